Source: an optimization exercise on an open RTL-to-GDS flow (aim: small area and a short achievable clock period). Production flows keep margins and buffers that such runs may drop. RTL that was checked went through simulation tests only; none was proved equivalent to the original. Order is by start time. A run may have started before the one above it ended, and the first run may already hold edits. Some runs may be left out. An edit can pass the tests and still lose a function that they never use. No functional check of the RTL was part of runs 2 to 8, 12 to 16 and 22 to 24. Power and IR drop assume default switching activity.

[flow/design.v]
`timescale 1ns / 1ps
module full_adder(
    input a_in,
    input b_in,
    input c_in,
    output sum,
    output carry
    );
    assign sum=a_in^b_in^c_in;
    assign carry=(a_in & b_in)|(b_in & c_in)|(a_in & c_in);
endmodule
`timescale 1ns / 1ps
module genericadder(a_in, b_in, c_in, sum, carry);
    parameter width=24;
    input [width-1:0] a_in, b_in;
    input c_in;
    output [width-1:0] sum;
    output carry;
    wire[width:0] c;
    genvar i;
    assign c[0] = c_in;
    generate
    for(i=0; i<width; i=i+1)
    begin : Adder_gen
    full_adder dut(a_in[i],b_in[i],c[i],sum[i],c[i+1]);
    end
    endgenerate
    assign carry = c[width];
    endmodule
`timescale 1ns / 1ps
module multiplier(a_in, b_in, prod);
    parameter width = 12;
    input [width-1:0] a_in;
    input [width-1:0] b_in;
    output [2*width-1:0] prod;
    assign prod = a_in * b_in;
endmodule
`timescale 1ns / 1ps
module mac(
     input [11:0] Ain,
     input [11:0] Bin,
     input clk,reset,
     output [24:0] Mac_out
);
    wire carry;
    wire Cin;
    reg [24:0] sum_reg;
    assign Cin = 1'b0;
    wire [23:0] mult_out;
    wire [24:0] add_out;
    wire [24:0] sum;
    multiplier dut1(Ain,Bin,mult_out);
    genericadder #(.width(25)) dut2({1'b0,mult_out},sum,Cin,add_out,carry);
    always @(posedge clk)
    if (reset) begin
    sum_reg <= 24'b0;
    end else begin
    sum_reg <= add_out;
    end
    assign Mac_out = sum_reg;
    assign sum = sum_reg;
endmodule
[flow/config.mk]
export PLATFORM = sky130hd
export DESIGN_NAME = mac
export DESIGN_NICKNAME = mac
export VERILOG_FILES = /design/flow/design.v
export SDC_FILE = /design/flow/constraint.sdc
export NUM_CORES = 4
export LEC_CHECK = 0
export CAP_MARGIN = 20
export CORE_MARGIN = 2
export CORE_UTILIZATION = 40
export SLEW_MARGIN = 20
[flow/run.sh]
#!/bin/bash
# synth_recipe.tcl (not shown) runs the flow's synth.tcl, then flattens the netlist and writes it again
# the make line also repeats each setting of config.mk as NAME=value (left out here)
make -C /OpenROAD-flow-scripts/flow DESIGN_CONFIG=/design/flow/config.mk WORK_HOME=/design/flow/orfs CLKGATE_MAP_FILE= SYNTH_SCRIPT=/design/flow/synth_recipe.tcl finish
[flow/constraint.sdc]
create_clock -name core_clock -period 12.5 [get_ports {clk}]
set_input_delay 2.5000 -clock core_clock [delete_from_list [all_inputs] [get_ports {clk}]]
set_output_delay 2.5000 -clock core_clock [all_outputs]
set_load 0.01 [all_outputs]
==> insert_results.sql, run 1 <==
INSERT INTO impl_metrics (metric_group, metric, value, unit) VALUES
('status', 'run_status', 'complete, no violations', ''),
('yosys', 'synthesis.area', '6250', 'um^2'),
('placement', 'placement.setup.worst_slack', '-0.739', 'ns'),
('worst_setup_path', 'cp_max_fo', '4', ''),
('timing', 'fmax', '0.0821', 'GHz'),
('timing', 'setup_viol', '0', ''),
('finish', 'flow.area_growth_from_synthesis', '14.4', '%'),
('worst_setup_path', 'worst_r2r_endpoint', 'sum_reg[23]$_SDFF_PP0_', ''),
('clock_network', 'clock_sink_count', '25', ''),
('yosys', 'synth-edff-count', '0', ''),
('floorplanning', 'initial_standard_cell_utilization_of_the_core', '41.0', '%'),
('placement', 'placedInstanceArea', '7000', 'um^2'),
('floorplanning', 'overall_die_area', '16600', 'um^2'),
('worst_setup_path', 'worst_path_dominant_cell_family', 'adder cells', ''),
('worst_setup_path', 'path_common_cell', 'sky130_fd_sc_hd__fa_2', ''),
('yosys', 'ys_top_cells_by_area', 'sky130_fd_sc_hd__fa_1 39%, sky130_fd_sc_hd__ha_1 13%, sky130_fd_sc_hd__and2_1 10%', ''),
('drt', 'detail_route.wl_per_cell', '14.4', 'um'),
('worst_setup_path', 'criticalPathCategory', 'in2reg', ''),
('worst_setup_path', 'timing.critical_path.required', '12.61', 'ns'),
('worst_setup_path', 'critPathArrivalTime', '12.28', 'ns'),
('grt', 'globalRouteOverflowTotal', '0', ''),
('worst_setup_path', 'startpoint', 'Ain[2]', ''),
('yosys', 'synth_fp_nets', '899', ''),
('drt', 'vias_per_cell', '4.84', ''),
('yosys', 'syn_avg_cell_area', '9.10', 'um^2'),
('grt', 'grt_pass1_wl', '22800', 'um'),
('worst_hold_path', 'holdCritPathClass', 'reg2reg', ''),
('timing', 'worstMarginPinSlew', '0.898', 'ns'),
('placement', 'hpwl', '11700', 'um'),
('finish', 'ant_cells', '0', ''),
('yosys', 'ys_warn_count', '1', ''),
('floorplanning', 'x_dimension_of_the_die', '129', 'um'),
('yosys', 'postSynthRegisterBits', '25', ''),
('floorplanning', 'num_rows', '45', ''),
('yosys', 'yosys_cell_types', '46', ''),
('pwr', 'vdd_drop_max', '0.156', 'mV'),
('grt', 'grt_antenna_before_repair', '0', ''),
('clock_network', 'cts.reportedPaths.clkPinSlew', '0.06', 'ns'),
('worst_setup_path', 'critical-path-max-stage-delay', '0.57', 'ns'),
('timing', 'slew_viol_final', '0', ''),
('timing', 'rsz_0062_raised_after_global_routing', 'no', ''),
('timing', 'finalHoldViolCount', '0', ''),
('yosys', 'post_synth_arst_share', '0', '%'),
('grt', 'grt_most_used_layer', 'met2', ''),
('clock_network', 'cts-hold-fix-buffers', '0', ''),
('grt', 'grtUsageMet2', '32.7', '%'),
('yosys', 'ys.flop_type', 'sky130_fd_sc_hd__dfxtp_1', ''),
('finish', 'largest_register_ff_count', '25', ''),
('pwr', 'totalPowerFinal', '2.02', 'mW'),
('clock_network', 'cts.path.max_buffers', '2', ''),
('worst_setup_path', 'reg2reg_slack', '3.77', 'ns'),
('grt', 'grt.met3_usage', '1.87', '%'),
('grt', 'number_of_global_route_vias_before_repair', '4997', ''),
('floorplanning', 'ioPinCount', '51', ''),
('drt', 'detail-route-antenna-nets', '0', ''),
('drt', 'total_routed_length', '13500', 'um'),
('clock_network', 'tritoncts_clock_tree', 'done', ''),
('job', 'count_of_max_cap_constraint_violations', '0', ''),
('timing', 'fin_crit_sh', '97.4', '%'),
('yosys', 'synth.yosys.seq_area_share', '8.01', '%'),
('worst_setup_path', 'reg2reg_depth', '27', ''),
('pwr', 'p_per_area', '282', 'nW/um^2'),
('timing', 'worst_slack', '0.325', 'ns'),
('drt', 'detailedRoute.firstIterationViolations', '189', ''),
('clock_network', 'worstSkewPairLatency', '0.26', 'ns'),
('grt', 'grt_max_degree', '26', ''),
('timing', 'fin_crit', '12.17', 'ns'),
('yosys', 'syn-instance-count', '687', ''),
('finish', 'post-route-util', '46.8', '%'),
('worst_setup_path', 'timing.critical_path.buf_inv', '4', ''),
('grt', 'global_route.usage.met1', '20.9', '%');
cell usage in the layout, fill, tap and decap left out, types with 2 or more instances in the layout:
cell type,Yosys,layout
sky130_fd_sc_hd__nor2_1,23,23
sky130_fd_sc_hd__a21oi_2,3,3
sky130_fd_sc_hd__dfxtp_1,25,25
sky130_fd_sc_hd__fa_1,123,103
sky130_fd_sc_hd__nand3_1,6,6
sky130_fd_sc_hd__nor2b_1,7,7
sky130_fd_sc_hd__or3_1,2,2
sky130_fd_sc_hd__ha_4,0,4
sky130_fd_sc_hd__xnor2_1,10,9
sky130_fd_sc_hd__dlymetal6s2s_1,0,2
sky130_fd_sc_hd__nor3_1,4,4
sky130_fd_sc_hd__dlygate4sd2_1,0,2
sky130_fd_sc_hd__a41oi_1,2,2
sky130_fd_sc_hd__a211o_1,2,2
sky130_fd_sc_hd__inv_1,136,135
sky130_fd_sc_hd__a21oi_1,13,13
sky130_fd_sc_hd__o21ai_0,11,11
sky130_fd_sc_hd__o21ai_1,2,2
sky130_fd_sc_hd__fa_2,0,20
sky130_fd_sc_hd__and2_1,104,104
sky130_fd_sc_hd__a21o_1,4,4
sky130_fd_sc_hd__ha_1,63,58
sky130_fd_sc_hd__clkbuf_16,0,3
sky130_fd_sc_hd__buf_4,26,29
sky130_fd_sc_hd__a31oi_1,2,2
sky130_fd_sc_hd__clkdlybuf4s50_1,0,36
sky130_fd_sc_hd__nand2_1,58,58
sky130_fd_sc_hd__nor3b_1,3,3
sky130_fd_sc_hd__clkbuf_2,1,8
sky130_fd_sc_hd__xor2_1,8,8
sky130_fd_sc_hd__buf_6,0,6
sky130_fd_sc_hd__o21bai_1,2,2
synth_stat cells (3+ instances only):
| cell | instances |
|---|---|
| sky130_fd_sc_hd__nor2_1 | 23 |
| sky130_fd_sc_hd__a21oi_1 | 13 |
| sky130_fd_sc_hd__nand2_1 | 58 |
| sky130_fd_sc_hd__and2_1 | 104 |
| sky130_fd_sc_hd__fa_1 | 123 |
| sky130_fd_sc_hd__buf_4 | 26 |
| sky130_fd_sc_hd__clkbuf_1 | 27 |
| sky130_fd_sc_hd__xnor2_1 | 10 |
| sky130_fd_sc_hd__nor3b_1 | 3 |
| sky130_fd_sc_hd__nor2b_1 | 7 |
| sky130_fd_sc_hd__o21ai_0 | 11 |
| sky130_fd_sc_hd__ha_1 | 63 |
| sky130_fd_sc_hd__xor2_1 | 8 |
| sky130_fd_sc_hd__dfxtp_1 | 25 |
| sky130_fd_sc_hd__nand3_1 | 6 |
| sky130_fd_sc_hd__a21oi_2 | 3 |
| sky130_fd_sc_hd__inv_1 | 136 |
| sky130_fd_sc_hd__nor3_1 | 4 |
| sky130_fd_sc_hd__a21o_1 | 4 |
through the flow:
stage | cells | setup TNS [ns]
after floorplan | 687 | 0
after global placement | 928 | -1.08
after detailed placement | 928 | -1.61
after CTS | 933 | 0
after global routing | 933 | 0
final | 933 | 0
kinds of logic after synthesis:
| logic type | count (synthesis) | synth area share (%) |
|---|---|---|
| muxes | 1 | 0.160 |
| buffers and inverters | 190 | 13.0 |
| xor gates and xnor gates | 18 | 2.52 |
| and+or+nand+nor | 212 | 18.0 |
| AOI/OAI and AO/OA | 55 | 6.31 |
| DFF | 25 | 8.01 |
| adders and majority gates | 186 | 52.0 |
repair_timing:
action	CTS	global route
setup buffers	1	0
endpoints found under the setup margin	3	2
gates resized for setup	24	33
pin swaps	6	20
where the power goes:
part           internal [mW]  leakage (nW)  total [mW]  switching [mW]
Combinational          0.829          3.10        1.80           0.971
Sequential             0.126         0.208       0.146          0.0191
Clock                 0.0431        0.0409      0.0711          0.0280
Total                  0.998          3.35        2.02            1.02
worst min path at each step:
stage                                 startpoint                endpoint  slack, ns  cells past startpoint
after floorplan           sum_reg[24]$_SDFF_PP0_  sum_reg[24]$_SDFF_PP0_       0.48                      2
after global placement    sum_reg[24]$_SDFF_PP0_  sum_reg[24]$_SDFF_PP0_       0.50                      2
after detailed placement  sum_reg[24]$_SDFF_PP0_  sum_reg[24]$_SDFF_PP0_       0.51                      2
after CTS                 sum_reg[24]$_SDFF_PP0_  sum_reg[24]$_SDFF_PP0_       0.53                      2
after global routing      sum_reg[24]$_SDFF_PP0_  sum_reg[24]$_SDFF_PP0_       0.55                      2
final                     sum_reg[24]$_SDFF_PP0_  sum_reg[24]$_SDFF_PP0_       0.53                      2
worst min-delay path: stages, from the launching register on:
cell and delay, ns:
sky130_fd_sc_hd__dfxtp_1 0.35, sky130_fd_sc_hd__xnor2_1 0.07, sky130_fd_sc_hd__nor2_1 0.07
final cells by class:
cell class              instances  area, um^2
clock buffers                   3        75.1
clock inverters                 1        5.00
fillers                      1461        8110
inverters                     136         510
multi-input cells             472        5050
flip-flops and latches         25         500
well taps                     211         264
repair buffers                 85         746
layer usage:
metal | vias to the layer above | part of all wire [%]
li1 | 2118 | -
met1 | 2301 | 40
met2 | 81 | 55
met3 | 12 | 3.2
met4 | 0 | 1.1
met5 | - | 0
==> run 2: changes to the inputs <==
==> flow/design.v (replaced) <==
`timescale 1ns / 1ps
module full_adder(
    input a_in,
    input b_in,
    input c_in,
    output sum,
    output carry
    );
    assign sum=a_in^b_in^c_in;
    assign carry=(a_in & b_in)|(b_in & c_in)|(a_in & c_in);
endmodule
`timescale 1ns / 1ps
module genericadder(a_in, b_in, c_in, sum, carry);
    parameter width=24;
    input [width-1:0] a_in, b_in;
    input c_in;
    output [width-1:0] sum;
    output carry;
    wire[width:0] c;
    genvar i;
    assign c[0] = c_in;
    generate
    for(i=0; i<width; i=i+1)
    begin : Adder_gen
    full_adder dut(a_in[i],b_in[i],c[i],sum[i],c[i+1]);
    end
    endgenerate
    assign carry = c[width];
    endmodule
`timescale 1ns / 1ps
module multiplier(a_in, b_in, prod);
    parameter width = 12;
    input [width-1:0] a_in;
    input [width-1:0] b_in;
    output [2*width-1:0] prod;
    assign prod = a_in * b_in;
endmodule
module mac(
     input [11:0] Ain,
     input [11:0] Bin,
     input clk,reset,
     output [24:0] Mac_out
);
    wire [11:0] a = Ain;
    wire [11:0] b = Bin;
    wire bone0;
    wire btwo0;
    wire bneg0;
    wire pp1;
    wire pp2;
    wire pp3;
    wire pp4;
    wire pp5;
    wire pp6;
    wire pp7;
    wire pp8;
    wire pp9;
    wire pp10;
    wire pp11;
    wire pp12;
    wire pp13;
    wire pp14;
    wire bone1;
    wire btwo1;
    wire bneg1;
    wire pp15;
    wire pp16;
    wire pp17;
    wire pp18;
    wire pp19;
    wire pp20;
    wire pp21;
    wire pp22;
    wire pp23;
    wire pp24;
    wire pp25;
    wire pp26;
    wire pp27;
    wire pp28;
    wire bone2;
    wire btwo2;
    wire bneg2;
    wire pp29;
    wire pp30;
    wire pp31;
    wire pp32;
    wire pp33;
    wire pp34;
    wire pp35;
    wire pp36;
    wire pp37;
    wire pp38;
    wire pp39;
    wire pp40;
    wire pp41;
    wire pp42;
    wire bone3;
    wire btwo3;
    wire bneg3;
    wire pp43;
    wire pp44;
    wire pp45;
    wire pp46;
    wire pp47;
    wire pp48;
    wire pp49;
    wire pp50;
    wire pp51;
    wire pp52;
    wire pp53;
    wire pp54;
    wire pp55;
    wire pp56;
    wire bone4;
    wire btwo4;
    wire bneg4;
    wire pp57;
    wire pp58;
    wire pp59;
    wire pp60;
    wire pp61;
    wire pp62;
    wire pp63;
    wire pp64;
    wire pp65;
    wire pp66;
    wire pp67;
    wire pp68;
    wire pp69;
    wire pp70;
    wire bone5;
    wire btwo5;
    wire bneg5;
    wire pp71;
    wire pp72;
    wire pp73;
    wire pp74;
    wire pp75;
    wire pp76;
    wire pp77;
    wire pp78;
    wire pp79;
    wire pp80;
    wire pp81;
    wire pp82;
    wire pp83;
    wire pp84;
    wire pp85;
    wire pp86;
    wire pp87;
    wire pp88;
    wire pp89;
    wire pp90;
    wire pp91;
    wire pp92;
    wire pp93;
    wire pp94;
    wire pp95;
    wire pp96;
    wire s97;
    wire c98;
    wire s99;
    wire c100;
    wire s101;
    wire c102;
    wire s103;
    wire c104;
    wire s105;
    wire c106;
    wire s107;
    wire c108;
    wire s109;
    wire c110;
    wire s111;
    wire c112;
    wire s113;
    wire c114;
    wire s115;
    wire c116;
    wire s117;
    wire c118;
    wire s119;
    wire c120;
    wire s121;
    wire c122;
    wire s123;
    wire c124;
    wire s125;
    wire c126;
    wire s127;
    wire c128;
    wire s129;
    wire c130;
    wire s131;
    wire c132;
    wire s133;
    wire c134;
    wire s135;
    wire c136;
    wire s137;
    wire c138;
    wire s139;
    wire c140;
    wire s141;
    wire c142;
    wire s143;
    wire c144;
    wire s145;
    wire c146;
    wire s147;
    wire c148;
    wire s149;
    wire c150;
    wire s151;
    wire c152;
    wire s153;
    wire c154;
    wire s155;
    wire c156;
    wire s157;
    wire c158;
    wire s159;
    wire c160;
    wire s161;
    wire c162;
    wire s163;
    wire c164;
    wire s165;
    wire c166;
    wire s167;
    wire c168;
    wire s169;
    wire c170;
    wire s171;
    wire c172;
    wire s173;
    wire c174;
    wire s175;
    wire c176;
    wire s177;
    wire c178;
    wire s179;
    wire c180;
    wire s181;
    wire c182;
    wire s183;
    wire c184;
    wire s185;
    wire c186;
    wire s187;
    wire c188;
    wire s189;
    wire c190;
    wire s191;
    wire c192;
    wire s193;
    wire c194;
    wire s195;
    wire c196;
    wire s197;
    wire c198;
    wire s199;
    wire c200;
    wire s201;
    wire c202;
    wire s203;
    wire c204;
    wire s205;
    wire c206;
    wire s207;
    wire c208;
    wire s209;
    wire c210;
    wire s211;
    wire c212;
    wire s213;
    wire c214;
    wire s215;
    wire c216;
    wire s217;
    wire c218;
    wire s219;
    wire c220;
    wire s221;
    wire c222;
    wire s223;
    wire c224;
    wire s225;
    wire c226;
    wire s227;
    wire c228;
    wire s229;
    wire c230;
    wire s231;
    wire c232;
    wire s233;
    wire c234;
    wire s235;
    wire c236;
    wire s237;
    wire c238;
    wire s239;
    wire c240;
    wire s241;
    wire c242;
    wire s243;
    wire c244;
    wire s245;
    wire c246;
    wire s247;
    wire c248;
    wire s249;
    wire c250;
    wire s251;
    wire c252;
    wire s253;
    wire c254;
    wire s255;
    wire c256;
    wire s257;
    wire c258;
    wire s259;
    wire c260;
    wire s261;
    wire c262;
    wire s263;
    wire c264;
    wire s265;
    wire c266;
    wire s267;
    wire c268;
    wire s269;
    wire c270;
    wire s271;
    wire c272;
    wire s273;
    wire c274;
    wire s275;
    wire c276;
    wire s277;
    wire c278;
    wire s279;
    wire c280;
    wire s281;
    wire c282;
    wire s283;
    wire c284;
    wire s285;
    wire c286;
    wire s287;
    wire c288;
    wire s289;
    wire c290;
    wire s291;
    wire c292;
    wire s293;
    wire c294;
    wire s295;
    wire c296;
    wire s297;
    wire c298;
    wire s299;
    wire c300;
    wire s301;
    wire c302;
    wire s303;
    wire c304;
    wire s305;
    wire c306;
    wire s307;
    wire c308;
    wire s309;
    wire c310;
    wire s311;
    wire c312;
    wire s313;
    wire c314;
    wire s315;
    wire c316;
    wire s317;
    wire c318;
    wire s319;
    wire c320;
    wire s321;
    wire c322;
    wire s323;
    wire c324;
    wire s325;
    wire c326;
    wire s327;
    wire c328;
    wire s329;
    wire c330;
    wire s331;
    wire c332;
    wire s333;
    wire c334;
    wire s335;
    wire c336;
    wire s337;
    wire c338;
    wire s339;
    wire c340;
    wire s341;
    wire c342;
    wire s343;
    wire c344;
    wire s345;
    wire c346;
    wire s347;
    wire c348;
    wire [24:0] row0, row1;
    reg [24:0] acc_s;
    reg [24:0] acc_c;
    assign bone0 = b[0] ^ 1'b0;
    assign btwo0 = (b[1] & ~b[0] & ~1'b0) | (~b[1] & b[0] & 1'b0);
    assign bneg0 = b[1];
    assign pp1 = ((bone0 & a[0]) | (btwo0 & 1'b0)) ^ bneg0;
    assign pp2 = ((bone0 & a[1]) | (btwo0 & a[0])) ^ bneg0;
    assign pp3 = ((bone0 & a[2]) | (btwo0 & a[1])) ^ bneg0;
    assign pp4 = ((bone0 & a[3]) | (btwo0 & a[2])) ^ bneg0;
    assign pp5 = ((bone0 & a[4]) | (btwo0 & a[3])) ^ bneg0;
    assign pp6 = ((bone0 & a[5]) | (btwo0 & a[4])) ^ bneg0;
    assign pp7 = ((bone0 & a[6]) | (btwo0 & a[5])) ^ bneg0;
    assign pp8 = ((bone0 & a[7]) | (btwo0 & a[6])) ^ bneg0;
    assign pp9 = ((bone0 & a[8]) | (btwo0 & a[7])) ^ bneg0;
    assign pp10 = ((bone0 & a[9]) | (btwo0 & a[8])) ^ bneg0;
    assign pp11 = ((bone0 & a[10]) | (btwo0 & a[9])) ^ bneg0;
    assign pp12 = ((bone0 & a[11]) | (btwo0 & a[10])) ^ bneg0;
    assign pp13 = ((bone0 & 1'b0) | (btwo0 & a[11])) ^ bneg0;
    assign pp14 = ~bneg0;
    assign bone1 = b[2] ^ b[1];
    assign btwo1 = (b[3] & ~b[2] & ~b[1]) | (~b[3] & b[2] & b[1]);
    assign bneg1 = b[3];
    assign pp15 = ((bone1 & a[0]) | (btwo1 & 1'b0)) ^ bneg1;
    assign pp16 = ((bone1 & a[1]) | (btwo1 & a[0])) ^ bneg1;
    assign pp17 = ((bone1 & a[2]) | (btwo1 & a[1])) ^ bneg1;
    assign pp18 = ((bone1 & a[3]) | (btwo1 & a[2])) ^ bneg1;
    assign pp19 = ((bone1 & a[4]) | (btwo1 & a[3])) ^ bneg1;
    assign pp20 = ((bone1 & a[5]) | (btwo1 & a[4])) ^ bneg1;
    assign pp21 = ((bone1 & a[6]) | (btwo1 & a[5])) ^ bneg1;
    assign pp22 = ((bone1 & a[7]) | (btwo1 & a[6])) ^ bneg1;
    assign pp23 = ((bone1 & a[8]) | (btwo1 & a[7])) ^ bneg1;
    assign pp24 = ((bone1 & a[9]) | (btwo1 & a[8])) ^ bneg1;
    assign pp25 = ((bone1 & a[10]) | (btwo1 & a[9])) ^ bneg1;
    assign pp26 = ((bone1 & a[11]) | (btwo1 & a[10])) ^ bneg1;
    assign pp27 = ((bone1 & 1'b0) | (btwo1 & a[11])) ^ bneg1;
    assign pp28 = ~bneg1;
    assign bone2 = b[4] ^ b[3];
    assign btwo2 = (b[5] & ~b[4] & ~b[3]) | (~b[5] & b[4] & b[3]);
    assign bneg2 = b[5];
    assign pp29 = ((bone2 & a[0]) | (btwo2 & 1'b0)) ^ bneg2;
    assign pp30 = ((bone2 & a[1]) | (btwo2 & a[0])) ^ bneg2;
    assign pp31 = ((bone2 & a[2]) | (btwo2 & a[1])) ^ bneg2;
    assign pp32 = ((bone2 & a[3]) | (btwo2 & a[2])) ^ bneg2;
    assign pp33 = ((bone2 & a[4]) | (btwo2 & a[3])) ^ bneg2;
    assign pp34 = ((bone2 & a[5]) | (btwo2 & a[4])) ^ bneg2;
    assign pp35 = ((bone2 & a[6]) | (btwo2 & a[5])) ^ bneg2;
    assign pp36 = ((bone2 & a[7]) | (btwo2 & a[6])) ^ bneg2;
    assign pp37 = ((bone2 & a[8]) | (btwo2 & a[7])) ^ bneg2;
    assign pp38 = ((bone2 & a[9]) | (btwo2 & a[8])) ^ bneg2;
    assign pp39 = ((bone2 & a[10]) | (btwo2 & a[9])) ^ bneg2;
    assign pp40 = ((bone2 & a[11]) | (btwo2 & a[10])) ^ bneg2;
    assign pp41 = ((bone2 & 1'b0) | (btwo2 & a[11])) ^ bneg2;
    assign pp42 = ~bneg2;
    assign bone3 = b[6] ^ b[5];
    assign btwo3 = (b[7] & ~b[6] & ~b[5]) | (~b[7] & b[6] & b[5]);
    assign bneg3 = b[7];
    assign pp43 = ((bone3 & a[0]) | (btwo3 & 1'b0)) ^ bneg3;
    assign pp44 = ((bone3 & a[1]) | (btwo3 & a[0])) ^ bneg3;
    assign pp45 = ((bone3 & a[2]) | (btwo3 & a[1])) ^ bneg3;
    assign pp46 = ((bone3 & a[3]) | (btwo3 & a[2])) ^ bneg3;
    assign pp47 = ((bone3 & a[4]) | (btwo3 & a[3])) ^ bneg3;
    assign pp48 = ((bone3 & a[5]) | (btwo3 & a[4])) ^ bneg3;
    assign pp49 = ((bone3 & a[6]) | (btwo3 & a[5])) ^ bneg3;
    assign pp50 = ((bone3 & a[7]) | (btwo3 & a[6])) ^ bneg3;
    assign pp51 = ((bone3 & a[8]) | (btwo3 & a[7])) ^ bneg3;
    assign pp52 = ((bone3 & a[9]) | (btwo3 & a[8])) ^ bneg3;
    assign pp53 = ((bone3 & a[10]) | (btwo3 & a[9])) ^ bneg3;
    assign pp54 = ((bone3 & a[11]) | (btwo3 & a[10])) ^ bneg3;
    assign pp55 = ((bone3 & 1'b0) | (btwo3 & a[11])) ^ bneg3;
    assign pp56 = ~bneg3;
    assign bone4 = b[8] ^ b[7];
    assign btwo4 = (b[9] & ~b[8] & ~b[7]) | (~b[9] & b[8] & b[7]);
    assign bneg4 = b[9];
    assign pp57 = ((bone4 & a[0]) | (btwo4 & 1'b0)) ^ bneg4;
    assign pp58 = ((bone4 & a[1]) | (btwo4 & a[0])) ^ bneg4;
    assign pp59 = ((bone4 & a[2]) | (btwo4 & a[1])) ^ bneg4;
    assign pp60 = ((bone4 & a[3]) | (btwo4 & a[2])) ^ bneg4;
    assign pp61 = ((bone4 & a[4]) | (btwo4 & a[3])) ^ bneg4;
    assign pp62 = ((bone4 & a[5]) | (btwo4 & a[4])) ^ bneg4;
    assign pp63 = ((bone4 & a[6]) | (btwo4 & a[5])) ^ bneg4;
    assign pp64 = ((bone4 & a[7]) | (btwo4 & a[6])) ^ bneg4;
    assign pp65 = ((bone4 & a[8]) | (btwo4 & a[7])) ^ bneg4;
    assign pp66 = ((bone4 & a[9]) | (btwo4 & a[8])) ^ bneg4;
    assign pp67 = ((bone4 & a[10]) | (btwo4 & a[9])) ^ bneg4;
    assign pp68 = ((bone4 & a[11]) | (btwo4 & a[10])) ^ bneg4;
    assign pp69 = ((bone4 & 1'b0) | (btwo4 & a[11])) ^ bneg4;
    assign pp70 = ~bneg4;
    assign bone5 = b[10] ^ b[9];
    assign btwo5 = (b[11] & ~b[10] & ~b[9]) | (~b[11] & b[10] & b[9]);
    assign bneg5 = b[11];
    assign pp71 = ((bone5 & a[0]) | (btwo5 & 1'b0)) ^ bneg5;
    assign pp72 = ((bone5 & a[1]) | (btwo5 & a[0])) ^ bneg5;
    assign pp73 = ((bone5 & a[2]) | (btwo5 & a[1])) ^ bneg5;
    assign pp74 = ((bone5 & a[3]) | (btwo5 & a[2])) ^ bneg5;
    assign pp75 = ((bone5 & a[4]) | (btwo5 & a[3])) ^ bneg5;
    assign pp76 = ((bone5 & a[5]) | (btwo5 & a[4])) ^ bneg5;
    assign pp77 = ((bone5 & a[6]) | (btwo5 & a[5])) ^ bneg5;
    assign pp78 = ((bone5 & a[7]) | (btwo5 & a[6])) ^ bneg5;
    assign pp79 = ((bone5 & a[8]) | (btwo5 & a[7])) ^ bneg5;
    assign pp80 = ((bone5 & a[9]) | (btwo5 & a[8])) ^ bneg5;
    assign pp81 = ((bone5 & a[10]) | (btwo5 & a[9])) ^ bneg5;
    assign pp82 = ((bone5 & a[11]) | (btwo5 & a[10])) ^ bneg5;
    assign pp83 = ((bone5 & 1'b0) | (btwo5 & a[11])) ^ bneg5;
    assign pp84 = ~bneg5;
    assign pp85 = a[0] & b[11];
    assign pp86 = a[1] & b[11];
    assign pp87 = a[2] & b[11];
    assign pp88 = a[3] & b[11];
    assign pp89 = a[4] & b[11];
    assign pp90 = a[5] & b[11];
    assign pp91 = a[6] & b[11];
    assign pp92 = a[7] & b[11];
    assign pp93 = a[8] & b[11];
    assign pp94 = a[9] & b[11];
    assign pp95 = a[10] & b[11];
    assign pp96 = a[11] & b[11];
    assign s97 = 1'b1 ^ acc_s[13];
    assign c98 = 1'b1 & acc_s[13];
    assign s99 = 1'b1 ^ acc_s[14];
    assign c100 = 1'b1 & acc_s[14];
    assign s101 = acc_s[6] ^ acc_c[6];
    assign c102 = acc_s[6] & acc_c[6];
    assign s103 = acc_s[7] ^ acc_c[7];
    assign c104 = acc_s[7] & acc_c[7];
    full_adder fa1 (acc_s[8], acc_c[8], bneg4, s105, c106);
    assign s107 = pp9 ^ pp21;
    assign c108 = pp9 & pp21;
    full_adder fa2 (acc_s[9], acc_c[9], pp10, s109, c110);
    assign s111 = pp22 ^ pp34;
    assign c112 = pp22 & pp34;
    full_adder fa3 (acc_s[10], acc_c[10], bneg5, s113, c114);
    full_adder fa4 (pp11, pp23, pp35, s115, c116);
    assign s117 = pp47 ^ pp59;
    assign c118 = pp47 & pp59;
    full_adder fa5 (acc_s[11], acc_c[11], pp12, s119, c120);
    full_adder fa6 (pp24, pp36, pp48, s121, c122);
    assign s123 = pp60 ^ pp72;
    assign c124 = pp60 & pp72;
    full_adder fa7 (acc_s[12], acc_c[12], pp85, s125, c126);
    full_adder fa8 (pp13, pp25, pp37, s127, c128);
    full_adder fa9 (pp49, pp61, pp73, s129, c130);
    full_adder fa10 (acc_c[13], s97, pp14, s131, c132);
    full_adder fa11 (pp86, pp26, pp38, s133, c134);
    full_adder fa12 (pp50, pp62, pp74, s135, c136);
    full_adder fa13 (acc_c[14], c98, s99, s137, c138);
    full_adder fa14 (pp87, pp27, pp39, s139, c140);
    full_adder fa15 (pp51, pp63, pp75, s141, c142);
    full_adder fa16 (acc_s[15], acc_c[15], c100, s143, c144);
    full_adder fa17 (pp28, pp88, pp40, s145, c146);
    full_adder fa18 (pp52, pp64, pp76, s147, c148);
    full_adder fa19 (1'b1, acc_s[16], acc_c[16], s149, c150);
    full_adder fa20 (pp89, pp41, pp53, s151, c152);
    assign s153 = pp65 ^ pp77;
    assign c154 = pp65 & pp77;
    full_adder fa21 (acc_s[17], acc_c[17], pp42, s155, c156);
    full_adder fa22 (pp90, pp54, pp66, s157, c158);
    full_adder fa23 (1'b1, acc_s[18], acc_c[18], s159, c160);
    assign s161 = pp91 ^ pp55;
    assign c162 = pp91 & pp55;
    full_adder fa24 (acc_s[19], acc_c[19], pp56, s163, c164);
    assign s165 = 1'b1 ^ acc_s[20];
    assign c166 = 1'b1 & acc_s[20];
    assign s167 = acc_s[2] ^ acc_c[2];
    assign c168 = acc_s[2] & acc_c[2];
    assign s169 = acc_s[3] ^ acc_c[3];
    assign c170 = acc_s[3] & acc_c[3];
    full_adder fa25 (acc_s[4], acc_c[4], bneg2, s171, c172);
    assign s173 = pp5 ^ pp17;
    assign c174 = pp5 & pp17;
    full_adder fa26 (acc_s[5], acc_c[5], pp6, s175, c176);
    assign s177 = pp18 ^ pp30;
    assign c178 = pp18 & pp30;
    full_adder fa27 (s101, bneg3, pp7, s179, c180);
    full_adder fa28 (pp19, pp31, pp43, s181, c182);
    full_adder fa29 (c102, s103, pp8, s183, c184);
    full_adder fa30 (pp20, pp32, pp44, s185, c186);
    full_adder fa31 (c104, pp33, pp45, s187, c188);
    full_adder fa32 (pp57, s105, s107, s189, c190);
    full_adder fa33 (pp46, pp58, c106, s191, c192);
    full_adder fa34 (c108, s111, s109, s193, c194);
    full_adder fa35 (pp71, c112, s113, s195, c196);
    full_adder fa36 (s117, c110, s115, s197, c198);
    full_adder fa37 (c114, c118, s123, s199, c200);
    full_adder fa38 (c116, s119, s121, s201, c202);
    full_adder fa39 (c124, s125, c120, s203, c204);
    full_adder fa40 (c122, s127, s129, s205, c206);
    full_adder fa41 (c126, s131, c128, s207, c208);
    full_adder fa42 (c130, s133, s135, s209, c210);
    full_adder fa43 (s137, c132, c134, s211, c212);
    full_adder fa44 (c136, s139, s141, s213, c214);
    full_adder fa45 (c138, s143, c140, s215, c216);
    full_adder fa46 (c142, s145, s147, s217, c218);
    full_adder fa47 (s149, c144, s153, s219, c220);
    full_adder fa48 (c146, c148, s151, s221, c222);
    full_adder fa49 (c150, pp78, c154, s223, c224);
    full_adder fa50 (s155, c152, s157, s225, c226);
    full_adder fa51 (s159, pp67, pp79, s227, c228);
    full_adder fa52 (c156, s161, c158, s229, c230);
    full_adder fa53 (c160, pp92, pp68, s231, c232);
    full_adder fa54 (pp80, c162, s163, s233, c234);
    full_adder fa55 (acc_c[20], s165, pp93, s235, c236);
    full_adder fa56 (pp69, pp81, c164, s237, c238);
    full_adder fa57 (acc_s[21], acc_c[21], c166, s239, c240);
    full_adder fa58 (pp70, pp94, pp82, s241, c242);
    full_adder fa59 (1'b1, acc_s[22], acc_c[22], s243, c244);
    assign s245 = pp95 ^ pp83;
    assign c246 = pp95 & pp83;
    full_adder fa60 (acc_s[23], acc_c[23], pp84, s247, c248);
    assign s249 = acc_s[0] ^ acc_c[0];
    assign c250 = acc_s[0] & acc_c[0];
    assign s251 = acc_s[1] ^ acc_c[1];
    assign c252 = acc_s[1] & acc_c[1];
    full_adder fa61 (s167, bneg1, pp3, s253, c254);
    full_adder fa62 (c168, s169, pp4, s255, c256);
    full_adder fa63 (c170, pp29, s171, s257, c258);
    full_adder fa64 (c172, c174, s177, s259, c260);
    full_adder fa65 (c178, c176, s179, s261, c262);
    full_adder fa66 (c180, c182, s183, s263, c264);
    full_adder fa67 (c184, c186, s187, s265, c266);
    full_adder fa68 (c188, s191, c190, s267, c268);
    full_adder fa69 (c192, s195, c194, s269, c270);
    full_adder fa70 (c196, s199, c198, s271, c272);
    full_adder fa71 (c200, s203, c202, s273, c274);
    full_adder fa72 (c204, s207, c206, s275, c276);
    full_adder fa73 (c208, s211, c210, s277, c278);
    full_adder fa74 (c212, s215, c214, s279, c280);
    full_adder fa75 (s219, c216, c218, s281, c282);
    full_adder fa76 (c220, s223, c222, s283, c284);
    full_adder fa77 (s227, c224, s229, s285, c286);
    full_adder fa78 (c228, s231, s233, s287, c288);
    full_adder fa79 (s235, c232, c234, s289, c290);
    full_adder fa80 (s239, c236, c238, s291, c292);
    full_adder fa81 (s243, c240, s245, s293, c294);
    full_adder fa82 (c244, pp96, c246, s295, c296);
    full_adder fa83 (1'b1, acc_s[24], acc_c[24], s297, c298);
    assign s299 = s249 ^ bneg0;
    assign c300 = s249 & bneg0;
    full_adder fa84 (c250, s251, pp2, s301, c302);
    full_adder fa85 (c252, pp15, s253, s303, c304);
    full_adder fa86 (pp16, c254, s255, s305, c306);
    full_adder fa87 (s173, c256, s257, s307, c308);
    full_adder fa88 (s175, c258, s259, s309, c310);
    full_adder fa89 (s181, c260, s261, s311, c312);
    full_adder fa90 (s185, c262, s263, s313, c314);
    full_adder fa91 (s189, c264, s265, s315, c316);
    full_adder fa92 (c266, s193, s267, s317, c318);
    full_adder fa93 (s197, c268, s269, s319, c320);
    full_adder fa94 (s201, c270, s271, s321, c322);
    full_adder fa95 (s205, c272, s273, s323, c324);
    full_adder fa96 (s209, c274, s275, s325, c326);
    full_adder fa97 (s213, c276, s277, s327, c328);
    full_adder fa98 (s217, c278, s279, s329, c330);
    full_adder fa99 (s221, c280, s281, s331, c332);
    full_adder fa100 (s225, c282, s283, s333, c334);
    full_adder fa101 (c226, c284, s285, s335, c336);
    full_adder fa102 (c230, s287, c286, s337, c338);
    full_adder fa103 (s237, c288, s289, s339, c340);
    full_adder fa104 (s241, c290, s291, s341, c342);
    full_adder fa105 (c242, s293, c292, s343, c344);
    full_adder fa106 (s247, c294, s295, s345, c346);
    full_adder fa107 (s297, c248, c296, s347, c348);
    assign row0 = {c346, s345, c342, c340, s339, c336, c334, c332, c330, c328, c326, c324, c322, c320, c318, c316, c314, c312, c310, c308, c306, c304, c302, c300, s299};
    assign row1 = {s347, c344, s343, s341, c338, s337, s335, s333, s331, s329, s327, s325, s323, s321, s319, s317, s315, s313, s311, s309, s307, s305, s303, s301, pp1};
    always @(posedge clk)
        if (reset) begin
            acc_s <= 25'd0;
            acc_c <= 25'd0;
        end else begin
            acc_s <= row0;
            acc_c <= row1;
        end
    assign Mac_out = acc_s + acc_c;
endmodule
==> insert_results.sql, run 2 <==
INSERT INTO impl_metrics (metric_group, metric, value, unit) VALUES
('worst_setup_path', 'cp_max_fo', '22', ''),
('yosys', 'synth_top_cells_by_count', '122 x sky130_fd_sc_hd__inv_1, 105 x sky130_fd_sc_hd__fa_1, 93 x sky130_fd_sc_hd__nor2_1', ''),
('timing', 'worst_slack', '5.84', 'ns'),
('worst_hold_path', 'min_delay_path_depth', '3', ''),
('drt', 'vias', '6665', ''),
('clock_network', 'postCtsResizedCells', '0', ''),
('timing', 'worstMarginPinSlew', '1.08', 'ns'),
('clock_network', 'tritoncts_clock_tree', 'done', ''),
('finish', 'ant_cells', '0', ''),
('status', 'run_status', 'complete, no violations', ''),
('finish', 'finish.net_count', '1155', ''),
('placement', 'placement.setup.worst_slack', '5.41', 'ns'),
('yosys', 'ys_top_cells_by_area', 'sky130_fd_sc_hd__fa_1 27%, sky130_fd_sc_hd__dfxtp_1 13%, sky130_fd_sc_hd__ha_1 6.3%', ''),
('finish', 'layout_common_cells', '122 x sky130_fd_sc_hd__inv_1, 105 x sky130_fd_sc_hd__fa_1, 91 x sky130_fd_sc_hd__nor2_1', ''),
('yosys', 'syn_avg_cell_area', '7.91', 'um^2'),
('floorplanning', 'ioPinCount', '51', ''),
('worst_hold_path', 'hold_path_startpoint', 'acc_c[24]$_SDFF_PP0_', ''),
('pwr', 'p_per_area', '217', 'nW/um^2'),
('timing', 'worst_hold_margin', '0.696', 'ns'),
('finish', 'flow.area_growth_from_synthesis', '9.38', '%'),
('worst_setup_path', 'reg2reg_slack', '9.70', 'ns'),
('worst_setup_path', 'criticalPathCategory', 'in2reg', ''),
('placement', 'numPortBuffers', '50', ''),
('finish', 'share_of_layout_cells_above_drive_strength_1', '2.64', '%'),
('timing', 'slew_viol_final', '0', ''),
('clock_network', 'clock_sink_count', '50', ''),
('timing', 'fin_crit', '6.66', 'ns'),
('yosys', 'synth-edff-count', '0', ''),
('yosys', 'ys_warn_count', '1', ''),
('finish', 'post-route-util', '44.5', '%'),
('drt', 'detail_route.wl_per_cell', '16.5', 'um'),
('floorplanning', 'core', '19400', 'um^2'),
('worst_setup_path', 'setup.worst_path.end_class', 'flip-flop', ''),
('worst_setup_path', 'critical_path.startpoint_type', 'input pin', ''),
('pwr', 'vdd_drop_max', '0.0750', 'mV'),
('yosys', 'postSynthRegisterBits', '50', ''),
('yosys', 'synth.yosys.seq_area_share', '12.7', '%'),
('drt', 'detail-route-antenna-nets', '0', ''),
('yosys', 'synth_area_leader_cell', 'sky130_fd_sc_hd__fa_1', ''),
('finish', 'most_common_cell_after_layout_fill_and_taps_aside', 'sky130_fd_sc_hd__inv_1', ''),
('clock_network', 'cts_root_buffer', 'sky130_fd_sc_hd__clkbuf_16', ''),
('clock_network', 'worstSkewPairLatency', '0.29', 'ns'),
('worst_setup_path', 'critPathArrivalTime', '6.81', 'ns'),
('timing', 'setup_total_negative_slack', '0', 'ns'),
('pwr', 'static-leakage-power', '3.63', 'nW'),
('timing', 'slew_headroom', '27.7', '%'),
('yosys', 'synth_top_area_share', '26.6', '%'),
('timing', 'rsz_0062_raised_after_global_routing', 'no', ''),
('yosys', 'synth_fp_nets', '1169', ''),
('drt', 'detailedRoute.firstIterationViolations', '563', ''),
('yosys', 'synthesis.area', '7900', 'um^2'),
('grt', 'globalRouteOverflowTotal', '0', ''),
('yosys', 'syn-instance-count', '998', ''),
('floorplanning', 'initial_standard_cell_utilization_of_the_core', '40.7', '%'),
('timing', 'fin_crit_sh', '53.3', '%'),
('worst_setup_path', 'reg2reg_depth', '8', ''),
('grt', 'grt_max_degree', '55', ''),
('drt', 'vias_per_cell', '5.33', ''),
('yosys', 'ys.flop_type', 'sky130_fd_sc_hd__dfxtp_1', ''),
('clock_network', 'cts_max_level', '2', ''),
('clock_network', 'cts.reportedPaths.clkPinSlew', '0.07', 'ns'),
('worst_hold_path', 'holdPathEnd', 'acc_c[24]$_SDFF_PP0_', ''),
('floorplanning', 'x_dimension_of_the_die', '145', 'um'),
('floorplanning', 'overall_die_area', '20900', 'um^2'),
('timing', 'fin_worst_skew', '0.00887', 'ns'),
('worst_hold_path', 'holdCritPathClass', 'reg2reg', ''),
('drt', 'drt-pass1-iter-count', '8', ''),
('grt', 'grt_pass1_wl', '34500', 'um'),
('clock_network', 'cts-hold-fix-buffers', '0', ''),
('worst_setup_path', 'timing.rr.start', 'acc_s[14]$_SDFF_PP0_', ''),
('drt', 'total_routed_length', '20600', 'um'),
('worst_setup_path', 'timing.critical_path.required', '12.65', 'ns'),
('grt', 'number_of_global_route_vias_before_repair', '6291', ''),
('job', 'count_of_max_cap_constraint_violations', '0', ''),
('yosys', 'yosys_cell_types', '62', ''),
('grt', 'globalRouteTotalUtil', '21.2', '%'),
('yosys', 'post_synth_arst_share', '0', '%'),
('floorplanning', 'die_height', '145', 'um'),
('clock_network', 'cts.path.max_buffers', '2', ''),
('placement', 'hpwl', '15900', 'um'),
('grt', 'grt_antenna_before_repair', '0', ''),
('yosys', 'synth_most_common_cell', 'sky130_fd_sc_hd__inv_1', ''),
('clock_network', 'numCtsBuffers', '5', ''),
('timing', 'setup_viol', '0', ''),
('pwr', 'totalPowerFinal', '1.87', 'mW'),
('drt', 'route.detailed.drc', '0', ''),
('worst_setup_path', 'worst_r2r_endpoint', 'acc_c[14]$_SDFF_PP0_', ''),
('clock_network', 'cts.repair_timing.setup_buffer_count', '0', ''),
('floorplanning', 'num_rows', '51', ''),
('timing', 'fmax', '0.150', 'GHz'),
('timing', 'finalHoldViolCount', '0', ''),
('placement', 'final_gp_congestion', '0.898', '');
==> run 2: cell types whose count changed in the layout (fill, tap and decap cells not counted), moves of 15 or more <==
| cell | before | now |
|---|---|---|
| sky130_fd_sc_hd__and2_1 | 104 | 15 |
| sky130_fd_sc_hd__nor2_1 | 23 | 91 |
| sky130_fd_sc_hd__a21oi_1 | 13 | 67 |
| sky130_fd_sc_hd__o21ai_0 | 11 | 62 |
| sky130_fd_sc_hd__nor2b_1 | 7 | 53 |
| sky130_fd_sc_hd__a211oi_1 | 0 | 29 |
| sky130_fd_sc_hd__a221oi_1 | 0 | 29 |
| sky130_fd_sc_hd__dfxtp_1 | 25 | 50 |
| sky130_fd_sc_hd__nand2_1 | 58 | 83 |
| sky130_fd_sc_hd__buf_4 | 29 | 8 |
| sky130_fd_sc_hd__fa_2 | 20 | 0 |
| sky130_fd_sc_hd__ha_1 | 58 | 40 |
| sky130_fd_sc_hd__xor2_1 | 8 | 23 |
==> run 2: layer usage <==
layer  routed length [um]  track usage (%)  part of all wire (%)
met2                 8690             31.5                    42
met3                 1160             2.68                   5.6
met1                10400             32.9                    51
met5                    0                0                     0
met4                  318             4.45                   1.5
==> run 2: logic make-up (layout without fill, tap and decap cells) <==
family,after synthesis,count (layout),synth area share (%)
adder cells (fa/ha/maj),157,157,34.5
buffers and inverters,204,191,9.84
AND/OR/NAND/NOR,285,285,17.1
XOR/XNOR,45,45,4.99
flip-flops,50,50,12.7
AO/OA/AOI/OAI,257,257,20.9
==> run 2: power by group <==
group	internal [mW]	switching, mW	total (mW)	leakage [nW]
combinational	0.697	0.740	1.44	3.14
clock	0.0945	0.0595	0.154	0.0771
sequential	0.232	0.0462	0.278	0.416
total	1.02	0.846	1.87	3.63
==> run 2: cell type report <==
type	count	area, um^2
well taps	265	332
clock inverters	2	37.5
clock buffers	6	129
flip-flops and latches	50	1000
repair buffers	58	546
inverters	125	469
multi-input cells	744	6120
fillers	1970	10800
==> run 2: metrics by stage <==
step           instances  cell area, um^2
2_1_floorplan        998             7900
3_3_place_gp        1242             8470
3_5_place_dp        1242             8470
4_1_cts             1250             8630
5_1_grt             1250             8640
6_report            1250             8640
==> run 2: how the worst max path moves through the flow <==
stage,endpoint,cells after the start,slack (ns),startpoint
global route,acc_c[18]$_SDFF_PP0_,13,5.45,Bin[7]
CTS,acc_c[15]$_SDFF_PP0_,10,5.72,Bin[9]
global placement,acc_c[15]$_SDFF_PP0_,10,5.45,Bin[9]
floorplan,acc_c[18]$_SDFF_PP0_,12,6.67,Bin[7]
detailed placement,acc_c[13]$_SDFF_PP0_,12,5.41,Bin[9]
finish,acc_c[18]$_SDFF_PP0_,13,5.84,Bin[7]
==> run 2: worst max-delay path, stage by stage <==
cell,delay (ns)
sky130_fd_sc_hd__clkdlybuf4s50_1,1.07
sky130_fd_sc_hd__nand2_1,0.48
sky130_fd_sc_hd__nor2_1,0.20
sky130_fd_sc_hd__a211oi_1,0.07
sky130_fd_sc_hd__nor2_1,0.10
sky130_fd_sc_hd__a221oi_1,0.09
sky130_fd_sc_hd__fa_1,0.51
sky130_fd_sc_hd__fa_1,0.54
sky130_fd_sc_hd__inv_1,0.05
sky130_fd_sc_hd__fa_1,0.53
sky130_fd_sc_hd__inv_1,0.06
sky130_fd_sc_hd__fa_1,0.46
sky130_fd_sc_hd__nor2b_1,0.13
==> run 3: changes to the inputs <==
==> flow/design.v (replaced) <==
`timescale 1ns / 1ps
module full_adder(
    input a_in,
    input b_in,
    input c_in,
    output sum,
    output carry
    );
    assign sum=a_in^b_in^c_in;
    assign carry=(a_in & b_in)|(b_in & c_in)|(a_in & c_in);
endmodule
`timescale 1ns / 1ps
module genericadder(a_in, b_in, c_in, sum, carry);
    parameter width=24;
    input [width-1:0] a_in, b_in;
    input c_in;
    output [width-1:0] sum;
    output carry;
    wire[width:0] c;
    genvar i;
    assign c[0] = c_in;
    generate
    for(i=0; i<width; i=i+1)
    begin : Adder_gen
    full_adder dut(a_in[i],b_in[i],c[i],sum[i],c[i+1]);
    end
    endgenerate
    assign carry = c[width];
    endmodule
`timescale 1ns / 1ps
module multiplier(a_in, b_in, prod);
    parameter width = 12;
    input [width-1:0] a_in;
    input [width-1:0] b_in;
    output [2*width-1:0] prod;
    assign prod = a_in * b_in;
endmodule
module mac(
     input [11:0] Ain,
     input [11:0] Bin,
     input clk,reset,
     output [24:0] Mac_out
);
    wire [11:0] a = Ain;
    wire [11:0] b = Bin;
    wire pp1;
    wire pp2;
    wire pp3;
    wire pp4;
    wire pp5;
    wire pp6;
    wire pp7;
    wire pp8;
    wire pp9;
    wire pp10;
    wire pp11;
    wire pp12;
    wire pp13;
    wire pp14;
    wire pp15;
    wire pp16;
    wire pp17;
    wire pp18;
    wire pp19;
    wire pp20;
    wire pp21;
    wire pp22;
    wire pp23;
    wire pp24;
    wire pp25;
    wire pp26;
    wire pp27;
    wire pp28;
    wire pp29;
    wire pp30;
    wire pp31;
    wire pp32;
    wire pp33;
    wire pp34;
    wire pp35;
    wire pp36;
    wire pp37;
    wire pp38;
    wire pp39;
    wire pp40;
    wire pp41;
    wire pp42;
    wire pp43;
    wire pp44;
    wire pp45;
    wire pp46;
    wire pp47;
    wire pp48;
    wire pp49;
    wire pp50;
    wire pp51;
    wire pp52;
    wire pp53;
    wire pp54;
    wire pp55;
    wire pp56;
    wire pp57;
    wire pp58;
    wire pp59;
    wire pp60;
    wire pp61;
    wire pp62;
    wire pp63;
    wire pp64;
    wire pp65;
    wire pp66;
    wire pp67;
    wire pp68;
    wire pp69;
    wire pp70;
    wire pp71;
    wire pp72;
    wire pp73;
    wire pp74;
    wire pp75;
    wire pp76;
    wire pp77;
    wire pp78;
    wire pp79;
    wire pp80;
    wire pp81;
    wire pp82;
    wire pp83;
    wire pp84;
    wire pp85;
    wire pp86;
    wire pp87;
    wire pp88;
    wire pp89;
    wire pp90;
    wire pp91;
    wire pp92;
    wire pp93;
    wire pp94;
    wire pp95;
    wire pp96;
    wire pp97;
    wire pp98;
    wire pp99;
    wire pp100;
    wire pp101;
    wire pp102;
    wire pp103;
    wire pp104;
    wire pp105;
    wire pp106;
    wire pp107;
    wire pp108;
    wire pp109;
    wire pp110;
    wire pp111;
    wire pp112;
    wire pp113;
    wire pp114;
    wire pp115;
    wire pp116;
    wire pp117;
    wire pp118;
    wire pp119;
    wire pp120;
    wire pp121;
    wire pp122;
    wire pp123;
    wire pp124;
    wire pp125;
    wire pp126;
    wire pp127;
    wire pp128;
    wire pp129;
    wire pp130;
    wire pp131;
    wire pp132;
    wire pp133;
    wire pp134;
    wire pp135;
    wire pp136;
    wire pp137;
    wire pp138;
    wire pp139;
    wire pp140;
    wire pp141;
    wire pp142;
    wire pp143;
    wire pp144;
    wire s145;
    wire c146;
    wire s147;
    wire c148;
    wire s149;
    wire c150;
    wire s151;
    wire c152;
    wire s153;
    wire c154;
    wire s155;
    wire c156;
    wire s157;
    wire c158;
    wire s159;
    wire c160;
    wire s161;
    wire c162;
    wire s163;
    wire c164;
    wire s165;
    wire c166;
    wire s167;
    wire c168;
    wire s169;
    wire c170;
    wire s171;
    wire c172;
    wire s173;
    wire c174;
    wire s175;
    wire c176;
    wire s177;
    wire c178;
    wire s179;
    wire c180;
    wire s181;
    wire c182;
    wire s183;
    wire c184;
    wire s185;
    wire c186;
    wire s187;
    wire c188;
    wire s189;
    wire c190;
    wire s191;
    wire c192;
    wire s193;
    wire c194;
    wire s195;
    wire c196;
    wire s197;
    wire c198;
    wire s199;
    wire c200;
    wire s201;
    wire c202;
    wire s203;
    wire c204;
    wire s205;
    wire c206;
    wire s207;
    wire c208;
    wire s209;
    wire c210;
    wire s211;
    wire c212;
    wire s213;
    wire c214;
    wire s215;
    wire c216;
    wire s217;
    wire c218;
    wire s219;
    wire c220;
    wire s221;
    wire c222;
    wire s223;
    wire c224;
    wire s225;
    wire c226;
    wire s227;
    wire c228;
    wire s229;
    wire c230;
    wire s231;
    wire c232;
    wire s233;
    wire c234;
    wire s235;
    wire c236;
    wire s237;
    wire c238;
    wire s239;
    wire c240;
    wire s241;
    wire c242;
    wire s243;
    wire c244;
    wire s245;
    wire c246;
    wire s247;
    wire c248;
    wire s249;
    wire c250;
    wire s251;
    wire c252;
    wire s253;
    wire c254;
    wire s255;
    wire c256;
    wire s257;
    wire c258;
    wire s259;
    wire c260;
    wire s261;
    wire c262;
    wire s263;
    wire c264;
    wire s265;
    wire c266;
    wire s267;
    wire c268;
    wire s269;
    wire c270;
    wire s271;
    wire c272;
    wire s273;
    wire c274;
    wire s275;
    wire c276;
    wire s277;
    wire c278;
    wire s279;
    wire c280;
    wire s281;
    wire c282;
    wire s283;
    wire c284;
    wire s285;
    wire c286;
    wire s287;
    wire c288;
    wire s289;
    wire c290;
    wire s291;
    wire c292;
    wire s293;
    wire c294;
    wire s295;
    wire c296;
    wire s297;
    wire c298;
    wire s299;
    wire c300;
    wire s301;
    wire c302;
    wire s303;
    wire c304;
    wire s305;
    wire c306;
    wire s307;
    wire c308;
    wire s309;
    wire c310;
    wire s311;
    wire c312;
    wire s313;
    wire c314;
    wire s315;
    wire c316;
    wire s317;
    wire c318;
    wire s319;
    wire c320;
    wire s321;
    wire c322;
    wire s323;
    wire c324;
    wire s325;
    wire c326;
    wire s327;
    wire c328;
    wire s329;
    wire c330;
    wire s331;
    wire c332;
    wire s333;
    wire c334;
    wire s335;
    wire c336;
    wire s337;
    wire c338;
    wire s339;
    wire c340;
    wire s341;
    wire c342;
    wire s343;
    wire c344;
    wire s345;
    wire c346;
    wire s347;
    wire c348;
    wire s349;
    wire c350;
    wire s351;
    wire c352;
    wire s353;
    wire c354;
    wire s355;
    wire c356;
    wire s357;
    wire c358;
    wire s359;
    wire c360;
    wire s361;
    wire c362;
    wire s363;
    wire c364;
    wire s365;
    wire c366;
    wire s367;
    wire c368;
    wire s369;
    wire c370;
    wire s371;
    wire c372;
    wire s373;
    wire c374;
    wire s375;
    wire c376;
    wire s377;
    wire c378;
    wire s379;
    wire c380;
    wire s381;
    wire c382;
    wire s383;
    wire c384;
    wire s385;
    wire c386;
    wire s387;
    wire c388;
    wire s389;
    wire c390;
    wire s391;
    wire c392;
    wire s393;
    wire c394;
    wire s395;
    wire c396;
    wire s397;
    wire c398;
    wire s399;
    wire c400;
    wire s401;
    wire c402;
    wire s403;
    wire c404;
    wire s405;
    wire c406;
    wire s407;
    wire c408;
    wire s409;
    wire c410;
    wire s411;
    wire c412;
    wire s413;
    wire c414;
    wire s415;
    wire c416;
    wire s417;
    wire c418;
    wire s419;
    wire c420;
    wire s421;
    wire c422;
    wire s423;
    wire c424;
    wire s425;
    wire c426;
    wire s427;
    wire c428;
    wire s429;
    wire c430;
    wire s431;
    wire c432;
    wire s433;
    wire c434;
    wire s435;
    wire c436;
    wire s437;
    wire c438;
    wire s439;
    wire c440;
    wire s441;
    wire c442;
    wire s443;
    wire c444;
    wire s445;
    wire c446;
    wire s447;
    wire c448;
    wire s449;
    wire c450;
    wire s451;
    wire c452;
    wire s453;
    wire c454;
    wire s455;
    wire c456;
    wire s457;
    wire c458;
    wire [24:0] row0, row1;
    reg [24:0] acc_s;
    reg [24:0] acc_c;
    assign pp1 = a[0] & b[0];
    assign pp2 = a[0] & b[1];
    assign pp3 = a[0] & b[2];
    assign pp4 = a[0] & b[3];
    assign pp5 = a[0] & b[4];
    assign pp6 = a[0] & b[5];
    assign pp7 = a[0] & b[6];
    assign pp8 = a[0] & b[7];
    assign pp9 = a[0] & b[8];
    assign pp10 = a[0] & b[9];
    assign pp11 = a[0] & b[10];
    assign pp12 = a[0] & b[11];
    assign pp13 = a[1] & b[0];
    assign pp14 = a[1] & b[1];
    assign pp15 = a[1] & b[2];
    assign pp16 = a[1] & b[3];
    assign pp17 = a[1] & b[4];
    assign pp18 = a[1] & b[5];
    assign pp19 = a[1] & b[6];
    assign pp20 = a[1] & b[7];
    assign pp21 = a[1] & b[8];
    assign pp22 = a[1] & b[9];
    assign pp23 = a[1] & b[10];
    assign pp24 = a[1] & b[11];
    assign pp25 = a[2] & b[0];
    assign pp26 = a[2] & b[1];
    assign pp27 = a[2] & b[2];
    assign pp28 = a[2] & b[3];
    assign pp29 = a[2] & b[4];
    assign pp30 = a[2] & b[5];
    assign pp31 = a[2] & b[6];
    assign pp32 = a[2] & b[7];
    assign pp33 = a[2] & b[8];
    assign pp34 = a[2] & b[9];
    assign pp35 = a[2] & b[10];
    assign pp36 = a[2] & b[11];
    assign pp37 = a[3] & b[0];
    assign pp38 = a[3] & b[1];
    assign pp39 = a[3] & b[2];
    assign pp40 = a[3] & b[3];
    assign pp41 = a[3] & b[4];
    assign pp42 = a[3] & b[5];
    assign pp43 = a[3] & b[6];
    assign pp44 = a[3] & b[7];
    assign pp45 = a[3] & b[8];
    assign pp46 = a[3] & b[9];
    assign pp47 = a[3] & b[10];
    assign pp48 = a[3] & b[11];
    assign pp49 = a[4] & b[0];
    assign pp50 = a[4] & b[1];
    assign pp51 = a[4] & b[2];
    assign pp52 = a[4] & b[3];
    assign pp53 = a[4] & b[4];
    assign pp54 = a[4] & b[5];
    assign pp55 = a[4] & b[6];
    assign pp56 = a[4] & b[7];
    assign pp57 = a[4] & b[8];
    assign pp58 = a[4] & b[9];
    assign pp59 = a[4] & b[10];
    assign pp60 = a[4] & b[11];
    assign pp61 = a[5] & b[0];
    assign pp62 = a[5] & b[1];
    assign pp63 = a[5] & b[2];
    assign pp64 = a[5] & b[3];
    assign pp65 = a[5] & b[4];
    assign pp66 = a[5] & b[5];
    assign pp67 = a[5] & b[6];
    assign pp68 = a[5] & b[7];
    assign pp69 = a[5] & b[8];
    assign pp70 = a[5] & b[9];
    assign pp71 = a[5] & b[10];
    assign pp72 = a[5] & b[11];
    assign pp73 = a[6] & b[0];
    assign pp74 = a[6] & b[1];
    assign pp75 = a[6] & b[2];
    assign pp76 = a[6] & b[3];
    assign pp77 = a[6] & b[4];
    assign pp78 = a[6] & b[5];
    assign pp79 = a[6] & b[6];
    assign pp80 = a[6] & b[7];
    assign pp81 = a[6] & b[8];
    assign pp82 = a[6] & b[9];
    assign pp83 = a[6] & b[10];
    assign pp84 = a[6] & b[11];
    assign pp85 = a[7] & b[0];
    assign pp86 = a[7] & b[1];
    assign pp87 = a[7] & b[2];
    assign pp88 = a[7] & b[3];
    assign pp89 = a[7] & b[4];
    assign pp90 = a[7] & b[5];
    assign pp91 = a[7] & b[6];
    assign pp92 = a[7] & b[7];
    assign pp93 = a[7] & b[8];
    assign pp94 = a[7] & b[9];
    assign pp95 = a[7] & b[10];
    assign pp96 = a[7] & b[11];
    assign pp97 = a[8] & b[0];
    assign pp98 = a[8] & b[1];
    assign pp99 = a[8] & b[2];
    assign pp100 = a[8] & b[3];
    assign pp101 = a[8] & b[4];
    assign pp102 = a[8] & b[5];
    assign pp103 = a[8] & b[6];
    assign pp104 = a[8] & b[7];
    assign pp105 = a[8] & b[8];
    assign pp106 = a[8] & b[9];
    assign pp107 = a[8] & b[10];
    assign pp108 = a[8] & b[11];
    assign pp109 = a[9] & b[0];
    assign pp110 = a[9] & b[1];
    assign pp111 = a[9] & b[2];
    assign pp112 = a[9] & b[3];
    assign pp113 = a[9] & b[4];
    assign pp114 = a[9] & b[5];
    assign pp115 = a[9] & b[6];
    assign pp116 = a[9] & b[7];
    assign pp117 = a[9] & b[8];
    assign pp118 = a[9] & b[9];
    assign pp119 = a[9] & b[10];
    assign pp120 = a[9] & b[11];
    assign pp121 = a[10] & b[0];
    assign pp122 = a[10] & b[1];
    assign pp123 = a[10] & b[2];
    assign pp124 = a[10] & b[3];
    assign pp125 = a[10] & b[4];
    assign pp126 = a[10] & b[5];
    assign pp127 = a[10] & b[6];
    assign pp128 = a[10] & b[7];
    assign pp129 = a[10] & b[8];
    assign pp130 = a[10] & b[9];
    assign pp131 = a[10] & b[10];
    assign pp132 = a[10] & b[11];
    assign pp133 = a[11] & b[0];
    assign pp134 = a[11] & b[1];
    assign pp135 = a[11] & b[2];
    assign pp136 = a[11] & b[3];
    assign pp137 = a[11] & b[4];
    assign pp138 = a[11] & b[5];
    assign pp139 = a[11] & b[6];
    assign pp140 = a[11] & b[7];
    assign pp141 = a[11] & b[8];
    assign pp142 = a[11] & b[9];
    assign pp143 = a[11] & b[10];
    assign pp144 = a[11] & b[11];
    assign s145 = acc_s[11] ^ acc_c[11];
    assign c146 = acc_s[11] & acc_c[11];
    assign s147 = acc_s[12] ^ acc_c[12];
    assign c148 = acc_s[12] & acc_c[12];
    assign s149 = acc_s[7] ^ acc_c[7];
    assign c150 = acc_s[7] & acc_c[7];
    full_adder fa1 (acc_s[8], acc_c[8], pp9, s151, c152);
    assign s153 = pp20 ^ pp31;
    assign c154 = pp20 & pp31;
    full_adder fa2 (acc_s[9], acc_c[9], pp10, s155, c156);
    full_adder fa3 (pp21, pp32, pp43, s157, c158);
    assign s159 = pp54 ^ pp65;
    assign c160 = pp54 & pp65;
    full_adder fa4 (acc_s[10], acc_c[10], pp11, s161, c162);
    full_adder fa5 (pp22, pp33, pp44, s163, c164);
    full_adder fa6 (pp55, pp66, pp77, s165, c166);
    assign s167 = pp88 ^ pp99;
    assign c168 = pp88 & pp99;
    full_adder fa7 (s145, pp12, pp23, s169, c170);
    full_adder fa8 (pp34, pp45, pp56, s171, c172);
    full_adder fa9 (pp67, pp78, pp89, s173, c174);
    full_adder fa10 (pp100, pp111, pp122, s175, c176);
    full_adder fa11 (c146, s147, pp24, s177, c178);
    full_adder fa12 (pp35, pp46, pp57, s179, c180);
    full_adder fa13 (pp68, pp79, pp90, s181, c182);
    full_adder fa14 (pp101, pp112, pp123, s183, c184);
    full_adder fa15 (acc_s[13], acc_c[13], c148, s185, c186);
    full_adder fa16 (pp36, pp47, pp58, s187, c188);
    full_adder fa17 (pp69, pp80, pp91, s189, c190);
    full_adder fa18 (pp102, pp113, pp124, s191, c192);
    full_adder fa19 (acc_s[14], acc_c[14], pp48, s193, c194);
    full_adder fa20 (pp59, pp70, pp81, s195, c196);
    full_adder fa21 (pp92, pp103, pp114, s197, c198);
    full_adder fa22 (acc_s[15], acc_c[15], pp60, s199, c200);
    full_adder fa23 (pp71, pp82, pp93, s201, c202);
    full_adder fa24 (acc_s[16], acc_c[16], pp72, s203, c204);
    assign s205 = acc_s[4] ^ acc_c[4];
    assign c206 = acc_s[4] & acc_c[4];
    full_adder fa25 (acc_s[5], acc_c[5], pp6, s207, c208);
    assign s209 = pp17 ^ pp28;
    assign c210 = pp17 & pp28;
    full_adder fa26 (acc_s[6], acc_c[6], pp7, s211, c212);
    full_adder fa27 (pp18, pp29, pp40, s213, c214);
    assign s215 = pp51 ^ pp62;
    assign c216 = pp51 & pp62;
    full_adder fa28 (s149, pp8, pp19, s217, c218);
    full_adder fa29 (pp30, pp41, pp52, s219, c220);
    full_adder fa30 (pp63, pp74, pp85, s221, c222);
    full_adder fa31 (c150, pp42, pp53, s223, c224);
    full_adder fa32 (pp64, pp75, pp86, s225, c226);
    full_adder fa33 (pp97, s153, s151, s227, c228);
    full_adder fa34 (pp76, pp87, pp98, s229, c230);
    full_adder fa35 (pp109, c154, s159, s231, c232);
    full_adder fa36 (c152, s155, s157, s233, c234);
    full_adder fa37 (pp110, pp121, c160, s235, c236);
    full_adder fa38 (s167, c156, c158, s237, c238);
    full_adder fa39 (s161, s163, s165, s239, c240);
    full_adder fa40 (pp133, c168, c162, s241, c242);
    full_adder fa41 (c164, c166, s169, s243, c244);
    full_adder fa42 (s171, s173, s175, s245, c246);
    full_adder fa43 (pp134, c170, c172, s247, c248);
    full_adder fa44 (c174, c176, s177, s249, c250);
    full_adder fa45 (s179, s181, s183, s251, c252);
    full_adder fa46 (s185, pp135, c178, s253, c254);
    full_adder fa47 (c180, c182, c184, s255, c256);
    full_adder fa48 (s187, s189, s191, s257, c258);
    full_adder fa49 (c186, pp125, pp136, s259, c260);
    full_adder fa50 (c188, c190, c192, s261, c262);
    full_adder fa51 (s193, s195, s197, s263, c264);
    full_adder fa52 (pp104, pp115, pp126, s265, c266);
    full_adder fa53 (pp137, c194, c196, s267, c268);
    full_adder fa54 (c198, s199, s201, s269, c270);
    full_adder fa55 (pp83, pp94, pp105, s271, c272);
    full_adder fa56 (pp116, pp127, pp138, s273, c274);
    full_adder fa57 (c200, c202, s203, s275, c276);
    full_adder fa58 (acc_s[17], acc_c[17], pp84, s277, c278);
    full_adder fa59 (pp95, pp106, pp117, s279, c280);
    full_adder fa60 (pp128, pp139, c204, s281, c282);
    full_adder fa61 (acc_s[18], acc_c[18], pp96, s283, c284);
    full_adder fa62 (pp107, pp118, pp129, s285, c286);
    full_adder fa63 (acc_s[19], acc_c[19], pp108, s287, c288);
    assign s289 = acc_s[2] ^ acc_c[2];
    assign c290 = acc_s[2] & acc_c[2];
    full_adder fa64 (acc_s[3], acc_c[3], pp4, s291, c292);
    assign s293 = pp15 ^ pp26;
    assign c294 = pp15 & pp26;
    full_adder fa65 (s205, pp5, pp16, s295, c296);
    full_adder fa66 (pp27, pp38, pp49, s297, c298);
    full_adder fa67 (c206, pp39, pp50, s299, c300);
    full_adder fa68 (pp61, s209, s207, s301, c302);
    full_adder fa69 (pp73, c210, s215, s303, c304);
    full_adder fa70 (c208, s211, s213, s305, c306);
    full_adder fa71 (c216, c212, c214, s307, c308);
    full_adder fa72 (s217, s219, s221, s309, c310);
    full_adder fa73 (c218, c220, c222, s311, c312);
    full_adder fa74 (s223, s225, s227, s313, c314);
    full_adder fa75 (c224, c226, s229, s315, c316);
    full_adder fa76 (s231, c228, s233, s317, c318);
    full_adder fa77 (c230, c232, s235, s319, c320);
    full_adder fa78 (c234, s237, s239, s321, c322);
    full_adder fa79 (c236, c238, c240, s323, c324);
    full_adder fa80 (s241, s243, s245, s325, c326);
    full_adder fa81 (c242, c244, c246, s327, c328);
    full_adder fa82 (s247, s249, s251, s329, c330);
    full_adder fa83 (c248, c250, c252, s331, c332);
    full_adder fa84 (s253, s255, s257, s333, c334);
    full_adder fa85 (s259, c254, c256, s335, c336);
    full_adder fa86 (c258, s261, s263, s337, c338);
    full_adder fa87 (c260, s265, c262, s339, c340);
    full_adder fa88 (c264, s267, s269, s341, c342);
    full_adder fa89 (c266, s271, s273, s343, c344);
    full_adder fa90 (c268, c270, s275, s345, c346);
    full_adder fa91 (c272, c274, s277, s347, c348);
    full_adder fa92 (s279, c276, s281, s349, c350);
    full_adder fa93 (pp140, c278, c280, s351, c352);
    full_adder fa94 (s283, s285, c282, s353, c354);
    full_adder fa95 (pp119, pp130, pp141, s355, c356);
    full_adder fa96 (c284, c286, s287, s357, c358);
    full_adder fa97 (acc_s[20], acc_c[20], pp120, s359, c360);
    full_adder fa98 (pp131, pp142, c288, s361, c362);
    full_adder fa99 (acc_s[21], acc_c[21], pp132, s363, c364);
    assign s365 = acc_s[1] ^ acc_c[1];
    assign c366 = acc_s[1] & acc_c[1];
    full_adder fa100 (s289, pp3, pp14, s367, c368);
    full_adder fa101 (c290, pp37, s293, s369, c370);
    full_adder fa102 (c294, c292, s295, s371, c372);
    full_adder fa103 (c296, c298, s299, s373, c374);
    full_adder fa104 (c300, s303, c302, s375, c376);
    full_adder fa105 (c304, c306, s307, s377, c378);
    full_adder fa106 (c308, c310, s311, s379, c380);
    full_adder fa107 (c312, s315, c314, s381, c382);
    full_adder fa108 (c316, s319, c318, s383, c384);
    full_adder fa109 (c320, c322, s323, s385, c386);
    full_adder fa110 (c324, c326, s327, s387, c388);
    full_adder fa111 (c328, c330, s331, s389, c390);
    full_adder fa112 (c332, s335, c334, s391, c392);
    full_adder fa113 (c336, s339, c338, s393, c394);
    full_adder fa114 (s343, c340, c342, s395, c396);
    full_adder fa115 (c344, s347, c346, s397, c398);
    full_adder fa116 (c348, s351, c350, s399, c400);
    full_adder fa117 (s355, c352, s357, s401, c402);
    full_adder fa118 (c356, s359, c358, s403, c404);
    full_adder fa119 (pp143, c360, s363, s405, c406);
    full_adder fa120 (acc_s[22], acc_c[22], pp144, s407, c408);
    assign s409 = acc_s[0] ^ acc_c[0];
    assign c410 = acc_s[0] & acc_c[0];
    full_adder fa121 (s365, pp2, pp13, s411, c412);
    full_adder fa122 (c366, pp25, s367, s413, c414);
    full_adder fa123 (c368, s291, s369, s415, c416);
    full_adder fa124 (s297, c370, s371, s417, c418);
    full_adder fa125 (c372, s373, s301, s419, c420);
    full_adder fa126 (c374, s305, s375, s421, c422);
    full_adder fa127 (s309, c376, s377, s423, c424);
    full_adder fa128 (c378, s379, s313, s425, c426);
    full_adder fa129 (c380, s317, s381, s427, c428);
    full_adder fa130 (s321, c382, s383, s429, c430);
    full_adder fa131 (s325, c384, s385, s431, c432);
    full_adder fa132 (s329, c386, s387, s433, c434);
    full_adder fa133 (s333, c388, s389, s435, c436);
    full_adder fa134 (s337, c390, s391, s437, c438);
    full_adder fa135 (s341, c392, s393, s439, c440);
    full_adder fa136 (s345, c394, s395, s441, c442);
    full_adder fa137 (s349, c396, s397, s443, c444);
    full_adder fa138 (s353, c398, s399, s445, c446);
    full_adder fa139 (c354, s401, c400, s447, c448);
    full_adder fa140 (s361, c402, s403, s449, c450);
    full_adder fa141 (c362, s405, c404, s451, c452);
    full_adder fa142 (c364, s407, c406, s453, c454);
    full_adder fa143 (acc_s[23], acc_c[23], c408, s455, c456);
    assign s457 = acc_s[24] ^ acc_c[24];
    assign c458 = acc_s[24] & acc_c[24];
    assign row0 = {s457, s455, s453, c450, s449, c446, c444, c442, c440, c438, c436, c434, c432, c430, c428, c426, c424, c422, c420, c418, c416, c414, c412, c410, s409};
    assign row1 = {c456, c454, c452, s451, c448, s447, s445, s443, s441, s439, s437, s435, s433, s431, s429, s427, s425, s423, s421, s419, s417, s415, s413, s411, pp1};
    always @(posedge clk)
        if (reset) begin
            acc_s <= 25'd0;
            acc_c <= 25'd0;
        end else begin
            acc_s <= row0;
            acc_c <= row1;
        end
    assign Mac_out = acc_s + acc_c;
endmodule
==> insert_results.sql, run 3 <==
INSERT INTO impl_metrics (metric_group, metric, value, unit) VALUES
('pwr', 'static-leakage-power', '3.71', 'nW'),
('yosys', 'synth_fp_nets', '970', ''),
('clock_network', 'cts-hold-fix-buffers', '0', ''),
('clock_network', 'cts.reportedPaths.clkPinSlew', '0.07', 'ns'),
('grt', 'globalRouteTotalUtil', '19.1', '%'),
('floorplanning', 'die_height', '136', 'um'),
('placement', 'final_gp_congestion', '0.826', ''),
('finish', 'finish.net_count', '990', ''),
('clock_network', 'cts_root_buffer', 'sky130_fd_sc_hd__clkbuf_16', ''),
('timing', 'fin_worst_skew', '0.00394', 'ns'),
('drt', 'detail-route-antenna-nets', '0', ''),
('floorplanning', 'overall_die_area', '18600', 'um^2'),
('clock_network', 'cts.repair_timing.setup_buffer_count', '0', ''),
('floorplanning', 'core', '17200', 'um^2'),
('floorplanning', 'ioPinCount', '51', ''),
('yosys', 'ys.flop_type', 'sky130_fd_sc_hd__dfxtp_1', ''),
('drt', 'vias', '4885', ''),
('drt', 'detail_route.wl_per_cell', '16.0', 'um'),
('worst_setup_path', 'criticalPathCategory', 'in2reg', ''),
('finish', 'share_of_layout_cells_above_drive_strength_1', '2.91', '%'),
('timing', 'rsz_0062_raised_after_global_routing', 'no', ''),
('finish', 'ant_cells', '0', ''),
('timing', 'fmax', '0.165', 'GHz'),
('worst_setup_path', 'reg2reg_depth', '11', ''),
('status', 'run_status', 'complete, no violations', ''),
('drt', 'detailedRoute.firstIterationViolations', '244', ''),
('timing', 'setup_viol', '0', ''),
('worst_setup_path', 'timing.critical_path.required', '12.65', 'ns'),
('timing', 'worstMarginPinSlew', '0.952', 'ns'),
('placement', 'numPortBuffers', '50', ''),
('yosys', 'synthesis.area', '7020', 'um^2'),
('timing', 'finalHoldViolCount', '0', ''),
('timing', 'worst_hold_margin', '0.576', 'ns'),
('worst_setup_path', 'critPathArrivalTime', '6.19', 'ns'),
('yosys', 'yosys_cell_types', '50', ''),
('yosys', 'post_synth_arst_share', '0', '%'),
('timing', 'slew_viol_final', '0', ''),
('yosys', 'synth-edff-count', '0', ''),
('yosys', 'syn_avg_cell_area', '9.11', 'um^2'),
('grt', 'grt_pass1_wl', '27500', 'um'),
('clock_network', 'tritoncts_clock_tree', 'done', ''),
('grt', 'grt_max_degree', '51', ''),
('clock_network', 'numCtsBuffers', '5', ''),
('worst_setup_path', 'cp_max_fo', '12', ''),
('worst_hold_path', 'min_delay_path_depth', '2', ''),
('clock_network', 'worstSkewPairLatency', '0.29', 'ns'),
('worst_setup_path', 'critical-path-max-stage-delay', '0.71', 'ns'),
('yosys', 'ys_top_cells_by_area', 'sky130_fd_sc_hd__fa_1 41%, sky130_fd_sc_hd__dfxtp_1 14%, sky130_fd_sc_hd__inv_1 8.8%', ''),
('yosys', 'synth_area_leader_cell', 'sky130_fd_sc_hd__fa_1', ''),
('timing', 'fin_crit', '6.04', 'ns'),
('timing', 'slew_headroom', '36.6', '%'),
('finish', 'most_common_cell_after_layout_fill_and_taps_aside', 'sky130_fd_sc_hd__inv_1', ''),
('finish', 'flow.area_growth_from_synthesis', '11.8', '%'),
('grt', 'number_of_global_route_vias_before_repair', '5263', ''),
('yosys', 'syn-instance-count', '770', ''),
('grt', 'grt_antenna_before_repair', '0', ''),
('drt', 'total_routed_length', '16200', 'um'),
('yosys', 'synth_most_common_cell', 'sky130_fd_sc_hd__inv_1', ''),
('floorplanning', 'num_rows', '48', ''),
('worst_setup_path', 'path_common_cell', 'sky130_fd_sc_hd__fa_1', ''),
('worst_setup_path', 'crit_path_top_delay_cell', 'sky130_fd_sc_hd__clkdlybuf4s50_1', ''),
('pwr', 'vdd_drop_max', '0.0869', 'mV'),
('drt', 'vias_per_cell', '4.81', ''),
('worst_hold_path', 'holdCritPathClass', 'reg2reg', ''),
('drt', 'drt-pass1-iter-count', '4', ''),
('worst_setup_path', 'crit_chain', 'clkdlybuf4s50_1 -> and2_1 -> fa_1 -> fa_1 -> inv_1 -> fa_1 -> fa_1 -> inv_1 -> fa_1 -> nor2b_1', ''),
('yosys', 'synth_top_area_share', '40.8', '%'),
('clock_network', 'cts.path.max_buffers', '2', ''),
('placement', 'dp.cells', '1008', ''),
('yosys', 'synth.yosys.seq_area_share', '14.3', '%'),
('job', 'count_of_max_cap_constraint_violations', '0', ''),
('yosys', 'synth_top_cells_by_count', '164 x sky130_fd_sc_hd__inv_1, 143 x sky130_fd_sc_hd__fa_1, 101 x sky130_fd_sc_hd__nand2_1', ''),
('grt', 'globalRouteOverflowTotal', '0', ''),
('placement', 'hpwl', '13300', 'um'),
('timing', 'fin_crit_sh', '48.4', '%'),
('pwr', 'p_per_area', '210', 'nW/um^2'),
('floorplanning', 'initial_standard_cell_utilization_of_the_core', '40.7', '%'),
('yosys', 'ys_warn_count', '1', ''),
('worst_setup_path', 'critical_path.startpoint_type', 'input pin', ''),
('drt', 'route.detailed.drc', '0', ''),
('timing', 'setup_total_negative_slack', '0', 'ns'),
('worst_setup_path', 'setup.worst_path.end_class', 'flip-flop', ''),
('finish', 'stdcell_count', '1016', ''),
('floorplanning', 'x_dimension_of_the_die', '136', 'um'),
('clock_network', 'cts_max_level', '2', ''),
('yosys', 'postSynthRegisterBits', '50', ''),
('clock_network', 'clock_sink_count', '50', ''),
('finish', 'layout_common_cells', '164 x sky130_fd_sc_hd__inv_1, 143 x sky130_fd_sc_hd__fa_1, 101 x sky130_fd_sc_hd__nand2_1', ''),
('clock_network', 'postCtsResizedCells', '0', '');
run 3: cell types whose count changed in the layout (fill, tap and decap cells not counted), moves of 11 or more:
cell                       delta
sky130_fd_sc_hd__a211oi_1    -26
sky130_fd_sc_hd__a21oi_1     -47
sky130_fd_sc_hd__a221oi_1    -28
sky130_fd_sc_hd__and2_1      +40
sky130_fd_sc_hd__fa_1        +38
sky130_fd_sc_hd__inv_1       +42
sky130_fd_sc_hd__maj3_1      -12
sky130_fd_sc_hd__nand2_1     +18
sky130_fd_sc_hd__nor2_1      -76
sky130_fd_sc_hd__o21ai_0     -52
sky130_fd_sc_hd__o22ai_1     -12
sky130_fd_sc_hd__xnor2_1     -11
sky130_fd_sc_hd__xor2_1      -12
run 3: per-layer routing:
layer / track usage (%) / part of all wire [%]
met2: 31.5 / 47
met1: 26.9 / 47
met4: 4.34 / 1.2
met5: 0 / 0
met3: 2.46 / 4.8
run 3: path summary, 6_finish.rpt:
path	startpoint	end	slack [ns]
max	Bin[9]	acc_c[11]$_SDFF_PP0_	6.46
min	acc_s[24]$_SDFF_PP0_	acc_s[24]$_SDFF_PP0_	0.58
max reg2reg	acc_s[11]$_SDFF_PP0_	acc_c[12]$_SDFF_PP0_	8.93
min reg2reg	acc_s[24]$_SDFF_PP0_	acc_s[24]$_SDFF_PP0_	0.58
run 3: report_power, final:
part           leakage (nW)  switching [mW]  internal, mW  total (mW)
registers             0.413          0.0345         0.220       0.255
clock network        0.0971          0.0628         0.120       0.183
logic                  3.20           0.636         0.576        1.21
total                  3.71           0.733         0.916        1.65
run 3: per-stage QoR:
stage                     area [um^2]  util [%]  setup WS (ns)  power [mW]
final                            7850      45.5           6.46        1.65
after global placement           7650      44.4           6.15        1.47
after global routing             7850      45.5           6.28        1.87
after CTS                        7850      45.5           6.44        1.68
after detailed placement         7650      44.4           6.13        1.49
after floorplan                  7020         -           6.96        1.11
run 3: final cells by class:
class / instances / area (um^2)
timing repair buffer: 50 / 495
fill: 1734 / 9390
clock inverter: 2 / 60.1
inverter: 164 / 616
clock buffer: 6 / 139
sequential: 50 / 1000
tap: 225 / 282
multi-input combinational: 519 / 5250
run 3: cells by family (layout without fill, tap and decap cells):
kind of cell | after synthesis | count (layout) | synth area share, %
AOI/OAI and AO/OA | 72 | 72 | 7.29
xor gates and xnor gates | 22 | 22 | 2.75
adders and majority gates | 174 | 174 | 46.3
buffers and inverters | 201 | 222 | 10.9
DFF | 50 | 50 | 14.3
muxes | 2 | 2 | 0.303
and+or+nand+nor | 249 | 249 | 18.2
run 3: worst max-delay path, delay by kind of cell:
kind | cells | cell delay, ns
adder cells (fa/ha/maj) | 5 | 2.38
buffers and inverters | 3 | 0.82
AND/OR/NAND/NOR | 2 | 0.48
==> run 4: changes to the inputs <==
--- a/flow/config.mk
+++ b/flow/config.mk
@@ -10,2 +10,3 @@
 export CORE_UTILIZATION = 40
 export SLEW_MARGIN = 20
+export SYNTH_HIERARCHICAL = 1
==> insert_results.sql, run 4 <==
INSERT INTO impl_metrics (metric_group, metric, value, unit) VALUES
('grt', 'globalRouteOverflowTotal', '0', ''),
('yosys', 'synth_xor_area_share', '2.95', '%'),
('yosys', 'synth_top_area_share', '44.1', '%'),
('clock_network', 'cts_max_level', '2', ''),
('placement', 'hpwl', '12800', 'um'),
('worst_setup_path', 'reg2reg_depth', '7', ''),
('grt', 'grt_pass1_wl', '27600', 'um'),
('floorplanning', 'num_rows', '46', ''),
('yosys', 'ys_top_cells_by_area', 'sky130_fd_sc_hd__fa_1 44%, sky130_fd_sc_hd__dfxtp_1 15%, sky130_fd_sc_hd__and2_1 14%', ''),
('floorplanning', 'initial_standard_cell_utilization_of_the_core', '41.0', '%'),
('timing', 'slew_headroom', '32.3', '%'),
('placement', 'final_gp_congestion', '0.837', ''),
('yosys', 'yosys_cell_types', '42', ''),
('clock_network', 'clock_sink_count', '50', ''),
('yosys', 'synth_area_leader_cell', 'sky130_fd_sc_hd__fa_1', ''),
('worst_hold_path', 'holdCritPathClass', 'reg2reg', ''),
('floorplanning', 'core', '15900', 'um^2'),
('floorplanning', 'overall_die_area', '17400', 'um^2'),
('yosys', 'syn_avg_cell_area', '11.0', 'um^2'),
('drt', 'detail-route-antenna-nets', '0', ''),
('grt', 'globalRouteTotalUtil', '20.5', '%'),
('timing', 'setup_total_negative_slack', '0', 'ns'),
('pwr', 'p_per_area', '222', 'nW/um^2'),
('yosys', 'postSynthRegisterBits', '50', ''),
('timing', 'setup_viol', '0', ''),
('clock_network', 'cts.repair_timing.setup_buffer_count', '0', ''),
('yosys', 'post_synth_arst_share', '0', '%'),
('drt', 'vias', '4310', ''),
('drt', 'detail_route.wl_per_cell', '19.8', 'um'),
('timing', 'worstMarginPinSlew', '1.02', 'ns'),
('grt', 'number_of_global_route_vias_before_repair', '5013', ''),
('drt', 'route.detailed.drc', '0', ''),
('pwr', 'vdd_drop_max', '0.135', 'mV'),
('yosys', 'synth-adder-area-share', '49.8', '%'),
('finish', 'most_common_cell_after_layout_fill_and_taps_aside', 'sky130_fd_sc_hd__fa_1', ''),
('yosys', 'synthesis.area', '6540', 'um^2'),
('clock_network', 'cts_root_buffer', 'sky130_fd_sc_hd__clkbuf_16', ''),
('yosys', 'yosys-mux-area-fraction', '0', '%'),
('floorplanning', 'die_height', '132', 'um'),
('yosys', 'synth_fp_nets', '797', ''),
('yosys', 'synth-edff-count', '0', ''),
('clock_network', 'worstSkewPairLatency', '0.29', 'ns'),
('clock_network', 'cts-hold-fix-buffers', '0', ''),
('grt', 'grt_max_degree', '51', ''),
('yosys', 'synth-compound-area-share', '7.73', '%'),
('timing', 'fin_crit', '6.19', 'ns'),
('drt', 'vias_per_cell', '5.18', ''),
('drt', 'total_routed_length', '16500', 'um'),
('worst_setup_path', 'timing.critical_path.required', '12.64', 'ns'),
('timing', 'slew_viol_final', '0', ''),
('yosys', 'synth_top_cells_by_count', '144 x sky130_fd_sc_hd__fa_1, 143 x sky130_fd_sc_hd__and2_1, 51 x sky130_fd_sc_hd__nor2b_1', ''),
('worst_setup_path', 'setup.worst_path.end_class', 'flip-flop', ''),
('worst_hold_path', 'min_delay_path_depth', '2', ''),
('floorplanning', 'x_dimension_of_the_die', '132', 'um'),
('worst_setup_path', 'critical_path.startpoint_type', 'input pin', ''),
('timing', 'rsz_0062_raised_after_global_routing', 'no', ''),
('drt', 'drt-pass1-iter-count', '4', ''),
('clock_network', 'tritoncts_clock_tree', 'done', ''),
('timing', 'finalHoldViolCount', '0', ''),
('finish', 'layout.filler_cells', '1512', ''),
('finish', 'ant_cells', '0', ''),
('placement', 'numPortBuffers', '50', ''),
('worst_setup_path', 'cp_max_fo', '12', ''),
('floorplanning', 'ioPinCount', '51', ''),
('finish', 'share_of_layout_cells_above_drive_strength_1', '3.25', '%'),
('clock_network', 'cts.reportedPaths.clkPinSlew', '0.07', 'ns'),
('timing', 'fmax', '0.162', 'GHz'),
('timing', 'fin_worst_skew', '0.00382', 'ns'),
('yosys', 'ys.flop_type', 'sky130_fd_sc_hd__dfxtp_1', ''),
('yosys', 'yosys.area_share.simple', '21.7', '%'),
('job', 'count_of_max_cap_constraint_violations', '0', ''),
('finish', 'finish.net_count', '815', ''),
('yosys', 'synth_most_common_cell', 'sky130_fd_sc_hd__fa_1', ''),
('worst_setup_path', 'critPathArrivalTime', '6.33', 'ns'),
('finish', 'layout_common_cells', '144 x sky130_fd_sc_hd__fa_1, 143 x sky130_fd_sc_hd__and2_1, 51 x sky130_fd_sc_hd__nor2b_1', ''),
('pwr', 'totalPowerFinal', '1.64', 'mW'),
('clock_network', 'numCtsBuffers', '5', ''),
('clock_network', 'cts.path.max_buffers', '2', ''),
('yosys', 'dominant_combinational_cell_family_by_area_after_synthesis', 'adder cells', ''),
('drt', 'detailedRoute.firstIterationViolations', '204', ''),
('yosys', 'ys_warn_count', '7', ''),
('status', 'run_status', 'complete, no violations', ''),
('yosys', 'syn-instance-count', '597', ''),
('pwr', 'static-leakage-power', '3.24', 'nW'),
('finish', 'flow.area_growth_from_synthesis', '12.4', '%'),
('clock_network', 'postCtsResizedCells', '0', ''),
('grt', 'grt_antenna_before_repair', '0', ''),
('timing', 'fin_crit_sh', '49.5', '%'),
('worst_setup_path', 'criticalPathCategory', 'in2reg', ''),
('yosys', 'synth.yosys.seq_area_share', '15.3', '%');
[run 4: changes by cell type after synthesis, sizes merged, moves of 3 or more]
cell / delta
buf: -4
nor2b: +4
nand2: -88
xnor2: +3
and2: +88
a21o: +4
clkbuf: +6
nor2: -7
inv: -160
nand3: -5
xor2: -3
a31o: -3
[run 4: modules after synthesis (local to each module, per instance)]
module	cells	flip-flops and latches	cell area [um^2]
mac	454	50	3680
full_adder	1	0	20.0
[run 4: kinds of logic (layout without fill, tap and decap cells)]
logic type,Yosys count,in the layout
buf+inv,43,62
flops,50,50
fa+ha+maj,174,174
simple gates,236,236
compound gates,72,72
xor+xnor,22,22
[run 4: metrics by stage]
| step | hold slack, ns | cell area, um^2 | util (%) | std cells | setup WS [ns] |
|---|---|---|---|---|---|
| after detailed placement | 0.578 | 7160 | 44.9 | 824 | 5.98 |
| after floorplan | 0.545 | 6540 | - | 597 | 7.00 |
| after CTS | 0.592 | 7360 | 46.1 | 832 | 6.29 |
| final | 0.587 | 7360 | 46.1 | 832 | 6.31 |
| after global placement | 0.555 | 7160 | 44.9 | 824 | 6.04 |
| after global routing | 0.600 | 7360 | 46.1 | 832 | 6.20 |
[run 4: worst paths after layout]
path / slack (ns) / from / end
min reg2reg: 0.59 / acc_c[24]$_SDFF_PP0_ / acc_s[24]$_SDFF_PP0_
min: 0.59 / acc_c[24]$_SDFF_PP0_ / acc_s[24]$_SDFF_PP0_
max reg2reg: 8.93 / acc_s[12]$_SDFF_PP0_ / acc_c[13]$_SDFF_PP0_
max: 6.31 / Ain[2] / acc_c[10]$_SDFF_PP0_
[run 4: cell type report]
cell class	count	area, um^2	share of cell area [%]
Timing Repair Buffer	50	495	6.73
Inverter	4	15.0	0.204
Tap cell	216	270	3.67
Clock buffer	6	139	1.89
Sequential cell	50	1000	13.6
Multi-Input combinational cell	504	5380	73.1
Clock inverter	2	60.1	0.816
[run 4: where the power goes]
part	leakage, nW	switching (mW)	total (mW)	internal, mW
sequential	0.413	0.0407	0.261	0.220
combinational	2.73	0.584	1.19	0.606
clock	0.0971	0.0651	0.185	0.120
total	3.24	0.690	1.64	0.947
[run 4: critical path: stages]
cell                              delay [ns]
sky130_fd_sc_hd__clkdlybuf4s50_1        0.76
sky130_fd_sc_hd__and2_1                 0.36
sky130_fd_sc_hd__fa_1                   0.49
sky130_fd_sc_hd__fa_1                   0.54
sky130_fd_sc_hd__fa_1                   0.47
sky130_fd_sc_hd__fa_1                   0.54
sky130_fd_sc_hd__fa_1                   0.52
sky130_fd_sc_hd__nor2b_1                0.15
[run 4: routing by layer]
metal / track usage (%) / wire [um] / vias up
met3: 2.85 / 508 / 20
li1: - / - / 1950
met2: 36.3 / 8580 / 88
met1: 26.9 / 7160 / 2252
met4: 3.93 / 217 / 0
met5: 0 / 0 / -
==> run 5: changes to the inputs <==
--- a/flow/design.v
+++ b/flow/design.v
@@ -505,166 +505,166 @@
     reg [24:0] acc_s;
     reg [24:0] acc_c;
-    assign pp1 = a[0] & b[0];
-    assign pp2 = a[0] & b[1];
-    assign pp3 = a[0] & b[2];
-    assign pp4 = a[0] & b[3];
-    assign pp5 = a[0] & b[4];
-    assign pp6 = a[0] & b[5];
-    assign pp7 = a[0] & b[6];
-    assign pp8 = a[0] & b[7];
-    assign pp9 = a[0] & b[8];
-    assign pp10 = a[0] & b[9];
-    assign pp11 = a[0] & b[10];
-    assign pp12 = a[0] & b[11];
-    assign pp13 = a[1] & b[0];
-    assign pp14 = a[1] & b[1];
-    assign pp15 = a[1] & b[2];
-    assign pp16 = a[1] & b[3];
-    assign pp17 = a[1] & b[4];
-    assign pp18 = a[1] & b[5];
-    assign pp19 = a[1] & b[6];
-    assign pp20 = a[1] & b[7];
-    assign pp21 = a[1] & b[8];
-    assign pp22 = a[1] & b[9];
-    assign pp23 = a[1] & b[10];
-    assign pp24 = a[1] & b[11];
-    assign pp25 = a[2] & b[0];
-    assign pp26 = a[2] & b[1];
-    assign pp27 = a[2] & b[2];
-    assign pp28 = a[2] & b[3];
-    assign pp29 = a[2] & b[4];
-    assign pp30 = a[2] & b[5];
-    assign pp31 = a[2] & b[6];
-    assign pp32 = a[2] & b[7];
-    assign pp33 = a[2] & b[8];
-    assign pp34 = a[2] & b[9];
-    assign pp35 = a[2] & b[10];
-    assign pp36 = a[2] & b[11];
-    assign pp37 = a[3] & b[0];
-    assign pp38 = a[3] & b[1];
-    assign pp39 = a[3] & b[2];
-    assign pp40 = a[3] & b[3];
-    assign pp41 = a[3] & b[4];
-    assign pp42 = a[3] & b[5];
-    assign pp43 = a[3] & b[6];
-    assign pp44 = a[3] & b[7];
-    assign pp45 = a[3] & b[8];
-    assign pp46 = a[3] & b[9];
-    assign pp47 = a[3] & b[10];
-    assign pp48 = a[3] & b[11];
-    assign pp49 = a[4] & b[0];
-    assign pp50 = a[4] & b[1];
-    assign pp51 = a[4] & b[2];
-    assign pp52 = a[4] & b[3];
-    assign pp53 = a[4] & b[4];
-    assign pp54 = a[4] & b[5];
-    assign pp55 = a[4] & b[6];
-    assign pp56 = a[4] & b[7];
-    assign pp57 = a[4] & b[8];
-    assign pp58 = a[4] & b[9];
-    assign pp59 = a[4] & b[10];
-    assign pp60 = a[4] & b[11];
-    assign pp61 = a[5] & b[0];
-    assign pp62 = a[5] & b[1];
-    assign pp63 = a[5] & b[2];
-    assign pp64 = a[5] & b[3];
-    assign pp65 = a[5] & b[4];
-    assign pp66 = a[5] & b[5];
-    assign pp67 = a[5] & b[6];
-    assign pp68 = a[5] & b[7];
-    assign pp69 = a[5] & b[8];
-    assign pp70 = a[5] & b[9];
-    assign pp71 = a[5] & b[10];
-    assign pp72 = a[5] & b[11];
-    assign pp73 = a[6] & b[0];
-    assign pp74 = a[6] & b[1];
-    assign pp75 = a[6] & b[2];
-    assign pp76 = a[6] & b[3];
-    assign pp77 = a[6] & b[4];
-    assign pp78 = a[6] & b[5];
-    assign pp79 = a[6] & b[6];
-    assign pp80 = a[6] & b[7];
-    assign pp81 = a[6] & b[8];
-    assign pp82 = a[6] & b[9];
-    assign pp83 = a[6] & b[10];
-    assign pp84 = a[6] & b[11];
-    assign pp85 = a[7] & b[0];
-    assign pp86 = a[7] & b[1];
-    assign pp87 = a[7] & b[2];
-    assign pp88 = a[7] & b[3];
-    assign pp89 = a[7] & b[4];
-    assign pp90 = a[7] & b[5];
-    assign pp91 = a[7] & b[6];
-    assign pp92 = a[7] & b[7];
-    assign pp93 = a[7] & b[8];
-    assign pp94 = a[7] & b[9];
-    assign pp95 = a[7] & b[10];
-    assign pp96 = a[7] & b[11];
-    assign pp97 = a[8] & b[0];
-    assign pp98 = a[8] & b[1];
-    assign pp99 = a[8] & b[2];
-    assign pp100 = a[8] & b[3];
-    assign pp101 = a[8] & b[4];
-    assign pp102 = a[8] & b[5];
-    assign pp103 = a[8] & b[6];
-    assign pp104 = a[8] & b[7];
-    assign pp105 = a[8] & b[8];
-    assign pp106 = a[8] & b[9];
-    assign pp107 = a[8] & b[10];
-    assign pp108 = a[8] & b[11];
-    assign pp109 = a[9] & b[0];
-    assign pp110 = a[9] & b[1];
-    assign pp111 = a[9] & b[2];
-    assign pp112 = a[9] & b[3];
-    assign pp113 = a[9] & b[4];
-    assign pp114 = a[9] & b[5];
-    assign pp115 = a[9] & b[6];
-    assign pp116 = a[9] & b[7];
-    assign pp117 = a[9] & b[8];
-    assign pp118 = a[9] & b[9];
-    assign pp119 = a[9] & b[10];
-    assign pp120 = a[9] & b[11];
-    assign pp121 = a[10] & b[0];
-    assign pp122 = a[10] & b[1];
-    assign pp123 = a[10] & b[2];
-    assign pp124 = a[10] & b[3];
-    assign pp125 = a[10] & b[4];
-    assign pp126 = a[10] & b[5];
-    assign pp127 = a[10] & b[6];
-    assign pp128 = a[10] & b[7];
-    assign pp129 = a[10] & b[8];
-    assign pp130 = a[10] & b[9];
-    assign pp131 = a[10] & b[10];
-    assign pp132 = a[10] & b[11];
-    assign pp133 = a[11] & b[0];
-    assign pp134 = a[11] & b[1];
-    assign pp135 = a[11] & b[2];
-    assign pp136 = a[11] & b[3];
-    assign pp137 = a[11] & b[4];
-    assign pp138 = a[11] & b[5];
-    assign pp139 = a[11] & b[6];
-    assign pp140 = a[11] & b[7];
-    assign pp141 = a[11] & b[8];
-    assign pp142 = a[11] & b[9];
-    assign pp143 = a[11] & b[10];
-    assign pp144 = a[11] & b[11];
-    assign s145 = acc_s[11] ^ acc_c[11];
-    assign c146 = acc_s[11] & acc_c[11];
-    assign s147 = acc_s[12] ^ acc_c[12];
-    assign c148 = acc_s[12] & acc_c[12];
-    assign s149 = acc_s[7] ^ acc_c[7];
-    assign c150 = acc_s[7] & acc_c[7];
+    assign pp1 = ~(a[0] & b[0]);
+    assign pp2 = ~(a[0] & b[1]);
+    assign pp3 = ~(a[0] & b[2]);
+    assign pp4 = ~(a[0] & b[3]);
+    assign pp5 = ~(a[0] & b[4]);
+    assign pp6 = ~(a[0] & b[5]);
+    assign pp7 = ~(a[0] & b[6]);
+    assign pp8 = ~(a[0] & b[7]);
+    assign pp9 = ~(a[0] & b[8]);
+    assign pp10 = ~(a[0] & b[9]);
+    assign pp11 = ~(a[0] & b[10]);
+    assign pp12 = ~(a[0] & b[11]);
+    assign pp13 = ~(a[1] & b[0]);
+    assign pp14 = ~(a[1] & b[1]);
+    assign pp15 = ~(a[1] & b[2]);
+    assign pp16 = ~(a[1] & b[3]);
+    assign pp17 = ~(a[1] & b[4]);
+    assign pp18 = ~(a[1] & b[5]);
+    assign pp19 = ~(a[1] & b[6]);
+    assign pp20 = ~(a[1] & b[7]);
+    assign pp21 = ~(a[1] & b[8]);
+    assign pp22 = ~(a[1] & b[9]);
+    assign pp23 = ~(a[1] & b[10]);
+    assign pp24 = ~(a[1] & b[11]);
+    assign pp25 = ~(a[2] & b[0]);
+    assign pp26 = ~(a[2] & b[1]);
+    assign pp27 = ~(a[2] & b[2]);
+    assign pp28 = ~(a[2] & b[3]);
+    assign pp29 = ~(a[2] & b[4]);
+    assign pp30 = ~(a[2] & b[5]);
+    assign pp31 = ~(a[2] & b[6]);
+    assign pp32 = ~(a[2] & b[7]);
+    assign pp33 = ~(a[2] & b[8]);
+    assign pp34 = ~(a[2] & b[9]);
+    assign pp35 = ~(a[2] & b[10]);
+    assign pp36 = ~(a[2] & b[11]);
+    assign pp37 = ~(a[3] & b[0]);
+    assign pp38 = ~(a[3] & b[1]);
+    assign pp39 = ~(a[3] & b[2]);
+    assign pp40 = ~(a[3] & b[3]);
+    assign pp41 = ~(a[3] & b[4]);
+    assign pp42 = ~(a[3] & b[5]);
+    assign pp43 = ~(a[3] & b[6]);
+    assign pp44 = ~(a[3] & b[7]);
+    assign pp45 = ~(a[3] & b[8]);
+    assign pp46 = ~(a[3] & b[9]);
+    assign pp47 = ~(a[3] & b[10]);
+    assign pp48 = ~(a[3] & b[11]);
+    assign pp49 = ~(a[4] & b[0]);
+    assign pp50 = ~(a[4] & b[1]);
+    assign pp51 = ~(a[4] & b[2]);
+    assign pp52 = ~(a[4] & b[3]);
+    assign pp53 = ~(a[4] & b[4]);
+    assign pp54 = ~(a[4] & b[5]);
+    assign pp55 = ~(a[4] & b[6]);
+    assign pp56 = ~(a[4] & b[7]);
+    assign pp57 = ~(a[4] & b[8]);
+    assign pp58 = ~(a[4] & b[9]);
+    assign pp59 = ~(a[4] & b[10]);
+    assign pp60 = ~(a[4] & b[11]);
+    assign pp61 = ~(a[5] & b[0]);
+    assign pp62 = ~(a[5] & b[1]);
+    assign pp63 = ~(a[5] & b[2]);
+    assign pp64 = ~(a[5] & b[3]);
+    assign pp65 = ~(a[5] & b[4]);
+    assign pp66 = ~(a[5] & b[5]);
+    assign pp67 = ~(a[5] & b[6]);
+    assign pp68 = ~(a[5] & b[7]);
+    assign pp69 = ~(a[5] & b[8]);
+    assign pp70 = ~(a[5] & b[9]);
+    assign pp71 = ~(a[5] & b[10]);
+    assign pp72 = ~(a[5] & b[11]);
+    assign pp73 = ~(a[6] & b[0]);
+    assign pp74 = ~(a[6] & b[1]);
+    assign pp75 = ~(a[6] & b[2]);
+    assign pp76 = ~(a[6] & b[3]);
+    assign pp77 = ~(a[6] & b[4]);
+    assign pp78 = ~(a[6] & b[5]);
+    assign pp79 = ~(a[6] & b[6]);
+    assign pp80 = ~(a[6] & b[7]);
+    assign pp81 = ~(a[6] & b[8]);
+    assign pp82 = ~(a[6] & b[9]);
+    assign pp83 = ~(a[6] & b[10]);
+    assign pp84 = ~(a[6] & b[11]);
+    assign pp85 = ~(a[7] & b[0]);
+    assign pp86 = ~(a[7] & b[1]);
+    assign pp87 = ~(a[7] & b[2]);
+    assign pp88 = ~(a[7] & b[3]);
+    assign pp89 = ~(a[7] & b[4]);
+    assign pp90 = ~(a[7] & b[5]);
+    assign pp91 = ~(a[7] & b[6]);
+    assign pp92 = ~(a[7] & b[7]);
+    assign pp93 = ~(a[7] & b[8]);
+    assign pp94 = ~(a[7] & b[9]);
+    assign pp95 = ~(a[7] & b[10]);
+    assign pp96 = ~(a[7] & b[11]);
+    assign pp97 = ~(a[8] & b[0]);
+    assign pp98 = ~(a[8] & b[1]);
+    assign pp99 = ~(a[8] & b[2]);
+    assign pp100 = ~(a[8] & b[3]);
+    assign pp101 = ~(a[8] & b[4]);
+    assign pp102 = ~(a[8] & b[5]);
+    assign pp103 = ~(a[8] & b[6]);
+    assign pp104 = ~(a[8] & b[7]);
+    assign pp105 = ~(a[8] & b[8]);
+    assign pp106 = ~(a[8] & b[9]);
+    assign pp107 = ~(a[8] & b[10]);
+    assign pp108 = ~(a[8] & b[11]);
+    assign pp109 = ~(a[9] & b[0]);
+    assign pp110 = ~(a[9] & b[1]);
+    assign pp111 = ~(a[9] & b[2]);
+    assign pp112 = ~(a[9] & b[3]);
+    assign pp113 = ~(a[9] & b[4]);
+    assign pp114 = ~(a[9] & b[5]);
+    assign pp115 = ~(a[9] & b[6]);
+    assign pp116 = ~(a[9] & b[7]);
+    assign pp117 = ~(a[9] & b[8]);
+    assign pp118 = ~(a[9] & b[9]);
+    assign pp119 = ~(a[9] & b[10]);
+    assign pp120 = ~(a[9] & b[11]);
+    assign pp121 = ~(a[10] & b[0]);
+    assign pp122 = ~(a[10] & b[1]);
+    assign pp123 = ~(a[10] & b[2]);
+    assign pp124 = ~(a[10] & b[3]);
+    assign pp125 = ~(a[10] & b[4]);
+    assign pp126 = ~(a[10] & b[5]);
+    assign pp127 = ~(a[10] & b[6]);
+    assign pp128 = ~(a[10] & b[7]);
+    assign pp129 = ~(a[10] & b[8]);
+    assign pp130 = ~(a[10] & b[9]);
+    assign pp131 = ~(a[10] & b[10]);
+    assign pp132 = ~(a[10] & b[11]);
+    assign pp133 = ~(a[11] & b[0]);
+    assign pp134 = ~(a[11] & b[1]);
+    assign pp135 = ~(a[11] & b[2]);
+    assign pp136 = ~(a[11] & b[3]);
+    assign pp137 = ~(a[11] & b[4]);
+    assign pp138 = ~(a[11] & b[5]);
+    assign pp139 = ~(a[11] & b[6]);
+    assign pp140 = ~(a[11] & b[7]);
+    assign pp141 = ~(a[11] & b[8]);
+    assign pp142 = ~(a[11] & b[9]);
+    assign pp143 = ~(a[11] & b[10]);
+    assign pp144 = ~(a[11] & b[11]);
+    assign s145 = ~(acc_s[11] ^ acc_c[11]);
+    assign c146 = acc_s[11] | acc_c[11];
+    assign s147 = ~(acc_s[12] ^ acc_c[12]);
+    assign c148 = acc_s[12] | acc_c[12];
+    assign s149 = ~(acc_s[7] ^ acc_c[7]);
+    assign c150 = acc_s[7] | acc_c[7];
     full_adder fa1 (acc_s[8], acc_c[8], pp9, s151, c152);
-    assign s153 = pp20 ^ pp31;
-    assign c154 = pp20 & pp31;
+    assign s153 = ~(pp20 ^ pp31);
+    assign c154 = pp20 | pp31;
     full_adder fa2 (acc_s[9], acc_c[9], pp10, s155, c156);
     full_adder fa3 (pp21, pp32, pp43, s157, c158);
-    assign s159 = pp54 ^ pp65;
-    assign c160 = pp54 & pp65;
+    assign s159 = ~(pp54 ^ pp65);
+    assign c160 = pp54 | pp65;
     full_adder fa4 (acc_s[10], acc_c[10], pp11, s161, c162);
     full_adder fa5 (pp22, pp33, pp44, s163, c164);
     full_adder fa6 (pp55, pp66, pp77, s165, c166);
-    assign s167 = pp88 ^ pp99;
-    assign c168 = pp88 & pp99;
+    assign s167 = ~(pp88 ^ pp99);
+    assign c168 = pp88 | pp99;
     full_adder fa7 (s145, pp12, pp23, s169, c170);
     full_adder fa8 (pp34, pp45, pp56, s171, c172);
@@ -685,13 +685,13 @@
     full_adder fa23 (pp71, pp82, pp93, s201, c202);
     full_adder fa24 (acc_s[16], acc_c[16], pp72, s203, c204);
-    assign s205 = acc_s[4] ^ acc_c[4];
-    assign c206 = acc_s[4] & acc_c[4];
+    assign s205 = ~(acc_s[4] ^ acc_c[4]);
+    assign c206 = acc_s[4] | acc_c[4];
     full_adder fa25 (acc_s[5], acc_c[5], pp6, s207, c208);
-    assign s209 = pp17 ^ pp28;
-    assign c210 = pp17 & pp28;
+    assign s209 = ~(pp17 ^ pp28);
+    assign c210 = pp17 | pp28;
     full_adder fa26 (acc_s[6], acc_c[6], pp7, s211, c212);
     full_adder fa27 (pp18, pp29, pp40, s213, c214);
-    assign s215 = pp51 ^ pp62;
-    assign c216 = pp51 & pp62;
+    assign s215 = ~(pp51 ^ pp62);
+    assign c216 = pp51 | pp62;
     full_adder fa28 (s149, pp8, pp19, s217, c218);
     full_adder fa29 (pp30, pp41, pp52, s219, c220);
@@ -730,9 +730,9 @@
     full_adder fa62 (pp107, pp118, pp129, s285, c286);
     full_adder fa63 (acc_s[19], acc_c[19], pp108, s287, c288);
-    assign s289 = acc_s[2] ^ acc_c[2];
-    assign c290 = acc_s[2] & acc_c[2];
+    assign s289 = ~(acc_s[2] ^ acc_c[2]);
+    assign c290 = acc_s[2] | acc_c[2];
     full_adder fa64 (acc_s[3], acc_c[3], pp4, s291, c292);
-    assign s293 = pp15 ^ pp26;
-    assign c294 = pp15 & pp26;
+    assign s293 = ~(pp15 ^ pp26);
+    assign c294 = pp15 | pp26;
     full_adder fa65 (s205, pp5, pp16, s295, c296);
     full_adder fa66 (pp27, pp38, pp49, s297, c298);
@@ -770,6 +770,6 @@
     full_adder fa98 (pp131, pp142, c288, s361, c362);
     full_adder fa99 (acc_s[21], acc_c[21], pp132, s363, c364);
-    assign s365 = acc_s[1] ^ acc_c[1];
-    assign c366 = acc_s[1] & acc_c[1];
+    assign s365 = ~(acc_s[1] ^ acc_c[1]);
+    assign c366 = acc_s[1] | acc_c[1];
     full_adder fa100 (s289, pp3, pp14, s367, c368);
     full_adder fa101 (c290, pp37, s293, s369, c370);
@@ -793,6 +793,6 @@
     full_adder fa119 (pp143, c360, s363, s405, c406);
     full_adder fa120 (acc_s[22], acc_c[22], pp144, s407, c408);
-    assign s409 = acc_s[0] ^ acc_c[0];
-    assign c410 = acc_s[0] & acc_c[0];
+    assign s409 = ~(acc_s[0] ^ acc_c[0]);
+    assign c410 = acc_s[0] | acc_c[0];
     full_adder fa121 (s365, pp2, pp13, s411, c412);
     full_adder fa122 (c366, pp25, s367, s413, c414);
@@ -818,16 +818,16 @@
     full_adder fa142 (c364, s407, c406, s453, c454);
     full_adder fa143 (acc_s[23], acc_c[23], c408, s455, c456);
-    assign s457 = acc_s[24] ^ acc_c[24];
-    assign c458 = acc_s[24] & acc_c[24];
+    assign s457 = ~(acc_s[24] ^ acc_c[24]);
+    assign c458 = acc_s[24] | acc_c[24];
     assign row0 = {s457, s455, s453, c450, s449, c446, c444, c442, c440, c438, c436, c434, c432, c430, c428, c426, c424, c422, c420, c418, c416, c414, c412, c410, s409};
     assign row1 = {c456, c454, c452, s451, c448, s447, s445, s443, s441, s439, s437, s435, s433, s431, s429, s427, s425, s423, s421, s419, s417, s415, s413, s411, pp1};
     always @(posedge clk)
         if (reset) begin
-            acc_s <= 25'd0;
-            acc_c <= 25'd0;
+            acc_s <= {25{1'b1}};
+            acc_c <= {25{1'b1}};
         end else begin
             acc_s <= row0;
             acc_c <= row1;
         end
-    assign Mac_out = acc_s + acc_c;
+    assign Mac_out = (~acc_s) + (~acc_c);
 endmodule
==> insert_results.sql, run 5 <==
INSERT INTO impl_metrics (metric_group, metric, value, unit) VALUES
('drt', 'total_routed_length', '16200', 'um'),
('floorplanning', 'overall_die_area', '17200', 'um^2'),
('clock_network', 'cts.path.max_buffers', '2', ''),
('clock_network', 'worstSkewPairLatency', '0.30', 'ns'),
('job', 'count_of_max_cap_constraint_violations', '0', ''),
('grt', 'number_of_global_route_vias_before_repair', '5322', ''),
('clock_network', 'tritoncts_clock_tree', 'done', ''),
('clock_network', 'numCtsBuffers', '5', ''),
('yosys', 'ys.flop_type', 'sky130_fd_sc_hd__dfxtp_1', ''),
('clock_network', 'cts.reportedPaths.clkPinSlew', '0.07', 'ns'),
('clock_network', 'cts_root_buffer', 'sky130_fd_sc_hd__clkbuf_16', ''),
('drt', 'drt-pass1-iter-count', '4', ''),
('worst_setup_path', 'path_common_cell', 'sky130_fd_sc_hd__fa_1', ''),
('placement', 'placedInstanceArea', '7110', 'um^2'),
('status', 'run_status', 'complete, no violations', ''),
('finish', 'finish.net_count', '893', ''),
('timing', 'finalHoldViolCount', '0', ''),
('yosys', 'synth.yosys.seq_area_share', '15.5', '%'),
('yosys', 'syn_avg_cell_area', '9.65', 'um^2'),
('floorplanning', 'num_rows', '46', ''),
('floorplanning', 'x_dimension_of_the_die', '131', 'um'),
('yosys', 'synth_fp_nets', '871', ''),
('worst_hold_path', 'hold_path_startpoint', 'acc_s[24]$_SDFF_PP1_', ''),
('placement', 'numPortBuffers', '50', ''),
('timing', 'fin_crit', '6.31', 'ns'),
('worst_setup_path', 'timing.critical_path.required', '12.69', 'ns'),
('finish', 'most_common_cell_after_layout_fill_and_taps_aside', 'sky130_fd_sc_hd__nand2_1', ''),
('yosys', 'ys_warn_count', '7', ''),
('yosys', 'postSynthRegisterBits', '50', ''),
('yosys', 'synth-edff-count', '0', ''),
('finish', 'share_of_layout_cells_above_drive_strength_1', '9.08', '%'),
('timing', 'rsz_0062_raised_after_global_routing', 'no', ''),
('floorplanning', 'ioPinCount', '51', ''),
('timing', 'slew_headroom', '48.1', '%'),
('clock_network', 'cts_max_level', '2', ''),
('worst_hold_path', 'holdCritPathClass', 'reg2reg', ''),
('pwr', 'vdd_drop_max', '0.115', 'mV'),
('yosys', 'synth_top_area_share', '44.5', '%'),
('finish', 'stdcell_count', '910', ''),
('grt', 'grt_max_degree', '51', ''),
('placement', 'final_gp_congestion', '0.861', ''),
('timing', 'setup_viol', '0', ''),
('drt', 'route.detailed.drc', '0', ''),
('clock_network', 'postCtsResizedCells', '0', ''),
('yosys', 'synthesis.area', '6470', 'um^2'),
('finish', 'flow.area_growth_from_synthesis', '12.4', '%'),
('yosys', 'ys_top_cells_by_area', 'sky130_fd_sc_hd__fa_1 45%, sky130_fd_sc_hd__dfxtp_1 15%, sky130_fd_sc_hd__nand2_1 8.5%', ''),
('floorplanning', 'core', '15800', 'um^2'),
('placement', 'hpwl', '12900', 'um'),
('pwr', 'static-leakage-power', '2.98', 'nW'),
('worst_setup_path', 'crit_chain', 'clkdlybuf4s50_1 -> nand2_1 -> fa_1 -> fa_1 -> fa_1 -> fa_1 -> fa_1 -> or2_2', ''),
('yosys', 'synth_area_leader_cell', 'sky130_fd_sc_hd__fa_1', ''),
('floorplanning', 'die_height', '131', 'um'),
('timing', 'fin_crit_sh', '50.5', '%'),
('yosys', 'synth_most_common_cell', 'sky130_fd_sc_hd__nand2_1', ''),
('worst_setup_path', 'startpoint', 'Ain[3]', ''),
('finish', 'layout.filler_cells', '1524', ''),
('finish', 'layout_common_cells', '147 x sky130_fd_sc_hd__nand2_1, 144 x sky130_fd_sc_hd__fa_1, 81 x sky130_fd_sc_hd__inv_1', ''),
('worst_setup_path', 'timing.critical_path.buf_inv', '1', ''),
('clock_network', 'cts.repair_timing.setup_buffer_count', '0', ''),
('drt', 'detail-route-antenna-nets', '0', ''),
('yosys', 'post_synth_arst_share', '0', '%'),
('clock_network', 'cts-hold-fix-buffers', '0', ''),
('floorplanning', 'initial_standard_cell_utilization_of_the_core', '40.9', '%'),
('finish', 'ant_cells', '0', ''),
('worst_setup_path', 'critPathArrivalTime', '6.50', 'ns'),
('finish', 'postLayoutCellArea', '7280', 'um^2'),
('yosys', 'synth_top_cells_by_count', '147 x sky130_fd_sc_hd__nand2_1, 144 x sky130_fd_sc_hd__fa_1, 81 x sky130_fd_sc_hd__inv_1', ''),
('grt', 'globalRouteOverflowTotal', '0', ''),
('worst_setup_path', 'setup.worst_path.end_class', 'flip-flop', ''),
('pwr', 'p_per_area', '222', 'nW/um^2'),
('timing', 'setup_total_negative_slack', '0', 'ns'),
('drt', 'detail_route.wl_per_cell', '17.9', 'um'),
('worst_setup_path', 'criticalPathCategory', 'in2reg', ''),
('worst_setup_path', 'crit_path_top_delay_cell', 'sky130_fd_sc_hd__clkdlybuf4s50_1', ''),
('clock_network', 'clock_sink_count', '50', ''),
('yosys', 'syn-instance-count', '671', ''),
('grt', 'grt_pass1_wl', '27800', 'um'),
('timing', 'fmax', '0.158', 'GHz'),
('drt', 'vias_per_cell', '5.10', ''),
('drt', 'detailedRoute.firstIterationViolations', '284', ''),
('worst_setup_path', 'cp_max_fo', '12', ''),
('timing', 'worstMarginPinSlew', '0.778', 'ns'),
('grt', 'grt_antenna_before_repair', '0', ''),
('drt', 'vias', '4640', ''),
('worst_setup_path', 'timing.rr.start', 'acc_s[11]$_SDFF_PP1_', ''),
('worst_setup_path', 'worst_path_dominant_cell_family', 'adder cells', ''),
('grt', 'globalRouteTotalUtil', '20.4', '%'),
('worst_setup_path', 'critical_path.startpoint_type', 'input pin', ''),
('placement', 'dp.cells', '902', ''),
('worst_setup_path', 'critical-path-max-stage-delay', '0.93', 'ns'),
('timing', 'fin_worst_skew', '0.00524', 'ns'),
('yosys', 'yosys_cell_types', '44', ''),
('timing', 'slew_viol_final', '0', '');
-- run 5: metal layers --
layer  share of wire, %  track usage, %  vias to the layer above
met3                5.2            4.09                       32
li1                   -               -                     2097
met4                2.9            6.28                        0
met5                  0               0                        -
met2                 50            35.2                      133
met1                 42            26.0                     2378
-- run 5: logic make-up after synthesis --
logic type                 count (synthesis)  synth area share (%)
AOI/OAI and AO/OA                         63                  6.63
xor gates and xnor gates                  23                  3.11
adders and majority gates                174                  50.3
buffers and inverters                    116                  6.73
DFF                                       50                  15.5
and+or+nand+nor                          245                  17.7
-- run 5: area by class of cell --
class / instances / area, um^2 / area share, %
clock inverter: 3 / 45.0 / 0.619
inverter: 81 / 304 / 4.18
clock buffer: 5 / 125 / 1.72
timing repair buffer: 50 / 495 / 6.81
tap: 216 / 270 / 3.71
multi-input combinational: 505 / 5040 / 69.2
sequential: 50 / 1000 / 13.8
-- run 5: worst min-delay path, cell delays in order (launching register included) --
cell                       delay, ns
sky130_fd_sc_hd__dfxtp_1        0.33
sky130_fd_sc_hd__xor2_1         0.09
sky130_fd_sc_hd__nand2b_1       0.06
-- run 5: Yosys stat by module (local to each module, per instance) --
module | times used | cells inside
full_adder | 143 | 1
mac | 1 | 528
-- run 5: report_power, final --
group | internal, mW | leakage [nW] | switching (mW) | total [mW]
clock network | 0.0946 | 0.0760 | 0.0671 | 0.162
logic | 0.595 | 2.49 | 0.603 | 1.20
registers | 0.220 | 0.415 | 0.0352 | 0.255
total | 0.910 | 2.98 | 0.705 | 1.61
-- run 5: per-stage QoR --
stage                     utilization [%]  setup WS, ns  power, mW  hold WS, ns
after detailed placement             44.9          5.89       1.46        0.493
after global placement               44.9          5.90       1.44        0.483
after global routing                 46.0          6.05       1.82        0.541
after CTS                            46.0          6.19       1.65        0.515
after floorplan                         -          6.80       1.07        0.468
final                                46.0          6.19       1.61        0.506
-- run 5: worst paths after layout --
path                                             end  slack, ns  cells past startpoint
worst max-delay path            acc_c[10]$_SDFF_PP1_       6.19                      8
worst min-delay path            acc_s[24]$_SDFF_PP1_       0.51                      2
worst max register to register  acc_c[12]$_SDFF_PP1_       8.74                      9
worst min register to register  acc_s[24]$_SDFF_PP1_       0.51                      2
==> run 6: changes to the inputs <==
--- a/flow/design.v
+++ b/flow/design.v
@@ -830,4 +830,4 @@
             acc_c <= row1;
         end
-    assign Mac_out = (~acc_s) + (~acc_c);
+    assign Mac_out = ~(acc_s + acc_c + 25'd1);
 endmodule
==> flow/flow/run.sh (new file) <==
#!/bin/bash
# Standard layout with port buffers of a fixed, faster cell and a tighter
# setup-repair target; every tool's output stays in orfs/logs and standard.log.
set -o pipefail
bash standard.sh BUFFER_PORTS_ARGS="-buffer_cell sky130_fd_sc_hd__buf_2" SETUP_SLACK_MARGIN=6.5 finish > standard.log 2>&1
==> flow/standard.sh (new file) <==
#!/bin/bash
# synth_recipe.tcl (not shown) runs the flow's synth.tcl, then flattens the netlist and writes it again
# the make line also repeats each setting of config.mk as NAME=value (left out here)
make -C /OpenROAD-flow-scripts/flow DESIGN_CONFIG=/design/flow/config.mk WORK_HOME=/design/flow/orfs CLKGATE_MAP_FILE= SYNTH_SCRIPT=/design/flow/synth_recipe.tcl "${@:-finish}"
removed: flow/run.sh
==> insert_results.sql, run 6 <==
INSERT INTO impl_metrics (metric_group, metric, value, unit) VALUES
('placement', 'placement.setup.worst_slack', '6.60', 'ns'),
('clock_network', 'tritoncts_clock_tree', 'done', ''),
('worst_setup_path', 'crit_path_top_delay_cell', 'sky130_fd_sc_hd__fa_1', ''),
('pwr', 'p_per_area', '248', 'nW/um^2'),
('grt', 'grt_max_degree', '51', ''),
('yosys', 'synth_fp_nets', '836', ''),
('grt', 'globalRouteOverflowTotal', '0', ''),
('worst_setup_path', 'timing.rr.start', 'acc_c[11]$_SDFF_PP1_', ''),
('grt', 'grt_antenna_before_repair', '0', ''),
('grt', 'globalRouteTotalUtil', '19.9', '%'),
('placement', 'numPortBuffers', '50', ''),
('floorplanning', 'die_height', '130', 'um'),
('worst_setup_path', 'critPathArrivalTime', '5.79', 'ns'),
('worst_setup_path', 'setup.worst_path.end_class', 'flip-flop', ''),
('worst_hold_path', 'hold_path_startpoint', 'acc_c[0]$_SDFF_PP1_', ''),
('drt', 'routed-wl-met2', '7960', 'um'),
('yosys', 'ys.flop_type', 'sky130_fd_sc_hd__dfxtp_1', ''),
('status', 'run_status', 'complete, no violations', ''),
('finish', 'finish.net_count', '862', ''),
('grt', 'grt_pass1_wl', '25700', 'um'),
('worst_setup_path', 'startpoint', 'Bin[1]', ''),
('yosys', 'syn_avg_cell_area', '10.1', 'um^2'),
('yosys', 'dominant_combinational_cell_family_by_area_after_synthesis', 'adder cells', ''),
('drt', 'detail-route-antenna-nets', '0', ''),
('timing', 'worstMarginPinSlew', '0.764', 'ns'),
('placement', 'final_gp_congestion', '0.875', ''),
('clock_network', 'numCtsBuffers', '5', ''),
('clock_network', 'cts.repair_timing.setup_buffer_count', '0', ''),
('drt', 'vias_per_cell', '5.11', ''),
('floorplanning', 'core', '15700', 'um^2'),
('drt', 'total_routed_length', '15100', 'um'),
('grt', 'number_of_global_route_vias_before_repair', '5049', ''),
('worst_hold_path', 'holdCritPathClass', 'reg2reg', ''),
('worst_setup_path', 'crit_chain', 'buf_2 -> nand2_1 -> fa_1 -> fa_1 -> fa_1 -> fa_1 -> fa_1 -> or2_2', ''),
('yosys', 'synthesis.area', '6350', 'um^2'),
('placement', 'hpwl', '12200', 'um'),
('finish', 'most_common_cell_after_layout_fill_and_taps_aside', 'sky130_fd_sc_hd__fa_1', ''),
('yosys', 'synth_most_common_cell', 'sky130_fd_sc_hd__fa_1', ''),
('timing', 'fin_crit', '5.61', 'ns'),
('floorplanning', 'ioPinCount', '51', ''),
('worst_setup_path', 'path_common_cell', 'sky130_fd_sc_hd__fa_1', ''),
('timing', 'fin_worst_skew', '0.00483', 'ns'),
('yosys', 'ys_top_cells_by_area', 'sky130_fd_sc_hd__fa_1 45%, sky130_fd_sc_hd__dfxtp_1 16%, sky130_fd_sc_hd__nand2_1 8.4%', ''),
('yosys', 'ys_warn_count', '7', ''),
('drt', 'highest_layer', 'met4', ''),
('timing', 'fmax', '0.178', 'GHz'),
('job', 'count_of_max_cap_constraint_violations', '0', ''),
('clock_network', 'cts_max_level', '2', ''),
('drt', 'route.detailed.drc', '0', ''),
('floorplanning', 'num_rows', '46', ''),
('worst_setup_path', 'critical-path-max-stage-delay', '0.54', 'ns'),
('drt', 'drt-pass1-iter-count', '5', ''),
('floorplanning', 'overall_die_area', '16900', 'um^2'),
('timing', 'slew_headroom', '49.1', '%'),
('worst_setup_path', 'criticalPathCategory', 'in2reg', ''),
('pwr', 'vdd_drop_max', '0.128', 'mV'),
('worst_setup_path', 'timing.critical_path.required', '12.69', 'ns'),
('clock_network', 'postCtsResizedCells', '0', ''),
('clock_network', 'cts-hold-fix-buffers', '0', ''),
('worst_hold_path', 'min_delay_path_depth', '3', ''),
('timing', 'worst_slack', '6.89', 'ns'),
('drt', 'vias', '4460', ''),
('finish', 'layout.filler_cells', '1527', ''),
('timing', 'finalHoldViolCount', '0', ''),
('drt', 'route.layer.met1.wl', '6080', 'um'),
('finish', 'stdcell_count', '872', ''),
('yosys', 'synth_top_cells_by_count', '144 x sky130_fd_sc_hd__fa_1, 142 x sky130_fd_sc_hd__nand2_1, 50 x sky130_fd_sc_hd__dfxtp_1', ''),
('finish', 'flow.area_growth_from_synthesis', '8.57', '%'),
('yosys', 'synth_xor_area_share', '3.17', '%'),
('placement', 'dp.cells', '864', ''),
('yosys', 'synth_area_leader_cell', 'sky130_fd_sc_hd__fa_1', ''),
('timing', 'slew_viol_final', '0', ''),
('drt', 'detailedRoute.firstIterationViolations', '173', ''),
('clock_network', 'clock_sink_count', '50', ''),
('yosys', 'yosys_cell_types', '43', ''),
('yosys', 'yosys.area_share.simple', '17.3', '%'),
('worst_setup_path', 'critical_path.startpoint_type', 'input pin', ''),
('clock_network', 'cts.path.max_buffers', '2', ''),
('clock_network', 'cts_root_buffer', 'sky130_fd_sc_hd__clkbuf_16', ''),
('clock_network', 'worstSkewPairLatency', '0.30', 'ns'),
('pwr', 'static-leakage-power', '2.65', 'nW'),
('finish', 'share_of_layout_cells_above_drive_strength_1', '16.8', '%'),
('drt', 'detail_route.wl_per_cell', '17.3', 'um'),
('timing', 'fin_crit_sh', '44.9', '%'),
('timing', 'rsz_0062_raised_after_global_routing', 'no', ''),
('yosys', 'synth-compound-area-share', '6.54', '%'),
('yosys', 'syn-instance-count', '629', ''),
('floorplanning', 'x_dimension_of_the_die', '130', 'um'),
('clock_network', 'cts.reportedPaths.clkPinSlew', '0.07', 'ns'),
('floorplanning', 'initial_standard_cell_utilization_of_the_core', '40.4', '%'),
('yosys', 'synth_top_area_share', '45.4', '%'),
('yosys', 'synth.yosys.seq_area_share', '15.8', '%'),
('yosys', 'synth-adder-area-share', '52.7', '%'),
('worst_setup_path', 'reg2reg_depth', '9', ''),
('yosys', 'post_synth_arst_share', '0', '%'),
('timing', 'setup_total_negative_slack', '0', 'ns'),
('yosys', 'synth-edff-count', '0', ''),
('worst_setup_path', 'cp_max_fo', '12', ''),
('finish', 'layout_common_cells', '144 x sky130_fd_sc_hd__fa_1, 142 x sky130_fd_sc_hd__nand2_1, 50 x sky130_fd_sc_hd__dfxtp_1, 50 x sky130_fd_sc_hd__buf_2, 47 x sky130_fd_sc_hd__or2_2', ''),
('finish', 'post-route-util', '43.9', '%'),
('finish', 'ant_cells', '0', ''),
('yosys', 'yosys-mux-area-fraction', '0', '%'),
('timing', 'setup_viol', '0', ''),
('yosys', 'postSynthRegisterBits', '50', ''),
('drt', 'met3_length', '797', 'um');
-- run 6: cell count changes in the layout (fill, tap and decap cells not counted), moves of 5 or more --
cell / change
sky130_fd_sc_hd__buf_2: +49
sky130_fd_sc_hd__clkdlybuf4s50_1: -49
sky130_fd_sc_hd__inv_1: -36
sky130_fd_sc_hd__nand3_1: +5
sky130_fd_sc_hd__ha_1: +7
sky130_fd_sc_hd__a21oi_1: -5
sky130_fd_sc_hd__nand2_1: -5
-- run 6: final cells by class --
type	instances	area, um^2	share of cell area (%)
Clock inverter	1	5.00	0.0726
Clock buffer	7	143	2.07
Sequential cell	50	1000	14.5
Timing Repair Buffer	50	250	3.63
Multi-Input combinational cell	503	5060	73.4
Tap cell	216	270	3.92
Inverter	45	169	2.45
-- run 6: where the power goes --
| group | total (mW) | internal [mW] | switching, mW |
|---|---|---|---|
| clock network | 0.140 | 0.0795 | 0.0609 |
| logic | 1.31 | 0.615 | 0.692 |
| registers | 0.262 | 0.220 | 0.0421 |
-- run 6: logic make-up after synthesis --
kind of cell	after synthesis
fa+ha+maj	181
compound gates	63
buf+inv	76
flops	50
simple gates	236
xor+xnor	23
-- run 6: layer usage --
metal  global-route usage (%)  vias up
li1                         -     2024
met1                     25.3     2292
met2                     35.9      124
met3                     3.08       20
met4                     4.68        0
met5                        0        -
-- run 6: final timing paths --
check                         endpoint  slack [ns]
setup / recovery  acc_c[12]$_SDFF_PP1_        6.89
hold reg to reg    acc_s[1]$_SDFF_PP1_        0.59
hold / removal     acc_s[1]$_SDFF_PP1_        0.59
setup reg to reg  acc_c[12]$_SDFF_PP1_        8.75
-- run 6: through the flow --
stage	hold WS, ns	instance area (um^2)	total power, mW
finish	0.588	6900	1.71
global route	0.613	6900	1.93
CTS	0.592	6900	1.74
detailed placement	0.584	6750	1.59
global placement	0.572	6750	1.57
floorplan	0.559	6350	1.22
-- run 6: modules after synthesis, one instance, submodules excluded --
module,times used,flops+latches,area (um^2),cells
full_adder,143,0,20.0,1
mac,1,50,3490,486
-- run 6: critical path: cells and delay by family --
kind                       cells  cell delay (ns)
buffers and inverters          1             0.29
adders and majority gates      5             2.56
and+or+nand+nor                2             0.43
==> run 7: changes to the inputs <==
==> flow/flow/run.sh (replaced) <==
#!/bin/bash
# Standard layout with port buffers of a fixed, faster cell and a tighter
# setup-repair target; every tool's output stays in orfs/logs and standard.log.
set -o pipefail
bash standard.sh BUFFER_PORTS_ARGS="-buffer_cell sky130_fd_sc_hd__buf_2" SETUP_SLACK_MARGIN=7.5 finish > standard.log 2>&1
==> insert_results.sql, run 7 <==
INSERT INTO impl_metrics (metric_group, metric, value, unit) VALUES
('status', 'run_status', 'complete, no violations', ''),
('clock_network', 'cts.reportedPaths.clkPinSlew', '0.07', 'ns'),
('floorplanning', 'die_height', '130', 'um'),
('drt', 'detailedRoute.firstIterationViolations', '214', ''),
('pwr', 'totalPowerFinal', '2.05', 'mW'),
('grt', 'globalRouteOverflowTotal', '0', ''),
('yosys', 'synth_area_leader_cell', 'sky130_fd_sc_hd__fa_1', ''),
('pwr', 'static-leakage-power', '3.17', 'nW'),
('yosys', 'synthesis.area', '6350', 'um^2'),
('floorplanning', 'x_dimension_of_the_die', '130', 'um'),
('yosys', 'syn_avg_cell_area', '10.1', 'um^2'),
('clock_network', 'cts_root_buffer', 'sky130_fd_sc_hd__clkbuf_16', ''),
('clock_network', 'cts.path.max_buffers', '2', ''),
('pwr', 'p_per_area', '242', 'nW/um^2'),
('clock_network', 'clock_sink_count', '50', ''),
('timing', 'fin_crit_sh', '41.8', '%'),
('finish', 'most_common_cell_after_layout_fill_and_taps_aside', 'sky130_fd_sc_hd__nand2_1', ''),
('yosys', 'post_synth_arst_share', '0', '%'),
('timing', 'slew_headroom', '43.3', '%'),
('job', 'count_of_max_cap_constraint_violations', '0', ''),
('drt', 'detail-route-antenna-nets', '0', ''),
('finish', 'layout_common_cells', '108 x sky130_fd_sc_hd__nand2_1, 83 x sky130_fd_sc_hd__fa_1, 61 x sky130_fd_sc_hd__fa_2', ''),
('placement', 'numPortBuffers', '50', ''),
('drt', 'total_routed_length', '17400', 'um'),
('placement', 'dp.cells', '864', ''),
('drt', 'detail_route.wl_per_cell', '18.8', 'um'),
('clock_network', 'cts_max_level', '2', ''),
('worst_setup_path', 'timing.critical_path.required', '10.00', 'ns'),
('yosys', 'ys.flop_type', 'sky130_fd_sc_hd__dfxtp_1', ''),
('timing', 'fin_crit', '5.22', 'ns'),
('worst_setup_path', 'criticalPathCategory', 'reg2out', ''),
('yosys', 'synth_fp_nets', '836', ''),
('grt', 'grt_antenna_before_repair', '0', ''),
('yosys', 'synth-edff-count', '0', ''),
('finish', 'finish.net_count', '912', ''),
('placement', 'final_gp_congestion', '0.903', ''),
('yosys', 'ys_top_cells_by_area', 'sky130_fd_sc_hd__fa_1 45%, sky130_fd_sc_hd__dfxtp_1 16%, sky130_fd_sc_hd__nand2_1 8.4%', ''),
('yosys', 'synth_top_cells_by_count', '144 x sky130_fd_sc_hd__fa_1, 142 x sky130_fd_sc_hd__nand2_1, 50 x sky130_fd_sc_hd__dfxtp_1', ''),
('timing', 'setup_viol', '0', ''),
('worst_hold_path', 'holdCritPathClass', 'reg2reg', ''),
('grt', 'grt_max_degree', '51', ''),
('timing', 'slew_viol_final', '0', ''),
('yosys', 'syn-instance-count', '629', ''),
('drt', 'route.detailed.drc', '0', ''),
('timing', 'finalHoldViolCount', '0', ''),
('timing', 'worstMarginPinSlew', '0.850', 'ns'),
('timing', 'setup_total_negative_slack', '0', 'ns'),
('timing', 'worst_hold_margin', '0.603', 'ns'),
('finish', 'ant_cells', '0', ''),
('yosys', 'synth_top_area_share', '45.4', '%'),
('yosys', 'synth.yosys.seq_area_share', '15.8', '%'),
('clock_network', 'worstSkewPairLatency', '0.29', 'ns'),
('drt', 'vias_per_cell', '5.11', ''),
('worst_setup_path', 'setup.worst_path.end_class', 'output pin', ''),
('yosys', 'synth_most_common_cell', 'sky130_fd_sc_hd__fa_1', ''),
('worst_setup_path', 'critPathArrivalTime', '2.72', 'ns'),
('clock_network', 'tritoncts_clock_tree', 'done', ''),
('timing', 'rsz_0062_raised_after_global_routing', 'yes', ''),
('floorplanning', 'core', '15700', 'um^2'),
('clock_network', 'numCtsBuffers', '5', ''),
('timing', 'fmax', '0.192', 'GHz'),
('pwr', 'vdd_drop_max', '0.141', 'mV'),
('placement', 'placedInstanceArea', '6960', 'um^2'),
('yosys', 'yosys_cell_types', '43', ''),
('worst_setup_path', 'cp_max_fo', '2', ''),
('clock_network', 'cts-hold-fix-buffers', '0', ''),
('grt', 'globalRouteTotalUtil', '21.3', '%'),
('finish', 'share_of_layout_cells_above_drive_strength_1', '45.8', '%'),
('worst_setup_path', 'critical_path.startpoint_type', 'flip-flop', ''),
('floorplanning', 'initial_standard_cell_utilization_of_the_core', '40.4', '%'),
('drt', 'vias', '4715', ''),
('floorplanning', 'num_rows', '46', ''),
('finish', 'postLayoutCellArea', '8480', 'um^2'),
('placement', 'hpwl', '12600', 'um'),
('finish', 'flow.area_growth_from_synthesis', '33.5', '%'),
('timing', 'fin_worst_skew', '0.00849', 'ns'),
('floorplanning', 'overall_die_area', '16900', 'um^2'),
('grt', 'number_of_global_route_vias_before_repair', '5287', ''),
('drt', 'drt-pass1-iter-count', '5', ''),
('floorplanning', 'ioPinCount', '51', ''),
('finish', 'layout.filler_cells', '1331', ''),
('yosys', 'postSynthRegisterBits', '50', ''),
('finish', 'stdcell_count', '922', ''),
('yosys', 'ys_warn_count', '7', ''),
('grt', 'grt_pass1_wl', '27200', 'um');
run 7: cell counts after synthesis:
Identical to the previous run, type by type.
run 7: path summary, 6_finish.rpt:
check	startpoint	endpoint	slack, ns	depth (start not counted)
setup / recovery	acc_c[7]$_SDFF_PP1_	Mac_out[24]	7.28	11
setup reg to reg	acc_s[12]$_SDFF_PP1_	acc_c[14]$_SDFF_PP1_	8.88	10
hold / removal	acc_c[0]$_SDFF_PP1_	acc_s[0]$_SDFF_PP1_	0.60	3
hold reg to reg	acc_c[0]$_SDFF_PP1_	acc_s[0]$_SDFF_PP1_	0.60	3
run 7: per-module statistics from Yosys, one instance, submodules excluded:
module,flops+latches,cells inside
full_adder,0,1
mac,50,486
run 7: final cells by class:
cell class | instances | area [um^2] | area share [%]
Clock buffer | 6 | 139 | 1.64
Clock inverter | 2 | 12.5 | 0.148
Inverter | 45 | 171 | 2.02
Multi-Input combinational cell | 503 | 5770 | 68.0
Sequential cell | 50 | 1030 | 12.2
Tap cell | 216 | 270 | 3.19
Timing Repair Buffer | 100 | 1090 | 12.8
run 7: cell families after synthesis:
logic type	count (synthesis)	synth area share (%)
and+or+nand+nor	236	17.3
AOI/OAI and AO/OA	63	6.54
adders and majority gates	181	52.7
buffers and inverters	76	4.61
DFF	50	15.8
xor gates and xnor gates	23	3.17
run 7: where the power goes:
| group | switching [mW] | leakage [nW] | internal (mW) |
|---|---|---|---|
| registers | 0.0498 | 0.409 | 0.225 |
| clock network | 0.0639 | 0.0729 | 0.0795 |
| logic | 0.794 | 2.69 | 0.838 |
run 7: timing repair:
item | in CTS | in global routing
pin swaps | 49 | 48
buffers inserted | 34 | 13
gates resized for setup | 172 | 64
cloned | 1 | 2
endpoints found under the setup margin | 37 | 30
run 7: critical path, stage by stage (launching register included):
cell and delay, ns:
sky130_fd_sc_hd__dfxtp_2 0.34, sky130_fd_sc_hd__inv_2 0.04, sky130_fd_sc_hd__ha_4 0.25, sky130_fd_sc_hd__a21oi_4 0.14, sky130_fd_sc_hd__o211ai_1 0.15, sky130_fd_sc_hd__or3b_4 0.41
sky130_fd_sc_hd__o21ai_4 0.17, sky130_fd_sc_hd__a31oi_4 0.11, sky130_fd_sc_hd__or2_4 0.26, sky130_fd_sc_hd__a221oi_2 0.26, sky130_fd_sc_hd__xnor2_1 0.14, sky130_fd_sc_hd__buf_2 0.15
run 7: per-layer routing:
layer	wire length (um)	part of all wire (%)	GRT usage [%]
met1	6750	39	25.4
met2	9520	55	40.2
met4	400	2.3	5.06
met3	706	4.1	3.28
met5	0	0	0
run 7: stage by stage:
step           util [%]  worst slack (ns)
2_1_floorplan         -              7.12
4_1_cts            51.2              7.29
6_report           54.0              7.28
5_1_grt            54.0              7.17
3_3_place_gp       44.3              6.79
3_5_place_dp       44.3              6.74
==> run 8: changes to the inputs <==
==> flow/design.v (replaced) <==
`timescale 1ns / 1ps
module full_adder(
    input a_in,
    input b_in,
    input c_in,
    output sum,
    output carry
    );
    assign sum=a_in^b_in^c_in;
    assign carry=(a_in & b_in)|(b_in & c_in)|(a_in & c_in);
endmodule
`timescale 1ns / 1ps
module genericadder(a_in, b_in, c_in, sum, carry);
    parameter width=24;
    input [width-1:0] a_in, b_in;
    input c_in;
    output [width-1:0] sum;
    output carry;
    wire[width:0] c;
    genvar i;
    assign c[0] = c_in;
    generate
    for(i=0; i<width; i=i+1)
    begin : Adder_gen
    full_adder dut(a_in[i],b_in[i],c[i],sum[i],c[i+1]);
    end
    endgenerate
    assign carry = c[width];
    endmodule
`timescale 1ns / 1ps
module multiplier(a_in, b_in, prod);
    parameter width = 12;
    input [width-1:0] a_in;
    input [width-1:0] b_in;
    output [2*width-1:0] prod;
    assign prod = a_in * b_in;
endmodule
module mac(
     input [11:0] Ain,
     input [11:0] Bin,
     input clk,reset,
     output [24:0] Mac_out
);
    reg [24:0] acc_s;
    reg [24:4] acc_c;
    wire pp0_0 = ~(Ain[0] & Bin[0]);
    wire pp0_1 = ~(Ain[0] & Bin[1]);
    wire pp0_2 = ~(Ain[0] & Bin[2]);
    wire pp0_3 = ~(Ain[0] & Bin[3]);
    wire pp0_4 = ~(Ain[0] & Bin[4]);
    wire pp0_5 = ~(Ain[0] & Bin[5]);
    wire pp0_6 = ~(Ain[0] & Bin[6]);
    wire pp0_7 = ~(Ain[0] & Bin[7]);
    wire pp0_8 = ~(Ain[0] & Bin[8]);
    wire pp0_9 = ~(Ain[0] & Bin[9]);
    wire pp0_10 = ~(Ain[0] & Bin[10]);
    wire pp0_11 = ~(Ain[0] & Bin[11]);
    wire pp1_0 = ~(Ain[1] & Bin[0]);
    wire pp1_1 = ~(Ain[1] & Bin[1]);
    wire pp1_2 = ~(Ain[1] & Bin[2]);
    wire pp1_3 = ~(Ain[1] & Bin[3]);
    wire pp1_4 = ~(Ain[1] & Bin[4]);
    wire pp1_5 = ~(Ain[1] & Bin[5]);
    wire pp1_6 = ~(Ain[1] & Bin[6]);
    wire pp1_7 = ~(Ain[1] & Bin[7]);
    wire pp1_8 = ~(Ain[1] & Bin[8]);
    wire pp1_9 = ~(Ain[1] & Bin[9]);
    wire pp1_10 = ~(Ain[1] & Bin[10]);
    wire pp1_11 = ~(Ain[1] & Bin[11]);
    wire pp2_0 = ~(Ain[2] & Bin[0]);
    wire pp2_1 = ~(Ain[2] & Bin[1]);
    wire pp2_2 = ~(Ain[2] & Bin[2]);
    wire pp2_3 = ~(Ain[2] & Bin[3]);
    wire pp2_4 = ~(Ain[2] & Bin[4]);
    wire pp2_5 = ~(Ain[2] & Bin[5]);
    wire pp2_6 = ~(Ain[2] & Bin[6]);
    wire pp2_7 = ~(Ain[2] & Bin[7]);
    wire pp2_8 = ~(Ain[2] & Bin[8]);
    wire pp2_9 = ~(Ain[2] & Bin[9]);
    wire pp2_10 = ~(Ain[2] & Bin[10]);
    wire pp2_11 = ~(Ain[2] & Bin[11]);
    wire pp3_0 = ~(Ain[3] & Bin[0]);
    wire pp3_1 = ~(Ain[3] & Bin[1]);
    wire pp3_2 = ~(Ain[3] & Bin[2]);
    wire pp3_3 = ~(Ain[3] & Bin[3]);
    wire pp3_4 = ~(Ain[3] & Bin[4]);
    wire pp3_5 = ~(Ain[3] & Bin[5]);
    wire pp3_6 = ~(Ain[3] & Bin[6]);
    wire pp3_7 = ~(Ain[3] & Bin[7]);
    wire pp3_8 = ~(Ain[3] & Bin[8]);
    wire pp3_9 = ~(Ain[3] & Bin[9]);
    wire pp3_10 = ~(Ain[3] & Bin[10]);
    wire pp3_11 = ~(Ain[3] & Bin[11]);
    wire pp4_0 = ~(Ain[4] & Bin[0]);
    wire pp4_1 = ~(Ain[4] & Bin[1]);
    wire pp4_2 = ~(Ain[4] & Bin[2]);
    wire pp4_3 = ~(Ain[4] & Bin[3]);
    wire pp4_4 = ~(Ain[4] & Bin[4]);
    wire pp4_5 = ~(Ain[4] & Bin[5]);
    wire pp4_6 = ~(Ain[4] & Bin[6]);
    wire pp4_7 = ~(Ain[4] & Bin[7]);
    wire pp4_8 = ~(Ain[4] & Bin[8]);
    wire pp4_9 = ~(Ain[4] & Bin[9]);
    wire pp4_10 = ~(Ain[4] & Bin[10]);
    wire pp4_11 = ~(Ain[4] & Bin[11]);
    wire pp5_0 = ~(Ain[5] & Bin[0]);
    wire pp5_1 = ~(Ain[5] & Bin[1]);
    wire pp5_2 = ~(Ain[5] & Bin[2]);
    wire pp5_3 = ~(Ain[5] & Bin[3]);
    wire pp5_4 = ~(Ain[5] & Bin[4]);
    wire pp5_5 = ~(Ain[5] & Bin[5]);
    wire pp5_6 = ~(Ain[5] & Bin[6]);
    wire pp5_7 = ~(Ain[5] & Bin[7]);
    wire pp5_8 = ~(Ain[5] & Bin[8]);
    wire pp5_9 = ~(Ain[5] & Bin[9]);
    wire pp5_10 = ~(Ain[5] & Bin[10]);
    wire pp5_11 = ~(Ain[5] & Bin[11]);
    wire pp6_0 = ~(Ain[6] & Bin[0]);
    wire pp6_1 = ~(Ain[6] & Bin[1]);
    wire pp6_2 = ~(Ain[6] & Bin[2]);
    wire pp6_3 = ~(Ain[6] & Bin[3]);
    wire pp6_4 = ~(Ain[6] & Bin[4]);
    wire pp6_5 = ~(Ain[6] & Bin[5]);
    wire pp6_6 = ~(Ain[6] & Bin[6]);
    wire pp6_7 = ~(Ain[6] & Bin[7]);
    wire pp6_8 = ~(Ain[6] & Bin[8]);
    wire pp6_9 = ~(Ain[6] & Bin[9]);
    wire pp6_10 = ~(Ain[6] & Bin[10]);
    wire pp6_11 = ~(Ain[6] & Bin[11]);
    wire pp7_0 = ~(Ain[7] & Bin[0]);
    wire pp7_1 = ~(Ain[7] & Bin[1]);
    wire pp7_2 = ~(Ain[7] & Bin[2]);
    wire pp7_3 = ~(Ain[7] & Bin[3]);
    wire pp7_4 = ~(Ain[7] & Bin[4]);
    wire pp7_5 = ~(Ain[7] & Bin[5]);
    wire pp7_6 = ~(Ain[7] & Bin[6]);
    wire pp7_7 = ~(Ain[7] & Bin[7]);
    wire pp7_8 = ~(Ain[7] & Bin[8]);
    wire pp7_9 = ~(Ain[7] & Bin[9]);
    wire pp7_10 = ~(Ain[7] & Bin[10]);
    wire pp7_11 = ~(Ain[7] & Bin[11]);
    wire pp8_0 = ~(Ain[8] & Bin[0]);
    wire pp8_1 = ~(Ain[8] & Bin[1]);
    wire pp8_2 = ~(Ain[8] & Bin[2]);
    wire pp8_3 = ~(Ain[8] & Bin[3]);
    wire pp8_4 = ~(Ain[8] & Bin[4]);
    wire pp8_5 = ~(Ain[8] & Bin[5]);
    wire pp8_6 = ~(Ain[8] & Bin[6]);
    wire pp8_7 = ~(Ain[8] & Bin[7]);
    wire pp8_8 = ~(Ain[8] & Bin[8]);
    wire pp8_9 = ~(Ain[8] & Bin[9]);
    wire pp8_10 = ~(Ain[8] & Bin[10]);
    wire pp8_11 = ~(Ain[8] & Bin[11]);
    wire pp9_0 = ~(Ain[9] & Bin[0]);
    wire pp9_1 = ~(Ain[9] & Bin[1]);
    wire pp9_2 = ~(Ain[9] & Bin[2]);
    wire pp9_3 = ~(Ain[9] & Bin[3]);
    wire pp9_4 = ~(Ain[9] & Bin[4]);
    wire pp9_5 = ~(Ain[9] & Bin[5]);
    wire pp9_6 = ~(Ain[9] & Bin[6]);
    wire pp9_7 = ~(Ain[9] & Bin[7]);
    wire pp9_8 = ~(Ain[9] & Bin[8]);
    wire pp9_9 = ~(Ain[9] & Bin[9]);
    wire pp9_10 = ~(Ain[9] & Bin[10]);
    wire pp9_11 = ~(Ain[9] & Bin[11]);
    wire pp10_0 = ~(Ain[10] & Bin[0]);
    wire pp10_1 = ~(Ain[10] & Bin[1]);
    wire pp10_2 = ~(Ain[10] & Bin[2]);
    wire pp10_3 = ~(Ain[10] & Bin[3]);
    wire pp10_4 = ~(Ain[10] & Bin[4]);
    wire pp10_5 = ~(Ain[10] & Bin[5]);
    wire pp10_6 = ~(Ain[10] & Bin[6]);
    wire pp10_7 = ~(Ain[10] & Bin[7]);
    wire pp10_8 = ~(Ain[10] & Bin[8]);
    wire pp10_9 = ~(Ain[10] & Bin[9]);
    wire pp10_10 = ~(Ain[10] & Bin[10]);
    wire pp10_11 = ~(Ain[10] & Bin[11]);
    wire pp11_0 = ~(Ain[11] & Bin[0]);
    wire pp11_1 = ~(Ain[11] & Bin[1]);
    wire pp11_2 = ~(Ain[11] & Bin[2]);
    wire pp11_3 = ~(Ain[11] & Bin[3]);
    wire pp11_4 = ~(Ain[11] & Bin[4]);
    wire pp11_5 = ~(Ain[11] & Bin[5]);
    wire pp11_6 = ~(Ain[11] & Bin[6]);
    wire pp11_7 = ~(Ain[11] & Bin[7]);
    wire pp11_8 = ~(Ain[11] & Bin[8]);
    wire pp11_9 = ~(Ain[11] & Bin[9]);
    wire pp11_10 = ~(Ain[11] & Bin[10]);
    wire pp11_11 = ~(Ain[11] & Bin[11]);
    wire na_s0 = ~acc_s[0];
    wire na_s1 = ~acc_s[1];
    wire na_s2 = ~acc_s[2];
    wire na_s3 = ~acc_s[3];
    wire na_s4 = ~acc_s[4];
    wire na_c4 = ~acc_c[4];
    wire na_s5 = ~acc_s[5];
    wire na_c5 = ~acc_c[5];
    wire na_s6 = ~acc_s[6];
    wire na_c6 = ~acc_c[6];
    wire na_s7 = ~acc_s[7];
    wire na_c7 = ~acc_c[7];
    wire na_s8 = ~acc_s[8];
    wire na_c8 = ~acc_c[8];
    wire na_s9 = ~acc_s[9];
    wire na_c9 = ~acc_c[9];
    wire na_s10 = ~acc_s[10];
    wire na_c10 = ~acc_c[10];
    wire na_s11 = ~acc_s[11];
    wire na_c11 = ~acc_c[11];
    wire na_s12 = ~acc_s[12];
    wire na_c12 = ~acc_c[12];
    wire na_s13 = ~acc_s[13];
    wire na_c13 = ~acc_c[13];
    wire na_s14 = ~acc_s[14];
    wire na_c14 = ~acc_c[14];
    wire na_s15 = ~acc_s[15];
    wire na_c15 = ~acc_c[15];
    wire na_s16 = ~acc_s[16];
    wire na_c16 = ~acc_c[16];
    wire na_s17 = ~acc_s[17];
    wire na_c17 = ~acc_c[17];
    wire na_s18 = ~acc_s[18];
    wire na_c18 = ~acc_c[18];
    wire na_s19 = ~acc_s[19];
    wire na_c19 = ~acc_c[19];
    wire na_s20 = ~acc_s[20];
    wire na_c20 = ~acc_c[20];
    wire na_s21 = ~acc_s[21];
    wire na_c21 = ~acc_c[21];
    wire na_s22 = ~acc_s[22];
    wire na_c22 = ~acc_c[22];
    wire na_s23 = ~acc_s[23];
    wire na_c23 = ~acc_c[23];
    wire na_s24 = ~acc_s[24];
    wire na_c24 = ~acc_c[24];
    wire s1, c2;
    wire s3, c4;
    wire s5, c6;
    wire s7, c8;
    wire s9, c10;
    wire s11, c12;
    wire s13, c14;
    wire s15, c16;
    wire s17, c18;
    wire s19, c20;
    wire s21, c22;
    wire s23, c24;
    wire s25, c26;
    wire s27, c28;
    wire s29, c30;
    wire s31, c32;
    wire s33, c34;
    wire s35, c36;
    wire s37, c38;
    wire s39, c40;
    wire s41, c42;
    wire s43, c44;
    wire s45, c46;
    wire s47, c48;
    wire s49, c50;
    wire s51, c52;
    wire s53, c54;
    wire s55, c56;
    wire s57, c58;
    wire s59, c60;
    wire s61, c62;
    wire s63, c64;
    wire s65, c66;
    wire s67, c68;
    wire s69, c70;
    wire s71, c72;
    wire s73, c74;
    wire s75, c76;
    wire s77, c78;
    wire s79, c80;
    wire s81, c82;
    wire s83, c84;
    wire s85, c86;
    wire s87, c88;
    wire s89, c90;
    wire s91, c92;
    wire s93, c94;
    wire s95, c96;
    wire s97, c98;
    wire s99, c100;
    wire s101, c102;
    wire s103, c104;
    wire s105, c106;
    wire s107, c108;
    wire s109, c110;
    wire s111, c112;
    wire s113, c114;
    wire s115, c116;
    wire s117, c118;
    wire s119, c120;
    wire s121, c122;
    wire s123, c124;
    wire s125, c126;
    wire s127, c128;
    wire s129, c130;
    wire s131, c132;
    wire s133, c134;
    wire s135, c136;
    wire s137, c138;
    wire s139, c140;
    wire s141, c142;
    wire s143, c144;
    wire s145, c146;
    wire s147, c148;
    wire s149, c150;
    wire s151, c152;
    wire s153, c154;
    wire s155, c156;
    wire s157, c158;
    wire s159, c160;
    wire s161, c162;
    wire s163, c164;
    wire s165, c166;
    wire s167, c168;
    wire s169, c170;
    wire s171, c172;
    wire s173, c174;
    wire s175, c176;
    wire s177, c178;
    wire s179, c180;
    wire s181, c182;
    wire s183, c184;
    wire s185, c186;
    wire s187, c188;
    wire s189, c190;
    wire s191, c192;
    wire s193, c194;
    wire s195, c196;
    wire s197, c198;
    wire s199, c200;
    wire s201, c202;
    wire s203, c204;
    wire s205, c206;
    wire s207, c208;
    wire s209, c210;
    wire s211, c212;
    wire s213, c214;
    wire s215, c216;
    wire s217, c218;
    wire s219, c220;
    wire s221, c222;
    wire s223, c224;
    wire s225, c226;
    wire s227, c228;
    wire s229, c230;
    wire s231, c232;
    wire s233, c234;
    wire s235, c236;
    wire s237, c238;
    wire s239, c240;
    wire s241, c242;
    wire s243, c244;
    wire s245, c246;
    wire s247, c248;
    wire s249, c250;
    wire s251, c252;
    wire s253, c254;
    wire s255, c256;
    wire s257, c258;
    wire s259, c260;
    wire s261, c262;
    wire s263, c264;
    wire s265, c266;
    wire s267, c268;
    wire s269, c270;
    wire s271, c272;
    wire s273, c274;
    wire s275, c276;
    wire s277, c278;
    wire s279, c280;
    wire s281, c282;
    wire s283, c284;
    wire s285, c286;
    wire s287, c288;
    wire s289, c290;
    wire s291, c292;
    wire s293, c294;
    wire s295, c296;
    wire s297, c298;
    wire s299, c300;
    wire s301, c302;
    wire s303, c304;
    wire s305, c306;
    wire s307, c308;
    wire s309, c310;
    wire s311, c312;
    wire s313, c314;
    xnor2m h0s (na_s0, pp0_0, s1);
    or2m h0c (na_s0, pp0_0, c2);
    xnor2m h1s (na_s1, pp0_1, s3);
    or2m h1c (na_s1, pp0_1, c4);
    full_adder f2 (c2, s3, pp1_0, s5, c6);
    xnor2m h3s (na_s2, pp0_2, s7);
    or2m h3c (na_s2, pp0_2, c8);
    full_adder f4 (s7, pp2_0, pp1_1, s9, c10);
    full_adder f5 (c6, s9, c4, s11, c12);
    xnor2m h6s (na_s3, pp0_3, s13);
    or2m h6c (na_s3, pp0_3, c14);
    full_adder f7 (pp3_0, pp2_1, pp1_2, s15, c16);
    full_adder f8 (s15, c8, s13, s17, c18);
    full_adder f9 (c12, s17, c10, s19, c20);
    xnor2m h10s (na_s4, na_c4, s21);
    or2m h10c (na_s4, na_c4, c22);
    full_adder f11 (pp1_3, pp0_4, s21, s23, c24);
    full_adder f12 (pp4_0, pp3_1, pp2_2, s25, c26);
    full_adder f13 (s25, s23, c14, s27, c28);
    full_adder f14 (s27, c18, c16, s29, c30);
    xnor2m h15s (na_s5, na_c5, s31);
    or2m h15c (na_s5, na_c5, c32);
    full_adder f16 (pp0_5, c22, s31, s33, c34);
    full_adder f17 (pp3_2, pp2_3, pp1_4, s35, c36);
    full_adder f18 (s33, pp5_0, pp4_1, s37, c38);
    full_adder f19 (s35, c26, c24, s39, c40);
    full_adder f20 (s39, s37, c28, s41, c42);
    xnor2m h21s (na_s6, na_c6, s43);
    or2m h21c (na_s6, na_c6, c44);
    full_adder f22 (pp0_6, c32, s43, s45, c46);
    full_adder f23 (pp3_3, pp2_4, pp1_5, s47, c48);
    full_adder f24 (pp6_0, pp5_1, pp4_2, s49, c50);
    full_adder f25 (s49, s47, s45, s51, c52);
    full_adder f26 (c38, c36, c34, s53, c54);
    fa_fast f27 (c40, s51, s53, s55, c56);
    xnor2m h28s (na_s7, na_c7, s57);
    or2m h28c (na_s7, na_c7, c58);
    full_adder f29 (pp0_7, c44, s57, s59, c60);
    full_adder f30 (pp3_4, pp2_5, pp1_6, s61, c62);
    full_adder f31 (pp6_1, pp5_2, pp4_3, s63, c64);
    full_adder f32 (s61, s59, pp7_0, s65, c66);
    full_adder f33 (s63, c48, c46, s67, c68);
    fa_fast f34 (c50, c52, s65, s69, c70);
    fa_fast f35 (s67, s69, c54, s71, c72);
    xnor2m h36s (na_s8, na_c8, s73);
    or2m h36c (na_s8, na_c8, c74);
    full_adder f37 (pp0_8, c58, s73, s75, c76);
    full_adder f38 (pp3_5, pp2_6, pp1_7, s77, c78);
    full_adder f39 (pp6_2, pp5_3, pp4_4, s79, c80);
    fa_fast f40 (pp8_0, pp7_1, s75, s81, c82);
    full_adder f41 (s79, s77, c60, s83, c84);
    fa_fast f42 (c64, c62, s81, s85, c86);
    fa_fast f43 (s85, c66, s83, s87, c88);
    fa_fast f44 (c68, s87, c70, s89, c90);
    xnor2m h45s (na_s9, na_c9, s91);
    or2m h45c (na_s9, na_c9, c92);
    full_adder f46 (pp0_9, c74, s91, s93, c94);
    fa_fast f47 (pp3_6, pp2_7, pp1_8, s95, c96);
    fa_fast f48 (pp6_3, pp5_4, pp4_5, s97, c98);
    full_adder f49 (pp9_0, pp8_1, pp7_2, s99, c100);
    fa_fast f50 (s97, s95, s93, s101, c102);
    full_adder f51 (s99, c78, c76, s103, c104);
    full_adder f52 (c82, s101, c80, s105, c106);
    fa_fast f53 (c84, s103, c86, s107, c108);
    fa_fast f54 (s105, s107, c88, s109, c110);
    xnor2m h55s (na_s10, na_c10, s111);
    or2m h55c (na_s10, na_c10, c112);
    fa_fast f56 (s111, c92, pp0_10, s113, c114);
    fa_fast f57 (pp3_7, pp2_8, pp1_9, s115, c116);
    fa_fast f58 (pp6_4, pp5_5, pp4_6, s117, c118);
    fa_fast f59 (pp9_1, pp8_2, pp7_3, s119, c120);
    fa_fast f60 (pp10_0, s113, s115, s121, c122);
    fa_fast f61 (s119, s117, c94, s123, c124);
    full_adder f62 (c100, c98, c96, s125, c126);
    fa_fast f63 (s121, s123, c102, s127, c128);
    fa_fast f64 (s125, c104, s127, s129, c130);
    fa_fast f65 (c106, s129, c108, s131, c132);
    xnor2m h66s (na_s11, na_c11, s133);
    or2m h66c (na_s11, na_c11, c134);
    fa_fast f67 (s133, c112, pp0_11, s135, c136);
    fa_fast f68 (pp3_8, pp2_9, pp1_10, s137, c138);
    fa_fast f69 (pp6_5, pp5_6, pp4_7, s139, c140);
    fa_fast f70 (pp9_2, pp8_3, pp7_4, s141, c142);
    full_adder f71 (s135, pp11_0, pp10_1, s143, c144);
    fa_fast f72 (s141, s139, s137, s145, c146);
    fa_fast f73 (c118, c116, c114, s147, c148);
    fa_fast f74 (c120, s143, s145, s149, c150);
    fa_fast f75 (s147, c122, c124, s151, c152);
    fa_fast f76 (c126, s149, s151, s153, c154);
    fa_fast f77 (c128, s153, c130, s155, c156);
    xnor2m h78s (na_s12, na_c12, s157);
    or2m h78c (na_s12, na_c12, c158);
    fa_fast f79 (s157, c134, pp1_11, s159, c160);
    fa_fast f80 (pp4_8, pp3_9, pp2_10, s161, c162);
    fa_fast f81 (pp7_5, pp6_6, pp5_7, s163, c164);
    fa_fast f82 (pp10_2, pp9_3, pp8_4, s165, c166);
    fa_fast f83 (pp11_1, s159, s161, s167, c168);
    fa_fast f84 (s165, s163, c136, s169, c170);
    fa_fast f85 (c142, c140, c138, s171, c172);
    fa_fast f86 (s167, c144, s169, s173, c174);
    fa_fast f87 (s171, c146, c148, s175, c176);
    fa_fast f88 (s173, s175, c150, s177, c178);
    fa_fast f89 (c152, s177, c154, s179, c180);
    full_adder f90 (c158, na_c13, na_s13, s181, c182);
    fa_fast f91 (s181, pp3_10, pp2_11, s183, c184);
    fa_fast f92 (pp6_7, pp5_8, pp4_9, s185, c186);
    fa_fast f93 (pp9_4, pp8_5, pp7_6, s187, c188);
    fa_fast f94 (pp11_2, pp10_3, s183, s189, c190);
    fa_fast f95 (s187, s185, c160, s191, c192);
    fa_fast f96 (c166, c164, c162, s193, c194);
    fa_fast f97 (s189, s191, c168, s195, c196);
    fa_fast f98 (s193, c172, c170, s197, c198);
    fa_fast f99 (s195, c174, s197, s199, c200);
    fa_fast f100 (c176, s199, c178, s201, c202);
    full_adder f101 (c182, na_c14, na_s14, s203, c204);
    fa_fast f102 (s203, pp4_10, pp3_11, s205, c206);
    fa_fast f103 (pp7_7, pp6_8, pp5_9, s207, c208);
    fa_fast f104 (pp10_4, pp9_5, pp8_6, s209, c210);
    fa_fast f105 (pp11_3, s207, s205, s211, c212);
    fa_fast f106 (s209, c186, c184, s213, c214);
    fa_fast f107 (c188, s211, c190, s215, c216);
    fa_fast f108 (s213, c194, c192, s217, c218);
    fa_fast f109 (s215, s217, c196, s219, c220);
    fa_fast f110 (c198, s219, c200, s221, c222);
    full_adder f111 (c204, na_c15, na_s15, s223, c224);
    fa_fast f112 (s223, pp5_10, pp4_11, s225, c226);
    fa_fast f113 (pp8_7, pp7_8, pp6_9, s227, c228);
    fa_fast f114 (pp11_4, pp10_5, pp9_6, s229, c230);
    fa_fast f115 (s229, s227, s225, s231, c232);
    fa_fast f116 (c210, c208, c206, s233, c234);
    fa_fast f117 (s231, s233, c212, s235, c236);
    fa_fast f118 (c214, s235, c216, s237, c238);
    fa_fast f119 (c218, s237, c220, s239, c240);
    fa_fast f120 (na_c16, na_s16, c224, s241, c242);
    full_adder f121 (pp6_10, pp5_11, s241, s243, c244);
    full_adder f122 (pp9_7, pp8_8, pp7_9, s245, c246);
    fa_fast f123 (pp11_5, pp10_6, s243, s247, c248);
    full_adder f124 (s245, c228, c226, s249, c250);
    fa_fast f125 (c230, s247, c232, s251, c252);
    fa_fast f126 (c234, s249, s251, s253, c254);
    fa_fast f127 (c236, s253, c238, s255, c256);
    fa_fast f128 (na_c17, na_s17, c242, s257, c258);
    fa_fast f129 (pp7_10, pp6_11, s257, s259, c260);
    full_adder f130 (pp10_7, pp9_8, pp8_9, s261, c262);
    fa_fast f131 (pp11_6, s259, s261, s263, c264);
    fa_fast f132 (c246, c244, s263, s265, c266);
    fa_fast f133 (c248, s265, c250, s267, c268);
    fa_fast f134 (c252, s267, c254, s269, c270);
    full_adder f135 (pp7_11, na_c18, na_s18, s271, c272);
    full_adder f136 (pp10_8, pp9_9, pp8_10, s273, c274);
    full_adder f137 (s271, c258, pp11_7, s275, c276);
    full_adder f138 (s273, c260, c262, s277, c278);
    fa_fast f139 (c264, s275, s277, s279, c280);
    fa_fast f140 (c266, s279, c268, s281, c282);
    full_adder f141 (pp8_11, na_c19, na_s19, s283, c284);
    full_adder f142 (pp11_8, pp10_9, pp9_10, s285, c286);
    full_adder f143 (s285, s283, c272, s287, c288);
    fa_fast f144 (c274, c276, s287, s289, c290);
    fa_fast f145 (c278, s289, c280, s291, c292);
    full_adder f146 (pp9_11, na_c20, na_s20, s293, c294);
    full_adder f147 (s293, pp11_9, pp10_10, s295, c296);
    fa_fast f148 (c286, c284, s295, s297, c298);
    fa_fast f149 (c288, s297, c290, s299, c300);
    full_adder f150 (pp10_11, na_c21, na_s21, s301, c302);
    full_adder f151 (s301, c294, pp11_10, s303, c304);
    fa_fast f152 (c296, s303, c298, s305, c306);
    full_adder f153 (pp11_11, na_c22, na_s22, s307, c308);
    full_adder f154 (c304, s307, c302, s309, c310);
    full_adder f155 (c308, na_c23, na_s23, s311, c312);
    xnor2m h156s (na_s24, na_c24, s313);
    or2m h156c (na_s24, na_c24, c314);
    wire [24:0] ns = {s313, s311, s309, s305, s299, s291, s281, s269, s255, s239, s221, s201, s179, s155, s131, s109, s89, s71, c42, c30, s29, s19, s11, s5, s1};
    wire [24:4] nc = {c312, c310, c306, c300, c292, c282, c270, c256, c240, c222, c202, c180, c156, c132, c110, c90, c72, c56, s55, s41, c20};
    always @(posedge clk) begin
        acc_s <= ~(ns | {25{reset}});
        acc_c <= ~(nc | {21{reset}});
    end
    assign Mac_out = acc_s + {acc_c, 4'd0};
endmodule
module fa_fast(input a, input b, input c, output sum, output carry);
    wire ab;
    xor2m x1 (a, b, ab);
    xor2m x2 (ab, c, sum);
    maj3m m1 (a, b, c, carry);
endmodule
module xor2m(input a, input b, output y);
    assign y = a ^ b;
endmodule
module xnor2m(input a, input b, output y);
    assign y = ~(a ^ b);
endmodule
module or2m(input a, input b, output y);
    assign y = a | b;
endmodule
module maj3m(input a, input b, input c, output y);
    assign y = (a & b) | (a & c) | (b & c);
endmodule
==> flow/flow/run.sh (replaced) <==
#!/bin/bash
# The standard layout (standard.sh, standard synthesis unchanged), with
# two options: the port buffers are buf_2 cells, and the setup repair aims at
# a slack margin of 6.5 ns.  ORFS keeps each step's log in orfs/logs; the make
# output goes to standard.log.
set -o pipefail
bash standard.sh BUFFER_PORTS_ARGS="-buffer_cell sky130_fd_sc_hd__buf_2" SETUP_SLACK_MARGIN=6.5 finish > standard.log 2>&1
==> insert_results.sql, run 8 <==
INSERT INTO impl_metrics (metric_group, metric, value, unit) VALUES
('timing', 'fin_crit_sh', '40.8', '%'),
('drt', 'detail-route-antenna-nets', '0', ''),
('clock_network', 'cts-hold-fix-buffers', '0', ''),
('worst_hold_path', 'holdCritPathClass', 'reg2reg', ''),
('yosys', 'ys_top_cells_by_area', 'sky130_fd_sc_hd__xor2_1 23%, sky130_fd_sc_hd__fa_1 16%, sky130_fd_sc_hd__maj3_2 14%', ''),
('floorplanning', 'num_rows', '48', ''),
('clock_network', 'numCtsBuffers', '5', ''),
('floorplanning', 'ioPinCount', '51', ''),
('clock_network', 'clock_sink_count', '46', ''),
('yosys', 'synthesis.area', '6950', 'um^2'),
('grt', 'globalRouteOverflowTotal', '0', ''),
('drt', 'vias', '5373', ''),
('clock_network', 'cts.path.max_buffers', '2', ''),
('worst_setup_path', 'setup.worst_path.end_class', 'output pin', ''),
('floorplanning', 'x_dimension_of_the_die', '136', 'um'),
('drt', 'detail_route.wl_per_cell', '15.8', 'um'),
('drt', 'vias_per_cell', '5.06', ''),
('yosys', 'synth_area_leader_cell', 'sky130_fd_sc_hd__xor2_1', ''),
('yosys', 'postSynthRegisterBits', '46', ''),
('grt', 'grt_antenna_before_repair', '0', ''),
('worst_hold_path', 'holdPathEnd', 'acc_s[24]$_DFF_P_', ''),
('clock_network', 'worstSkewPairLatency', '0.29', 'ns'),
('job', 'count_of_max_cap_constraint_violations', '0', ''),
('drt', 'route.detailed.drc', '0', ''),
('worst_setup_path', 'worst_r2r_endpoint', 'acc_s[17]$_DFF_P_', ''),
('worst_setup_path', 'critical-path-max-stage-delay', '0.42', 'ns'),
('worst_setup_path', 'crit_chain', 'ha_1 -> fa_1 -> a211o_1 -> a21o_1 -> a21bo_2 -> a22o_1 -> xor2_1 -> buf_2', ''),
('worst_hold_path', 'min_delay_path_depth', '3', ''),
('timing', 'worstMarginPinSlew', '0.878', 'ns'),
('clock_network', 'cts.reportedPaths.clkPinSlew', '0.07', 'ns'),
('timing', 'fin_crit', '5.10', 'ns'),
('floorplanning', 'overall_die_area', '18400', 'um^2'),
('clock_network', 'cts_max_level', '2', ''),
('timing', 'finalHoldViolCount', '0', ''),
('yosys', 'ys.flop_type', 'sky130_fd_sc_hd__dfxtp_1', ''),
('finish', 'share_of_layout_cells_above_drive_strength_1', '18.7', '%'),
('worst_setup_path', 'startpoint', 'acc_s[4]$_DFF_P_', ''),
('finish', 'multi_input_gate_area_in_the_final_layout', '5670', 'um^2'),
('worst_setup_path', 'cp_max_fo', '4', ''),
('worst_setup_path', 'criticalPathCategory', 'reg2out', ''),
('yosys', 'syn_avg_cell_area', '8.50', 'um^2'),
('placement', 'hpwl', '13300', 'um'),
('worst_setup_path', 'reg2reg_slack', '8.00', 'ns'),
('yosys', 'synth-edff-count', '0', ''),
('yosys', 'synth_top_area_share', '23.1', '%'),
('grt', 'number_of_global_route_vias_before_repair', '5168', ''),
('grt', 'grt_max_degree', '47', ''),
('worst_setup_path', 'timing.critical_path.required', '10.00', 'ns'),
('worst_setup_path', 'critPathArrivalTime', '2.60', 'ns'),
('pwr', 'p_per_area', '263', 'nW/um^2'),
('drt', 'detailedRoute.firstIterationViolations', '209', ''),
('finish', 'layout.filler_cells', '1773', ''),
('drt', 'total_routed_length', '16800', 'um'),
('timing', 'setup_total_negative_slack', '0', 'ns'),
('timing', 'rsz_0062_raised_after_global_routing', 'no', ''),
('pwr', 'static-leakage-power', '2.86', 'nW'),
('yosys', 'synth_most_common_cell', 'sky130_fd_sc_hd__xor2_1', ''),
('placement', 'final_gp_congestion', '0.829', ''),
('floorplanning', 'initial_standard_cell_utilization_of_the_core', '40.6', '%'),
('grt', 'globalRouteTotalUtil', '18.9', '%'),
('finish', 'layout_common_cells', '183 x sky130_fd_sc_hd__xor2_1, 155 x sky130_fd_sc_hd__nand2_1, 87 x sky130_fd_sc_hd__maj3_2', ''),
('finish', 'post-route-util', '43.7', '%'),
('yosys', 'synth.yosys.seq_area_share', '13.3', '%'),
('worst_setup_path', 'timing.critical_path.buf_inv', '1', ''),
('timing', 'fmax', '0.196', 'GHz'),
('yosys', 'synth_fp_nets', '920', ''),
('finish', 'ant_cells', '0', ''),
('clock_network', 'cts_root_buffer', 'sky130_fd_sc_hd__clkbuf_16', ''),
('worst_setup_path', 'worst_path_dominant_cell_family', 'compound AO/OA/AOI/OAI gates', ''),
('yosys', 'syn-instance-count', '817', ''),
('timing', 'slew_viol_final', '0', ''),
('timing', 'fin_worst_skew', '0.00549', 'ns'),
('worst_setup_path', 'crit_path_top_delay_cell', 'sky130_fd_sc_hd__fa_1', ''),
('finish', 'flow.area_growth_from_synthesis', '7.71', '%'),
('clock_network', 'postCtsResizedCells', '0', ''),
('finish', 'largest_register_ff_count', '25', ''),
('timing', 'slew_headroom', '41.5', '%'),
('grt', 'grt_pass1_wl', '27400', 'um'),
('yosys', 'synth_top_cells_by_count', '183 x sky130_fd_sc_hd__xor2_1, 155 x sky130_fd_sc_hd__nand2_1, 87 x sky130_fd_sc_hd__maj3_2', ''),
('finish', 'most_common_cell_after_layout_fill_and_taps_aside', 'sky130_fd_sc_hd__xor2_1', ''),
('worst_hold_path', 'hold_path_startpoint', 'acc_s[24]$_DFF_P_', ''),
('clock_network', 'tritoncts_clock_tree', 'done', ''),
('timing', 'worst_hold_margin', '0.547', 'ns'),
('placement', 'numPortBuffers', '50', ''),
('status', 'run_status', 'complete, no violations', ''),
('yosys', 'post_synth_arst_share', '0', '%'),
('pwr', 'vdd_drop_max', '0.0935', 'mV'),
('yosys', 'ys_warn_count', '7', ''),
('finish', 'layout.area.seq', '921', 'um^2'),
('finish', 'finish.net_count', '938', ''),
('floorplanning', 'core', '17100', 'um^2'),
('worst_setup_path', 'critical_path.startpoint_type', 'flip-flop', ''),
('clock_network', 'cts.repair_timing.setup_buffer_count', '0', ''),
('worst_setup_path', 'timing.rr.start', 'acc_c[12]$_DFF_P_', ''),
('floorplanning', 'die_height', '136', 'um'),
('worst_setup_path', 'reg2reg_depth', '16', ''),
('timing', 'setup_viol', '0', ''),
('yosys', 'yosys_cell_types', '55', ''),
('drt', 'drt-pass1-iter-count', '4', '');
## run 8: layer usage
layer	wire length, um	vias to the layer above	part of all wire [%]	track usage (%)
met5	0	-	0	0
met4	165	0	0.98	3.94
met3	819	9	4.9	2.84
met2	7180	100	43	28.5
met1	8610	2600	51	28.6
li1	-	2664	-	-
## run 8: kinds of logic after synthesis
kind of cell | after synthesis | synth area share [%]
simple gates | 254 | 15.3
compound gates | 62 | 6.67
mux | 1 | 0.144
xor+xnor | 202 | 25.5
fa+ha+maj | 164 | 34.1
buf+inv | 88 | 5.04
flops | 46 | 13.3
## run 8: how the worst max path moves through the flow
| stage | slack, ns | endpoint | cells past startpoint |
|---|---|---|---|
| global placement | 7.27 | acc_s[15]$_DFF_P_ | 13 |
| detailed placement | 7.19 | acc_s[14]$_DFF_P_ | 13 |
| CTS | 7.37 | Mac_out[20] | 8 |
| floorplan | 7.49 | acc_s[14]$_DFF_P_ | 13 |
| finish | 7.40 | Mac_out[20] | 8 |
| global route | 7.22 | acc_s[14]$_DFF_P_ | 13 |
## run 8: through the flow
stage	total power [mW]	cells	setup slack [ns]	instance area, um^2
final	1.96	1061	7.40	7480
after global routing	2.17	1061	7.22	7480
after CTS	1.98	1061	7.37	7480
after detailed placement	1.81	1053	7.19	7310
after global placement	1.80	1053	7.27	7310
after floorplan	1.54	817	7.49	6950
## run 8: final cells by class
type                    instances  share of cell area [%]
multi-input cells             683                    75.8
flip-flops and latches         46                    12.3
well taps                     225                    3.76
repair buffers                 50                    3.35
inverters                      49                    2.46
clock buffers                   5                    1.67
clock inverters                 3                   0.602
## run 8: where the power goes
part	switching [mW]	internal [mW]
clock network	0.0601	0.0943
logic	0.865	0.708
registers	0.0295	0.207
total	0.955	1.01
## run 8: per-module statistics from Yosys (local to each module, per instance), a selection
module | area (um^2) | copies in the design
xor2m | 8.76 | 174
full_adder | 20.0 | 56
or2m | 6.26 | 13
maj3m | 11.3 | 87
mac | 3120 | 1
xnor2m | 8.76 | 14
## run 8: worst register-to-register path, stage by stage, from the launching register on
cell	delay, ns
sky130_fd_sc_hd__dfxtp_1	0.33
sky130_fd_sc_hd__inv_1	0.06
sky130_fd_sc_hd__or2_1	0.24
sky130_fd_sc_hd__fa_1	0.39
sky130_fd_sc_hd__fa_1	0.39
sky130_fd_sc_hd__fa_1	0.43
sky130_fd_sc_hd__maj3_2	0.36
sky130_fd_sc_hd__xor2_1	0.34
sky130_fd_sc_hd__xor2_1	0.27
sky130_fd_sc_hd__xor2_1	0.21
sky130_fd_sc_hd__xor2_1	0.25
sky130_fd_sc_hd__xor2_1	0.24
sky130_fd_sc_hd__xor2_1	0.19
sky130_fd_sc_hd__xor2_1	0.24
sky130_fd_sc_hd__xor2_1	0.20
sky130_fd_sc_hd__xor2_1	0.15
sky130_fd_sc_hd__nor2_1	0.06
==> run 9: changes to the inputs <==
--- a/flow/design.v
+++ b/flow/design.v
@@ -409,13 +409,13 @@
     full_adder f11 (pp1_3, pp0_4, s21, s23, c24);
     full_adder f12 (pp4_0, pp3_1, pp2_2, s25, c26);
-    full_adder f13 (s25, s23, c14, s27, c28);
-    full_adder f14 (s27, c18, c16, s29, c30);
+    full_adder f13 (s23, c16, c14, s27, c28);
+    full_adder f14 (s27, c18, s25, s29, c30);
     xnor2m h15s (na_s5, na_c5, s31);
     or2m h15c (na_s5, na_c5, c32);
     full_adder f16 (pp0_5, c22, s31, s33, c34);
     full_adder f17 (pp3_2, pp2_3, pp1_4, s35, c36);
-    full_adder f18 (s33, pp5_0, pp4_1, s37, c38);
-    full_adder f19 (s35, c26, c24, s39, c40);
-    full_adder f20 (s39, s37, c28, s41, c42);
+    full_adder f18 (c24, pp5_0, pp4_1, s37, c38);
+    full_adder f19 (s35, s33, c26, s39, c40);
+    full_adder f20 (s39, c28, s37, s41, c42);
     xnor2m h21s (na_s6, na_c6, s43);
     or2m h21c (na_s6, na_c6, c44);
@@ -423,7 +423,7 @@
     full_adder f23 (pp3_3, pp2_4, pp1_5, s47, c48);
     full_adder f24 (pp6_0, pp5_1, pp4_2, s49, c50);
-    full_adder f25 (s49, s47, s45, s51, c52);
-    full_adder f26 (c38, c36, c34, s53, c54);
-    fa_fast f27 (c40, s51, s53, s55, c56);
+    full_adder f25 (s45, c36, c34, s51, c52);
+    full_adder f26 (c38, s49, s47, s53, c54);
+    full_adder f27 (s53, s51, c40, s55, c56);
     xnor2m h28s (na_s7, na_c7, s57);
     or2m h28c (na_s7, na_c7, c58);
@@ -431,8 +431,8 @@
     full_adder f30 (pp3_4, pp2_5, pp1_6, s61, c62);
     full_adder f31 (pp6_1, pp5_2, pp4_3, s63, c64);
-    full_adder f32 (s61, s59, pp7_0, s65, c66);
-    full_adder f33 (s63, c48, c46, s67, c68);
-    fa_fast f34 (c50, c52, s65, s69, c70);
-    fa_fast f35 (s67, s69, c54, s71, c72);
+    full_adder f32 (c48, c46, pp7_0, s65, c66);
+    full_adder f33 (s61, s59, c50, s67, c68);
+    full_adder f34 (s65, c52, s63, s69, c70);
+    full_adder f35 (s69, c54, s67, s71, c72);
     xnor2m h36s (na_s8, na_c8, s73);
     or2m h36c (na_s8, na_c8, c74);
@@ -440,121 +440,121 @@
     full_adder f38 (pp3_5, pp2_6, pp1_7, s77, c78);
     full_adder f39 (pp6_2, pp5_3, pp4_4, s79, c80);
-    fa_fast f40 (pp8_0, pp7_1, s75, s81, c82);
-    full_adder f41 (s79, s77, c60, s83, c84);
-    fa_fast f42 (c64, c62, s81, s85, c86);
-    fa_fast f43 (s85, c66, s83, s87, c88);
-    fa_fast f44 (c68, s87, c70, s89, c90);
+    full_adder f40 (c60, pp8_0, pp7_1, s81, c82);
+    full_adder f41 (s75, c64, c62, s83, c84);
+    full_adder f42 (c66, s79, s77, s85, c86);
+    full_adder f43 (s83, c68, s81, s87, c88);
+    full_adder f44 (s87, c70, s85, s89, c90);
     xnor2m h45s (na_s9, na_c9, s91);
     or2m h45c (na_s9, na_c9, c92);
     full_adder f46 (pp0_9, c74, s91, s93, c94);
-    fa_fast f47 (pp3_6, pp2_7, pp1_8, s95, c96);
-    fa_fast f48 (pp6_3, pp5_4, pp4_5, s97, c98);
+    full_adder f47 (pp3_6, pp2_7, pp1_8, s95, c96);
+    full_adder f48 (pp6_3, pp5_4, pp4_5, s97, c98);
     full_adder f49 (pp9_0, pp8_1, pp7_2, s99, c100);
-    fa_fast f50 (s97, s95, s93, s101, c102);
-    full_adder f51 (s99, c78, c76, s103, c104);
-    full_adder f52 (c82, s101, c80, s105, c106);
-    fa_fast f53 (c84, s103, c86, s107, c108);
-    fa_fast f54 (s105, s107, c88, s109, c110);
+    full_adder f50 (c80, c78, c76, s101, c102);
+    full_adder f51 (s97, s95, s93, s103, c104);
+    full_adder f52 (c84, c82, s99, s105, c106);
+    full_adder f53 (c86, s103, s101, s107, c108);
+    full_adder f54 (s107, s105, c88, s109, c110);
     xnor2m h55s (na_s10, na_c10, s111);
     or2m h55c (na_s10, na_c10, c112);
-    fa_fast f56 (s111, c92, pp0_10, s113, c114);
-    fa_fast f57 (pp3_7, pp2_8, pp1_9, s115, c116);
-    fa_fast f58 (pp6_4, pp5_5, pp4_6, s117, c118);
-    fa_fast f59 (pp9_1, pp8_2, pp7_3, s119, c120);
-    fa_fast f60 (pp10_0, s113, s115, s121, c122);
-    fa_fast f61 (s119, s117, c94, s123, c124);
-    full_adder f62 (c100, c98, c96, s125, c126);
-    fa_fast f63 (s121, s123, c102, s127, c128);
-    fa_fast f64 (s125, c104, s127, s129, c130);
-    fa_fast f65 (c106, s129, c108, s131, c132);
+    full_adder f56 (pp0_10, c92, s111, s113, c114);
+    full_adder f57 (pp3_7, pp2_8, pp1_9, s115, c116);
+    full_adder f58 (pp6_4, pp5_5, pp4_6, s117, c118);
+    full_adder f59 (pp9_1, pp8_2, pp7_3, s119, c120);
+    full_adder f60 (c96, c94, pp10_0, s121, c122);
+    full_adder f61 (s113, c100, c98, s123, c124);
+    full_adder f62 (s119, s117, s115, s125, c126);
+    full_adder f63 (c104, s121, c102, s127, c128);
+    full_adder f64 (c106, s125, s123, s129, c130);
+    full_adder f65 (s129, c108, s127, s131, c132);
     xnor2m h66s (na_s11, na_c11, s133);
     or2m h66c (na_s11, na_c11, c134);
-    fa_fast f67 (s133, c112, pp0_11, s135, c136);
-    fa_fast f68 (pp3_8, pp2_9, pp1_10, s137, c138);
-    fa_fast f69 (pp6_5, pp5_6, pp4_7, s139, c140);
-    fa_fast f70 (pp9_2, pp8_3, pp7_4, s141, c142);
-    full_adder f71 (s135, pp11_0, pp10_1, s143, c144);
-    fa_fast f72 (s141, s139, s137, s145, c146);
-    fa_fast f73 (c118, c116, c114, s147, c148);
-    fa_fast f74 (c120, s143, s145, s149, c150);
-    fa_fast f75 (s147, c122, c124, s151, c152);
-    fa_fast f76 (c126, s149, s151, s153, c154);
-    fa_fast f77 (c128, s153, c130, s155, c156);
+    full_adder f67 (pp0_11, c112, s133, s135, c136);
+    full_adder f68 (pp3_8, pp2_9, pp1_10, s137, c138);
+    full_adder f69 (pp6_5, pp5_6, pp4_7, s139, c140);
+    full_adder f70 (pp9_2, pp8_3, pp7_4, s141, c142);
+    full_adder f71 (c114, pp11_0, pp10_1, s143, c144);
+    full_adder f72 (c120, c118, c116, s145, c146);
+    full_adder f73 (s139, s137, s135, s147, c148);
+    full_adder f74 (c124, c122, s141, s149, c150);
+    full_adder f75 (s145, c126, s143, s151, c152);
+    full_adder f76 (s149, c128, s147, s153, c154);
+    full_adder f77 (s153, c130, s151, s155, c156);
     xnor2m h78s (na_s12, na_c12, s157);
     or2m h78c (na_s12, na_c12, c158);
-    fa_fast f79 (s157, c134, pp1_11, s159, c160);
-    fa_fast f80 (pp4_8, pp3_9, pp2_10, s161, c162);
-    fa_fast f81 (pp7_5, pp6_6, pp5_7, s163, c164);
-    fa_fast f82 (pp10_2, pp9_3, pp8_4, s165, c166);
-    fa_fast f83 (pp11_1, s159, s161, s167, c168);
-    fa_fast f84 (s165, s163, c136, s169, c170);
-    fa_fast f85 (c142, c140, c138, s171, c172);
-    fa_fast f86 (s167, c144, s169, s173, c174);
-    fa_fast f87 (s171, c146, c148, s175, c176);
-    fa_fast f88 (s173, s175, c150, s177, c178);
-    fa_fast f89 (c152, s177, c154, s179, c180);
+    full_adder f79 (pp1_11, c134, s157, s159, c160);
+    full_adder f80 (pp4_8, pp3_9, pp2_10, s161, c162);
+    full_adder f81 (pp7_5, pp6_6, pp5_7, s163, c164);
+    full_adder f82 (pp10_2, pp9_3, pp8_4, s165, c166);
+    full_adder f83 (c138, c136, pp11_1, s167, c168);
+    full_adder f84 (s159, c142, c140, s169, c170);
+    full_adder f85 (s165, s163, s161, s171, c172);
+    full_adder f86 (s167, c146, c144, s173, c174);
+    full_adder f87 (s171, s169, c148, s175, c176);
+    full_adder f88 (s173, c152, c150, s177, c178);
+    full_adder f89 (s177, c154, s175, s179, c180);
     full_adder f90 (c158, na_c13, na_s13, s181, c182);
-    fa_fast f91 (s181, pp3_10, pp2_11, s183, c184);
-    fa_fast f92 (pp6_7, pp5_8, pp4_9, s185, c186);
-    fa_fast f93 (pp9_4, pp8_5, pp7_6, s187, c188);
-    fa_fast f94 (pp11_2, pp10_3, s183, s189, c190);
-    fa_fast f95 (s187, s185, c160, s191, c192);
-    fa_fast f96 (c166, c164, c162, s193, c194);
-    fa_fast f97 (s189, s191, c168, s195, c196);
-    fa_fast f98 (s193, c172, c170, s197, c198);
-    fa_fast f99 (s195, c174, s197, s199, c200);
-    fa_fast f100 (c176, s199, c178, s201, c202);
+    full_adder f91 (pp3_10, pp2_11, s181, s183, c184);
+    full_adder f92 (pp6_7, pp5_8, pp4_9, s185, c186);
+    full_adder f93 (pp9_4, pp8_5, pp7_6, s187, c188);
+    full_adder f94 (c160, pp11_2, pp10_3, s189, c190);
+    full_adder f95 (c166, c164, c162, s191, c192);
+    full_adder f96 (s187, s185, s183, s193, c194);
+    full_adder f97 (s189, c170, c168, s195, c196);
+    full_adder f98 (s193, s191, c172, s197, c198);
+    full_adder f99 (c176, s195, c174, s199, c200);
+    full_adder f100 (s199, c178, s197, s201, c202);
     full_adder f101 (c182, na_c14, na_s14, s203, c204);
-    fa_fast f102 (s203, pp4_10, pp3_11, s205, c206);
-    fa_fast f103 (pp7_7, pp6_8, pp5_9, s207, c208);
-    fa_fast f104 (pp10_4, pp9_5, pp8_6, s209, c210);
-    fa_fast f105 (pp11_3, s207, s205, s211, c212);
-    fa_fast f106 (s209, c186, c184, s213, c214);
-    fa_fast f107 (c188, s211, c190, s215, c216);
-    fa_fast f108 (s213, c194, c192, s217, c218);
-    fa_fast f109 (s215, s217, c196, s219, c220);
-    fa_fast f110 (c198, s219, c200, s221, c222);
+    full_adder f102 (pp4_10, pp3_11, s203, s205, c206);
+    full_adder f103 (pp7_7, pp6_8, pp5_9, s207, c208);
+    full_adder f104 (pp10_4, pp9_5, pp8_6, s209, c210);
+    full_adder f105 (c186, c184, pp11_3, s211, c212);
+    full_adder f106 (s207, s205, c188, s213, c214);
+    full_adder f107 (c192, c190, s209, s215, c216);
+    full_adder f108 (s213, c194, s211, s217, c218);
+    full_adder f109 (c198, s215, c196, s219, c220);
+    full_adder f110 (s219, c200, s217, s221, c222);
     full_adder f111 (c204, na_c15, na_s15, s223, c224);
-    fa_fast f112 (s223, pp5_10, pp4_11, s225, c226);
-    fa_fast f113 (pp8_7, pp7_8, pp6_9, s227, c228);
-    fa_fast f114 (pp11_4, pp10_5, pp9_6, s229, c230);
-    fa_fast f115 (s229, s227, s225, s231, c232);
-    fa_fast f116 (c210, c208, c206, s233, c234);
-    fa_fast f117 (s231, s233, c212, s235, c236);
-    fa_fast f118 (c214, s235, c216, s237, c238);
-    fa_fast f119 (c218, s237, c220, s239, c240);
-    fa_fast f120 (na_c16, na_s16, c224, s241, c242);
-    full_adder f121 (pp6_10, pp5_11, s241, s243, c244);
-    full_adder f122 (pp9_7, pp8_8, pp7_9, s245, c246);
-    fa_fast f123 (pp11_5, pp10_6, s243, s247, c248);
-    full_adder f124 (s245, c228, c226, s249, c250);
-    fa_fast f125 (c230, s247, c232, s251, c252);
-    fa_fast f126 (c234, s249, s251, s253, c254);
-    fa_fast f127 (c236, s253, c238, s255, c256);
-    fa_fast f128 (na_c17, na_s17, c242, s257, c258);
-    fa_fast f129 (pp7_10, pp6_11, s257, s259, c260);
-    full_adder f130 (pp10_7, pp9_8, pp8_9, s261, c262);
-    fa_fast f131 (pp11_6, s259, s261, s263, c264);
-    fa_fast f132 (c246, c244, s263, s265, c266);
-    fa_fast f133 (c248, s265, c250, s267, c268);
-    fa_fast f134 (c252, s267, c254, s269, c270);
+    full_adder f112 (pp5_10, pp4_11, s223, s225, c226);
+    full_adder f113 (pp8_7, pp7_8, pp6_9, s227, c228);
+    full_adder f114 (pp11_4, pp10_5, pp9_6, s229, c230);
+    full_adder f115 (c210, c208, c206, s231, c232);
+    full_adder f116 (s229, s227, s225, s233, c234);
+    full_adder f117 (s231, c214, c212, s235, c236);
+    full_adder f118 (c218, c216, s233, s237, c238);
+    full_adder f119 (s237, c220, s235, s239, c240);
+    full_adder f120 (c224, na_c16, na_s16, s241, c242);
+    full_adder f121 (pp7_9, pp6_10, pp5_11, s243, c244);
+    full_adder f122 (pp10_6, pp9_7, pp8_8, s245, c246);
+    full_adder f123 (c226, s241, pp11_5, s247, c248);
+    full_adder f124 (s243, c230, c228, s249, c250);
+    full_adder f125 (s247, c232, s245, s251, c252);
+    full_adder f126 (c236, s249, c234, s253, c254);
+    full_adder f127 (c238, s253, s251, s255, c256);
+    full_adder f128 (pp6_11, na_c17, na_s17, s257, c258);
+    full_adder f129 (pp9_8, pp8_9, pp7_10, s259, c260);
+    full_adder f130 (c242, pp11_6, pp10_7, s261, c262);
+    full_adder f131 (s257, c246, c244, s263, c264);
+    full_adder f132 (c248, s261, s259, s265, c266);
+    full_adder f133 (c252, s263, c250, s267, c268);
+    full_adder f134 (s267, c254, s265, s269, c270);
     full_adder f135 (pp7_11, na_c18, na_s18, s271, c272);
     full_adder f136 (pp10_8, pp9_9, pp8_10, s273, c274);
-    full_adder f137 (s271, c258, pp11_7, s275, c276);
-    full_adder f138 (s273, c260, c262, s277, c278);
-    fa_fast f139 (c264, s275, s277, s279, c280);
-    fa_fast f140 (c266, s279, c268, s281, c282);
+    full_adder f137 (c260, c258, pp11_7, s275, c276);
+    full_adder f138 (s273, s271, c262, s277, c278);
+    full_adder f139 (s277, s275, c264, s279, c280);
+    full_adder f140 (c268, s279, c266, s281, c282);
     full_adder f141 (pp8_11, na_c19, na_s19, s283, c284);
     full_adder f142 (pp11_8, pp10_9, pp9_10, s285, c286);
-    full_adder f143 (s285, s283, c272, s287, c288);
-    fa_fast f144 (c274, c276, s287, s289, c290);
-    fa_fast f145 (c278, s289, c280, s291, c292);
+    full_adder f143 (s283, c274, c272, s287, c288);
+    full_adder f144 (c278, c276, s285, s289, c290);
+    full_adder f145 (s289, c280, s287, s291, c292);
     full_adder f146 (pp9_11, na_c20, na_s20, s293, c294);
-    full_adder f147 (s293, pp11_9, pp10_10, s295, c296);
-    fa_fast f148 (c286, c284, s295, s297, c298);
-    fa_fast f149 (c288, s297, c290, s299, c300);
+    full_adder f147 (c284, pp11_9, pp10_10, s295, c296);
+    full_adder f148 (c288, s293, c286, s297, c298);
+    full_adder f149 (s297, c290, s295, s299, c300);
     full_adder f150 (pp10_11, na_c21, na_s21, s301, c302);
     full_adder f151 (s301, c294, pp11_10, s303, c304);
-    fa_fast f152 (c296, s303, c298, s305, c306);
+    full_adder f152 (c298, s303, c296, s305, c306);
     full_adder f153 (pp11_11, na_c22, na_s22, s307, c308);
     full_adder f154 (c304, s307, c302, s309, c310);
@@ -562,6 +562,6 @@
     xnor2m h156s (na_s24, na_c24, s313);
     or2m h156c (na_s24, na_c24, c314);
-    wire [24:0] ns = {s313, s311, s309, s305, s299, s291, s281, s269, s255, s239, s221, s201, s179, s155, s131, s109, s89, s71, c42, c30, s29, s19, s11, s5, s1};
-    wire [24:4] nc = {c312, c310, c306, c300, c292, c282, c270, c256, c240, c222, c202, c180, c156, c132, c110, c90, c72, c56, s55, s41, c20};
+    wire [24:0] ns = {s313, s311, s309, c300, c292, s291, c270, c256, c240, c222, c202, c180, c156, c132, c110, c90, c72, c56, c42, c30, s29, s19, s11, s5, s1};
+    wire [24:4] nc = {c312, c310, c306, s305, s299, c282, s281, s269, s255, s239, s221, s201, s179, s155, s131, s109, s89, s71, s55, s41, c20};
     always @(posedge clk) begin
         acc_s <= ~(ns | {25{reset}});
==> insert_results.sql, run 9 <==
INSERT INTO impl_metrics (metric_group, metric, value, unit) VALUES
('status', 'run_status', 'complete, no violations', ''),
('yosys', 'synth_xor_area_share', '4.38', '%'),
('yosys', 'synthesis.area', '6000', 'um^2'),
('finish', 'finish.net_count', '831', ''),
('timing', 'setup_total_negative_slack', '0', 'ns'),
('worst_setup_path', 'reg2reg_depth', '11', ''),
('clock_network', 'postCtsResizedCells', '0', ''),
('clock_network', 'cts.repair_timing.setup_buffer_count', '0', ''),
('yosys', 'ys_top_cells_by_area', 'sky130_fd_sc_hd__fa_1 48%, sky130_fd_sc_hd__dfxtp_1 15%, sky130_fd_sc_hd__nand2_1 9.6%', ''),
('timing', 'finalHoldViolCount', '0', ''),
('timing', 'worstMarginPinSlew', '0.913', 'ns'),
('worst_setup_path', 'setup.worst_path.end_class', 'flip-flop', ''),
('yosys', 'synth-compound-area-share', '5.95', '%'),
('yosys', 'synth-edff-count', '0', ''),
('grt', 'globalRouteOverflowTotal', '0', ''),
('clock_network', 'cts.path.max_buffers', '2', ''),
('yosys', 'yosys.area_share.simple', '16.4', '%'),
('pwr', 'vdd_drop_max', '0.109', 'mV'),
('finish', 'layout_common_cells', '154 x sky130_fd_sc_hd__nand2_1, 144 x sky130_fd_sc_hd__fa_1, 54 x sky130_fd_sc_hd__nor2_1', ''),
('yosys', 'yosys-mux-area-fraction', '0.167', '%'),
('yosys', 'synth_top_cells_by_count', '154 x sky130_fd_sc_hd__nand2_1, 144 x sky130_fd_sc_hd__fa_1, 54 x sky130_fd_sc_hd__nor2_1', ''),
('clock_network', 'numCtsBuffers', '5', ''),
('yosys', 'synth_most_common_cell', 'sky130_fd_sc_hd__nand2_1', ''),
('yosys', 'ys_warn_count', '7', ''),
('drt', 'vias', '4308', ''),
('worst_setup_path', 'cp_max_fo', '12', ''),
('finish', 'stdcell_count', '826', ''),
('floorplanning', 'overall_die_area', '16000', 'um^2'),
('placement', 'dp.cells', '818', ''),
('clock_network', 'cts.reportedPaths.clkPinSlew', '0.07', 'ns'),
('yosys', 'synth_fp_nets', '808', ''),
('yosys', 'ys.flop_type', 'sky130_fd_sc_hd__dfxtp_1', ''),
('clock_network', 'tritoncts_clock_tree', 'done', ''),
('clock_network', 'cts_max_level', '2', ''),
('yosys', 'synth.yosys.seq_area_share', '15.4', '%'),
('clock_network', 'cts_root_buffer', 'sky130_fd_sc_hd__clkbuf_16', ''),
('drt', 'route.detailed.drc', '0', ''),
('worst_setup_path', 'critical_path.startpoint_type', 'input pin', ''),
('worst_setup_path', 'critPathArrivalTime', '5.58', 'ns'),
('yosys', 'syn-instance-count', '618', ''),
('clock_network', 'clock_sink_count', '46', ''),
('pwr', 'totalPowerFinal', '1.49', 'mW'),
('grt', 'grt_antenna_before_repair', '0', ''),
('drt', 'detailedRoute.firstIterationViolations', '228', ''),
('grt', 'grt_pass1_wl', '25100', 'um'),
('yosys', 'postSynthRegisterBits', '46', ''),
('timing', 'setup_viol', '0', ''),
('pwr', 'p_per_area', '229', 'nW/um^2'),
('floorplanning', 'initial_standard_cell_utilization_of_the_core', '41.1', '%'),
('yosys', 'syn_avg_cell_area', '9.70', 'um^2'),
('worst_hold_path', 'min_delay_path_depth', '3', ''),
('clock_network', 'cts-hold-fix-buffers', '0', ''),
('job', 'count_of_max_cap_constraint_violations', '0', ''),
('placement', 'hpwl', '11500', 'um'),
('worst_hold_path', 'holdCritPathClass', 'reg2reg', ''),
('worst_setup_path', 'criticalPathCategory', 'in2reg', ''),
('drt', 'total_routed_length', '14500', 'um'),
('worst_setup_path', 'cp_capture_point', 'acc_c[15]$_DFF_P_', ''),
('grt', 'number_of_global_route_vias_before_repair', '4989', ''),
('finish', 'ant_cells', '0', ''),
('finish', 'largest_register_ff_count', '25', ''),
('timing', 'fmax', '0.184', 'GHz'),
('finish', 'flow.area_growth_from_synthesis', '8.10', '%'),
('finish', 'most_common_cell_after_layout_fill_and_taps_aside', 'sky130_fd_sc_hd__nand2_1', ''),
('worst_setup_path', 'startpoint', 'Ain[7]', ''),
('worst_setup_path', 'timing.critical_path.required', '12.64', 'ns'),
('yosys', 'dominant_combinational_cell_family_by_area_after_synthesis', 'adder cells', ''),
('drt', 'detail-route-antenna-nets', '0', ''),
('timing', 'fin_worst_skew', '0.0114', 'ns'),
('drt', 'vias_per_cell', '5.22', ''),
('timing', 'slew_headroom', '39.1', '%'),
('floorplanning', 'num_rows', '44', ''),
('timing', 'fin_crit', '5.44', 'ns'),
('finish', 'layout.filler_cells', '1415', ''),
('worst_setup_path', 'worst_r2r_endpoint', 'acc_c[17]$_DFF_P_', ''),
('floorplanning', 'ioPinCount', '51', ''),
('drt', 'drt-pass1-iter-count', '4', ''),
('timing', 'rsz_0062_raised_after_global_routing', 'no', ''),
('grt', 'globalRouteTotalUtil', '20.0', '%'),
('worst_setup_path', 'reg2reg_slack', '7.64', 'ns'),
('grt', 'grt_max_degree', '47', ''),
('drt', 'detail_route.wl_per_cell', '17.5', 'um'),
('timing', 'worst_hold_margin', '0.542', 'ns'),
('yosys', 'synth_top_area_share', '48.1', '%'),
('placement', 'numPortBuffers', '50', ''),
('floorplanning', 'core', '14600', 'um^2'),
('clock_network', 'worstSkewPairLatency', '0.30', 'ns'),
('yosys', 'post_synth_arst_share', '0', '%'),
('yosys', 'yosys_cell_types', '42', ''),
('floorplanning', 'die_height', '126', 'um'),
('yosys', 'synth_area_leader_cell', 'sky130_fd_sc_hd__fa_1', ''),
('placement', 'final_gp_congestion', '0.856', ''),
('finish', 'share_of_layout_cells_above_drive_strength_1', '9.66', '%'),
('floorplanning', 'x_dimension_of_the_die', '126', 'um'),
('worst_setup_path', 'timing.rr.start', 'acc_c[12]$_DFF_P_', ''),
('timing', 'slew_viol_final', '0', ''),
('yosys', 'synth-adder-area-share', '52.3', '%'),
('pwr', 'static-leakage-power', '2.50', 'nW'),
('timing', 'fin_crit_sh', '43.5', '%');
## run 9: through the flow
step | instance area, um^2 | utilization [%] | setup WS [ns]
floorplan | 6000 | - | 6.95
global placement | 6330 | 43.4 | 6.83
detailed placement | 6330 | 43.4 | 6.76
CTS | 6480 | 44.4 | 7.06
global route | 6480 | 44.4 | 6.94
finish | 6480 | 44.4 | 7.06
## run 9: critical path: stages
cell and delay, ns:
sky130_fd_sc_hd__buf_2 0.30, sky130_fd_sc_hd__nand2_1 0.13, sky130_fd_sc_hd__fa_1 0.52, sky130_fd_sc_hd__fa_1 0.52, sky130_fd_sc_hd__fa_1 0.48, sky130_fd_sc_hd__fa_1 0.53
sky130_fd_sc_hd__fa_1 0.56, sky130_fd_sc_hd__nor2_1 0.04
## run 9: how the worst min path moves through the flow
stage                       from                end
2_1_floorplan  acc_s[24]$_DFF_P_  acc_s[24]$_DFF_P_
3_3_place_gp    acc_s[0]$_DFF_P_   acc_s[0]$_DFF_P_
3_5_place_dp    acc_s[0]$_DFF_P_   acc_s[0]$_DFF_P_
4_1_cts         acc_s[0]$_DFF_P_   acc_s[0]$_DFF_P_
5_1_grt         acc_s[0]$_DFF_P_   acc_s[0]$_DFF_P_
6_report        acc_s[0]$_DFF_P_   acc_s[0]$_DFF_P_
## run 9: cells by family after synthesis
family	after synthesis
AO/OA/AOI/OAI	53
multiplexers	1
AND/OR/NAND/NOR	240
adder cells (fa/ha/maj)	164
XOR/XNOR	30
buffers and inverters	84
flip-flops	46
## run 9: layout make-up
type | count | area (um^2) | area share (%)
Clock buffer | 7 | 143 | 2.20
Clock inverter | 1 | 5.00 | 0.0772
Inverter | 50 | 188 | 2.90
Multi-Input combinational cell | 488 | 4740 | 73.2
Sequential cell | 46 | 921 | 14.2
Tap cell | 184 | 230 | 3.55
Timing Repair Buffer | 50 | 250 | 3.86
## run 9: routing by layer
| metal | part of all wire [%] | track usage (%) | vias up |
|---|---|---|---|
| met3 | 5.0 | 2.70 | 31 |
| met5 | 0 | 0 | - |
| met2 | 53 | 36.1 | 137 |
| li1 | - | - | 1937 |
| met1 | 39 | 24.8 | 2203 |
| met4 | 2.8 | 6.21 | 0 |
## run 9: Yosys stat by module, one instance, submodules excluded
module	times used	flip-flops and latches	area [um^2]	cells
xnor2m	14	0	8.76	1
or2m	13	0	6.26	1
mac	1	46	2930	448
full_adder	143	0	20.0	1
## run 9: power by group
part,internal [mW],switching (mW)
registers,0.207,0.0308
clock network,0.0795,0.0581
logic,0.504,0.606
total,0.791,0.695
==> run 10: changes to the inputs <==
==> flow/flow/run.sh (replaced) <==
#!/bin/bash
# The standard layout (standard.sh, standard synthesis unchanged), with
# two options: the port buffers are buf_2 cells, and the setup repair aims at
# a slack margin of 8.0 ns.  ORFS keeps each step's log in orfs/logs; the make
# output goes to standard.log.
set -o pipefail
bash standard.sh BUFFER_PORTS_ARGS="-buffer_cell sky130_fd_sc_hd__buf_2" SETUP_SLACK_MARGIN=8.0 finish > standard.log 2>&1
==> insert_results.sql, run 10 <==
INSERT INTO impl_metrics (metric_group, metric, value, unit) VALUES
('floorplanning', 'overall_die_area', '16000', 'um^2'),
('timing', 'setup_viol', '0', ''),
('finish', 'multi_input_gate_area_in_the_final_layout', '5520', 'um^2'),
('yosys', 'synth_area_leader_cell', 'sky130_fd_sc_hd__fa_1', ''),
('placement', 'placedInstanceArea', '6660', 'um^2'),
('floorplanning', 'initial_standard_cell_utilization_of_the_core', '41.1', '%'),
('grt', 'grt_antenna_before_repair', '0', ''),
('drt', 'detail-route-antenna-nets', '0', ''),
('clock_network', 'clock_sink_count', '46', ''),
('yosys', 'yosys_cell_types', '42', ''),
('finish', 'ant_cells', '0', ''),
('clock_network', 'numCtsBuffers', '5', ''),
('yosys', 'postSynthRegisterBits', '46', ''),
('placement', 'numPortBuffers', '50', ''),
('timing', 'setup_total_negative_slack', '0', 'ns'),
('floorplanning', 'ioPinCount', '51', ''),
('yosys', 'syn_avg_cell_area', '9.70', 'um^2'),
('yosys', 'post_synth_arst_share', '0', '%'),
('floorplanning', 'core', '14600', 'um^2'),
('floorplanning', 'num_rows', '44', ''),
('pwr', 'p_per_area', '214', 'nW/um^2'),
('timing', 'fin_worst_skew', '0.00644', 'ns'),
('pwr', 'totalPowerFinal', '1.79', 'mW'),
('yosys', 'synth_fp_nets', '808', ''),
('yosys', 'ys.flop_type', 'sky130_fd_sc_hd__dfxtp_1', ''),
('yosys', 'synth_top_cells_by_count', '154 x sky130_fd_sc_hd__nand2_1, 144 x sky130_fd_sc_hd__fa_1, 54 x sky130_fd_sc_hd__nor2_1', ''),
('timing', 'finalHoldViolCount', '0', ''),
('yosys', 'synthesis.area', '6000', 'um^2'),
('finish', 'share_of_layout_cells_above_drive_strength_1', '45.0', '%'),
('worst_setup_path', 'critPathArrivalTime', '5.10', 'ns'),
('yosys', 'synth-edff-count', '0', ''),
('finish', 'post-route-util', '57.2', '%'),
('drt', 'drt-pass1-iter-count', '5', ''),
('timing', 'worstMarginPinSlew', '0.904', 'ns'),
('drt', 'vias_per_cell', '5.31', ''),
('grt', 'grt_max_degree', '47', ''),
('timing', 'slew_viol_final', '0', ''),
('drt', 'detail_route.wl_per_cell', '19.3', 'um'),
('finish', 'postLayoutCellArea', '8340', 'um^2'),
('worst_hold_path', 'holdCritPathClass', 'reg2reg', ''),
('worst_setup_path', 'critical_path.startpoint_type', 'input pin', ''),
('pwr', 'vdd_drop_max', '0.111', 'mV'),
('timing', 'worst_hold_margin', '0.547', 'ns'),
('worst_setup_path', 'setup.worst_path.end_class', 'flip-flop', ''),
('clock_network', 'cts.path.max_buffers', '2', ''),
('finish', 'finish.net_count', '894', ''),
('yosys', 'ys_warn_count', '7', ''),
('grt', 'globalRouteOverflowTotal', '0', ''),
('timing', 'slew_headroom', '39.8', '%'),
('job', 'count_of_max_cap_constraint_violations', '0', ''),
('drt', 'total_routed_length', '17200', 'um'),
('drt', 'vias', '4723', ''),
('grt', 'globalRouteTotalUtil', '22.5', '%'),
('placement', 'hpwl', '12400', 'um'),
('floorplanning', 'x_dimension_of_the_die', '126', 'um'),
('yosys', 'synth_top_area_share', '48.1', '%'),
('finish', 'flow.area_growth_from_synthesis', '39.1', '%'),
('timing', 'rsz_0062_raised_after_global_routing', 'yes', ''),
('yosys', 'synth.yosys.seq_area_share', '15.4', '%'),
('clock_network', 'worstSkewPairLatency', '0.29', 'ns'),
('timing', 'fmax', '0.202', 'GHz'),
('drt', 'detailedRoute.firstIterationViolations', '181', ''),
('finish', 'most_common_cell_after_layout_fill_and_taps_aside', 'sky130_fd_sc_hd__nand2_1', ''),
('yosys', 'ys_top_cells_by_area', 'sky130_fd_sc_hd__fa_1 48%, sky130_fd_sc_hd__dfxtp_1 15%, sky130_fd_sc_hd__nand2_1 9.6%', ''),
('clock_network', 'cts_root_buffer', 'sky130_fd_sc_hd__clkbuf_16', ''),
('clock_network', 'cts_max_level', '2', ''),
('grt', 'grt_pass1_wl', '27800', 'um'),
('status', 'run_status', 'complete, no violations', ''),
('yosys', 'synth_most_common_cell', 'sky130_fd_sc_hd__nand2_1', ''),
('clock_network', 'cts.reportedPaths.clkPinSlew', '0.07', 'ns'),
('finish', 'layout.area.seq', '941', 'um^2'),
('pwr', 'static-leakage-power', '3.13', 'nW'),
('drt', 'route.detailed.drc', '0', ''),
('finish', 'layout_common_cells', '114 x sky130_fd_sc_hd__nand2_1, 95 x sky130_fd_sc_hd__fa_2, 51 x sky130_fd_sc_hd__nor2_1', ''),
('placement', 'final_gp_congestion', '0.858', ''),
('timing', 'fin_crit', '4.96', 'ns'),
('worst_setup_path', 'timing.critical_path.required', '12.65', 'ns'),
('yosys', 'syn-instance-count', '618', ''),
('timing', 'fin_crit_sh', '39.6', '%'),
('grt', 'number_of_global_route_vias_before_repair', '5386', ''),
('worst_setup_path', 'cp_max_fo', '8', ''),
('finish', 'layout.filler_cells', '1223', ''),
('worst_setup_path', 'criticalPathCategory', 'in2reg', ''),
('floorplanning', 'die_height', '126', 'um'),
('finish', 'largest_register_ff_count', '25', ''),
('clock_network', 'tritoncts_clock_tree', 'done', '');
[run 10: cell types whose count changed in the layout (fill, tap and decap cells not counted), moves of 12 or more]
cell	change
sky130_fd_sc_hd__dfxtp_1	-14
sky130_fd_sc_hd__a21oi_1	-14
sky130_fd_sc_hd__dfxtp_2	+13
sky130_fd_sc_hd__buf_4	+39
sky130_fd_sc_hd__nand2_2	+22
sky130_fd_sc_hd__buf_2	-24
sky130_fd_sc_hd__ha_1	-12
sky130_fd_sc_hd__nand2_4	+18
sky130_fd_sc_hd__buf_6	+15
sky130_fd_sc_hd__fa_2	+95
sky130_fd_sc_hd__buf_12	+20
sky130_fd_sc_hd__fa_1	-95
sky130_fd_sc_hd__nand2_1	-40
[run 10: worst max-delay path, stage by stage]
cell and delay, ns:
sky130_fd_sc_hd__buf_12 0.11, sky130_fd_sc_hd__nand2_4 0.05, sky130_fd_sc_hd__fa_2 0.59, sky130_fd_sc_hd__fa_2 0.47
sky130_fd_sc_hd__fa_2 0.38, sky130_fd_sc_hd__fa_2 0.42, sky130_fd_sc_hd__fa_2 0.53, sky130_fd_sc_hd__nor2_1 0.04
[run 10: Yosys stat by module, one instance, submodules excluded]
module | times used | area [um^2] | flops+latches
mac | 1 | 2930 | 46
full_adder | 143 | 20.0 | 0
xnor2m | 14 | 8.76 | 0
or2m | 13 | 6.26 | 0
[run 10: per-layer routing]
layer,up-vias,part of all wire [%],GRT usage [%]
met1,2457,38,26.9
li1,2068,-,-
met5,-,0,0
met4,0,3.0,7.18
met3,45,4.1,3.46
met2,153,55,41.4
[run 10: what timing repair did]
item | CTS | global route
hold buffers | 0 | 0
gates resized for setup | 191 | 32
setup endpoints to repair | 46 | 42
pin swaps | 63 | 27
setup buffers | 47 | 11
gates cloned | 3 | 2
[run 10: per-stage QoR]
step,setup WS [ns],instances
CTS,7.55,876
finish,7.54,889
global route,7.48,889
detailed placement,6.93,818
floorplan,7.39,618
global placement,6.99,818
[run 10: final timing paths]
kind                       end  slack [ns]               from  cells after the start
min reg2reg   acc_s[0]$_DFF_P_        0.55   acc_s[0]$_DFF_P_                      3
min           acc_s[0]$_DFF_P_        0.55   acc_s[0]$_DFF_P_                      3
max reg2reg  acc_c[18]$_DFF_P_        7.89  acc_c[12]$_DFF_P_                     11
max          acc_c[15]$_DFF_P_        7.54             Bin[8]                      8
[run 10: area by class of cell]
cell class | instances | share of cell area, %
Multi-Input combinational cell | 488 | 66.2
Timing Repair Buffer | 113 | 15.1
Sequential cell | 46 | 11.3
Tap cell | 184 | 2.76
Inverter | 50 | 2.25
Clock buffer | 5 | 1.50
Clock inverter | 3 | 0.825
[run 10: power breakdown]
group	switching, mW	internal, mW
sequential	0.0440	0.212
clock	0.0618	0.115
combinational	0.692	0.664
[run 10: logic make-up after synthesis]
logic type / count (synthesis) / share of synthesized area (%)
and+or+nand+nor: 240 / 16.4
adders and majority gates: 164 / 52.3
buffers and inverters: 84 / 5.51
AOI/OAI and AO/OA: 53 / 5.95
DFF: 46 / 15.4
xor gates and xnor gates: 30 / 4.38
muxes: 1 / 0.167
==> run 11: changes to the inputs <==
==> flow/flow/run.sh (replaced) <==
#!/bin/bash
# The standard layout (standard.sh, standard synthesis unchanged), with
# two options: the port buffers are buf_2 cells, and the setup repair aims at
# a slack margin of 7.5 ns.  ORFS keeps each step's log in orfs/logs; the make
# output goes to standard.log.
set -o pipefail
bash standard.sh BUFFER_PORTS_ARGS="-buffer_cell sky130_fd_sc_hd__buf_2" SETUP_SLACK_MARGIN=7.5 finish > standard.log 2>&1
==> insert_results.sql, run 11 <==
INSERT INTO impl_metrics (metric_group, metric, value, unit) VALUES
('pwr', 'total_switching_power', '0.703', 'mW'),
('timing', 'finalHoldViolCount', '0', ''),
('clock_network', 'clock_sink_count', '46', ''),
('drt', 'drt-pass1-iter-count', '4', ''),
('worst_hold_path', 'holdPathEnd', 'acc_s[0]$_DFF_P_', ''),
('worst_setup_path', 'worst_r2r_endpoint', 'acc_c[18]$_DFF_P_', ''),
('yosys', 'synthesis.area', '6000', 'um^2'),
('clock_network', 'numCtsBuffers', '5', ''),
('placement', 'numPortBuffers', '50', ''),
('yosys', 'yosys.area_share.simple', '16.4', '%'),
('yosys', 'synth_most_common_cell', 'sky130_fd_sc_hd__nand2_1', ''),
('yosys', 'synth_xor_area_share', '4.38', '%'),
('timing', 'rsz_0062_raised_after_global_routing', 'yes', ''),
('yosys', 'ys_warn_count', '7', ''),
('finish', 'largest_register_ff_count', '25', ''),
('yosys', 'synth_top_cells_by_count', '154 x sky130_fd_sc_hd__nand2_1, 144 x sky130_fd_sc_hd__fa_1, 54 x sky130_fd_sc_hd__nor2_1', ''),
('yosys', 'syn_avg_cell_area', '9.70', 'um^2'),
('clock_network', 'cts.path.max_buffers', '2', ''),
('finish', 'finish.net_count', '831', ''),
('worst_setup_path', 'critical-path-max-stage-delay', '0.57', 'ns'),
('timing', 'fin_worst_skew', '0.00721', 'ns'),
('worst_setup_path', 'setup.worst_path.end_class', 'flip-flop', ''),
('drt', 'total_routed_length', '14700', 'um'),
('pwr', 'swShare', '46.1', '%'),
('finish', 'share_of_layout_cells_above_drive_strength_1', '23.1', '%'),
('yosys', 'synth-edff-count', '0', ''),
('finish', 'layout_common_cells', '132 x sky130_fd_sc_hd__nand2_1, 89 x sky130_fd_sc_hd__fa_1, 55 x sky130_fd_sc_hd__fa_2', ''),
('grt', 'grt_max_degree', '47', ''),
('placement', 'hpwl', '11800', 'um'),
('finish', 'flow.area_growth_from_synthesis', '15.2', '%'),
('drt', 'vias', '4304', ''),
('worst_setup_path', 'path_common_cell', 'sky130_fd_sc_hd__fa_2', ''),
('grt', 'grt_pass1_wl', '25200', 'um'),
('pwr', 'vdd_drop_max', '0.0966', 'mV'),
('floorplanning', 'ioPinCount', '51', ''),
('clock_network', 'cts-hold-fix-buffers', '0', ''),
('yosys', 'synth_top_area_share', '48.1', '%'),
('clock_network', 'cts_max_level', '2', ''),
('worst_setup_path', 'critPathArrivalTime', '5.10', 'ns'),
('pwr', 'intPower', '0.823', 'mW'),
('job', 'count_of_max_cap_constraint_violations', '0', ''),
('yosys', 'synth_fp_nets', '808', ''),
('timing', 'setup_total_negative_slack', '0', 'ns'),
('timing', 'fin_crit', '4.96', 'ns'),
('timing', 'setup_viol', '0', ''),
('yosys', 'synth.yosys.seq_area_share', '15.4', '%'),
('clock_network', 'cts.repair_timing.setup_buffer_count', '0', ''),
('worst_hold_path', 'min_delay_path_depth', '3', ''),
('floorplanning', 'overall_die_area', '16000', 'um^2'),
('worst_hold_path', 'holdCritPathClass', 'reg2reg', ''),
('grt', 'number_of_global_route_vias_before_repair', '5009', ''),
('worst_setup_path', 'reg2reg_slack', '7.77', 'ns'),
('worst_setup_path', 'crit_chain', 'buf_6 -> nand2_2 -> fa_2 -> fa_2 -> fa_2 -> fa_1 -> fa_1 -> nor2_1', ''),
('status', 'run_status', 'complete, no violations', ''),
('worst_setup_path', 'reg2reg_depth', '11', ''),
('pwr', 'clkPwrFrac', '8.9', '%'),
('pwr', 'static-leakage-power', '2.57', 'nW'),
('drt', 'vias_per_cell', '5.21', ''),
('grt', 'globalRouteTotalUtil', '20.0', '%'),
('floorplanning', 'core', '14600', 'um^2'),
('yosys', 'dominant_combinational_cell_family_by_area_after_synthesis', 'adder cells', ''),
('pwr', 'p_per_area', '221', 'nW/um^2'),
('yosys', 'synth-adder-area-share', '52.3', '%'),
('clock_network', 'worstSkewPairLatency', '0.29', 'ns'),
('worst_setup_path', 'crit_path_top_delay_cell', 'sky130_fd_sc_hd__fa_2', ''),
('floorplanning', 'x_dimension_of_the_die', '126', 'um'),
('finish', 'most_common_cell_after_layout_fill_and_taps_aside', 'sky130_fd_sc_hd__nand2_1', ''),
('yosys', 'ys.flop_type', 'sky130_fd_sc_hd__dfxtp_1', ''),
('drt', 'route.detailed.drc', '0', ''),
('floorplanning', 'num_rows', '44', ''),
('yosys', 'synth_area_leader_cell', 'sky130_fd_sc_hd__fa_1', ''),
('worst_hold_path', 'hold_path_startpoint', 'acc_s[0]$_DFF_P_', ''),
('timing', 'slew_headroom', '39.7', '%'),
('worst_setup_path', 'cp_max_fo', '12', ''),
('clock_network', 'tritoncts_clock_tree', 'done', ''),
('finish', 'ant_cells', '0', ''),
('finish', 'post-route-util', '47.3', '%'),
('finish', 'layout.filler_cells', '1353', ''),
('worst_setup_path', 'critical_path.startpoint_type', 'input pin', ''),
('yosys', 'yosys_cell_types', '42', ''),
('timing', 'worstMarginPinSlew', '0.905', 'ns'),
('yosys', 'ys_top_cells_by_area', 'sky130_fd_sc_hd__fa_1 48%, sky130_fd_sc_hd__dfxtp_1 15%, sky130_fd_sc_hd__nand2_1 9.6%', ''),
('yosys', 'syn-instance-count', '618', ''),
('timing', 'slew_viol_final', '0', ''),
('floorplanning', 'initial_standard_cell_utilization_of_the_core', '41.1', '%'),
('floorplanning', 'die_height', '126', 'um'),
('drt', 'detail_route.wl_per_cell', '17.8', 'um'),
('grt', 'grt_antenna_before_repair', '0', ''),
('timing', 'fin_crit_sh', '39.7', '%'),
('yosys', 'post_synth_arst_share', '0', '%'),
('drt', 'detailedRoute.firstIterationViolations', '154', ''),
('yosys', 'yosys-mux-area-fraction', '0.167', '%'),
('pwr', 'power_frac_seq', '15.8', '%'),
('worst_setup_path', 'timing.rr.start', 'acc_c[12]$_DFF_P_', ''),
('worst_setup_path', 'timing.critical_path.required', '12.64', 'ns'),
('placement', 'final_gp_congestion', '0.827', ''),
('clock_network', 'cts_root_buffer', 'sky130_fd_sc_hd__clkbuf_16', ''),
('drt', 'detail-route-antenna-nets', '0', ''),
('yosys', 'synth-compound-area-share', '5.95', '%'),
('pwr', 'power.combinational.fraction', '75.3', '%'),
('yosys', 'postSynthRegisterBits', '46', ''),
('clock_network', 'cts.reportedPaths.clkPinSlew', '0.06', 'ns'),
('timing', 'fmax', '0.202', 'GHz'),
('worst_setup_path', 'criticalPathCategory', 'in2reg', ''),
('grt', 'globalRouteOverflowTotal', '0', '');
run 11: area by class of cell:
cell class,instances,area (um^2),area share (%)
clock inverter,1,5.00,0.0725
sequential,46,922,13.4
inverter,50,188,2.72
clock buffer,7,143,2.07
timing repair buffer,50,414,6.00
multi-input combinational,488,5000,72.5
tap,184,230,3.33
run 11: metal layers:
layer / global-route usage [%] / up-vias / wire length [um]
li1: - / 1941 / -
met3: 2.40 / 37 / 545
met1: 23.3 / 2221 / 5660
met5: 0 / - / 0
met2: 38.6 / 105 / 8090
met4: 5.56 / 0 / 425
run 11: metrics by stage:
stage          hold WS [ns]  worst slack (ns)  std cells  instance area, um^2  total power, mW
3_3_place_gp          0.518              7.04        818                 6540             1.37
4_1_cts               0.557              7.49        826                 6790             1.55
5_1_grt               0.609              7.46        826                 6910             1.73
2_1_floorplan         0.503              7.39        618                 6510             1.10
3_5_place_dp          0.541              6.98        818                 6540             1.40
6_report              0.546              7.54        826                 6910             1.53
run 11: kinds of logic (layout without fill, tap and decap cells):
kind of cell	Yosys count	count (layout)
mux	1	1
flops	46	46
compound gates	53	53
xor+xnor	30	30
buf+inv	84	108
simple gates	240	240
fa+ha+maj	164	164
run 11: timing repair:
item | 4_1_cts | 5_1_grt
pin swaps | 0 | 7
resized for setup | 35 | 31
endpoints found under the setup margin | 19 | 14
run 11: power by group through the flow:
| stage | combinational [mW] | sequential (mW) | clock (mW) |
|---|---|---|---|
| finish | 1.15 | 0.241 | 0.137 |
| detailed placement | 1.16 | 0.243 | 0 |
| global route | 1.34 | 0.247 | 0.145 |
| floorplan | 0.872 | 0.231 | 0 |
| global placement | 1.13 | 0.243 | 0 |
| CTS | 1.17 | 0.241 | 0.140 |
run 11: worst max path at each step:
stage / to / slack [ns] / start
6_report: acc_c[13]$_DFF_P_ / 7.54 / Ain[9]
5_1_grt: Mac_out[18] / 7.46 / acc_s[4]$_DFF_P_
4_1_cts: acc_c[14]$_DFF_P_ / 7.49 / Bin[10]
3_5_place_dp: acc_c[14]$_DFF_P_ / 6.98 / Bin[10]
3_3_place_gp: acc_c[14]$_DFF_P_ / 7.04 / Bin[10]
2_1_floorplan: acc_c[13]$_DFF_P_ / 7.39 / Bin[5]
run 11: per-module statistics from Yosys (local to each module, per instance):
module	cells	area [um^2]
xnor2m	1	8.76
mac	448	2930
or2m	1	6.26
full_adder	1	20.0
run 11: critical path, delay by kind of cell:
| family | cells | cell delay (ns) |
|---|---|---|
| buffers and inverters | 1 | 0.16 |
| and+or+nand+nor | 2 | 0.12 |
| adders and majority gates | 5 | 2.31 |
==> run 12: changes to the inputs <==
--- a/flow/design.v
+++ b/flow/design.v
@@ -395,169 +395,169 @@
     xnor2m h1s (na_s1, pp0_1, s3);
     or2m h1c (na_s1, pp0_1, c4);
-    full_adder f2 (c2, s3, pp1_0, s5, c6);
+    full_adder f2 (pp1_0, s3, c2, s5, c6);
     xnor2m h3s (na_s2, pp0_2, s7);
     or2m h3c (na_s2, pp0_2, c8);
-    full_adder f4 (s7, pp2_0, pp1_1, s9, c10);
-    full_adder f5 (c6, s9, c4, s11, c12);
+    full_adder f4 (pp1_1, pp2_0, s7, s9, c10);
+    full_adder f5 (c4, s9, c6, s11, c12);
     xnor2m h6s (na_s3, pp0_3, s13);
     or2m h6c (na_s3, pp0_3, c14);
-    full_adder f7 (pp3_0, pp2_1, pp1_2, s15, c16);
-    full_adder f8 (s15, c8, s13, s17, c18);
-    full_adder f9 (c12, s17, c10, s19, c20);
+    full_adder f7 (pp1_2, pp2_1, pp3_0, s15, c16);
+    full_adder f8 (s13, c8, s15, s17, c18);
+    full_adder f9 (c10, s17, c12, s19, c20);
     xnor2m h10s (na_s4, na_c4, s21);
     or2m h10c (na_s4, na_c4, c22);
-    full_adder f11 (pp1_3, pp0_4, s21, s23, c24);
-    full_adder f12 (pp4_0, pp3_1, pp2_2, s25, c26);
-    full_adder f13 (s23, c16, c14, s27, c28);
-    full_adder f14 (s27, c18, s25, s29, c30);
+    full_adder f11 (s21, pp0_4, pp1_3, s23, c24);
+    full_adder f12 (pp2_2, pp3_1, pp4_0, s25, c26);
+    full_adder f13 (c14, c16, s23, s27, c28);
+    full_adder f14 (s25, c18, s27, s29, c30);
     xnor2m h15s (na_s5, na_c5, s31);
     or2m h15c (na_s5, na_c5, c32);
-    full_adder f16 (pp0_5, c22, s31, s33, c34);
-    full_adder f17 (pp3_2, pp2_3, pp1_4, s35, c36);
-    full_adder f18 (c24, pp5_0, pp4_1, s37, c38);
-    full_adder f19 (s35, s33, c26, s39, c40);
-    full_adder f20 (s39, c28, s37, s41, c42);
+    full_adder f16 (s31, c22, pp0_5, s33, c34);
+    full_adder f17 (pp1_4, pp2_3, pp3_2, s35, c36);
+    full_adder f18 (pp4_1, pp5_0, c24, s37, c38);
+    full_adder f19 (c26, s33, s35, s39, c40);
+    full_adder f20 (s37, c28, s39, s41, c42);
     xnor2m h21s (na_s6, na_c6, s43);
     or2m h21c (na_s6, na_c6, c44);
-    full_adder f22 (pp0_6, c32, s43, s45, c46);
-    full_adder f23 (pp3_3, pp2_4, pp1_5, s47, c48);
-    full_adder f24 (pp6_0, pp5_1, pp4_2, s49, c50);
-    full_adder f25 (s45, c36, c34, s51, c52);
-    full_adder f26 (c38, s49, s47, s53, c54);
-    full_adder f27 (s53, s51, c40, s55, c56);
+    full_adder f22 (s43, c32, pp0_6, s45, c46);
+    full_adder f23 (pp1_5, pp2_4, pp3_3, s47, c48);
+    full_adder f24 (pp4_2, pp5_1, pp6_0, s49, c50);
+    full_adder f25 (c34, c36, s45, s51, c52);
+    full_adder f26 (s47, s49, c38, s53, c54);
+    full_adder f27 (c40, s51, s53, s55, c56);
     xnor2m h28s (na_s7, na_c7, s57);
     or2m h28c (na_s7, na_c7, c58);
-    full_adder f29 (pp0_7, c44, s57, s59, c60);
-    full_adder f30 (pp3_4, pp2_5, pp1_6, s61, c62);
-    full_adder f31 (pp6_1, pp5_2, pp4_3, s63, c64);
-    full_adder f32 (c48, c46, pp7_0, s65, c66);
-    full_adder f33 (s61, s59, c50, s67, c68);
-    full_adder f34 (s65, c52, s63, s69, c70);
-    full_adder f35 (s69, c54, s67, s71, c72);
+    full_adder f29 (s57, c44, pp0_7, s59, c60);
+    full_adder f30 (pp1_6, pp2_5, pp3_4, s61, c62);
+    full_adder f31 (pp4_3, pp5_2, pp6_1, s63, c64);
+    full_adder f32 (pp7_0, c46, c48, s65, c66);
+    full_adder f33 (c50, s59, s61, s67, c68);
+    full_adder f34 (s63, c52, s65, s69, c70);
+    full_adder f35 (s67, c54, s69, s71, c72);
     xnor2m h36s (na_s8, na_c8, s73);
     or2m h36c (na_s8, na_c8, c74);
-    full_adder f37 (pp0_8, c58, s73, s75, c76);
-    full_adder f38 (pp3_5, pp2_6, pp1_7, s77, c78);
-    full_adder f39 (pp6_2, pp5_3, pp4_4, s79, c80);
-    full_adder f40 (c60, pp8_0, pp7_1, s81, c82);
-    full_adder f41 (s75, c64, c62, s83, c84);
-    full_adder f42 (c66, s79, s77, s85, c86);
-    full_adder f43 (s83, c68, s81, s87, c88);
-    full_adder f44 (s87, c70, s85, s89, c90);
+    full_adder f37 (s73, c58, pp0_8, s75, c76);
+    full_adder f38 (pp1_7, pp2_6, pp3_5, s77, c78);
+    full_adder f39 (pp4_4, pp5_3, pp6_2, s79, c80);
+    full_adder f40 (pp7_1, pp8_0, c60, s81, c82);
+    full_adder f41 (c62, c64, s75, s83, c84);
+    full_adder f42 (s77, s79, c66, s85, c86);
+    full_adder f43 (s81, c68, s83, s87, c88);
+    full_adder f44 (s85, c70, s87, s89, c90);
     xnor2m h45s (na_s9, na_c9, s91);
     or2m h45c (na_s9, na_c9, c92);
-    full_adder f46 (pp0_9, c74, s91, s93, c94);
-    full_adder f47 (pp3_6, pp2_7, pp1_8, s95, c96);
-    full_adder f48 (pp6_3, pp5_4, pp4_5, s97, c98);
-    full_adder f49 (pp9_0, pp8_1, pp7_2, s99, c100);
-    full_adder f50 (c80, c78, c76, s101, c102);
-    full_adder f51 (s97, s95, s93, s103, c104);
-    full_adder f52 (c84, c82, s99, s105, c106);
-    full_adder f53 (c86, s103, s101, s107, c108);
-    full_adder f54 (s107, s105, c88, s109, c110);
+    full_adder f46 (s91, c74, pp0_9, s93, c94);
+    full_adder f47 (pp1_8, pp2_7, pp3_6, s95, c96);
+    full_adder f48 (pp4_5, pp5_4, pp6_3, s97, c98);
+    full_adder f49 (pp7_2, pp8_1, pp9_0, s99, c100);
+    full_adder f50 (c76, c78, c80, s101, c102);
+    full_adder f51 (s93, s95, s97, s103, c104);
+    full_adder f52 (s99, c82, c84, s105, c106);
+    full_adder f53 (s101, s103, c86, s107, c108);
+    full_adder f54 (c88, s105, s107, s109, c110);
     xnor2m h55s (na_s10, na_c10, s111);
     or2m h55c (na_s10, na_c10, c112);
-    full_adder f56 (pp0_10, c92, s111, s113, c114);
-    full_adder f57 (pp3_7, pp2_8, pp1_9, s115, c116);
-    full_adder f58 (pp6_4, pp5_5, pp4_6, s117, c118);
-    full_adder f59 (pp9_1, pp8_2, pp7_3, s119, c120);
-    full_adder f60 (c96, c94, pp10_0, s121, c122);
-    full_adder f61 (s113, c100, c98, s123, c124);
-    full_adder f62 (s119, s117, s115, s125, c126);
-    full_adder f63 (c104, s121, c102, s127, c128);
-    full_adder f64 (c106, s125, s123, s129, c130);
-    full_adder f65 (s129, c108, s127, s131, c132);
+    full_adder f56 (s111, c92, pp0_10, s113, c114);
+    full_adder f57 (pp1_9, pp2_8, pp3_7, s115, c116);
+    full_adder f58 (pp4_6, pp5_5, pp6_4, s117, c118);
+    full_adder f59 (pp7_3, pp8_2, pp9_1, s119, c120);
+    full_adder f60 (pp10_0, c94, c96, s121, c122);
+    full_adder f61 (c98, c100, s113, s123, c124);
+    full_adder f62 (s115, s117, s119, s125, c126);
+    full_adder f63 (c102, s121, c104, s127, c128);
+    full_adder f64 (s123, s125, c106, s129, c130);
+    full_adder f65 (s127, c108, s129, s131, c132);
     xnor2m h66s (na_s11, na_c11, s133);
     or2m h66c (na_s11, na_c11, c134);
-    full_adder f67 (pp0_11, c112, s133, s135, c136);
-    full_adder f68 (pp3_8, pp2_9, pp1_10, s137, c138);
-    full_adder f69 (pp6_5, pp5_6, pp4_7, s139, c140);
-    full_adder f70 (pp9_2, pp8_3, pp7_4, s141, c142);
-    full_adder f71 (c114, pp11_0, pp10_1, s143, c144);
-    full_adder f72 (c120, c118, c116, s145, c146);
-    full_adder f73 (s139, s137, s135, s147, c148);
-    full_adder f74 (c124, c122, s141, s149, c150);
-    full_adder f75 (s145, c126, s143, s151, c152);
-    full_adder f76 (s149, c128, s147, s153, c154);
-    full_adder f77 (s153, c130, s151, s155, c156);
+    full_adder f67 (s133, c112, pp0_11, s135, c136);
+    full_adder f68 (pp1_10, pp2_9, pp3_8, s137, c138);
+    full_adder f69 (pp4_7, pp5_6, pp6_5, s139, c140);
+    full_adder f70 (pp7_4, pp8_3, pp9_2, s141, c142);
+    full_adder f71 (pp10_1, pp11_0, c114, s143, c144);
+    full_adder f72 (c116, c118, c120, s145, c146);
+    full_adder f73 (s135, s137, s139, s147, c148);
+    full_adder f74 (s141, c122, c124, s149, c150);
+    full_adder f75 (s143, c126, s145, s151, c152);
+    full_adder f76 (s147, c128, s149, s153, c154);
+    full_adder f77 (s151, c130, s153, s155, c156);
     xnor2m h78s (na_s12, na_c12, s157);
     or2m h78c (na_s12, na_c12, c158);
-    full_adder f79 (pp1_11, c134, s157, s159, c160);
-    full_adder f80 (pp4_8, pp3_9, pp2_10, s161, c162);
-    full_adder f81 (pp7_5, pp6_6, pp5_7, s163, c164);
-    full_adder f82 (pp10_2, pp9_3, pp8_4, s165, c166);
-    full_adder f83 (c138, c136, pp11_1, s167, c168);
-    full_adder f84 (s159, c142, c140, s169, c170);
-    full_adder f85 (s165, s163, s161, s171, c172);
-    full_adder f86 (s167, c146, c144, s173, c174);
-    full_adder f87 (s171, s169, c148, s175, c176);
-    full_adder f88 (s173, c152, c150, s177, c178);
-    full_adder f89 (s177, c154, s175, s179, c180);
-    full_adder f90 (c158, na_c13, na_s13, s181, c182);
-    full_adder f91 (pp3_10, pp2_11, s181, s183, c184);
-    full_adder f92 (pp6_7, pp5_8, pp4_9, s185, c186);
-    full_adder f93 (pp9_4, pp8_5, pp7_6, s187, c188);
-    full_adder f94 (c160, pp11_2, pp10_3, s189, c190);
-    full_adder f95 (c166, c164, c162, s191, c192);
-    full_adder f96 (s187, s185, s183, s193, c194);
-    full_adder f97 (s189, c170, c168, s195, c196);
-    full_adder f98 (s193, s191, c172, s197, c198);
-    full_adder f99 (c176, s195, c174, s199, c200);
-    full_adder f100 (s199, c178, s197, s201, c202);
-    full_adder f101 (c182, na_c14, na_s14, s203, c204);
-    full_adder f102 (pp4_10, pp3_11, s203, s205, c206);
-    full_adder f103 (pp7_7, pp6_8, pp5_9, s207, c208);
-    full_adder f104 (pp10_4, pp9_5, pp8_6, s209, c210);
-    full_adder f105 (c186, c184, pp11_3, s211, c212);
-    full_adder f106 (s207, s205, c188, s213, c214);
-    full_adder f107 (c192, c190, s209, s215, c216);
-    full_adder f108 (s213, c194, s211, s217, c218);
-    full_adder f109 (c198, s215, c196, s219, c220);
-    full_adder f110 (s219, c200, s217, s221, c222);
-    full_adder f111 (c204, na_c15, na_s15, s223, c224);
-    full_adder f112 (pp5_10, pp4_11, s223, s225, c226);
-    full_adder f113 (pp8_7, pp7_8, pp6_9, s227, c228);
-    full_adder f114 (pp11_4, pp10_5, pp9_6, s229, c230);
-    full_adder f115 (c210, c208, c206, s231, c232);
-    full_adder f116 (s229, s227, s225, s233, c234);
-    full_adder f117 (s231, c214, c212, s235, c236);
-    full_adder f118 (c218, c216, s233, s237, c238);
-    full_adder f119 (s237, c220, s235, s239, c240);
-    full_adder f120 (c224, na_c16, na_s16, s241, c242);
-    full_adder f121 (pp7_9, pp6_10, pp5_11, s243, c244);
-    full_adder f122 (pp10_6, pp9_7, pp8_8, s245, c246);
-    full_adder f123 (c226, s241, pp11_5, s247, c248);
-    full_adder f124 (s243, c230, c228, s249, c250);
-    full_adder f125 (s247, c232, s245, s251, c252);
-    full_adder f126 (c236, s249, c234, s253, c254);
-    full_adder f127 (c238, s253, s251, s255, c256);
-    full_adder f128 (pp6_11, na_c17, na_s17, s257, c258);
-    full_adder f129 (pp9_8, pp8_9, pp7_10, s259, c260);
-    full_adder f130 (c242, pp11_6, pp10_7, s261, c262);
-    full_adder f131 (s257, c246, c244, s263, c264);
-    full_adder f132 (c248, s261, s259, s265, c266);
-    full_adder f133 (c252, s263, c250, s267, c268);
-    full_adder f134 (s267, c254, s265, s269, c270);
-    full_adder f135 (pp7_11, na_c18, na_s18, s271, c272);
-    full_adder f136 (pp10_8, pp9_9, pp8_10, s273, c274);
-    full_adder f137 (c260, c258, pp11_7, s275, c276);
-    full_adder f138 (s273, s271, c262, s277, c278);
-    full_adder f139 (s277, s275, c264, s279, c280);
-    full_adder f140 (c268, s279, c266, s281, c282);
-    full_adder f141 (pp8_11, na_c19, na_s19, s283, c284);
-    full_adder f142 (pp11_8, pp10_9, pp9_10, s285, c286);
-    full_adder f143 (s283, c274, c272, s287, c288);
-    full_adder f144 (c278, c276, s285, s289, c290);
-    full_adder f145 (s289, c280, s287, s291, c292);
-    full_adder f146 (pp9_11, na_c20, na_s20, s293, c294);
-    full_adder f147 (c284, pp11_9, pp10_10, s295, c296);
-    full_adder f148 (c288, s293, c286, s297, c298);
-    full_adder f149 (s297, c290, s295, s299, c300);
-    full_adder f150 (pp10_11, na_c21, na_s21, s301, c302);
-    full_adder f151 (s301, c294, pp11_10, s303, c304);
-    full_adder f152 (c298, s303, c296, s305, c306);
-    full_adder f153 (pp11_11, na_c22, na_s22, s307, c308);
-    full_adder f154 (c304, s307, c302, s309, c310);
-    full_adder f155 (c308, na_c23, na_s23, s311, c312);
+    full_adder f79 (s157, c134, pp1_11, s159, c160);
+    full_adder f80 (pp2_10, pp3_9, pp4_8, s161, c162);
+    full_adder f81 (pp5_7, pp6_6, pp7_5, s163, c164);
+    full_adder f82 (pp8_4, pp9_3, pp10_2, s165, c166);
+    full_adder f83 (pp11_1, c136, c138, s167, c168);
+    full_adder f84 (c140, c142, s159, s169, c170);
+    full_adder f85 (s161, s163, s165, s171, c172);
+    full_adder f86 (c144, c146, s167, s173, c174);
+    full_adder f87 (c148, s169, s171, s175, c176);
+    full_adder f88 (c150, c152, s173, s177, c178);
+    full_adder f89 (s175, c154, s177, s179, c180);
+    full_adder f90 (na_s13, na_c13, c158, s181, c182);
+    full_adder f91 (s181, pp2_11, pp3_10, s183, c184);
+    full_adder f92 (pp4_9, pp5_8, pp6_7, s185, c186);
+    full_adder f93 (pp7_6, pp8_5, pp9_4, s187, c188);
+    full_adder f94 (pp10_3, pp11_2, c160, s189, c190);
+    full_adder f95 (c162, c164, c166, s191, c192);
+    full_adder f96 (s183, s185, s187, s193, c194);
+    full_adder f97 (c168, c170, s189, s195, c196);
+    full_adder f98 (c172, s191, s193, s197, c198);
+    full_adder f99 (c174, s195, c176, s199, c200);
+    full_adder f100 (s197, c178, s199, s201, c202);
+    full_adder f101 (na_s14, na_c14, c182, s203, c204);
+    full_adder f102 (s203, pp3_11, pp4_10, s205, c206);
+    full_adder f103 (pp5_9, pp6_8, pp7_7, s207, c208);
+    full_adder f104 (pp8_6, pp9_5, pp10_4, s209, c210);
+    full_adder f105 (pp11_3, c184, c186, s211, c212);
+    full_adder f106 (c188, s205, s207, s213, c214);
+    full_adder f107 (s209, c190, c192, s215, c216);
+    full_adder f108 (s211, c194, s213, s217, c218);
+    full_adder f109 (c196, s215, c198, s219, c220);
+    full_adder f110 (s217, c200, s219, s221, c222);
+    full_adder f111 (na_s15, na_c15, c204, s223, c224);
+    full_adder f112 (s223, pp4_11, pp5_10, s225, c226);
+    full_adder f113 (pp6_9, pp7_8, pp8_7, s227, c228);
+    full_adder f114 (pp9_6, pp10_5, pp11_4, s229, c230);
+    full_adder f115 (c206, c208, c210, s231, c232);
+    full_adder f116 (s225, s227, s229, s233, c234);
+    full_adder f117 (c212, c214, s231, s235, c236);
+    full_adder f118 (s233, c216, c218, s237, c238);
+    full_adder f119 (s235, c220, s237, s239, c240);
+    full_adder f120 (na_s16, na_c16, c224, s241, c242);
+    full_adder f121 (pp5_11, pp6_10, pp7_9, s243, c244);
+    full_adder f122 (pp8_8, pp9_7, pp10_6, s245, c246);
+    full_adder f123 (pp11_5, s241, c226, s247, c248);
+    full_adder f124 (c228, c230, s243, s249, c250);
+    full_adder f125 (s245, c232, s247, s251, c252);
+    full_adder f126 (c234, s249, c236, s253, c254);
+    full_adder f127 (s251, s253, c238, s255, c256);
+    full_adder f128 (na_s17, na_c17, pp6_11, s257, c258);
+    full_adder f129 (pp7_10, pp8_9, pp9_8, s259, c260);
+    full_adder f130 (pp10_7, pp11_6, c242, s261, c262);
+    full_adder f131 (c244, c246, s257, s263, c264);
+    full_adder f132 (s259, s261, c248, s265, c266);
+    full_adder f133 (c250, s263, c252, s267, c268);
+    full_adder f134 (s265, c254, s267, s269, c270);
+    full_adder f135 (na_s18, na_c18, pp7_11, s271, c272);
+    full_adder f136 (pp8_10, pp9_9, pp10_8, s273, c274);
+    full_adder f137 (pp11_7, c258, c260, s275, c276);
+    full_adder f138 (c262, s271, s273, s277, c278);
+    full_adder f139 (c264, s275, s277, s279, c280);
+    full_adder f140 (c266, s279, c268, s281, c282);
+    full_adder f141 (na_s19, na_c19, pp8_11, s283, c284);
+    full_adder f142 (pp9_10, pp10_9, pp11_8, s285, c286);
+    full_adder f143 (c272, c274, s283, s287, c288);
+    full_adder f144 (s285, c276, c278, s289, c290);
+    full_adder f145 (s287, c280, s289, s291, c292);
+    full_adder f146 (na_s20, na_c20, pp9_11, s293, c294);
+    full_adder f147 (pp10_10, pp11_9, c284, s295, c296);
+    full_adder f148 (c286, s293, c288, s297, c298);
+    full_adder f149 (s295, c290, s297, s299, c300);
+    full_adder f150 (na_s21, na_c21, pp10_11, s301, c302);
+    full_adder f151 (pp11_10, c294, s301, s303, c304);
+    full_adder f152 (c296, s303, c298, s305, c306);
+    full_adder f153 (na_s22, na_c22, pp11_11, s307, c308);
+    full_adder f154 (c302, s307, c304, s309, c310);
+    full_adder f155 (na_s23, na_c23, c308, s311, c312);
     xnor2m h156s (na_s24, na_c24, s313);
     or2m h156c (na_s24, na_c24, c314);
==> insert_results.sql, run 12 <==
INSERT INTO impl_metrics (metric_group, metric, value, unit) VALUES
('floorplanning', 'num_rows', '44', ''),
('job', 'count_of_max_cap_constraint_violations', '0', ''),
('yosys', 'synth_fp_nets', '808', ''),
('floorplanning', 'initial_standard_cell_utilization_of_the_core', '41.1', '%'),
('grt', 'number_of_global_route_vias_before_repair', '4892', ''),
('timing', 'fmax', '0.202', 'GHz'),
('pwr', 'p_per_area', '218', 'nW/um^2'),
('yosys', 'syn-instance-count', '618', ''),
('worst_setup_path', 'crit_path_top_delay_cell', 'sky130_fd_sc_hd__fa_2', ''),
('grt', 'grt_max_degree', '47', ''),
('yosys', 'syn_avg_cell_area', '9.70', 'um^2'),
('finish', 'most_common_cell_after_layout_fill_and_taps_aside', 'sky130_fd_sc_hd__nand2_1', ''),
('yosys', 'post_synth_arst_share', '0', '%'),
('drt', 'detail_route.wl_per_cell', '17.9', 'um'),
('drt', 'drt-pass1-iter-count', '4', ''),
('pwr', 'vdd_drop_max', '0.142', 'mV'),
('clock_network', 'cts.path.max_buffers', '2', ''),
('status', 'run_status', 'complete, no violations', ''),
('yosys', 'synth_top_cells_by_count', '154 x sky130_fd_sc_hd__nand2_1, 144 x sky130_fd_sc_hd__fa_1, 54 x sky130_fd_sc_hd__nor2_1', ''),
('yosys', 'synth_most_common_cell', 'sky130_fd_sc_hd__nand2_1', ''),
('worst_setup_path', 'timing.critical_path.buf_inv', '1', ''),
('yosys', 'postSynthRegisterBits', '46', ''),
('grt', 'globalRouteOverflowTotal', '0', ''),
('drt', 'total_routed_length', '15100', 'um'),
('worst_setup_path', 'critical-path-max-stage-delay', '0.55', 'ns'),
('yosys', 'yosys_cell_types', '42', ''),
('timing', 'fin_crit', '4.95', 'ns'),
('worst_setup_path', 'path_common_cell', 'sky130_fd_sc_hd__fa_1', ''),
('placement', 'placedInstanceArea', '6480', 'um^2'),
('drt', 'vias', '4390', ''),
('floorplanning', 'x_dimension_of_the_die', '126', 'um'),
('floorplanning', 'core', '14600', 'um^2'),
('yosys', 'synthesis.area', '6000', 'um^2'),
('finish', 'share_of_layout_cells_above_drive_strength_1', '22.7', '%'),
('finish', 'post-route-util', '48.4', '%'),
('placement', 'numPortBuffers', '50', ''),
('timing', 'finalHoldViolCount', '0', ''),
('grt', 'globalRouteTotalUtil', '20.1', '%'),
('finish', 'layout_common_cells', '138 x sky130_fd_sc_hd__nand2_1, 99 x sky130_fd_sc_hd__fa_1, 54 x sky130_fd_sc_hd__nor2_1', ''),
('timing', 'setup_total_negative_slack', '0', 'ns'),
('drt', 'route.detailed.drc', '0', ''),
('clock_network', 'worstSkewPairLatency', '0.30', 'ns'),
('yosys', 'synth_area_leader_cell', 'sky130_fd_sc_hd__fa_1', ''),
('floorplanning', 'overall_die_area', '16000', 'um^2'),
('grt', 'grt_pass1_wl', '25000', 'um'),
('yosys', 'ys_warn_count', '7', ''),
('floorplanning', 'die_height', '126', 'um'),
('yosys', 'ys.flop_type', 'sky130_fd_sc_hd__dfxtp_1', ''),
('timing', 'fin_worst_skew', '0.00345', 'ns'),
('clock_network', 'cts-hold-fix-buffers', '0', ''),
('floorplanning', 'ioPinCount', '51', ''),
('clock_network', 'cts.reportedPaths.clkPinSlew', '0.06', 'ns'),
('timing', 'slew_headroom', '36.1', '%'),
('placement', 'final_gp_congestion', '0.801', ''),
('clock_network', 'clock_sink_count', '46', ''),
('finish', 'ant_cells', '0', ''),
('drt', 'detailedRoute.firstIterationViolations', '235', ''),
('finish', 'largest_register_ff_count', '25', ''),
('clock_network', 'cts_max_level', '2', ''),
('worst_setup_path', 'cp_max_fo', '7', ''),
('worst_setup_path', 'critical_path.startpoint_type', 'input pin', ''),
('yosys', 'ys_top_cells_by_area', 'sky130_fd_sc_hd__fa_1 48%, sky130_fd_sc_hd__dfxtp_1 15%, sky130_fd_sc_hd__nand2_1 9.6%', ''),
('timing', 'fin_crit_sh', '39.6', '%'),
('yosys', 'synth_top_area_share', '48.1', '%'),
('worst_setup_path', 'critPathArrivalTime', '5.10', 'ns'),
('timing', 'slew_viol_final', '0', ''),
('yosys', 'synth-edff-count', '0', ''),
('drt', 'vias_per_cell', '5.20', ''),
('timing', 'worstMarginPinSlew', '0.958', 'ns'),
('grt', 'grt_antenna_before_repair', '0', ''),
('clock_network', 'cts_root_buffer', 'sky130_fd_sc_hd__clkbuf_16', ''),
('timing', 'rsz_0062_raised_after_global_routing', 'yes', ''),
('worst_setup_path', 'timing.critical_path.required', '12.65', 'ns'),
('timing', 'setup_viol', '0', ''),
('drt', 'detail-route-antenna-nets', '0', ''),
('finish', 'finish.net_count', '851', ''),
('pwr', 'static-leakage-power', '2.69', 'nW'),
('worst_setup_path', 'crit_chain', 'buf_12 -> nand2_4 -> fa_2 -> fa_2 -> fa_1 -> fa_1 -> fa_1 -> nor2_1', ''),
('clock_network', 'tritoncts_clock_tree', 'done', ''),
('clock_network', 'numCtsBuffers', '5', ''),
('yosys', 'synth.yosys.seq_area_share', '15.4', '%'),
('timing', 'worst_hold_margin', '0.548', 'ns'),
('worst_setup_path', 'criticalPathCategory', 'in2reg', ''),
('finish', 'layout.filler_cells', '1346', ''),
('finish', 'flow.area_growth_from_synthesis', '17.7', '%'),
('worst_setup_path', 'setup.worst_path.end_class', 'flip-flop', ''),
('worst_setup_path', 'worst_path_dominant_cell_family', 'adder cells', ''),
('worst_hold_path', 'holdCritPathClass', 'reg2reg', ''),
('finish', 'postLayoutCellArea', '7060', 'um^2'),
('placement', 'hpwl', '11900', 'um');
[run 12: modules after synthesis, one instance, submodules excluded]
module | cells inside | times used | flops+latches
mac | 448 | 1 | 46
full_adder | 1 | 143 | 0
xnor2m | 1 | 14 | 0
or2m | 1 | 13 | 0
[run 12: timing repair]
action / 4_1_cts / 5_1_grt
gates resized for setup: 30 / 57
pin swaps: 3 / 13
endpoints found under the setup margin: 13 / 11
buffers inserted: 0 / 20
[run 12: metal layers]
metal / up-vias / share of wire (%) / track usage (%)
met1: 2306 / 40 / 25.1
li1: 1976 / - / -
met5: - / 0 / 0
met2: 93 / 55 / 35.7
met3: 15 / 3.7 / 3.16
met4: 0 / 1.8 / 6.72
[run 12: final timing paths]
check / startpoint / to / slack, ns / depth (start not counted)
max: Bin[11] / acc_c[12]$_DFF_P_ / 7.55 / 8
min: acc_s[24]$_DFF_P_ / acc_s[24]$_DFF_P_ / 0.55 / 3
max reg2reg: acc_c[12]$_DFF_P_ / acc_c[18]$_DFF_P_ / 8.11 / 11
min reg2reg: acc_s[24]$_DFF_P_ / acc_s[24]$_DFF_P_ / 0.55 / 3
[run 12: worst reg2reg max path: cells and delay by family, from the launching register on]
kind / cells / cell delay [ns]
DFF: 1 / 0.34
adders and majority gates: 8 / 3.56
and+or+nand+nor: 2 / 0.27
buffers and inverters: 1 / 0.06
[run 12: area by class of cell]
type / instances / area, um^2 / share of cell area, %
Multi-Input combinational cell: 488 / 4950 / 70.2
Sequential cell: 46 / 921 / 13.0
Timing Repair Buffer: 70 / 629 / 8.92
Tap cell: 184 / 230 / 3.26
Inverter: 50 / 188 / 2.66
Clock buffer: 6 / 129 / 1.83
Clock inverter: 1 / 7.51 / 0.106
[run 12: stage by stage]
stage                     worst slack [ns]  cells  total power [mW]
final                                 7.55    845              1.54
after floorplan                       7.38    618              1.09
after global routing                  7.47    845              1.73
after global placement                7.06    818              1.38
after detailed placement              7.03    818              1.39
after CTS                             7.50    825              1.55
[run 12: kinds of logic after synthesis]
| family | after synthesis | share of synthesized area [%] |
|---|---|---|
| and+or+nand+nor | 240 | 16.4 |
| adders and majority gates | 164 | 52.3 |
| buffers and inverters | 84 | 5.51 |
| AOI/OAI and AO/OA | 53 | 5.95 |
| DFF | 46 | 15.4 |
| xor gates and xnor gates | 30 | 4.38 |
| muxes | 1 | 0.167 |
[run 12: where the power goes]
group / internal (mW) / switching (mW)
clock: 0.0733 / 0.0616
sequential: 0.207 / 0.0328
combinational: 0.539 / 0.622
total: 0.819 / 0.716
==> run 13: changes to the inputs <==
==> flow/flow/run.sh (replaced) <==
#!/bin/bash
# The standard layout (standard.sh, standard synthesis unchanged), with
# two options: the port buffers are buf_2 cells, and the setup repair aims at
# a slack margin of 7.8 ns.  ORFS keeps each step's log in orfs/logs; the make
# output goes to standard.log.
set -o pipefail
bash standard.sh BUFFER_PORTS_ARGS="-buffer_cell sky130_fd_sc_hd__buf_2" SETUP_SLACK_MARGIN=7.8 finish > standard.log 2>&1
==> insert_results.sql, run 13 <==
INSERT INTO impl_metrics (metric_group, metric, value, unit) VALUES
('worst_hold_path', 'hold_path_startpoint', 'acc_s[24]$_DFF_P_', ''),
('yosys', 'synth_fp_nets', '808', ''),
('clock_network', 'cts-hold-fix-buffers', '0', ''),
('finish', 'flow.area_growth_from_synthesis', '30.6', '%'),
('job', 'count_of_max_cap_constraint_violations', '0', ''),
('timing', 'rsz_0062_raised_after_global_routing', 'yes', ''),
('grt', 'grt_antenna_before_repair', '0', ''),
('yosys', 'synth_most_common_cell', 'sky130_fd_sc_hd__nand2_1', ''),
('drt', 'detailedRoute.firstIterationViolations', '242', ''),
('placement', 'final_gp_congestion', '0.867', ''),
('worst_setup_path', 'critPathArrivalTime', '5.08', 'ns'),
('worst_setup_path', 'critical_path.startpoint_type', 'input pin', ''),
('timing', 'setup_total_negative_slack', '0', 'ns'),
('timing', 'worstMarginPinSlew', '0.955', 'ns'),
('placement', 'numPortBuffers', '50', ''),
('finish', 'largest_register_ff_count', '25', ''),
('worst_setup_path', 'crit_chain', 'buf_12 -> nand2_4 -> fa_2 -> fa_2 -> fa_1 -> fa_1 -> fa_2 -> nor2_1', ''),
('finish', 'share_of_layout_cells_above_drive_strength_1', '38.4', '%'),
('floorplanning', 'initial_standard_cell_utilization_of_the_core', '41.1', '%'),
('pwr', 'p_per_area', '216', 'nW/um^2'),
('yosys', 'synth_area_leader_cell', 'sky130_fd_sc_hd__fa_1', ''),
('yosys', 'syn_avg_cell_area', '9.70', 'um^2'),
('worst_setup_path', 'setup.worst_path.end_class', 'flip-flop', ''),
('clock_network', 'cts_max_level', '2', ''),
('timing', 'fin_crit', '4.93', 'ns'),
('worst_hold_path', 'holdPathEnd', 'acc_s[24]$_DFF_P_', ''),
('worst_hold_path', 'min_delay_path_depth', '3', ''),
('worst_setup_path', 'path_common_cell', 'sky130_fd_sc_hd__fa_2', ''),
('pwr', 'static-leakage-power', '2.92', 'nW'),
('clock_network', 'numCtsBuffers', '5', ''),
('timing', 'slew_viol_final', '0', ''),
('yosys', 'synth.yosys.seq_area_share', '15.4', '%'),
('clock_network', 'cts_root_buffer', 'sky130_fd_sc_hd__clkbuf_16', ''),
('grt', 'grt_max_degree', '47', ''),
('yosys', 'ys_top_cells_by_area', 'sky130_fd_sc_hd__fa_1 48%, sky130_fd_sc_hd__dfxtp_1 15%, sky130_fd_sc_hd__nand2_1 9.6%', ''),
('yosys', 'synth_top_cells_by_count', '154 x sky130_fd_sc_hd__nand2_1, 144 x sky130_fd_sc_hd__fa_1, 54 x sky130_fd_sc_hd__nor2_1', ''),
('yosys', 'synth_top_area_share', '48.1', '%'),
('finish', 'stdcell_count', '872', ''),
('clock_network', 'tritoncts_clock_tree', 'done', ''),
('status', 'run_status', 'complete, no violations', ''),
('clock_network', 'worstSkewPairLatency', '0.29', 'ns'),
('drt', 'detail-route-antenna-nets', '0', ''),
('worst_setup_path', 'timing.critical_path.buf_inv', '1', ''),
('finish', 'layout_common_cells', '123 x sky130_fd_sc_hd__nand2_1, 75 x sky130_fd_sc_hd__fa_2, 69 x sky130_fd_sc_hd__fa_1', ''),
('floorplanning', 'num_rows', '44', ''),
('yosys', 'synthesis.area', '6000', 'um^2'),
('worst_setup_path', 'criticalPathCategory', 'in2reg', ''),
('timing', 'fmax', '0.203', 'GHz'),
('worst_setup_path', 'crit_path_top_delay_cell', 'sky130_fd_sc_hd__fa_2', ''),
('floorplanning', 'ioPinCount', '51', ''),
('drt', 'detail_route.wl_per_cell', '18.3', 'um'),
('floorplanning', 'die_height', '126', 'um'),
('worst_setup_path', 'reg2reg_depth', '12', ''),
('worst_setup_path', 'critical-path-max-stage-delay', '0.54', 'ns'),
('drt', 'total_routed_length', '15900', 'um'),
('grt', 'globalRouteOverflowTotal', '0', ''),
('floorplanning', 'core', '14600', 'um^2'),
('finish', 'finish.net_count', '877', ''),
('grt', 'number_of_global_route_vias_before_repair', '5061', ''),
('pwr', 'vdd_drop_max', '0.126', 'mV'),
('drt', 'drt-pass1-iter-count', '5', ''),
('finish', 'ant_cells', '0', ''),
('timing', 'finalHoldViolCount', '0', ''),
('drt', 'vias_per_cell', '5.16', ''),
('placement', 'hpwl', '12100', 'um'),
('yosys', 'yosys_cell_types', '42', ''),
('drt', 'vias', '4502', ''),
('yosys', 'postSynthRegisterBits', '46', ''),
('worst_setup_path', 'worst_path_dominant_cell_family', 'adder cells', ''),
('yosys', 'ys_warn_count', '7', ''),
('clock_network', 'cts.reportedPaths.clkPinSlew', '0.07', 'ns'),
('yosys', 'ys.flop_type', 'sky130_fd_sc_hd__dfxtp_1', ''),
('floorplanning', 'overall_die_area', '16000', 'um^2'),
('worst_hold_path', 'holdCritPathClass', 'reg2reg', ''),
('yosys', 'syn-instance-count', '618', ''),
('worst_setup_path', 'worst_r2r_endpoint', 'acc_c[18]$_DFF_P_', ''),
('yosys', 'synth-edff-count', '0', ''),
('yosys', 'post_synth_arst_share', '0', '%'),
('drt', 'route.detailed.drc', '0', ''),
('timing', 'fin_crit_sh', '39.5', '%'),
('floorplanning', 'x_dimension_of_the_die', '126', 'um'),
('timing', 'setup_viol', '0', ''),
('clock_network', 'cts.path.max_buffers', '2', ''),
('timing', 'slew_headroom', '36.3', '%'),
('worst_setup_path', 'cp_max_fo', '7', ''),
('grt', 'globalRouteTotalUtil', '20.8', '%'),
('clock_network', 'clock_sink_count', '46', ''),
('placement', 'dp.cells', '818', ''),
('worst_setup_path', 'reg2reg_slack', '8.08', 'ns'),
('timing', 'fin_worst_skew', '0.00647', 'ns'),
('worst_setup_path', 'timing.rr.start', 'acc_s[12]$_DFF_P_', ''),
('finish', 'most_common_cell_after_layout_fill_and_taps_aside', 'sky130_fd_sc_hd__nand2_1', ''),
('grt', 'grt_pass1_wl', '26000', 'um'),
('worst_setup_path', 'timing.critical_path.required', '12.65', 'ns');
[run 13: cell counts after synthesis]
Identical to the previous run, type by type.
[run 13: stage by stage]
step | instance area (um^2) | power, mW | setup WS [ns] | util (%) | hold slack, ns
6_report | 7830 | 1.69 | 7.57 | 53.7 | 0.543
5_1_grt | 7830 | 1.88 | 7.51 | 53.7 | 0.578
4_1_cts | 7660 | 1.68 | 7.58 | 52.5 | 0.552
3_5_place_dp | 6560 | 1.42 | 7.01 | 45.0 | 0.530
3_3_place_gp | 6560 | 1.40 | 7.03 | 45.0 | 0.518
2_1_floorplan | 6540 | 1.11 | 7.39 | - | 0.503
[run 13: final cells by class]
class	count	area, um^2
inverter	50	188
timing repair buffer	96	978
sequential	46	946
clock inverter	1	8.76
clock buffer	7	153
multi-input combinational	488	5330
tap	184	230
fill	1301	6760
[run 13: layer usage]
metal	up-vias	track usage, %	share of wire (%)
met3	26	2.28	4.0
li1	2031	-	-
met1	2324	25.9	38
met4	0	5.37	2.1
met2	121	38.4	55
met5	-	0	0
[run 13: kinds of logic after synthesis]
| kind of cell | count (synthesis) | synth area share, % |
|---|---|---|
| flip-flops | 46 | 15.4 |
| AND/OR/NAND/NOR | 240 | 16.4 |
| adder cells (fa/ha/maj) | 164 | 52.3 |
| multiplexers | 1 | 0.167 |
| AO/OA/AOI/OAI | 53 | 5.95 |
| XOR/XNOR | 30 | 4.38 |
| buffers and inverters | 84 | 5.51 |
[run 13: where the power goes]
group	internal (mW)	total (mW)	switching (mW)	leakage, nW
registers	0.212	0.259	0.0463	0.386
logic	0.627	1.28	0.657	2.46
clock network	0.0856	0.146	0.0607	0.0801
total	0.925	1.69	0.764	2.92
[run 13: what timing repair did]
item                       in CTS  in global routing
cloned                          1                  0
resized for setup             157                 29
setup endpoints to repair      37                 32
setup buffers                  37                  8
pin swaps                      38                 18
[run 13: worst reg2reg max path: cells and delay by family, from the launching register on]
| family | cells | cell delay [ns] |
|---|---|---|
| flops | 1 | 0.35 |
| buf+inv | 2 | 0.16 |
| fa+ha+maj | 8 | 3.51 |
| simple gates | 2 | 0.26 |
[run 13: worst max-delay path by stage]
stage / startpoint / cells past startpoint / slack, ns / endpoint
2_1_floorplan: Ain[4] / 8 / 7.39 / acc_c[13]$_DFF_P_
3_3_place_gp: Bin[11] / 8 / 7.03 / acc_c[13]$_DFF_P_
3_5_place_dp: Bin[11] / 8 / 7.01 / acc_c[13]$_DFF_P_
4_1_cts: Bin[4] / 8 / 7.58 / acc_c[13]$_DFF_P_
5_1_grt: Bin[10] / 8 / 7.51 / acc_c[12]$_DFF_P_
6_report: Bin[10] / 8 / 7.57 / acc_c[12]$_DFF_P_
[run 13: per-module statistics from Yosys (local to each module, per instance)]
module,times used,cells inside
xnor2m,14,1
or2m,13,1
mac,1,448
full_adder,143,1
==> run 14: changes to the inputs <==
==> flow/flow/run.sh (replaced) <==
#!/bin/bash
# The standard layout (standard.sh, standard synthesis unchanged), with
# two options: the port buffers are buf_2 cells, and the setup repair aims at
# a slack margin of 7.5 ns.  ORFS keeps each step's log in orfs/logs; the make
# output goes to standard.log.
set -o pipefail
bash standard.sh BUFFER_PORTS_ARGS="-buffer_cell sky130_fd_sc_hd__buf_2" SETUP_SLACK_MARGIN=7.5 finish > standard.log 2>&1
--- a/flow/config.mk
+++ b/flow/config.mk
@@ -8,5 +8,6 @@
 export CAP_MARGIN = 20
 export CORE_MARGIN = 2
-export CORE_UTILIZATION = 40
+export CORE_UTILIZATION = 60
+export CTS_BUF_LIST = sky130_fd_sc_hd__clkbuf_4 sky130_fd_sc_hd__clkbuf_8
 export SLEW_MARGIN = 20
 export SYNTH_HIERARCHICAL = 1
==> insert_results.sql, run 14 <==
INSERT INTO impl_metrics (metric_group, metric, value, unit) VALUES
('status', 'run_status', 'complete, no violations', ''),
('timing', 'finalHoldViolCount', '0', ''),
('clock_network', 'cts.repair_timing.setup_buffer_count', '0', ''),
('timing', 'worstMarginPinSlew', '0.889', 'ns'),
('yosys', 'ys.flop_type', 'sky130_fd_sc_hd__dfxtp_1', ''),
('timing', 'rsz_0062_raised_after_global_routing', 'yes', ''),
('worst_setup_path', 'cp_max_fo', '12', ''),
('finish', 'finish.net_count', '831', ''),
('yosys', 'synth_most_common_cell', 'sky130_fd_sc_hd__nand2_1', ''),
('grt', 'number_of_global_route_vias_before_repair', '4997', ''),
('worst_hold_path', 'min_delay_path_depth', '3', ''),
('pwr', 'p_per_area', '229', 'nW/um^2'),
('placement', 'placement.setup.worst_slack', '7.01', 'ns'),
('clock_network', 'clock_sink_count', '46', ''),
('floorplanning', 'core', '9730', 'um^2'),
('timing', 'fmax', '0.202', 'GHz'),
('yosys', 'synth-adder-area-share', '52.3', '%'),
('finish', 'layout.filler_cells', '796', ''),
('pwr', 'vdd_drop_max', '0.154', 'mV'),
('finish', 'ant_cells', '0', ''),
('placement', 'hpwl', '12100', 'um'),
('grt', 'globalRouteTotalUtil', '30.6', '%'),
('floorplanning', 'num_rows', '36', ''),
('worst_setup_path', 'crit_path_top_delay_cell', 'sky130_fd_sc_hd__fa_1', ''),
('drt', 'total_routed_length', '15300', 'um'),
('yosys', 'yosys.area_share.simple', '16.4', '%'),
('grt', 'globalRouteOverflowTotal', '0', ''),
('finish', 'postLayoutCellArea', '6730', 'um^2'),
('clock_network', 'tritoncts_clock_tree', 'done', ''),
('placement', 'placedInstanceArea', '6420', 'um^2'),
('yosys', 'synth_area_leader_cell', 'sky130_fd_sc_hd__fa_1', ''),
('placement', 'dp.cells', '767', ''),
('worst_hold_path', 'holdCritPathClass', 'reg2reg', ''),
('yosys', 'yosys_cell_types', '42', ''),
('yosys', 'syn_avg_cell_area', '9.70', 'um^2'),
('finish', 'flow.area_growth_from_synthesis', '12.3', '%'),
('worst_setup_path', 'critical-path-max-stage-delay', '0.53', 'ns'),
('worst_setup_path', 'critPathArrivalTime', '5.13', 'ns'),
('yosys', 'synth_fp_nets', '808', ''),
('drt', 'detail-route-antenna-nets', '0', ''),
('yosys', 'synth_top_cells_by_count', '154 x sky130_fd_sc_hd__nand2_1, 144 x sky130_fd_sc_hd__fa_1, 54 x sky130_fd_sc_hd__nor2_1', ''),
('finish', 'layout_common_cells', '140 x sky130_fd_sc_hd__nand2_1, 102 x sky130_fd_sc_hd__fa_1, 54 x sky130_fd_sc_hd__nor2_1', ''),
('drt', 'vias_per_cell', '5.74', ''),
('worst_setup_path', 'crit_cells', '8', ''),
('finish', 'share_of_layout_cells_above_drive_strength_1', '19.9', '%'),
('drt', 'detailedRoute.firstIterationViolations', '210', ''),
('worst_setup_path', 'criticalPathCategory', 'in2reg', ''),
('job', 'count_of_max_cap_constraint_violations', '0', ''),
('clock_network', 'cts.path.max_buffers', '2', ''),
('floorplanning', 'x_dimension_of_the_die', '104', 'um'),
('timing', 'fin_crit_sh', '39.7', '%'),
('drt', 'detail_route.wl_per_cell', '19.8', 'um'),
('grt', 'grt_pass1_wl', '25400', 'um'),
('pwr', 'static-leakage-power', '2.54', 'nW'),
('yosys', 'yosys-mux-area-fraction', '0.167', '%'),
('yosys', 'dominant_combinational_cell_family_by_area_after_synthesis', 'adder cells', ''),
('finish', 'largest_register_ff_count', '25', ''),
('yosys', 'post_synth_arst_share', '0', '%'),
('yosys', 'postSynthRegisterBits', '46', ''),
('yosys', 'synth_xor_area_share', '4.38', '%'),
('drt', 'met3_length', '999', 'um'),
('yosys', 'synth_top_area_share', '48.1', '%'),
('clock_network', 'cts_root_buffer', 'sky130_fd_sc_hd__clkbuf_8', ''),
('floorplanning', 'initial_standard_cell_utilization_of_the_core', '61.6', '%'),
('grt', 'grt_max_degree', '47', ''),
('yosys', 'ys_warn_count', '7', ''),
('worst_setup_path', 'critical_path.startpoint_type', 'input pin', ''),
('worst_setup_path', 'setup.worst_path.end_class', 'flip-flop', ''),
('worst_setup_path', 'crit_chain', 'buf_6 -> nand2_1 -> fa_1 -> fa_2 -> fa_1 -> fa_1 -> fa_1 -> nor2_1', ''),
('timing', 'worst_slack', '7.54', 'ns'),
('timing', 'slew_viol_final', '0', ''),
('yosys', 'syn-instance-count', '618', ''),
('worst_setup_path', 'timing.critical_path.required', '12.67', 'ns'),
('clock_network', 'cts.reportedPaths.clkPinSlew', '0.10', 'ns'),
('drt', 'route.detailed.drc', '0', ''),
('drt', 'drt-pass1-iter-count', '5', ''),
('yosys', 'synth-compound-area-share', '5.95', '%'),
('grt', 'grt_antenna_before_repair', '0', ''),
('floorplanning', 'overall_die_area', '10800', 'um^2'),
('yosys', 'synthesis.area', '6000', 'um^2'),
('floorplanning', 'die_height', '104', 'um'),
('placement', 'numPortBuffers', '50', ''),
('worst_setup_path', 'reg2reg_depth', '11', ''),
('timing', 'fin_worst_skew', '0.0122', 'ns'),
('placement', 'final_gp_congestion', '0.843', ''),
('drt', 'routed-wl-met2', '8240', 'um'),
('worst_setup_path', 'timing.critical_path.buf_inv', '1', ''),
('finish', 'stdcell_count', '775', ''),
('timing', 'slew_headroom', '40.7', '%'),
('clock_network', 'cts_max_level', '2', ''),
('worst_setup_path', 'path_common_cell', 'sky130_fd_sc_hd__fa_1', ''),
('clock_network', 'numCtsBuffers', '5', ''),
('drt', 'vias', '4445', ''),
('timing', 'setup_viol', '0', ''),
('yosys', 'ys_top_cells_by_area', 'sky130_fd_sc_hd__fa_1 48%, sky130_fd_sc_hd__dfxtp_1 15%, sky130_fd_sc_hd__nand2_1 9.6%', ''),
('yosys', 'synth-edff-count', '0', ''),
('worst_setup_path', 'worst_path_dominant_cell_family', 'adder cells', ''),
('timing', 'setup_total_negative_slack', '0', 'ns'),
('yosys', 'synth.yosys.seq_area_share', '15.4', '%'),
('drt', 'highest_layer', 'met4', ''),
('clock_network', 'worstSkewPairLatency', '0.31', 'ns'),
('finish', 'most_common_cell_after_layout_fill_and_taps_aside', 'sky130_fd_sc_hd__nand2_1', ''),
('drt', 'route.layer.met1.wl', '5560', 'um'),
('timing', 'fin_crit', '4.96', 'ns'),
('floorplanning', 'ioPinCount', '51', '');
## run 14: changes by cell type in the layout (fill, tap and decap cells not counted), sizes merged
cell	before	now
buf	95	49
bufbuf	1	0
bufinv	0	1
clkinv	1	0
clkinvlp	0	1
## run 14: where the power goes
group	total, mW	leakage, nW	internal (mW)	switching, mW
clock network	0.118	0.0548	0.0620	0.0560
registers	0.243	0.381	0.207	0.0355
logic	1.18	2.11	0.540	0.641
total	1.54	2.54	0.810	0.733
## run 14: area by class of cell
type	count	area, um^2	share of cell area [%]
clock buffers	6	76.3	1.13
flip-flops and latches	46	922	13.7
multi-input cells	488	4950	73.5
clock inverters	2	37.5	0.557
repair buffers	50	394	5.85
well taps	133	166	2.47
inverters	50	188	2.79
## run 14: logic make-up after synthesis
| kind of cell | count (synthesis) |
|---|---|
| simple gates | 240 |
| fa+ha+maj | 164 |
| buf+inv | 84 |
| compound gates | 53 |
| flops | 46 |
| xor+xnor | 30 |
| mux | 1 |
## run 14: metrics by stage
stage                     util [%]  power (mW)  hold slack (ns)
after CTS                     67.8        1.54            0.564
after global routing          69.2        1.73            0.605
final                         69.2        1.54            0.555
after detailed placement      66.0        1.41            0.537
after global placement        66.0        1.39            0.516
after floorplan                  -        1.09            0.503
## run 14: per-layer routing
metal	vias to the layer above	track usage (%)
met5	-	0
met4	0	11.3
met3	51	6.70
met2	158	55.0
met1	2298	36.1
li1	1938	-
## run 14: tightest hold or removal path, delay by kind of cell (launching register included)
kind	cells	cell delay, ns
buffers and inverters	1	0.06
DFF	1	0.33
xor gates and xnor gates	1	0.06
and+or+nand+nor	1	0.08
## run 14: path summary, 6_finish.rpt
path                                          end         startpoint  slack (ns)
worst max-delay path            acc_c[12]$_DFF_P_             Bin[6]        7.54
worst max register to register  acc_c[17]$_DFF_P_  acc_c[12]$_DFF_P_        8.03
worst min-delay path            acc_s[24]$_DFF_P_  acc_s[24]$_DFF_P_        0.56
worst min register to register  acc_s[24]$_DFF_P_  acc_s[24]$_DFF_P_        0.56
## run 14: timing repair
action                                  4_1_cts  5_1_grt
gates resized for setup                      24       34
pin swaps                                     1       10
gates cloned                                  0        0
endpoints found under the setup margin       14       14
hold buffers                                  0        0
## run 14: Yosys stat by module (local to each module, per instance)
module | flops+latches | copies in the design | cell area, um^2
mac | 46 | 1 | 2930
full_adder | 0 | 143 | 20.0
xnor2m | 0 | 14 | 8.76
or2m | 0 | 13 | 6.26
==> run 15: changes to the inputs <==
==> flow/flow/run.sh (replaced) <==
#!/bin/bash
# The standard layout (standard.sh, standard synthesis unchanged), with
# two options: the port buffers are buf_2 cells, and the setup repair aims at
# a slack margin of 7.0 ns.  ORFS keeps each step's log in orfs/logs; the make
# output goes to standard.log.
set -o pipefail
bash standard.sh BUFFER_PORTS_ARGS="-buffer_cell sky130_fd_sc_hd__buf_2" SETUP_SLACK_MARGIN=7.0 finish > standard.log 2>&1
==> insert_results.sql, run 15 <==
INSERT INTO impl_metrics (metric_group, metric, value, unit) VALUES
('yosys', 'synth_fp_nets', '808', ''),
('finish', 'most_common_cell_after_layout_fill_and_taps_aside', 'sky130_fd_sc_hd__nand2_1', ''),
('clock_network', 'cts.reportedPaths.clkPinSlew', '0.09', 'ns'),
('yosys', 'ys_warn_count', '7', ''),
('clock_network', 'clock_sink_count', '46', ''),
('worst_setup_path', 'worst_path_dominant_cell_family', 'adder cells', ''),
('yosys', 'synth_top_cells_by_count', '154 x sky130_fd_sc_hd__nand2_1, 144 x sky130_fd_sc_hd__fa_1, 54 x sky130_fd_sc_hd__nor2_1', ''),
('drt', 'drt-pass1-iter-count', '5', ''),
('floorplanning', 'core', '9730', 'um^2'),
('worst_setup_path', 'path_common_cell', 'sky130_fd_sc_hd__fa_1', ''),
('finish', 'flow.area_growth_from_synthesis', '6.47', '%'),
('timing', 'worstMarginPinSlew', '0.875', 'ns'),
('yosys', 'ys.flop_type', 'sky130_fd_sc_hd__dfxtp_1', ''),
('yosys', 'synth_area_leader_cell', 'sky130_fd_sc_hd__fa_1', ''),
('job', 'count_of_max_cap_constraint_violations', '0', ''),
('pwr', 'totalPowerFinal', '1.45', 'mW'),
('drt', 'total_routed_length', '14500', 'um'),
('timing', 'finalHoldViolCount', '0', ''),
('floorplanning', 'initial_standard_cell_utilization_of_the_core', '61.6', '%'),
('drt', 'vias_per_cell', '5.63', ''),
('pwr', 'p_per_area', '227', 'nW/um^2'),
('clock_network', 'cts_max_level', '2', ''),
('yosys', 'synth-edff-count', '0', ''),
('clock_network', 'cts.repair_timing.setup_buffer_count', '0', ''),
('worst_hold_path', 'holdCritPathClass', 'reg2reg', ''),
('pwr', 'vdd_drop_max', '0.118', 'mV'),
('grt', 'globalRouteOverflowTotal', '0', ''),
('clock_network', 'cts-hold-fix-buffers', '0', ''),
('worst_setup_path', 'critical_path.startpoint_type', 'input pin', ''),
('drt', 'detailedRoute.firstIterationViolations', '162', ''),
('timing', 'setup_total_negative_slack', '0', 'ns'),
('clock_network', 'tritoncts_clock_tree', 'done', ''),
('status', 'run_status', 'complete, no violations', ''),
('grt', 'grtUsageMet2', '53.9', '%'),
('grt', 'grt_max_degree', '47', ''),
('clock_network', 'cts.path.max_buffers', '2', ''),
('yosys', 'synth.yosys.seq_area_share', '15.4', '%'),
('finish', 'layout_common_cells', '154 x sky130_fd_sc_hd__nand2_1, 144 x sky130_fd_sc_hd__fa_1, 54 x sky130_fd_sc_hd__nor2_1', ''),
('grt', 'grt_most_used_layer', 'met2', ''),
('placement', 'hpwl', '11300', 'um'),
('placement', 'numPortBuffers', '50', ''),
('timing', 'fmax', '0.191', 'GHz'),
('worst_setup_path', 'critical-path-max-stage-delay', '0.52', 'ns'),
('grt', 'number_of_global_route_vias_before_repair', '5035', ''),
('finish', 'share_of_layout_cells_above_drive_strength_1', '9.81', '%'),
('yosys', 'synth_most_common_cell', 'sky130_fd_sc_hd__nand2_1', ''),
('drt', 'detail-route-antenna-nets', '0', ''),
('grt', 'grt_pass1_wl', '25100', 'um'),
('worst_setup_path', 'cp_max_fo', '12', ''),
('finish', 'ant_cells', '0', ''),
('yosys', 'yosys_cell_types', '42', ''),
('placement', 'final_gp_congestion', '0.868', ''),
('yosys', 'syn-instance-count', '618', ''),
('yosys', 'post_synth_arst_share', '0', '%'),
('grt', 'global_route.usage.met1', '36.6', '%'),
('worst_setup_path', 'criticalPathCategory', 'in2reg', ''),
('worst_setup_path', 'timing.critical_path.required', '12.66', 'ns'),
('yosys', 'synth_top_area_share', '48.1', '%'),
('floorplanning', 'num_rows', '36', ''),
('drt', 'detail_route.wl_per_cell', '18.7', 'um'),
('yosys', 'postSynthRegisterBits', '46', ''),
('clock_network', 'worstSkewPairLatency', '0.31', 'ns'),
('finish', 'finish.net_count', '831', ''),
('clock_network', 'postCtsResizedCells', '0', ''),
('yosys', 'syn_avg_cell_area', '9.70', 'um^2'),
('grt', 'grt.met3_usage', '4.39', '%'),
('clock_network', 'cts_root_buffer', 'sky130_fd_sc_hd__clkbuf_8', ''),
('drt', 'vias', '4365', ''),
('grt', 'globalRouteTotalUtil', '30.0', '%'),
('timing', 'fin_crit_sh', '41.9', '%'),
('timing', 'fin_worst_skew', '0.00447', 'ns'),
('worst_setup_path', 'timing.critical_path.buf_inv', '1', ''),
('yosys', 'ys_top_cells_by_area', 'sky130_fd_sc_hd__fa_1 48%, sky130_fd_sc_hd__dfxtp_1 15%, sky130_fd_sc_hd__nand2_1 9.6%', ''),
('timing', 'slew_headroom', '41.7', '%'),
('floorplanning', 'x_dimension_of_the_die', '104', 'um'),
('yosys', 'synthesis.area', '6000', 'um^2'),
('clock_network', 'numCtsBuffers', '5', ''),
('drt', 'route.detailed.drc', '0', ''),
('floorplanning', 'overall_die_area', '10800', 'um^2'),
('timing', 'slew_viol_final', '0', ''),
('floorplanning', 'ioPinCount', '51', ''),
('finish', 'layout.filler_cells', '850', ''),
('timing', 'setup_viol', '0', ''),
('worst_setup_path', 'crit_path_top_delay_cell', 'sky130_fd_sc_hd__fa_1', ''),
('floorplanning', 'die_height', '104', 'um'),
('timing', 'fin_crit', '5.24', 'ns'),
('grt', 'grt_antenna_before_repair', '0', ''),
('pwr', 'static-leakage-power', '2.49', 'nW'),
('worst_setup_path', 'crit_chain', 'buf_2 -> nand2_1 -> fa_1 -> fa_1 -> fa_1 -> fa_1 -> fa_1 -> nor2_1', ''),
('timing', 'rsz_0062_raised_after_global_routing', 'no', ''),
('finish', 'largest_register_ff_count', '25', ''),
('worst_setup_path', 'setup.worst_path.end_class', 'flip-flop', ''),
('worst_setup_path', 'critPathArrivalTime', '5.40', 'ns');
## run 15: modules after synthesis (local to each module, per instance)
module      cells  flip-flops and latches  area [um^2]
or2m            1                       0         6.26
mac           448                      46         2930
xnor2m          1                       0         8.76
full_adder      1                       0         20.0
## run 15: metal layers
| layer | wire (um) | vias up |
|---|---|---|
| li1 | - | 1935 |
| met1 | 5310 | 2237 |
| met2 | 7790 | 154 |
| met3 | 841 | 39 |
| met4 | 549 | 0 |
| met5 | 0 | - |
## run 15: kinds of logic after synthesis
logic type,synth area share (%)
simple gates,16.4
fa+ha+maj,52.3
buf+inv,5.51
compound gates,5.95
flops,15.4
xor+xnor,4.38
mux,0.167
## run 15: final cells by class
cell class                 count  area (um^2)  share of cell area, %
tap                          133          166                   2.61
multi-input combinational    488         4740                   74.3
clock inverter                 1         30.0                  0.470
sequential                    46          921                   14.4
inverter                      50          188                   2.94
clock buffer                   7         83.8                   1.31
timing repair buffer          50          250                   3.92
## run 15: final timing paths
check | end | slack, ns | depth (start not counted) | from
worst min-delay path | acc_s[0]$_DFF_P_ | 0.56 | 3 | acc_s[0]$_DFF_P_
worst max register to register | acc_c[17]$_DFF_P_ | 8.16 | 11 | acc_c[12]$_DFF_P_
worst min register to register | acc_s[0]$_DFF_P_ | 0.56 | 3 | acc_s[0]$_DFF_P_
worst max-delay path | acc_c[12]$_DFF_P_ | 7.26 | 8 | Ain[1]
## run 15: stage by stage
| stage | area, um^2 | setup slack, ns | util, % | hold WS [ns] | cells |
|---|---|---|---|---|---|
| 2_1_floorplan | 6000 | 7.13 | - | 0.503 | 618 |
| 3_3_place_gp | 6270 | 6.93 | 64.4 | 0.517 | 767 |
| 3_5_place_dp | 6270 | 6.92 | 64.4 | 0.542 | 767 |
| 4_1_cts | 6380 | 7.26 | 65.6 | 0.568 | 775 |
| 5_1_grt | 6380 | 7.15 | 65.6 | 0.620 | 775 |
| 6_report | 6380 | 7.26 | 65.6 | 0.556 | 775 |
## run 15: worst reg2reg max path: cells and delay by family (launching register included)
kind	cells	cell delay (ns)
adder cells (fa/ha/maj)	8	3.54
flip-flops	1	0.35
AND/OR/NAND/NOR	2	0.26
buffers and inverters	1	0.06
## run 15: where the power goes
part	internal [mW]	switching, mW	total [mW]
Combinational	0.496	0.599	1.09
Clock	0.0643	0.0531	0.117
Sequential	0.207	0.0325	0.240
Total	0.767	0.684	1.45
==> run 16: changes to the inputs <==
==> flow/flow/run.sh (replaced) <==
#!/bin/bash
# The standard layout (standard.sh, standard synthesis unchanged), with
# two options: the port buffers are buf_2 cells, and the setup repair aims at
# a slack margin of 7.25 ns.  ORFS keeps each step's log in orfs/logs; the make
# output goes to standard.log.
set -o pipefail
bash standard.sh BUFFER_PORTS_ARGS="-buffer_cell sky130_fd_sc_hd__buf_2" SETUP_SLACK_MARGIN=7.25 finish > standard.log 2>&1
==> insert_results.sql, run 16 <==
INSERT INTO impl_metrics (metric_group, metric, value, unit) VALUES
('yosys', 'synth_top_cells_by_count', '154 x sky130_fd_sc_hd__nand2_1, 144 x sky130_fd_sc_hd__fa_1, 54 x sky130_fd_sc_hd__nor2_1', ''),
('floorplanning', 'initial_standard_cell_utilization_of_the_core', '61.6', '%'),
('yosys', 'synth_area_leader_cell', 'sky130_fd_sc_hd__fa_1', ''),
('clock_network', 'tritoncts_clock_tree', 'done', ''),
('floorplanning', 'overall_die_area', '10800', 'um^2'),
('worst_setup_path', 'path_common_cell', 'sky130_fd_sc_hd__fa_1', ''),
('finish', 'stdcell_count', '775', ''),
('drt', 'vias_per_cell', '5.58', ''),
('job', 'count_of_max_cap_constraint_violations', '0', ''),
('yosys', 'postSynthRegisterBits', '46', ''),
('timing', 'slew_viol_final', '0', ''),
('grt', 'number_of_global_route_vias_before_repair', '4805', ''),
('finish', 'post-route-util', '65.8', '%'),
('worst_setup_path', 'setup.worst_path.end_class', 'flip-flop', ''),
('finish', 'layout_common_cells', '154 x sky130_fd_sc_hd__nand2_1, 144 x sky130_fd_sc_hd__fa_1, 54 x sky130_fd_sc_hd__nor2_1', ''),
('worst_setup_path', 'crit_chain', 'buf_2 -> nand2_1 -> fa_1 -> fa_1 -> fa_1 -> fa_1 -> fa_1 -> nor2_1', ''),
('status', 'run_status', 'complete, no violations', ''),
('yosys', 'synth_fp_nets', '808', ''),
('worst_setup_path', 'cp_max_fo', '12', ''),
('yosys', 'post_synth_arst_share', '0', '%'),
('timing', 'finalHoldViolCount', '0', ''),
('clock_network', 'numCtsBuffers', '5', ''),
('yosys', 'synth.yosys.seq_area_share', '15.4', '%'),
('floorplanning', 'x_dimension_of_the_die', '104', 'um'),
('finish', 'finish.net_count', '831', ''),
('finish', 'most_common_cell_after_layout_fill_and_taps_aside', 'sky130_fd_sc_hd__nand2_1', ''),
('grt', 'globalRouteTotalUtil', '28.4', '%'),
('clock_network', 'cts.path.max_buffers', '2', ''),
('timing', 'rsz_0062_raised_after_global_routing', 'no', ''),
('clock_network', 'worstSkewPairLatency', '0.32', 'ns'),
('pwr', 'p_per_area', '229', 'nW/um^2'),
('yosys', 'dominant_combinational_cell_family_by_area_after_synthesis', 'adder cells', ''),
('clock_network', 'cts.reportedPaths.clkPinSlew', '0.09', 'ns'),
('yosys', 'synth_top_area_share', '48.1', '%'),
('finish', 'postLayoutCellArea', '6400', 'um^2'),
('timing', 'setup_total_negative_slack', '0', 'ns'),
('floorplanning', 'core', '9730', 'um^2'),
('floorplanning', 'die_height', '104', 'um'),
('placement', 'final_gp_congestion', '0.867', ''),
('yosys', 'syn-instance-count', '618', ''),
('drt', 'detailedRoute.firstIterationViolations', '192', ''),
('yosys', 'synth_xor_area_share', '4.38', '%'),
('placement', 'dp.cells', '767', ''),
('worst_setup_path', 'timing.critical_path.buf_inv', '1', ''),
('yosys', 'ys_top_cells_by_area', 'sky130_fd_sc_hd__fa_1 48%, sky130_fd_sc_hd__dfxtp_1 15%, sky130_fd_sc_hd__nand2_1 9.6%', ''),
('clock_network', 'cts-hold-fix-buffers', '0', ''),
('worst_setup_path', 'critical-path-max-stage-delay', '0.53', 'ns'),
('grt', 'grt_antenna_before_repair', '0', ''),
('worst_setup_path', 'criticalPathCategory', 'in2reg', ''),
('yosys', 'synth-adder-area-share', '52.3', '%'),
('worst_setup_path', 'reg2reg_slack', '8.09', 'ns'),
('floorplanning', 'ioPinCount', '51', ''),
('placement', 'hpwl', '11300', 'um'),
('finish', 'multi_input_gate_area_in_the_final_layout', '4740', 'um^2'),
('worst_setup_path', 'worst_path_dominant_cell_family', 'adder cells', ''),
('yosys', 'synth-compound-area-share', '5.95', '%'),
('timing', 'worst_slack', '7.33', 'ns'),
('worst_hold_path', 'holdCritPathClass', 'reg2reg', ''),
('clock_network', 'cts_max_level', '2', ''),
('drt', 'total_routed_length', '14000', 'um'),
('clock_network', 'cts_root_buffer', 'sky130_fd_sc_hd__clkbuf_8', ''),
('yosys', 'synth-edff-count', '0', ''),
('drt', 'detail_route.wl_per_cell', '18.1', 'um'),
('worst_setup_path', 'critPathArrivalTime', '5.35', 'ns'),
('clock_network', 'clock_sink_count', '46', ''),
('yosys', 'synthesis.area', '6000', 'um^2'),
('yosys', 'ys.flop_type', 'sky130_fd_sc_hd__dfxtp_1', ''),
('pwr', 'static-leakage-power', '2.49', 'nW'),
('yosys', 'synth_most_common_cell', 'sky130_fd_sc_hd__nand2_1', ''),
('timing', 'fin_crit', '5.17', 'ns'),
('placement', 'placedInstanceArea', '6270', 'um^2'),
('placement', 'placement.setup.worst_slack', '6.97', 'ns'),
('grt', 'grt_pass1_wl', '23700', 'um'),
('timing', 'slew_headroom', '38.7', '%'),
('drt', 'detail-route-antenna-nets', '0', ''),
('drt', 'route.detailed.drc', '0', ''),
('yosys', 'ys_warn_count', '7', ''),
('floorplanning', 'num_rows', '36', ''),
('drt', 'vias', '4324', ''),
('timing', 'fin_crit_sh', '41.4', '%'),
('finish', 'layout.filler_cells', '840', ''),
('finish', 'flow.area_growth_from_synthesis', '6.78', '%'),
('timing', 'worst_hold_margin', '0.552', 'ns'),
('grt', 'grt_max_degree', '47', ''),
('worst_setup_path', 'timing.critical_path.required', '12.67', 'ns'),
('pwr', 'vdd_drop_max', '0.130', 'mV'),
('timing', 'fmax', '0.193', 'GHz'),
('yosys', 'syn_avg_cell_area', '9.70', 'um^2'),
('placement', 'numPortBuffers', '50', ''),
('yosys', 'yosys.area_share.simple', '16.4', '%'),
('finish', 'layout.area.seq', '921', 'um^2'),
('finish', 'largest_register_ff_count', '25', ''),
('timing', 'setup_viol', '0', ''),
('finish', 'ant_cells', '0', ''),
('yosys', 'yosys_cell_types', '42', ''),
('yosys', 'yosys-mux-area-fraction', '0.167', '%'),
('worst_setup_path', 'crit_path_top_delay_cell', 'sky130_fd_sc_hd__fa_1', ''),
('timing', 'fin_worst_skew', '0.0126', 'ns'),
('timing', 'worstMarginPinSlew', '0.920', 'ns'),
('drt', 'drt-pass1-iter-count', '6', ''),
('grt', 'globalRouteOverflowTotal', '0', ''),
('worst_setup_path', 'critical_path.startpoint_type', 'input pin', ''),
('finish', 'share_of_layout_cells_above_drive_strength_1', '9.81', '%'),
('pwr', 'totalPowerFinal', '1.47', 'mW');
-- run 16: cell count changes in the layout (fill, tap and decap cells not counted) --
cell and delta:
sky130_fd_sc_hd__buf_2 -8, sky130_fd_sc_hd__clkbuf_4 +6, sky130_fd_sc_hd__clkinv_2 +1, sky130_fd_sc_hd__inv_6 +1, sky130_fd_sc_hd__o21ai_0 -1, sky130_fd_sc_hd__o21ai_1 +1
-- run 16: power breakdown --
part,switching (mW),total [mW],internal [mW]
clock network,0.0579,0.118,0.0600
logic,0.606,1.11,0.502
registers,0.0328,0.240,0.207
total,0.697,1.47,0.770
-- run 16: repair_timing --
action                     CTS  global route
setup endpoints to repair    0             7
setup buffers                0             0
gates resized for setup      0             9
-- run 16: modules after synthesis (local to each module, per instance) --
module | times used | flops+latches
full_adder | 143 | 0
mac | 1 | 46
or2m | 13 | 0
xnor2m | 14 | 0
-- run 16: path summary, 6_finish.rpt --
kind	cells past startpoint	startpoint	end
worst max-delay path	8	Ain[7]	acc_c[11]$_DFF_P_
worst min-delay path	3	acc_s[24]$_DFF_P_	acc_s[24]$_DFF_P_
worst max register to register	11	acc_c[12]$_DFF_P_	acc_c[17]$_DFF_P_
worst min register to register	3	acc_s[24]$_DFF_P_	acc_s[24]$_DFF_P_
-- run 16: area by class of cell --
type,instances,share of cell area [%]
inverters,50,2.93
multi-input cells,488,74.1
clock buffers,5,1.07
repair buffers,50,4.22
clock inverters,3,0.684
flip-flops and latches,46,14.4
well taps,133,2.60
-- run 16: worst min-delay path: cells and delay by family, from the launching register on --
family / cells / cell delay, ns
buf+inv: 1 / 0.06
flops: 1 / 0.33
xor+xnor: 1 / 0.06
simple gates: 1 / 0.07
-- run 16: metal layers --
| metal | track usage [%] | wire length (um) |
|---|---|---|
| met1 | 35.0 | 5180 |
| met2 | 51.2 | 7680 |
| met5 | 0 | 0 |
| met4 | 8.78 | 317 |
| met3 | 4.64 | 857 |
-- run 16: logic make-up after synthesis --
logic type               after synthesis
flip-flops                            46
XOR/XNOR                              30
AND/OR/NAND/NOR                      240
multiplexers                           1
AO/OA/AOI/OAI                         53
adder cells (fa/ha/maj)              164
buffers and inverters                 84
==> run 17: changes to the inputs <==
--- a/flow/design.v
+++ b/flow/design.v
@@ -193,11 +193,8 @@
     wire na_s3 = ~acc_s[3];
     wire na_s4 = ~acc_s[4];
-    wire na_c4 = ~acc_c[4];
     wire na_s5 = ~acc_s[5];
-    wire na_c5 = ~acc_c[5];
     wire na_s6 = ~acc_s[6];
     wire na_c6 = ~acc_c[6];
     wire na_s7 = ~acc_s[7];
-    wire na_c7 = ~acc_c[7];
     wire na_s8 = ~acc_s[8];
     wire na_c8 = ~acc_c[8];
@@ -227,11 +224,8 @@
     wire na_c20 = ~acc_c[20];
     wire na_s21 = ~acc_s[21];
-    wire na_c21 = ~acc_c[21];
     wire na_s22 = ~acc_s[22];
     wire na_c22 = ~acc_c[22];
     wire na_s23 = ~acc_s[23];
-    wire na_c23 = ~acc_c[23];
     wire na_s24 = ~acc_s[24];
-    wire na_c24 = ~acc_c[24];
     wire s1, c2;
     wire s3, c4;
@@ -405,34 +399,34 @@
     full_adder f8 (s13, c8, s15, s17, c18);
     full_adder f9 (c10, s17, c12, s19, c20);
-    xnor2m h10s (na_s4, na_c4, s21);
-    or2m h10c (na_s4, na_c4, c22);
-    full_adder f11 (s21, pp0_4, pp1_3, s23, c24);
-    full_adder f12 (pp2_2, pp3_1, pp4_0, s25, c26);
-    full_adder f13 (c14, c16, s23, s27, c28);
-    full_adder f14 (s25, c18, s27, s29, c30);
-    xnor2m h15s (na_s5, na_c5, s31);
-    or2m h15c (na_s5, na_c5, c32);
-    full_adder f16 (s31, c22, pp0_5, s33, c34);
-    full_adder f17 (pp1_4, pp2_3, pp3_2, s35, c36);
-    full_adder f18 (pp4_1, pp5_0, c24, s37, c38);
-    full_adder f19 (c26, s33, s35, s39, c40);
-    full_adder f20 (s37, c28, s39, s41, c42);
+    xnor2m h10s (na_s4, pp0_4, s21);
+    or2m h10c (na_s4, pp0_4, c22);
+    full_adder f11 (pp1_3, pp2_2, pp3_1, s23, c24);
+    full_adder f12 (pp4_0, s21, c14, s25, c26);
+    full_adder f13 (c16, s23, s25, s27, c28);
+    full_adder f14 (c18, s27, c20, s29, c30);
+    xnor2m h15s (na_s5, pp0_5, s31);
+    or2m h15c (na_s5, pp0_5, c32);
+    full_adder f16 (pp1_4, pp2_3, pp3_2, s33, c34);
+    full_adder f17 (pp4_1, pp5_0, s31, s35, c36);
+    full_adder f18 (c22, c24, s33, s37, c38);
+    full_adder f19 (s35, c26, s37, s39, c40);
+    full_adder f20 (c28, s39, c30, s41, c42);
     xnor2m h21s (na_s6, na_c6, s43);
     or2m h21c (na_s6, na_c6, c44);
-    full_adder f22 (s43, c32, pp0_6, s45, c46);
-    full_adder f23 (pp1_5, pp2_4, pp3_3, s47, c48);
-    full_adder f24 (pp4_2, pp5_1, pp6_0, s49, c50);
-    full_adder f25 (c34, c36, s45, s51, c52);
-    full_adder f26 (s47, s49, c38, s53, c54);
-    full_adder f27 (c40, s51, s53, s55, c56);
-    xnor2m h28s (na_s7, na_c7, s57);
-    or2m h28c (na_s7, na_c7, c58);
-    full_adder f29 (s57, c44, pp0_7, s59, c60);
-    full_adder f30 (pp1_6, pp2_5, pp3_4, s61, c62);
-    full_adder f31 (pp4_3, pp5_2, pp6_1, s63, c64);
-    full_adder f32 (pp7_0, c46, c48, s65, c66);
-    full_adder f33 (c50, s59, s61, s67, c68);
-    full_adder f34 (s63, c52, s65, s69, c70);
-    full_adder f35 (s67, c54, s69, s71, c72);
+    full_adder f22 (s43, pp0_6, pp1_5, s45, c46);
+    full_adder f23 (pp2_4, pp3_3, pp4_2, s47, c48);
+    full_adder f24 (pp5_1, pp6_0, c32, s49, c50);
+    full_adder f25 (c34, s45, s47, s51, c52);
+    full_adder f26 (c36, s49, c38, s53, c54);
+    full_adder f27 (s51, c40, s53, s55, c56);
+    xnor2m h28s (na_s7, c44, s57);
+    or2m h28c (na_s7, c44, c58);
+    full_adder f29 (s57, pp0_7, pp1_6, s59, c60);
+    full_adder f30 (pp2_5, pp3_4, pp4_3, s61, c62);
+    full_adder f31 (pp5_2, pp6_1, pp7_0, s63, c64);
+    full_adder f32 (c46, c48, s59, s65, c66);
+    full_adder f33 (s61, s63, c50, s67, c68);
+    full_adder f34 (c52, s65, s67, s69, c70);
+    full_adder f35 (c54, s69, c56, s71, c72);
     xnor2m h36s (na_s8, na_c8, s73);
     or2m h36c (na_s8, na_c8, c74);
@@ -442,6 +436,6 @@
     full_adder f40 (pp7_1, pp8_0, c60, s81, c82);
     full_adder f41 (c62, c64, s75, s83, c84);
-    full_adder f42 (s77, s79, c66, s85, c86);
-    full_adder f43 (s81, c68, s83, s87, c88);
+    full_adder f42 (s77, s79, s81, s85, c86);
+    full_adder f43 (c66, s83, c68, s87, c88);
     full_adder f44 (s85, c70, s87, s89, c90);
     xnor2m h45s (na_s9, na_c9, s91);
@@ -455,5 +449,5 @@
     full_adder f52 (s99, c82, c84, s105, c106);
     full_adder f53 (s101, s103, c86, s107, c108);
-    full_adder f54 (c88, s105, s107, s109, c110);
+    full_adder f54 (s105, c88, s107, s109, c110);
     xnor2m h55s (na_s10, na_c10, s111);
     or2m h55c (na_s10, na_c10, c112);
@@ -554,14 +548,14 @@
     full_adder f148 (c286, s293, c288, s297, c298);
     full_adder f149 (s295, c290, s297, s299, c300);
-    full_adder f150 (na_s21, na_c21, pp10_11, s301, c302);
-    full_adder f151 (pp11_10, c294, s301, s303, c304);
-    full_adder f152 (c296, s303, c298, s305, c306);
+    full_adder f150 (na_s21, pp10_11, pp11_10, s301, c302);
+    full_adder f151 (c294, s301, c296, s303, c304);
+    full_adder f152 (c298, s303, c300, s305, c306);
     full_adder f153 (na_s22, na_c22, pp11_11, s307, c308);
     full_adder f154 (c302, s307, c304, s309, c310);
-    full_adder f155 (na_s23, na_c23, c308, s311, c312);
-    xnor2m h156s (na_s24, na_c24, s313);
-    or2m h156c (na_s24, na_c24, c314);
-    wire [24:0] ns = {s313, s311, s309, c300, c292, s291, c270, c256, c240, c222, c202, c180, c156, c132, c110, c90, c72, c56, c42, c30, s29, s19, s11, s5, s1};
-    wire [24:4] nc = {c312, c310, c306, s305, s299, c282, s281, s269, s255, s239, s221, s201, s179, s155, s131, s109, s89, s71, s55, s41, c20};
+    full_adder f155 (na_s23, c308, c310, s311, c312);
+    xnor2m h156s (na_s24, c312, s313);
+    or2m h156c (na_s24, c312, c314);
+    wire [24:0] ns = {s313, s311, s309, s305, c292, s291, c270, c256, c240, c222, c202, c180, c156, c132, c110, c90, s89, s71, s55, s41, s29, s19, s11, s5, s1};
+    wire [24:4] nc = {1'b1, 1'b1, c306, 1'b1, s299, c282, s281, s269, s255, s239, s221, s201, s179, s155, s131, s109, c72, 1'b1, c42, 1'b1, 1'b1};
     always @(posedge clk) begin
         acc_s <= ~(ns | {25{reset}});
==> flow/flow/run.sh (replaced) <==
#!/bin/bash
# The standard layout (standard.sh, standard synthesis unchanged), with
# two options: the port buffers are buf_2 cells, and the setup repair aims at
# a slack margin of 7.5 ns.  ORFS keeps each step's log in orfs/logs; the make
# output goes to standard.log.
set -o pipefail
bash standard.sh BUFFER_PORTS_ARGS="-buffer_cell sky130_fd_sc_hd__buf_2" SETUP_SLACK_MARGIN=7.5 finish > standard.log 2>&1
==> insert_results.sql, run 17 <==
INSERT INTO impl_metrics (metric_group, metric, value, unit) VALUES
('yosys', 'yosys_cell_types', '40', ''),
('yosys', 'synth_top_area_share', '50.5', '%'),
('pwr', 'swShare', '47.3', '%'),
('worst_setup_path', 'cp_max_fo', '12', ''),
('clock_network', 'cts.reportedPaths.clkPinSlew', '0.09', 'ns'),
('timing', 'setup_total_negative_slack', '0', 'ns'),
('timing', 'slew_viol_final', '0', ''),
('timing', 'fmax', '0.202', 'GHz'),
('drt', 'total_routed_length', '13300', 'um'),
('floorplanning', 'die_height', '101', 'um'),
('clock_network', 'worstSkewPairLatency', '0.30', 'ns'),
('floorplanning', 'core', '9200', 'um^2'),
('yosys', 'post_synth_arst_share', '0', '%'),
('floorplanning', 'initial_standard_cell_utilization_of_the_core', '61.7', '%'),
('job', 'count_of_max_cap_constraint_violations', '0', ''),
('worst_setup_path', 'critPathArrivalTime', '5.11', 'ns'),
('finish', 'layout_common_cells', '133 x sky130_fd_sc_hd__nand2_1, 91 x sky130_fd_sc_hd__fa_1, 52 x sky130_fd_sc_hd__fa_2', ''),
('finish', 'most_common_cell_after_layout_fill_and_taps_aside', 'sky130_fd_sc_hd__nand2_1', ''),
('timing', 'worstMarginPinSlew', '0.822', 'ns'),
('finish', 'finish.net_count', '782', ''),
('grt', 'grt_max_degree', '41', ''),
('yosys', 'synth.yosys.seq_area_share', '14.1', '%'),
('yosys', 'synth_fp_nets', '760', ''),
('pwr', 'intPower', '0.768', 'mW'),
('timing', 'fin_crit', '4.95', 'ns'),
('pwr', 'static-leakage-power', '2.35', 'nW'),
('yosys', 'synthesis.area', '5670', 'um^2'),
('clock_network', 'tritoncts_clock_tree', 'done', ''),
('drt', 'detailedRoute.firstIterationViolations', '141', ''),
('placement', 'placement.setup.worst_slack', '7.05', 'ns'),
('worst_setup_path', 'setup.worst_path.end_class', 'flip-flop', ''),
('timing', 'worst_hold_margin', '0.549', 'ns'),
('timing', 'worst_slack', '7.55', 'ns'),
('worst_setup_path', 'critical_path.startpoint_type', 'input pin', ''),
('grt', 'grt_pass1_wl', '22500', 'um'),
('placement', 'hpwl', '10800', 'um'),
('clock_network', 'cts_root_buffer', 'sky130_fd_sc_hd__clkbuf_8', ''),
('timing', 'fin_crit_sh', '39.6', '%'),
('drt', 'detail-route-antenna-nets', '0', ''),
('timing', 'finalHoldViolCount', '0', ''),
('pwr', 'vdd_drop_max', '0.124', 'mV'),
('finish', 'share_of_layout_cells_above_drive_strength_1', '24.2', '%'),
('timing', 'setup_viol', '0', ''),
('finish', 'flow.area_growth_from_synthesis', '14.1', '%'),
('timing', 'slew_headroom', '45.2', '%'),
('finish', 'ant_cells', '0', ''),
('clock_network', 'cts_max_level', '2', ''),
('pwr', 'clkPwrFrac', '7.8', '%'),
('grt', 'globalRouteOverflowTotal', '0', ''),
('drt', 'drt-pass1-iter-count', '4', ''),
('yosys', 'synth-edff-count', '0', ''),
('worst_hold_path', 'holdCritPathClass', 'reg2reg', ''),
('worst_setup_path', 'timing.critical_path.required', '12.66', 'ns'),
('finish', 'postLayoutCellArea', '6470', 'um^2'),
('placement', 'final_gp_congestion', '0.869', ''),
('yosys', 'ys_warn_count', '7', ''),
('drt', 'vias', '4098', ''),
('yosys', 'synth_top_cells_by_count', '152 x sky130_fd_sc_hd__nand2_1, 143 x sky130_fd_sc_hd__fa_1, 44 x sky130_fd_sc_hd__nor2_1', ''),
('worst_setup_path', 'criticalPathCategory', 'in2reg', ''),
('clock_network', 'cts.path.max_buffers', '2', ''),
('yosys', 'synth_most_common_cell', 'sky130_fd_sc_hd__nand2_1', ''),
('floorplanning', 'num_rows', '35', ''),
('yosys', 'syn-instance-count', '575', ''),
('grt', 'number_of_global_route_vias_before_repair', '4524', ''),
('drt', 'vias_per_cell', '5.78', ''),
('yosys', 'ys_top_cells_by_area', 'sky130_fd_sc_hd__fa_1 50%, sky130_fd_sc_hd__dfxtp_1 14%, sky130_fd_sc_hd__nand2_1 10%', ''),
('yosys', 'syn_avg_cell_area', '9.87', 'um^2'),
('yosys', 'ys.flop_type', 'sky130_fd_sc_hd__dfxtp_1', ''),
('clock_network', 'numCtsBuffers', '5', ''),
('placement', 'placedInstanceArea', '6080', 'um^2'),
('floorplanning', 'x_dimension_of_the_die', '101', 'um'),
('pwr', 'power_frac_seq', '14.7', '%'),
('timing', 'rsz_0062_raised_after_global_routing', 'no', ''),
('grt', 'grt_antenna_before_repair', '0', ''),
('finish', 'largest_register_ff_count', '25', ''),
('yosys', 'synth_area_leader_cell', 'sky130_fd_sc_hd__fa_1', ''),
('clock_network', 'clock_sink_count', '40', ''),
('yosys', 'postSynthRegisterBits', '40', ''),
('placement', 'numPortBuffers', '50', ''),
('grt', 'globalRouteTotalUtil', '29.2', '%'),
('pwr', 'power.combinational.fraction', '77.5', '%'),
('floorplanning', 'ioPinCount', '51', ''),
('pwr', 'total_switching_power', '0.689', 'mW'),
('floorplanning', 'overall_die_area', '10300', 'um^2'),
('pwr', 'p_per_area', '225', 'nW/um^2'),
('timing', 'fin_worst_skew', '0.00648', 'ns'),
('pwr', 'totalPowerFinal', '1.46', 'mW'),
('drt', 'detail_route.wl_per_cell', '18.8', 'um'),
('drt', 'route.detailed.drc', '0', ''),
('status', 'run_status', 'complete, no violations', '');
## run 17: what timing repair did
item / CTS / global route
setup endpoints to repair: 6 / 12
hold buffers: 0 / 0
setup buffers: 0 / 1
resized for setup: 21 / 58
cloned: 0 / 0
pin swaps: 0 / 16
## run 17: power by group through the flow
stage | clock network [mW] | logic, mW | registers [mW]
floorplan | 0 | 0.841 | 0.206
global placement | 0 | 1.09 | 0.217
detailed placement | 0 | 1.13 | 0.217
CTS | 0.117 | 1.14 | 0.215
global route | 0.122 | 1.28 | 0.219
finish | 0.114 | 1.13 | 0.214
## run 17: kinds of logic (layout without fill, tap and decap cells)
group	after synthesis	in the layout	share of synthesized area, %
and+or+nand+nor	222	222	15.9
adders and majority gates	159	159	54.0
buffers and inverters	78	101	5.69
AOI/OAI and AO/OA	47	47	5.87
DFF	40	40	14.1
xor gates and xnor gates	29	29	4.48
## run 17: worst max-delay path, stage by stage
cell and delay, ns:
sky130_fd_sc_hd__buf_12 0.12, sky130_fd_sc_hd__nand2_2 0.07, sky130_fd_sc_hd__fa_2 0.58, sky130_fd_sc_hd__fa_2 0.45, sky130_fd_sc_hd__fa_2 0.38, sky130_fd_sc_hd__fa_2 0.45, sky130_fd_sc_hd__fa_1 0.50, sky130_fd_sc_hd__nor2_1 0.04
## run 17: path summary, 6_finish.rpt
check	depth (start not counted)	slack [ns]	end	startpoint
worst min-delay path	3	0.55	acc_s[24]$_DFF_P_	acc_s[24]$_DFF_P_
worst max register to register	12	7.99	acc_s[21]$_DFF_P_	acc_c[12]$_DFF_P_
worst min register to register	3	0.55	acc_s[24]$_DFF_P_	acc_s[24]$_DFF_P_
worst max-delay path	8	7.55	acc_c[13]$_DFF_P_	Ain[9]
## run 17: Yosys stat by module (local to each module, per instance)
| module | area (um^2) | times used | cells inside | flip-flops and latches |
|---|---|---|---|---|
| xnor2m | 8.76 | 14 | 1 | 0 |
| full_adder | 20.0 | 143 | 1 | 0 |
| mac | 2610 | 1 | 405 | 40 |
| or2m | 6.26 | 13 | 1 | 0 |
## run 17: layout make-up
class,count,area [um^2]
clock inverter,3,46.3
tap,111,139
clock buffer,5,68.8
multi-input combinational,457,4770
timing repair buffer,51,492
fill,715,2720
sequential,40,801
inverter,42,158
## run 17: metal layers
metal | GRT usage, % | part of all wire (%) | vias to the layer above
met3 | 4.14 | 5.5 | 25
met5 | 0 | 0 | -
met2 | 51.2 | 55 | 122
li1 | - | - | 1803
met1 | 37.3 | 37 | 2148
met4 | 10.5 | 2.9 | 0
## run 17: through the flow
step / std cells / util (%)
after detailed placement: 700 / 66.1
after floorplan: 575 / -
after global routing: 709 / 70.4
final: 709 / 70.4
after global placement: 700 / 66.1
after CTS: 708 / 67.9
==> run 18: changes to the inputs <==
==> flow/flow/run.sh (replaced) <==
#!/bin/bash
# The standard layout (standard.sh, standard synthesis unchanged), with
# two options: the port buffers are buf_2 cells, and the setup repair aims at
# a slack margin of 7.25 ns.  ORFS keeps each step's log in orfs/logs; the make
# output goes to standard.log.
set -o pipefail
bash standard.sh BUFFER_PORTS_ARGS="-buffer_cell sky130_fd_sc_hd__buf_2" SETUP_SLACK_MARGIN=7.25 finish > standard.log 2>&1
==> insert_results.sql, run 18 <==
INSERT INTO impl_metrics (metric_group, metric, value, unit) VALUES
('status', 'run_status', 'complete, no violations', ''),
('job', 'count_of_max_cap_constraint_violations', '0', ''),
('finish', 'finish.net_count', '781', ''),
('clock_network', 'tritoncts_clock_tree', 'done', ''),
('pwr', 'static-leakage-power', '2.24', 'nW'),
('worst_setup_path', 'critPathArrivalTime', '5.34', 'ns'),
('pwr', 'intPower', '0.693', 'mW'),
('yosys', 'ys_top_cells_by_area', 'sky130_fd_sc_hd__fa_1 50%, sky130_fd_sc_hd__dfxtp_1 14%, sky130_fd_sc_hd__nand2_1 10%', ''),
('worst_setup_path', 'crit_chain', 'buf_2 -> nand2_1 -> xnor2_1 -> fa_1 -> fa_1 -> fa_1 -> fa_1 -> fa_1 -> nor2_1', ''),
('timing', 'worstMarginPinSlew', '0.839', 'ns'),
('grt', 'globalRouteOverflowTotal', '0', ''),
('grt', 'grt_max_degree', '41', ''),
('drt', 'vias', '4030', ''),
('grt', 'grt_pass1_wl', '22600', 'um'),
('grt', 'globalRouteTotalUtil', '29.4', '%'),
('floorplanning', 'overall_die_area', '10300', 'um^2'),
('placement', 'placedInstanceArea', '5900', 'um^2'),
('timing', 'fin_worst_skew', '0.00911', 'ns'),
('pwr', 'power.combinational.fraction', '77.4', '%'),
('timing', 'setup_total_negative_slack', '0', 'ns'),
('drt', 'drt-pass1-iter-count', '4', ''),
('yosys', 'synth_fp_nets', '760', ''),
('yosys', 'synth_xor_area_share', '4.48', '%'),
('finish', 'flow.area_growth_from_synthesis', '5.64', '%'),
('clock_network', 'cts_root_buffer', 'sky130_fd_sc_hd__clkbuf_8', ''),
('yosys', 'ys_warn_count', '7', ''),
('worst_hold_path', 'min_delay_path_depth', '3', ''),
('timing', 'finalHoldViolCount', '0', ''),
('finish', 'stdcell_count', '707', ''),
('yosys', 'yosys_cell_types', '40', ''),
('worst_setup_path', 'reg2reg_slack', '7.94', 'ns'),
('yosys', 'yosys-mux-area-fraction', '0', '%'),
('placement', 'final_gp_congestion', '0.900', ''),
('yosys', 'synth_area_leader_cell', 'sky130_fd_sc_hd__fa_1', ''),
('timing', 'rsz_0062_raised_after_global_routing', 'yes', ''),
('clock_network', 'cts.path.max_buffers', '2', ''),
('drt', 'total_routed_length', '13300', 'um'),
('pwr', 'power_frac_seq', '16.1', '%'),
('floorplanning', 'core', '9200', 'um^2'),
('worst_setup_path', 'crit_path_top_delay_cell', 'sky130_fd_sc_hd__fa_1', ''),
('yosys', 'yosys.area_share.simple', '15.9', '%'),
('finish', 'layout_common_cells', '152 x sky130_fd_sc_hd__nand2_1, 143 x sky130_fd_sc_hd__fa_1, 44 x sky130_fd_sc_hd__nor2_1, 44 x sky130_fd_sc_hd__buf_2, 42 x sky130_fd_sc_hd__inv_1', ''),
('worst_setup_path', 'setup.worst_path.end_class', 'flip-flop', ''),
('yosys', 'synth-edff-count', '0', ''),
('worst_setup_path', 'criticalPathCategory', 'in2reg', ''),
('yosys', 'synth-adder-area-share', '54.0', '%'),
('drt', 'detailedRoute.firstIterationViolations', '191', ''),
('finish', 'postLayoutCellArea', '5990', 'um^2'),
('placement', 'numPortBuffers', '50', ''),
('finish', 'layout.filler_cells', '814', ''),
('pwr', 'totalPowerFinal', '1.34', 'mW'),
('placement', 'hpwl', '10600', 'um'),
('clock_network', 'cts.repair_timing.setup_buffer_count', '0', ''),
('yosys', 'ys.flop_type', 'sky130_fd_sc_hd__dfxtp_1', ''),
('finish', 'post-route-util', '65.2', '%'),
('timing', 'worst_slack', '7.32', 'ns'),
('yosys', 'synth-compound-area-share', '5.87', '%'),
('yosys', 'post_synth_arst_share', '0', '%'),
('worst_setup_path', 'timing.critical_path.required', '12.66', 'ns'),
('timing', 'slew_headroom', '44.1', '%'),
('floorplanning', 'initial_standard_cell_utilization_of_the_core', '61.7', '%'),
('placement', 'placement.setup.worst_slack', '6.95', 'ns'),
('pwr', 'swShare', '48.3', '%'),
('drt', 'route.detailed.drc', '0', ''),
('placement', 'dp.cells', '700', ''),
('yosys', 'syn-instance-count', '575', ''),
('worst_setup_path', 'critical_path.startpoint_type', 'input pin', ''),
('worst_setup_path', 'worst_r2r_endpoint', 'acc_s[21]$_DFF_P_', ''),
('grt', 'grt_antenna_before_repair', '0', ''),
('yosys', 'syn_avg_cell_area', '9.87', 'um^2'),
('worst_hold_path', 'hold_path_startpoint', 'acc_s[24]$_DFF_P_', ''),
('floorplanning', 'ioPinCount', '51', ''),
('pwr', 'p_per_area', '223', 'nW/um^2'),
('yosys', 'postSynthRegisterBits', '40', ''),
('timing', 'worst_hold_margin', '0.543', 'ns'),
('finish', 'share_of_layout_cells_above_drive_strength_1', '11.2', '%'),
('timing', 'fin_crit', '5.18', 'ns'),
('worst_hold_path', 'holdCritPathClass', 'reg2reg', ''),
('yosys', 'synth_top_cells_by_count', '152 x sky130_fd_sc_hd__nand2_1, 143 x sky130_fd_sc_hd__fa_1, 44 x sky130_fd_sc_hd__nor2_1', ''),
('finish', 'ant_cells', '0', ''),
('timing', 'setup_viol', '0', ''),
('yosys', 'dominant_combinational_cell_family_by_area_after_synthesis', 'adder cells', ''),
('finish', 'most_common_cell_after_layout_fill_and_taps_aside', 'sky130_fd_sc_hd__nand2_1', ''),
('pwr', 'clkPwrFrac', '6.5', '%'),
('worst_setup_path', 'path_common_cell', 'sky130_fd_sc_hd__fa_1', ''),
('worst_setup_path', 'timing.rr.start', 'acc_c[12]$_DFF_P_', ''),
('clock_network', 'cts_max_level', '2', ''),
('worst_setup_path', 'cp_max_fo', '12', ''),
('clock_network', 'clock_sink_count', '40', ''),
('worst_setup_path', 'reg2reg_depth', '12', ''),
('grt', 'number_of_global_route_vias_before_repair', '4560', ''),
('floorplanning', 'x_dimension_of_the_die', '101', 'um'),
('clock_network', 'numCtsBuffers', '5', ''),
('timing', 'fmax', '0.193', 'GHz'),
('timing', 'slew_viol_final', '0', ''),
('yosys', 'synth.yosys.seq_area_share', '14.1', '%'),
('pwr', 'vdd_drop_max', '0.133', 'mV'),
('yosys', 'synth_most_common_cell', 'sky130_fd_sc_hd__nand2_1', ''),
('clock_network', 'cts.reportedPaths.clkPinSlew', '0.08', 'ns'),
('worst_hold_path', 'holdPathEnd', 'acc_s[24]$_DFF_P_', ''),
('clock_network', 'worstSkewPairLatency', '0.30', 'ns'),
('pwr', 'total_switching_power', '0.646', 'mW'),
('drt', 'vias_per_cell', '5.70', ''),
('worst_setup_path', 'critical-path-max-stage-delay', '0.49', 'ns'),
('drt', 'detail_route.wl_per_cell', '18.8', 'um'),
('floorplanning', 'die_height', '101', 'um'),
('timing', 'fin_crit_sh', '41.4', '%'),
('floorplanning', 'num_rows', '35', ''),
('drt', 'detail-route-antenna-nets', '0', ''),
('finish', 'layout.area.seq', '801', 'um^2'),
('finish', 'largest_register_ff_count', '25', ''),
('yosys', 'synth_top_area_share', '50.5', '%'),
('finish', 'multi_input_gate_area_in_the_final_layout', '4550', 'um^2'),
('yosys', 'synthesis.area', '5670', 'um^2');
## run 18: cell counts after synthesis
Identical to the previous run, type by type.
## run 18: kinds of logic (layout without fill, tap and decap cells)
family | after synthesis | count (layout)
AND/OR/NAND/NOR | 222 | 222
adder cells (fa/ha/maj) | 159 | 159
buffers and inverters | 78 | 99
AO/OA/AOI/OAI | 47 | 47
flip-flops | 40 | 40
XOR/XNOR | 29 | 29
## run 18: critical path, delay by kind of cell
family | cells | cell delay, ns
XOR/XNOR | 1 | 0.20
adder cells (fa/ha/maj) | 5 | 2.22
buffers and inverters | 1 | 0.24
AND/OR/NAND/NOR | 2 | 0.16
## run 18: how the worst max path moves through the flow
stage,from,endpoint,slack [ns],cells after the start
floorplan,Bin[0],acc_s[5]$_DFF_P_,7.25,9
global placement,Bin[10],acc_c[13]$_DFF_P_,6.96,8
detailed placement,Bin[10],acc_c[13]$_DFF_P_,6.95,8
CTS,Bin[10],acc_c[13]$_DFF_P_,7.27,8
global route,Bin[6],acc_c[13]$_DFF_P_,7.25,8
finish,Bin[2],acc_s[5]$_DFF_P_,7.32,9
## run 18: per-layer routing
| metal | up-vias | track usage [%] | routed length, um |
|---|---|---|---|
| li1 | 1795 | - | - |
| met1 | 2111 | 37.8 | 5240 |
| met5 | - | 0 | 0 |
| met4 | 0 | 8.42 | 231 |
| met2 | 108 | 52.7 | 7200 |
| met3 | 16 | 3.73 | 643 |
## run 18: final cells by class
cell class | instances | share of cell area, %
clock buffer | 5 | 1.15
clock inverter | 2 | 0.209
inverter | 42 | 2.63
multi-input combinational | 457 | 75.9
sequential | 40 | 13.4
tap | 111 | 2.32
timing repair buffer | 50 | 4.42
## run 18: Yosys stat by module (local to each module, per instance)
| module | area [um^2] | cells inside |
|---|---|---|
| or2m | 6.26 | 1 |
| mac | 2610 | 405 |
| xnor2m | 8.76 | 1 |
| full_adder | 20.0 | 1 |
## run 18: power by group through the flow
stage / clock [mW] / combinational, mW / sequential (mW)
2_1_floorplan: 0 / 0.802 / 0.206
3_3_place_gp: 0 / 1.03 / 0.218
3_5_place_dp: 0 / 1.05 / 0.218
4_1_cts: 0.0895 / 1.06 / 0.215
5_1_grt: 0.0954 / 1.20 / 0.220
6_report: 0.0877 / 1.04 / 0.215
## run 18: what timing repair did
item,in CTS,in global routing
hold buffers,0,0
gates resized for setup,0,6
hold endpoints to repair,0,0
setup endpoints to repair,0,5
==> run 19: changes to the inputs <==
==> flow/flow/run.sh (replaced) <==
#!/bin/bash
# The standard layout (standard.sh, standard synthesis unchanged), with
# two options: the port buffers are buf_2 cells, and the setup repair aims at
# a slack margin of 7.0 ns.  ORFS keeps each step's log in orfs/logs; the make
# output goes to standard.log.
set -o pipefail
bash standard.sh BUFFER_PORTS_ARGS="-buffer_cell sky130_fd_sc_hd__buf_2" SETUP_SLACK_MARGIN=7.0 finish > standard.log 2>&1
==> insert_results.sql, run 19 <==
INSERT INTO impl_metrics (metric_group, metric, value, unit) VALUES
('status', 'run_status', 'complete, no violations', ''),
('placement', 'numPortBuffers', '50', ''),
('yosys', 'post_synth_arst_share', '0', '%'),
('placement', 'placedInstanceArea', '5900', 'um^2'),
('yosys', 'dominant_combinational_cell_family_by_area_after_synthesis', 'adder cells', ''),
('pwr', 'totalPowerFinal', '1.36', 'mW'),
('clock_network', 'tritoncts_clock_tree', 'done', ''),
('timing', 'fin_crit', '5.21', 'ns'),
('clock_network', 'postCtsResizedCells', '0', ''),
('pwr', 'clkPwrFrac', '8.5', '%'),
('finish', 'post-route-util', '65.4', '%'),
('grt', 'globalRouteTotalUtil', '27.9', '%'),
('clock_network', 'cts-hold-fix-buffers', '0', ''),
('yosys', 'synth_fp_nets', '760', ''),
('worst_setup_path', 'reg2reg_slack', '7.86', 'ns'),
('placement', 'hpwl', '10400', 'um'),
('worst_setup_path', 'timing.critical_path.required', '12.67', 'ns'),
('floorplanning', 'ioPinCount', '51', ''),
('drt', 'detail_route.wl_per_cell', '18.1', 'um'),
('finish', 'most_common_cell_after_layout_fill_and_taps_aside', 'sky130_fd_sc_hd__nand2_1', ''),
('pwr', 'power.combinational.fraction', '75.8', '%'),
('drt', 'drt-pass1-iter-count', '4', ''),
('timing', 'worstMarginPinSlew', '0.851', 'ns'),
('timing', 'worst_slack', '7.29', 'ns'),
('finish', 'largest_register_ff_count', '25', ''),
('worst_setup_path', 'critical_path.startpoint_type', 'input pin', ''),
('pwr', 'static-leakage-power', '2.25', 'nW'),
('grt', 'grt_max_degree', '41', ''),
('pwr', 'total_switching_power', '0.650', 'mW'),
('yosys', 'synth_top_area_share', '50.5', '%'),
('placement', 'dp.cells', '700', ''),
('yosys', 'synth_most_common_cell', 'sky130_fd_sc_hd__nand2_1', ''),
('job', 'count_of_max_cap_constraint_violations', '0', ''),
('timing', 'rsz_0062_raised_after_global_routing', 'no', ''),
('grt', 'grt_antenna_before_repair', '0', ''),
('timing', 'setup_total_negative_slack', '0', 'ns'),
('yosys', 'yosys-mux-area-fraction', '0', '%'),
('yosys', 'synth-edff-count', '0', ''),
('worst_hold_path', 'hold_path_startpoint', 'acc_s[24]$_DFF_P_', ''),
('yosys', 'synth_top_cells_by_count', '152 x sky130_fd_sc_hd__nand2_1, 143 x sky130_fd_sc_hd__fa_1, 44 x sky130_fd_sc_hd__nor2_1', ''),
('finish', 'layout.filler_cells', '793', ''),
('pwr', 'swShare', '47.6', '%'),
('placement', 'placement.setup.worst_slack', '6.96', 'ns'),
('worst_hold_path', 'holdPathEnd', 'acc_s[24]$_DFF_P_', ''),
('finish', 'ant_cells', '0', ''),
('worst_setup_path', 'worst_r2r_endpoint', 'acc_s[21]$_DFF_P_', ''),
('yosys', 'ys_warn_count', '7', ''),
('worst_setup_path', 'critPathArrivalTime', '5.38', 'ns'),
('placement', 'final_gp_congestion', '0.857', ''),
('yosys', 'postSynthRegisterBits', '40', ''),
('yosys', 'synth-compound-area-share', '5.87', '%'),
('timing', 'slew_headroom', '43.3', '%'),
('finish', 'stdcell_count', '708', ''),
('clock_network', 'cts.reportedPaths.clkPinSlew', '0.09', 'ns'),
('yosys', 'synth.yosys.seq_area_share', '14.1', '%'),
('yosys', 'synthesis.area', '5670', 'um^2'),
('drt', 'total_routed_length', '12800', 'um'),
('yosys', 'yosys_cell_types', '40', ''),
('clock_network', 'cts.repair_timing.setup_buffer_count', '0', ''),
('worst_setup_path', 'setup.worst_path.end_class', 'flip-flop', ''),
('clock_network', 'clock_sink_count', '40', ''),
('floorplanning', 'num_rows', '35', ''),
('clock_network', 'numCtsBuffers', '5', ''),
('finish', 'finish.net_count', '781', ''),
('worst_setup_path', 'timing.rr.start', 'acc_c[12]$_DFF_P_', ''),
('worst_setup_path', 'startpoint', 'Bin[10]', ''),
('pwr', 'vdd_drop_max', '0.115', 'mV'),
('floorplanning', 'core', '9200', 'um^2'),
('yosys', 'synth-adder-area-share', '54.0', '%'),
('pwr', 'p_per_area', '227', 'nW/um^2'),
('worst_setup_path', 'cp_max_fo', '12', ''),
('drt', 'vias', '4030', ''),
('pwr', 'intPower', '0.714', 'mW'),
('yosys', 'ys.flop_type', 'sky130_fd_sc_hd__dfxtp_1', ''),
('timing', 'worst_hold_margin', '0.554', 'ns'),
('worst_setup_path', 'reg2reg_depth', '12', ''),
('yosys', 'yosys.area_share.simple', '15.9', '%'),
('drt', 'detailedRoute.firstIterationViolations', '175', ''),
('worst_hold_path', 'min_delay_path_depth', '3', ''),
('grt', 'number_of_global_route_vias_before_repair', '4299', ''),
('drt', 'route.detailed.drc', '0', ''),
('clock_network', 'cts.path.max_buffers', '2', ''),
('clock_network', 'worstSkewPairLatency', '0.30', 'ns'),
('timing', 'setup_viol', '0', ''),
('yosys', 'syn-instance-count', '575', ''),
('worst_hold_path', 'holdCritPathClass', 'reg2reg', ''),
('yosys', 'synth_xor_area_share', '4.48', '%'),
('timing', 'finalHoldViolCount', '0', ''),
('pwr', 'power_frac_seq', '15.7', '%'),
('finish', 'share_of_layout_cells_above_drive_strength_1', '11.4', '%'),
('worst_setup_path', 'criticalPathCategory', 'in2reg', ''),
('yosys', 'syn_avg_cell_area', '9.87', 'um^2'),
('timing', 'slew_viol_final', '0', ''),
('timing', 'fin_crit_sh', '41.7', '%'),
('yosys', 'ys_top_cells_by_area', 'sky130_fd_sc_hd__fa_1 50%, sky130_fd_sc_hd__dfxtp_1 14%, sky130_fd_sc_hd__nand2_1 10%', ''),
('floorplanning', 'die_height', '101', 'um'),
('yosys', 'synth_area_leader_cell', 'sky130_fd_sc_hd__fa_1', ''),
('clock_network', 'cts_max_level', '2', ''),
('timing', 'fmax', '0.192', 'GHz'),
('finish', 'flow.area_growth_from_synthesis', '5.98', '%'),
('finish', 'postLayoutCellArea', '6010', 'um^2'),
('drt', 'vias_per_cell', '5.69', ''),
('floorplanning', 'x_dimension_of_the_die', '101', 'um'),
('floorplanning', 'initial_standard_cell_utilization_of_the_core', '61.7', '%'),
('clock_network', 'cts_root_buffer', 'sky130_fd_sc_hd__clkbuf_8', ''),
('grt', 'grt_pass1_wl', '21700', 'um'),
('timing', 'fin_worst_skew', '0.00554', 'ns'),
('finish', 'layout_common_cells', '152 x sky130_fd_sc_hd__nand2_1, 143 x sky130_fd_sc_hd__fa_1, 50 x sky130_fd_sc_hd__buf_2', ''),
('floorplanning', 'overall_die_area', '10300', 'um^2'),
('drt', 'detail-route-antenna-nets', '0', ''),
('grt', 'globalRouteOverflowTotal', '0', '');
-- run 19: cell types whose count changed in the layout (fill, tap and decap cells not counted), sizes merged --
| cell | before | now |
|---|---|---|
| inv | 42 | 43 |
| buf | 44 | 50 |
| clkinv | 1 | 0 |
| clkbuf | 11 | 5 |
| bufinv | 0 | 1 |
-- run 19: cell families after synthesis --
family	count (synthesis)
AOI/OAI and AO/OA	47
xor gates and xnor gates	29
adders and majority gates	159
buffers and inverters	78
DFF	40
and+or+nand+nor	222
-- run 19: critical path: stages --
cell and delay [ns]:
sky130_fd_sc_hd__buf_2 0.29, sky130_fd_sc_hd__nand2_1 0.13, sky130_fd_sc_hd__fa_1 0.53, sky130_fd_sc_hd__fa_1 0.54, sky130_fd_sc_hd__fa_1 0.40, sky130_fd_sc_hd__fa_1 0.46
sky130_fd_sc_hd__fa_1 0.49, sky130_fd_sc_hd__nor2_1 0.04
-- run 19: modules after synthesis (local to each module, per instance) --
module,cell area (um^2),flops+latches
or2m,6.26,0
xnor2m,8.76,0
mac,2610,40
full_adder,20.0,0
-- run 19: power by group through the flow --
stage | combinational (mW) | clock [mW] | sequential (mW)
2_1_floorplan | 0.801 | 0 | 0.206
3_3_place_gp | 1.03 | 0 | 0.217
3_5_place_dp | 1.05 | 0 | 0.218
4_1_cts | 1.06 | 0.117 | 0.216
5_1_grt | 1.20 | 0.121 | 0.219
6_report | 1.03 | 0.115 | 0.214
-- run 19: final cells by class --
cell class	count	area (um^2)	share of cell area, %
sequential	40	801	13.3
multi-input combinational	457	4550	75.7
tap	111	139	2.31
inverter	42	158	2.62
clock inverter	3	46.3	0.770
clock buffer	5	68.8	1.14
timing repair buffer	50	250	4.16
-- run 19: how the worst max path moves through the flow --
stage	slack (ns)	end	depth (start not counted)
after floorplan	7.13	acc_c[13]$_DFF_P_	8
after global placement	6.98	acc_c[13]$_DFF_P_	8
after detailed placement	6.96	acc_c[13]$_DFF_P_	8
after CTS	7.29	acc_c[13]$_DFF_P_	8
after global routing	7.14	acc_s[5]$_DFF_P_	9
final	7.29	acc_c[13]$_DFF_P_	8
-- run 19: metal layers --
| metal | vias up | global-route usage [%] | routed length (um) |
|---|---|---|---|
| met5 | - | 0 | 0 |
| met4 | 0 | 8.11 | 296 |
| met3 | 19 | 3.45 | 756 |
| met2 | 151 | 49.1 | 6790 |
| met1 | 2066 | 36.5 | 4990 |
| li1 | 1794 | - | - |
==> run 20: changes to the inputs <==
==> flow/flow/run.sh (replaced) <==
#!/bin/bash
# The standard layout (standard.sh, standard synthesis unchanged), with
# two options: the port buffers are buf_2 cells, and the setup repair aims at
# a slack margin of 7.25 ns.  ORFS keeps each step's log in orfs/logs; the make
# output goes to standard.log.
set -o pipefail
bash standard.sh BUFFER_PORTS_ARGS="-buffer_cell sky130_fd_sc_hd__buf_2" SETUP_SLACK_MARGIN=7.25 finish > standard.log 2>&1
--- a/flow/config.mk
+++ b/flow/config.mk
@@ -10,4 +10,6 @@
 export CORE_UTILIZATION = 60
 export CTS_BUF_LIST = sky130_fd_sc_hd__clkbuf_4 sky130_fd_sc_hd__clkbuf_8
+export CTS_CLUSTER_DIAMETER = 200
+export CTS_CLUSTER_SIZE = 40
 export SLEW_MARGIN = 20
 export SYNTH_HIERARCHICAL = 1
==> insert_results.sql, run 20 <==
INSERT INTO impl_metrics (metric_group, metric, value, unit) VALUES
('worst_setup_path', 'timing.critical_path.required', '12.66', 'ns'),
('worst_setup_path', 'crit_path_top_delay_cell', 'sky130_fd_sc_hd__fa_1', ''),
('status', 'run_status', 'complete, no violations', ''),
('drt', 'met3_length', '643', 'um'),
('grt', 'globalRouteTotalUtil', '29.4', '%'),
('timing', 'finalHoldViolCount', '0', ''),
('clock_network', 'cts.reportedPaths.clkPinSlew', '0.08', 'ns'),
('grt', 'grt_pass1_wl', '22600', 'um'),
('yosys', 'yosys_cell_types', '40', ''),
('pwr', 'vdd_drop_max', '0.133', 'mV'),
('drt', 'highest_layer', 'met4', ''),
('finish', 'layout_common_cells', '152 x sky130_fd_sc_hd__nand2_1, 143 x sky130_fd_sc_hd__fa_1, 44 x sky130_fd_sc_hd__nor2_1, 44 x sky130_fd_sc_hd__buf_2, 42 x sky130_fd_sc_hd__inv_1', ''),
('yosys', 'synth_most_common_cell', 'sky130_fd_sc_hd__nand2_1', ''),
('floorplanning', 'ioPinCount', '51', ''),
('grt', 'grt_antenna_before_repair', '0', ''),
('yosys', 'synthesis.area', '5670', 'um^2'),
('worst_setup_path', 'worst_path_dominant_cell_family', 'adder cells', ''),
('drt', 'route.layer.met1.wl', '5240', 'um'),
('worst_setup_path', 'critical_path.startpoint_type', 'input pin', ''),
('yosys', 'synth_xor_area_share', '4.48', '%'),
('finish', 'largest_register_ff_count', '25', ''),
('drt', 'detail-route-antenna-nets', '0', ''),
('timing', 'setup_viol', '0', ''),
('yosys', 'synth_fp_nets', '760', ''),
('timing', 'slew_headroom', '44.1', '%'),
('clock_network', 'cts.path.max_buffers', '2', ''),
('timing', 'worstMarginPinSlew', '0.839', 'ns'),
('clock_network', 'numCtsBuffers', '5', ''),
('grt', 'grt_max_degree', '41', ''),
('timing', 'fin_crit_sh', '41.4', '%'),
('pwr', 'p_per_area', '223', 'nW/um^2'),
('finish', 'flow.area_growth_from_synthesis', '5.64', '%'),
('yosys', 'postSynthRegisterBits', '40', ''),
('worst_setup_path', 'criticalPathCategory', 'in2reg', ''),
('timing', 'setup_total_negative_slack', '0', 'ns'),
('clock_network', 'worstSkewPairLatency', '0.30', 'ns'),
('timing', 'fin_worst_skew', '0.00911', 'ns'),
('worst_setup_path', 'setup.worst_path.end_class', 'flip-flop', ''),
('floorplanning', 'num_rows', '35', ''),
('clock_network', 'tritoncts_clock_tree', 'done', ''),
('finish', 'finish.net_count', '781', ''),
('drt', 'vias_per_cell', '5.70', ''),
('placement', 'hpwl', '10600', 'um'),
('finish', 'ant_cells', '0', ''),
('yosys', 'synth-edff-count', '0', ''),
('floorplanning', 'x_dimension_of_the_die', '101', 'um'),
('timing', 'fmax', '0.193', 'GHz'),
('yosys', 'syn-instance-count', '575', ''),
('worst_setup_path', 'path_common_cell', 'sky130_fd_sc_hd__fa_1', ''),
('placement', 'final_gp_congestion', '0.900', ''),
('grt', 'globalRouteOverflowTotal', '0', ''),
('worst_setup_path', 'critPathArrivalTime', '5.34', 'ns'),
('worst_setup_path', 'crit_chain', 'buf_2 -> nand2_1 -> xnor2_1 -> fa_1 -> fa_1 -> fa_1 -> fa_1 -> fa_1 -> nor2_1', ''),
('drt', 'total_routed_length', '13300', 'um'),
('drt', 'route.detailed.drc', '0', ''),
('clock_network', 'cts.repair_timing.setup_buffer_count', '0', ''),
('yosys', 'synth_top_cells_by_count', '152 x sky130_fd_sc_hd__nand2_1, 143 x sky130_fd_sc_hd__fa_1, 44 x sky130_fd_sc_hd__nor2_1', ''),
('clock_network', 'clock_sink_count', '40', ''),
('yosys', 'ys_top_cells_by_area', 'sky130_fd_sc_hd__fa_1 50%, sky130_fd_sc_hd__dfxtp_1 14%, sky130_fd_sc_hd__nand2_1 10%', ''),
('finish', 'share_of_layout_cells_above_drive_strength_1', '11.2', '%'),
('grt', 'number_of_global_route_vias_before_repair', '4560', ''),
('floorplanning', 'initial_standard_cell_utilization_of_the_core', '61.7', '%'),
('yosys', 'dominant_combinational_cell_family_by_area_after_synthesis', 'adder cells', ''),
('timing', 'fin_crit', '5.18', 'ns'),
('yosys', 'synth.yosys.seq_area_share', '14.1', '%'),
('finish', 'postLayoutCellArea', '5990', 'um^2'),
('yosys', 'yosys.area_share.simple', '15.9', '%'),
('timing', 'rsz_0062_raised_after_global_routing', 'yes', ''),
('drt', 'routed-wl-met2', '7200', 'um'),
('floorplanning', 'overall_die_area', '10300', 'um^2'),
('job', 'count_of_max_cap_constraint_violations', '0', ''),
('worst_setup_path', 'critical-path-max-stage-delay', '0.49', 'ns'),
('drt', 'vias', '4030', ''),
('yosys', 'synth_area_leader_cell', 'sky130_fd_sc_hd__fa_1', ''),
('drt', 'detail_route.wl_per_cell', '18.8', 'um'),
('worst_hold_path', 'holdCritPathClass', 'reg2reg', ''),
('timing', 'slew_viol_final', '0', ''),
('drt', 'drt-pass1-iter-count', '4', ''),
('yosys', 'synth_top_area_share', '50.5', '%'),
('worst_setup_path', 'cp_max_fo', '12', ''),
('pwr', 'static-leakage-power', '2.24', 'nW'),
('yosys', 'yosys-mux-area-fraction', '0', '%'),
('drt', 'detailedRoute.firstIterationViolations', '191', ''),
('floorplanning', 'core', '9200', 'um^2'),
('clock_network', 'cts-hold-fix-buffers', '0', ''),
('placement', 'placedInstanceArea', '5900', 'um^2'),
('worst_setup_path', 'timing.critical_path.buf_inv', '1', ''),
('yosys', 'post_synth_arst_share', '0', '%'),
('yosys', 'ys_warn_count', '7', ''),
('yosys', 'synth-adder-area-share', '54.0', '%'),
('yosys', 'syn_avg_cell_area', '9.87', 'um^2'),
('yosys', 'ys.flop_type', 'sky130_fd_sc_hd__dfxtp_1', ''),
('yosys', 'synth-compound-area-share', '5.87', '%'),
('clock_network', 'cts_max_level', '2', ''),
('placement', 'numPortBuffers', '50', ''),
('clock_network', 'cts_root_buffer', 'sky130_fd_sc_hd__clkbuf_8', ''),
('finish', 'most_common_cell_after_layout_fill_and_taps_aside', 'sky130_fd_sc_hd__nand2_1', ''),
('floorplanning', 'die_height', '101', 'um');
==> run 20: routing by layer <==
metal / global-route usage [%] / vias up
li1: - / 1795
met1: 37.8 / 2111
met2: 52.7 / 108
met3: 3.73 / 16
met4: 8.42 / 0
met5: 0 / -
==> run 20: final cells by class <==
class | instances | area [um^2]
well taps | 111 | 139
flip-flops and latches | 40 | 801
clock buffers | 5 | 68.8
fillers | 814 | 3200
clock inverters | 2 | 12.5
inverters | 42 | 158
multi-input cells | 457 | 4550
repair buffers | 50 | 265
==> run 20: worst reg2reg max path, delay by kind of cell, from the launching register on <==
kind | cells | cell delay, ns
adder cells (fa/ha/maj) | 9 | 3.76
buffers and inverters | 1 | 0.06
flip-flops | 1 | 0.34
AND/OR/NAND/NOR | 2 | 0.28
==> run 20: path summary, 6_finish.rpt <==
check                    startpoint                 to  slack (ns)  cells past startpoint
setup reg to reg  acc_c[12]$_DFF_P_  acc_s[21]$_DFF_P_        7.94                     12
hold / removal    acc_s[24]$_DFF_P_  acc_s[24]$_DFF_P_        0.54                      3
hold reg to reg   acc_s[24]$_DFF_P_  acc_s[24]$_DFF_P_        0.54                      3
setup / recovery             Bin[2]   acc_s[5]$_DFF_P_        7.32                      9
==> run 20: cells by family after synthesis <==
family | after synthesis
AOI/OAI and AO/OA | 47
xor gates and xnor gates | 29
adders and majority gates | 159
buffers and inverters | 78
DFF | 40
and+or+nand+nor | 222
==> run 20: per-stage QoR <==
step	hold WS [ns]	util (%)	cells	total power, mW	setup WS, ns
2_1_floorplan	0.504	-	575	1.01	7.25
3_3_place_gp	0.519	64.1	700	1.25	6.96
3_5_place_dp	0.526	64.1	700	1.27	6.95
4_1_cts	0.551	65.0	707	1.36	7.27
5_1_grt	0.599	65.2	707	1.52	7.25
6_report	0.543	65.2	707	1.34	7.32
==> run 20: where the power goes <==
part           internal, mW  switching [mW]  total (mW)  leakage (nW)
registers             0.184          0.0311       0.215         0.332
clock network        0.0379          0.0497      0.0877        0.0400
logic                 0.471           0.565        1.04          1.87
total                 0.693           0.646        1.34          2.24
==> run 20: what timing repair did <==
item	CTS	global route
setup endpoints to repair	0	5
hold endpoints to repair	0	0
resized for setup	0	6
==> run 20: per-module statistics from Yosys (local to each module, per instance) <==
module	flops+latches	cells
mac	40	405
full_adder	0	1
xnor2m	0	1
or2m	0	1
==> run 21: changes to the inputs <==
--- a/flow/config.mk
+++ b/flow/config.mk
@@ -8,8 +8,7 @@
 export CAP_MARGIN = 20
 export CORE_MARGIN = 2
-export CORE_UTILIZATION = 60
+export CORE_UTILIZATION = 75
 export CTS_BUF_LIST = sky130_fd_sc_hd__clkbuf_4 sky130_fd_sc_hd__clkbuf_8
-export CTS_CLUSTER_DIAMETER = 200
-export CTS_CLUSTER_SIZE = 40
+export PLACE_DENSITY = 0.8
 export SLEW_MARGIN = 20
 export SYNTH_HIERARCHICAL = 1
==> insert_results.sql, run 21 <==
INSERT INTO impl_metrics (metric_group, metric, value, unit) VALUES
('timing', 'fmax', '0.193', 'GHz'),
('yosys', 'postSynthRegisterBits', '40', ''),
('status', 'run_status', 'complete, no violations', ''),
('yosys', 'synth_top_area_share', '50.5', '%'),
('floorplanning', 'overall_die_area', '8280', 'um^2'),
('yosys', 'ys.flop_type', 'sky130_fd_sc_hd__dfxtp_1', ''),
('drt', 'met3_length', '1290', 'um'),
('placement', 'hpwl', '10700', 'um'),
('yosys', 'syn_avg_cell_area', '9.87', 'um^2'),
('timing', 'fin_crit_sh', '41.5', '%'),
('worst_setup_path', 'critical_path.startpoint_type', 'input pin', ''),
('yosys', 'post_synth_arst_share', '0', '%'),
('drt', 'detail_route.wl_per_cell', '19.6', 'um'),
('finish', 'post-route-util', '82.8', '%'),
('placement', 'numPortBuffers', '50', ''),
('finish', 'ant_cells', '0', ''),
('timing', 'fin_worst_skew', '0.0133', 'ns'),
('worst_setup_path', 'criticalPathCategory', 'in2reg', ''),
('grt', 'grt_max_degree', '41', ''),
('finish', 'layout_common_cells', '152 x sky130_fd_sc_hd__nand2_1, 143 x sky130_fd_sc_hd__fa_1, 44 x sky130_fd_sc_hd__nor2_1', ''),
('floorplanning', 'core', '7290', 'um^2'),
('drt', 'detailedRoute.firstIterationViolations', '352', ''),
('pwr', 'p_per_area', '231', 'nW/um^2'),
('drt', 'route.layer.met1.wl', '4500', 'um'),
('yosys', 'synth.yosys.seq_area_share', '14.1', '%'),
('finish', 'finish.net_count', '781', ''),
('finish', 'flow.area_growth_from_synthesis', '6.39', '%'),
('job', 'count_of_max_cap_constraint_violations', '0', ''),
('floorplanning', 'num_rows', '31', ''),
('yosys', 'synth-edff-count', '0', ''),
('clock_network', 'worstSkewPairLatency', '0.30', 'ns'),
('clock_network', 'cts.repair_timing.setup_buffer_count', '0', ''),
('clock_network', 'tritoncts_clock_tree', 'done', ''),
('yosys', 'ys_top_cells_by_area', 'sky130_fd_sc_hd__fa_1 50%, sky130_fd_sc_hd__dfxtp_1 14%, sky130_fd_sc_hd__nand2_1 10%', ''),
('clock_network', 'cts_root_buffer', 'sky130_fd_sc_hd__clkbuf_8', ''),
('floorplanning', 'die_height', '91.0', 'um'),
('yosys', 'ys_warn_count', '7', ''),
('yosys', 'synth_area_leader_cell', 'sky130_fd_sc_hd__fa_1', ''),
('pwr', 'totalPowerFinal', '1.40', 'mW'),
('yosys', 'synth_top_cells_by_count', '152 x sky130_fd_sc_hd__nand2_1, 143 x sky130_fd_sc_hd__fa_1, 44 x sky130_fd_sc_hd__nor2_1', ''),
('yosys', 'synth_most_common_cell', 'sky130_fd_sc_hd__nand2_1', ''),
('yosys', 'yosys_cell_types', '40', ''),
('floorplanning', 'ioPinCount', '51', ''),
('timing', 'fin_crit', '5.18', 'ns'),
('yosys', 'synth_fp_nets', '760', ''),
('clock_network', 'numCtsBuffers', '5', ''),
('worst_hold_path', 'holdCritPathClass', 'reg2reg', ''),
('drt', 'vias', '4323', ''),
('floorplanning', 'x_dimension_of_the_die', '91.0', 'um'),
('worst_setup_path', 'critPathArrivalTime', '5.33', 'ns'),
('grt', 'grt_antenna_before_repair', '0', ''),
('timing', 'finalHoldViolCount', '0', ''),
('clock_network', 'cts.path.max_buffers', '2', ''),
('grt', 'grt_pass1_wl', '23100', 'um'),
('drt', 'routed-wl-met2', '7130', 'um'),
('drt', 'detail-route-antenna-nets', '0', ''),
('grt', 'number_of_global_route_vias_before_repair', '4712', ''),
('finish', 'largest_register_ff_count', '25', ''),
('grt', 'globalRouteTotalUtil', '36.8', '%'),
('worst_setup_path', 'cp_max_fo', '12', ''),
('timing', 'worstMarginPinSlew', '0.848', 'ns'),
('drt', 'route.detailed.drc', '0', ''),
('finish', 'most_common_cell_after_layout_fill_and_taps_aside', 'sky130_fd_sc_hd__nand2_1', ''),
('drt', 'total_routed_length', '13700', 'um'),
('clock_network', 'cts-hold-fix-buffers', '0', ''),
('timing', 'slew_viol_final', '0', ''),
('worst_setup_path', 'setup.worst_path.end_class', 'flip-flop', ''),
('clock_network', 'cts_max_level', '2', ''),
('yosys', 'syn-instance-count', '575', ''),
('placement', 'final_gp_congestion', '0.921', ''),
('grt', 'globalRouteOverflowTotal', '0', ''),
('floorplanning', 'initial_standard_cell_utilization_of_the_core', '77.8', '%'),
('finish', 'share_of_layout_cells_above_drive_strength_1', '11.4', '%'),
('drt', 'drt-pass1-iter-count', '5', ''),
('timing', 'setup_viol', '0', ''),
('clock_network', 'cts.reportedPaths.clkPinSlew', '0.08', 'ns'),
('drt', 'highest_layer', 'met4', ''),
('timing', 'setup_total_negative_slack', '0', 'ns'),
('pwr', 'static-leakage-power', '2.27', 'nW'),
('timing', 'rsz_0062_raised_after_global_routing', 'yes', ''),
('pwr', 'vdd_drop_max', '0.140', 'mV'),
('timing', 'slew_headroom', '43.4', '%'),
('clock_network', 'clock_sink_count', '40', ''),
('drt', 'vias_per_cell', '6.21', ''),
('worst_setup_path', 'timing.critical_path.required', '12.65', 'ns'),
('yosys', 'synthesis.area', '5670', 'um^2');
## run 21: cell counts after synthesis
No cell type changed its count.
## run 21: stage by stage
stage               worst slack, ns  instances  hold slack, ns  cell area, um^2
finish                         7.32        696           0.564             6040
global route                   7.24        696           0.597             6040
CTS                            7.27        696           0.571             6010
detailed placement             6.96        688           0.546             5880
global placement               7.01        688           0.520             5880
floorplan                      7.25        575           0.504             5700
## run 21: per-module statistics from Yosys, one instance, submodules excluded
module | cell area (um^2) | flip-flops and latches | cells inside | times used
mac | 2610 | 40 | 405 | 1
full_adder | 20.0 | 0 | 1 | 143
xnor2m | 8.76 | 0 | 1 | 14
or2m | 6.26 | 0 | 1 | 13
## run 21: repair_timing
| item | in CTS | in global routing |
|---|---|---|
| resized for setup | 0 | 11 |
| endpoints found under the hold margin | 0 | 0 |
| endpoints found under the setup margin | 0 | 5 |
## run 21: layout make-up
type / instances / area (um^2)
clock buffer: 7 / 96.3
clock inverter: 1 / 30.0
fill: 466 / 1250
inverter: 42 / 158
multi-input combinational: 457 / 4550
sequential: 40 / 801
tap: 99 / 124
timing repair buffer: 50 / 278
## run 21: worst paths after layout
| kind | startpoint | endpoint | slack (ns) | cells past startpoint |
|---|---|---|---|---|
| setup / recovery | Ain[8] | acc_c[13]$_DFF_P_ | 7.32 | 8 |
| setup reg to reg | acc_c[12]$_DFF_P_ | acc_s[21]$_DFF_P_ | 7.90 | 12 |
| hold reg to reg | acc_s[24]$_DFF_P_ | acc_s[24]$_DFF_P_ | 0.56 | 3 |
| hold / removal | acc_s[24]$_DFF_P_ | acc_s[24]$_DFF_P_ | 0.56 | 3 |
## run 21: critical path: stages
cell and delay (ns):
sky130_fd_sc_hd__buf_2 0.27, sky130_fd_sc_hd__nand2_1 0.13, sky130_fd_sc_hd__fa_1 0.56, sky130_fd_sc_hd__fa_1 0.46, sky130_fd_sc_hd__fa_1 0.41, sky130_fd_sc_hd__fa_1 0.46, sky130_fd_sc_hd__fa_1 0.49, sky130_fd_sc_hd__nor2_1 0.04
## run 21: logic make-up (layout without fill, tap and decap cells)
kind of cell	after synthesis	count (layout)	share of synthesized area, %
xor+xnor	29	29	4.48
flops	40	40	14.1
compound gates	47	47	5.87
simple gates	222	222	15.9
buf+inv	78	100	5.69
fa+ha+maj	159	159	54.0
## run 21: power by group
| group | switching (mW) | internal [mW] | total, mW |
|---|---|---|---|
| Clock | 0.0521 | 0.0706 | 0.123 |
| Combinational | 0.581 | 0.478 | 1.06 |
| Sequential | 0.0321 | 0.184 | 0.216 |
## run 21: layer usage
layer	up-vias	global-route usage, %
met4	0	16.4
met2	285	62.7
met3	77	8.13
li1	1798	-
met1	2163	45.4
met5	-	0
==> run 22: changes to the inputs <==
--- a/flow/design.v
+++ b/flow/design.v
@@ -385,26 +385,26 @@
     wire s311, c312;
     wire s313, c314;
-    xnor2m h0s (na_s0, pp0_0, s1);
-    or2m h0c (na_s0, pp0_0, c2);
-    xnor2m h1s (na_s1, pp0_1, s3);
-    or2m h1c (na_s1, pp0_1, c4);
+    xor2m h0s (acc_s[0], pp0_0, s1);
+    nand3m h0c (acc_s[0], Ain[0], Bin[0], c2);
+    xor2m h1s (acc_s[1], pp0_1, s3);
+    nand3m h1c (acc_s[1], Ain[0], Bin[1], c4);
     full_adder f2 (pp1_0, s3, c2, s5, c6);
-    xnor2m h3s (na_s2, pp0_2, s7);
-    or2m h3c (na_s2, pp0_2, c8);
+    xor2m h3s (acc_s[2], pp0_2, s7);
+    nand3m h3c (acc_s[2], Ain[0], Bin[2], c8);
     full_adder f4 (pp1_1, pp2_0, s7, s9, c10);
     full_adder f5 (c4, s9, c6, s11, c12);
-    xnor2m h6s (na_s3, pp0_3, s13);
-    or2m h6c (na_s3, pp0_3, c14);
+    xor2m h6s (acc_s[3], pp0_3, s13);
+    nand3m h6c (acc_s[3], Ain[0], Bin[3], c14);
     full_adder f7 (pp1_2, pp2_1, pp3_0, s15, c16);
     full_adder f8 (s13, c8, s15, s17, c18);
     full_adder f9 (c10, s17, c12, s19, c20);
-    xnor2m h10s (na_s4, pp0_4, s21);
-    or2m h10c (na_s4, pp0_4, c22);
+    xor2m h10s (acc_s[4], pp0_4, s21);
+    nand3m h10c (acc_s[4], Ain[0], Bin[4], c22);
     full_adder f11 (pp1_3, pp2_2, pp3_1, s23, c24);
     full_adder f12 (pp4_0, s21, c14, s25, c26);
     full_adder f13 (c16, s23, s25, s27, c28);
     full_adder f14 (c18, s27, c20, s29, c30);
-    xnor2m h15s (na_s5, pp0_5, s31);
-    or2m h15c (na_s5, pp0_5, c32);
+    xor2m h15s (acc_s[5], pp0_5, s31);
+    nand3m h15c (acc_s[5], Ain[0], Bin[5], c32);
     full_adder f16 (pp1_4, pp2_3, pp3_2, s33, c34);
     full_adder f17 (pp4_1, pp5_0, s31, s35, c36);
@@ -412,6 +412,6 @@
     full_adder f19 (s35, c26, s37, s39, c40);
     full_adder f20 (c28, s39, c30, s41, c42);
-    xnor2m h21s (na_s6, na_c6, s43);
-    or2m h21c (na_s6, na_c6, c44);
+    xnor2m h21s (acc_s[6], acc_c[6], s43);
+    nand2m h21c (acc_s[6], acc_c[6], c44);
     full_adder f22 (s43, pp0_6, pp1_5, s45, c46);
     full_adder f23 (pp2_4, pp3_3, pp4_2, s47, c48);
@@ -420,6 +420,6 @@
     full_adder f26 (c36, s49, c38, s53, c54);
     full_adder f27 (s51, c40, s53, s55, c56);
-    xnor2m h28s (na_s7, c44, s57);
-    or2m h28c (na_s7, c44, c58);
+    xor2m h28s (acc_s[7], c44, s57);
+    ornm h28c (c44, acc_s[7], c58);
     full_adder f29 (s57, pp0_7, pp1_6, s59, c60);
     full_adder f30 (pp2_5, pp3_4, pp4_3, s61, c62);
@@ -429,6 +429,6 @@
     full_adder f34 (c52, s65, s67, s69, c70);
     full_adder f35 (c54, s69, c56, s71, c72);
-    xnor2m h36s (na_s8, na_c8, s73);
-    or2m h36c (na_s8, na_c8, c74);
+    xnor2m h36s (acc_s[8], acc_c[8], s73);
+    nand2m h36c (acc_s[8], acc_c[8], c74);
     full_adder f37 (s73, c58, pp0_8, s75, c76);
     full_adder f38 (pp1_7, pp2_6, pp3_5, s77, c78);
@@ -439,6 +439,6 @@
     full_adder f43 (c66, s83, c68, s87, c88);
     full_adder f44 (s85, c70, s87, s89, c90);
-    xnor2m h45s (na_s9, na_c9, s91);
-    or2m h45c (na_s9, na_c9, c92);
+    xnor2m h45s (acc_s[9], acc_c[9], s91);
+    nand2m h45c (acc_s[9], acc_c[9], c92);
     full_adder f46 (s91, c74, pp0_9, s93, c94);
     full_adder f47 (pp1_8, pp2_7, pp3_6, s95, c96);
@@ -450,6 +450,6 @@
     full_adder f53 (s101, s103, c86, s107, c108);
     full_adder f54 (s105, c88, s107, s109, c110);
-    xnor2m h55s (na_s10, na_c10, s111);
-    or2m h55c (na_s10, na_c10, c112);
+    xnor2m h55s (acc_s[10], acc_c[10], s111);
+    nand2m h55c (acc_s[10], acc_c[10], c112);
     full_adder f56 (s111, c92, pp0_10, s113, c114);
     full_adder f57 (pp1_9, pp2_8, pp3_7, s115, c116);
@@ -462,6 +462,6 @@
     full_adder f64 (s123, s125, c106, s129, c130);
     full_adder f65 (s127, c108, s129, s131, c132);
-    xnor2m h66s (na_s11, na_c11, s133);
-    or2m h66c (na_s11, na_c11, c134);
+    xnor2m h66s (acc_s[11], acc_c[11], s133);
+    nand2m h66c (acc_s[11], acc_c[11], c134);
     full_adder f67 (s133, c112, pp0_11, s135, c136);
     full_adder f68 (pp1_10, pp2_9, pp3_8, s137, c138);
@@ -475,6 +475,6 @@
     full_adder f76 (s147, c128, s149, s153, c154);
     full_adder f77 (s151, c130, s153, s155, c156);
-    xnor2m h78s (na_s12, na_c12, s157);
-    or2m h78c (na_s12, na_c12, c158);
+    xnor2m h78s (acc_s[12], acc_c[12], s157);
+    nand2m h78c (acc_s[12], acc_c[12], c158);
     full_adder f79 (s157, c134, pp1_11, s159, c160);
     full_adder f80 (pp2_10, pp3_9, pp4_8, s161, c162);
@@ -554,6 +554,6 @@
     full_adder f154 (c302, s307, c304, s309, c310);
     full_adder f155 (na_s23, c308, c310, s311, c312);
-    xnor2m h156s (na_s24, c312, s313);
-    or2m h156c (na_s24, c312, c314);
+    xor2m h156s (acc_s[24], c312, s313);
+    ornm h156c (c312, acc_s[24], c314);
     wire [24:0] ns = {s313, s311, s309, s305, c292, s291, c270, c256, c240, c222, c202, c180, c156, c132, c110, c90, s89, s71, s55, s41, s29, s19, s11, s5, s1};
     wire [24:4] nc = {1'b1, 1'b1, c306, 1'b1, s299, c282, s281, s269, s255, s239, s221, s201, s179, s155, s131, s109, c72, 1'b1, c42, 1'b1, 1'b1};
@@ -579,4 +579,13 @@
     assign y = a | b;
 endmodule
+module nand2m(input a, input b, output y);
+    assign y = ~(a & b);
+endmodule
+module nand3m(input a, input b, input c, output y);
+    assign y = ~(a & b & c);
+endmodule
+module ornm(input a, input bn, output y);
+    assign y = a | ~bn;
+endmodule
 module maj3m(input a, input b, input c, output y);
     assign y = (a & b) | (a & c) | (b & c);
--- a/flow/config.mk
+++ b/flow/config.mk
@@ -8,7 +8,6 @@
 export CAP_MARGIN = 20
 export CORE_MARGIN = 2
-export CORE_UTILIZATION = 75
+export CORE_UTILIZATION = 60
 export CTS_BUF_LIST = sky130_fd_sc_hd__clkbuf_4 sky130_fd_sc_hd__clkbuf_8
-export PLACE_DENSITY = 0.8
 export SLEW_MARGIN = 20
 export SYNTH_HIERARCHICAL = 1
==> insert_results.sql, run 22 <==
INSERT INTO impl_metrics (metric_group, metric, value, unit) VALUES
('status', 'run_status', 'complete, no violations', ''),
('worst_hold_path', 'holdCritPathClass', 'reg2reg', ''),
('yosys', 'synth_top_area_share', '50.3', '%'),
('finish', 'multi_input_gate_area_in_the_final_layout', '4660', 'um^2'),
('finish', 'most_common_cell_after_layout_fill_and_taps_aside', 'sky130_fd_sc_hd__nand2_1', ''),
('clock_network', 'clock_sink_count', '40', ''),
('floorplanning', 'num_rows', '35', ''),
('drt', 'detail_route.wl_per_cell', '18.0', 'um'),
('timing', 'setup_viol', '0', ''),
('grt', 'grt_pass1_wl', '21900', 'um'),
('yosys', 'syn_avg_cell_area', '9.90', 'um^2'),
('grt', 'grt_most_used_layer', 'met2', ''),
('drt', 'total_routed_length', '13100', 'um'),
('clock_network', 'cts.repair_timing.setup_buffer_count', '0', ''),
('pwr', 'static-leakage-power', '2.26', 'nW'),
('timing', 'slew_viol_final', '0', ''),
('timing', 'finalHoldViolCount', '0', ''),
('timing', 'setup_total_negative_slack', '0', 'ns'),
('drt', 'drt-pass1-iter-count', '8', ''),
('finish', 'share_of_layout_cells_above_drive_strength_1', '10.5', '%'),
('yosys', 'post_synth_arst_share', '0', '%'),
('drt', 'vias', '4144', ''),
('yosys', 'ys_top_cells_by_area', 'sky130_fd_sc_hd__fa_1 50%, sky130_fd_sc_hd__dfxtp_1 14%, sky130_fd_sc_hd__nand2_1 11%', ''),
('worst_setup_path', 'criticalPathCategory', 'in2reg', ''),
('placement', 'final_gp_congestion', '0.846', ''),
('clock_network', 'worstSkewPairLatency', '0.30', 'ns'),
('clock_network', 'cts.reportedPaths.clkPinSlew', '0.09', 'ns'),
('worst_setup_path', 'critical_path.startpoint_type', 'input pin', ''),
('grt', 'grt_antenna_before_repair', '0', ''),
('clock_network', 'numCtsBuffers', '5', ''),
('drt', 'route.detailed.drc', '0', ''),
('yosys', 'synth_most_common_cell', 'sky130_fd_sc_hd__nand2_1', ''),
('yosys', 'ys_warn_count', '7', ''),
('grt', 'globalRouteOverflowTotal', '0', ''),
('worst_setup_path', 'timing.critical_path.required', '12.67', 'ns'),
('placement', 'dp.cells', '720', ''),
('finish', 'finish.net_count', '783', ''),
('drt', 'detailedRoute.firstIterationViolations', '244', ''),
('timing', 'rsz_0062_raised_after_global_routing', 'no', ''),
('placement', 'numPortBuffers', '50', ''),
('clock_network', 'cts_root_buffer', 'sky130_fd_sc_hd__clkbuf_8', ''),
('placement', 'hpwl', '10700', 'um'),
('yosys', 'synthesis.area', '5690', 'um^2'),
('pwr', 'p_per_area', '230', 'nW/um^2'),
('floorplanning', 'x_dimension_of_the_die', '101', 'um'),
('yosys', 'synth-edff-count', '0', ''),
('yosys', 'synth.yosys.seq_area_share', '14.1', '%'),
('grt', 'globalRouteTotalUtil', '28.2', '%'),
('job', 'count_of_max_cap_constraint_violations', '0', ''),
('yosys', 'postSynthRegisterBits', '40', ''),
('yosys', 'synth_fp_nets', '760', ''),
('floorplanning', 'ioPinCount', '51', ''),
('timing', 'worstMarginPinSlew', '0.816', 'ns'),
('finish', 'layout_common_cells', '167 x sky130_fd_sc_hd__nand2_1, 143 x sky130_fd_sc_hd__fa_1, 52 x sky130_fd_sc_hd__nor2_1', ''),
('clock_network', 'cts.path.max_buffers', '2', ''),
('yosys', 'ys.flop_type', 'sky130_fd_sc_hd__dfxtp_1', ''),
('finish', 'flow.area_growth_from_synthesis', '6.77', '%'),
('yosys', 'synth_area_leader_cell', 'sky130_fd_sc_hd__fa_1', ''),
('grt', 'grtUsageMet2', '50.3', '%'),
('floorplanning', 'initial_standard_cell_utilization_of_the_core', '61.6', '%'),
('timing', 'fin_crit_sh', '41.3', '%'),
('floorplanning', 'die_height', '101', 'um'),
('grt', 'grt_max_degree', '41', ''),
('timing', 'fin_worst_skew', '0.00658', 'ns'),
('worst_setup_path', 'setup.worst_path.end_class', 'flip-flop', ''),
('timing', 'fmax', '0.194', 'GHz'),
('floorplanning', 'overall_die_area', '10300', 'um^2'),
('clock_network', 'tritoncts_clock_tree', 'done', ''),
('finish', 'stdcell_count', '728', ''),
('timing', 'slew_headroom', '45.6', '%'),
('finish', 'largest_register_ff_count', '25', ''),
('yosys', 'syn-instance-count', '575', ''),
('worst_setup_path', 'cp_max_fo', '12', ''),
('yosys', 'yosys_cell_types', '43', ''),
('yosys', 'synth_top_cells_by_count', '167 x sky130_fd_sc_hd__nand2_1, 143 x sky130_fd_sc_hd__fa_1, 52 x sky130_fd_sc_hd__nor2_1', ''),
('floorplanning', 'core', '9240', 'um^2'),
('clock_network', 'cts_max_level', '2', ''),
('grt', 'grt.met3_usage', '3.24', '%'),
('drt', 'vias_per_cell', '5.69', ''),
('pwr', 'vdd_drop_max', '0.132', 'mV'),
('grt', 'number_of_global_route_vias_before_repair', '4377', ''),
('drt', 'detail-route-antenna-nets', '0', ''),
('finish', 'layout.filler_cells', '760', ''),
('finish', 'ant_cells', '0', ''),
('grt', 'global_route.usage.met1', '36.9', '%'),
('finish', 'layout.area.seq', '801', 'um^2'),
('timing', 'fin_crit', '5.16', 'ns'),
('worst_setup_path', 'critPathArrivalTime', '5.33', 'ns');
==> run 22: repair_timing <==
action                                  CTS  global route
hold buffers                              0             0
endpoints found under the setup margin    0             5
resized for setup                         0             3
==> run 22: worst paths after layout <==
check | startpoint | to | slack, ns | depth (start not counted)
hold reg to reg | acc_s[24]$_DFF_P_ | acc_s[24]$_DFF_P_ | 0.54 | 2
hold / removal | acc_s[24]$_DFF_P_ | acc_s[24]$_DFF_P_ | 0.54 | 2
setup reg to reg | acc_s[12]$_DFF_P_ | acc_s[21]$_DFF_P_ | 8.06 | 11
setup / recovery | Ain[4] | acc_c[14]$_DFF_P_ | 7.34 | 8
==> run 22: modules after synthesis, one instance, submodules excluded <==
module	cells inside	flip-flops and latches
ornm	1	0
nand3m	1	0
mac	405	40
nand2m	1	0
xnor2m	1	0
xor2m	1	0
full_adder	1	0
==> run 22: cell families (layout without fill, tap and decap cells) <==
family                   Yosys count  in the layout  share of synthesized area [%]
XOR/XNOR                          28             28                           4.31
flip-flops                        40             40                           14.1
AO/OA/AOI/OAI                     39             39                           5.63
buffers and inverters             57             81                           4.15
multiplexers                       2              2                          0.374
AND/OR/NAND/NOR                  250            250                           17.7
adder cells (fa/ha/maj)          159            159                           53.8
==> run 22: layer usage <==
layer	routed length [um]	part of all wire (%)	vias to the layer above
li1	-	-	1838
met5	0	0	-
met2	7140	54	145
met3	648	4.9	26
met4	279	2.1	0
met1	5060	39	2135
==> run 22: worst max-delay path, cell delays in order <==
cell	delay [ns]
sky130_fd_sc_hd__buf_2	0.25
sky130_fd_sc_hd__nand2_1	0.15
sky130_fd_sc_hd__fa_1	0.59
sky130_fd_sc_hd__fa_1	0.46
sky130_fd_sc_hd__fa_1	0.40
sky130_fd_sc_hd__fa_1	0.46
sky130_fd_sc_hd__fa_1	0.49
sky130_fd_sc_hd__nor2_1	0.04
==> run 22: report_power, final <==
group | switching (mW) | internal, mW
clock | 0.0542 | 0.0603
combinational | 0.577 | 0.484
sequential | 0.0399 | 0.184
==> run 22: final cells by class <==
| type | count | share of cell area, % |
|---|---|---|
| tap | 129 | 2.65 |
| clock inverter | 3 | 0.782 |
| inverter | 23 | 1.42 |
| sequential | 40 | 13.2 |
| multi-input combinational | 478 | 76.6 |
| clock buffer | 5 | 1.13 |
| timing repair buffer | 50 | 4.24 |
==> run 22: metrics by stage <==
stage	power (mW)	hold slack, ns	util (%)	cell area [um^2]	setup slack [ns]
final	1.40	0.538	65.8	6080	7.34
after global routing	1.57	0.574	65.8	6080	7.26
after CTS	1.43	0.548	65.7	6070	7.32
after detailed placement	1.30	0.528	64.5	5960	6.98
after global placement	1.28	0.514	64.5	5960	7.01
after floorplan	1.02	0.497	-	5720	7.25
==> run 23: changes to the inputs <==
--- a/flow/design.v
+++ b/flow/design.v
@@ -562,5 +562,112 @@
         acc_c <= ~(nc | {21{reset}});
     end
-    assign Mac_out = acc_s + {acc_c, 4'd0};
+    out_adder oa (acc_s, {acc_c[22], acc_c[20], acc_c[19], acc_c[18], acc_c[17], acc_c[16], acc_c[15], acc_c[14], acc_c[13], acc_c[12], acc_c[11], acc_c[10], acc_c[9], acc_c[8], acc_c[6]}, Mac_out);
+endmodule
+module out_adder(input [24:0] s, input [14:0] c, output [24:0] y);
+    assign y[0] = s[0];
+    assign y[1] = s[1];
+    assign y[2] = s[2];
+    assign y[3] = s[3];
+    assign y[4] = s[4];
+    assign y[5] = s[5];
+    wire g6_6 = s[6] & c[0];
+    wire p6_6 = s[6] ^ c[0];
+    wire g7_7 = 1'b0;
+    wire p7_7 = s[7];
+    wire g8_8 = s[8] & c[1];
+    wire p8_8 = s[8] ^ c[1];
+    wire g9_9 = s[9] & c[2];
+    wire p9_9 = s[9] ^ c[2];
+    wire g10_10 = s[10] & c[3];
+    wire p10_10 = s[10] ^ c[3];
+    wire g11_11 = s[11] & c[4];
+    wire p11_11 = s[11] ^ c[4];
+    wire g12_12 = s[12] & c[5];
+    wire p12_12 = s[12] ^ c[5];
+    wire g13_13 = s[13] & c[6];
+    wire p13_13 = s[13] ^ c[6];
+    wire g14_14 = s[14] & c[7];
+    wire p14_14 = s[14] ^ c[7];
+    wire g15_15 = s[15] & c[8];
+    wire p15_15 = s[15] ^ c[8];
+    wire g16_16 = s[16] & c[9];
+    wire p16_16 = s[16] ^ c[9];
+    wire g17_17 = s[17] & c[10];
+    wire p17_17 = s[17] ^ c[10];
+    wire g18_18 = s[18] & c[11];
+    wire p18_18 = s[18] ^ c[11];
+    wire g19_19 = s[19] & c[12];
+    wire p19_19 = s[19] ^ c[12];
+    wire g20_20 = s[20] & c[13];
+    wire p20_20 = s[20] ^ c[13];
+    wire g21_21 = 1'b0;
+    wire p21_21 = s[21];
+    wire g22_22 = s[22] & c[14];
+    wire p22_22 = s[22] ^ c[14];
+    wire g23_23 = 1'b0;
+    wire p23_23 = s[23];
+    wire g24_24 = 1'b0;
+    wire p24_24 = s[24];
+    wire g7_6 = g7_7 | (p7_7 & g6_6);
+    wire g9_8 = g9_9 | (p9_9 & g8_8);
+    wire p9_8 = p9_9 & p8_8;
+    wire g11_10 = g11_11 | (p11_11 & g10_10);
+    wire p11_10 = p11_11 & p10_10;
+    wire g13_12 = g13_13 | (p13_13 & g12_12);
+    wire p13_12 = p13_13 & p12_12;
+    wire g15_14 = g15_15 | (p15_15 & g14_14);
+    wire p15_14 = p15_15 & p14_14;
+    wire g17_16 = g17_17 | (p17_17 & g16_16);
+    wire p17_16 = p17_17 & p16_16;
+    wire g19_18 = g19_19 | (p19_19 & g18_18);
+    wire p19_18 = p19_19 & p18_18;
+    wire g21_20 = g21_21 | (p21_21 & g20_20);
+    wire p21_20 = p21_21 & p20_20;
+    wire g23_22 = g23_23 | (p23_23 & g22_22);
+    wire p23_22 = p23_23 & p22_22;
+    wire g9_6 = g9_8 | (p9_8 & g7_6);
+    wire g13_10 = g13_12 | (p13_12 & g11_10);
+    wire p13_10 = p13_12 & p11_10;
+    wire g17_14 = g17_16 | (p17_16 & g15_14);
+    wire p17_14 = p17_16 & p15_14;
+    wire g21_18 = g21_20 | (p21_20 & g19_18);
+    wire p21_18 = p21_20 & p19_18;
+    wire g13_6 = g13_10 | (p13_10 & g9_6);
+    wire g21_14 = g21_18 | (p21_18 & g17_14);
+    wire p21_14 = p21_18 & p17_14;
+    wire g21_6 = g21_14 | (p21_14 & g13_6);
+    wire g17_6 = g17_14 | (p17_14 & g13_6);
+    wire g11_6 = g11_10 | (p11_10 & g9_6);
+    wire g15_6 = g15_14 | (p15_14 & g13_6);
+    wire g19_6 = g19_18 | (p19_18 & g17_6);
+    wire g23_6 = g23_22 | (p23_22 & g21_6);
+    wire g8_6 = g8_8 | (p8_8 & g7_6);
+    wire g10_6 = g10_10 | (p10_10 & g9_6);
+    wire g12_6 = g12_12 | (p12_12 & g11_6);
+    wire g14_6 = g14_14 | (p14_14 & g13_6);
+    wire g16_6 = g16_16 | (p16_16 & g15_6);
+    wire g18_6 = g18_18 | (p18_18 & g17_6);
+    wire g20_6 = g20_20 | (p20_20 & g19_6);
+    wire g22_6 = g22_22 | (p22_22 & g21_6);
+    wire g24_6 = g24_24 | (p24_24 & g23_6);
+    assign y[6] = p6_6;
+    assign y[7] = p7_7 ^ g6_6;
+    assign y[8] = p8_8 ^ g7_6;
+    assign y[9] = p9_9 ^ g8_6;
+    assign y[10] = p10_10 ^ g9_6;
+    assign y[11] = p11_11 ^ g10_6;
+    assign y[12] = p12_12 ^ g11_6;
+    assign y[13] = p13_13 ^ g12_6;
+    assign y[14] = p14_14 ^ g13_6;
+    assign y[15] = p15_15 ^ g14_6;
+    assign y[16] = p16_16 ^ g15_6;
+    assign y[17] = p17_17 ^ g16_6;
+    assign y[18] = p18_18 ^ g17_6;
+    assign y[19] = p19_19 ^ g18_6;
+    assign y[20] = p20_20 ^ g19_6;
+    assign y[21] = p21_21 ^ g20_6;
+    assign y[22] = p22_22 ^ g21_6;
+    assign y[23] = p23_23 ^ g22_6;
+    assign y[24] = p24_24 ^ g23_6;
 endmodule
 module fa_fast(input a, input b, input c, output sum, output carry);
==> insert_results.sql, run 23 <==
INSERT INTO impl_metrics (metric_group, metric, value, unit) VALUES
('clock_network', 'cts_max_level', '2', ''),
('grt', 'grt_antenna_before_repair', '0', ''),
('pwr', 'total_switching_power', '0.631', 'mW'),
('grt', 'grt_max_degree', '41', ''),
('worst_setup_path', 'critical_path.startpoint_type', 'flip-flop', ''),
('yosys', 'ys_warn_count', '7', ''),
('finish', 'ant_cells', '0', ''),
('finish', 'layout.filler_cells', '765', ''),
('yosys', 'ys.flop_type', 'sky130_fd_sc_hd__dfxtp_1', ''),
('finish', 'post-route-util', '65.9', '%'),
('worst_setup_path', 'criticalPathCategory', 'reg2out', ''),
('worst_setup_path', 'cp_max_fo', '3', ''),
('status', 'run_status', 'complete, no violations', ''),
('placement', 'final_gp_congestion', '0.848', ''),
('job', 'count_of_max_cap_constraint_violations', '0', ''),
('grt', 'number_of_global_route_vias_before_repair', '4254', ''),
('clock_network', 'cts.reportedPaths.clkPinSlew', '0.09', 'ns'),
('pwr', 'power.combinational.fraction', '74.3', '%'),
('yosys', 'synthesis.area', '5550', 'um^2'),
('pwr', 'power_frac_seq', '17.4', '%'),
('timing', 'worstMarginPinSlew', '0.821', 'ns'),
('finish', 'finish.net_count', '748', ''),
('worst_hold_path', 'hold_path_startpoint', 'acc_s[0]$_DFF_P_', ''),
('drt', 'drt-pass1-iter-count', '4', ''),
('finish', 'layout.area.seq', '806', 'um^2'),
('floorplanning', 'x_dimension_of_the_die', '100', 'um'),
('finish', 'stdcell_count', '667', ''),
('drt', 'route.detailed.drc', '0', ''),
('worst_setup_path', 'reg2reg_slack', '7.99', 'ns'),
('timing', 'slew_viol_final', '0', ''),
('pwr', 'swShare', '46.9', '%'),
('pwr', 'vdd_drop_max', '0.115', 'mV'),
('floorplanning', 'die_height', '100', 'um'),
('worst_hold_path', 'holdCritPathClass', 'reg2reg', ''),
('timing', 'setup_viol', '0', ''),
('grt', 'globalRouteOverflowTotal', '0', ''),
('grt', 'grt_pass1_wl', '21200', 'um'),
('floorplanning', 'ioPinCount', '51', ''),
('yosys', 'synth_most_common_cell', 'sky130_fd_sc_hd__nand2_1', ''),
('yosys', 'synth-edff-count', '0', ''),
('timing', 'slew_headroom', '45.3', '%'),
('worst_setup_path', 'timing.rr.start', 'acc_c[8]$_DFF_P_', ''),
('worst_setup_path', 'worst_r2r_endpoint', 'acc_s[21]$_DFF_P_', ''),
('drt', 'vias', '3735', ''),
('timing', 'fin_crit', '5.23', 'ns'),
('clock_network', 'worstSkewPairLatency', '0.30', 'ns'),
('yosys', 'ys_top_cells_by_area', 'sky130_fd_sc_hd__fa_1 55%, sky130_fd_sc_hd__dfxtp_1 14%, sky130_fd_sc_hd__nand2_1 11%', ''),
('worst_setup_path', 'timing.critical_path.required', '10.00', 'ns'),
('yosys', 'postSynthRegisterBits', '40', ''),
('finish', 'share_of_layout_cells_above_drive_strength_1', '14.7', '%'),
('timing', 'fin_worst_skew', '0.00773', 'ns'),
('finish', 'multi_input_gate_area_in_the_final_layout', '4490', 'um^2'),
('drt', 'detail_route.wl_per_cell', '18.6', 'um'),
('placement', 'numPortBuffers', '50', ''),
('floorplanning', 'core', '9110', 'um^2'),
('yosys', 'syn_avg_cell_area', '10.5', 'um^2'),
('drt', 'total_routed_length', '12400', 'um'),
('yosys', 'synth_top_cells_by_count', '156 x sky130_fd_sc_hd__nand2_1, 151 x sky130_fd_sc_hd__fa_1, 42 x sky130_fd_sc_hd__nor2_1', ''),
('finish', 'largest_register_ff_count', '25', ''),
('clock_network', 'numCtsBuffers', '5', ''),
('timing', 'setup_total_negative_slack', '0', 'ns'),
('timing', 'fin_crit_sh', '41.9', '%'),
('finish', 'most_common_cell_after_layout_fill_and_taps_aside', 'sky130_fd_sc_hd__nand2_1', ''),
('yosys', 'synth_area_leader_cell', 'sky130_fd_sc_hd__fa_1', ''),
('placement', 'placement.setup.worst_slack', '6.92', 'ns'),
('pwr', 'intPower', '0.714', 'mW'),
('worst_setup_path', 'reg2reg_depth', '11', ''),
('worst_hold_path', 'holdPathEnd', 'acc_s[0]$_DFF_P_', ''),
('worst_hold_path', 'min_delay_path_depth', '2', ''),
('clock_network', 'cts_root_buffer', 'sky130_fd_sc_hd__clkbuf_8', ''),
('pwr', 'static-leakage-power', '2.28', 'nW'),
('yosys', 'yosys_cell_types', '30', ''),
('clock_network', 'clock_sink_count', '40', ''),
('pwr', 'p_per_area', '224', 'nW/um^2'),
('clock_network', 'tritoncts_clock_tree', 'done', ''),
('pwr', 'clkPwrFrac', '8.4', '%'),
('timing', 'finalHoldViolCount', '0', ''),
('timing', 'rsz_0062_raised_after_global_routing', 'yes', ''),
('timing', 'worst_slack', '7.27', 'ns'),
('drt', 'detailedRoute.firstIterationViolations', '112', ''),
('floorplanning', 'num_rows', '35', ''),
('grt', 'globalRouteTotalUtil', '28.2', '%'),
('yosys', 'synth_fp_nets', '722', ''),
('yosys', 'synth.yosys.seq_area_share', '14.4', '%'),
('drt', 'detail-route-antenna-nets', '0', ''),
('clock_network', 'cts-hold-fix-buffers', '0', ''),
('placement', 'hpwl', '10000', 'um'),
('finish', 'layout_common_cells', '156 x sky130_fd_sc_hd__nand2_1, 148 x sky130_fd_sc_hd__fa_1, 42 x sky130_fd_sc_hd__nor2_1', ''),
('placement', 'dp.cells', '655', ''),
('floorplanning', 'initial_standard_cell_utilization_of_the_core', '60.9', '%'),
('yosys', 'post_synth_arst_share', '0', '%'),
('drt', 'vias_per_cell', '5.60', ''),
('worst_setup_path', 'setup.worst_path.end_class', 'output pin', ''),
('floorplanning', 'overall_die_area', '10000', 'um^2'),
('yosys', 'syn-instance-count', '529', ''),
('yosys', 'synth_top_area_share', '54.5', '%'),
('finish', 'flow.area_growth_from_synthesis', '8.26', '%'),
('worst_setup_path', 'critPathArrivalTime', '2.73', 'ns'),
('clock_network', 'cts.path.max_buffers', '2', ''),
('timing', 'fmax', '0.191', 'GHz');
run 23: changes by cell type in the layout (fill, tap and decap cells not counted), moves of 4 or more:
cell	delta
sky130_fd_sc_hd__buf_4	+6
sky130_fd_sc_hd__dfxtp_1	-4
sky130_fd_sc_hd__xnor2_1	-5
sky130_fd_sc_hd__dfxtp_2	+4
sky130_fd_sc_hd__buf_2	-16
sky130_fd_sc_hd__nand2_1	-11
sky130_fd_sc_hd__fa_1	+5
sky130_fd_sc_hd__inv_1	+10
sky130_fd_sc_hd__clkbuf_4	+14
sky130_fd_sc_hd__nor2_1	-10
sky130_fd_sc_hd__nor3_1	-7
run 23: per-stage QoR:
stage / cell area, um^2 / power (mW) / hold slack, ns
4_1_cts: 5930 / 1.37 / 0.558
3_3_place_gp: 5720 / 1.20 / 0.517
2_1_floorplan: 5550 / 0.967 / 0.500
3_5_place_dp: 5720 / 1.22 / 0.532
5_1_grt: 6000 / 1.53 / 0.586
6_report: 6000 / 1.34 / 0.548
run 23: kinds of logic (layout without fill, tap and decap cells):
group | Yosys count | count (layout) | synth area share (%)
XOR/XNOR | 22 | 22 | 3.47
AND/OR/NAND/NOR | 209 | 209 | 14.6
adder cells (fa/ha/maj) | 167 | 167 | 58.1
AO/OA/AOI/OAI | 22 | 22 | 3.14
buffers and inverters | 69 | 96 | 6.23
flip-flops | 40 | 40 | 14.4
run 23: what timing repair did:
item | CTS | global route
pin swaps | 3 | 0
gates resized for setup | 17 | 22
buffers inserted | 4 | 0
endpoints found under the hold margin | 0 | 0
endpoints found under the setup margin | 6 | 11
run 23: cell type report:
class / count / area share [%]
Sequential cell: 40 / 13.4
Clock buffer: 6 / 1.27
Clock inverter: 2 / 0.583
Timing Repair Buffer: 54 / 5.52
Multi-Input combinational cell: 420 / 74.8
Tap cell: 111 / 2.31
Inverter: 34 / 2.13
run 23: worst max-delay path, stage by stage, from the launching register on:
cell	delay, ns
sky130_fd_sc_hd__dfxtp_2	0.34
sky130_fd_sc_hd__ha_4	0.16
sky130_fd_sc_hd__ha_4	0.16
sky130_fd_sc_hd__a211o_4	0.33
sky130_fd_sc_hd__a211oi_4	0.34
sky130_fd_sc_hd__o31ai_4	0.14
sky130_fd_sc_hd__a31oi_4	0.19
sky130_fd_sc_hd__o21ai_1	0.11
sky130_fd_sc_hd__fa_2	0.35
sky130_fd_sc_hd__xor2_1	0.16
sky130_fd_sc_hd__buf_2	0.14
run 23: worst max path at each step:
stage,slack (ns),end,start
after global placement,6.92,acc_c[9]$_DFF_P_,Ain[0]
after floorplan,7.28,acc_c[9]$_DFF_P_,Ain[4]
after global routing,7.17,Mac_out[21],acc_c[2]$_DFF_P_
after CTS,7.25,Mac_out[19],acc_c[2]$_DFF_P_
after detailed placement,6.92,acc_c[9]$_DFF_P_,Ain[0]
final,7.27,Mac_out[21],acc_c[2]$_DFF_P_
run 23: power by group through the flow:
stage | logic, mW | clock network (mW) | registers (mW)
detailed placement | 0.983 | 0 | 0.234
global placement | 0.964 | 0 | 0.233
finish | 0.999 | 0.112 | 0.233
global route | 1.16 | 0.123 | 0.241
floorplan | 0.747 | 0 | 0.221
CTS | 1.02 | 0.117 | 0.232
run 23: Yosys stat by module, one instance, submodules excluded, excerpt:
module,copies in the design,flip-flops and latches,cells inside,area (um^2)
nand3m,6,0,1,5.00
out_adder,1,0,87,771
mac,1,40,272,1730
ornm,1,0,1,6.26
xnor2m,6,0,1,8.76
full_adder,143,0,1,20.0
nand2m,6,0,1,3.75
run 23: metal layers:
metal	track usage [%]	part of all wire, %	wire, um
met1	36.5	37	4570
met2	48.9	54	6680
met3	3.55	5.7	703
met4	11.0	3.6	445
met5	0	0	0
==> run 24: changes to the inputs <==
--- a/flow/design.v
+++ b/flow/design.v
@@ -610,45 +610,113 @@
     wire p24_24 = s[24];
     wire g7_6 = g7_7 | (p7_7 & g6_6);
+    wire g8_7 = g8_8 | (p8_8 & g7_7);
+    wire p8_7 = p8_8 & p7_7;
     wire g9_8 = g9_9 | (p9_9 & g8_8);
     wire p9_8 = p9_9 & p8_8;
+    wire g10_9 = g10_10 | (p10_10 & g9_9);
+    wire p10_9 = p10_10 & p9_9;
     wire g11_10 = g11_11 | (p11_11 & g10_10);
     wire p11_10 = p11_11 & p10_10;
+    wire g12_11 = g12_12 | (p12_12 & g11_11);
+    wire p12_11 = p12_12 & p11_11;
     wire g13_12 = g13_13 | (p13_13 & g12_12);
     wire p13_12 = p13_13 & p12_12;
+    wire g14_13 = g14_14 | (p14_14 & g13_13);
+    wire p14_13 = p14_14 & p13_13;
     wire g15_14 = g15_15 | (p15_15 & g14_14);
     wire p15_14 = p15_15 & p14_14;
+    wire g16_15 = g16_16 | (p16_16 & g15_15);
+    wire p16_15 = p16_16 & p15_15;
     wire g17_16 = g17_17 | (p17_17 & g16_16);
     wire p17_16 = p17_17 & p16_16;
+    wire g18_17 = g18_18 | (p18_18 & g17_17);
+    wire p18_17 = p18_18 & p17_17;
     wire g19_18 = g19_19 | (p19_19 & g18_18);
     wire p19_18 = p19_19 & p18_18;
+    wire g20_19 = g20_20 | (p20_20 & g19_19);
+    wire p20_19 = p20_20 & p19_19;
     wire g21_20 = g21_21 | (p21_21 & g20_20);
     wire p21_20 = p21_21 & p20_20;
+    wire g22_21 = g22_22 | (p22_22 & g21_21);
+    wire p22_21 = p22_22 & p21_21;
     wire g23_22 = g23_23 | (p23_23 & g22_22);
     wire p23_22 = p23_23 & p22_22;
+    wire g24_23 = g24_24 | (p24_24 & g23_23);
+    wire p24_23 = p24_24 & p23_23;
+    wire g8_6 = g8_7 | (p8_7 & g6_6);
     wire g9_6 = g9_8 | (p9_8 & g7_6);
+    wire g10_7 = g10_9 | (p10_9 & g8_7);
+    wire p10_7 = p10_9 & p8_7;
+    wire g11_8 = g11_10 | (p11_10 & g9_8);
+    wire p11_8 = p11_10 & p9_8;
+    wire g12_9 = g12_11 | (p12_11 & g10_9);
+    wire p12_9 = p12_11 & p10_9;
     wire g13_10 = g13_12 | (p13_12 & g11_10);
     wire p13_10 = p13_12 & p11_10;
+    wire g14_11 = g14_13 | (p14_13 & g12_11);
+    wire p14_11 = p14_13 & p12_11;
+    wire g15_12 = g15_14 | (p15_14 & g13_12);
+    wire p15_12 = p15_14 & p13_12;
+    wire g16_13 = g16_15 | (p16_15 & g14_13);
+    wire p16_13 = p16_15 & p14_13;
     wire g17_14 = g17_16 | (p17_16 & g15_14);
     wire p17_14 = p17_16 & p15_14;
+    wire g18_15 = g18_17 | (p18_17 & g16_15);
+    wire p18_15 = p18_17 & p16_15;
+    wire g19_16 = g19_18 | (p19_18 & g17_16);
+    wire p19_16 = p19_18 & p17_16;
+    wire g20_17 = g20_19 | (p20_19 & g18_17);
+    wire p20_17 = p20_19 & p18_17;
     wire g21_18 = g21_20 | (p21_20 & g19_18);
     wire p21_18 = p21_20 & p19_18;
+    wire g22_19 = g22_21 | (p22_21 & g20_19);
+    wire p22_19 = p22_21 & p20_19;
+    wire g23_20 = g23_22 | (p23_22 & g21_20);
+    wire p23_20 = p23_22 & p21_20;
+    wire g24_21 = g24_23 | (p24_23 & g22_21);
+    wire p24_21 = p24_23 & p22_21;
+    wire g10_6 = g10_7 | (p10_7 & g6_6);
+    wire g11_6 = g11_8 | (p11_8 & g7_6);
+    wire g12_6 = g12_9 | (p12_9 & g8_6);
     wire g13_6 = g13_10 | (p13_10 & g9_6);
+    wire g14_7 = g14_11 | (p14_11 & g10_7);
+    wire p14_7 = p14_11 & p10_7;
+    wire g15_8 = g15_12 | (p15_12 & g11_8);
+    wire p15_8 = p15_12 & p11_8;
+    wire g16_9 = g16_13 | (p16_13 & g12_9);
+    wire p16_9 = p16_13 & p12_9;
+    wire g17_10 = g17_14 | (p17_14 & g13_10);
+    wire p17_10 = p17_14 & p13_10;
+    wire g18_11 = g18_15 | (p18_15 & g14_11);
+    wire p18_11 = p18_15 & p14_11;
+    wire g19_12 = g19_16 | (p19_16 & g15_12);
+    wire p19_12 = p19_16 & p15_12;
+    wire g20_13 = g20_17 | (p20_17 & g16_13);
+    wire p20_13 = p20_17 & p16_13;
     wire g21_14 = g21_18 | (p21_18 & g17_14);
     wire p21_14 = p21_18 & p17_14;
+    wire g22_15 = g22_19 | (p22_19 & g18_15);
+    wire p22_15 = p22_19 & p18_15;
+    wire g23_16 = g23_20 | (p23_20 & g19_16);
+    wire p23_16 = p23_20 & p19_16;
+    wire g24_17 = g24_21 | (p24_21 & g20_17);
+    wire p24_17 = p24_21 & p20_17;
+    wire g14_6 = g14_7 | (p14_7 & g6_6);
+    wire g15_6 = g15_8 | (p15_8 & g7_6);
+    wire g16_6 = g16_9 | (p16_9 & g8_6);
+    wire g17_6 = g17_10 | (p17_10 & g9_6);
+    wire g18_6 = g18_11 | (p18_11 & g10_6);
+    wire g19_6 = g19_12 | (p19_12 & g11_6);
+    wire g20_6 = g20_13 | (p20_13 & g12_6);
     wire g21_6 = g21_14 | (p21_14 & g13_6);
-    wire g17_6 = g17_14 | (p17_14 & g13_6);
-    wire g11_6 = g11_10 | (p11_10 & g9_6);
-    wire g15_6 = g15_14 | (p15_14 & g13_6);
-    wire g19_6 = g19_18 | (p19_18 & g17_6);
-    wire g23_6 = g23_22 | (p23_22 & g21_6);
-    wire g8_6 = g8_8 | (p8_8 & g7_6);
-    wire g10_6 = g10_10 | (p10_10 & g9_6);
-    wire g12_6 = g12_12 | (p12_12 & g11_6);
-    wire g14_6 = g14_14 | (p14_14 & g13_6);
-    wire g16_6 = g16_16 | (p16_16 & g15_6);
-    wire g18_6 = g18_18 | (p18_18 & g17_6);
-    wire g20_6 = g20_20 | (p20_20 & g19_6);
-    wire g22_6 = g22_22 | (p22_22 & g21_6);
-    wire g24_6 = g24_24 | (p24_24 & g23_6);
+    wire g22_7 = g22_15 | (p22_15 & g14_7);
+    wire p22_7 = p22_15 & p14_7;
+    wire g23_8 = g23_16 | (p23_16 & g15_8);
+    wire p23_8 = p23_16 & p15_8;
+    wire g24_9 = g24_17 | (p24_17 & g16_9);
+    wire p24_9 = p24_17 & p16_9;
+    wire g22_6 = g22_7 | (p22_7 & g6_6);
+    wire g23_6 = g23_8 | (p23_8 & g7_6);
+    wire g24_6 = g24_9 | (p24_9 & g8_6);
     assign y[6] = p6_6;
     assign y[7] = p7_7 ^ g6_6;
==> insert_results.sql, run 24 <==
INSERT INTO impl_metrics (metric_group, metric, value, unit) VALUES
('drt', 'highest_layer', 'met4', ''),
('timing', 'fmax', '0.193', 'GHz'),
('drt', 'route.layer.met1.wl', '5140', 'um'),
('grt', 'grt_pass1_wl', '22400', 'um'),
('timing', 'rsz_0062_raised_after_global_routing', 'no', ''),
('worst_setup_path', 'critical_path.startpoint_type', 'input pin', ''),
('floorplanning', 'ioPinCount', '51', ''),
('finish', 'layout_common_cells', '162 x sky130_fd_sc_hd__nand2_1, 143 x sky130_fd_sc_hd__fa_1, 54 x sky130_fd_sc_hd__nor2_1', ''),
('placement', 'placedInstanceArea', '5990', 'um^2'),
('finish', 'ant_cells', '0', ''),
('yosys', 'ys_warn_count', '7', ''),
('grt', 'grt_antenna_before_repair', '0', ''),
('clock_network', 'cts_root_buffer', 'sky130_fd_sc_hd__clkbuf_8', ''),
('clock_network', 'numCtsBuffers', '5', ''),
('pwr', 'clkPwrFrac', '7.9', '%'),
('floorplanning', 'initial_standard_cell_utilization_of_the_core', '62.4', '%'),
('clock_network', 'cts.reportedPaths.clkPinSlew', '0.09', 'ns'),
('drt', 'detail-route-antenna-nets', '0', ''),
('yosys', 'synth_top_area_share', '49.2', '%'),
('clock_network', 'tritoncts_clock_tree', 'done', ''),
('placement', 'final_gp_congestion', '0.866', ''),
('floorplanning', 'overall_die_area', '10500', 'um^2'),
('yosys', 'synth_top_cells_by_count', '162 x sky130_fd_sc_hd__nand2_1, 143 x sky130_fd_sc_hd__fa_1, 54 x sky130_fd_sc_hd__nor2_1', ''),
('yosys', 'syn_avg_cell_area', '9.90', 'um^2'),
('grt', 'number_of_global_route_vias_before_repair', '4422', ''),
('status', 'run_status', 'complete, no violations', ''),
('worst_setup_path', 'setup.worst_path.end_class', 'flip-flop', ''),
('grt', 'globalRouteTotalUtil', '28.3', '%'),
('clock_network', 'cts.path.max_buffers', '2', ''),
('timing', 'slew_viol_final', '0', ''),
('yosys', 'syn-instance-count', '588', ''),
('floorplanning', 'die_height', '103', 'um'),
('timing', 'fin_crit_sh', '41.5', '%'),
('clock_network', 'cts_max_level', '2', ''),
('finish', 'most_common_cell_after_layout_fill_and_taps_aside', 'sky130_fd_sc_hd__nand2_1', ''),
('yosys', 'ys.flop_type', 'sky130_fd_sc_hd__dfxtp_1', ''),
('timing', 'setup_total_negative_slack', '0', 'ns'),
('floorplanning', 'num_rows', '35', ''),
('floorplanning', 'core', '9330', 'um^2'),
('timing', 'fin_crit', '5.19', 'ns'),
('placement', 'numPortBuffers', '50', ''),
('yosys', 'yosys_cell_types', '50', ''),
('drt', 'detailedRoute.firstIterationViolations', '288', ''),
('finish', 'layout.area.seq', '801', 'um^2'),
('clock_network', 'worstSkewPairLatency', '0.30', 'ns'),
('timing', 'fin_worst_skew', '0.0141', 'ns'),
('placement', 'dp.cells', '728', ''),
('finish', 'largest_register_ff_count', '25', ''),
('worst_setup_path', 'crit_chain', 'buf_2 -> nand2_1 -> fa_1 -> fa_1 -> fa_1 -> fa_1 -> fa_1 -> nor2_1', '');
run 24: cell count changes after synthesis, sizes merged, moves of 6 or more:
cell | before | now
inv | 34 | 24
fa | 151 | 143
a21oi | 4 | 11
nor2 | 42 | 54
nand2 | 156 | 162
o21ai | 2 | 11
run 24: area by class of cell:
cell class,instances,share of cell area [%]
Multi-Input combinational cell,485,76.4
Sequential cell,40,13.1
Timing Repair Buffer,50,4.53
Tap cell,129,2.63
Inverter,24,1.47
Clock buffer,5,1.12
Clock inverter,3,0.754
run 24: what timing repair did:
| action | CTS | global route |
|---|---|---|
| hold buffers | 0 | 0 |
| setup endpoints to repair | 0 | 7 |
| resized for setup | 0 | 11 |
run 24: stage by stage:
stage	utilization [%]	power, mW
2_1_floorplan	-	1.03
3_3_place_gp	64.3	1.30
3_5_place_dp	64.3	1.33
4_1_cts	65.5	1.45
5_1_grt	65.8	1.60
6_report	65.8	1.43
run 24: worst max-delay path: cells and delay by family:
kind	cells	cell delay (ns)
AND/OR/NAND/NOR	2	0.16
buffers and inverters	1	0.25
adder cells (fa/ha/maj)	5	2.45
run 24: logic make-up after synthesis:
family | after synthesis | share of synthesized area (%)
compound gates | 47 | 6.06
fa+ha+maj | 159 | 52.6
buf+inv | 63 | 5.69
mux | 1 | 0.172
flops | 40 | 13.8
xor+xnor | 25 | 3.76
simple gates | 253 | 18.0
run 24: power by group through the flow:
stage	sequential (mW)	combinational (mW)	clock, mW
floorplan	0.213	0.820	0
global placement	0.227	1.07	0
detailed placement	0.228	1.10	0
CTS	0.225	1.11	0.117
global route	0.231	1.24	0.121
finish	0.224	1.09	0.113
run 24: worst paths after layout:
path / endpoint / startpoint
max reg2reg: acc_s[21]$_DFF_P_ / acc_c[8]$_DFF_P_
min reg2reg: acc_s[24]$_DFF_P_ / acc_s[24]$_DFF_P_
max: acc_c[8]$_DFF_P_ / Bin[9]
min: acc_s[24]$_DFF_P_ / acc_s[24]$_DFF_P_
run 24: routing by layer:
metal / track usage [%] / up-vias
met2: 48.8 / 174
li1: - / 1873
met4: 8.51 / 0
met5: 0 / -
met1: 38.3 / 2170
met3: 3.19 / 27
run 24: modules after synthesis (local to each module, per instance):
module      copies in the design  cells
full_adder                   143      1
mac                            1    272
nand2m                         6      1
nand3m                         6      1
ornm                           1      1
out_adder                      1    146
xnor2m                         6      1
xor2m                          8      1

-- port drivers added, routing unchanged --
No port has a modelled driver above. Below, the same layouts with a new extraction and two added sets of constraints.
Step 1, drivers: a clkbuf_16 drives clk and a buf_2 each remaining input, both assumed.
Step 2 adds t to the input delays and takes it off the output delays; t is the mean of the earliest and latest rising clock arrival at the registers after step 1. Input paths then give back, and output paths get back, about the clock's delay inside the block.
Three values: ideal ports, drivers, drivers and shift; two values: the first two.
| run | shift t [ns] | slack for setup (ns) | worst slew at a driven data input, ns |
|---|---|---|---|
| run 1 | 0.291 | 0.325 / 0.335 / 0.044 | 0.04 |
| run 2 | 0.326 | 5.838 / 5.850 / 5.524 | 0.04 |
| run 3 | 0.330 | 6.456 / 6.464 / 6.134 | 0.03 |
| run 4 | 0.329 | 6.311 / 6.319 / 5.990 | 0.04 |
| run 5 | 0.337 | 6.189 / 6.202 / 5.866 | 0.04 |
| run 6 | 0.329 | 6.892 / 6.874 / 6.577 | 0.04 |
| run 7 | 0.330 | 7.280 / 7.241 / 6.931 | 0.15 |
| run 8 | 0.332 | 7.399 / 7.359 / 7.187 | 0.04 |
| run 9 | 0.328 | 7.061 / 7.075 / 6.748 | 0.03 |
| run 10 | 0.326 | 7.544 / 7.423 / 7.097 | 0.18 |
| run 11 | 0.322 | 7.538 / 7.535 / 7.213 | 0.06 |
| run 12 | 0.346 | 7.550 / 7.520 / 7.184 | 0.09 |
| run 13 | 0.327 | 7.566 / 7.541 / 7.214 | 0.09 |
| run 14 | 0.342 | 7.543 / 7.532 / 7.191 | 0.07 |
| run 15 | 0.337 | 7.263 / 7.276 / 6.939 | 0.03 |
| run 16 | 0.352 | 7.326 / 7.340 / 6.988 | 0.04 |
| run 17 | 0.333 | 7.554 / 7.525 / 7.192 | 0.07 |
| run 18 | 0.334 | 7.322 / 7.336 / 7.002 | 0.03 |
| run 19 | 0.334 | 7.290 / 7.300 / 6.966 | 0.03 |
| run 20 | 0.334 | 7.322 / 7.336 / 7.002 | 0.03 |
| run 21 | 0.332 | 7.317 / 7.321 / 6.989 | 0.05 |
| run 22 | 0.338 | 7.341 / 7.357 / 7.019 | 0.03 |
| run 23 | 0.334 | 7.267 / 7.233 / 7.014 | 0.04 |
| run 24 | 0.333 | 7.314 / 7.327 / 6.994 | 0.04 |
After both steps setup and hold are still met in every run listed. The setup slack of run 10, which loses most, moves by -0.121 ns with the drivers and by -0.447 ns with both steps.
